This design comes from an exercise in tuning for small area and a short achievable clock period on the open sky130 flow, not from production work.
RTL that was checked went through simulation tests only; none was proved equivalent to the original.
Runs are listed by start time; runs that overlapped did not see each other's results, and the first one shown may already differ from the original design.
The series may have gaps, and a smaller design here may also do less where the tests do not look.
For runs 2, 3, 20 to 22, 25 and 26, only the layout was checked, not whether the RTL still works.
No activity file was given, so power comes from the tool's default toggle rates.

--- flow/config.mk ---
export PLATFORM = sky130hd
export DESIGN_NAME = mac
export DESIGN_NICKNAME = mac
export VERILOG_FILES = /design/flow/design.v
export SDC_FILE = /design/flow/constraint.sdc
export NUM_CORES = 4
export LEC_CHECK = 0
export CAP_MARGIN = 20
export CORE_MARGIN = 2
export CORE_UTILIZATION = 40
export SLEW_MARGIN = 20
--- flow/constraint.sdc ---
create_clock -name core_clock -period 4.2 [get_ports {clk}]
set_input_delay 0.8400 -clock core_clock [delete_from_list [all_inputs] [get_ports {clk}]]
set_output_delay 0.8400 -clock core_clock [all_outputs]
set_load 0.01 [all_outputs]
--- flow/design.v ---
module mac(
  input clk,
  input rst,
  input signed [7:0] in_a,
  input signed [7:0] in_b,
  output logic signed [15:0] out);
  logic [7:0] reg_a;
  logic [7:0] reg_b;
  logic [15:0] reg_c;
  always@(posedge clk) begin
    if (rst) begin
      reg_a <= 8'h00;
      reg_b <= 8'h00;
    end
    else begin
      reg_a <= in_a;
      reg_b <= in_b;
    end
  end
  always@(posedge clk) begin
    if (rst) begin
      reg_c <= 16'h0000;
    end
    else begin
      reg_c <= (reg_a*reg_b) + reg_c;
    end
  end  
  assign out = reg_c;
endmodule
--- flow/run.sh ---
#!/bin/bash
# synth_recipe.tcl (not shown) runs the flow's synth.tcl, then flattens the netlist and writes it again
# the make line also repeats each setting of config.mk as NAME=value (left out here)
make -C /OpenROAD-flow-scripts/flow DESIGN_CONFIG=/design/flow/config.mk WORK_HOME=/design/flow/orfs CLKGATE_MAP_FILE= SYNTH_SCRIPT=/design/flow/synth_recipe.tcl finish
==> summary.txt, run 1 <==
run status no timing/DRC/antenna violations; Net Switching 0.688 mW; sw frac 41.5%; Pint 0.969 mW; CTS clock-pin slew for the worst setup and hold paths 70 ps; Largest stage delay, worst path 580 ps; crit-path leading delay family adder cells; CP Capture Type register; most frequent cells in the layout inv_1 (98), fa_1 (47), and2_1 (35); per-cell routed wire length 13.3 µm; Synth Cell Area 0.00343 mm²; Num CTS Buffers 5; clk root buf clkbuf_8; Starting Density 41.6%; DRC 0; Clock Path Buffers 2; Syn-to-layout area delta 22.0%; routing usage on met1 23.5%; post-DR vias/cell 4.60; Max Clock Skew 8.76 ps; first-pass GRT wire length 12.5 mm; WHS Path Cells 2; CTS sink cnt 32; total die area 0.00934 mm²; Net Count, Synth 484; Final setup violation count 0; DR iter-0 viols 54; WS Path Type register to register; core area 0.00826 mm²; gr ovfl total 0; Stages on worst setup path 13; fraction of layout cells with a size suffix above 1 13.3%; crit path DAT 4310 ps; relative slew slack 50.4%; Pins Over Slew Limit 0; chip height 96.6 µm; setup TNS 0 ps; largest net degree at the start of global routing 22; Mean Syn Cell Area 9.01 µm²; post-route ant nets 0; Final Cycle Share 97.0%; RD Place Congestion 0.853; max_cap viols 0; hpwl dp 5.98 mm; Primary FF master, synth dfxtp_1; Critical Path Fanout Max 8; most frequent CP cell fa_1; layer with the highest usage met2; Pleak 1.99 nW; M2 GR Usage 25.8%; Antenna diodes 0; most common cell after layout, fill and taps aside inv_1; Final Hold Viols 0; fin crit period 4080 ps; FP Rows 33; Total Wirelength 7.12 mm; Power Dens Cells 396 mW/mm²; H-tree depth 2; CTS tree yes; sequential power share 24.9%; chip width 96.6 µm; post-synthesis cell count 381; Yosys cell types 43; vias in the first global route 2581; Post-synth EDFFs 0; Placed Cells 525; fillcell total 792; buffers added on ports 33; clock power share 15.6%; Least-Margin Pin Slew 742 ps; Worst Hold Class register to register; Seq/Total Area, Yosys 18.7%; maximum vdd drop 0.215 mV; non-filler cells, final 535; buffers and inverters on the worst path 2; NumNets Final 532; CP max stage cell fa_1; met3 Usage GRT 2.96%; Gate power share 59.6%; synth warn 1; WP data required 4430 ps; Final Hold Slack 597 ps; max frequency 0.245 GHz; Setup crit start kind register; Synth Register Bits 32; IO Count 34; clock latency on the worst-skew pair 290 ps; initial antenna violation count 0; CP cell instances and2_1 > fa_1 > fa_1 > fa_1 > inv_1 > fa_1 > inv_1 > ha_4 > nand4_1 > nor2_2 > a21oi_2 > or4_1 > nand4_1; asr flop ratio synth 0%; First-pass DRT Iterations 4; Total GRT Usage 16.4%; DR vias 2460; R2R cell count 13
## cells by family (layout without fill, tap and decap cells)
kind of cell	count (synthesis)	in the layout	share of synthesized area [%]
DFF	32	32	18.7
xor gates and xnor gates	6	6	1.53
muxes	2	2	0.765
AOI/OAI and AO/OA	27	27	5.83
adders and majority gates	85	85	41.9
buffers and inverters	102	151	11.2
and+or+nand+nor	127	127	20.1
## worst reg2reg max path, delay by kind of cell, from the launching register on
| kind | cells | cell delay, ps |
|---|---|---|
| AOI/OAI and AO/OA | 1 | 100 |
| adders and majority gates | 5 | 2410 |
| buffers and inverters | 2 | 120 |
| DFF | 1 | 380 |
| and+or+nand+nor | 5 | 1020 |
## state kept, by name, indices dropped and copies added, names as in the netlist
register,count
reg_a,8
reg_c,16
reg_b,8
## stage by stage
| stage | total power, mW | utilization, % | setup slack, ps | cell area [µm²] |
|---|---|---|---|---|
| after floorplan | 1.03 | - | 271 | 3430 |
| after global placement | 1.33 | 47.9 | -109 | 3950 |
| after detailed placement | 1.34 | 47.9 | -129 | 3950 |
| after CTS | 1.62 | 49.2 | -3.57 | 4060 |
| after global routing | 1.83 | 50.7 | -45.6 | 4190 |
| final | 1.66 | 50.7 | 125 | 4190 |
## Yosys cell counts, types with 2 or more instances
cell	n	area (µm²)
nor2b_1	23	144
inv_1	98	368
nand4b_1	2	17.5
and2_1	35	219
dfxtp_1	32	641
o21ai_0	2	10.0
nor3b_1	2	15.0
o21ai_2	2	17.5
nand2_1	32	120
nor3_1	2	10.0
ha_1	35	438
a21oi_1	9	45.0
nand4_1	2	12.5
or4_1	2	15.0
xnor2_1	3	26.3
xor2_1	3	26.3
clkbuf_1	2	7.51
fa_1	50	1000
a21oi_2	3	26.3
nand3_1	5	25.0
nor2_1	15	56.3
## layer usage
metal | wire length [µm] | share of wire, %
met5 | 0 | 0
met4 | 106 | 1.5
met3 | 167 | 2.3
met2 | 3290 | 46
met1 | 3560 | 50
## final timing paths
path / end / start / slack (ps)
setup / recovery: reg_c[14] / reg_a[3] / 120
hold / removal: reg_c[0] / reg_c[0] / 600
setup reg to reg: reg_c[14] / reg_a[3] / 120
hold reg to reg: reg_c[0] / reg_c[0] / 600
## timing repair
action | in CTS | in global routing
endpoints found under the setup margin | 4 | 6
buffers inserted | 0 | 2
pin swaps | 0 | 11
hold buffers | 0 | 0
gates resized for setup | 12 | 28
cloned | 0 | 0
## cell type report
class                      instances  area [µm²]  area share (%)
multi-input combinational        247        2490            59.5
inverter                          98         368            8.78
tap                              105         131            3.14
sequential                        32         687            16.4
clock buffer                       8        90.1            2.15
timing repair buffer              45         420            10.0
## power by group through the flow
stage	combinational, mW	sequential [mW]	clock, mW
global route	1.13	0.421	0.284
detailed placement	0.921	0.423	0
CTS	0.931	0.417	0.271
finish	0.987	0.412	0.258
floorplan	0.601	0.429	0
global placement	0.912	0.422	0
==> run 2: changes to the inputs <==
==> flow/design.v (replaced) <==
module mac(
  input clk,
  input rst,
  input signed [7:0] in_a,
  input signed [7:0] in_b,
  output logic signed [15:0] out);
  logic [15:0] reg_p;
  logic [15:0] reg_c;
  always @(posedge clk) begin
    if (rst) begin
      reg_p <= 16'h0000;
      reg_c <= 16'h0000;
    end
    else begin
      reg_p <= $unsigned(in_a) * $unsigned(in_b);
      reg_c <= reg_c + reg_p;
    end
  end
  assign out = reg_c;
endmodule
==> run 2 against run 1 <==
  * Now fails the layout checks on setup timing
  * Non-clock buffer count rose by 47
  * Power rose by 50%
  * Register-to-register slack improved by 1700 ps
  * Cell area rose by 16%
  * Sequential share of layout area down 3.2 points
  * Die area is 6.6% higher
  * First-iteration DRC count rose by 1.9%
  * Flip-flop and latch count unchanged
  * Core utilization rose by 4.5 points
  * Critical path depth is 3 higher
  * Critical path type is now primary input to register
  * Highest routed layer unchanged
==> summary.txt, run 2 <==
Num CTS Buffers 5 (unchanged); Yosys cell types 47 (was 43); initial antenna violation count 0 (unchanged); CP Capture Type register (unchanged); synth warn 1 (unchanged); Final Worst Setup Slack -188 ps (was 125 ps); per-cell routed wire length 13.1 µm (was 13.3 µm); vias in the first global route 3302 (was 2581); Critical Path Fanout Max 5 (was 8); Net Switching 1.05 mW (was 0.688 mW); post-synth top area cell fa_1 (unchanged); post-route ant nets 0 (unchanged); top cell type's share of synthesized area 20.2% (was 29.2%); gr ovfl total 0 (unchanged); FP Rows 34 (was 33); fraction of layout cells with a size suffix above 1 25.9% (was 13.3%); r2r setup slk 1860 ps (was 120 ps); top flop regs reg_c: 16 flops, reg_p: 16 flops (was reg_c: 16 flops, reg_a: 8 flops, reg_b: 8 flops); max frequency 0.228 GHz (was 0.245 GHz); hpwl dp 6.60 mm (was 5.98 mm); Min-Delay Endpoint reg_c[0] (unchanged); DRC 0 (unchanged); sequential power share 18.4% (was 24.9%); IO Count 34 (unchanged); most frequent cells in the layout inv_1 (53), buf_4 (49), ha_1 (46) (was inv_1 (98), fa_1 (47), and2_1 (35)); First-pass DRT Iterations 4 (unchanged); Final setup violation count 4 (was 0); asr flop ratio synth 0% (unchanged); Synth Cell Area 0.00367 mm² (was 0.00343 mm²); clock power share 9.6% (was 15.6%); run status finished with violations (was no timing/DRC/antenna violations); chip height 99.8 µm (was 96.6 µm); CTS tree yes (unchanged); most common cell after layout, fill and taps aside inv_1 (unchanged); Net Count, Synth 522 (was 484); clk root buf clkbuf_8 (unchanged); Total Wirelength 8.07 mm (was 7.12 mm); Post-synth EDFFs 0 (unchanged); Synth Register Bits 32 (unchanged); Mean Syn Cell Area 8.82 µm² (was 9.01 µm²); CTS clock-pin slew for the worst setup and hold paths 60 ps (was 70 ps); Syn-to-layout area delta 32.4% (was 22.0%); Least-Margin Pin Slew 628 ps (was 742 ps); maximum vdd drop 0.236 mV (was 0.215 mV); Post-synth top cells inv_1 (56), ha_1 (51), and2_1 (49), fa_1 (37), dfxtp_1 (32) (was inv_1 (98), fa_1 (50), and2_1 (35), ha_1 (35)); fillcell total 816 (was 792); Worst Hold Class register to register (unchanged); Final Hold Viols 0 (unchanged); Total GRT Usage 17.4% (was 16.4%); RD Place Congestion 0.866 (was 0.853); H-tree depth 2 (unchanged); count leader, synth inv_1 (unchanged); post-DR vias/cell 5.05 (was 4.60); hold path startpoint reg_p[0] (was reg_c[0]); WS Path Type primary input to register (was register to register); Pleak 2.44 nW (was 1.99 nW); WP data required 4360 ps (was 4430 ps); sw frac 42.1% (was 41.5%); Starting Density 41.7% (was 41.6%); Clock Path Buffers 2 (unchanged); R2R cell count 8 (was 13); top cells by area, synth fa_1 (20%), dfxtp_1 (17%), ha_1 (17%), and2_1 (8.4%), inv_1 (5.7%) (was fa_1 (29%), dfxtp_1 (19%), ha_1 (13%), inv_1 (11%), and2_1 (6.4%)); WL met2 4.04 mm (was 3.29 mm); cts hold-fix bufs 0 (unchanged); sequential standard cell area 641 µm² (was 687 µm²); Pins Over Slew Limit 0 (unchanged); setup TNS -451 ps (was 0 ps); post-layout util 55.2% (was 50.7%); layout violations setup timing; DR iter-0 viols 55 (was 54); worst flop-to-flop path endpoint reg_c[14] (unchanged)
-- run 2: final cells by class --
type	count	area share (%)
clock buffer	8	1.85
inverter	56	4.33
multi-input combinational	322	61.5
sequential	32	13.2
tap	108	2.78
timing repair buffer	92	16.4
-- run 2: kinds of logic (layout without fill, tap and decap cells) --
logic type | after synthesis | after routing | share of synthesized area [%]
flip-flops | 32 | 32 | 17.5
XOR/XNOR | 10 | 10 | 2.39
AND/OR/NAND/NOR | 146 | 146 | 21.3
buffers and inverters | 62 | 156 | 6.37
multiplexers | 6 | 6 | 1.84
AO/OA/AOI/OAI | 72 | 72 | 13.1
adder cells (fa/ha/maj) | 88 | 88 | 37.6
-- run 2: worst max-delay path: stages --
cell     delay [ps]
buf_8           110
buf_6           110
buf_6           100
and2_4          130
fa_1            490
fa_1            450
fa_1            520
inv_1            50
fa_1            470
inv_1            40
ha_2            180
a21o_1          180
a21o_1          150
a21o_1          190
a41oi_2         230
mux2_4          330
-- run 2: worst max path at each step --
stage / end / slack, ps / cells after the start
after global placement: reg_p[12] / -960 / 15
after CTS: reg_p[12] / -210 / 15
after global routing: reg_p[12] / -260 / 15
final: reg_p[12] / -190 / 16
after detailed placement: reg_p[12] / -1030 / 15
after floorplan: reg_p[14] / -250 / 13
-- run 2: power groups by stage --
stage / combinational (mW) / sequential (mW) / clock, mW
4_1_cts: 1.72 / 0.459 / 0.250
2_1_floorplan: 1.08 / 0.476 / 0
6_report: 1.79 / 0.459 / 0.240
5_1_grt: 2.01 / 0.469 / 0.264
3_5_place_dp: 1.65 / 0.466 / 0
3_3_place_gp: 1.61 / 0.465 / 0
-- run 2: metrics by stage --
step	hold slack (ps)	power, mW	setup WS, ps	instances
after floorplan	524	1.55	-249	416
after global placement	530	2.08	-957	599
after detailed placement	554	2.11	-1030	599
after CTS	576	2.43	-211	616
after global routing	620	2.74	-256	618
final	564	2.49	-188	618
-- run 2: metal layers --
layer  vias up  track usage [%]
li1       1570                -
met1      1497             21.2
met3        12             1.88
met2        39             32.4
met4         0             4.53
met5         -                0
-- run 2: what timing repair did --
item,in CTS,in global routing
pin swaps,22,13
endpoints found under the setup margin,9,7
buffers inserted,9,3
gates resized for setup,95,18
==> run 3: changes to the inputs <==
==> flow/design.v (replaced) <==
module mac(
  input clk,
  input rst,
  input signed [7:0] in_a,
  input signed [7:0] in_b,
  output logic signed [15:0] out);
  logic [7:0] ga;
  logic [15:0] row0_d, row1_d;
  logic [15:0] row0, row1;
  logic [15:0] reg_c;
  wire pp0_0, pp0_1, pp0_2, pp0_3, pp0_4, pp0_5, pp0_6, pp0_7, pp1_0, pp1_1, pp1_2, pp1_3, pp1_4, pp1_5, pp1_6, pp1_7, pp2_0, pp2_1, pp2_2, pp2_3, pp2_4, pp2_5, pp2_6, pp2_7, pp3_0, pp3_1, pp3_2, pp3_3, pp3_4, pp3_5, pp3_6, pp3_7, pp4_0, pp4_1, pp4_2, pp4_3, pp4_4, pp4_5, pp4_6, pp4_7, pp5_0, pp5_1, pp5_2, pp5_3, pp5_4, pp5_5, pp5_6, pp5_7, pp6_0, pp6_1, pp6_2, pp6_3, pp6_4, pp6_5, pp6_6, pp6_7, pp7_0, pp7_1, pp7_2, pp7_3, pp7_4, pp7_5, pp7_6, pp7_7, s1, c2, s3, c4, s5, c6, s7, c8, s9, c10, s11, c12, s13, c14, s15, c16, s17, c18, s19, c20, s21, c22, s23, c24, s25, c26, s27, c28, s29, c30, s31, c32, s33, c34, s35, c36, s37, c38, s39, c40, s41, c42, s43, c44, s45, c46, s47, c48, s49, c50, s51, c52, s53, c54, s55, c56, s57, c58, s59, c60, s61, c62, s63, c64, s65, c66, s67, c68, s69, c70, s71, c72, s73, c74, s75, c76, s77, c78, s79, c80, s81, c82, s83, c84;
  assign ga = rst ? 8'h00 : in_a;
  assign pp0_0 = ga[0] & in_b[0];
  assign pp0_1 = ga[0] & in_b[1];
  assign pp0_2 = ga[0] & in_b[2];
  assign pp0_3 = ga[0] & in_b[3];
  assign pp0_4 = ga[0] & in_b[4];
  assign pp0_5 = ga[0] & in_b[5];
  assign pp0_6 = ga[0] & in_b[6];
  assign pp0_7 = ga[0] & in_b[7];
  assign pp1_0 = ga[1] & in_b[0];
  assign pp1_1 = ga[1] & in_b[1];
  assign pp1_2 = ga[1] & in_b[2];
  assign pp1_3 = ga[1] & in_b[3];
  assign pp1_4 = ga[1] & in_b[4];
  assign pp1_5 = ga[1] & in_b[5];
  assign pp1_6 = ga[1] & in_b[6];
  assign pp1_7 = ga[1] & in_b[7];
  assign pp2_0 = ga[2] & in_b[0];
  assign pp2_1 = ga[2] & in_b[1];
  assign pp2_2 = ga[2] & in_b[2];
  assign pp2_3 = ga[2] & in_b[3];
  assign pp2_4 = ga[2] & in_b[4];
  assign pp2_5 = ga[2] & in_b[5];
  assign pp2_6 = ga[2] & in_b[6];
  assign pp2_7 = ga[2] & in_b[7];
  assign pp3_0 = ga[3] & in_b[0];
  assign pp3_1 = ga[3] & in_b[1];
  assign pp3_2 = ga[3] & in_b[2];
  assign pp3_3 = ga[3] & in_b[3];
  assign pp3_4 = ga[3] & in_b[4];
  assign pp3_5 = ga[3] & in_b[5];
  assign pp3_6 = ga[3] & in_b[6];
  assign pp3_7 = ga[3] & in_b[7];
  assign pp4_0 = ga[4] & in_b[0];
  assign pp4_1 = ga[4] & in_b[1];
  assign pp4_2 = ga[4] & in_b[2];
  assign pp4_3 = ga[4] & in_b[3];
  assign pp4_4 = ga[4] & in_b[4];
  assign pp4_5 = ga[4] & in_b[5];
  assign pp4_6 = ga[4] & in_b[6];
  assign pp4_7 = ga[4] & in_b[7];
  assign pp5_0 = ga[5] & in_b[0];
  assign pp5_1 = ga[5] & in_b[1];
  assign pp5_2 = ga[5] & in_b[2];
  assign pp5_3 = ga[5] & in_b[3];
  assign pp5_4 = ga[5] & in_b[4];
  assign pp5_5 = ga[5] & in_b[5];
  assign pp5_6 = ga[5] & in_b[6];
  assign pp5_7 = ga[5] & in_b[7];
  assign pp6_0 = ga[6] & in_b[0];
  assign pp6_1 = ga[6] & in_b[1];
  assign pp6_2 = ga[6] & in_b[2];
  assign pp6_3 = ga[6] & in_b[3];
  assign pp6_4 = ga[6] & in_b[4];
  assign pp6_5 = ga[6] & in_b[5];
  assign pp6_6 = ga[6] & in_b[6];
  assign pp6_7 = ga[6] & in_b[7];
  assign pp7_0 = ga[7] & in_b[0];
  assign pp7_1 = ga[7] & in_b[1];
  assign pp7_2 = ga[7] & in_b[2];
  assign pp7_3 = ga[7] & in_b[3];
  assign pp7_4 = ga[7] & in_b[4];
  assign pp7_5 = ga[7] & in_b[5];
  assign pp7_6 = ga[7] & in_b[6];
  assign pp7_7 = ga[7] & in_b[7];
  assign s1 = pp0_2 ^ pp1_1;
  assign c2 = pp0_2 & pp1_1;
  assign s3 = pp0_3 ^ pp1_2 ^ pp2_1;
  assign c4 = (pp0_3 & pp1_2) | (pp0_3 & pp2_1) | (pp1_2 & pp2_1);
  assign s5 = pp3_0 ^ c2;
  assign c6 = pp3_0 & c2;
  assign s7 = pp0_4 ^ pp1_3 ^ pp2_2;
  assign c8 = (pp0_4 & pp1_3) | (pp0_4 & pp2_2) | (pp1_3 & pp2_2);
  assign s9 = pp3_1 ^ pp4_0 ^ c4;
  assign c10 = (pp3_1 & pp4_0) | (pp3_1 & c4) | (pp4_0 & c4);
  assign s11 = c6 ^ s7;
  assign c12 = c6 & s7;
  assign s13 = pp0_5 ^ pp1_4 ^ pp2_3;
  assign c14 = (pp0_5 & pp1_4) | (pp0_5 & pp2_3) | (pp1_4 & pp2_3);
  assign s15 = pp3_2 ^ pp4_1 ^ pp5_0;
  assign c16 = (pp3_2 & pp4_1) | (pp3_2 & pp5_0) | (pp4_1 & pp5_0);
  assign s17 = c8 ^ s13 ^ s15;
  assign c18 = (c8 & s13) | (c8 & s15) | (s13 & s15);
  assign s19 = c12 ^ c10;
  assign c20 = c12 & c10;
  assign s21 = pp0_6 ^ pp1_5 ^ pp2_4;
  assign c22 = (pp0_6 & pp1_5) | (pp0_6 & pp2_4) | (pp1_5 & pp2_4);
  assign s23 = pp3_3 ^ pp4_2 ^ pp5_1;
  assign c24 = (pp3_3 & pp4_2) | (pp3_3 & pp5_1) | (pp4_2 & pp5_1);
  assign s25 = pp6_0 ^ c14 ^ c16;
  assign c26 = (pp6_0 & c14) | (pp6_0 & c16) | (c14 & c16);
  assign s27 = s21 ^ s23 ^ c18;
  assign c28 = (s21 & s23) | (s21 & c18) | (s23 & c18);
  assign s29 = s25 ^ c20;
  assign c30 = s25 & c20;
  assign s31 = pp0_7 ^ pp1_6 ^ pp2_5;
  assign c32 = (pp0_7 & pp1_6) | (pp0_7 & pp2_5) | (pp1_6 & pp2_5);
  assign s33 = pp3_4 ^ pp4_3 ^ pp5_2;
  assign c34 = (pp3_4 & pp4_3) | (pp3_4 & pp5_2) | (pp4_3 & pp5_2);
  assign s35 = pp6_1 ^ pp7_0 ^ c22;
  assign c36 = (pp6_1 & pp7_0) | (pp6_1 & c22) | (pp7_0 & c22);
  assign s37 = c24 ^ s31 ^ s33;
  assign c38 = (c24 & s31) | (c24 & s33) | (s31 & s33);
  assign s39 = c26 ^ s35 ^ s37;
  assign c40 = (c26 & s35) | (c26 & s37) | (s35 & s37);
  assign s41 = c30 ^ c28;
  assign c42 = c30 & c28;
  assign s43 = pp1_7 ^ pp2_6 ^ pp3_5;
  assign c44 = (pp1_7 & pp2_6) | (pp1_7 & pp3_5) | (pp2_6 & pp3_5);
  assign s45 = pp4_4 ^ pp5_3 ^ pp6_2;
  assign c46 = (pp4_4 & pp5_3) | (pp4_4 & pp6_2) | (pp5_3 & pp6_2);
  assign s47 = pp7_1 ^ c32 ^ c34;
  assign c48 = (pp7_1 & c32) | (pp7_1 & c34) | (c32 & c34);
  assign s49 = s43 ^ s45 ^ c36;
  assign c50 = (s43 & s45) | (s43 & c36) | (s45 & c36);
  assign s51 = c38 ^ s47 ^ s49;
  assign c52 = (c38 & s47) | (c38 & s49) | (s47 & s49);
  assign s53 = c40 ^ c42;
  assign c54 = c40 & c42;
  assign s55 = pp2_7 ^ pp3_6 ^ pp4_5;
  assign c56 = (pp2_7 & pp3_6) | (pp2_7 & pp4_5) | (pp3_6 & pp4_5);
  assign s57 = pp5_4 ^ pp6_3 ^ pp7_2;
  assign c58 = (pp5_4 & pp6_3) | (pp5_4 & pp7_2) | (pp6_3 & pp7_2);
  assign s59 = c44 ^ c46 ^ s55;
  assign c60 = (c44 & c46) | (c44 & s55) | (c46 & s55);
  assign s61 = s57 ^ c48 ^ s59;
  assign c62 = (s57 & c48) | (s57 & s59) | (c48 & s59);
  assign s63 = c50 ^ s61 ^ c54;
  assign c64 = (c50 & s61) | (c50 & c54) | (s61 & c54);
  assign s65 = pp3_7 ^ pp4_6 ^ pp5_5;
  assign c66 = (pp3_7 & pp4_6) | (pp3_7 & pp5_5) | (pp4_6 & pp5_5);
  assign s67 = pp6_4 ^ pp7_3 ^ c56;
  assign c68 = (pp6_4 & pp7_3) | (pp6_4 & c56) | (pp7_3 & c56);
  assign s69 = c58 ^ s65 ^ c60;
  assign c70 = (c58 & s65) | (c58 & c60) | (s65 & c60);
  assign s71 = s67 ^ c62 ^ s69;
  assign c72 = (s67 & c62) | (s67 & s69) | (c62 & s69);
  assign s73 = pp4_7 ^ pp5_6 ^ pp6_5;
  assign c74 = (pp4_7 & pp5_6) | (pp4_7 & pp6_5) | (pp5_6 & pp6_5);
  assign s75 = pp7_4 ^ c66 ^ s73;
  assign c76 = (pp7_4 & c66) | (pp7_4 & s73) | (c66 & s73);
  assign s77 = c68 ^ s75 ^ c70;
  assign c78 = (c68 & s75) | (c68 & c70) | (s75 & c70);
  assign s79 = pp5_7 ^ pp6_6 ^ pp7_5;
  assign c80 = (pp5_7 & pp6_6) | (pp5_7 & pp7_5) | (pp6_6 & pp7_5);
  assign s81 = c74 ^ s79 ^ c76;
  assign c82 = (c74 & s79) | (c74 & c76) | (s79 & c76);
  assign s83 = pp6_7 ^ pp7_6 ^ c80;
  assign c84 = (pp6_7 & pp7_6) | (pp6_7 & c80) | (pp7_6 & c80);
  assign row0_d = {1'b0, pp7_7, s83, s81, c72, s71, c52, s51, s39, s29, s17, s11, s3, pp2_0, pp0_1, pp0_0};
  assign row1_d = {1'b0, c84, c82, c78, s77, c64, s63, s53, s41, s27, s19, s9, s5, s1, pp1_0, 1'b0};
  always @(posedge clk) begin
    row0 <= row0_d;
    row1 <= row1_d;
    if (rst)
      reg_c <= 16'h0000;
    else
      reg_c <= reg_c + row0 + row1;
  end
  assign out = reg_c;
endmodule
==> run 3 against run 2 <==
  * Now clean on timing, DRC and antenna
  * Combinational power shrank 44%
  * Critical path depth down 8
  * Routed wire length decreased by 22%
  * Synthesized cell count is 25% lower
  * Final cell count fell by 25%
  * Worst hold slack about the same
  * Count of clock-buffer cells in the layout down 2
  * Maximum frequency up 16%
  * Area after synthesis down 10%
  * Highest routed layer unchanged
==> summary.txt, run 3 <==
post-synth top area cell fa_1 (unchanged); Post-Synth Adder-Cell Area 38.8% (was 37.6%); top cells by area, synth fa_1 (30%), dfxtp_1 (27%), ha_1 (8.4%), and2_1 (6.3%), nand2_1 (3.9%) (was fa_1 (20%), dfxtp_1 (17%), ha_1 (17%), and2_1 (8.4%), inv_1 (5.7%)); largest net degree at the start of global routing 25 (was 41); post-layout util 48.4% (was 55.2%); clk root buf clkbuf_8 (unchanged); Yosys cell types 47 (unchanged); CTS clock-pin slew for the worst setup and hold paths 80 ps (was 60 ps); first-pass GRT wire length 11.0 mm (was 14.4 mm); Syn-to-layout area delta 18.9% (was 32.4%); max_cap viols 0 (unchanged); Final Hold Viols 0 (unchanged); FP Rows 33 (was 34); post-synthesis xor/xnor area fraction 1.33% (was 2.39%); RD Place Congestion 0.818 (was 0.866); post-synthesis cell count 312 (was 416); fillcell total 778 (was 816); vias in the first global route 2282 (was 3302); Placed Cells 454 (was 599); WL met2 2.88 mm (was 4.04 mm); fin crit period 3790 ps (was 4390 ps); Least-Margin Pin Slew 387 ps (was 628 ps); DR iter-0 viols 59 (was 55); post-route ant nets 0 (unchanged); Total Wirelength 6.33 mm (was 8.07 mm); largest reg by FF count reg_c; R2R cell count 9 (was 8); Final Worst Setup Slack 409 ps (was -188 ps); initial antenna violation count 0 (unchanged); total die area 0.00897 mm² (was 0.00996 mm²); max reg flops 16; Setup crit start kind primary input (unchanged); DR vias 2244 (was 3118); Mean Syn Cell Area 10.6 µm² (was 8.82 µm²); Antenna diodes 0 (unchanged); sequential power share 30.5% (was 18.4%); CP Capture Type register (unchanged); chip height 94.7 µm (was 99.8 µm); CTS sink cnt 45 (was 32); finished layout cell area 0.00391 mm² (was 0.00486 mm²); Tot Pwr 1.95 mW (was 2.49 mW); sw frac 38.3% (was 42.1%); WHS Path Cells 2 (unchanged); metal3 WL 173 µm (was 139 µm); crit path DAT 3960 ps (was 4550 ps); compound-gate portion of the synthesized area 9.20% (was 13.1%); run status no timing/DRC/antenna violations (was finished with violations); buffers added on ports 33 (unchanged); clock latency on the worst-skew pair 290 ps (was 270 ps); cts hold-fix bufs 0 (unchanged); count leader, synth fa_1 (was inv_1); Num CTS Buffers 5 (unchanged); First-pass DRT Iterations 4 (unchanged); Worst Hold Class register to register (unchanged); Simple-Gate Fraction of Synth Area 18.3% (was 21.3%); most common cell after layout, fill and taps aside fa_1 (was inv_1); Net Count, Synth 402 (was 522); pre-CTS setup slack 80.6 ps (was -1030 ps); post-DR vias/cell 4.86 (was 5.05); gr ovfl total 0 (unchanged); CTS-repair resized insts 0 (was 95); WS Path Type primary input to register (unchanged); hpwl dp 5.21 mm (was 6.60 mm); synth warn 1 (unchanged); Pleak 1.78 nW (was 2.44 nW); Final Cycle Share 90.3% (was 104%); Post-CTS Setup Repair Bufs 0 (was 9); non-filler cells, final 462 (was 618); Pint 1.20 mW (was 1.44 mW); relative slew slack 73.5% (was 57.0%); largest family of logic cells by synthesized area adder cells (unchanged)
## run 3: cell types whose count changed after synthesis, moves of 6 or more
cell,delta
ha_1,-29
inv_1,-26
and2_1,-16
dfxtp_1,+13
fa_1,+13
o21ai_0,-13
nor2_1,-12
a21oi_1,-8
a21o_1,-6
## run 3: critical path, cell delays in order
cell             delay [ps]
clkdlybuf4s50_1         530
nor2b_1                 390
and2_1                  210
fa_1                    440
fa_1                    500
fa_1                    400
ha_1                    230
fa_1                    420
## run 3: cell families (layout without fill, tap and decap cells)
logic type / Yosys count / count (layout)
flops: 45 / 45
mux: 2 / 2
simple gates: 114 / 114
xor+xnor: 5 / 5
compound gates: 39 / 39
fa+ha+maj: 72 / 72
buf+inv: 35 / 80
## run 3: routing by layer
layer | track usage (%) | vias to the layer above
li1 | - | 1099
met1 | 23.0 | 1089
met2 | 24.5 | 49
met3 | 1.44 | 7
met4 | 4.83 | 0
met5 | 0 | -
## run 3: final timing paths
| check | startpoint | end | slack, ps |
|---|---|---|---|
| worst max-delay path | rst | row1[9] | 410 |
| worst min-delay path | row0[0] | reg_c[0] | 560 |
| worst max register to register | reg_c[1] | reg_c[13] | 1510 |
| worst min register to register | row0[0] | reg_c[0] | 560 |
## run 3: area by class of cell
| class | instances | area, µm² | share of cell area (%) |
|---|---|---|---|
| inverters | 30 | 113 | 2.88 |
| clock buffers | 6 | 82.6 | 2.11 |
| repair buffers | 42 | 398 | 10.2 |
| multi-input cells | 232 | 2250 | 57.5 |
| flip-flops and latches | 45 | 901 | 23.0 |
| clock inverters | 2 | 37.5 | 0.959 |
| well taps | 105 | 131 | 3.36 |
## run 3: power groups by stage
stage / logic [mW] / clock network, mW / registers (mW)
6_report: 1.01 / 0.340 / 0.594
5_1_grt: 1.15 / 0.365 / 0.609
4_1_cts: 1.02 / 0.350 / 0.598
3_5_place_dp: 1.01 / 0 / 0.607
3_3_place_gp: 0.993 / 0 / 0.605
2_1_floorplan: 0.722 / 0 / 0.616
==> run 4: changes to the inputs <==
--- a/flow/design.v
+++ b/flow/design.v
@@ -5,74 +5,73 @@
   input signed [7:0] in_b,
   output logic signed [15:0] out);
-  logic [7:0] ga;
+  logic rst_q;
   logic [15:0] row0_d, row1_d;
   logic [15:0] row0, row1;
   logic [15:0] reg_c;
   wire pp0_0, pp0_1, pp0_2, pp0_3, pp0_4, pp0_5, pp0_6, pp0_7, pp1_0, pp1_1, pp1_2, pp1_3, pp1_4, pp1_5, pp1_6, pp1_7, pp2_0, pp2_1, pp2_2, pp2_3, pp2_4, pp2_5, pp2_6, pp2_7, pp3_0, pp3_1, pp3_2, pp3_3, pp3_4, pp3_5, pp3_6, pp3_7, pp4_0, pp4_1, pp4_2, pp4_3, pp4_4, pp4_5, pp4_6, pp4_7, pp5_0, pp5_1, pp5_2, pp5_3, pp5_4, pp5_5, pp5_6, pp5_7, pp6_0, pp6_1, pp6_2, pp6_3, pp6_4, pp6_5, pp6_6, pp6_7, pp7_0, pp7_1, pp7_2, pp7_3, pp7_4, pp7_5, pp7_6, pp7_7, s1, c2, s3, c4, s5, c6, s7, c8, s9, c10, s11, c12, s13, c14, s15, c16, s17, c18, s19, c20, s21, c22, s23, c24, s25, c26, s27, c28, s29, c30, s31, c32, s33, c34, s35, c36, s37, c38, s39, c40, s41, c42, s43, c44, s45, c46, s47, c48, s49, c50, s51, c52, s53, c54, s55, c56, s57, c58, s59, c60, s61, c62, s63, c64, s65, c66, s67, c68, s69, c70, s71, c72, s73, c74, s75, c76, s77, c78, s79, c80, s81, c82, s83, c84;
-  assign ga = rst ? 8'h00 : in_a;
-  assign pp0_0 = ga[0] & in_b[0];
-  assign pp0_1 = ga[0] & in_b[1];
-  assign pp0_2 = ga[0] & in_b[2];
-  assign pp0_3 = ga[0] & in_b[3];
-  assign pp0_4 = ga[0] & in_b[4];
-  assign pp0_5 = ga[0] & in_b[5];
-  assign pp0_6 = ga[0] & in_b[6];
-  assign pp0_7 = ga[0] & in_b[7];
-  assign pp1_0 = ga[1] & in_b[0];
-  assign pp1_1 = ga[1] & in_b[1];
-  assign pp1_2 = ga[1] & in_b[2];
-  assign pp1_3 = ga[1] & in_b[3];
-  assign pp1_4 = ga[1] & in_b[4];
-  assign pp1_5 = ga[1] & in_b[5];
-  assign pp1_6 = ga[1] & in_b[6];
-  assign pp1_7 = ga[1] & in_b[7];
-  assign pp2_0 = ga[2] & in_b[0];
-  assign pp2_1 = ga[2] & in_b[1];
-  assign pp2_2 = ga[2] & in_b[2];
-  assign pp2_3 = ga[2] & in_b[3];
-  assign pp2_4 = ga[2] & in_b[4];
-  assign pp2_5 = ga[2] & in_b[5];
-  assign pp2_6 = ga[2] & in_b[6];
-  assign pp2_7 = ga[2] & in_b[7];
-  assign pp3_0 = ga[3] & in_b[0];
-  assign pp3_1 = ga[3] & in_b[1];
-  assign pp3_2 = ga[3] & in_b[2];
-  assign pp3_3 = ga[3] & in_b[3];
-  assign pp3_4 = ga[3] & in_b[4];
-  assign pp3_5 = ga[3] & in_b[5];
-  assign pp3_6 = ga[3] & in_b[6];
-  assign pp3_7 = ga[3] & in_b[7];
-  assign pp4_0 = ga[4] & in_b[0];
-  assign pp4_1 = ga[4] & in_b[1];
-  assign pp4_2 = ga[4] & in_b[2];
-  assign pp4_3 = ga[4] & in_b[3];
-  assign pp4_4 = ga[4] & in_b[4];
-  assign pp4_5 = ga[4] & in_b[5];
-  assign pp4_6 = ga[4] & in_b[6];
-  assign pp4_7 = ga[4] & in_b[7];
-  assign pp5_0 = ga[5] & in_b[0];
-  assign pp5_1 = ga[5] & in_b[1];
-  assign pp5_2 = ga[5] & in_b[2];
-  assign pp5_3 = ga[5] & in_b[3];
-  assign pp5_4 = ga[5] & in_b[4];
-  assign pp5_5 = ga[5] & in_b[5];
-  assign pp5_6 = ga[5] & in_b[6];
-  assign pp5_7 = ga[5] & in_b[7];
-  assign pp6_0 = ga[6] & in_b[0];
-  assign pp6_1 = ga[6] & in_b[1];
-  assign pp6_2 = ga[6] & in_b[2];
-  assign pp6_3 = ga[6] & in_b[3];
-  assign pp6_4 = ga[6] & in_b[4];
-  assign pp6_5 = ga[6] & in_b[5];
-  assign pp6_6 = ga[6] & in_b[6];
-  assign pp6_7 = ga[6] & in_b[7];
-  assign pp7_0 = ga[7] & in_b[0];
-  assign pp7_1 = ga[7] & in_b[1];
-  assign pp7_2 = ga[7] & in_b[2];
-  assign pp7_3 = ga[7] & in_b[3];
-  assign pp7_4 = ga[7] & in_b[4];
-  assign pp7_5 = ga[7] & in_b[5];
-  assign pp7_6 = ga[7] & in_b[6];
-  assign pp7_7 = ga[7] & in_b[7];
+  assign pp0_0 = in_a[0] & in_b[0];
+  assign pp0_1 = in_a[0] & in_b[1];
+  assign pp0_2 = in_a[0] & in_b[2];
+  assign pp0_3 = in_a[0] & in_b[3];
+  assign pp0_4 = in_a[0] & in_b[4];
+  assign pp0_5 = in_a[0] & in_b[5];
+  assign pp0_6 = in_a[0] & in_b[6];
+  assign pp0_7 = in_a[0] & in_b[7];
+  assign pp1_0 = in_a[1] & in_b[0];
+  assign pp1_1 = in_a[1] & in_b[1];
+  assign pp1_2 = in_a[1] & in_b[2];
+  assign pp1_3 = in_a[1] & in_b[3];
+  assign pp1_4 = in_a[1] & in_b[4];
+  assign pp1_5 = in_a[1] & in_b[5];
+  assign pp1_6 = in_a[1] & in_b[6];
+  assign pp1_7 = in_a[1] & in_b[7];
+  assign pp2_0 = in_a[2] & in_b[0];
+  assign pp2_1 = in_a[2] & in_b[1];
+  assign pp2_2 = in_a[2] & in_b[2];
+  assign pp2_3 = in_a[2] & in_b[3];
+  assign pp2_4 = in_a[2] & in_b[4];
+  assign pp2_5 = in_a[2] & in_b[5];
+  assign pp2_6 = in_a[2] & in_b[6];
+  assign pp2_7 = in_a[2] & in_b[7];
+  assign pp3_0 = in_a[3] & in_b[0];
+  assign pp3_1 = in_a[3] & in_b[1];
+  assign pp3_2 = in_a[3] & in_b[2];
+  assign pp3_3 = in_a[3] & in_b[3];
+  assign pp3_4 = in_a[3] & in_b[4];
+  assign pp3_5 = in_a[3] & in_b[5];
+  assign pp3_6 = in_a[3] & in_b[6];
+  assign pp3_7 = in_a[3] & in_b[7];
+  assign pp4_0 = in_a[4] & in_b[0];
+  assign pp4_1 = in_a[4] & in_b[1];
+  assign pp4_2 = in_a[4] & in_b[2];
+  assign pp4_3 = in_a[4] & in_b[3];
+  assign pp4_4 = in_a[4] & in_b[4];
+  assign pp4_5 = in_a[4] & in_b[5];
+  assign pp4_6 = in_a[4] & in_b[6];
+  assign pp4_7 = in_a[4] & in_b[7];
+  assign pp5_0 = in_a[5] & in_b[0];
+  assign pp5_1 = in_a[5] & in_b[1];
+  assign pp5_2 = in_a[5] & in_b[2];
+  assign pp5_3 = in_a[5] & in_b[3];
+  assign pp5_4 = in_a[5] & in_b[4];
+  assign pp5_5 = in_a[5] & in_b[5];
+  assign pp5_6 = in_a[5] & in_b[6];
+  assign pp5_7 = in_a[5] & in_b[7];
+  assign pp6_0 = in_a[6] & in_b[0];
+  assign pp6_1 = in_a[6] & in_b[1];
+  assign pp6_2 = in_a[6] & in_b[2];
+  assign pp6_3 = in_a[6] & in_b[3];
+  assign pp6_4 = in_a[6] & in_b[4];
+  assign pp6_5 = in_a[6] & in_b[5];
+  assign pp6_6 = in_a[6] & in_b[6];
+  assign pp6_7 = in_a[6] & in_b[7];
+  assign pp7_0 = in_a[7] & in_b[0];
+  assign pp7_1 = in_a[7] & in_b[1];
+  assign pp7_2 = in_a[7] & in_b[2];
+  assign pp7_3 = in_a[7] & in_b[3];
+  assign pp7_4 = in_a[7] & in_b[4];
+  assign pp7_5 = in_a[7] & in_b[5];
+  assign pp7_6 = in_a[7] & in_b[6];
+  assign pp7_7 = in_a[7] & in_b[7];
   assign s1 = pp0_2 ^ pp1_1;
   assign c2 = pp0_2 & pp1_1;
@@ -164,5 +163,6 @@
     row0 <= row0_d;
     row1 <= row1_d;
-    if (rst)
+    rst_q <= rst;
+    if (rst || rst_q)
       reg_c <= 16'h0000;
     else
==> run 4 against run 3 <==
  * Largest power group unchanged
  * Power increased by 8.3%
  * Via count shrank 8.8%
  * Die area fell by 3.9%
  * Count of clock-buffer cells in the layout is the same
  * Critical path type unchanged
  * Sequential share of layout area up 1.8 points
  * Maximum frequency up 9.3%
  * Global-route usage is 0.87 points lower
  * Clock power decreased by 4%
==> summary.txt, run 4 <==
run status no timing/DRC/antenna violations (unchanged); Final setup violation count 0 (unchanged); Total GRT Usage 14.8% (was 15.6%); DR iter-0 viols 36 (was 59); Final Worst Setup Slack 731 ps (was 409 ps); clock latency on the worst-skew pair 300 ps (was 290 ps); Placement Cell Area 0.00360 mm² (was 0.00379 mm²); r2r setup slk 1450 ps (was 1510 ps); top cells by area, synth fa_1 (32%), dfxtp_1 (29%), ha_1 (8.7%), and2_1 (6.3%), nand2_1 (4.6%) (was fa_1 (30%), dfxtp_1 (27%), ha_1 (8.4%), and2_1 (6.3%), nand2_1 (3.9%)); asr flop ratio synth 0% (unchanged); CP max stage cell fa_1 (was clkdlybuf4s50_1); most frequent cells in the layout fa_1 (50), dfxtp_1 (46), nand2_1 (39) (was fa_1 (50), dfxtp_1 (45), nand2_1 (34)); Num CTS Buffers 5 (unchanged); top cell type's share of synthesized area 31.7% (was 30.4%); NumNets Final 427 (was 446); Syn-to-layout area delta 17.4% (was 18.9%); Worst Hold Class register to register (unchanged); max reg flops 16 (unchanged); RSZ-0062 raised after global routing no (unchanged); Pleak 1.67 nW (was 1.78 nW); Setup crit start kind primary input (unchanged); max frequency 0.288 GHz (was 0.264 GHz); WP data required 4380 ps (was 4370 ps); non-filler cells, final 440 (was 462); total die area 0.00862 mm² (was 0.00897 mm²); most common cell after layout, fill and taps aside fa_1 (unchanged); post-DR vias/cell 4.65 (was 4.86); CTS clock-pin slew for the worst setup and hold paths 80 ps (about the same); relative slew slack 78.0% (was 73.5%); Synth Cell Area 0.00316 mm² (was 0.00329 mm²); setup TNS 0 ps (unchanged); per-cell routed wire length 13.1 µm (was 13.7 µm); largest net degree at the start of global routing 17 (was 25); Pins Over Slew Limit 0 (unchanged); DR vias 2046 (was 2244); hpwl dp 4.78 mm (was 5.21 mm); finished layout cell area 0.00371 mm² (was 0.00391 mm²); cts hold-fix bufs 0 (unchanged); Post-CTS Setup Repair Bufs 0 (unchanged); Final Hold Viols 0 (unchanged); synth warn 1 (unchanged); post-synth top area cell fa_1 (unchanged); First-pass DRT Iterations 6 (was 4); Total Wirelength 5.75 mm (was 6.33 mm); most frequent CP cell fa_1 (unchanged); Antenna diodes 0 (unchanged); Synth Register Bits 46 (was 45); max_cap viols 0 (unchanged); CP Capture Type register (unchanged); vias in the first global route 2107 (was 2282); CTS tree yes (unchanged); post-layout util 48.2% (was 48.4%); largest reg by FF count reg_c (unchanged); Yosys cell types 33 (was 47); RD Place Congestion 0.852 (was 0.818); post-synthesis cell count 300 (was 312); fin crit period 3470 ps (was 3790 ps); CTS sink cnt 46 (was 45); fraction of layout cells with a size suffix above 1 3.85% (was 8.96%); chip height 92.9 µm (was 94.7 µm); count leader, synth fa_1 (unchanged); WS Path Type primary input to register (unchanged); Mean Syn Cell Area 10.5 µm² (was 10.6 µm²); Largest stage delay, worst path 560 ps (was 530 ps); Max Clock Skew 7.51 ps (was 6.46 ps); FP Rows 32 (was 33); crit path DAT 3650 ps (was 3960 ps); initial antenna violation count 0 (unchanged); Net Count, Synth 390 (was 402); Power Dens Cells 569 mW/mm² (was 498 mW/mm²); Starting Density 41.1% (was 40.7%); top flop regs reg_c: 16 flops, row0: 15 flops, row1: 14 flops (unchanged); core area 0.00769 mm² (was 0.00809 mm²); Critical Path Fanout Max 8 (was 7); clk root buf clkbuf_8 (unchanged); Seq/Total Area, Yosys 29.1% (was 27.4%); buffers added on ports 33 (unchanged); H-tree depth 2 (unchanged); maximum vdd drop 0.194 mV (about the same); IO Count 34 (unchanged); DRC 0 (unchanged); first-pass GRT wire length 10.1 mm (was 11.0 mm); Placed Cells 432 (was 454); Primary FF master, synth dfxtp_1 (unchanged); Final Cycle Share 82.6% (was 90.3%); Post-synth EDFFs 0 (unchanged); chip width 92.9 µm (was 94.7 µm); gr ovfl total 0 (unchanged); CTS-repair resized insts 0 (unchanged); CP cell instances clkdlybuf4s50_1 > and2_1 > fa_1 > fa_1 > fa_1 > ha_1 > fa_1 (was clkdlybuf4s50_1 > nor2b_1 > and2_1 > fa_1 > fa_1 > fa_1 > ha_1 > fa_1); pre-CTS setup slack 421 ps (was 80.6 ps); Clock Path Buffers 2 (unchanged); post-route ant nets 0 (unchanged); Tot Pwr 2.11 mW (was 1.95 mW); Post-synth top cells fa_1 (50), dfxtp_1 (46), nand2_1 (39), and2_1 (32), inv_1 (31) (was fa_1 (50), dfxtp_1 (45), nand2_1 (34), and2_1 (33), inv_1 (30)); Least-Margin Pin Slew 325 ps (was 387 ps); Final Hold Slack 607 ps (was 563 ps)
run 4: cell types whose count changed after synthesis, moves of 2 or more:
cell	before	now
nor2b_1	14	3
nor2_1	10	17
nand2_1	34	39
nor3_1	6	1
xnor2_1	1	6
a21o_1	6	2
a21oi_1	8	12
o21ai_0	2	5
a21oi_2	2	0
nand3_1	6	4
nand4_1	1	3
o21ai_2	2	0
or3_1	2	0
xor2_1	4	6
run 4: routing by layer:
| metal | track usage, % | share of wire [%] | vias to the layer above |
|---|---|---|---|
| met1 | 21.4 | 51 | 979 |
| met3 | 2.03 | 2.6 | 5 |
| li1 | - | - | 1025 |
| met5 | 0 | 0 | - |
| met2 | 23.2 | 45 | 37 |
| met4 | 4.04 | 1.2 | 0 |
run 4: final timing paths:
kind | from | end | depth (start not counted)
setup / recovery | in_b[7] | row1[9] | 7
hold / removal | row0[0] | reg_c[0] | 3
setup reg to reg | reg_c[1] | reg_c[15] | 10
hold reg to reg | row0[0] | reg_c[0] | 3
run 4: area by class of cell:
cell class / instances / area, µm²
clock buffer: 6 / 72.6
clock inverter: 2 / 37.5
fill: 723 / 3980
inverter: 31 / 116
multi-input combinational: 220 / 2100
sequential: 46 / 921
tap: 102 / 128
timing repair buffer: 33 / 330
run 4: cells by family after synthesis:
kind of cell	synth area share (%)
and+or+nand+nor	16.9
xor gates and xnor gates	3.33
AOI/OAI and AO/OA	5.94
DFF	29.1
adders and majority gates	40.4
buffers and inverters	4.28
run 4: worst max-delay path: cells and delay by family:
| kind | cells | cell delay (ps) |
|---|---|---|
| adders and majority gates | 5 | 2020 |
| buffers and inverters | 1 | 540 |
| and+or+nand+nor | 1 | 240 |
run 4: where the power goes:
| part | switching [mW] | internal (mW) |
|---|---|---|
| Combinational | 0.621 | 0.552 |
| Sequential | 0.0685 | 0.543 |
| Clock | 0.148 | 0.178 |
| Total | 0.837 | 1.27 |
==> run 5: changes to the inputs <==
--- a/flow/config.mk
+++ b/flow/config.mk
@@ -9,3 +9,4 @@
 export CORE_MARGIN = 2
 export CORE_UTILIZATION = 40
+export SETUP_SLACK_MARGIN = 0.6
 export SLEW_MARGIN = 20
==> run 5 against run 4 <==
  * First-iteration DRC count is the same
  * Combinational power is essentially flat
  * Flip-flop and latch count is the same
  * Synthesized cell count is the same
  * Final cell count is the same
  * Critical path depth is the same
  * Worst hold slack is the same
  * Sequential share of layout area is the same
  * Register-to-register slack is essentially flat
  * Clock skew is the same
  * Sequential power is essentially flat
  * Global-route usage is the same
  * Largest power group unchanged
==> summary.txt, run 5 <==
run status no timing/DRC/antenna violations (unchanged); Power Dens Cells 569 mW/mm² (unchanged); post-synth top area cell fa_1 (unchanged); WP data required 4380 ps (about the same); largest family of logic cells by synthesized area adder cells (unchanged); asr flop ratio synth 0% (unchanged); First-pass DRT Iterations 6 (unchanged); post-synthesis xor/xnor area fraction 3.33% (unchanged); DR vias 2046 (unchanged); max reg flops 16 (unchanged); Synth Cell Area 0.00316 mm² (unchanged); top cells by area, synth fa_1 (32%), dfxtp_1 (29%), ha_1 (8.7%), and2_1 (6.3%), nand2_1 (4.6%) (unchanged); Simple-Gate Fraction of Synth Area 16.9% (unchanged); compound-gate portion of the synthesized area 5.94% (unchanged); Seq/Total Area, Yosys 29.1% (unchanged); chip width 92.9 µm (unchanged); max_cap viols 0 (unchanged); Syn-to-layout area delta 17.4% (unchanged); DR iter-0 viols 36 (unchanged); Total GRT Usage 14.8% (unchanged); Mean Syn Cell Area 10.5 µm² (unchanged); per-cell routed wire length 13.1 µm (unchanged); chip height 92.9 µm (unchanged); top cell type's share of synthesized area 31.7% (unchanged); Placed Cells 432 (unchanged); fillcell total 723 (unchanged); Total Wirelength 5.75 mm (unchanged); CTS clock-pin slew for the worst setup and hold paths 80 ps (about the same); CTS sink cnt 46 (unchanged); Starting Density 41.1% (unchanged); Antenna diodes 0 (unchanged); maximum vdd drop 0.194 mV (unchanged); post-DR vias/cell 4.65 (unchanged); vias in the first global route 2107 (unchanged); CTS-repair resized insts 0 (unchanged); setup TNS 0 ps (unchanged); largest net degree at the start of global routing 17 (unchanged); most common cell after layout, fill and taps aside fa_1 (unchanged); hpwl dp 4.78 mm (unchanged); Post-synth EDFFs 0 (unchanged); gr ovfl total 0 (unchanged); Final Hold Viols 0 (unchanged); Clock Path Buffers 2 (unchanged); NumNets Final 427 (unchanged); CTS tree yes (unchanged); Final Hold Slack 607 ps (unchanged); Pleak 1.67 nW (unchanged); H-tree depth 2 (unchanged); Placement Cell Area 0.00360 mm² (unchanged); buffers added on ports 33 (unchanged); Final setup violation count 0 (unchanged); Synth Register Bits 46 (unchanged); initial antenna violation count 0 (unchanged); IO Count 34 (unchanged); non-filler cells, final 440 (unchanged); clk root buf clkbuf_8 (unchanged); FP Rows 32 (unchanged); WS Path Type primary input to register (unchanged); crit path DAT 3650 ps (about the same); Num CTS Buffers 5 (unchanged); Setup crit start kind primary input (unchanged); Post-Synth Adder-Cell Area 40.4% (unchanged); count leader, synth fa_1 (unchanged); largest reg by FF count reg_c (unchanged); Pins Over Slew Limit 0 (unchanged); Primary FF master, synth dfxtp_1 (unchanged); synth warn 1 (unchanged); clock latency on the worst-skew pair 300 ps (about the same); DRC 0 (unchanged); Worst Hold Class register to register (unchanged); max frequency 0.288 GHz (unchanged); Max Clock Skew 7.51 ps (unchanged); top flop regs reg_c: 16 flops, row0: 15 flops, row1: 14 flops (unchanged); cts hold-fix bufs 0 (unchanged); Critical Path Fanout Max 8 (unchanged); RSZ-0062 raised after global routing no (unchanged); relative slew slack 78.0% (unchanged); Final Cycle Share 82.6% (unchanged); post-layout util 48.2% (unchanged); finished layout cell area 0.00371 mm² (unchanged); Least-Margin Pin Slew 325 ps (unchanged); post-synthesis cell count 300 (unchanged); Post-CTS Setup Repair Bufs 0 (unchanged); RD Place Congestion 0.852 (unchanged); most frequent cells in the layout fa_1 (50), dfxtp_1 (46), nand2_1 (39) (unchanged); mux cell area share after synthesis 0% (unchanged); fraction of layout cells with a size suffix above 1 3.85% (unchanged); total die area 0.00862 mm² (unchanged); fin crit period 3470 ps (unchanged); first-pass GRT wire length 10.1 mm (unchanged); post-route ant nets 0 (unchanged); Post-synth top cells fa_1 (50), dfxtp_1 (46), nand2_1 (39), and2_1 (32), inv_1 (31) (unchanged); core area 0.00769 mm² (unchanged); Yosys cell types 33 (unchanged); CP Capture Type register (unchanged); Net Count, Synth 390 (unchanged)
==> run 5: cell families after synthesis <==
family / after synthesis
DFF: 46
AOI/OAI and AO/OA: 29
adders and majority gates: 72
and+or+nand+nor: 107
xor gates and xnor gates: 12
buffers and inverters: 34
==> run 5: layer usage <==
layer  wire length, µm  global-route usage, %  vias to the layer above
li1                  -                      -                     1025
met2              2620                   23.2                       37
met3               151                   2.03                        5
met4                70                   4.04                        0
met1              2910                   21.4                      979
met5                 0                      0                        -
==> run 5: final timing paths <==
kind                                from        end  slack [ps]  cells after the start
worst max-delay path             in_b[7]    row1[9]         730                      7
worst min-delay path             row0[0]   reg_c[0]         610                      3
worst min register to register   row0[0]   reg_c[0]         610                      3
worst max register to register  reg_c[1]  reg_c[15]        1450                     10
==> run 5: where the power goes <==
group          total, mW  switching [mW]  internal (mW)
clock              0.326           0.148          0.178
combinational       1.17           0.621          0.552
sequential         0.611          0.0685          0.543
total               2.11           0.837           1.27
==> run 5: critical path, cell delays in order <==
cell	delay, ps
clkdlybuf4s50_1	540
and2_1	240
fa_1	560
fa_1	450
fa_1	380
ha_1	210
fa_1	420
==> run 5: area by class of cell <==
cell class / count / area [µm²] / area share [%]
sequential: 46 / 921 / 24.8
clock buffer: 6 / 72.6 / 1.96
multi-input combinational: 220 / 2100 / 56.7
inverter: 31 / 116 / 3.14
clock inverter: 2 / 37.5 / 1.01
tap: 102 / 128 / 3.44
timing repair buffer: 33 / 330 / 8.91
==> run 5: stage by stage <==
step / setup slack, ps / total power [mW]
after floorplan: 1110 / 1.53
after global placement: 455 / 1.77
after detailed placement: 421 / 1.79
after CTS: 744 / 2.13
after global routing: 641 / 2.31
final: 731 / 2.11
==> run 6: changes to the inputs <==
--- a/flow/config.mk
+++ b/flow/config.mk
@@ -9,4 +9,4 @@
 export CORE_MARGIN = 2
 export CORE_UTILIZATION = 40
-export SETUP_SLACK_MARGIN = 0.6
+export SETUP_SLACK_MARGIN = 1.0
 export SLEW_MARGIN = 20
==> run 6 against run 5 <==
  * Sequential power barely moved
  * Power fell by 0.33%
  * Sequential share of layout area rose by 0.38 points
  * Flip-flop and latch count did not move
  * Core utilization fell by 0.73 points
  * Maximum frequency rose by 10%
  * Worst setup slack improved by 320 ps
  * Cell area fell by 1.5%
  * Final cell count did not move
  * Critical endpoint unchanged
  * Largest power group unchanged
==> summary.txt, run 6 <==
H-tree depth 2 (unchanged); Final setup violation count 0 (unchanged); Post-synth top cells fa_1 (50), dfxtp_1 (46), nand2_1 (39), and2_1 (32), inv_1 (31) (unchanged); NumNets Final 427 (unchanged); clk root buf clkbuf_8 (unchanged); cts hold-fix bufs 0 (unchanged); First-pass DRT Iterations 4 (was 6); RSZ-0062 raised after global routing no (unchanged); DR iter-0 viols 38 (was 36); largest reg by FF count reg_c (unchanged); fillcell total 732 (was 723); total die area 0.00862 mm² (unchanged); Total Wirelength 5.78 mm (was 5.75 mm); finished layout cell area 0.00365 mm² (was 0.00371 mm²); worst flop-to-flop path endpoint reg_c[15] (unchanged); Yosys cell types 33 (unchanged); Syn-to-layout area delta 15.6% (was 17.4%); Clock Path Buffers 2 (unchanged); top cells by area, synth fa_1 (32%), dfxtp_1 (29%), ha_1 (8.7%), and2_1 (6.3%), nand2_1 (4.6%) (unchanged); IO Count 34 (unchanged); Mean Syn Cell Area 10.5 µm² (unchanged); Min-Delay Endpoint reg_c[0] (unchanged); fin crit period 3150 ps (was 3470 ps); R2R cell count 10 (unchanged); Num CTS Buffers 5 (unchanged); top flop regs reg_c: 16 flops, row0: 15 flops, row1: 14 flops (unchanged); clock latency on the worst-skew pair 300 ps (about the same); count leader, synth fa_1 (unchanged); Antenna diodes 0 (unchanged); max reg flops 16 (unchanged); Net Count, Synth 390 (unchanged); Starting Density 41.1% (unchanged); post-synthesis cell count 300 (unchanged); CTS clock-pin slew for the worst setup and hold paths 80 ps (about the same); per-cell routed wire length 13.1 µm (about the same); CP max stage cell fa_1 (unchanged); pre-CTS setup slack 421 ps (unchanged); post-synth top area cell fa_1 (unchanged); non-filler cells, final 440 (unchanged); most frequent CP cell fa_1 (unchanged); CTS tree yes (unchanged); max_cap viols 0 (unchanged); maximum vdd drop 0.193 mV (was 0.194 mV); r2r setup slk 1440 ps (was 1450 ps); post-DR vias/cell 4.66 (was 4.65); hpwl dp 4.78 mm (unchanged); first-pass GRT wire length 10.1 mm (about the same); worst reg2reg path startpoint reg_c[1] (unchanged); crit path DAT 3320 ps (was 3650 ps); Total GRT Usage 14.8% (about the same); synth warn 1 (unchanged); Power Dens Cells 576 mW/mm² (was 569 mW/mm²); DR vias 2050 (was 2046); WHS Path Cells 3 (unchanged); fraction of layout cells with a size suffix above 1 6.80% (was 3.85%); Final Cycle Share 74.9% (was 82.6%); Synth Register Bits 46 (unchanged); Seq/Total Area, Yosys 29.1% (unchanged); vias in the first global route 2100 (was 2107); Largest stage delay, worst path 500 ps (was 560 ps); buffers added on ports 33 (unchanged); Synth Cell Area 0.00316 mm² (unchanged); initial antenna violation count 0 (unchanged); WP data required 4380 ps (about the same); Max Clock Skew 8.30 ps (was 7.51 ps); chip width 92.9 µm (unchanged); hold path startpoint row0[0] (unchanged); gr ovfl total 0 (unchanged); relative slew slack 77.7% (was 78.0%); Placed Cells 432 (unchanged); RD Place Congestion 0.852 (unchanged); Pleak 1.68 nW (was 1.67 nW); Primary FF master, synth dfxtp_1 (unchanged); asr flop ratio synth 0% (unchanged); core area 0.00769 mm² (unchanged); Setup crit start kind primary input (unchanged); Post-synth EDFFs 0 (unchanged); max frequency 0.318 GHz (was 0.288 GHz); most common cell after layout, fill and taps aside fa_1 (unchanged); Least-Margin Pin Slew 329 ps (was 325 ps); Final Worst Setup Slack 1050 ps (was 731 ps); DRC 0 (unchanged); Worst Hold Class register to register (unchanged); setup TNS 0 ps (unchanged); Critical Path Fanout Max 8 (unchanged); Placement Cell Area 0.00360 mm² (unchanged); top cell type's share of synthesized area 31.7% (unchanged); Final Hold Viols 0 (unchanged); CTS sink cnt 46 (unchanged); WS Path Type primary input to register (unchanged); largest net degree at the start of global routing 17 (unchanged); CP cell instances dlygate4sd2_1 > and2_1 > fa_1 > fa_1 > fa_1 > ha_1 > fa_1 (was clkdlybuf4s50_1 > and2_1 > fa_1 > fa_1 > fa_1 > ha_1 > fa_1); CP Capture Type register (unchanged); FP Rows 32 (unchanged); post-route ant nets 0 (unchanged); most frequent cells in the layout fa_1 (50), dfxtp_1 (46), nand2_1 (39) (unchanged); Pins Over Slew Limit 0 (unchanged); chip height 92.9 µm (unchanged); run status no timing/DRC/antenna violations (unchanged)
run 6: power breakdown:
group	internal [mW]	switching [mW]	total (mW)
sequential	0.543	0.0683	0.611
combinational	0.546	0.621	1.17
clock	0.178	0.148	0.325
run 6: worst max-delay path, delay by kind of cell:
family,cells,cell delay [ps]
fa+ha+maj,5,1950
simple gates,1,210
buf+inv,1,320
run 6: worst max path at each step:
| stage | endpoint | cells past startpoint | startpoint |
|---|---|---|---|
| floorplan | row1[9] | 6 | in_b[7] |
| finish | row1[9] | 7 | in_a[5] |
| CTS | row1[9] | 7 | in_b[7] |
| detailed placement | row1[9] | 11 | in_a[0] |
| global placement | row1[9] | 7 | in_b[7] |
| global route | row1[9] | 7 | in_a[5] |
run 6: through the flow:
step	hold slack [ps]	total power [mW]	utilization (%)
after CTS	608	2.12	48.0
after global routing	610	2.30	47.5
after global placement	574	1.77	46.8
after floorplan	533	1.53	-
final	607	2.10	47.5
after detailed placement	586	1.79	46.8
run 6: cell families (layout without fill, tap and decap cells):
| family | Yosys count | after routing | share of synthesized area (%) |
|---|---|---|---|
| AOI/OAI and AO/OA | 29 | 29 | 5.94 |
| xor gates and xnor gates | 12 | 12 | 3.33 |
| adders and majority gates | 72 | 72 | 40.4 |
| buffers and inverters | 34 | 72 | 4.28 |
| DFF | 46 | 46 | 29.1 |
| and+or+nand+nor | 107 | 107 | 16.9 |
run 6: what timing repair did:
item | in CTS | in global routing
gates resized for setup | 15 | 20
setup endpoints to repair | 5 | 2
setup buffers | 0 | 0
pin swaps | 0 | 0
run 6: final cells by class:
cell class	count	area [µm²]	area share [%]
repair buffers	33	274	7.50
clock inverters	2	37.5	1.03
well taps	102	128	3.49
flip-flops and latches	46	921	25.2
inverters	31	116	3.19
clock buffers	6	72.6	1.99
multi-input cells	220	2100	57.6
run 6: metal layers:
layer | wire length [µm] | track usage, % | up-vias
met2 | 2660 | 23.2 | 41
met3 | 151 | 2.03 | 2
met4 | 34 | 4.04 | 0
li1 | - | - | 1022
met1 | 2940 | 21.5 | 985
met5 | 0 | 0 | -
==> run 7: changes to the inputs <==
--- a/flow/config.mk
+++ b/flow/config.mk
@@ -9,4 +9,4 @@
 export CORE_MARGIN = 2
 export CORE_UTILIZATION = 40
-export SETUP_SLACK_MARGIN = 1.0
+export SETUP_SLACK_MARGIN = 1.7
 export SLEW_MARGIN = 20
==> run 7 against run 6 <==
  * Sequential share of layout area shrank 2.0 points
  * Count of clock-buffer cells in the layout shrank 1
  * Register-to-register slack gained 170 ps
  * Clock power grew 1%
  * Sequential power shrank 0.7%
  * Critical path type unchanged
  * Global-route usage grew 0.70 points
  * Clock skew grew 4.1 ps
  * Die area is the same
  * Area after synthesis is the same
  * Synthesized cell count is the same
==> summary.txt, run 7 <==
vias in the first global route 2172 (was 2100); Num CTS Buffers 5 (unchanged); Yosys cell types 33 (unchanged); RSZ-0062 raised after global routing yes (was no); Final Hold Slack 567 ps (was 607 ps); DR vias 2096 (was 2050); largest reg by FF count reg_c (unchanged); max frequency 0.341 GHz (was 0.318 GHz); hpwl dp 4.94 mm (was 4.78 mm); largest net degree at the start of global routing 17 (unchanged); crit path DAT 3170 ps (was 3320 ps); most frequent cells in the layout dfxtp_1 (44), fa_1 (36), nand2_1 (30) (was fa_1 (50), dfxtp_1 (46), nand2_1 (39)); WL met2 2.90 mm (was 2.66 mm); Antenna diodes 0 (unchanged); run status no timing/DRC/antenna violations (unchanged); post-DR vias/cell 4.70 (was 4.66); chip width 92.9 µm (unchanged); maximum vdd drop 0.181 mV (was 0.193 mV); Worst Hold Class register to register (unchanged); WS Path Type primary input to register (unchanged); cts hold-fix bufs 0 (unchanged); Final Cycle Share 69.9% (was 74.9%); clk root buf clkbuf_8 (unchanged); post-route ant nets 0 (unchanged); initial antenna violation count 0 (unchanged); Net Count, Synth 390 (unchanged); Total Wirelength 6.16 mm (was 5.78 mm); Synth Register Bits 46 (unchanged); mux cell area share after synthesis 0% (unchanged); fin crit period 2930 ps (was 3150 ps); Total GRT Usage 15.5% (was 14.8%); total die area 0.00862 mm² (unchanged); CTS clock-pin slew for the worst setup and hold paths 90 ps (was 80 ps); CTS sink cnt 46 (unchanged); NumNets Final 433 (was 427); Simple-Gate Fraction of Synth Area 16.9% (unchanged); sequential standard cell area 923 µm² (was 921 µm²); relative slew slack 76.1% (was 77.7%); CTS tree yes (unchanged); Pins Over Slew Limit 0 (unchanged); Multi-input gate area 0.00227 mm² (was 0.00210 mm²); FP Rows 32 (unchanged); fillcell total 736 (was 732); Synth Cell Area 0.00316 mm² (unchanged); Syn-to-layout area delta 26.1% (was 15.6%); CP Capture Type register (unchanged); metal3 WL 156 µm (was 151 µm); DRC 0 (unchanged); Primary FF master, synth dfxtp_1 (unchanged); post-synth top area cell fa_1 (unchanged); core area 0.00769 mm² (unchanged); H-tree depth 2 (unchanged); chip height 92.9 µm (unchanged); wire length on met1 3.02 mm (was 2.94 mm); IO Count 34 (unchanged); per-cell routed wire length 13.8 µm (was 13.1 µm); Critical Path Fanout Max 7 (was 8); Setup crit start kind primary input (unchanged); largest family of logic cells by synthesized area adder cells (unchanged); RD Place Congestion 0.876 (was 0.852); most common cell after layout, fill and taps aside dfxtp_1 (was fa_1); compound-gate portion of the synthesized area 5.94% (unchanged); post-synthesis xor/xnor area fraction 3.33% (unchanged); top cell type's share of synthesized area 31.7% (unchanged); Least-Margin Pin Slew 358 ps (was 329 ps); post-synthesis cell count 300 (unchanged); top cells by area, synth fa_1 (32%), dfxtp_1 (29%), ha_1 (8.7%), and2_1 (6.3%), nand2_1 (4.6%) (unchanged); asr flop ratio synth 0% (unchanged); gr ovfl total 0 (unchanged); fraction of layout cells with a size suffix above 1 23.5% (was 6.80%); Final Hold Viols 0 (unchanged); synth warn 1 (unchanged); Starting Density 41.1% (unchanged); Seq/Total Area, Yosys 29.1% (unchanged); Clock Path Buffers 2 (unchanged); First-pass DRT Iterations 4 (unchanged); buffers added on ports 33 (unchanged); Post-Synth Adder-Cell Area 40.4% (unchanged); clock latency on the worst-skew pair 300 ps (about the same); Power Dens Cells 554 mW/mm² (was 576 mW/mm²); first-pass GRT wire length 10.4 mm (was 10.1 mm); top flop regs reg_c: 16 flops, row0: 15 flops, row1: 14 flops (unchanged); Mean Syn Cell Area 10.5 µm² (unchanged); count leader, synth fa_1 (unchanged); r2r setup slk 1610 ps (was 1440 ps); Pleak 1.75 nW (was 1.68 nW); Tot Pwr 2.21 mW (was 2.10 mW); WP data required 4440 ps (was 4380 ps); uppermost layer routed met4 (unchanged); non-filler cells, final 446 (was 440); Post-synth EDFFs 0 (unchanged); Post-synth top cells fa_1 (50), dfxtp_1 (46), nand2_1 (39), and2_1 (32), inv_1 (31) (unchanged); max reg flops 16 (unchanged); DR iter-0 viols 53 (was 38); Max Clock Skew 12.4 ps (was 8.30 ps); Placed Cells 433 (was 432); max_cap viols 0 (unchanged); Final setup violation count 0 (unchanged); setup TNS 0 ps (unchanged)
## run 7: cells by family (layout without fill, tap and decap cells)
kind of cell / count (synthesis) / count (layout)
flops: 46 / 46
buf+inv: 34 / 78
fa+ha+maj: 72 / 72
xor+xnor: 12 / 12
compound gates: 29 / 29
simple gates: 107 / 107
## run 7: timing repair
action | CTS | global route
pin swaps | 13 | 14
gates resized for setup | 117 | 30
endpoints found under the setup margin | 21 | 15
buffers inserted | 3 | 2
## run 7: layout make-up
| type | count | share of cell area (%) |
|---|---|---|
| multi-input combinational | 220 | 57.0 |
| clock buffer | 5 | 1.73 |
| tap | 102 | 3.20 |
| sequential | 46 | 23.2 |
| clock inverter | 3 | 1.13 |
| inverter | 31 | 2.92 |
| timing repair buffer | 39 | 10.9 |
## run 7: worst max-delay path: stages
cell and delay [ps]:
buf_12 110, and2_4 150, fa_1 550, fa_1 460, fa_2 380, ha_4 170, fa_2 500
## run 7: worst paths after layout
path | from | endpoint | depth (start not counted)
max | in_a[4] | row1[9] | 7
min | row0[0] | reg_c[0] | 3
max reg2reg | row1[1] | reg_c[15] | 10
min reg2reg | row0[0] | reg_c[0] | 3
## run 7: stage by stage
stage               util [%]  worst slack, ps  cell area, µm²
finish                  51.8             1270            3990
floorplan                  -             1180            3220
global placement        47.7              411            3670
CTS                     50.7             1230            3900
global route            51.8             1240            3990
detailed placement      47.7              316            3670
## run 7: layer usage
layer | vias to the layer above | GRT usage, %
met5 | - | 0
met3 | 6 | 2.20
met1 | 1014 | 22.2
li1 | 1038 | -
met4 | 0 | 4.78
met2 | 38 | 24.4
## run 7: power by group
| part | internal (mW) | leakage [nW] | switching (mW) | total [mW] |
|---|---|---|---|---|
| Sequential | 0.543 | 0.383 | 0.0644 | 0.607 |
| Combinational | 0.598 | 1.32 | 0.675 | 1.27 |
| Clock | 0.177 | 0.0504 | 0.152 | 0.329 |
| Total | 1.32 | 1.75 | 0.891 | 2.21 |
==> run 8: changes to the inputs <==
--- a/flow/config.mk
+++ b/flow/config.mk
@@ -9,4 +9,4 @@
 export CORE_MARGIN = 2
 export CORE_UTILIZATION = 40
-export SETUP_SLACK_MARGIN = 1.7
+export SETUP_SLACK_MARGIN = 2.0
 export SLEW_MARGIN = 20
==> run 8 against run 7 <==
  * Still clean
  * Core utilization rose by 3.4 points
  * Power rose by 12%
  * Die area is the same
  * Register-to-register slack got worse by 30 ps
  * Critical path depth is the same
  * Non-clock buffer count increased by 9
  * Cell area increased by 6.5%
  * Critical endpoint unchanged
  * Largest cell class unchanged
  * Largest power group unchanged
==> summary.txt, run 8 <==
run status no timing/DRC/antenna violations (unchanged); IO Count 34 (unchanged); max frequency 0.341 GHz (about the same); total die area 0.00862 mm² (unchanged); Final Hold Slack 573 ps (was 567 ps); Critical Path Fanout Max 6 (was 7); buffers and inverters on the worst path 1 (unchanged); relative slew slack 76.3% (was 76.1%); Num CTS Buffers 5 (unchanged); DR iter-0 viols 41 (was 53); NumNets Final 442 (was 433); Synth Cell Area 0.00316 mm² (unchanged); Final Hold Viols 0 (unchanged); crit-path leading delay family adder cells (unchanged); CTS sink cnt 46 (unchanged); Largest stage delay, worst path 550 ps (about the same); finished layout cell area 0.00424 mm² (was 0.00399 mm²); Total GRT Usage 16.3% (was 15.5%); gr ovfl total 0 (unchanged); Starting Density 41.1% (unchanged); hpwl dp 4.92 mm (was 4.94 mm); Final Cycle Share 69.8% (was 69.9%); Least-Margin Pin Slew 355 ps (was 358 ps); fillcell total 699 (was 736); Pleak 1.82 nW (was 1.75 nW); chip height 92.9 µm (unchanged); vias in the first global route 2296 (was 2172); Seq/Total Area, Yosys 29.1% (unchanged); crit path DAT 3090 ps (was 3170 ps); WP data required 4360 ps (was 4440 ps); Antenna diodes 0 (unchanged); Total Wirelength 6.51 mm (was 6.16 mm); first-pass GRT wire length 11.0 mm (was 10.4 mm); Final Worst Setup Slack 1270 ps (about the same); Max Clock Skew 16.9 ps (was 12.4 ps); Net Count, Synth 390 (unchanged); Mean Syn Cell Area 10.5 µm² (unchanged); First-pass DRT Iterations 4 (unchanged); DR vias 2154 (was 2096); clock latency on the worst-skew pair 300 ps (about the same); synth warn 1 (unchanged); Placement Cell Area 0.00373 mm² (was 0.00367 mm²); initial antenna violation count 0 (unchanged); Post-synth EDFFs 0 (unchanged); Final setup violation count 0 (unchanged); CP Capture Type register (unchanged); most common cell after layout, fill and taps aside dfxtp_1 (unchanged); post-synth top area cell fa_1 (unchanged); Tot Pwr 2.47 mW (was 2.21 mW); largest net degree at the start of global routing 17 (unchanged); Syn-to-layout area delta 34.3% (was 26.1%); cts hold-fix bufs 0 (unchanged); max_cap viols 0 (unchanged); RSZ-0062 raised after global routing yes (unchanged); per-cell routed wire length 14.3 µm (was 13.8 µm); Pins Over Slew Limit 0 (unchanged); chip width 92.9 µm (unchanged); FP Rows 32 (unchanged); post-DR vias/cell 4.74 (was 4.70); Primary FF master, synth dfxtp_1 (unchanged); buffers added on ports 33 (unchanged); fraction of layout cells with a size suffix above 1 34.4% (was 23.5%); fin crit period 2930 ps (about the same); CP cell instances buf_12 > and2_4 > fa_1 > fa_1 > fa_2 > ha_4 > fa_1 (was buf_12 > and2_4 > fa_1 > fa_1 > fa_2 > ha_4 > fa_2); Synth Register Bits 46 (unchanged); DRC 0 (unchanged); post-synthesis cell count 300 (unchanged); CTS tree yes (unchanged); top cell type's share of synthesized area 31.7% (unchanged); WS Path Type primary input to register (unchanged); setup TNS 0 ps (unchanged); pre-CTS setup slack 316 ps (about the same); most frequent cells in the layout dfxtp_1 (42), fa_1 (30), nand2_1 (26) (was dfxtp_1 (44), fa_1 (36), nand2_1 (30)); Yosys cell types 33 (unchanged); count leader, synth fa_1 (unchanged); top cells by area, synth fa_1 (32%), dfxtp_1 (29%), ha_1 (8.7%), and2_1 (6.3%), nand2_1 (4.6%) (unchanged); post-route ant nets 0 (unchanged); Power Dens Cells 582 mW/mm² (was 554 mW/mm²); top flop regs reg_c: 16 flops, row0: 15 flops, row1: 14 flops (unchanged); Post-synth top cells fa_1 (50), dfxtp_1 (46), nand2_1 (39), and2_1 (32), inv_1 (31) (unchanged); RD Place Congestion 0.867 (was 0.876); CP max stage cell fa_1 (unchanged); largest reg by FF count reg_c (unchanged); max reg flops 16 (unchanged); asr flop ratio synth 0% (unchanged); Clock Path Buffers 2 (unchanged); H-tree depth 2 (unchanged); Setup crit start kind primary input (unchanged); core area 0.00769 mm² (unchanged); Worst Hold Class register to register (unchanged); clk root buf clkbuf_8 (unchanged); maximum vdd drop 0.225 mV (was 0.181 mV); CTS clock-pin slew for the worst setup and hold paths 70 ps (was 90 ps); most frequent CP cell fa_1
[run 8: cell counts after synthesis]
No cell type changed its count.
[run 8: layer usage]
metal	global-route usage (%)	vias up	part of all wire, %
met2	26.3	34	46
li1	-	1051	-
met1	23.2	1063	50
met5	0	-	0
met4	4.78	0	1.3
met3	1.95	6	2.5
[run 8: kinds of logic after synthesis]
kind of cell	count (synthesis)	synth area share (%)
compound gates	29	5.94
xor+xnor	12	3.33
fa+ha+maj	72	40.4
buf+inv	34	4.28
flops	46	29.1
simple gates	107	16.9
[run 8: repair_timing]
item                       in CTS  in global routing
resized for setup             137                 38
pin swaps                      25                 23
setup endpoints to repair      30                 24
setup buffers                   8                  6
[run 8: cell type report]
type / count / area (µm²) / area share (%)
tap: 102 / 128 / 3.01
sequential: 46 / 926 / 21.8
multi-input combinational: 220 / 2470 / 58.3
timing repair buffer: 48 / 526 / 12.4
inverter: 31 / 116 / 2.74
clock buffer: 7 / 76.3 / 1.80
[run 8: worst paths after layout]
kind | endpoint | from | cells past startpoint | slack, ps
min | reg_c[0] | row0[0] | 3 | 570
min reg2reg | reg_c[0] | row0[0] | 3 | 570
max reg2reg | reg_c[15] | row1[1] | 10 | 1580
max | row1[9] | in_a[3] | 7 | 1270
[run 8: report_power, final]
part	internal, mW	leakage, nW	total (mW)	switching [mW]
Combinational	0.795	1.40	1.61	0.811
Clock	0.115	0.0383	0.252	0.138
Sequential	0.544	0.384	0.610	0.0662
Total	1.45	1.82	2.47	1.02
[run 8: through the flow]
stage	std cells	util, %
floorplan	300	-
global placement	433	48.6
detailed placement	433	48.6
CTS	448	52.4
global route	454	55.2
finish	454	55.2
[run 8: worst reg2reg max path, cell delays in order, from the launching register on]
cell and delay (ps):
dfxtp_2 320, fa_1 540, ha_2 180, inv_2 40, fa_2 330, and2b_2 270
o211ai_4 110, a31oi_4 270, nand4_1 150, a31o_2 250, a21oi_1 110
==> run 9: changes to the inputs <==
==> flow/flow/run.sh (new file) <==
#!/bin/bash
# Standard layout flow, unchanged; each tool's output goes to its own log.
set -e
bash standard.sh > standard.log 2>&1
==> flow/standard.sh (new file) <==
#!/bin/bash
# synth_recipe.tcl (not shown) runs the flow's synth.tcl, then flattens the netlist and writes it again
# the make line also repeats each setting of config.mk as NAME=value (left out here)
make -C /OpenROAD-flow-scripts/flow DESIGN_CONFIG=/design/flow/config.mk WORK_HOME=/design/flow/orfs CLKGATE_MAP_FILE= SYNTH_SCRIPT=/design/flow/synth_recipe.tcl "${@:-finish}"
--- a/flow/config.mk
+++ b/flow/config.mk
@@ -9,4 +9,4 @@
 export CORE_MARGIN = 2
 export CORE_UTILIZATION = 40
-export SETUP_SLACK_MARGIN = 2.0
+export SETUP_SLACK_MARGIN = 1.4
 export SLEW_MARGIN = 20
removed: flow/run.sh
==> run 9 against run 8 <==
  * Area after synthesis did not move
  * Highest routed layer unchanged
  * Sequential share of layout area grew 2.4 points
  * Flip-flop and latch count did not move
  * Combinational power fell by 24%
  * Sequential power hardly changed
  * Power down 16%
  * Worst setup slack improved by 21 ps
  * Clock power about the same
  * Largest power group unchanged
  * Routed wire length down 10%
==> summary.txt, run 9 <==
top cells by area, synth fa_1 (32%), dfxtp_1 (29%), ha_1 (8.7%), and2_1 (6.3%), nand2_1 (4.6%) (unchanged); Mean Syn Cell Area 10.5 µm² (unchanged); DR iter-0 viols 38 (was 41); hpwl dp 4.60 mm (was 4.92 mm); Pleak 1.72 nW (was 1.82 nW); CTS sink cnt 46 (unchanged); CP Capture Type register (unchanged); Antenna diodes 0 (unchanged); Num CTS Buffers 5 (unchanged); initial antenna violation count 0 (unchanged); Yosys cell types 33 (unchanged); max_cap viols 0 (unchanged); CP max stage cell fa_1 (unchanged); per-cell routed wire length 13.1 µm (was 14.3 µm); core area 0.00769 mm² (unchanged); Placed Cells 432 (was 433); Seq/Total Area, Yosys 29.1% (unchanged); CTS tree yes (unchanged); CP cell instances buf_12 > and2_4 > fa_1 > fa_1 > fa_2 > ha_4 > fa_1 (unchanged); Synth Register Bits 46 (unchanged); buffers added on ports 33 (unchanged); WHS Path Cells 3 (unchanged); setup TNS 0 ps (unchanged); largest net degree at the start of global routing 17 (unchanged); Total GRT Usage 14.9% (was 16.3%); cts hold-fix bufs 0 (unchanged); FP Rows 32 (unchanged); clock latency on the worst-skew pair 290 ps (was 300 ps); non-filler cells, final 446 (was 454); total die area 0.00862 mm² (unchanged); CTS clock-pin slew for the worst setup and hold paths 80 ps (was 70 ps); post-route ant nets 0 (unchanged); chip height 92.9 µm (unchanged); R2R cell count 11 (was 10); Final Cycle Share 69.3% (was 69.8%); Final Hold Viols 0 (unchanged); Max Clock Skew 7.73 ps (was 16.9 ps); IO Count 34 (unchanged); post-synth top area cell fa_1 (unchanged); Final Worst Setup Slack 1290 ps (was 1270 ps); Total Wirelength 5.86 mm (was 6.51 mm); Worst Hold Class register to register (unchanged); Pins Over Slew Limit 0 (unchanged); Post-synth top cells fa_1 (50), dfxtp_1 (46), nand2_1 (39), and2_1 (32), inv_1 (31) (unchanged); max reg flops 16 (unchanged); crit path DAT 3080 ps (was 3090 ps); asr flop ratio synth 0% (unchanged); post-layout util 49.5% (was 55.2%); fin crit period 2910 ps (was 2930 ps); gr ovfl total 0 (unchanged); Tot Pwr 2.08 mW (was 2.47 mW); synth warn 1 (unchanged); post-DR vias/cell 4.64 (was 4.74); vias in the first global route 2159 (was 2296); top cell type's share of synthesized area 31.7% (unchanged); largest reg by FF count reg_c (unchanged); Clock Path Buffers 2 (unchanged); Net Count, Synth 390 (unchanged); top flop regs reg_c: 16 flops, row0: 15 flops, row1: 14 flops (unchanged); Largest stage delay, worst path 510 ps (was 550 ps); first-pass GRT wire length 10.1 mm (was 11.0 mm); Final setup violation count 0 (unchanged); fraction of layout cells with a size suffix above 1 14.2% (was 34.4%); H-tree depth 2 (unchanged); Post-synth EDFFs 0 (unchanged); chip width 92.9 µm (unchanged); Starting Density 41.1% (unchanged); RD Place Congestion 0.841 (was 0.867); run status no timing/DRC/antenna violations (unchanged); most frequent CP cell fa_1 (unchanged); Least-Margin Pin Slew 361 ps (was 355 ps); most frequent cells in the layout dfxtp_1 (46), fa_1 (45), nand2_1 (39) (was dfxtp_1 (42), fa_1 (30), nand2_1 (26)); WP data required 4370 ps (was 4360 ps); First-pass DRT Iterations 6 (was 4); most common cell after layout, fill and taps aside dfxtp_1 (unchanged); max frequency 0.344 GHz (was 0.341 GHz); clk root buf clkbuf_8 (unchanged); fillcell total 737 (was 699); Critical Path Fanout Max 7 (was 6); post-synthesis cell count 300 (unchanged); relative slew slack 76.0% (was 76.3%); pre-CTS setup slack 454 ps (was 316 ps); maximum vdd drop 0.173 mV (was 0.225 mV); DR vias 2069 (was 2154); NumNets Final 434 (was 442); WS Path Type primary input to register (unchanged); RSZ-0062 raised after global routing yes (unchanged); count leader, synth fa_1 (unchanged); Primary FF master, synth dfxtp_1 (unchanged); Power Dens Cells 548 mW/mm² (was 582 mW/mm²); DRC 0 (unchanged); Syn-to-layout area delta 20.4% (was 34.3%); Synth Cell Area 0.00316 mm² (unchanged); Setup crit start kind primary input (unchanged)
run 9: cell counts after synthesis:
Identical to the previous run, type by type.
run 9: what timing repair did:
item                       4_1_cts  5_1_grt
resized for setup               95       13
gates cloned                     0        0
pin swaps                        7        8
buffers inserted                 2        5
setup endpoints to repair       13        4
run 9: path summary, 6_finish.rpt:
kind	startpoint	endpoint	slack (ps)
worst max-delay path	in_b[3]	row1[9]	1290
worst min-delay path	row0[0]	reg_c[0]	570
worst max register to register	reg_c[1]	reg_c[11]	1490
worst min register to register	row0[0]	reg_c[0]	570
run 9: final cells by class:
class / count / area (µm²) / area share [%]
clock buffer: 6 / 72.6 / 1.91
clock inverter: 1 / 7.51 / 0.197
inverter: 31 / 116 / 3.06
multi-input combinational: 220 / 2170 / 57.0
sequential: 46 / 921 / 24.2
tap: 102 / 128 / 3.36
timing repair buffer: 40 / 390 / 10.3
run 9: through the flow:
step           hold WS, ps  instance area (µm²)
2_1_floorplan          533                 3170
3_3_place_gp           546                 3610
3_5_place_dp           560                 3610
4_1_cts                579                 3720
5_1_grt                622                 3800
6_report               571                 3800
run 9: critical path, delay by kind of cell:
family / cells / cell delay (ps)
fa+ha+maj: 5 / 1980
buf+inv: 1 / 110
simple gates: 1 / 150
run 9: power by group:
group / internal, mW / total, mW / leakage, nW / switching [mW]
Sequential: 0.543 / 0.608 / 0.382 / 0.0653
Combinational: 0.576 / 1.22 / 1.30 / 0.646
Clock: 0.114 / 0.255 / 0.0373 / 0.141
run 9: cells by family (layout without fill, tap and decap cells):
group	Yosys count	in the layout	share of synthesized area (%)
AND/OR/NAND/NOR	107	107	16.9
buffers and inverters	34	78	4.28
adder cells (fa/ha/maj)	72	72	40.4
XOR/XNOR	12	12	3.33
AO/OA/AOI/OAI	29	29	5.94
flip-flops	46	46	29.1
run 9: per-layer routing:
layer | up-vias | routed length (µm) | global-route usage [%]
met5 | - | 0 | 0
met4 | 0 | 119 | 5.88
met3 | 11 | 194 | 2.28
met2 | 56 | 2600 | 23.6
met1 | 971 | 2940 | 20.7
li1 | 1031 | - | -
==> run 10: changes to the inputs <==
==> flow/run.sh (new file) <==
#!/bin/bash
# synth_recipe.tcl (not shown) runs the flow's synth.tcl, then flattens the netlist and writes it again
# the make line also repeats each setting of config.mk as NAME=value (left out here)
make -C /OpenROAD-flow-scripts/flow DESIGN_CONFIG=/design/flow/config.mk WORK_HOME=/design/flow/orfs CLKGATE_MAP_FILE= SYNTH_SCRIPT=/design/flow/synth_recipe.tcl finish
removed: flow/flow/run.sh
removed: flow/standard.sh
==> run 10 against run 9 <==
  * Die area unchanged
  * Cell area unchanged
  * Register-to-register slack about the same
  * Non-clock buffer count unchanged
  * Clock skew unchanged
  * Worst setup slack unchanged
  * Maximum frequency unchanged
  * First-iteration DRC count unchanged
  * Worst hold slack unchanged
==> summary.txt, run 10 <==
post-synthesis cell count 300 (unchanged); top flop regs reg_c: 16 flops, row0: 15 flops, row1: 14 flops (unchanged); Setup crit start kind primary input (unchanged); fin crit period 2910 ps (unchanged); CTS sink cnt 46 (unchanged); post-DR vias/cell 4.64 (unchanged); hpwl dp 4.60 mm (unchanged); Final setup violation count 0 (unchanged); DR iter-0 viols 38 (unchanged); Max Clock Skew 7.73 ps (unchanged); fraction of layout cells with a size suffix above 1 14.2% (unchanged); gr ovfl total 0 (unchanged); largest net degree at the start of global routing 17 (unchanged); IO Count 34 (unchanged); chip width 92.9 µm (unchanged); maximum vdd drop 0.173 mV (unchanged); CP Capture Type register (unchanged); initial antenna violation count 0 (unchanged); cts hold-fix bufs 0 (unchanged); per-cell routed wire length 13.1 µm (unchanged); fillcell total 737 (unchanged); total die area 0.00862 mm² (unchanged); max_cap viols 0 (unchanged); setup TNS 0 ps (unchanged); post-synth top area cell fa_1 (unchanged); Least-Margin Pin Slew 361 ps (unchanged); Net Count, Synth 390 (unchanged); run status no timing/DRC/antenna violations (unchanged); Starting Density 41.1% (unchanged); crit path DAT 3080 ps (about the same); Synth Cell Area 0.00316 mm² (unchanged); Pins Over Slew Limit 0 (unchanged); most frequent cells in the layout dfxtp_1 (46), fa_1 (45), nand2_1 (39) (unchanged); chip height 92.9 µm (unchanged); RSZ-0062 raised after global routing yes (unchanged); CTS clock-pin slew for the worst setup and hold paths 80 ps (about the same); Multi-input gate area 0.00217 mm² (unchanged); vias in the first global route 2159 (unchanged); Post-synth top cells fa_1 (50), dfxtp_1 (46), nand2_1 (39), and2_1 (32), inv_1 (31) (unchanged); Final Hold Viols 0 (unchanged); sequential standard cell area 921 µm² (unchanged); Worst Hold Class register to register (unchanged); WP data required 4370 ps (about the same); WS Path Type primary input to register (unchanged); Clock Path Buffers 2 (unchanged); DR vias 2069 (unchanged); DRC 0 (unchanged); RD Place Congestion 0.841 (unchanged); Num CTS Buffers 5 (unchanged); clock latency on the worst-skew pair 290 ps (about the same); Post-synth EDFFs 0 (unchanged); Total GRT Usage 14.9% (unchanged); Antenna diodes 0 (unchanged); Syn-to-layout area delta 20.4% (unchanged); Pleak 1.72 nW (unchanged); clk root buf clkbuf_8 (unchanged); max reg flops 16 (unchanged); most common cell after layout, fill and taps aside dfxtp_1 (unchanged); H-tree depth 2 (unchanged); core area 0.00769 mm² (unchanged); FP Rows 32 (unchanged); Synth Register Bits 46 (unchanged); First-pass DRT Iterations 6 (unchanged); largest reg by FF count reg_c (unchanged); CTS tree yes (unchanged); Power Dens Cells 548 mW/mm² (unchanged); Placed Cells 432 (unchanged); NumNets Final 434 (unchanged); Critical Path Fanout Max 7 (unchanged); non-filler cells, final 446 (unchanged); Mean Syn Cell Area 10.5 µm² (unchanged); first-pass GRT wire length 10.1 mm (unchanged); count leader, synth fa_1 (unchanged); synth warn 1 (unchanged); post-route ant nets 0 (unchanged); relative slew slack 76.0% (unchanged); max frequency 0.344 GHz (unchanged); Final Cycle Share 69.3% (unchanged); buffers added on ports 33 (unchanged); Total Wirelength 5.86 mm (unchanged); Primary FF master, synth dfxtp_1 (unchanged); Yosys cell types 33 (unchanged); Seq/Total Area, Yosys 29.1% (unchanged); asr flop ratio synth 0% (unchanged); top cell type's share of synthesized area 31.7% (unchanged); top cells by area, synth fa_1 (32%), dfxtp_1 (29%), ha_1 (8.7%), and2_1 (6.3%), nand2_1 (4.6%) (unchanged)
## run 10: cell counts in the layout (fill, tap and decap cells not counted)
Identical to the previous run, type by type.
## run 10: where the power goes
group / switching, mW / total (mW) / internal [mW]
Sequential: 0.0653 / 0.608 / 0.543
Clock: 0.141 / 0.255 / 0.114
Combinational: 0.646 / 1.22 / 0.576
Total: 0.852 / 2.08 / 1.23
## run 10: worst paths after layout
check / endpoint / cells after the start / from / slack, ps
max: row1[9] / 7 / in_b[3] / 1290
min: reg_c[0] / 3 / row0[0] / 570
max reg2reg: reg_c[11] / 11 / reg_c[1] / 1490
min reg2reg: reg_c[0] / 3 / row0[0] / 570
## run 10: per-stage QoR
| stage | hold slack (ps) | setup WS, ps | area [µm²] | power [mW] | util (%) |
|---|---|---|---|---|---|
| global route | 622 | 1250 | 3800 | 2.30 | 49.5 |
| floorplan | 533 | 1180 | 3170 | 1.53 | - |
| CTS | 579 | 1280 | 3720 | 2.07 | 48.4 |
| detailed placement | 560 | 454 | 3610 | 1.79 | 47.0 |
| global placement | 546 | 465 | 3610 | 1.78 | 47.0 |
| finish | 571 | 1290 | 3800 | 2.08 | 49.5 |
## run 10: kinds of logic after synthesis
family          after synthesis  share of synthesized area (%)
compound gates               29                           5.94
xor+xnor                     12                           3.33
fa+ha+maj                    72                           40.4
buf+inv                      34                           4.28
flops                        46                           29.1
simple gates                107                           16.9
## run 10: per-layer routing
| metal | GRT usage, % | vias to the layer above | part of all wire [%] |
|---|---|---|---|
| li1 | - | 1031 | - |
| met1 | 20.7 | 971 | 50 |
| met2 | 23.6 | 56 | 44 |
| met3 | 2.28 | 11 | 3.3 |
| met4 | 5.88 | 0 | 2.0 |
| met5 | 0 | - | 0 |
## run 10: worst max-delay path: stages
cell	delay (ps)
buf_12	110
and2_4	150
fa_1	500
fa_1	510
fa_2	380
ha_4	170
fa_1	420
## run 10: timing repair
item                       4_1_cts  5_1_grt
pin swaps                        7        8
setup endpoints to repair       13        4
buffers inserted                 2        5
gates resized for setup         95       13
## run 10: cell type report
class / count / share of cell area [%]
multi-input cells: 220 / 57.0
flip-flops and latches: 46 / 24.2
repair buffers: 40 / 10.3
well taps: 102 / 3.36
inverters: 31 / 3.06
clock buffers: 6 / 1.91
clock inverters: 1 / 0.197
==> run 11: changes to the inputs <==
==> flow/flow/run.sh (new file) <==
#!/bin/bash
# Standard layout flow with plain buf_1 cells as the port buffers (repair
# still upsizes them where timing needs it); each tool's output goes to its own log.
set -e
bash standard.sh "BUFFER_PORTS_ARGS=-buffer_cell sky130_fd_sc_hd__buf_1" finish > standard.log 2>&1
==> flow/standard.sh (new file) <==
#!/bin/bash
# synth_recipe.tcl (not shown) runs the flow's synth.tcl, then flattens the netlist and writes it again
# the make line also repeats each setting of config.mk as NAME=value (left out here)
make -C /OpenROAD-flow-scripts/flow DESIGN_CONFIG=/design/flow/config.mk WORK_HOME=/design/flow/orfs CLKGATE_MAP_FILE= SYNTH_SCRIPT=/design/flow/synth_recipe.tcl "${@:-finish}"
removed: flow/run.sh
==> run 11 against run 10 <==
  * Worst hold slack worse by 6.5 ps
  * Cell area down 3.8%
  * Critical path depth unchanged
  * Final cell count down 0.90%
  * Flip-flop and latch count unchanged
  * Non-clock buffer count down 5
  * Core utilization down 1.9 points
  * Die area unchanged
  * Critical endpoint unchanged
  * Largest power group unchanged
==> summary.txt, run 11 <==
Worst Hold Class register to register (unchanged); Total Wirelength 5.82 mm (was 5.86 mm); sequential standard cell area 921 µm² (unchanged); Synth Register Bits 46 (unchanged); DRC 0 (unchanged); CP Capture Type register (unchanged); RSZ-0062 raised after global routing yes (unchanged); Total GRT Usage 15.1% (was 14.9%); most common cell after layout, fill and taps aside dfxtp_1 (unchanged); maximum vdd drop 0.198 mV (was 0.173 mV); Post-synth EDFFs 0 (unchanged); WP data required 4430 ps (was 4370 ps); Least-Margin Pin Slew 337 ps (was 361 ps); Power Dens Cells 572 mW/mm² (was 548 mW/mm²); Simple-Gate Fraction of Synth Area 16.9% (unchanged); H-tree depth 2 (unchanged); Setup crit start kind primary input (unchanged); max_cap viols 0 (unchanged); CTS sink cnt 46 (unchanged); chip width 92.9 µm (unchanged); synth warn 1 (unchanged); core area 0.00769 mm² (unchanged); Net Count, Synth 390 (unchanged); Final setup violation count 0 (unchanged); fin crit period 2930 ps (was 2910 ps); Max Clock Skew 7.99 ps (was 7.73 ps); top flop regs reg_c: 16 flops, row0: 15 flops, row1: 14 flops (unchanged); post-synthesis xor/xnor area fraction 3.33% (unchanged); run status no timing/DRC/antenna violations (unchanged); Placed Cells 432 (unchanged); Primary FF master, synth dfxtp_1 (unchanged); finished layout cell area 0.00366 mm² (was 0.00380 mm²); FP Rows 32 (unchanged); post-synthesis cell count 300 (unchanged); IO Count 34 (unchanged); Synth Cell Area 0.00316 mm² (unchanged); clock latency on the worst-skew pair 290 ps (about the same); per-cell routed wire length 13.2 µm (was 13.1 µm); asr flop ratio synth 0% (unchanged); NumNets Final 429 (was 434); post-DR vias/cell 4.76 (was 4.64); buffers added on ports 33 (unchanged); CP max stage cell fa_2 (was fa_1); CTS tree yes (unchanged); gr ovfl total 0 (unchanged); total die area 0.00862 mm² (unchanged); Pleak 1.65 nW (was 1.72 nW); non-filler cells, final 442 (was 446); Mean Syn Cell Area 10.5 µm² (unchanged); DR vias 2104 (was 2069); post-layout util 47.6% (was 49.5%); Num CTS Buffers 5 (unchanged); Post-synth top cells fa_1 (50), dfxtp_1 (46), nand2_1 (39), and2_1 (32), inv_1 (31) (unchanged); DR iter-0 viols 46 (was 38); post-route ant nets 0 (unchanged); Post-Synth Adder-Cell Area 40.4% (unchanged); post-synth top area cell fa_1 (unchanged); Final Hold Viols 0 (unchanged); Placement Cell Area 0.00340 mm² (was 0.00361 mm²); Yosys cell types 33 (unchanged); top cell type's share of synthesized area 31.7% (unchanged); max frequency 0.341 GHz (was 0.344 GHz); largest net degree at the start of global routing 17 (unchanged); Seq/Total Area, Yosys 29.1% (unchanged); top cells by area, synth fa_1 (32%), dfxtp_1 (29%), ha_1 (8.7%), and2_1 (6.3%), nand2_1 (4.6%) (unchanged); cts hold-fix bufs 0 (unchanged); clk root buf clkbuf_8 (unchanged); hpwl dp 4.74 mm (was 4.60 mm); CP cell instances buf_4 > and2_1 > fa_1 > fa_1 > fa_2 > ha_4 > fa_2 (was buf_12 > and2_4 > fa_1 > fa_1 > fa_2 > ha_4 > fa_1); initial antenna violation count 0 (unchanged); Antenna diodes 0 (unchanged); First-pass DRT Iterations 4 (was 6); fillcell total 742 (was 737); setup TNS 0 ps (unchanged); fraction of layout cells with a size suffix above 1 14.1% (was 14.2%); count leader, synth fa_1 (unchanged); most frequent cells in the layout dfxtp_1 (46), fa_1 (42), nand2_1 (39) (was dfxtp_1 (46), fa_1 (45), nand2_1 (39)); Clock Path Buffers 2 (unchanged); max reg flops 16 (unchanged); Multi-input gate area 0.00217 mm² (about the same); compound-gate portion of the synthesized area 5.94% (unchanged); WS Path Type primary input to register (unchanged); CTS clock-pin slew for the worst setup and hold paths 80 ps (about the same); largest family of logic cells by synthesized area adder cells (unchanged); RD Place Congestion 0.861 (was 0.841); largest reg by FF count reg_c (unchanged); chip height 92.9 µm (unchanged); mux cell area share after synthesis 0% (unchanged); crit path DAT 3170 ps (was 3080 ps); relative slew slack 77.2% (was 76.0%); Final Hold Slack 565 ps (was 571 ps); Largest stage delay, worst path 510 ps (about the same); Final Cycle Share 69.8% (was 69.3%); Critical Path Fanout Max 8 (was 7); Pins Over Slew Limit 0 (unchanged); Starting Density 41.1% (unchanged); vias in the first global route 2185 (was 2159); Syn-to-layout area delta 15.8% (was 20.4%); first-pass GRT wire length 10.2 mm (was 10.1 mm)
run 11: power breakdown:
group	internal [mW]	total, mW	switching (mW)
combinational	0.522	1.16	0.638
sequential	0.543	0.609	0.0658
clock	0.178	0.323	0.145
total	1.24	2.09	0.849
run 11: logic make-up (layout without fill, tap and decap cells):
logic type      Yosys count  count (layout)
compound gates           29              29
xor+xnor                 12              12
fa+ha+maj                72              72
buf+inv                  34              74
flops                    46              46
simple gates            107             107
run 11: layout make-up:
class | instances | share of cell area (%)
Inverter | 31 | 3.18
Tap cell | 102 | 3.49
Sequential cell | 46 | 25.2
Timing Repair Buffer | 35 | 5.81
Clock inverter | 2 | 1.03
Clock buffer | 6 | 1.98
Multi-Input combinational cell | 220 | 59.4
run 11: final timing paths:
| kind | from | endpoint | slack [ps] | cells past startpoint |
|---|---|---|---|---|
| hold / removal | row0[0] | reg_c[0] | 560 | 3 |
| hold reg to reg | row0[0] | reg_c[0] | 560 | 3 |
| setup / recovery | in_b[7] | row1[9] | 1270 | 7 |
| setup reg to reg | reg_c[1] | reg_c[15] | 1540 | 10 |
run 11: layer usage:
metal	wire, µm	up-vias	share of wire [%]	global-route usage, %
li1	-	1024	-	-
met1	2770	1011	48	19.6
met2	2700	59	46	25.2
met3	240	10	4.1	2.93
met4	100	0	1.7	5.39
met5	0	-	0	0
run 11: timing repair:
| action | 4_1_cts | 5_1_grt |
|---|---|---|
| endpoints found under the setup margin | 5 | 5 |
| setup buffers | 0 | 2 |
| gates resized for setup | 29 | 24 |
| pin swaps | 3 | 6 |
| cloned | 0 | 0 |
run 11: stage by stage:
stage,power (mW),setup WS [ps]
final,2.09,1270
after floorplan,1.53,1180
after detailed placement,1.74,763
after CTS,2.10,1260
after global routing,2.32,1250
after global placement,1.73,823
run 11: critical path, delay by kind of cell:
family | cells | cell delay [ps]
adders and majority gates | 5 | 2010
buffers and inverters | 1 | 140
and+or+nand+nor | 1 | 170
==> run 12: changes to the inputs <==
==> flow/flow/run.sh (replaced) <==
#!/bin/bash
# Standard layout flow with plain buf_1 cells as the port buffers and area
# recovery on paths with slack; each tool's output goes to its own log.
set -e
bash standard.sh "BUFFER_PORTS_ARGS=-buffer_cell sky130_fd_sc_hd__buf_1" RECOVER_POWER=100 finish > standard.log 2>&1
==> run 12 against run 11 <==
  * Worst setup slack worse by 220 ps
  * Die area stayed put
  * Largest cell class unchanged
  * Clock skew is 1.3 ps higher
  * Non-clock buffer count stayed put
  * Worst hold slack hardly changed
  * Still clean
  * Global-route usage stayed put
==> summary.txt, run 12 <==
post-synth top area cell fa_1 (unchanged); DR vias 2069 (was 2104); hold path startpoint row0[0] (unchanged); Clock Path Buffers 2 (unchanged); hpwl dp 4.74 mm (unchanged); r2r setup slk 1360 ps (was 1540 ps); top cells by area, synth fa_1 (32%), dfxtp_1 (29%), ha_1 (8.7%), and2_1 (6.3%), nand2_1 (4.6%) (unchanged); DR iter-0 viols 46 (unchanged); CTS sink cnt 46 (unchanged); most common cell after layout, fill and taps aside dfxtp_1 (unchanged); asr flop ratio synth 0% (unchanged); Post-synth top cells fa_1 (50), dfxtp_1 (46), nand2_1 (39), and2_1 (32), inv_1 (31) (unchanged); setup TNS 0 ps (unchanged); vias in the first global route 2185 (unchanged); DRC 0 (unchanged); post-route ant nets 0 (unchanged); Syn-to-layout area delta 14.5% (was 15.8%); Placement Cell Area 0.00340 mm² (unchanged); Setup crit start kind primary input (unchanged); post-DR vias/cell 4.68 (was 4.76); count leader, synth fa_1 (unchanged); Critical Path Fanout Max 8 (unchanged); chip height 92.9 µm (unchanged); maximum vdd drop 0.198 mV (about the same); per-cell routed wire length 13.1 µm (was 13.2 µm); max reg flops 16 (unchanged); largest reg by FF count reg_c (unchanged); Pleak 1.63 nW (was 1.65 nW); largest net degree at the start of global routing 17 (unchanged); CP max stage cell fa_1 (was fa_2); Yosys cell types 33 (unchanged); chip width 92.9 µm (unchanged); synth warn 1 (unchanged); Net Count, Synth 390 (unchanged); Min-Delay Endpoint reg_c[0] (unchanged); Num CTS Buffers 5 (unchanged); Mean Syn Cell Area 10.5 µm² (unchanged); WP data required 4370 ps (was 4430 ps); Total Wirelength 5.81 mm (was 5.82 mm); Total GRT Usage 15.1% (unchanged); CTS clock-pin slew for the worst setup and hold paths 80 ps (about the same); Final Hold Viols 0 (unchanged); Final Cycle Share 75.0% (was 69.8%); Worst Setup SP in_a[1] (was in_b[7]); top cell type's share of synthesized area 31.7% (unchanged); CTS tree yes (unchanged); Antenna diodes 0 (unchanged); Final setup violation count 0 (unchanged); post-synthesis cell count 300 (unchanged); FP Rows 32 (unchanged); Pins Over Slew Limit 0 (unchanged); Worst Hold Class register to register (unchanged); Least-Margin Pin Slew 989 ps (was 337 ps); Seq/Total Area, Yosys 29.1% (unchanged); Synth Cell Area 0.00316 mm² (unchanged); top flop regs reg_c: 16 flops, row0: 15 flops, row1: 14 flops (unchanged); RSZ-0062 raised after global routing yes (unchanged); CP Capture Type register (unchanged); NumNets Final 429 (unchanged); Post-synth EDFFs 0 (unchanged); Starting Density 41.1% (unchanged); Primary FF master, synth dfxtp_1 (unchanged); Largest stage delay, worst path 570 ps (was 510 ps); fin crit period 3150 ps (was 2930 ps); First-pass DRT Iterations 4 (unchanged); gr ovfl total 0 (unchanged); H-tree depth 2 (unchanged); worst flop-to-flop path endpoint reg_c[15] (unchanged); WHS Path Cells 3 (unchanged); finished layout cell area 0.00362 mm² (was 0.00366 mm²); worst reg2reg path startpoint reg_c[1] (unchanged); R2R cell count 10 (unchanged); post-layout util 47.1% (was 47.6%); clock latency on the worst-skew pair 290 ps (about the same); WS Path Type primary input to register (unchanged); run status no timing/DRC/antenna violations (unchanged); IO Count 34 (unchanged); CP cell instances clkbuf_1 > nand2_1 > fa_1 > fa_1 > inv_1 > fa_2 > fa_2 (was buf_4 > and2_1 > fa_1 > fa_1 > fa_2 > ha_4 > fa_2); relative slew slack 34.0% (was 77.2%); fraction of layout cells with a size suffix above 1 10.3% (was 14.1%); most frequent cells in the layout dfxtp_1 (46), fa_1 (45), nand2_1 (39) (was dfxtp_1 (46), fa_1 (42), nand2_1 (39)); Synth Register Bits 46 (unchanged); RD Place Congestion 0.861 (unchanged); crit path DAT 3320 ps (was 3170 ps); max_cap viols 0 (unchanged); Max Clock Skew 9.24 ps (was 7.99 ps); Power Dens Cells 571 mW/mm² (was 572 mW/mm²); max frequency 0.318 GHz (was 0.341 GHz); first-pass GRT wire length 10.2 mm (unchanged); buffers added on ports 33 (unchanged); total die area 0.00862 mm² (unchanged); core area 0.00769 mm² (unchanged); clk root buf clkbuf_8 (unchanged); initial antenna violation count 0 (unchanged)
[run 12: changes by cell type in the layout (fill, tap and decap cells not counted), moves of 2 or more]
cell,previous run,this run
and2_0,0,7
and2_1,26,21
and2_4,7,5
buf_4,7,5
clkbuf_1,1,5
fa_1,42,45
fa_2,8,5
inv_1,29,31
inv_2,2,0
[run 12: repair_timing]
item	CTS	global route
buffers inserted	0	2
gates resized for setup	29	24
setup endpoints to repair	5	5
pin swaps	3	6
hold buffers	0	0
[run 12: cell type report]
| cell class | count | area (µm²) |
|---|---|---|
| fill | 752 | 4070 |
| timing repair buffer | 35 | 204 |
| sequential | 46 | 921 |
| tap | 102 | 128 |
| multi-input combinational | 220 | 2140 |
| inverter | 31 | 116 |
| clock inverter | 2 | 37.5 |
| clock buffer | 6 | 72.6 |
[run 12: worst max path at each step]
stage                     slack [ps]       to  cells after the start
after floorplan                 1180  row1[9]                      6
after global placement           820  row1[9]                     11
after detailed placement         760  row1[9]                      7
after CTS                       1260  row1[9]                      7
after global routing             950  row1[9]                     10
final                           1050  row1[9]                      7
[run 12: cells by family (layout without fill, tap and decap cells)]
logic type	count (synthesis)	in the layout	share of synthesized area, %
DFF	46	46	29.1
buffers and inverters	34	74	4.28
adders and majority gates	72	72	40.4
xor gates and xnor gates	12	12	3.33
AOI/OAI and AO/OA	29	29	5.94
and+or+nand+nor	107	107	16.9
[run 12: report_power, final]
part,leakage [nW],total (mW),switching (mW),internal (mW)
Combinational,1.20,1.13,0.620,0.513
Sequential,0.382,0.609,0.0657,0.543
Clock,0.0514,0.323,0.145,0.178
[run 12: through the flow]
stage               worst slack [ps]  power (mW)  hold slack, ps  cells
floorplan                       1180        1.53             533    300
global placement                 823        1.73             549    432
detailed placement               763        1.74             554    432
CTS                             1260        2.10             575    440
global route                     948        2.29             600    442
finish                          1050        2.06             565    442
[run 12: per-layer routing]
| metal | global-route usage (%) | part of all wire [%] |
|---|---|---|
| met1 | 19.6 | 48 |
| met2 | 25.2 | 47 |
| met3 | 2.93 | 3.6 |
| met4 | 5.39 | 1.3 |
| met5 | 0 | 0 |
[run 12: worst max-delay path: cells and delay by family]
family                     cells  cell delay [ps]
adders and majority gates      4             2010
and+or+nand+nor                1              140
buffers and inverters          2              330
==> run 13: changes to the inputs <==
==> flow/design.v (replaced) <==
module mac(
  input clk,
  input rst,
  input signed [7:0] in_a,
  input signed [7:0] in_b,
  output logic signed [15:0] out);
  logic rst_q;
  logic [15:0] reg_c;
  logic [15:0] row0_d, row0;
  logic [15:0] row1_d, row1;
  wire pp0_0, pp0_1, pp0_2, pp0_3, pp0_4, pp0_5, pp0_6, pp0_7, pp1_0, pp1_1,
       pp1_2, pp1_3, pp1_4, pp1_5, pp1_6, pp1_7, pp2_0, pp2_1, pp2_2, pp2_3,
       pp2_4, pp2_5, pp2_6, pp2_7, pp3_0, pp3_1, pp3_2, pp3_3, pp3_4, pp3_5,
       pp3_6, pp3_7, pp4_0, pp4_1, pp4_2, pp4_3, pp4_4, pp4_5, pp4_6, pp4_7,
       pp5_0, pp5_1, pp5_2, pp5_3, pp5_4, pp5_5, pp5_6, pp5_7, pp6_0, pp6_1,
       pp6_2, pp6_3, pp6_4, pp6_5, pp6_6, pp6_7, pp7_0, pp7_1, pp7_2, pp7_3,
       pp7_4, pp7_5, pp7_6, pp7_7, s1, c2, s3, c4, s5, c6,
       s7, c8, s9, c10, s11, c12, s13, c14, s15, c16,
       s17, c18, s19, c20, s21, c22, s23, c24, s25, c26,
       s27, c28, s29, c30, s31, c32, s33, c34, s35, c36,
       s37, c38, s39, c40, s41, c42, s43, c44, s45, c46,
       s47, c48, s49, c50, s51, c52, s53, c54, s55, c56,
       s57, c58, s59, c60, s61, c62, s63, c64, s65, c66,
       s67, c68, s69, c70, s71, c72, s73, c74, s75, c76,
       s77, c78, s79, c80, s81, c82, s83, c84;
  assign pp0_0 = in_a[0] & in_b[0];
  assign pp0_1 = in_a[0] & in_b[1];
  assign pp0_2 = in_a[0] & in_b[2];
  assign pp0_3 = in_a[0] & in_b[3];
  assign pp0_4 = in_a[0] & in_b[4];
  assign pp0_5 = in_a[0] & in_b[5];
  assign pp0_6 = in_a[0] & in_b[6];
  assign pp0_7 = in_a[0] & in_b[7];
  assign pp1_0 = in_a[1] & in_b[0];
  assign pp1_1 = in_a[1] & in_b[1];
  assign pp1_2 = in_a[1] & in_b[2];
  assign pp1_3 = in_a[1] & in_b[3];
  assign pp1_4 = in_a[1] & in_b[4];
  assign pp1_5 = in_a[1] & in_b[5];
  assign pp1_6 = in_a[1] & in_b[6];
  assign pp1_7 = in_a[1] & in_b[7];
  assign pp2_0 = in_a[2] & in_b[0];
  assign pp2_1 = in_a[2] & in_b[1];
  assign pp2_2 = in_a[2] & in_b[2];
  assign pp2_3 = in_a[2] & in_b[3];
  assign pp2_4 = in_a[2] & in_b[4];
  assign pp2_5 = in_a[2] & in_b[5];
  assign pp2_6 = in_a[2] & in_b[6];
  assign pp2_7 = in_a[2] & in_b[7];
  assign pp3_0 = in_a[3] & in_b[0];
  assign pp3_1 = in_a[3] & in_b[1];
  assign pp3_2 = in_a[3] & in_b[2];
  assign pp3_3 = in_a[3] & in_b[3];
  assign pp3_4 = in_a[3] & in_b[4];
  assign pp3_5 = in_a[3] & in_b[5];
  assign pp3_6 = in_a[3] & in_b[6];
  assign pp3_7 = in_a[3] & in_b[7];
  assign pp4_0 = in_a[4] & in_b[0];
  assign pp4_1 = in_a[4] & in_b[1];
  assign pp4_2 = in_a[4] & in_b[2];
  assign pp4_3 = in_a[4] & in_b[3];
  assign pp4_4 = in_a[4] & in_b[4];
  assign pp4_5 = in_a[4] & in_b[5];
  assign pp4_6 = in_a[4] & in_b[6];
  assign pp4_7 = in_a[4] & in_b[7];
  assign pp5_0 = in_a[5] & in_b[0];
  assign pp5_1 = in_a[5] & in_b[1];
  assign pp5_2 = in_a[5] & in_b[2];
  assign pp5_3 = in_a[5] & in_b[3];
  assign pp5_4 = in_a[5] & in_b[4];
  assign pp5_5 = in_a[5] & in_b[5];
  assign pp5_6 = in_a[5] & in_b[6];
  assign pp5_7 = in_a[5] & in_b[7];
  assign pp6_0 = in_a[6] & in_b[0];
  assign pp6_1 = in_a[6] & in_b[1];
  assign pp6_2 = in_a[6] & in_b[2];
  assign pp6_3 = in_a[6] & in_b[3];
  assign pp6_4 = in_a[6] & in_b[4];
  assign pp6_5 = in_a[6] & in_b[5];
  assign pp6_6 = in_a[6] & in_b[6];
  assign pp6_7 = in_a[6] & in_b[7];
  assign pp7_0 = in_a[7] & in_b[0];
  assign pp7_1 = in_a[7] & in_b[1];
  assign pp7_2 = in_a[7] & in_b[2];
  assign pp7_3 = in_a[7] & in_b[3];
  assign pp7_4 = in_a[7] & in_b[4];
  assign pp7_5 = in_a[7] & in_b[5];
  assign pp7_6 = in_a[7] & in_b[6];
  assign pp7_7 = in_a[7] & in_b[7];
  assign s1 = pp0_6 ^ pp1_5;
  assign c2 = pp0_6 & pp1_5;
  assign s3 = pp0_7 ^ pp1_6 ^ pp2_5;
  assign c4 = (pp0_7 & pp1_6) | (pp0_7 & pp2_5) | (pp1_6 & pp2_5);
  assign s5 = pp3_4 ^ pp4_3;
  assign c6 = pp3_4 & pp4_3;
  assign s7 = pp1_7 ^ pp2_6 ^ pp3_5;
  assign c8 = (pp1_7 & pp2_6) | (pp1_7 & pp3_5) | (pp2_6 & pp3_5);
  assign s9 = pp4_4 ^ pp5_3;
  assign c10 = pp4_4 & pp5_3;
  assign s11 = pp2_7 ^ pp3_6 ^ pp4_5;
  assign c12 = (pp2_7 & pp3_6) | (pp2_7 & pp4_5) | (pp3_6 & pp4_5);
  assign s13 = pp0_4 ^ pp1_3;
  assign c14 = pp0_4 & pp1_3;
  assign s15 = pp0_5 ^ pp1_4 ^ pp2_3;
  assign c16 = (pp0_5 & pp1_4) | (pp0_5 & pp2_3) | (pp1_4 & pp2_3);
  assign s17 = pp3_2 ^ pp4_1;
  assign c18 = pp3_2 & pp4_1;
  assign s19 = pp2_4 ^ pp3_3 ^ pp4_2;
  assign c20 = (pp2_4 & pp3_3) | (pp2_4 & pp4_2) | (pp3_3 & pp4_2);
  assign s21 = pp5_1 ^ pp6_0 ^ s1;
  assign c22 = (pp5_1 & pp6_0) | (pp5_1 & s1) | (pp6_0 & s1);
  assign s23 = pp5_2 ^ pp6_1 ^ pp7_0;
  assign c24 = (pp5_2 & pp6_1) | (pp5_2 & pp7_0) | (pp6_1 & pp7_0);
  assign s25 = c2 ^ s3 ^ s5;
  assign c26 = (c2 & s3) | (c2 & s5) | (s3 & s5);
  assign s27 = pp6_2 ^ pp7_1 ^ c4;
  assign c28 = (pp6_2 & pp7_1) | (pp6_2 & c4) | (pp7_1 & c4);
  assign s29 = c6 ^ s7 ^ s9;
  assign c30 = (c6 & s7) | (c6 & s9) | (s7 & s9);
  assign s31 = pp5_4 ^ pp6_3 ^ pp7_2;
  assign c32 = (pp5_4 & pp6_3) | (pp5_4 & pp7_2) | (pp6_3 & pp7_2);
  assign s33 = c8 ^ c10 ^ s11;
  assign c34 = (c8 & c10) | (c8 & s11) | (c10 & s11);
  assign s35 = pp3_7 ^ pp4_6 ^ pp5_5;
  assign c36 = (pp3_7 & pp4_6) | (pp3_7 & pp5_5) | (pp4_6 & pp5_5);
  assign s37 = pp6_4 ^ pp7_3 ^ c12;
  assign c38 = (pp6_4 & pp7_3) | (pp6_4 & c12) | (pp7_3 & c12);
  assign s39 = pp4_7 ^ pp5_6 ^ pp6_5;
  assign c40 = (pp4_7 & pp5_6) | (pp4_7 & pp6_5) | (pp5_6 & pp6_5);
  assign s41 = pp0_3 ^ pp1_2;
  assign c42 = pp0_3 & pp1_2;
  assign s43 = pp2_2 ^ pp3_1 ^ pp4_0;
  assign c44 = (pp2_2 & pp3_1) | (pp2_2 & pp4_0) | (pp3_1 & pp4_0);
  assign s45 = pp5_0 ^ c14 ^ s15;
  assign c46 = (pp5_0 & c14) | (pp5_0 & s15) | (c14 & s15);
  assign s47 = c16 ^ c18 ^ s19;
  assign c48 = (c16 & c18) | (c16 & s19) | (c18 & s19);
  assign s49 = c20 ^ c22 ^ s23;
  assign c50 = (c20 & c22) | (c20 & s23) | (c22 & s23);
  assign s51 = c24 ^ c26 ^ s27;
  assign c52 = (c24 & c26) | (c24 & s27) | (c26 & s27);
  assign s53 = c28 ^ c30 ^ s31;
  assign c54 = (c28 & c30) | (c28 & s31) | (c30 & s31);
  assign s55 = c32 ^ c34 ^ s35;
  assign c56 = (c32 & c34) | (c32 & s35) | (c34 & s35);
  assign s57 = pp7_4 ^ c36 ^ c38;
  assign c58 = (pp7_4 & c36) | (pp7_4 & c38) | (c36 & c38);
  assign s59 = pp5_7 ^ pp6_6 ^ pp7_5;
  assign c60 = (pp5_7 & pp6_6) | (pp5_7 & pp7_5) | (pp6_6 & pp7_5);
  assign s61 = pp0_2 ^ pp1_1;
  assign c62 = pp0_2 & pp1_1;
  assign s63 = pp2_1 ^ pp3_0 ^ s41;
  assign c64 = (pp2_1 & pp3_0) | (pp2_1 & s41) | (pp3_0 & s41);
  assign s65 = s13 ^ c42 ^ s43;
  assign c66 = (s13 & c42) | (s13 & s43) | (c42 & s43);
  assign s67 = s17 ^ c44 ^ s45;
  assign c68 = (s17 & c44) | (s17 & s45) | (c44 & s45);
  assign s69 = s21 ^ c46 ^ s47;
  assign c70 = (s21 & c46) | (s21 & s47) | (c46 & s47);
  assign s71 = s25 ^ c48 ^ s49;
  assign c72 = (s25 & c48) | (s25 & s49) | (c48 & s49);
  assign s73 = s29 ^ c50 ^ s51;
  assign c74 = (s29 & c50) | (s29 & s51) | (c50 & s51);
  assign s75 = s33 ^ c52 ^ s53;
  assign c76 = (s33 & c52) | (s33 & s53) | (c52 & s53);
  assign s77 = s37 ^ c54 ^ s55;
  assign c78 = (s37 & c54) | (s37 & s55) | (c54 & s55);
  assign s79 = s39 ^ c56 ^ s57;
  assign c80 = (s39 & c56) | (s39 & s57) | (c56 & s57);
  assign s81 = c40 ^ c58 ^ s59;
  assign c82 = (c40 & c58) | (c40 & s59) | (c58 & s59);
  assign s83 = pp6_7 ^ pp7_6 ^ c60;
  assign c84 = (pp6_7 & pp7_6) | (pp6_7 & c60) | (pp7_6 & c60);
  assign row0_d = {1'b0, pp7_7, c82, c80, c78, c76, c74, c72, c70, c68, c66, c64, c62, pp2_0, pp0_1, pp0_0};
  assign row1_d = {1'b0, c84, s83, s81, s79, s77, s75, s73, s71, s69, s67, s65, s63, s61, pp1_0, 1'b0};
  always @(posedge clk) begin
    row0 <= row0_d;
    row1 <= row1_d;
    rst_q <= rst;
    if (rst || rst_q)
      reg_c <= 16'h0000;
    else
      reg_c <= reg_c + row0 + row1;
  end
  assign out = reg_c;
endmodule
==> flow/run.sh (new file) <==
#!/bin/bash
# synth_recipe.tcl (not shown) runs the flow's synth.tcl, then flattens the netlist and writes it again
# the make line also repeats each setting of config.mk as NAME=value (left out here)
make -C /OpenROAD-flow-scripts/flow DESIGN_CONFIG=/design/flow/config.mk WORK_HOME=/design/flow/orfs CLKGATE_MAP_FILE= SYNTH_SCRIPT=/design/flow/synth_recipe.tcl finish
removed: flow/flow/run.sh
removed: flow/standard.sh
==> run 13 against run 12 <==
  * Register-to-register slack improved by 160 ps
  * Clock power is 19% lower
  * Sequential share of layout area is 1.2 points lower
  * First-iteration DRC count decreased by 15%
  * Worst hold slack got worse by 12 ps
  * Synthesized cell count grew 5.0%
  * Area after synthesis increased by 2.4%
  * Largest cell class unchanged
  * Highest routed layer unchanged
==> summary.txt, run 13 <==
run status no timing/DRC/antenna violations (unchanged); First-pass DRT Iterations 4 (unchanged); count leader, synth fa_1 (unchanged); WS Path Type primary input to register (unchanged); Pins Over Slew Limit 0 (unchanged); crit-path leading delay family adder cells (unchanged); Final Worst Setup Slack 1440 ps (was 1050 ps); pre-CTS setup slack 492 ps (was 763 ps); cts hold-fix bufs 0 (unchanged); post-route ant nets 0 (unchanged); post-synthesis cell count 315 (was 300); Power Dens Cells 550 mW/mm² (was 571 mW/mm²); per-cell routed wire length 14.2 µm (was 13.1 µm); largest reg by FF count reg_c (unchanged); Total GRT Usage 16.4% (was 15.1%); Syn-to-layout area delta 17.4% (was 14.5%); CTS clock-pin slew for the worst setup and hold paths 90 ps (was 80 ps); Final Cycle Share 65.6% (was 75.0%); top cell type's share of synthesized area 30.9% (was 31.7%); top flop regs reg_c: 16 flops, row0: 15 flops, row1: 14 flops (unchanged); core area 0.00777 mm² (was 0.00769 mm²); Primary FF master, synth dfxtp_1 (unchanged); Final Hold Slack 552 ps (was 565 ps); Pint 1.21 mW (was 1.23 mW); post-DR vias/cell 4.91 (was 4.68); max frequency 0.363 GHz (was 0.318 GHz); gr ovfl total 0 (unchanged); buffers and inverters on the worst path 4 (was 2); Worst Hold Class register to register (unchanged); max reg flops 16 (unchanged); Critical Path Fanout Max 8 (unchanged); largest net degree at the start of global routing 16 (was 17); Num CTS Buffers 5 (unchanged); Post-synth top cells fa_1 (50), dfxtp_1 (46), inv_1 (38), nand2_1 (38), and2_1 (35) (was fa_1 (50), dfxtp_1 (46), nand2_1 (39), and2_1 (32), inv_1 (31)); crit path DAT 2930 ps (was 3320 ps); Synth Register Bits 46 (unchanged); Max Clock Skew 6.76 ps (was 9.24 ps); sequential power share 29.3% (was 29.5%); sw frac 42.3% (was 40.3%); Mean Syn Cell Area 10.3 µm² (was 10.5 µm²); CP Capture Type register (unchanged); Seq/Total Area, Yosys 28.5% (was 29.1%); relative slew slack 73.4% (was 34.0%); IO Count 34 (unchanged); Tot Pwr 2.09 mW (was 2.06 mW); setup TNS 0 ps (unchanged); most common cell after layout, fill and taps aside dfxtp_1 (unchanged); DRC 0 (unchanged); post-synth top area cell fa_1 (unchanged); chip width 93.9 µm (was 92.9 µm); first-pass GRT wire length 11.2 mm (was 10.2 mm); H-tree depth 2 (unchanged); Largest stage delay, worst path 530 ps (was 570 ps); RSZ-0062 raised after global routing yes (unchanged); FP Rows 32 (unchanged); Antenna diodes 0 (unchanged); Net Switching 0.885 mW (was 0.831 mW); post-layout util 48.9% (was 47.1%); CP cell instances buf_2 > nand2_1 > fa_2 > inv_1 > fa_2 > inv_2 > fa_1 > inv_1 > fa_1 (was clkbuf_1 > nand2_1 > fa_1 > fa_1 > inv_1 > fa_2 > fa_2); CTS sink cnt 46 (unchanged); WP data required 4380 ps (was 4370 ps); fin crit period 2760 ps (was 3150 ps); DR iter-0 viols 39 (was 46); most frequent cells in the layout dfxtp_1 (46), fa_1 (45), inv_1 (36) (was dfxtp_1 (46), fa_1 (45), nand2_1 (39)); max_cap viols 0 (unchanged); initial antenna violation count 0 (unchanged); Gate power share 58.2% (was 54.9%); Synth Cell Area 0.00324 mm² (was 0.00316 mm²); fraction of layout cells with a size suffix above 1 10.7% (was 10.3%); vias in the first global route 2312 (was 2185); asr flop ratio synth 0% (unchanged); maximum vdd drop 0.184 mV (was 0.198 mV); Yosys cell types 39 (was 33); Least-Margin Pin Slew 394 ps (was 989 ps); RD Place Congestion 0.816 (was 0.861); clk root buf clkbuf_8 (unchanged); Starting Density 41.7% (was 41.1%); chip height 93.9 µm (was 92.9 µm); CTS tree yes (unchanged); Final setup violation count 0 (unchanged); buffers added on ports 33 (unchanged); Post-synth EDFFs 0 (unchanged); Final Hold Viols 0 (unchanged); DR vias 2240 (was 2069); clock power share 12.6% (was 15.6%); clock latency on the worst-skew pair 290 ps (about the same); hpwl dp 5.24 mm (was 4.74 mm); Setup crit start kind primary input (unchanged); NumNets Final 443 (was 429); Total Wirelength 6.50 mm (was 5.81 mm); Pleak 1.70 nW (was 1.63 nW); total die area 0.00882 mm² (was 0.00862 mm²); CP max stage cell fa_2 (was fa_1); Net Count, Synth 405 (was 390); Clock Path Buffers 2 (unchanged); top cells by area, synth fa_1 (31%), dfxtp_1 (28%), ha_1 (8.5%), and2_1 (6.8%), inv_1 (4.4%) (was fa_1 (32%), dfxtp_1 (29%), ha_1 (8.7%), and2_1 (6.3%), nand2_1 (4.6%)); synth warn 1 (unchanged)
## run 13: area by class of cell
cell class                 instances  area [µm²]
inverter                          38         143
clock buffer                       6        72.6
sequential                        46         921
timing repair buffer              35         307
clock inverter                     2        13.8
multi-input combinational        227        2220
tap                              102         128
fill                             762        3970
## run 13: cells by family after synthesis
kind of cell | synth area share, %
fa+ha+maj | 39.4
buf+inv | 4.87
simple gates | 18.9
flops | 28.5
compound gates | 6.65
xor+xnor | 1.62
## run 13: timing repair
item	CTS	global route
gates resized for setup	58	18
gates cloned	0	0
setup endpoints to repair	16	5
pin swaps	1	3
setup buffers	1	1
## run 13: path summary, 6_finish.rpt
path                            slack, ps  cells after the start   endpoint     start
worst max-delay path                 1440                      9    row1[8]   in_a[0]
worst min-delay path                  550                      2   reg_c[0]   row0[0]
worst max register to register       1520                      9  reg_c[13]  reg_c[1]
worst min register to register        550                      2   reg_c[0]   row0[0]
## run 13: worst min-delay path: cells and delay by family, from the launching register on
| kind | cells | cell delay [ps] |
|---|---|---|
| simple gates | 1 | 100 |
| fa+ha+maj | 1 | 100 |
| flops | 1 | 320 |
## run 13: metal layers
metal	routed length (µm)	up-vias	GRT usage (%)
met3	227	6	1.85
met2	3050	47	26.1
li1	-	1087	-
met5	0	-	0
met1	3140	1100	23.7
met4	78	0	4.47
## run 13: per-stage QoR
step	cell area [µm²]	cells
detailed placement	3710	446
global placement	3710	446
CTS	3780	455
finish	3800	456
floorplan	3270	315
global route	3800	456
## run 13: power by group through the flow
| stage | Combinational [mW] | Sequential, mW | Clock, mW |
|---|---|---|---|
| floorplan | 0.866 | 0.628 | 0 |
| global placement | 1.17 | 0.624 | 0 |
| detailed placement | 1.19 | 0.625 | 0 |
| CTS | 1.20 | 0.615 | 0.275 |
| global route | 1.37 | 0.629 | 0.291 |
| finish | 1.22 | 0.613 | 0.263 |
==> run 14: changes to the inputs <==
==> flow/flow/run.sh (new file) <==
#!/bin/bash
# Standard layout flow with two changes: Yosys's synth runs with -noabc, so
# the full adders written in the RTL reach extract_fa without the inverters
# abc -fast would add, and the port buffers are plain buf_1 cells (repair
# still upsizes them where timing needs it). Each tool's output is logged.
set -e
bash standard.sh SYNTH_ARGS=-noabc "BUFFER_PORTS_ARGS=-buffer_cell sky130_fd_sc_hd__buf_1" finish > standard.log 2>&1
==> flow/standard.sh (new file) <==
#!/bin/bash
# synth_recipe.tcl (not shown) runs the flow's synth.tcl, then flattens the netlist and writes it again
# the make line also repeats each setting of config.mk as NAME=value (left out here)
make -C /OpenROAD-flow-scripts/flow DESIGN_CONFIG=/design/flow/config.mk WORK_HOME=/design/flow/orfs CLKGATE_MAP_FILE= SYNTH_SCRIPT=/design/flow/synth_recipe.tcl "${@:-finish}"
--- a/flow/config.mk
+++ b/flow/config.mk
@@ -9,4 +9,4 @@
 export CORE_MARGIN = 2
 export CORE_UTILIZATION = 40
-export SETUP_SLACK_MARGIN = 1.4
+export SETUP_SLACK_MARGIN = 1.7
 export SLEW_MARGIN = 20
removed: flow/run.sh
==> run 14 against run 13 <==
  * Core utilization down 0.69 points
  * Clock power up 5%
  * Worst setup slack better by 46 ps
  * Register-to-register slack better by 210 ps
  * Critical path type unchanged
  * Highest routed layer unchanged
==> summary.txt, run 14 <==
run status no timing/DRC/antenna violations (unchanged); CTS sink cnt 46 (unchanged); fin crit period 2710 ps (was 2760 ps); initial antenna violation count 0 (unchanged); max reg flops 16 (unchanged); Critical Path Fanout Max 6 (was 8); total die area 0.00858 mm² (was 0.00882 mm²); count leader, synth and2_1 (was fa_1); largest reg by FF count reg_c (unchanged); RSZ-0062 raised after global routing yes (unchanged); core area 0.00769 mm² (was 0.00777 mm²); gr ovfl total 0 (unchanged); most frequent cells in the layout and2_1 (55), dfxtp_1 (46), fa_1 (32) (was dfxtp_1 (46), fa_1 (45), inv_1 (36)); DR iter-0 viols 35 (was 39); Final Cycle Share 64.5% (was 65.6%); setup TNS 0 ps (unchanged); clk root buf clkbuf_8 (unchanged); Max Clock Skew 6.55 ps (was 6.76 ps); relative slew slack 70.7% (was 73.4%); Worst Hold Class register to register (unchanged); crit path DAT 2890 ps (was 2930 ps); Mean Syn Cell Area 11.6 µm² (was 10.3 µm²); post-route ant nets 0 (unchanged); synth warn 1 (unchanged); post-synthesis cell count 271 (was 315); Antenna diodes 0 (unchanged); Least-Margin Pin Slew 438 ps (was 394 ps); Power Dens Cells 559 mW/mm² (was 550 mW/mm²); maximum vdd drop 0.180 mV (was 0.184 mV); post-synth top area cell fa_1 (unchanged); max_cap viols 0 (unchanged); Total Wirelength 6.17 mm (was 6.50 mm); max frequency 0.369 GHz (was 0.363 GHz); CTS clock-pin slew for the worst setup and hold paths 90 ps (about the same); first-pass GRT wire length 10.5 mm (was 11.2 mm); Post-synth top cells and2_1 (68), fa_1 (50), dfxtp_1 (46), ha_1 (22), a21oi_1 (13) (was fa_1 (50), dfxtp_1 (46), inv_1 (38), nand2_1 (38), and2_1 (35)); WS Path Type primary input to register (unchanged); Syn-to-layout area delta 18.0% (was 17.4%); Synth Cell Area 0.00314 mm² (was 0.00324 mm²); Seq/Total Area, Yosys 29.3% (was 28.5%); Setup crit start kind primary input (unchanged); RD Place Congestion 0.855 (was 0.816); buffers added on ports 33 (unchanged); Final Hold Viols 0 (unchanged); Num CTS Buffers 5 (unchanged); H-tree depth 2 (unchanged); CTS tree yes (unchanged); Net Count, Synth 361 (was 405); Synth Register Bits 46 (unchanged); Pleak 1.61 nW (was 1.70 nW); clock latency on the worst-skew pair 300 ps (was 290 ps); Yosys cell types 36 (was 39); top flop regs reg_c: 16 flops, row0: 15 flops, row1: 14 flops (unchanged); Pint 1.18 mW (was 1.21 mW); most common cell after layout, fill and taps aside and2_1 (was dfxtp_1); cts hold-fix bufs 0 (unchanged); NumNets Final 403 (was 443); Starting Density 40.9% (was 41.7%); WP data required 4380 ps (about the same); FP Rows 32 (unchanged); hpwl dp 5.06 mm (was 5.24 mm); CP Capture Type register (unchanged); Net Switching 0.889 mW (was 0.885 mW); Clock Path Buffers 2 (unchanged); per-cell routed wire length 14.8 µm (was 14.2 µm); fillcell total 752 (was 762); vias in the first global route 2121 (was 2312); chip height 92.6 µm (was 93.9 µm); sw frac 42.9% (was 42.3%); Placement Cell Area 0.00346 mm² (was 0.00371 mm²); asr flop ratio synth 0% (unchanged); DR vias 1999 (was 2240); top cell type's share of synthesized area 31.9% (was 30.9%); Final setup violation count 0 (unchanged); fraction of layout cells with a size suffix above 1 21.3% (was 10.7%); top cells by area, synth fa_1 (32%), dfxtp_1 (29%), and2_1 (14%), ha_1 (8.8%), a21oi_1 (2.1%) (was fa_1 (31%), dfxtp_1 (28%), ha_1 (8.5%), and2_1 (6.8%), inv_1 (4.4%)); finished layout cell area 0.00371 mm² (was 0.00380 mm²); post-DR vias/cell 4.81 (was 4.91); chip width 92.6 µm (was 93.9 µm); First-pass DRT Iterations 4 (unchanged); Primary FF master, synth dfxtp_1 (unchanged); IO Count 34 (unchanged); Total GRT Usage 15.6% (was 16.4%); clock power share 13.4% (was 12.6%); sequential power share 29.4% (was 29.3%); DRC 0 (unchanged); largest net degree at the start of global routing 17 (was 16); Gate power share 57.2% (was 58.2%); Post-synth EDFFs 0 (unchanged); Pins Over Slew Limit 0 (unchanged)
-- run 14: changes by cell type after synthesis, sizes merged, moves of 5 or more --
cell / before / now
nand2: 38 / 11
inv: 38 / 3
nor3: 11 / 6
and2: 35 / 68
-- run 14: worst paths after layout --
| check | depth (start not counted) | from | slack [ps] | endpoint |
|---|---|---|---|---|
| hold reg to reg | 2 | rst_q | 540 | reg_c[12] |
| setup / recovery | 6 | in_b[5] | 1490 | row1[9] |
| hold / removal | 2 | rst_q | 540 | reg_c[12] |
| setup reg to reg | 7 | reg_c[5] | 1730 | reg_c[12] |
-- run 14: worst max-delay path, stage by stage --
cell    delay (ps)
buf_8          100
and2_4         150
fa_2           460
fa_2           350
fa_1           530
fa_2           440
-- run 14: layout make-up --
type                       count  area (µm²)  share of cell area (%)
clock buffer                   5        68.8                    1.86
clock inverter                 3        22.5                   0.607
inverter                       3        11.3                   0.304
multi-input combinational    221        2330                    62.9
sequential                    46         921                    24.8
tap                          102         128                    3.44
timing repair buffer          36         224                    6.04
-- run 14: cells by family after synthesis --
logic type,share of synthesized area [%]
mux,0.319
fa+ha+maj,40.6
buf+inv,0.478
compound gates,7.89
simple gates,19.2
xor+xnor,2.23
flops,29.3
-- run 14: metrics by stage --
step / instances / total power [mW] / hold slack, ps / worst slack, ps / utilization (%)
detailed placement: 405 / 1.74 / 525 / 959 / 45.0
CTS: 414 / 2.04 / 546 / 1470 / 47.2
global placement: 405 / 1.73 / 529 / 1020 / 45.0
global route: 416 / 2.28 / 577 / 1460 / 48.2
floorplan: 271 / 1.50 / 507 / 1350 / -
finish: 416 / 2.07 / 540 / 1490 / 48.2
-- run 14: layer usage --
layer	GRT usage, %	share of wire, %
met1	22.7	51
met2	24.6	45
met3	2.28	3.2
met4	4.04	1.2
met5	0	0
-- run 14: repair_timing --
| item | in CTS | in global routing |
|---|---|---|
| pin swaps | 9 | 13 |
| buffers inserted | 1 | 2 |
| resized for setup | 34 | 14 |
| hold endpoints to repair | 0 | 0 |
| endpoints found under the setup margin | 14 | 15 |
-- run 14: power by group through the flow --
stage	clock [mW]	sequential, mW	combinational [mW]
floorplan	0	0.627	0.868
global placement	0	0.624	1.11
detailed placement	0	0.624	1.12
CTS	0.286	0.613	1.14
global route	0.298	0.627	1.36
finish	0.277	0.611	1.19
==> run 15: changes to the inputs <==
--- a/flow/config.mk
+++ b/flow/config.mk
@@ -9,4 +9,4 @@
 export CORE_MARGIN = 2
 export CORE_UTILIZATION = 40
-export SETUP_SLACK_MARGIN = 1.7
+export SETUP_SLACK_MARGIN = 1.4
 export SLEW_MARGIN = 20
==> run 15 against run 14 <==
  * Still clean on timing, DRC and antenna
  * Global-route usage increased by 0.13 points
  * Sequential power about the same
  * Die area unchanged
  * Clock skew increased by 4.4 ps
  * Maximum frequency decreased by 2.4%
  * Area after synthesis unchanged
  * Power decreased by 0.32%
  * Flip-flop and latch count unchanged
  * Sequential share of layout area increased by 1.2 points
  * Highest routed layer unchanged
==> summary.txt, run 15 <==
synth warn 1 (unchanged); clock power share 16.2% (was 13.4%); First-pass DRT Iterations 4 (unchanged); run status no timing/DRC/antenna violations (unchanged); Final Worst Setup Slack 1420 ps (was 1490 ps); Pleak 1.56 nW (was 1.61 nW); Yosys cell types 36 (unchanged); Mean Syn Cell Area 11.6 µm² (unchanged); FP Rows 32 (unchanged); Placement Cell Area 0.00341 mm² (was 0.00346 mm²); sequential standard cell area 921 µm² (unchanged); WHS Path Cells 2 (unchanged); sw frac 40.8% (was 42.9%); Synth Register Bits 46 (unchanged); CP cell instances buf_2 > and2_4 > fa_2 > fa_2 > fa_1 > fa_1 (was buf_8 > and2_4 > fa_2 > fa_2 > fa_1 > fa_2); most common cell after layout, fill and taps aside and2_1 (unchanged); total die area 0.00858 mm² (unchanged); fraction of layout cells with a size suffix above 1 10.0% (was 21.3%); CP Capture Type register (unchanged); chip height 92.6 µm (unchanged); Clock Path Buffers 2 (unchanged); crit path DAT 2950 ps (was 2890 ps); CTS tree yes (unchanged); crit-path leading delay family adder cells (unchanged); Post-synth top cells and2_1 (68), fa_1 (50), dfxtp_1 (46), ha_1 (22), a21oi_1 (13) (unchanged); Num CTS Buffers 5 (unchanged); Critical Path Fanout Max 8 (was 6); Synth Cell Area 0.00314 mm² (unchanged); Multi-input gate area 0.00223 mm² (was 0.00233 mm²); Worst Hold Class register to register (unchanged); DR iter-0 viols 56 (was 35); Final Cycle Share 66.1% (was 64.5%); Post-synth EDFFs 0 (unchanged); NumNets Final 400 (was 403); post-route ant nets 0 (unchanged); WS Path Type primary input to register (unchanged); clock latency on the worst-skew pair 300 ps (about the same); IO Count 34 (unchanged); initial antenna violation count 0 (unchanged); Pint 1.22 mW (was 1.18 mW); RD Place Congestion 0.868 (was 0.855); DR vias 2041 (was 1999); vias in the first global route 2073 (was 2121); Total Wirelength 6.26 mm (was 6.17 mm); RSZ-0062 raised after global routing yes (unchanged); H-tree depth 2 (unchanged); R2R cell count 8 (was 7); fillcell total 739 (was 752); Least-Margin Pin Slew 439 ps (was 438 ps); finished layout cell area 0.00354 mm² (was 0.00371 mm²); Setup crit start kind primary input (unchanged); relative slew slack 70.6% (was 70.7%); Total GRT Usage 15.7% (was 15.6%); chip width 92.6 µm (unchanged); post-DR vias/cell 4.95 (was 4.81); count leader, synth and2_1 (unchanged); Final Hold Viols 0 (unchanged); top cell type's share of synthesized area 31.9% (unchanged); fin crit period 2780 ps (was 2710 ps); asr flop ratio synth 0% (unchanged); Max Clock Skew 10.9 ps (was 6.55 ps); Antenna diodes 0 (unchanged); Stages on worst setup path 6 (unchanged); Gate power share 54.1% (was 57.2%); Net Count, Synth 361 (unchanged); buffers added on ports 33 (unchanged); sequential power share 29.7% (was 29.4%); largest net degree at the start of global routing 14 (was 17); Tot Pwr 2.07 mW (about the same); Seq/Total Area, Yosys 29.3% (unchanged); max frequency 0.360 GHz (was 0.369 GHz); Final setup violation count 0 (unchanged); first-pass GRT wire length 10.4 mm (was 10.5 mm); CTS clock-pin slew for the worst setup and hold paths 90 ps (about the same); gr ovfl total 0 (unchanged); setup TNS 0 ps (unchanged); maximum vdd drop 0.203 mV (was 0.180 mV); CP max stage cell fa_2 (was fa_1); hpwl dp 5.30 mm (was 5.06 mm); per-cell routed wire length 15.2 µm (was 14.8 µm); DRC 0 (unchanged); CTS sink cnt 46 (unchanged); Starting Density 40.9% (unchanged); Net Switching 0.843 mW (was 0.889 mW); post-synth top area cell fa_1 (unchanged); top flop regs reg_c: 16 flops, row0: 15 flops, row1: 14 flops (unchanged); core area 0.00769 mm² (unchanged); WP data required 4380 ps (about the same); most frequent cells in the layout and2_1 (65), dfxtp_1 (46), fa_1 (43) (was and2_1 (55), dfxtp_1 (46), fa_1 (32)); max reg flops 16 (unchanged); post-synthesis cell count 271 (unchanged); max_cap viols 0 (unchanged); Pins Over Slew Limit 0 (unchanged); top cells by area, synth fa_1 (32%), dfxtp_1 (29%), and2_1 (14%), ha_1 (8.8%), a21oi_1 (2.1%) (unchanged); Power Dens Cells 584 mW/mm² (was 559 mW/mm²); Primary FF master, synth dfxtp_1 (unchanged); buffers and inverters on the worst path 1 (unchanged); clk root buf clkbuf_8 (unchanged); pre-CTS setup slack 996 ps (was 959 ps); Largest stage delay, worst path 550 ps (was 530 ps); Syn-to-layout area delta 12.6% (was 18.0%); largest reg by FF count reg_c (unchanged)
run 15: cell counts after synthesis:
Identical to the previous run, type by type.
run 15: through the flow:
step	cells	hold slack, ps	utilization, %
final	412	570	46.0
after global routing	412	582	46.0
after CTS	412	567	45.9
after detailed placement	405	539	44.4
after global placement	405	528	44.4
after floorplan	271	507	-
run 15: cells by family after synthesis:
family | synth area share, %
xor gates and xnor gates | 2.23
buffers and inverters | 0.478
DFF | 29.3
muxes | 0.319
adders and majority gates | 40.6
AOI/OAI and AO/OA | 7.89
and+or+nand+nor | 19.2
run 15: final timing paths:
kind	endpoint	start	slack, ps
setup / recovery	row1[8]	in_a[2]	1420
hold / removal	reg_c[12]	rst_q	570
setup reg to reg	reg_c[11]	reg_c[1]	1710
hold reg to reg	reg_c[12]	rst_q	570
run 15: tightest hold or removal path, cell delays in order (launching register included):
cell and delay (ps):
dfxtp_1 360, or3_2 120, mux2i_1 50
run 15: repair_timing:
action | 4_1_cts | 5_1_grt
endpoints found under the setup margin | 5 | 6
setup buffers | 0 | 0
endpoints found under the hold margin | 0 | 0
hold buffers | 0 | 0
pin swaps | 0 | 1
gates resized for setup | 6 | 4
cloned | 0 | 0
run 15: routing by layer:
| layer | up-vias | global-route usage [%] | part of all wire, % |
|---|---|---|---|
| met3 | 5 | 2.20 | 2.9 |
| met2 | 36 | 25.2 | 46 |
| met1 | 1016 | 22.4 | 50 |
| met4 | 0 | 4.78 | 1.2 |
| li1 | 984 | - | - |
| met5 | - | 0 | 0 |
run 15: power by group through the flow:
stage,clock [mW],combinational (mW),sequential (mW)
after floorplan,0,0.859,0.627
after CTS,0.342,1.13,0.616
final,0.335,1.12,0.614
after global routing,0.356,1.29,0.627
after global placement,0,1.09,0.625
after detailed placement,0,1.12,0.627
run 15: layout make-up:
cell class              count  area share, %
multi-input cells         221           63.1
flip-flops and latches     46           26.0
repair buffers             33           3.78
well taps                 102           3.61
clock buffers               6           2.33
clock inverters             1          0.849
inverters                   3          0.318
==> run 16: changes to the inputs <==
--- a/flow/config.mk
+++ b/flow/config.mk
@@ -9,4 +9,4 @@
 export CORE_MARGIN = 2
 export CORE_UTILIZATION = 40
-export SETUP_SLACK_MARGIN = 1.4
+export SETUP_SLACK_MARGIN = 1.2
 export SLEW_MARGIN = 20
==> run 16 against run 15 <==
  * Synthesized cell count did not move
  * Core utilization fell by 0.81 points
  * Critical path type unchanged
  * Cell area fell by 1.8%
  * Highest routed layer unchanged
  * Critical endpoint is now row1[9]
==> summary.txt, run 16 <==
DR iter-0 viols 65 (was 56); Pint 1.14 mW (was 1.22 mW); fraction of layout cells with a size suffix above 1 4.52% (was 10.0%); Post-synth top cells and2_1 (68), fa_1 (50), dfxtp_1 (46), ha_1 (22), a21oi_1 (13) (unchanged); Starting Density 40.9% (unchanged); finished layout cell area 0.00347 mm² (was 0.00354 mm²); relative slew slack 70.5% (was 70.6%); clock latency on the worst-skew pair 300 ps (about the same); top cells by area, synth fa_1 (32%), dfxtp_1 (29%), and2_1 (14%), ha_1 (8.8%), a21oi_1 (2.1%) (unchanged); fin crit period 2940 ps (was 2780 ps); Power Dens Cells 569 mW/mm² (was 584 mW/mm²); count leader, synth and2_1 (unchanged); Pleak 1.52 nW (was 1.56 nW); DR vias 1981 (was 2041); clock power share 13.2% (was 16.2%); max frequency 0.341 GHz (was 0.360 GHz); Yosys cell types 36 (unchanged); top flop regs reg_c: 16 flops, row0: 15 flops, row1: 14 flops (unchanged); chip width 92.6 µm (unchanged); r2r setup slk 1730 ps (was 1710 ps); most frequent cells in the layout and2_1 (68), fa_1 (50), dfxtp_1 (46) (was and2_1 (65), dfxtp_1 (46), fa_1 (43)); Total GRT Usage 15.1% (was 15.7%); H-tree depth 2 (unchanged); per-cell routed wire length 14.5 µm (was 15.2 µm); Num CTS Buffers 5 (unchanged); first-pass GRT wire length 10.0 mm (was 10.4 mm); Synth Cell Area 0.00314 mm² (unchanged); top cell type's share of synthesized area 31.9% (unchanged); Final Cycle Share 69.9% (was 66.1%); Final Hold Viols 0 (unchanged); crit path DAT 3120 ps (was 2950 ps); Max Clock Skew 5.28 ps (was 10.9 ps); clk root buf clkbuf_8 (unchanged); largest reg by FF count reg_c (unchanged); RSZ-0062 raised after global routing no (was yes); most common cell after layout, fill and taps aside and2_1 (unchanged); gr ovfl total 0 (unchanged); total die area 0.00858 mm² (unchanged); vias in the first global route 1983 (was 2073); maximum vdd drop 0.182 mV (was 0.203 mV); Least-Margin Pin Slew 440 ps (was 439 ps); Placement Cell Area 0.00339 mm² (was 0.00341 mm²); Clock Path Buffers 2 (unchanged); Antenna diodes 0 (unchanged); max_cap viols 0 (unchanged); WS Path Type primary input to register (unchanged); Total Wirelength 5.97 mm (was 6.26 mm); Final setup violation count 0 (unchanged); post-DR vias/cell 4.81 (was 4.95); asr flop ratio synth 0% (unchanged); run status no timing/DRC/antenna violations (unchanged); DRC 0 (unchanged); largest net degree at the start of global routing 15 (was 14); sw frac 42.4% (was 40.8%); initial antenna violation count 0 (unchanged); CTS clock-pin slew for the worst setup and hold paths 80 ps (was 90 ps); CP Capture Type register (unchanged); core area 0.00769 mm² (unchanged); Net Count, Synth 361 (unchanged); Setup crit start kind primary input (unchanged); Mean Syn Cell Area 11.6 µm² (unchanged); Post-CTS Setup Repair Bufs 0 (unchanged); CTS sink cnt 46 (unchanged); Critical Path Fanout Max 8 (unchanged); RD Place Congestion 0.816 (was 0.868); Worst Hold Class register to register (unchanged); Net Switching 0.839 mW (was 0.843 mW); setup TNS 0 ps (unchanged); CTS tree yes (unchanged); Tot Pwr 1.98 mW (was 2.07 mW); WP data required 4380 ps (about the same); max reg flops 16 (unchanged); Seq/Total Area, Yosys 29.3% (unchanged); post-synthesis cell count 271 (unchanged); Pins Over Slew Limit 0 (unchanged); FP Rows 32 (unchanged); chip height 92.6 µm (unchanged); post-synth top area cell fa_1 (unchanged); sequential power share 31.0% (was 29.7%); buffers added on ports 33 (unchanged); IO Count 34 (unchanged); post-route ant nets 0 (unchanged); First-pass DRT Iterations 4 (unchanged); synth warn 1 (unchanged); Gate power share 55.9% (was 54.1%); hpwl dp 4.97 mm (was 5.30 mm); Synth Register Bits 46 (unchanged); Primary FF master, synth dfxtp_1 (unchanged); Post-synth EDFFs 0 (unchanged); NumNets Final 400 (unchanged); Syn-to-layout area delta 10.6% (was 12.6%)
==> run 16: cell counts after synthesis <==
Identical to the previous run, type by type.
==> run 16: cell type report <==
cell class	count	area, µm²
Sequential cell	46	921
Fill cell	751	4210
Tap cell	102	128
Inverter	3	11.3
Clock buffer	5	68.8
Multi-Input combinational cell	221	2210
Clock inverter	2	15.0
Timing Repair Buffer	33	125
==> run 16: routing by layer <==
metal  vias to the layer above  global-route usage, %  part of all wire [%]
met5                         -                      0                     0
met4                         0                   4.41                   1.2
met3                         7                   2.52                   3.1
met1                       963                   22.6                    51
met2                        31                   22.7                    44
li1                        980                      -                     -
==> run 16: path summary, 6_finish.rpt <==
check	from	cells after the start	endpoint
worst min-delay path	rst_q	2	reg_c[12]
worst min register to register	rst_q	2	reg_c[12]
worst max-delay path	in_a[3]	6	row1[9]
worst max register to register	reg_c[1]	8	reg_c[11]
==> run 16: power groups by stage <==
stage          Clock, mW  Sequential [mW]  Combinational [mW]
4_1_cts            0.272            0.615                1.11
5_1_grt            0.287            0.628                1.27
6_report           0.260            0.613                1.11
2_1_floorplan          0            0.627               0.855
3_5_place_dp           0            0.626                1.10
3_3_place_gp           0            0.625                1.09
==> run 16: cell families (layout without fill, tap and decap cells) <==
family / Yosys count / after routing / share of synthesized area (%)
and+or+nand+nor: 104 / 104 / 19.2
buffers and inverters: 4 / 43 / 0.478
muxes: 1 / 1 / 0.319
AOI/OAI and AO/OA: 36 / 36 / 7.89
DFF: 46 / 46 / 29.3
adders and majority gates: 72 / 72 / 40.6
xor gates and xnor gates: 8 / 8 / 2.23
==> run 16: timing repair <==
action                     CTS  global route
resized for setup            0             1
setup endpoints to repair    0             2
hold buffers                 0             0
==> run 16: per-stage QoR <==
stage               utilization, %  hold WS, ps  instances  worst slack, ps
global route                  45.2          578        412             1210
finish                        45.2          556        412             1260
global placement              44.1          537        405              977
detailed placement            44.1          535        405              933
floorplan                        -          507        271             1250
CTS                           45.2          558        412             1260
==> run 16: critical path, stage by stage <==
cell and delay (ps):
buf_1 260, and2_1 190, fa_1 430, fa_1 440
fa_1 540, fa_1 410
==> run 17: changes to the inputs <==
--- a/flow/config.mk
+++ b/flow/config.mk
@@ -8,5 +8,5 @@
 export CAP_MARGIN = 20
 export CORE_MARGIN = 2
-export CORE_UTILIZATION = 40
-export SETUP_SLACK_MARGIN = 1.2
+export CORE_UTILIZATION = 60
+export SETUP_SLACK_MARGIN = 1.4
 export SLEW_MARGIN = 20
==> run 17 against run 16 <==
  * Final cell count is 7.8% lower
  * Maximum frequency is 6.0% higher
  * Via count is 2.5% higher
  * Worst hold slack worse by 5.2 ps
  * Die area is 32% lower
  * Power is 4.7% higher
  * Worst setup slack better by 170 ps
  * Cell area is 0.79% higher
  * Combinational power hardly changed
  * Register-to-register slack worse by 60 ps
  * Sequential share of layout area is 0.21 points lower
  * Still clean
==> summary.txt, run 17 <==
Net Count, Synth 361 (unchanged); Post-CTS Setup Repair Bufs 0 (unchanged); post-synth top area cell fa_1 (unchanged); Tot Pwr 2.07 mW (was 1.98 mW); Setup crit start kind primary input (unchanged); Starting Density 61.9% (was 40.9%); R2R cell count 8 (unchanged); worst reg2reg path startpoint reg_c[1] (unchanged); RD Place Congestion 0.849 (was 0.816); chip width 76.4 µm (was 92.6 µm); Num CTS Buffers 5 (unchanged); CTS sink cnt 46 (unchanged); fin crit period 2770 ps (was 2940 ps); clock latency on the worst-skew pair 300 ps (about the same); Synth Register Bits 46 (unchanged); NumNets Final 400 (unchanged); hold path startpoint rst_q (unchanged); Synth Cell Area 0.00314 mm² (unchanged); Stages on worst setup path 6 (unchanged); WS Path Type primary input to register (unchanged); Clock Path Buffers 2 (unchanged); post-synthesis cell count 271 (unchanged); Final Cycle Share 65.9% (was 69.9%); top cells by area, synth fa_1 (32%), dfxtp_1 (29%), and2_1 (14%), ha_1 (8.8%), a21oi_1 (2.1%) (unchanged); CP Capture Type register (unchanged); Pins Over Slew Limit 0 (unchanged); crit-path leading delay family adder cells (unchanged); top cell type's share of synthesized area 31.9% (unchanged); buffers and inverters on the worst path 1 (unchanged); max reg flops 16 (unchanged); CTS tree yes (unchanged); post-DR vias/cell 5.34 (was 4.81); hpwl dp 4.79 mm (was 4.97 mm); Mean Syn Cell Area 11.6 µm² (unchanged); maximum vdd drop 0.299 mV (was 0.182 mV); largest net degree at the start of global routing 14 (was 15); CTS clock-pin slew for the worst setup and hold paths 80 ps (about the same); WHS Path Cells 2 (unchanged); WP data required 4370 ps (was 4380 ps); CP cell instances clkbuf_4 > and2_4 > fa_2 > fa_2 > fa_1 > fa_1 (was buf_1 > and2_1 > fa_1 > fa_1 > fa_1 > fa_1); Simple-Gate Fraction of Synth Area 19.2% (unchanged); most frequent cells in the layout and2_1 (64), dfxtp_1 (46), fa_1 (43) (was and2_1 (68), fa_1 (50), dfxtp_1 (46)); Syn-to-layout area delta 11.5% (was 10.6%); Final setup violation count 0 (unchanged); WL met2 2.64 mm (was 2.65 mm); Final Hold Viols 0 (unchanged); run status no timing/DRC/antenna violations (unchanged); per-cell routed wire length 15.6 µm (was 14.5 µm); fraction of layout cells with a size suffix above 1 10.3% (was 4.52%); compound-gate portion of the synthesized area 7.89% (unchanged); Yosys cell types 36 (unchanged); chip height 76.4 µm (was 92.6 µm); DR iter-0 viols 44 (was 65); Pleak 1.56 nW (was 1.52 nW); Seq/Total Area, Yosys 29.3% (unchanged); uppermost layer routed met4 (unchanged); core area 0.00507 mm² (was 0.00769 mm²); count leader, synth and2_1 (unchanged); Post-synth EDFFs 0 (unchanged); setup TNS 0 ps (unchanged); Total GRT Usage 22.6% (was 15.1%); total die area 0.00583 mm² (was 0.00858 mm²); top flop regs reg_c: 16 flops, row0: 15 flops, row1: 14 flops (unchanged); wire length on met1 2.95 mm (was 3.06 mm); worst flop-to-flop path endpoint reg_c[11] (unchanged); Worst Hold Class register to register (unchanged); Least-Margin Pin Slew 346 ps (was 440 ps); H-tree depth 2 (unchanged); buffers added on ports 33 (unchanged); max_cap viols 0 (unchanged); mux cell area share after synthesis 0.319% (unchanged)
[run 17: cell families after synthesis]
| group | count (synthesis) |
|---|---|
| AND/OR/NAND/NOR | 104 |
| adder cells (fa/ha/maj) | 72 |
| flip-flops | 46 |
| AO/OA/AOI/OAI | 36 |
| XOR/XNOR | 8 |
| buffers and inverters | 4 |
| multiplexers | 1 |
[run 17: per-stage QoR]
stage	area (µm²)	util [%]	hold slack, ps	instances	setup WS (ps)
3_3_place_gp	3370	66.4	525	373	1070
4_1_cts	3490	68.9	558	380	1430
3_5_place_dp	3370	66.4	544	373	1010
6_report	3500	69.0	551	380	1430
2_1_floorplan	3160	-	507	271	1330
5_1_grt	3500	69.0	612	380	1400
[run 17: how the worst max path moves through the flow]
stage | start | slack (ps) | end
after detailed placement | in_a[2] | 1010 | row1[9]
final | in_a[2] | 1430 | row1[8]
after global placement | in_b[6] | 1070 | row1[8]
after floorplan | in_a[2] | 1330 | row1[10]
after CTS | in_a[2] | 1430 | row1[10]
after global routing | in_a[2] | 1400 | row1[8]
[run 17: worst register-to-register path: stages, from the launching register on]
cell	delay [ps]
dfxtp_1	340
fa_1	480
ha_1	240
fa_1	420
a21oi_1	320
o211ai_2	190
a21oi_1	200
xor2_1	170
nor2_1	50
[run 17: per-layer routing]
metal,global-route usage (%),vias to the layer above
met3,4.86,9
met5,0,-
met1,32.9,987
met2,35.0,55
li1,-,980
met4,5.82,0
[run 17: area by class of cell]
type	instances	area, µm²
multi-input cells	221	2230
fillers	428	1570
clock inverters	1	30.0
well taps	70	87.6
repair buffers	33	136
clock buffers	6	82.6
inverters	3	11.3
flip-flops and latches	46	921
[run 17: report_power, final]
part / switching (mW) / internal [mW]
registers: 0.0668 / 0.545
clock network: 0.142 / 0.190
logic: 0.637 / 0.490
[run 17: what timing repair did]
action                                  4_1_cts  5_1_grt
pin swaps                                     0        1
hold buffers                                  0        0
gates cloned                                  0        0
gates resized for setup                       8        3
endpoints found under the setup margin        4        3
==> run 18: changes to the inputs <==
==> flow/flow/run.sh (replaced) <==
#!/bin/bash
# Standard layout flow with two changes: Yosys's synth runs with -noabc, so
# the full adders written in the RTL reach extract_fa without the inverters
# abc -fast would add, CTS adds no dummy loads, and the port buffers are plain buf_1 cells (repair
# still upsizes them where timing needs it). Each tool's output is logged.
set -e
bash standard.sh SYNTH_ARGS=-noabc "BUFFER_PORTS_ARGS=-buffer_cell sky130_fd_sc_hd__buf_1" "CTS_ARGS=-sink_clustering_enable -repair_clock_nets -dont_use_dummy_load -buf_list sky130_fd_sc_hd__clkbuf_4 -sink_clustering_size 30 -sink_clustering_max_diameter 100" finish > standard.log 2>&1
--- a/flow/config.mk
+++ b/flow/config.mk
@@ -8,5 +8,5 @@
 export CAP_MARGIN = 20
 export CORE_MARGIN = 2
-export CORE_UTILIZATION = 60
+export CORE_UTILIZATION = 40
 export SETUP_SLACK_MARGIN = 1.4
 export SLEW_MARGIN = 20
==> run 18 against run 17 <==
  * Core utilization shrank 24 points
  * Final cell count up 7.9%
  * Global-route usage decreased by 7.1 points
  * Register-to-register slack barely moved
  * Clock power is 45% lower
  * Sequential share of layout area rose by 0.32 points
  * Largest power group unchanged
==> summary.txt, run 18 <==
max reg flops 16 (unchanged); buffers and inverters on the worst path 1 (unchanged); DR iter-0 viols 59 (was 44); buffers added on ports 33 (unchanged); Least-Margin Pin Slew 429 ps (was 346 ps); CTS sink cnt 46 (unchanged); hpwl dp 5.30 mm (was 4.79 mm); top cells by area, synth fa_1 (32%), dfxtp_1 (29%), and2_1 (14%), ha_1 (8.8%), a21oi_1 (2.1%) (unchanged); Post-Synth Adder-Cell Area 40.6% (unchanged); DRC 0 (unchanged); fraction of layout cells with a size suffix above 1 9.09% (was 10.3%); Final Cycle Share 64.7% (was 65.9%); CTS tree yes (unchanged); Tot Pwr 1.91 mW (was 2.07 mW); RD Place Congestion 0.868 (was 0.849); Final Hold Viols 0 (unchanged); finished layout cell area 0.00346 mm² (was 0.00350 mm²); mux cell area share after synthesis 0.319% (unchanged); IO Count 34 (unchanged); Yosys cell types 36 (unchanged); synth warn 1 (unchanged); DR vias 2032 (was 2031); relative slew slack 71.3% (was 76.8%); top flop regs reg_c: 16 flops, row0: 15 flops, row1: 14 flops (unchanged); asr flop ratio synth 0% (unchanged); initial antenna violation count 0 (unchanged); Pins Over Slew Limit 0 (unchanged); First-pass DRT Iterations 4 (unchanged); Total GRT Usage 15.5% (was 22.6%); Net Count, Synth 361 (unchanged); gr ovfl total 0 (unchanged); Num CTS Buffers 5 (unchanged); clk root buf clkbuf_4 (was clkbuf_8); Worst Hold Class register to register (unchanged); Placement Cell Area 0.00341 mm² (was 0.00337 mm²); clock latency on the worst-skew pair 340 ps (was 300 ps); Clock Path Buffers 2 (unchanged); CTS clock-pin slew for the worst setup and hold paths 120 ps (was 80 ps); RSZ-0062 raised after global routing no (was yes); Post-synth EDFFs 0 (unchanged); Synth Cell Area 0.00314 mm² (unchanged); Antenna diodes 0 (unchanged); post-synth top area cell fa_1 (unchanged); Post-synth top cells and2_1 (68), fa_1 (50), dfxtp_1 (46), ha_1 (22), a21oi_1 (13) (unchanged); Pleak 1.52 nW (was 1.56 nW); pre-CTS setup slack 996 ps (was 1010 ps); core area 0.00769 mm² (was 0.00507 mm²); vias in the first global route 2062 (was 2104); Primary FF master, synth dfxtp_1 (unchanged); total die area 0.00858 mm² (was 0.00583 mm²); H-tree depth 2 (unchanged); most frequent cells in the layout and2_1 (66), dfxtp_1 (46), fa_1 (43) (was and2_1 (64), dfxtp_1 (46), fa_1 (43)); Syn-to-layout area delta 10.1% (was 11.5%); WS Path Type primary input to register (unchanged); post-DR vias/cell 4.96 (was 5.34); per-cell routed wire length 15.2 µm (was 15.6 µm); largest family of logic cells by synthesized area adder cells (unchanged); run status no timing/DRC/antenna violations (unchanged); post-layout util 45.0% (was 69.0%); Mean Syn Cell Area 11.6 µm² (unchanged); setup TNS 0 ps (unchanged); most common cell after layout, fill and taps aside and2_1 (unchanged); crit path DAT 2950 ps (was 2940 ps); first-pass GRT wire length 10.3 mm (about the same); post-synthesis cell count 271 (unchanged); Post-CTS Setup Repair Bufs 0 (unchanged); Simple-Gate Fraction of Synth Area 19.2% (unchanged); Placed Cells 405 (was 373); Setup crit start kind primary input (unchanged); fin crit period 2720 ps (was 2770 ps); WP data required 4440 ps (was 4370 ps); chip height 92.6 µm (was 76.4 µm); maximum vdd drop 0.177 mV (was 0.299 mV); Critical Path Fanout Max 8 (unchanged); cts hold-fix bufs 0 (unchanged); max_cap viols 0 (unchanged); post-synthesis xor/xnor area fraction 2.23% (unchanged); Max Clock Skew 11.4 ps (about the same); chip width 92.6 µm (was 76.4 µm); CP max stage cell fa_2 (unchanged); Synth Register Bits 46 (unchanged); Final Hold Slack 574 ps (was 551 ps); Seq/Total Area, Yosys 29.3% (unchanged); CP Capture Type register (unchanged); largest reg by FF count reg_c (unchanged); Total Wirelength 6.23 mm (was 5.92 mm); Largest stage delay, worst path 540 ps (about the same); FP Rows 32 (was 26); post-route ant nets 0 (unchanged); NumNets Final 400 (unchanged); crit-path leading delay family adder cells (unchanged); non-filler cells, final 410 (was 380); top cell type's share of synthesized area 31.9% (unchanged); CP cell instances clkbuf_2 > and2_4 > fa_2 > fa_2 > fa_1 > fa_1 (was clkbuf_4 > and2_4 > fa_2 > fa_2 > fa_1 > fa_1); compound-gate portion of the synthesized area 7.89% (unchanged); largest net degree at the start of global routing 14 (unchanged); count leader, synth and2_1 (unchanged); Final Worst Setup Slack 1480 ps (was 1430 ps); Power Dens Cells 553 mW/mm² (was 592 mW/mm²); Starting Density 40.9% (was 61.9%); Final setup violation count 0 (unchanged); max frequency 0.368 GHz (was 0.361 GHz)
[run 18: cell counts after synthesis]
Identical to the previous run, type by type.
[run 18: kinds of logic (layout without fill, tap and decap cells)]
family	after synthesis	in the layout
adders and majority gates	72	72
DFF	46	46
buffers and inverters	4	41
xor gates and xnor gates	8	8
and+or+nand+nor	104	104
AOI/OAI and AO/OA	36	36
muxes	1	1
[run 18: what timing repair did]
| item | 4_1_cts | 5_1_grt |
|---|---|---|
| cloned | 0 | 0 |
| gates resized for setup | 1 | 7 |
| endpoints found under the setup margin | 1 | 3 |
[run 18: power breakdown]
part	leakage, nW	internal [mW]	switching (mW)
logic	1.12	0.488	0.629
registers	0.382	0.545	0.0683
clock network	0.0230	0.0563	0.127
total	1.52	1.09	0.824
[run 18: tightest hold or removal path, cell delays in order (launching register included)]
cell and delay, ps:
dfxtp_1 360, or3_2 120, mux2i_1 50
[run 18: final timing paths]
check,cells past startpoint,slack (ps),end,start
worst max register to register,8,1670,reg_c[11],reg_c[1]
worst min-delay path,2,570,reg_c[12],rst_q
worst min register to register,2,570,reg_c[12],rst_q
worst max-delay path,6,1480,row1[8],in_a[2]
[run 18: final cells by class]
type | count | area [µm²]
Tap cell | 102 | 128
Sequential cell | 46 | 921
Multi-Input combinational cell | 221 | 2230
Fill cell | 754 | 4230
Clock buffer | 5 | 37.5
Inverter | 3 | 11.3
Timing Repair Buffer | 33 | 134
[run 18: metal layers]
metal	GRT usage, %	vias up	routed length (µm)
met1	22.2	1006	3090
li1	-	981	-
met4	3.68	0	69
met3	2.20	5	206
met2	25.3	40	2870
met5	0	-	0
==> run 19: changes to the inputs <==
==> flow/flow/run.sh (replaced) <==
#!/bin/bash
# Standard layout flow with two changes: Yosys's synth runs with -noabc, so
# the full adders written in the RTL reach extract_fa without the inverters
# abc -fast would add, CTS adds no dummy loads, and the port buffers are plain buf_1 cells (repair
# still upsizes them where timing needs it). Each tool's output is logged.
set -e
bash standard.sh SYNTH_ARGS=-noabc "BUFFER_PORTS_ARGS=-buffer_cell sky130_fd_sc_hd__buf_1" "CTS_ARGS=-sink_clustering_enable -repair_clock_nets -dont_use_dummy_load -buf_list sky130_fd_sc_hd__clkbuf_4" finish > standard.log 2>&1
==> run 19 against run 18 <==
  * Maximum frequency stayed put
  * Via count stayed put
  * Die area stayed put
  * Power stayed put
  * Sequential power hardly changed
  * First-iteration DRC count stayed put
  * Register-to-register slack hardly changed
  * Non-clock buffer count stayed put
  * Area after synthesis stayed put
  * Critical path type unchanged
  * Largest power group unchanged
  * Highest routed layer unchanged
==> summary.txt, run 19 <==
relative slew slack 71.3% (unchanged); Least-Margin Pin Slew 429 ps (unchanged); maximum vdd drop 0.177 mV (unchanged); CTS tree yes (unchanged); most common cell after layout, fill and taps aside and2_1 (unchanged); RSZ-0062 raised after global routing no (unchanged); Max Clock Skew 11.4 ps (unchanged); top flop regs reg_c: 16 flops, row0: 15 flops, row1: 14 flops (unchanged); Net Switching 0.824 mW (unchanged); CP cell instances clkbuf_2 > and2_4 > fa_2 > fa_2 > fa_1 > fa_1 (unchanged); hold path startpoint rst_q (unchanged); core area 0.00769 mm² (unchanged); Total Wirelength 6.23 mm (unchanged); Pleak 1.52 nW (unchanged); chip height 92.6 µm (unchanged); top cell type's share of synthesized area 31.9% (unchanged); Yosys cell types 36 (unchanged); Stages on worst setup path 6 (unchanged); WS Path Type primary input to register (unchanged); Pins Over Slew Limit 0 (unchanged); max reg flops 16 (unchanged); sequential power share 32.1% (about the same); post-route ant nets 0 (unchanged); Net Count, Synth 361 (unchanged); Post-synth EDFFs 0 (unchanged); cts hold-fix bufs 0 (unchanged); NumNets Final 400 (unchanged); hpwl dp 5.30 mm (unchanged); Gate power share 58.4% (about the same); clock latency on the worst-skew pair 340 ps (about the same); Synth Register Bits 46 (unchanged); Final setup violation count 0 (unchanged); Seq/Total Area, Yosys 29.3% (unchanged); per-cell routed wire length 15.2 µm (unchanged); crit path DAT 2950 ps (about the same); clk root buf clkbuf_4 (unchanged); First-pass DRT Iterations 4 (unchanged); clock power share 9.6% (about the same); count leader, synth and2_1 (unchanged); run status no timing/DRC/antenna violations (unchanged); Largest stage delay, worst path 540 ps (about the same); H-tree depth 2 (unchanged); CTS clock-pin slew for the worst setup and hold paths 120 ps (about the same); vias in the first global route 2062 (unchanged); most frequent cells in the layout and2_1 (66), dfxtp_1 (46), fa_1 (43) (unchanged); IO Count 34 (unchanged); fin crit period 2720 ps (unchanged); Final Hold Viols 0 (unchanged); pre-CTS setup slack 996 ps (unchanged); synth warn 1 (unchanged); post-synthesis cell count 271 (unchanged); largest reg by FF count reg_c (unchanged); max frequency 0.368 GHz (unchanged); Pint 1.09 mW (unchanged); chip width 92.6 µm (unchanged); gr ovfl total 0 (unchanged); Clock Path Buffers 2 (unchanged); Final Cycle Share 64.7% (unchanged); initial antenna violation count 0 (unchanged); Worst Setup SP in_a[2] (unchanged); worst reg2reg path startpoint reg_c[1] (unchanged); Tot Pwr 1.91 mW (unchanged); Starting Density 40.9% (unchanged); Critical Path Fanout Max 8 (unchanged); sw frac 43.1% (unchanged); post-DR vias/cell 4.96 (unchanged); Primary FF master, synth dfxtp_1 (unchanged); buffers and inverters on the worst path 1 (unchanged); DR vias 2032 (unchanged); Num CTS Buffers 5 (unchanged); top cells by area, synth fa_1 (32%), dfxtp_1 (29%), and2_1 (14%), ha_1 (8.8%), a21oi_1 (2.1%) (unchanged); first-pass GRT wire length 10.3 mm (unchanged); DRC 0 (unchanged); Worst Hold Class register to register (unchanged); Total GRT Usage 15.5% (unchanged); Mean Syn Cell Area 11.6 µm² (unchanged); largest net degree at the start of global routing 14 (unchanged); FP Rows 32 (unchanged); WHS Path Cells 2 (unchanged); CTS sink cnt 46 (unchanged); R2R cell count 8 (unchanged); Syn-to-layout area delta 10.1% (unchanged); WP data required 4440 ps (about the same); Setup crit start kind primary input (unchanged); Post-synth top cells and2_1 (68), fa_1 (50), dfxtp_1 (46), ha_1 (22), a21oi_1 (13) (unchanged); Power Dens Cells 553 mW/mm² (unchanged); post-synth top area cell fa_1 (unchanged); Final Worst Setup Slack 1480 ps (unchanged); max_cap viols 0 (unchanged); asr flop ratio synth 0% (unchanged); DR iter-0 viols 59 (unchanged); Antenna diodes 0 (unchanged); buffers added on ports 33 (unchanged); CP Capture Type register (unchanged); total die area 0.00858 mm² (unchanged); crit-path leading delay family adder cells (unchanged); fraction of layout cells with a size suffix above 1 9.09% (unchanged); Synth Cell Area 0.00314 mm² (unchanged); RD Place Congestion 0.868 (unchanged); fillcell total 754 (unchanged); CP max stage cell fa_2 (unchanged); setup TNS 0 ps (unchanged)
## run 19: cell counts after synthesis
Identical to the previous run, type by type.
## run 19: worst paths after layout
kind	to	slack (ps)
setup / recovery	row1[8]	1480
setup reg to reg	reg_c[11]	1670
hold reg to reg	reg_c[12]	570
hold / removal	reg_c[12]	570
## run 19: power by group through the flow
stage | sequential (mW) | clock (mW) | combinational [mW]
after floorplan | 0.627 | 0 | 0.859
after detailed placement | 0.627 | 0 | 1.12
final | 0.613 | 0.183 | 1.12
after global placement | 0.625 | 0 | 1.09
after global routing | 0.627 | 0.202 | 1.29
after CTS | 0.616 | 0.190 | 1.12
## run 19: cell families after synthesis
family	after synthesis	synth area share (%)
AO/OA/AOI/OAI	36	7.89
XOR/XNOR	8	2.23
AND/OR/NAND/NOR	104	19.2
flip-flops	46	29.3
adder cells (fa/ha/maj)	72	40.6
buffers and inverters	4	0.478
multiplexers	1	0.319
## run 19: layer usage
layer	global-route usage (%)	vias to the layer above	wire, µm
li1	-	981	-
met1	22.2	1006	3090
met2	25.3	40	2870
met3	2.20	5	206
met4	3.68	0	69
met5	0	-	0
## run 19: layout make-up
class	count	area, µm²	area share [%]
Multi-Input combinational cell	221	2230	64.4
Sequential cell	46	921	26.6
Timing Repair Buffer	33	134	3.87
Tap cell	102	128	3.69
Clock buffer	5	37.5	1.08
Inverter	3	11.3	0.325
## run 19: what timing repair did
item	CTS	global route
setup endpoints to repair	1	3
buffers inserted	0	0
gates resized for setup	1	7
## run 19: worst min-delay path, cell delays in order, from the launching register on
cell and delay [ps]:
dfxtp_1 360, or3_2 120, mux2i_1 50
## run 19: through the flow
stage	std cells	instance area (µm²)	hold WS (ps)	utilization, %
2_1_floorplan	271	3160	507	-
3_3_place_gp	405	3410	528	44.4
3_5_place_dp	405	3410	539	44.4
4_1_cts	410	3450	571	44.9
5_1_grt	410	3460	586	45.0
6_report	410	3460	574	45.0
==> run 20: changes to the inputs <==
--- a/flow/design.v
+++ b/flow/design.v
@@ -7,6 +7,6 @@
   logic rst_q;
   logic [15:0] reg_c;
-  logic [15:0] row0_d, row0;
-  logic [15:0] row1_d, row1;
+  logic [15:0] sum_a, sum_b;
+  logic q_pp0_0, q_pp0_1, q_pp1_0, q_pp2_0, q_s61, q_c62, q_s63, q_c64, q_s65, q_c66, q_s67, q_c68, q_s69, q_c70, q_s71, q_c72, q_s73, q_c74, q_s75, q_c76, q_s77, q_c78, q_s79, q_c80, q_s81, q_c82, q_s83, q_pp7_7, q_c84;
   wire pp0_0, pp0_1, pp0_2, pp0_3, pp0_4, pp0_5, pp0_6, pp0_7, pp1_0, pp1_1,
        pp1_2, pp1_3, pp1_4, pp1_5, pp1_6, pp1_7, pp2_0, pp2_1, pp2_2, pp2_3,
@@ -23,5 +23,8 @@
        s57, c58, s59, c60, s61, c62, s63, c64, s65, c66,
        s67, c68, s69, c70, s71, c72, s73, c74, s75, c76,
-       s77, c78, s79, c80, s81, c82, s83, c84;
+       s77, c78, s79, c80, s81, c82, s83, c84, s85, c86,
+       s87, c88, s89, c90, s91, c92, s93, c94, s95, c96,
+       s97, c98, s99, c100, s101, c102, s103, c104, s105, c106,
+       s107, c108, s109, c110, s111, c112;
   assign pp0_0 = in_a[0] & in_b[0];
   assign pp0_1 = in_a[0] & in_b[1];
@@ -172,14 +175,69 @@
   assign s83 = pp6_7 ^ pp7_6 ^ c60;
   assign c84 = (pp6_7 & pp7_6) | (pp6_7 & c60) | (pp7_6 & c60);
-  assign row0_d = {1'b0, pp7_7, c82, c80, c78, c76, c74, c72, c70, c68, c66, c64, c62, pp2_0, pp0_1, pp0_0};
-  assign row1_d = {1'b0, c84, s83, s81, s79, s77, s75, s73, s71, s69, s67, s65, s63, s61, pp1_0, 1'b0};
+  assign s85 = reg_c[1] ^ q_pp0_1 ^ q_pp1_0;
+  assign c86 = (reg_c[1] & q_pp0_1) | (reg_c[1] & q_pp1_0) | (q_pp0_1 & q_pp1_0);
+  assign s87 = reg_c[2] ^ q_pp2_0 ^ q_s61;
+  assign c88 = (reg_c[2] & q_pp2_0) | (reg_c[2] & q_s61) | (q_pp2_0 & q_s61);
+  assign s89 = reg_c[3] ^ q_c62 ^ q_s63;
+  assign c90 = (reg_c[3] & q_c62) | (reg_c[3] & q_s63) | (q_c62 & q_s63);
+  assign s91 = reg_c[4] ^ q_c64 ^ q_s65;
+  assign c92 = (reg_c[4] & q_c64) | (reg_c[4] & q_s65) | (q_c64 & q_s65);
+  assign s93 = reg_c[5] ^ q_c66 ^ q_s67;
+  assign c94 = (reg_c[5] & q_c66) | (reg_c[5] & q_s67) | (q_c66 & q_s67);
+  assign s95 = reg_c[6] ^ q_c68 ^ q_s69;
+  assign c96 = (reg_c[6] & q_c68) | (reg_c[6] & q_s69) | (q_c68 & q_s69);
+  assign s97 = reg_c[7] ^ q_c70 ^ q_s71;
+  assign c98 = (reg_c[7] & q_c70) | (reg_c[7] & q_s71) | (q_c70 & q_s71);
+  assign s99 = reg_c[8] ^ q_c72 ^ q_s73;
+  assign c100 = (reg_c[8] & q_c72) | (reg_c[8] & q_s73) | (q_c72 & q_s73);
+  assign s101 = reg_c[9] ^ q_c74 ^ q_s75;
+  assign c102 = (reg_c[9] & q_c74) | (reg_c[9] & q_s75) | (q_c74 & q_s75);
+  assign s103 = reg_c[10] ^ q_c76 ^ q_s77;
+  assign c104 = (reg_c[10] & q_c76) | (reg_c[10] & q_s77) | (q_c76 & q_s77);
+  assign s105 = reg_c[11] ^ q_c78 ^ q_s79;
+  assign c106 = (reg_c[11] & q_c78) | (reg_c[11] & q_s79) | (q_c78 & q_s79);
+  assign s107 = reg_c[12] ^ q_c80 ^ q_s81;
+  assign c108 = (reg_c[12] & q_c80) | (reg_c[12] & q_s81) | (q_c80 & q_s81);
+  assign s109 = reg_c[13] ^ q_c82 ^ q_s83;
+  assign c110 = (reg_c[13] & q_c82) | (reg_c[13] & q_s83) | (q_c82 & q_s83);
+  assign s111 = reg_c[14] ^ q_pp7_7 ^ q_c84;
+  assign c112 = (reg_c[14] & q_pp7_7) | (reg_c[14] & q_c84) | (q_pp7_7 & q_c84);
+  assign sum_a = {reg_c[15], s111, s109, s107, s105, s103, s101, s99, s97, s95, s93, s91, s89, s87, s85, reg_c[0]};
+  assign sum_b = {c112, c110, c108, c106, c104, c102, c100, c98, c96, c94, c92, c90, c88, c86, 1'b0, q_pp0_0};
   always @(posedge clk) begin
-    row0 <= row0_d;
-    row1 <= row1_d;
+    q_pp0_0 <= pp0_0;
+    q_pp0_1 <= pp0_1;
+    q_pp1_0 <= pp1_0;
+    q_pp2_0 <= pp2_0;
+    q_s61 <= s61;
+    q_c62 <= c62;
+    q_s63 <= s63;
+    q_c64 <= c64;
+    q_s65 <= s65;
+    q_c66 <= c66;
+    q_s67 <= s67;
+    q_c68 <= c68;
+    q_s69 <= s69;
+    q_c70 <= c70;
+    q_s71 <= s71;
+    q_c72 <= c72;
+    q_s73 <= s73;
+    q_c74 <= c74;
+    q_s75 <= s75;
+    q_c76 <= c76;
+    q_s77 <= s77;
+    q_c78 <= c78;
+    q_s79 <= s79;
+    q_c80 <= c80;
+    q_s81 <= s81;
+    q_c82 <= c82;
+    q_s83 <= s83;
+    q_pp7_7 <= pp7_7;
+    q_c84 <= c84;
     rst_q <= rst;
     if (rst || rst_q)
       reg_c <= 16'h0000;
     else
-      reg_c <= reg_c + row0 + row1;
+      reg_c <= sum_a + sum_b;
   end
   assign out = reg_c;
==> flow/flow/run.sh (replaced) <==
#!/bin/bash
# Standard layout flow with two changes: Yosys's synth runs with -noabc, so
# the full adders written in the RTL reach extract_fa without the inverters
# abc -fast would add, CTS adds no dummy loads, and the port buffers are plain buf_1 cells (repair
# still upsizes them where timing needs it). Each tool's output is logged.
set -e
bash standard.sh SYNTH_ARGS=-noabc "BUFFER_PORTS_ARGS=-buffer_cell sky130_fd_sc_hd__buf_1" "CTS_ARGS=-sink_clustering_enable -repair_clock_nets -dont_use_dummy_load" finish > standard.log 2>&1
==> run 20 against run 19 <==
  * Still clean on timing, DRC and antenna
  * Non-clock buffer count stayed put
  * Worst hold slack worse by 14 ps
  * First-iteration DRC count rose by 29%
  * Global-route usage increased by 0.66 points
  * Routed wire length grew 7.2%
  * Via count is 3.9% higher
  * Synthesized cell count up 5.2%
  * Cell area grew 2.8%
  * Register-to-register slack worse by 160 ps
  * Largest power group unchanged
==> summary.txt, run 20 <==
run status no timing/DRC/antenna violations (unchanged); Clock Path Buffers 2 (unchanged); Final Hold Slack 560 ps (was 574 ps); largest net degree at the start of global routing 14 (unchanged); clock power share 11.4% (was 9.6%); post-route ant nets 0 (unchanged); DR vias 2112 (was 2032); Antenna diodes 0 (unchanged); crit path DAT 2940 ps (was 2950 ps); Synth Register Bits 46 (unchanged); post-layout util 45.8% (was 45.0%); max_cap viols 0 (unchanged); metal3 WL 239 µm (was 206 µm); sw frac 44.8% (was 43.1%); NumNets Final 409 (was 400); Final Hold Viols 0 (unchanged); CP cell instances buf_2 > and2_4 > fa_1 > fa_2 > fa_1 > fa_1 (was clkbuf_2 > and2_4 > fa_2 > fa_2 > fa_1 > fa_1); Final Cycle Share 66.0% (was 64.7%); CTS sink cnt 46 (unchanged); CP max stage cell fa_1 (was fa_2); WL met2 3.06 mm (was 2.87 mm); first-pass GRT wire length 10.8 mm (was 10.3 mm); post-synthesis cell count 285 (was 271); Net Switching 0.961 mW (was 0.824 mW); post-synth top area cell fa_1 (unchanged); buffers and inverters on the worst path 1 (unchanged); largest reg by FF count reg_c (unchanged); max reg flops 16 (unchanged); First-pass DRT Iterations 4 (unchanged); RSZ-0062 raised after global routing yes (was no); CP Capture Type register (unchanged); core area 0.00777 mm² (was 0.00769 mm²); chip height 93.9 µm (was 92.6 µm); vias in the first global route 2170 (was 2062); Largest stage delay, worst path 510 ps (was 540 ps); DRC 0 (unchanged); non-filler cells, final 420 (was 410); Primary FF master, synth dfxtp_1 (unchanged); initial antenna violation count 0 (unchanged); max frequency 0.361 GHz (was 0.368 GHz); DR iter-0 viols 76 (was 59); WS Path Type primary input to register (unchanged); post-DR vias/cell 5.03 (was 4.96); gr ovfl total 0 (unchanged); Mean Syn Cell Area 11.3 µm² (was 11.6 µm²); most common cell after layout, fill and taps aside and2_1 (unchanged); chip width 93.9 µm (was 92.6 µm); Power Dens Cells 603 mW/mm² (was 553 mW/mm²); Syn-to-layout area delta 9.98% (was 10.1%); Placed Cells 415 (was 405); top cells by area, synth fa_1 (30%), dfxtp_1 (28%), and2_1 (13%), ha_1 (8.5%), a21oi_1 (1.7%) (was fa_1 (32%), dfxtp_1 (29%), and2_1 (14%), ha_1 (8.8%), a21oi_1 (2.1%)); total die area 0.00882 mm² (was 0.00858 mm²); synth warn 1 (unchanged); H-tree depth 2 (unchanged); Final setup violation count 0 (unchanged); Post-CTS Setup Repair Bufs 0 (unchanged); Critical Path Fanout Max 8 (unchanged); worst flop-to-flop path endpoint reg_c[12] (was reg_c[11]); top cell type's share of synthesized area 30.3% (was 31.9%); RD Place Congestion 0.847 (was 0.868); wire length on met1 3.30 mm (was 3.09 mm); cts hold-fix bufs 0 (unchanged); sequential power share 29.0% (was 32.1%); Gate power share 59.6% (was 58.4%); Worst Hold Class register to register (unchanged); CTS clock-pin slew for the worst setup and hold paths 80 ps (was 120 ps); maximum vdd drop 0.184 mV (was 0.177 mV); clk root buf clkbuf_8 (was clkbuf_4); Min-Delay Endpoint reg_c[0] (was reg_c[12]); Pins Over Slew Limit 0 (unchanged); WP data required 4370 ps (was 4440 ps)
[run 20: worst max path at each step]
| stage | startpoint | to | depth (start not counted) |
|---|---|---|---|
| finish | in_a[4] | q_s77 | 6 |
| global route | in_a[4] | q_s77 | 6 |
| CTS | in_a[4] | q_s77 | 6 |
| detailed placement | in_a[3] | q_s77 | 6 |
| global placement | in_a[3] | q_s77 | 6 |
| floorplan | in_a[2] | q_s77 | 5 |
[run 20: final cells by class]
type | count | area [µm²] | share of cell area [%]
timing repair buffer | 33 | 134 | 3.76
tap | 102 | 128 | 3.59
inverter | 3 | 11.3 | 0.317
clock buffer | 5 | 68.8 | 1.93
sequential | 46 | 921 | 25.9
multi-input combinational | 231 | 2290 | 64.5
[run 20: kinds of logic (layout without fill, tap and decap cells)]
group | Yosys count | in the layout | synth area share (%)
AND/OR/NAND/NOR | 112 | 112 | 20.2
adder cells (fa/ha/maj) | 71 | 71 | 38.8
flip-flops | 46 | 46 | 28.5
AO/OA/AOI/OAI | 39 | 39 | 8.51
XOR/XNOR | 9 | 9 | 2.44
buffers and inverters | 8 | 41 | 1.51
[run 20: repair_timing]
action,CTS,global route
resized for setup,5,7
pin swaps,0,4
cloned,0,0
endpoints found under the setup margin,5,6
[run 20: metal layers]
metal,GRT usage [%],up-vias
met3,2.01,5
li1,-,1029
met1,23.7,1025
met2,25.1,53
met4,4.95,0
met5,0,-
[run 20: power groups by stage]
stage | combinational [mW] | clock, mW | sequential (mW)
finish | 1.28 | 0.244 | 0.621
global route | 1.43 | 0.270 | 0.639
CTS | 1.27 | 0.256 | 0.624
detailed placement | 1.26 | 0 | 0.635
global placement | 1.23 | 0 | 0.632
floorplan | 1.01 | 0 | 0.637
[run 20: through the flow]
| step | worst slack [ps] | cell area, µm² |
|---|---|---|
| after CTS | 1390 | 3550 |
| after floorplan | 1330 | 3260 |
| final | 1430 | 3560 |
| after detailed placement | 995 | 3470 |
| after global routing | 1390 | 3560 |
| after global placement | 1050 | 3470 |
[run 20: worst reg2reg max path, cell delays in order, from the launching register on]
cell and delay [ps]:
dfxtp_1 340, fa_1 480, ha_1 330, a21o_2 260, a221oi_4 430, nor3_2 100, or4_1 470, and3_1 180
==> run 21: changes to the inputs <==
--- a/flow/design.v
+++ b/flow/design.v
@@ -8,5 +8,5 @@
   logic [15:0] reg_c;
   logic [15:0] sum_a, sum_b;
-  logic q_pp0_0, q_pp0_1, q_pp1_0, q_pp2_0, q_s61, q_c62, q_s63, q_c64, q_s65, q_c66, q_s67, q_c68, q_s69, q_c70, q_s71, q_c72, q_s73, q_c74, q_s75, q_c76, q_s77, q_c78, q_s79, q_c80, q_s81, q_c82, q_s83, q_pp7_7, q_c84;
+  logic q_pp0_0, q_s85, q_s87, q_s89, q_s91, q_c66, q_s67, q_c92, q_c68, q_s69, q_c70, q_s71, q_c72, q_s73, q_c74, q_s75, q_c76, q_s77, q_c78, q_s79, q_c80, q_s81, q_c82, q_s83, q_pp7_7, q_c84;
   wire pp0_0, pp0_1, pp0_2, pp0_3, pp0_4, pp0_5, pp0_6, pp0_7, pp1_0, pp1_1,
        pp1_2, pp1_3, pp1_4, pp1_5, pp1_6, pp1_7, pp2_0, pp2_1, pp2_2, pp2_3,
@@ -175,12 +175,12 @@
   assign s83 = pp6_7 ^ pp7_6 ^ c60;
   assign c84 = (pp6_7 & pp7_6) | (pp6_7 & c60) | (pp7_6 & c60);
-  assign s85 = reg_c[1] ^ q_pp0_1 ^ q_pp1_0;
-  assign c86 = (reg_c[1] & q_pp0_1) | (reg_c[1] & q_pp1_0) | (q_pp0_1 & q_pp1_0);
-  assign s87 = reg_c[2] ^ q_pp2_0 ^ q_s61;
-  assign c88 = (reg_c[2] & q_pp2_0) | (reg_c[2] & q_s61) | (q_pp2_0 & q_s61);
-  assign s89 = reg_c[3] ^ q_c62 ^ q_s63;
-  assign c90 = (reg_c[3] & q_c62) | (reg_c[3] & q_s63) | (q_c62 & q_s63);
-  assign s91 = reg_c[4] ^ q_c64 ^ q_s65;
-  assign c92 = (reg_c[4] & q_c64) | (reg_c[4] & q_s65) | (q_c64 & q_s65);
+  assign s85 = pp0_1 ^ pp1_0;
+  assign c86 = pp0_1 & pp1_0;
+  assign s87 = pp2_0 ^ s61 ^ c86;
+  assign c88 = (pp2_0 & s61) | (pp2_0 & c86) | (s61 & c86);
+  assign s89 = c62 ^ s63 ^ c88;
+  assign c90 = (c62 & s63) | (c62 & c88) | (s63 & c88);
+  assign s91 = c64 ^ s65 ^ c90;
+  assign c92 = (c64 & s65) | (c64 & c90) | (s65 & c90);
   assign s93 = reg_c[5] ^ q_c66 ^ q_s67;
   assign c94 = (reg_c[5] & q_c66) | (reg_c[5] & q_s67) | (q_c66 & q_s67);
@@ -203,18 +203,15 @@
   assign s111 = reg_c[14] ^ q_pp7_7 ^ q_c84;
   assign c112 = (reg_c[14] & q_pp7_7) | (reg_c[14] & q_c84) | (q_pp7_7 & q_c84);
-  assign sum_a = {reg_c[15], s111, s109, s107, s105, s103, s101, s99, s97, s95, s93, s91, s89, s87, s85, reg_c[0]};
-  assign sum_b = {c112, c110, c108, c106, c104, c102, c100, c98, c96, c94, c92, c90, c88, c86, 1'b0, q_pp0_0};
+  assign sum_a = {reg_c[15], s111, s109, s107, s105, s103, s101, s99, s97, s95, s93, reg_c[4], reg_c[3], reg_c[2], reg_c[1], reg_c[0]};
+  assign sum_b = {c112, c110, c108, c106, c104, c102, c100, c98, c96, c94, q_c92, q_s91, q_s89, q_s87, q_s85, q_pp0_0};
   always @(posedge clk) begin
     q_pp0_0 <= pp0_0;
-    q_pp0_1 <= pp0_1;
-    q_pp1_0 <= pp1_0;
-    q_pp2_0 <= pp2_0;
-    q_s61 <= s61;
-    q_c62 <= c62;
-    q_s63 <= s63;
-    q_c64 <= c64;
-    q_s65 <= s65;
+    q_s85 <= s85;
+    q_s87 <= s87;
+    q_s89 <= s89;
+    q_s91 <= s91;
     q_c66 <= c66;
     q_s67 <= s67;
+    q_c92 <= c92;
     q_c68 <= c68;
     q_s69 <= s69;
==> run 21 against run 20 <==
  * Worst setup slack got worse by 18 ps
  * Register-to-register slack improved by 410 ps
  * Final cell count decreased by 1.7%
  * Flip-flop and latch count decreased by 3
  * Highest routed layer unchanged
  * Via count decreased by 2.5%
==> summary.txt, run 21 <==
Post-synth EDFFs 0 (unchanged); Starting Density 41.5% (was 41.6%); Synth Cell Area 0.00322 mm² (was 0.00323 mm²); initial antenna violation count 0 (unchanged); FP Rows 32 (unchanged); Synth Register Bits 43 (was 46); clock power share 11.2% (was 11.4%); largest reg by FF count reg_c (unchanged); post-synthesis xor/xnor area fraction 2.45% (was 2.44%); max reg flops 16 (unchanged); NumNets Final 403 (was 409); Net Switching 0.912 mW (was 0.961 mW); M2 GR Usage 26.1% (was 25.1%); top cell type's share of synthesized area 30.4% (was 30.3%); Critical Path Fanout Max 7 (was 8); fraction of layout cells with a size suffix above 1 15.4% (was 10.7%); Worst Hold Class register to register (unchanged); DR vias 2059 (was 2112); Placed Cells 407 (was 415); Clock Path Buffers 2 (unchanged); Net Count, Synth 365 (was 374); Tot Pwr 2.08 mW (was 2.14 mW); post-synth top area cell fa_1 (unchanged); First-pass DRT Iterations 4 (unchanged); layer with the highest usage met2 (unchanged); Syn-to-layout area delta 11.6% (was 9.98%); mux cell area share after synthesis 0.311% (was 0%); post-route ant nets 0 (unchanged); largest net degree at the start of global routing 14 (unchanged); max_cap viols 0 (unchanged); Total GRT Usage 16.1% (was 16.2%); asr flop ratio synth 0% (unchanged); WS Path Type primary input to register (unchanged); total die area 0.00879 mm² (was 0.00882 mm²); Post-Synth Adder-Cell Area 39.4% (was 38.8%); synth warn 1 (unchanged); Final Hold Slack 541 ps (was 560 ps); non-filler cells, final 413 (was 420); crit path DAT 2960 ps (was 2940 ps); pre-CTS setup slack 1000 ps (was 995 ps); setup TNS 0 ps (unchanged); DRC 0 (unchanged); post-DR vias/cell 4.99 (was 5.03); gr ovfl total 0 (unchanged); relative slew slack 75.0% (was 57.2%); H-tree depth 2 (unchanged); Simple-Gate Fraction of Synth Area 19.0% (was 20.2%); Mean Syn Cell Area 11.7 µm² (was 11.3 µm²); clk root buf clkbuf_8 (unchanged); sequential power share 28.5% (was 29.0%); run status no timing/DRC/antenna violations (unchanged); Final setup violation count 0 (unchanged); post-synthesis cell count 275 (was 285); IO Count 34 (unchanged); compound-gate portion of the synthesized area 11.1% (was 8.51%); most common cell after layout, fill and taps aside and2_1 (unchanged); CTS sink cnt 43 (was 46); max frequency 0.359 GHz (was 0.361 GHz); Gate power share 60.3% (was 59.6%); Seq/Total Area, Yosys 26.7% (was 28.5%); Primary FF master, synth dfxtp_1 (unchanged); RD Place Congestion 0.884 (was 0.847); most frequent cells in the layout and2_1 (61), dfxtp_1 (43), fa_1 (42) (was and2_1 (62), dfxtp_1 (46), fa_1 (42)); Pint 1.17 mW (was 1.18 mW); Yosys cell types 45 (was 40); Post-synth top cells and2_1 (66), fa_1 (49), dfxtp_1 (43), ha_1 (23), a21oi_1 (11) (was and2_1 (66), fa_1 (49), dfxtp_1 (46), ha_1 (22), nor2_1 (12)); Final Worst Setup Slack 1410 ps (was 1430 ps); top cells by area, synth fa_1 (30%), dfxtp_1 (27%), and2_1 (13%), ha_1 (8.9%), a21oi_1 (1.7%) (was fa_1 (30%), dfxtp_1 (28%), and2_1 (13%), ha_1 (8.5%), a21oi_1 (1.7%)); cts hold-fix bufs 0 (unchanged); clock latency on the worst-skew pair 290 ps (about the same); Max Clock Skew 13.2 ps (was 10.7 ps); core area 0.00777 mm² (unchanged); Worst Setup SP in_b[5] (was in_a[4]); count leader, synth and2_1 (unchanged); chip height 93.8 µm (was 93.9 µm); CP Capture Type register (unchanged); Setup crit start kind primary input (unchanged); Least-Margin Pin Slew 374 ps (was 640 ps); CTS clock-pin slew for the worst setup and hold paths 70 ps (was 80 ps); routing usage on met1 22.8% (was 23.7%); Total Wirelength 6.36 mm (was 6.68 mm); hold path startpoint rst_q (was q_pp0_0); CTS tree yes (unchanged); Pleak 1.56 nW (was 1.54 nW); RSZ-0062 raised after global routing yes (unchanged); worst reg2reg path startpoint reg_c[8] (was reg_c[2]); largest family of logic cells by synthesized area adder cells (unchanged); WP data required 4370 ps (about the same); Num CTS Buffers 5 (unchanged); chip width 93.8 µm (was 93.9 µm); DR iter-0 viols 46 (was 76); met3 Usage GRT 2.01% (unchanged); Power Dens Cells 578 mW/mm² (was 603 mW/mm²); Final Cycle Share 66.4% (was 66.0%); hpwl dp 5.36 mm (was 5.51 mm); sw frac 43.9% (was 44.8%); maximum vdd drop 0.193 mV (was 0.184 mV); buffers added on ports 33 (unchanged); vias in the first global route 2192 (was 2170); Pins Over Slew Limit 0 (unchanged); fin crit period 2790 ps (was 2770 ps); per-cell routed wire length 15.4 µm (was 15.9 µm); Antenna diodes 0 (unchanged); Final Hold Viols 0 (unchanged); first-pass GRT wire length 10.9 mm (was 10.8 mm)
==> run 21: path summary, 6_finish.rpt <==
kind | end | slack, ps | depth (start not counted)
min reg2reg | reg_c[11] | 540 | 2
min | reg_c[11] | 540 | 2
max | q_s77 | 1410 | 6
max reg2reg | reg_c[15] | 1920 | 7
==> run 21: logic make-up (layout without fill, tap and decap cells) <==
family,Yosys count,in the layout
buffers and inverters,4,40
AO/OA/AOI/OAI,44,44
XOR/XNOR,9,9
AND/OR/NAND/NOR,102,102
adder cells (fa/ha/maj),72,72
flip-flops,43,43
multiplexers,1,1
==> run 21: worst max-delay path, stage by stage <==
cell and delay (ps):
buf_8 110, and2_4 150, fa_1 500, fa_2 420, fa_1 470, fa_1 470
==> run 21: final cells by class <==
type	count	area [µm²]
fillers	750	4170
multi-input cells	228	2360
flip-flops and latches	43	861
repair buffers	34	179
well taps	102	128
clock buffers	5	68.8
inverters	1	3.75
==> run 21: per-stage QoR <==
stage | utilization [%] | instance area [µm²]
6_report | 46.3 | 3600
5_1_grt | 46.3 | 3600
4_1_cts | 45.6 | 3540
3_5_place_dp | 44.6 | 3470
3_3_place_gp | 44.6 | 3470
2_1_floorplan | - | 3250
==> run 21: what timing repair did <==
action,4_1_cts,5_1_grt
resized for setup,6,24
buffers inserted,0,1
hold endpoints to repair,0,0
pin swaps,0,5
setup endpoints to repair,4,4
==> run 21: power by group through the flow <==
stage                     combinational [mW]  sequential, mW  clock (mW)
after floorplan                         1.01           0.603           0
after global placement                  1.23           0.602           0
after detailed placement                1.25           0.605           0
after CTS                               1.25           0.595       0.242
after global routing                    1.41           0.607       0.258
final                                   1.25           0.592       0.233
==> run 21: layer usage <==
| metal | vias up | wire length, µm |
|---|---|---|
| li1 | 1008 | - |
| met1 | 1013 | 3130 |
| met2 | 33 | 3000 |
| met3 | 5 | 149 |
| met4 | 0 | 73 |
| met5 | - | 0 |
==> run 22: changes to the inputs <==
--- a/flow/config.mk
+++ b/flow/config.mk
@@ -6,4 +6,5 @@
 export NUM_CORES = 4
 export LEC_CHECK = 0
+export ABC_AREA = 1
 export CAP_MARGIN = 20
 export CORE_MARGIN = 2
==> run 22 against run 21 <==
  * Core utilization decreased by 0.45 points
  * Maximum frequency is 1.1% higher
  * Die area up 7.2%
  * Clock power rose by 3%
  * Sequential share of layout area down 1.3 points
  * Largest cell class unchanged
  * Largest power group unchanged
==> summary.txt, run 22 <==
run status no timing/DRC/antenna violations (unchanged); Pins Over Slew Limit 0 (unchanged); Total Wirelength 6.94 mm (was 6.36 mm); Seq/Total Area, Yosys 24.8% (was 26.7%); synth warn 1 (unchanged); total die area 0.00942 mm² (was 0.00879 mm²); top cells by area, synth fa_1 (28%), dfxtp_1 (25%), nand2_1 (15%), inv_1 (11%), ha_1 (8.3%) (was fa_1 (30%), dfxtp_1 (27%), and2_1 (13%), ha_1 (8.9%), a21oi_1 (1.7%)); Mean Syn Cell Area 7.86 µm² (was 11.7 µm²); most frequent cells in the layout nand2_1 (133), inv_1 (96), dfxtp_1 (43) (was and2_1 (61), dfxtp_1 (43), fa_1 (42)); clk root buf clkbuf_8 (unchanged); RD Place Congestion 0.836 (was 0.884); Yosys cell types 21 (was 45); chip width 97.1 µm (was 93.8 µm); Syn-to-layout area delta 9.90% (was 11.6%); Critical Path Fanout Max 8 (was 7); CP max stage cell fa_2 (was fa_1); Clock Path Buffers 2 (unchanged); FP Rows 33 (was 32); Total GRT Usage 16.1% (about the same); Starting Density 41.7% (was 41.5%); Synth Register Bits 43 (unchanged); Post-CTS Setup Repair Bufs 0 (unchanged); hold path startpoint q_pp0_0 (was rst_q); post-layout util 45.9% (was 46.3%); Net Count, Synth 531 (was 365); gr ovfl total 0 (unchanged); WHS Path Cells 3 (was 2); setup TNS 0 ps (unchanged); fin crit period 2760 ps (was 2790 ps); initial antenna violation count 0 (unchanged); Pleak 2.24 nW (was 1.56 nW); asr flop ratio synth 0% (unchanged); hpwl dp 5.92 mm (was 5.36 mm); Post-synth EDFFs 0 (unchanged); largest reg by FF count reg_c (unchanged); WP data required 4380 ps (was 4370 ps); core area 0.00830 mm² (was 0.00777 mm²); Num CTS Buffers 5 (unchanged); Worst Hold Class register to register (unchanged); DR vias 2526 (was 2059); crit path DAT 2940 ps (was 2960 ps); H-tree depth 2 (unchanged); largest net degree at the start of global routing 16 (was 14); post-route ant nets 0 (unchanged); r2r setup slk 2190 ps (was 1920 ps); clock latency on the worst-skew pair 300 ps (was 290 ps); Primary FF master, synth dfxtp_1 (unchanged); NumNets Final 554 (was 403); first-pass GRT wire length 12.4 mm (was 10.9 mm); vias in the first global route 2668 (was 2192); Largest stage delay, worst path 610 ps (was 500 ps); post-DR vias/cell 4.46 (was 4.99); cts hold-fix bufs 0 (unchanged); chip height 97.1 µm (was 93.8 µm); most common cell after layout, fill and taps aside nand2_1 (was and2_1); count leader, synth nand2_1 (was and2_1); R2R cell count 9 (was 7); Final setup violation count 0 (unchanged); Antenna diodes 0 (unchanged); most frequent CP cell fa_2 (was fa_1); worst reg2reg path startpoint reg_c[11] (was reg_c[8]); max reg flops 16 (unchanged); Synth Cell Area 0.00346 mm² (was 0.00322 mm²); RSZ-0062 raised after global routing no (was yes); CTS tree yes (unchanged); DR iter-0 viols 56 (was 46); Least-Margin Pin Slew 658 ps (was 374 ps); max frequency 0.362 GHz (was 0.359 GHz); Final Cycle Share 65.7% (was 66.4%); IO Count 34 (unchanged); Final Hold Viols 0 (unchanged); post-synthesis cell count 441 (was 275); Power Dens Cells 572 mW/mm² (was 578 mW/mm²); max_cap viols 0 (unchanged); post-synth top area cell fa_1 (unchanged); Setup crit start kind primary input (unchanged); per-cell routed wire length 12.2 µm (was 15.4 µm); fraction of layout cells with a size suffix above 1 11.0% (was 15.4%); maximum vdd drop 0.174 mV (was 0.193 mV); buffers added on ports 33 (unchanged); CP cell instances buf_6 > nand2_2 > inv_2 > fa_2 > fa_2 > fa_2 > fa_2 (was buf_8 > and2_4 > fa_1 > fa_2 > fa_1 > fa_1); DRC 0 (unchanged); CTS clock-pin slew for the worst setup and hold paths 80 ps (was 70 ps); top cell type's share of synthesized area 28.3% (was 30.4%); WS Path Type primary input to register (unchanged); CTS sink cnt 43 (unchanged); Final Hold Slack 576 ps (was 541 ps); worst flop-to-flop path endpoint reg_c[12] (was reg_c[15]); relative slew slack 56.1% (was 75.0%); CP Capture Type register (unchanged); Max Clock Skew 11.6 ps (was 13.2 ps); First-pass DRT Iterations 4 (unchanged); Post-synth top cells nand2_1 (136), inv_1 (100), fa_1 (49), dfxtp_1 (43), nor2_1 (27) (was and2_1 (66), fa_1 (49), dfxtp_1 (43), ha_1 (23), a21oi_1 (11)); Min-Delay Endpoint reg_c[0] (was reg_c[11])
[run 22: cell type report]
cell class / instances / area (µm²)
fill: 851 / 4490
multi-input combinational: 279 / 2190
tap: 105 / 131
sequential: 43 / 861
clock buffer: 5 / 68.8
inverter: 102 / 383
timing repair buffer: 33 / 173
[run 22: kinds of logic (layout without fill, tap and decap cells)]
kind of cell	Yosys count	in the layout	synth area share, %
AO/OA/AOI/OAI	21	21	3.36
XOR/XNOR	1	1	0.253
adder cells (fa/ha/maj)	72	72	36.6
buffers and inverters	119	140	13.1
flip-flops	43	43	24.8
AND/OR/NAND/NOR	185	185	21.8
[run 22: where the power goes]
group | total [mW] | switching, mW | internal, mW
registers | 0.602 | 0.0767 | 0.526
logic | 1.34 | 0.847 | 0.491
clock network | 0.239 | 0.132 | 0.107
total | 2.18 | 1.06 | 1.12
[run 22: what timing repair did]
action / CTS / global route
endpoints found under the hold margin: 0 / 0
setup endpoints to repair: 6 / 4
pin swaps: 0 / 4
resized for setup: 8 / 26
[run 22: worst max path at each step]
stage             from    end  slack [ps]  depth (start not counted)
2_1_floorplan  in_a[2]  q_s73        1260                          7
3_3_place_gp   in_a[2]  q_s75        1020                          7
3_5_place_dp   in_b[6]  q_s75         920                          7
4_1_cts        in_b[6]  q_s75        1400                          7
5_1_grt        in_a[1]  q_s75        1400                          7
6_report       in_a[1]  q_s75        1440                          7
[run 22: metal layers]
metal,up-vias,routed length [µm],track usage (%),share of wire (%)
li1,1305,-,-,-
met4,0,120,5.31,1.7
met1,1179,3240,21.0,47
met3,10,146,1.58,2.1
met2,32,3430,28.0,49
met5,-,0,0,0
[run 22: critical path: cells and delay by family]
family / cells / cell delay [ps]
fa+ha+maj: 4 / 1880
buf+inv: 2 / 150
simple gates: 1 / 60
[run 22: per-stage QoR]
stage	setup slack, ps	instance area, µm²	total power, mW	instances
after floorplan	1260	3570	1.64	441
after global placement	1020	3680	1.90	562
after detailed placement	922	3680	1.95	562
after CTS	1400	3760	2.20	567
after global routing	1400	3810	2.44	567
final	1440	3810	2.18	567
==> run 23: changes to the inputs <==
==> flow/design.v: back to that of run 13 <==
==> run 23 against run 22 <==
  * Still clean
  * Critical path depth unchanged
  * Core utilization is 1.6 points lower
  * Synthesized cell count fell by 1.8%
  * First-iteration DRC count shrank 45%
==> summary.txt, run 23 <==
IO Count 34 (unchanged); Power Dens Cells 572 mW/mm² (about the same); RD Place Congestion 0.846 (was 0.836); sequential power share 28.8% (was 27.6%); layer with the highest usage met2 (unchanged); top flop regs reg_c: 16 flops, row0: 15 flops, row1: 14 flops; chip width 97.4 µm (was 97.1 µm); most frequent cells in the layout nand2_1 (127), inv_1 (98), dfxtp_1 (46) (was nand2_1 (133), inv_1 (96), dfxtp_1 (43)); Final setup violation count 0 (unchanged); worst reg2reg path startpoint reg_c[1] (was reg_c[11]); sequential standard cell area 921 µm² (was 861 µm²); WS Path Type primary input to register (unchanged); Pleak 2.24 nW (about the same); total die area 0.00948 mm² (was 0.00942 mm²); Synth Cell Area 0.00349 mm² (was 0.00346 mm²); largest net degree at the start of global routing 16 (unchanged); count leader, synth nand2_1 (unchanged); WP data required 4360 ps (was 4380 ps); Pint 1.15 mW (was 1.12 mW); gr ovfl total 0 (unchanged); Seq/Total Area, Yosys 26.4% (was 24.8%); relative slew slack 41.8% (was 56.1%); Net Switching 1.03 mW (was 1.06 mW); most common cell after layout, fill and taps aside nand2_1 (unchanged); Final Hold Viols 0 (unchanged); buffers added on ports 33 (unchanged); Post-CTS Setup Repair Bufs 0 (unchanged); Final Cycle Share 65.9% (was 65.7%); core area 0.00859 mm² (was 0.00830 mm²); Net Count, Synth 523 (was 531); clock latency on the worst-skew pair 300 ps (about the same); Gate power share 60.2% (was 61.4%); per-cell routed wire length 12.3 µm (was 12.2 µm); finished layout cell area 0.00381 mm² (about the same); post-synthesis cell count 433 (was 441); r2r setup slk 1870 ps (was 2190 ps); clock power share 11.0% (about the same); Worst Hold Class register to register (unchanged); crit path DAT 2930 ps (was 2940 ps); Tot Pwr 2.18 mW (about the same); CTS tree yes (unchanged); Primary FF master, synth dfxtp_1 (unchanged); Post-synth top cells nand2_1 (129), inv_1 (101), fa_1 (50), dfxtp_1 (46), nor2_1 (23) (was nand2_1 (136), inv_1 (100), fa_1 (49), dfxtp_1 (43), nor2_1 (27)); CP Capture Type register (unchanged); WHS Path Cells 3 (unchanged); Antenna diodes 0 (unchanged); post-DR vias/cell 4.43 (was 4.46); Final Hold Slack 580 ps (was 576 ps); run status no timing/DRC/antenna violations (unchanged); post-synth top area cell fa_1 (unchanged); NumNets Final 546 (was 554); Setup crit start kind primary input (unchanged); Num CTS Buffers 5 (unchanged); Max Clock Skew 16.9 ps (was 11.6 ps); clk root buf clkbuf_8 (unchanged); synth warn 1 (unchanged); Total Wirelength 6.89 mm (was 6.94 mm); fillcell total 875 (was 851); DRC 0 (unchanged); R2R cell count 10 (was 9); Multi-input gate area 0.00215 mm² (was 0.00219 mm²); Synth Register Bits 46 (was 43); CTS clock-pin slew for the worst setup and hold paths 90 ps (was 80 ps); fraction of layout cells with a size suffix above 1 9.47% (was 11.0%); hpwl dp 5.92 mm (about the same); Yosys cell types 20 (was 21); Starting Density 40.6% (was 41.7%); top cells by area, synth fa_1 (29%), dfxtp_1 (26%), nand2_1 (14%), inv_1 (11%), ha_1 (7.9%) (was fa_1 (28%), dfxtp_1 (25%), nand2_1 (15%), inv_1 (11%), ha_1 (8.3%)); non-filler cells, final 562 (was 567); largest reg by FF count reg_c (unchanged); max_cap viols 0 (unchanged); Least-Margin Pin Slew 870 ps (was 658 ps); Critical Path Fanout Max 8 (unchanged); initial antenna violation count 0 (unchanged); setup TNS 0 ps (unchanged); Placement Cell Area 0.00371 mm² (was 0.00368 mm²); M2 GR Usage 27.1% (was 28.0%); Post-synth EDFFs 0 (unchanged); sw frac 47.2% (was 48.4%); Pins Over Slew Limit 0 (unchanged); DR vias 2491 (was 2526); DR iter-0 viols 31 (was 56); first-pass GRT wire length 12.1 mm (was 12.4 mm); worst flop-to-flop path endpoint reg_c[13] (was reg_c[12]); CP endpoint row1[10] (was q_s75); Placed Cells 557 (was 562); routing usage on met1 20.3% (was 21.0%); max reg flops 16 (unchanged); H-tree depth 2 (unchanged); Clock Path Buffers 2 (unchanged); asr flop ratio synth 0% (unchanged); maximum vdd drop 0.182 mV (was 0.174 mV); Syn-to-layout area delta 9.18% (was 9.90%); Worst Setup SP in_a[4] (was in_a[1]); top cell type's share of synthesized area 28.7% (was 28.3%); fin crit period 2770 ps (was 2760 ps); Total GRT Usage 15.7% (was 16.1%); FP Rows 34 (was 33); vias in the first global route 2640 (was 2668); RSZ-0062 raised after global routing no (unchanged); Mean Syn Cell Area 8.06 µm² (was 7.86 µm²); max frequency 0.361 GHz (was 0.362 GHz)
[run 23: routing by layer]
layer | routed length (µm) | share of wire [%] | vias to the layer above
li1 | - | - | 1281
met5 | 0 | 0 | -
met1 | 3360 | 49 | 1164
met3 | 153 | 2.2 | 12
met2 | 3230 | 47 | 34
met4 | 148 | 2.1 | 0
[run 23: metrics by stage]
stage	setup WS, ps	util, %
CTS	1420	44.1
detailed placement	946	43.1
floorplan	1260	-
global placement	1010	43.1
global route	1410	44.3
finish	1430	44.3
[run 23: what timing repair did]
item | 4_1_cts | 5_1_grt
hold buffers | 0 | 0
pin swaps | 0 | 4
endpoints found under the hold margin | 0 | 0
setup endpoints to repair | 4 | 2
resized for setup | 8 | 16
[run 23: power groups by stage]
stage / combinational (mW) / sequential [mW] / clock, mW
after floorplan: 1.01 / 0.641 / 0
after global placement: 1.28 / 0.639 / 0
after detailed placement: 1.31 / 0.642 / 0
after CTS: 1.32 / 0.631 / 0.251
after global routing: 1.53 / 0.645 / 0.268
final: 1.31 / 0.628 / 0.241
[run 23: critical path, stage by stage]
cell and delay [ps]:
buf_4 140, nand2_2 70, inv_2 40, fa_2 480, fa_2 400, fa_2 550, fa_1 410
[run 23: worst min path at each step]
stage | start | end | slack, ps
4_1_cts | row0[0] | reg_c[0] | 590
2_1_floorplan | rst_q | reg_c[7] | 500
6_report | row0[0] | reg_c[0] | 580
5_1_grt | row0[0] | reg_c[0] | 640
3_3_place_gp | row0[0] | reg_c[0] | 550
3_5_place_dp | row0[0] | reg_c[0] | 560
[run 23: layout make-up]
class	count	area share [%]
tap	108	3.55
clock buffer	5	1.81
inverter	101	9.95
sequential	46	24.2
timing repair buffer	33	4.04
multi-input combinational	269	56.5
[run 23: cell families after synthesis]
| logic type | count (synthesis) | synth area share (%) |
|---|---|---|
| and+or+nand+nor | 178 | 21.2 |
| AOI/OAI and AO/OA | 18 | 2.58 |
| buffers and inverters | 118 | 12.9 |
| adders and majority gates | 72 | 36.6 |
| DFF | 46 | 26.4 |
| xor gates and xnor gates | 1 | 0.251 |
==> run 24: changes to the inputs <==
--- a/flow/config.mk
+++ b/flow/config.mk
@@ -6,5 +6,4 @@
 export NUM_CORES = 4
 export LEC_CHECK = 0
-export ABC_AREA = 1
 export CAP_MARGIN = 20
 export CORE_MARGIN = 2
==> run 24 against run 23 <==
  * Area after synthesis down 9.9%
  * Maximum frequency is essentially flat
  * Sequential power shrank 2%
  * Routed wire length decreased by 8.9%
  * Worst setup slack got worse by 1.0 ps
  * Die area shrank 9.5%
  * Cell area decreased by 8.3%
  * Critical path type unchanged
  * Critical endpoint is now row1[8]
  * Largest cell class unchanged
==> summary.txt, run 24 <==
Final setup violation count 0 (unchanged); DR iter-0 viols 53 (was 31); Max Clock Skew 7.58 ps (was 16.9 ps); clock power share 12.2% (was 11.0%); max_cap viols 0 (unchanged); largest reg by FF count reg_c (unchanged); Setup crit start kind primary input (unchanged); Pins Over Slew Limit 0 (unchanged); buffers added on ports 33 (unchanged); Net Count, Synth 361 (was 523); initial antenna violation count 0 (unchanged); Starting Density 40.9% (was 40.6%); hpwl dp 5.30 mm (was 5.92 mm); largest net degree at the start of global routing 14 (was 16); Primary FF master, synth dfxtp_1 (unchanged); top cell type's share of synthesized area 31.9% (was 28.7%); CTS tree yes (unchanged); sequential standard cell area 921 µm² (unchanged); relative slew slack 71.2% (was 41.8%); Power Dens Cells 564 mW/mm² (was 572 mW/mm²); IO Count 34 (unchanged); WS Path Type primary input to register (unchanged); Critical Path Fanout Max 8 (unchanged); Antenna diodes 0 (unchanged); NumNets Final 400 (was 546); sw frac 42.1% (was 47.2%); Min-Delay Endpoint reg_c[12] (was reg_c[0]); top cells by area, synth fa_1 (32%), dfxtp_1 (29%), and2_1 (14%), ha_1 (8.8%), a21oi_1 (2.1%) (was fa_1 (29%), dfxtp_1 (26%), nand2_1 (14%), inv_1 (11%), ha_1 (7.9%)); RSZ-0062 raised after global routing yes (was no); worst reg2reg path startpoint reg_c[1] (unchanged); First-pass DRT Iterations 4 (unchanged); Final Hold Viols 0 (unchanged); worst flop-to-flop path endpoint reg_c[11] (was reg_c[13]); Largest stage delay, worst path 540 ps (was 550 ps); Post-synth top cells and2_1 (68), fa_1 (50), dfxtp_1 (46), ha_1 (22), a21oi_1 (13) (was nand2_1 (129), inv_1 (101), fa_1 (50), dfxtp_1 (46), nor2_1 (23)); r2r setup slk 1680 ps (was 1870 ps); Placed Cells 405 (was 557); most frequent cells in the layout and2_1 (65), dfxtp_1 (46), fa_1 (43) (was nand2_1 (127), inv_1 (98), dfxtp_1 (46)); chip width 92.6 µm (was 97.4 µm); CP max stage cell fa_2 (unchanged); Num CTS Buffers 5 (unchanged); per-cell routed wire length 15.3 µm (was 12.3 µm); Final Worst Setup Slack 1430 ps (about the same); Net Switching 0.829 mW (was 1.03 mW); Pint 1.14 mW (was 1.15 mW); buffers and inverters on the worst path 1 (was 2); Syn-to-layout area delta 11.2% (was 9.18%); crit path DAT 2940 ps (was 2930 ps); run status no timing/DRC/antenna violations (unchanged); finished layout cell area 0.00349 mm² (was 0.00381 mm²); count leader, synth and2_1 (was nand2_1); CP Capture Type register (unchanged); Total GRT Usage 15.7% (about the same); Synth Cell Area 0.00314 mm² (was 0.00349 mm²); vias in the first global route 2055 (was 2640); Final Cycle Share 65.9% (about the same); Tot Pwr 1.97 mW (was 2.18 mW); Least-Margin Pin Slew 430 ps (was 870 ps); hold path startpoint rst_q (was row0[0]); CTS clock-pin slew for the worst setup and hold paths 80 ps (was 90 ps); total die area 0.00858 mm² (was 0.00948 mm²); post-route ant nets 0 (unchanged); setup TNS 0 ps (unchanged); fillcell total 745 (was 875); clock latency on the worst-skew pair 290 ps (was 300 ps); WHS Path Cells 2 (was 3); post-layout util 45.4% (was 44.3%); DRC 0 (unchanged); crit-path leading delay family adder cells (unchanged); fin crit period 2770 ps (about the same); chip height 92.6 µm (was 97.4 µm)
[run 24: cell types whose count changed after synthesis, sizes merged, moves of 10 or more]
cell / before / now
clkbuf: 15 / 1
nand3: 12 / 2
nor2: 27 / 8
nand2: 134 / 11
inv: 101 / 3
and2: 3 / 68
[run 24: timing repair]
item | in CTS | in global routing
endpoints found under the setup margin | 5 | 6
buffers inserted | 0 | 0
pin swaps | 0 | 1
gates resized for setup | 6 | 4
[run 24: cell families after synthesis]
logic type / after synthesis / share of synthesized area [%]
DFF: 46 / 29.3
AOI/OAI and AO/OA: 36 / 7.89
and+or+nand+nor: 104 / 19.2
muxes: 1 / 0.319
buffers and inverters: 4 / 0.478
adders and majority gates: 72 / 40.6
xor gates and xnor gates: 8 / 2.23
[run 24: cell type report]
type	instances	area share, %
tap	102	3.65
sequential	46	26.4
clock buffer	5	1.97
timing repair buffer	33	3.83
inverter	3	0.322
multi-input combinational	221	63.9
[run 24: power by group through the flow]
| stage | registers, mW | logic (mW) | clock network (mW) |
|---|---|---|---|
| 2_1_floorplan | 0.627 | 0.859 | 0 |
| 4_1_cts | 0.616 | 1.12 | 0.248 |
| 5_1_grt | 0.627 | 1.29 | 0.260 |
| 3_3_place_gp | 0.625 | 1.09 | 0 |
| 3_5_place_dp | 0.627 | 1.12 | 0 |
| 6_report | 0.614 | 1.12 | 0.240 |
[run 24: how the worst max path moves through the flow]
stage               slack [ps]       end  depth (start not counted)     from
floorplan                 1330  row1[10]                          5  in_a[2]
global placement          1060   row1[8]                          6  in_a[1]
detailed placement        1000   row1[8]                          6  in_a[1]
CTS                       1380   row1[8]                          6  in_b[7]
global route              1380   row1[8]                          6  in_a[2]
finish                    1430   row1[8]                          6  in_a[2]
[run 24: worst min-delay path, cell delays in order (launching register included)]
cell     delay, ps
dfxtp_1        350
or3_2          120
mux2i_1         50
[run 24: layer usage]
| layer | global-route usage [%] | routed length [µm] | vias to the layer above |
|---|---|---|---|
| met5 | 0 | 0 | - |
| met4 | 4.78 | 82 | 0 |
| met3 | 2.20 | 170 | 4 |
| met2 | 25.3 | 2900 | 34 |
| met1 | 22.2 | 3130 | 1012 |
| li1 | - | - | 984 |
==> run 25: changes to the inputs <==
--- a/flow/design.v
+++ b/flow/design.v
@@ -9,4 +9,5 @@
   logic [15:0] row0_d, row0;
   logic [15:0] row1_d, row1;
+  logic [15:0] row2_d, row2;
   wire pp0_0, pp0_1, pp0_2, pp0_3, pp0_4, pp0_5, pp0_6, pp0_7, pp1_0, pp1_1,
        pp1_2, pp1_3, pp1_4, pp1_5, pp1_6, pp1_7, pp2_0, pp2_1, pp2_2, pp2_3,
@@ -21,7 +22,5 @@
        s37, c38, s39, c40, s41, c42, s43, c44, s45, c46,
        s47, c48, s49, c50, s51, c52, s53, c54, s55, c56,
-       s57, c58, s59, c60, s61, c62, s63, c64, s65, c66,
-       s67, c68, s69, c70, s71, c72, s73, c74, s75, c76,
-       s77, c78, s79, c80, s81, c82, s83, c84;
+       s57, c58, s59, c60;
   assign pp0_0 = in_a[0] & in_b[0];
   assign pp0_1 = in_a[0] & in_b[1];
@@ -148,38 +147,16 @@
   assign s59 = pp5_7 ^ pp6_6 ^ pp7_5;
   assign c60 = (pp5_7 & pp6_6) | (pp5_7 & pp7_5) | (pp6_6 & pp7_5);
-  assign s61 = pp0_2 ^ pp1_1;
-  assign c62 = pp0_2 & pp1_1;
-  assign s63 = pp2_1 ^ pp3_0 ^ s41;
-  assign c64 = (pp2_1 & pp3_0) | (pp2_1 & s41) | (pp3_0 & s41);
-  assign s65 = s13 ^ c42 ^ s43;
-  assign c66 = (s13 & c42) | (s13 & s43) | (c42 & s43);
-  assign s67 = s17 ^ c44 ^ s45;
-  assign c68 = (s17 & c44) | (s17 & s45) | (c44 & s45);
-  assign s69 = s21 ^ c46 ^ s47;
-  assign c70 = (s21 & c46) | (s21 & s47) | (c46 & s47);
-  assign s71 = s25 ^ c48 ^ s49;
-  assign c72 = (s25 & c48) | (s25 & s49) | (c48 & s49);
-  assign s73 = s29 ^ c50 ^ s51;
-  assign c74 = (s29 & c50) | (s29 & s51) | (c50 & s51);
-  assign s75 = s33 ^ c52 ^ s53;
-  assign c76 = (s33 & c52) | (s33 & s53) | (c52 & s53);
-  assign s77 = s37 ^ c54 ^ s55;
-  assign c78 = (s37 & c54) | (s37 & s55) | (c54 & s55);
-  assign s79 = s39 ^ c56 ^ s57;
-  assign c80 = (s39 & c56) | (s39 & s57) | (c56 & s57);
-  assign s81 = c40 ^ c58 ^ s59;
-  assign c82 = (c40 & c58) | (c40 & s59) | (c58 & s59);
-  assign s83 = pp6_7 ^ pp7_6 ^ c60;
-  assign c84 = (pp6_7 & pp7_6) | (pp6_7 & c60) | (pp7_6 & c60);
-  assign row0_d = {1'b0, pp7_7, c82, c80, c78, c76, c74, c72, c70, c68, c66, c64, c62, pp2_0, pp0_1, pp0_0};
-  assign row1_d = {1'b0, c84, s83, s81, s79, s77, s75, s73, s71, s69, s67, s65, s63, s61, pp1_0, 1'b0};
+  assign row0_d = {1'b0, pp7_7, pp6_7, c40, s39, s37, s33, s29, s25, s21, s17, s13, pp2_1, pp0_2, pp0_1, pp0_0};
+  assign row1_d = {1'b0, 1'b0, pp7_6, c58, c56, c54, c52, c50, c48, c46, c44, c42, pp3_0, pp1_1, pp1_0, 1'b0};
+  assign row2_d = {1'b0, 1'b0, c60, s59, s57, s55, s53, s51, s49, s47, s45, s43, s41, pp2_0, 1'b0, 1'b0};
   always @(posedge clk) begin
     row0 <= row0_d;
     row1 <= row1_d;
+    row2 <= row2_d;
     rst_q <= rst;
     if (rst || rst_q)
       reg_c <= 16'h0000;
     else
-      reg_c <= reg_c + row0 + row1;
+      reg_c <= reg_c + row0 + row1 + row2;
   end
   assign out = reg_c;
--- a/flow/config.mk
+++ b/flow/config.mk
@@ -9,4 +9,4 @@
 export CORE_MARGIN = 2
 export CORE_UTILIZATION = 40
-export SETUP_SLACK_MARGIN = 1.4
+export SETUP_SLACK_MARGIN = 1.8
 export SLEW_MARGIN = 20
==> run 25 against run 24 <==
  * Still clean
  * Combinational power increased by 58%
  * Clock power increased by 55%
  * Count of clock-buffer cells in the layout increased by 4
  * Maximum frequency decreased by 4.1%
  * Critical path type is now register to register
  * Critical endpoint is now reg_c[12]
==> summary.txt, run 25 <==
Post-synth top cells and2_1 (68), dfxtp_1 (57), fa_1 (50), ha_1 (23), nor2_1 (14) (was and2_1 (68), fa_1 (50), dfxtp_1 (46), ha_1 (22), a21oi_1 (13)); Total Wirelength 6.76 mm (was 6.28 mm); DR vias 2128 (was 2034); largest net degree at the start of global routing 12 (was 14); vias in the first global route 2291 (was 2055); first-pass GRT wire length 11.4 mm (was 10.3 mm); CTS sink cnt 57 (was 46); R2R cell count 9 (was 8); relative slew slack 50.3% (was 71.2%); Post-synth EDFFs 0 (unchanged); worst flop-to-flop path endpoint reg_c[12] (was reg_c[11]); CP Capture Type register (unchanged); chip height 96.2 µm (was 92.6 µm); Pleak 1.68 nW (was 1.54 nW); Critical Path Fanout Max 3 (was 8); Least-Margin Pin Slew 742 ps (was 430 ps); most common cell after layout, fill and taps aside and2_1 (unchanged); Primary FF master, synth dfxtp_1 (unchanged); Yosys cell types 37 (was 36); r2r setup slk 1320 ps (was 1680 ps); Final Cycle Share 68.7% (was 65.9%); core area 0.00822 mm² (was 0.00769 mm²); FP Rows 33 (was 32); maximum vdd drop 0.267 mV (was 0.198 mV); WP data required 4440 ps (was 4380 ps); CP endpoint reg_c[12] (was row1[8]); Final setup violation count 0 (unchanged); Synth Register Bits 57 (was 46); buffers added on ports 33 (unchanged); fin crit period 2880 ps (was 2770 ps); Antenna diodes 0 (unchanged); First-pass DRT Iterations 6 (was 4); hpwl dp 5.37 mm (was 5.30 mm); top cells by area, synth dfxtp_1 (34%), fa_1 (29%), and2_1 (13%), ha_1 (8.5%), nor2_1 (1.5%) (was fa_1 (32%), dfxtp_1 (29%), and2_1 (14%), ha_1 (8.8%), a21oi_1 (2.1%)); Setup crit start kind register (was primary input); IO Count 34 (unchanged); chip width 96.2 µm (was 92.6 µm); setup TNS 0 ps (unchanged); post-synthesis cell count 284 (was 271); fillcell total 755 (was 745); gr ovfl total 0 (unchanged); DR iter-0 viols 34 (was 53); max_cap viols 0 (unchanged); RD Place Congestion 0.806 (was 0.868); max frequency 0.347 GHz (was 0.361 GHz); initial antenna violation count 0 (unchanged); synth warn 1 (unchanged); WHS Path Cells 2 (unchanged); DRC 0 (unchanged); Max Clock Skew 22.2 ps (was 7.58 ps); Final Hold Viols 0 (unchanged); asr flop ratio synth 0% (unchanged); Starting Density 41.4% (was 40.9%); most frequent cells in the layout and2_1 (67), dfxtp_1 (52), fa_1 (42) (was and2_1 (65), dfxtp_1 (46), fa_1 (43)); WS Path Type register to register (was primary input to register); Synth Cell Area 0.00340 mm² (was 0.00314 mm²); clk root buf clkbuf_8 (unchanged); post-route ant nets 0 (unchanged); max reg flops 16 (unchanged); Num CTS Buffers 9 (was 5); NumNets Final 426 (was 400); cts hold-fix bufs 0 (unchanged); Pins Over Slew Limit 0 (unchanged); Net Count, Synth 375 (was 361); Power Dens Cells 704 mW/mm² (was 564 mW/mm²); post-DR vias/cell 4.86 (was 4.96); Tot Pwr 2.86 mW (was 1.97 mW); Clock Path Buffers 2 (unchanged); Worst Hold Class register to register (unchanged); post-synth top area cell dfxtp_1 (was fa_1); RSZ-0062 raised after global routing yes (unchanged); top cell type's share of synthesized area 33.6% (was 31.9%); Syn-to-layout area delta 19.4% (was 11.2%); crit path DAT 3130 ps (was 2940 ps); per-cell routed wire length 15.4 µm (was 15.3 µm); Min-Delay Endpoint reg_c[0] (was reg_c[12]); Worst Setup SP reg_c[2] (was in_a[2]); total die area 0.00925 mm² (was 0.00858 mm²); clock latency on the worst-skew pair 330 ps (was 290 ps); Mean Syn Cell Area 12.0 µm² (was 11.6 µm²); fraction of layout cells with a size suffix above 1 21.3% (was 9.42%); Total GRT Usage 16.8% (was 15.7%); top flop regs reg_c: 16 flops, row0: 15 flops, row1: 13 flops (was reg_c: 16 flops, row0: 15 flops, row1: 14 flops); H-tree depth 3 (was 2); CTS clock-pin slew for the worst setup and hold paths 70 ps (was 80 ps); hold path startpoint row0[0] (was rst_q); CTS tree yes (unchanged); count leader, synth and2_1 (unchanged); largest reg by FF count reg_c (unchanged); worst reg2reg path startpoint reg_c[2] (was reg_c[1]); run status no timing/DRC/antenna violations (unchanged); Seq/Total Area, Yosys 33.6% (was 29.3%)
-- run 25: changes by cell type in the layout (fill, tap and decap cells not counted), sizes merged, moves of 5 or more --
cell and change:
clkbuf +9, dfxtp +11, nand2 -5, nor2 +6
-- run 25: area by class of cell --
| class | count | area (µm²) | share of cell area [%] |
|---|---|---|---|
| sequential | 57 | 1150 | 28.3 |
| timing repair buffer | 41 | 195 | 4.81 |
| tap | 105 | 131 | 3.24 |
| clock buffer | 9 | 124 | 3.05 |
| multi-input combinational | 226 | 2460 | 60.6 |
-- run 25: metrics by stage --
step	instance area [µm²]	hold slack, ps	instances	utilization (%)	worst slack [ps]
after floorplan	3550	505	284	-	1500
after global placement	3800	527	421	46.2	1440
after detailed placement	3800	545	421	46.2	1370
after CTS	3990	563	434	48.6	1380
after global routing	4060	596	438	49.4	1260
final	4060	552	438	49.4	1320
-- run 25: metal layers --
layer  global-route usage [%]  vias up  routed length (µm)
met2                     24.4       37                2960
li1                         -     1050                   -
met5                        0        -                   0
met3                     4.15       13                 229
met1                     24.0     1028                3390
met4                     7.14        0                 176
-- run 25: power breakdown --
| group | total (mW) | internal, mW | switching (mW) |
|---|---|---|---|
| combinational | 1.77 | 0.861 | 0.911 |
| sequential | 0.716 | 0.643 | 0.0731 |
| clock | 0.371 | 0.190 | 0.181 |
| total | 2.86 | 1.69 | 1.16 |
-- run 25: cell families (layout without fill, tap and decap cells) --
logic type               after synthesis  in the layout  share of synthesized area, %
AO/OA/AOI/OAI                         38             38                          8.06
XOR/XNOR                               6              6                          1.55
adder cells (fa/ha/maj)               73             73                          37.9
buffers and inverters                  1             50                         0.110
flip-flops                            57             57                          33.6
multiplexers                           1              1                         0.295
AND/OR/NAND/NOR                      108            108                          18.5
-- run 25: timing repair --
| action | in CTS | in global routing |
|---|---|---|
| setup endpoints to repair | 10 | 15 |
| gates cloned | 0 | 0 |
| hold endpoints to repair | 0 | 0 |
| pin swaps | 10 | 18 |
| gates resized for setup | 9 | 16 |
| buffers inserted | 4 | 4 |
-- run 25: critical path: stages, from the launching register on --
cell and delay [ps]:
dfxtp_2 340, fa_2 570, fa_1 440, ha_4 190
fa_2 350, a21oi_2 170, nor2_2 80, o311a_1 320
o21ai_1 150, nor3b_2 190
==> run 26: changes to the inputs <==
--- a/flow/config.mk
+++ b/flow/config.mk
@@ -9,4 +9,4 @@
 export CORE_MARGIN = 2
 export CORE_UTILIZATION = 40
-export SETUP_SLACK_MARGIN = 1.8
+export SETUP_SLACK_MARGIN = 1.5
 export SLEW_MARGIN = 20
==> run 26 against run 25 <==
  * Final cell count is 0.46% lower
  * Sequential share of layout area up 0.50 points
  * Global-route usage barely moved
  * Core utilization fell by 1.0 points
  * Cell area decreased by 2.1%
  * Flip-flop and latch count unchanged
  * Combinational power down about 10%
  * Register-to-register slack is essentially flat
  * Count of clock-buffer cells in the layout is the same
  * Still clean on timing, DRC and antenna
  * Area after synthesis stayed put
  * Largest power group unchanged
==> summary.txt, run 26 <==
top cells by area, synth dfxtp_1 (34%), fa_1 (29%), and2_1 (13%), ha_1 (8.5%), nor2_1 (1.5%) (unchanged); count leader, synth and2_1 (unchanged); Pins Over Slew Limit 0 (unchanged); hpwl dp 5.28 mm (was 5.37 mm); CP max stage cell fa_2 (unchanged); asr flop ratio synth 0% (unchanged); Worst Hold Class register to register (unchanged); gr ovfl total 0 (unchanged); clk root buf clkbuf_8 (unchanged); Primary FF master, synth dfxtp_1 (unchanged); H-tree depth 3 (unchanged); max reg flops 16 (unchanged); crit-path leading delay family adder cells (unchanged); Final Hold Viols 0 (unchanged); per-cell routed wire length 15.4 µm (about the same); Largest stage delay, worst path 570 ps (about the same); Final Cycle Share 68.7% (about the same); most common cell after layout, fill and taps aside and2_1 (unchanged); FP Rows 33 (unchanged); DR vias 2157 (was 2128); NumNets Final 424 (was 426); Placed Cells 421 (unchanged); Least-Margin Pin Slew 736 ps (was 742 ps); CTS clock-pin slew for the worst setup and hold paths 60 ps (was 70 ps); buffers and inverters on the worst path 1 (was 0); Net Count, Synth 375 (unchanged); max frequency 0.346 GHz (was 0.347 GHz); DR iter-0 viols 58 (was 34); post-synth top area cell dfxtp_1 (unchanged); Final setup violation count 0 (unchanged); Pleak 1.66 nW (was 1.68 nW); clock latency on the worst-skew pair 330 ps (about the same); top flop regs reg_c: 16 flops, row0: 15 flops, row1: 13 flops (unchanged); Yosys cell types 37 (unchanged); CP cell instances fa_2 > fa_1 > ha_4 > fa_2 > a21oi_4 > nor2_4 > buf_4 > o211ai_1 > nand3_1 > a21oi_2 (was fa_2 > fa_1 > ha_4 > fa_2 > a21oi_2 > nor2_2 > o311a_1 > o21ai_1 > nor3b_2); vias in the first global route 2288 (was 2291); Post-synth top cells and2_1 (68), dfxtp_1 (57), fa_1 (50), ha_1 (23), nor2_1 (14) (unchanged); initial antenna violation count 0 (unchanged); largest net degree at the start of global routing 11 (was 12); total die area 0.00925 mm² (unchanged); max_cap viols 0 (unchanged); setup TNS 0 ps (unchanged); CTS tree yes (unchanged); IO Count 34 (unchanged); post-DR vias/cell 4.95 (was 4.86); relative slew slack 50.8% (was 50.3%); chip width 96.2 µm (unchanged); synth warn 1 (unchanged); maximum vdd drop 0.226 mV (was 0.267 mV); WS Path Type register to register (unchanged); Antenna diodes 0 (unchanged); Mean Syn Cell Area 12.0 µm² (unchanged); WP data required 4450 ps (was 4440 ps); largest reg by FF count reg_c (unchanged); Syn-to-layout area delta 17.0% (was 19.4%); Total Wirelength 6.73 mm (was 6.76 mm); Total GRT Usage 16.9% (was 16.8%); most frequent cells in the layout and2_1 (68), dfxtp_1 (55), fa_1 (47) (was and2_1 (67), dfxtp_1 (52), fa_1 (42)); Post-synth EDFFs 0 (unchanged); Critical Path Fanout Max 3 (unchanged); cts hold-fix bufs 0 (unchanged); fraction of layout cells with a size suffix above 1 13.9% (was 21.3%); crit path DAT 3140 ps (was 3130 ps); Setup crit start kind register (unchanged); post-route ant nets 0 (unchanged); run status no timing/DRC/antenna violations (unchanged); Synth Cell Area 0.00340 mm² (unchanged); chip height 96.2 µm (unchanged); Power Dens Cells 672 mW/mm² (was 704 mW/mm²); CTS sink cnt 57 (unchanged); buffers added on ports 33 (unchanged); Num CTS Buffers 9 (unchanged); non-filler cells, final 436 (was 438); Seq/Total Area, Yosys 33.6% (unchanged); Clock Path Buffers 2 (unchanged); DRC 0 (unchanged); post-synthesis cell count 284 (unchanged); fin crit period 2890 ps (was 2880 ps); CP Capture Type register (unchanged); first-pass GRT wire length 11.5 mm (was 11.4 mm); First-pass DRT Iterations 4 (was 6); Final Hold Slack 542 ps (was 552 ps); Synth Register Bits 57 (unchanged); RSZ-0062 raised after global routing yes (unchanged); Max Clock Skew 19.1 ps (was 22.2 ps); most frequent CP cell fa_2 (unchanged); top cell type's share of synthesized area 33.6% (unchanged); Starting Density 41.4% (unchanged); core area 0.00822 mm² (unchanged); RD Place Congestion 0.801 (was 0.806)
[run 26: cell counts after synthesis]
No cell type changed its count.
[run 26: power breakdown]
group	leakage, nW	internal (mW)	switching [mW]
Combinational	1.12	0.741	0.849
Sequential	0.474	0.642	0.0688
Clock	0.0647	0.190	0.183
[run 26: cells by family (layout without fill, tap and decap cells)]
logic type               count (synthesis)  count (layout)  synth area share, %
flip-flops                              57              57                 33.6
XOR/XNOR                                 6               6                 1.55
AO/OA/AOI/OAI                           38              38                 8.06
multiplexers                             1               1                0.295
adder cells (fa/ha/maj)                 73              73                 37.9
AND/OR/NAND/NOR                        108             108                 18.5
buffers and inverters                    1              48                0.110
[run 26: timing repair]
item / CTS / global route
setup endpoints to repair: 7 / 9
pin swaps: 2 / 10
cloned: 0 / 0
setup buffers: 2 / 4
resized for setup: 4 / 7
[run 26: worst reg2reg max path, cell delays in order (launching register included)]
cell and delay, ps:
dfxtp_2 330, fa_2 570, fa_1 450, ha_4 190
fa_2 370, a21oi_4 180, nor2_4 70, buf_4 130
o211ai_1 240, nand3_1 140, a21oi_2 140
[run 26: final timing paths]
kind                            startpoint         to  slack, ps  depth (start not counted)
worst max-delay path              reg_c[2]  reg_c[10]       1310                         10
worst min-delay path                 rst_q  reg_c[14]        540                          2
worst max register to register    reg_c[2]  reg_c[10]       1310                         10
worst min register to register       rst_q  reg_c[14]        540                          2
[run 26: cell type report]
cell class	instances	area, µm²
Fill cell	744	4240
Multi-Input combinational cell	226	2400
Sequential cell	57	1140
Timing Repair Buffer	39	173
Tap cell	105	131
Clock buffer	9	124
[run 26: through the flow]
step | instance area, µm² | util, % | setup slack, ps | total power, mW
finish | 3980 | 48.4 | 1310 | 2.67
global route | 3980 | 48.4 | 1230 | 2.92
CTS | 3910 | 47.5 | 1360 | 2.61
detailed placement | 3740 | 45.5 | 1340 | 2.17
global placement | 3740 | 45.5 | 1420 | 2.15
floorplan | 3490 | - | 1500 | 1.87
[run 26: layer usage]
metal	wire [µm]	track usage (%)
met1	3420	24.7
met4	138	6.31
met3	267	4.07
met5	0	0
met2	2900	24.1
==> run 27: changes to the inputs <==
==> flow/design.v: back to that of run 13 <==
--- a/flow/config.mk
+++ b/flow/config.mk
@@ -6,7 +6,8 @@
 export NUM_CORES = 4
 export LEC_CHECK = 0
+export ABC_CLOCK_PERIOD_IN_PS = 2500
 export CAP_MARGIN = 20
 export CORE_MARGIN = 2
 export CORE_UTILIZATION = 40
-export SETUP_SLACK_MARGIN = 1.5
+export SETUP_SLACK_MARGIN = 1.4
 export SLEW_MARGIN = 20
==> run 27 against run 26 <==
  * Non-clock buffer count shrank 6
  * Area after synthesis is 7.5% lower
  * Critical path type is now primary input to register
  * Global-route usage down 1.2 points
==> summary.txt, run 27 <==
run status no timing/DRC/antenna violations (unchanged); clock power share 12.2% (was 14.0%); Final Cycle Share 65.9% (was 68.7%); Final Hold Viols 0 (unchanged); FP Rows 32 (was 33); non-filler cells, final 410 (was 436); CP cell instances buf_2 > and2_4 > fa_2 > fa_2 > fa_1 > fa_1 (was fa_2 > fa_1 > ha_4 > fa_2 > a21oi_4 > nor2_4 > buf_4 > o211ai_1 > nand3_1 > a21oi_2); Yosys cell types 36 (was 37); Net Switching 0.829 mW (was 1.10 mW); Starting Density 40.9% (was 41.4%); CTS sink cnt 46 (was 57); post-DR vias/cell 4.96 (was 4.95); fraction of layout cells with a size suffix above 1 9.42% (was 13.9%); clock latency on the worst-skew pair 290 ps (was 330 ps); top cells by area, synth fa_1 (32%), dfxtp_1 (29%), and2_1 (14%), ha_1 (8.8%), a21oi_1 (2.1%) (was dfxtp_1 (34%), fa_1 (29%), and2_1 (13%), ha_1 (8.5%), nor2_1 (1.5%)); clk root buf clkbuf_8 (unchanged); count leader, synth and2_1 (unchanged); post-synthesis cell count 271 (was 284); DRC 0 (unchanged); largest net degree at the start of global routing 14 (was 11); CP max stage cell fa_2 (unchanged); NumNets Final 400 (was 424); post-route ant nets 0 (unchanged); Max Clock Skew 7.58 ps (was 19.1 ps); post-layout util 45.4% (was 48.4%); max frequency 0.361 GHz (was 0.346 GHz); CTS tree yes (unchanged); Mean Syn Cell Area 11.6 µm² (was 12.0 µm²); DR vias 2034 (was 2157); most frequent cells in the layout and2_1 (65), dfxtp_1 (46), fa_1 (43) (was and2_1 (68), dfxtp_1 (55), fa_1 (47)); WP data required 4380 ps (was 4450 ps); total die area 0.00858 mm² (was 0.00925 mm²); max reg flops 16 (unchanged); Least-Margin Pin Slew 430 ps (was 736 ps); buffers added on ports 33 (unchanged); top flop regs reg_c: 16 flops, row0: 15 flops, row1: 14 flops (was reg_c: 16 flops, row0: 15 flops, row1: 13 flops); Pint 1.14 mW (was 1.57 mW); crit path DAT 2940 ps (was 3140 ps); First-pass DRT Iterations 4 (unchanged); Pleak 1.54 nW (was 1.66 nW); Post-synth top cells and2_1 (68), fa_1 (50), dfxtp_1 (46), ha_1 (22), a21oi_1 (13) (was and2_1 (68), dfxtp_1 (57), fa_1 (50), ha_1 (23), nor2_1 (14)); Final setup violation count 0 (unchanged); synth warn 1 (unchanged); hpwl dp 5.30 mm (was 5.28 mm); asr flop ratio synth 0% (unchanged); H-tree depth 2 (was 3); chip width 92.6 µm (was 96.2 µm); Final Worst Setup Slack 1430 ps (was 1310 ps); top cell type's share of synthesized area 31.9% (was 33.6%); Post-CTS Setup Repair Bufs 0 (was 2); most common cell after layout, fill and taps aside and2_1 (unchanged); vias in the first global route 2055 (was 2288); Power Dens Cells 564 mW/mm² (was 672 mW/mm²); Syn-to-layout area delta 11.2% (was 17.0%); Synth Cell Area 0.00314 mm² (was 0.00340 mm²); pre-CTS setup slack 996 ps (was 1340 ps); Num CTS Buffers 5 (was 9); r2r setup slk 1680 ps (was 1310 ps); post-synth top area cell fa_1 (was dfxtp_1); Placed Cells 405 (was 421); Final Hold Slack 568 ps (was 542 ps); CP Capture Type register (unchanged); Total Wirelength 6.28 mm (was 6.73 mm); per-cell routed wire length 15.3 µm (was 15.4 µm); Primary FF master, synth dfxtp_1 (unchanged); IO Count 34 (unchanged); setup TNS 0 ps (unchanged); Gate power share 56.7% (was 59.5%); sw frac 42.1% (was 41.2%); max_cap viols 0 (unchanged); RSZ-0062 raised after global routing yes (unchanged); Net Count, Synth 361 (was 375); relative slew slack 71.2% (was 50.8%); CTS clock-pin slew for the worst setup and hold paths 80 ps (was 60 ps); Antenna diodes 0 (unchanged); largest reg by FF count reg_c (unchanged); Total GRT Usage 15.7% (was 16.9%); sequential power share 31.1% (was 26.6%); Synth Register Bits 46 (was 57); gr ovfl total 0 (unchanged); Worst Hold Class register to register (unchanged); Clock Path Buffers 2 (unchanged); Seq/Total Area, Yosys 29.3% (was 33.6%); fin crit period 2770 ps (was 2890 ps); chip height 92.6 µm (was 96.2 µm); first-pass GRT wire length 10.3 mm (was 11.5 mm); DR iter-0 viols 53 (was 58); Pins Over Slew Limit 0 (unchanged); maximum vdd drop 0.198 mV (was 0.226 mV); initial antenna violation count 0 (unchanged); Setup crit start kind primary input (was register); WS Path Type primary input to register (was register to register); Post-synth EDFFs 0 (unchanged); RD Place Congestion 0.868 (was 0.801); Critical Path Fanout Max 8 (was 3); Largest stage delay, worst path 540 ps (was 570 ps); core area 0.00769 mm² (was 0.00822 mm²)
## run 27: layer usage
metal	routed length [µm]	track usage, %
met5	0	0
met4	82	4.78
met2	2900	25.3
met3	170	2.20
met1	3130	22.2
## run 27: layout make-up
cell class,instances,area [µm²]
multi-input combinational,221,2230
inverter,3,11.3
clock buffer,5,68.8
fill,745,4190
sequential,46,921
tap,102,128
timing repair buffer,33,134
## run 27: worst max-delay path, delay by kind of cell
kind                       cells  cell delay (ps)
and+or+nand+nor                1              170
adders and majority gates      4             1790
buffers and inverters          1              140
## run 27: power by group through the flow
stage	Combinational, mW	Sequential, mW	Clock, mW
2_1_floorplan	0.859	0.627	0
3_3_place_gp	1.09	0.625	0
3_5_place_dp	1.12	0.627	0
4_1_cts	1.12	0.616	0.248
5_1_grt	1.29	0.627	0.260
6_report	1.12	0.614	0.240
## run 27: repair_timing
action                                  4_1_cts  5_1_grt
pin swaps                                     0        1
resized for setup                             6        4
endpoints found under the setup margin        5        6
hold buffers                                  0        0
## run 27: path summary, 6_finish.rpt
path	from	end	depth (start not counted)
min	rst_q	reg_c[12]	2
max reg2reg	reg_c[1]	reg_c[11]	8
min reg2reg	rst_q	reg_c[12]	2
max	in_a[2]	row1[8]	6
## run 27: kinds of logic after synthesis
logic type	count (synthesis)	synth area share, %
flops	46	29.3
buf+inv	4	0.478
simple gates	104	19.2
compound gates	36	7.89
fa+ha+maj	72	40.6
mux	1	0.319
xor+xnor	8	2.23
## run 27: through the flow
step,area (µm²),total power [mW]
4_1_cts,3490,1.99
2_1_floorplan,3160,1.49
6_report,3490,1.97
5_1_grt,3490,2.18
3_5_place_dp,3410,1.74
3_3_place_gp,3410,1.72
==> run 28: changes to the inputs <==
--- a/flow/config.mk
+++ b/flow/config.mk
@@ -6,5 +6,5 @@
 export NUM_CORES = 4
 export LEC_CHECK = 0
-export ABC_CLOCK_PERIOD_IN_PS = 2500
+export ABC_CLOCK_PERIOD_IN_PS = 10000
 export CAP_MARGIN = 20
 export CORE_MARGIN = 2
==> run 28 against run 27 <==
  * Maximum frequency stayed put
  * Routed wire length stayed put
  * Flip-flop and latch count stayed put
  * First-iteration DRC count stayed put
  * Sequential share of layout area stayed put
  * Count of clock-buffer cells in the layout stayed put
  * Power stayed put
  * Area after synthesis stayed put
  * Combinational power hardly changed
==> summary.txt, run 28 <==
synth warn 1 (unchanged); CTS clock-pin slew for the worst setup and hold paths 80 ps (about the same); Primary FF master, synth dfxtp_1 (unchanged); Multi-input gate area 0.00223 mm² (unchanged); Yosys cell types 36 (unchanged); most frequent cells in the layout and2_1 (65), dfxtp_1 (46), fa_1 (43) (unchanged); CP cell instances buf_2 > and2_4 > fa_2 > fa_2 > fa_1 > fa_1 (unchanged); Largest stage delay, worst path 540 ps (about the same); post-DR vias/cell 4.96 (unchanged); Num CTS Buffers 5 (unchanged); Setup crit start kind primary input (unchanged); fin crit period 2770 ps (unchanged); Critical Path Fanout Max 8 (unchanged); Final setup violation count 0 (unchanged); largest net degree at the start of global routing 14 (unchanged); core area 0.00769 mm² (unchanged); DRC 0 (unchanged); vias in the first global route 2055 (unchanged); max reg flops 16 (unchanged); max_cap viols 0 (unchanged); total die area 0.00858 mm² (unchanged); Post-synth EDFFs 0 (unchanged); RD Place Congestion 0.868 (unchanged); fillcell total 745 (unchanged); Post-Synth Adder-Cell Area 40.6% (unchanged); RSZ-0062 raised after global routing yes (unchanged); post-synthesis cell count 271 (unchanged); fraction of layout cells with a size suffix above 1 9.42% (unchanged); clock latency on the worst-skew pair 290 ps (about the same); relative slew slack 71.2% (unchanged); maximum vdd drop 0.198 mV (unchanged); Seq/Total Area, Yosys 29.3% (unchanged); Worst Hold Class register to register (unchanged); Mean Syn Cell Area 11.6 µm² (unchanged); Pins Over Slew Limit 0 (unchanged); post-synthesis xor/xnor area fraction 2.23% (unchanged); cts hold-fix bufs 0 (unchanged); Post-synth top cells and2_1 (68), fa_1 (50), dfxtp_1 (46), ha_1 (22), a21oi_1 (13) (unchanged); IO Count 34 (unchanged); First-pass DRT Iterations 4 (unchanged); DR iter-0 viols 53 (unchanged); CP max stage cell fa_2 (unchanged); Simple-Gate Fraction of Synth Area 19.2% (unchanged); Antenna diodes 0 (unchanged); CTS tree yes (unchanged); asr flop ratio synth 0% (unchanged); largest reg by FF count reg_c (unchanged); NumNets Final 400 (unchanged); chip width 92.6 µm (unchanged); DR vias 2034 (unchanged); setup TNS 0 ps (unchanged); post-route ant nets 0 (unchanged); initial antenna violation count 0 (unchanged); Starting Density 40.9% (unchanged); CP Capture Type register (unchanged); Syn-to-layout area delta 11.2% (unchanged); crit-path leading delay family adder cells (unchanged); H-tree depth 2 (unchanged); max frequency 0.361 GHz (unchanged); Max Clock Skew 7.58 ps (unchanged); Synth Register Bits 46 (unchanged); Placed Cells 405 (unchanged); non-filler cells, final 410 (unchanged); Clock Path Buffers 2 (unchanged); first-pass GRT wire length 10.3 mm (unchanged); compound-gate portion of the synthesized area 7.89% (unchanged); WS Path Type primary input to register (unchanged); top cells by area, synth fa_1 (32%), dfxtp_1 (29%), and2_1 (14%), ha_1 (8.8%), a21oi_1 (2.1%) (unchanged); hpwl dp 5.30 mm (unchanged); count leader, synth and2_1 (unchanged); Final Hold Viols 0 (unchanged); Total GRT Usage 15.7% (unchanged); sequential standard cell area 921 µm² (unchanged); Post-CTS Setup Repair Bufs 0 (unchanged); buffers and inverters on the worst path 1 (unchanged); FP Rows 32 (unchanged); Final Cycle Share 65.9% (unchanged); CTS sink cnt 46 (unchanged); most common cell after layout, fill and taps aside and2_1 (unchanged); WP data required 4380 ps (about the same); Least-Margin Pin Slew 430 ps (unchanged); gr ovfl total 0 (unchanged); buffers added on ports 33 (unchanged); chip height 92.6 µm (unchanged); Net Count, Synth 361 (unchanged); mux cell area share after synthesis 0.319% (unchanged); Power Dens Cells 564 mW/mm² (unchanged); post-synth top area cell fa_1 (unchanged); Pleak 1.54 nW (unchanged); largest family of logic cells by synthesized area adder cells (unchanged); per-cell routed wire length 15.3 µm (unchanged); run status no timing/DRC/antenna violations (unchanged); Synth Cell Area 0.00314 mm² (unchanged); crit path DAT 2940 ps (about the same); top cell type's share of synthesized area 31.9% (unchanged); Total Wirelength 6.28 mm (unchanged); clk root buf clkbuf_8 (unchanged); top flop regs reg_c: 16 flops, row0: 15 flops, row1: 14 flops (unchanged)
==> run 28: logic make-up after synthesis <==
| logic type | count (synthesis) |
|---|---|
| adders and majority gates | 72 |
| AOI/OAI and AO/OA | 36 |
| DFF | 46 |
| xor gates and xnor gates | 8 |
| buffers and inverters | 4 |
| muxes | 1 |
| and+or+nand+nor | 104 |
==> run 28: worst paths after layout <==
| path | start | endpoint | slack [ps] | cells after the start |
|---|---|---|---|---|
| worst max-delay path | in_a[2] | row1[8] | 1430 | 6 |
| worst min-delay path | rst_q | reg_c[12] | 570 | 2 |
| worst max register to register | reg_c[1] | reg_c[11] | 1680 | 8 |
| worst min register to register | rst_q | reg_c[12] | 570 | 2 |
==> run 28: area by class of cell <==
class	count	area share, %
timing repair buffer	33	3.83
multi-input combinational	221	63.9
tap	102	3.65
sequential	46	26.4
inverter	3	0.322
clock buffer	5	1.97
==> run 28: through the flow <==
step | utilization [%] | cell area, µm² | hold slack, ps | power, mW | setup WS, ps
floorplan | - | 3160 | 507 | 1.49 | 1330
global placement | 44.4 | 3410 | 528 | 1.72 | 1060
detailed placement | 44.4 | 3410 | 539 | 1.74 | 996
CTS | 45.4 | 3490 | 565 | 1.99 | 1380
global route | 45.4 | 3490 | 580 | 2.18 | 1380
finish | 45.4 | 3490 | 568 | 1.97 | 1430
==> run 28: what timing repair did <==
item,in CTS,in global routing
endpoints found under the setup margin,5,6
pin swaps,0,1
gates resized for setup,6,4
==> run 28: routing by layer <==
layer / routed length (µm) / GRT usage (%) / share of wire (%)
met1: 3130 / 22.2 / 50
met2: 2900 / 25.3 / 46
met3: 170 / 2.20 / 2.7
met4: 82 / 4.78 / 1.3
met5: 0 / 0 / 0
==> run 28: report_power, final <==
group / internal [mW] / switching [mW]
clock network: 0.107 / 0.133
registers: 0.546 / 0.0682
logic: 0.488 / 0.628
total: 1.14 / 0.829
==> run 28: worst reg2reg max path, cell delays in order (launching register included) <==
cell      delay, ps
dfxtp_1         330
fa_1            500
ha_1            260
fa_1            410
a21oi_1         290
o211ai_2        190
a21oi_1         190
xor2_1          170
nor2_1           60
==> run 29: changes to the inputs <==
--- a/flow/flow/run.sh
+++ b/flow/flow/run.sh
@@ -5,3 +5,3 @@
 # still upsizes them where timing needs it). Each tool's output is logged.
 set -e
-bash standard.sh SYNTH_ARGS=-noabc "BUFFER_PORTS_ARGS=-buffer_cell sky130_fd_sc_hd__buf_1" "CTS_ARGS=-sink_clustering_enable -repair_clock_nets -dont_use_dummy_load" finish > standard.log 2>&1
+bash standard.sh ADDER_MAP_FILE= SYNTH_ARGS=-noabc "BUFFER_PORTS_ARGS=-buffer_cell sky130_fd_sc_hd__buf_1" "CTS_ARGS=-sink_clustering_enable -repair_clock_nets -dont_use_dummy_load" finish > standard.log 2>&1
--- a/flow/config.mk
+++ b/flow/config.mk
@@ -6,5 +6,4 @@
 export NUM_CORES = 4
 export LEC_CHECK = 0
-export ABC_CLOCK_PERIOD_IN_PS = 10000
 export CAP_MARGIN = 20
 export CORE_MARGIN = 2
==> run 29 against run 28 <==
  * Clock power barely moved
  * Routed wire length grew 42%
  * Count of clock-buffer cells in the layout stayed put
  * Critical path type is now register to register
  * Core utilization down 1.4 points
  * Die area up 32%
  * Critical endpoint is now reg_c[15]
  * Sequential power rose by 14%
  * Synthesized cell count grew 94%
  * Global-route usage rose by 0.59 points
  * Register-to-register slack worse by 210 ps
  * First-iteration DRC count up 96%
  * Final cell count grew 64%
  * Cell area is 29% higher
==> summary.txt, run 29 <==
First-pass DRT Iterations 4 (unchanged); top cell type's share of synthesized area 22.0% (was 31.9%); CP Capture Type register (unchanged); metal3 WL 241 µm (was 170 µm); layer with the highest usage met2 (unchanged); hold path startpoint row0[0] (was rst_q); Yosys cell types 58 (was 36); DR iter-0 viols 104 (was 53); CTS clock-pin slew for the worst setup and hold paths 80 ps (about the same); H-tree depth 2 (unchanged); finished layout cell area 0.00451 mm² (was 0.00349 mm²); fraction of layout cells with a size suffix above 1 6.52% (was 9.42%); buffers and inverters on the worst path 0 (was 1); Worst Hold Class register to register (unchanged); Synth Cell Area 0.00418 mm² (was 0.00314 mm²); Total GRT Usage 16.3% (was 15.7%); max frequency 0.366 GHz (was 0.361 GHz); DRC 0 (unchanged); post-layout util 44.1% (was 45.4%); chip width 106 µm (was 92.6 µm); largest net degree at the start of global routing 20 (was 14); NumNets Final 557 (was 400); largest reg by FF count reg_c (unchanged); count leader, synth nand2_1 (was and2_1); sw frac 45.8% (was 42.1%); max reg flops 16 (unchanged); Pint 1.36 mW (was 1.14 mW); Multi-input gate area 0.00317 mm² (was 0.00223 mm²); Net Count, Synth 545 (was 361); WHS Path Cells 2 (unchanged); Primary FF master, synth dfxtp_1 (unchanged); initial antenna violation count 0 (unchanged); run status no timing/DRC/antenna violations (unchanged); top cells by area, synth dfxtp_1 (22%), xnor2_1 (13%), xor2_1 (8.8%), nand2_1 (8.2%), maj3_1 (7.7%) (was fa_1 (32%), dfxtp_1 (29%), and2_1 (14%), ha_1 (8.8%), a21oi_1 (2.1%)); Pins Over Slew Limit 0 (unchanged); Placement Cell Area 0.00437 mm² (was 0.00341 mm²); per-cell routed wire length 13.2 µm (was 15.3 µm); Post-Synth Adder-Cell Area 7.93% (was 40.6%); hpwl dp 6.93 mm (was 5.30 mm); FP Rows 37 (was 32); post-synthesis xor/xnor area fraction 27.6% (was 2.23%); Final Cycle Share 65.0% (was 65.9%); Starting Density 40.9% (about the same); WP data required 4370 ps (was 4380 ps); largest family of logic cells by synthesized area XOR/XNOR gates (was adder cells); Final Hold Viols 0 (unchanged); compound-gate portion of the synthesized area 20.6% (was 7.89%); WL met2 4.02 mm (was 2.90 mm); post-synth top area cell dfxtp_1 (was fa_1); first-pass GRT wire length 15.2 mm (was 10.3 mm); chip height 106 µm (was 92.6 µm); synth warn 1 (unchanged); fin crit period 2730 ps (was 2770 ps); RSZ-0062 raised after global routing yes (unchanged); Pleak 1.59 nW (was 1.54 nW); Tot Pwr 2.51 mW (was 1.97 mW); Seq/Total Area, Yosys 22.0% (was 29.3%); Mean Syn Cell Area 7.93 µm² (was 11.6 µm²); Post-synth EDFFs 0 (unchanged); Antenna diodes 0 (unchanged); maximum vdd drop 0.212 mV (was 0.198 mV); crit-path leading delay family compound AO/OA/AOI/OAI gates (was adder cells); routing usage on met1 23.4% (was 22.2%); Critical Path Fanout Max 5 (was 8); vias in the first global route 3252 (was 2055); setup TNS 0 ps (unchanged); Total Wirelength 8.90 mm (was 6.28 mm); fillcell total 1016 (was 745); Stages on worst setup path 8 (was 6); total die area 0.0113 mm² (was 0.00858 mm²); Clock Path Buffers 2 (unchanged)
[run 29: changes by cell type in the layout (fill, tap and decap cells not counted), moves of 27 or more]
cell | previous run | this run
nand2_1 | 11 | 91
and2_1 | 65 | 8
xnor2_1 | 4 | 60
fa_1 | 43 | 0
xor2_1 | 4 | 41
maj3_1 | 0 | 32
o21ai_0 | 1 | 28
[run 29: cells by family after synthesis]
| group | count (synthesis) |
|---|---|
| xor gates and xnor gates | 114 |
| AOI/OAI and AO/OA | 129 |
| buffers and inverters | 37 |
| muxes | 6 |
| and+or+nand+nor | 162 |
| DFF | 46 |
| adders and majority gates | 33 |
[run 29: area by class of cell]
type / count / area share (%)
repair buffers: 34 / 3.08
clock buffers: 5 / 1.53
flip-flops and latches: 46 / 20.6
inverters: 8 / 0.666
well taps: 136 / 3.77
multi-input cells: 444 / 70.4
[run 29: worst reg2reg max path, cell delays in order, from the launching register on]
cell and delay [ps]:
dfxtp_4 380, xnor3_2 460, xor2_2 190, or4b_4 550
a211oi_4 310, o211ai_4 140, a2111oi_4 350, or4_1 170
nand2_1 50
[run 29: final timing paths]
path	end	slack, ps
setup / recovery	reg_c[15]	1470
hold / removal	reg_c[0]	570
setup reg to reg	reg_c[15]	1470
hold reg to reg	reg_c[0]	570
[run 29: repair_timing]
item	4_1_cts	5_1_grt
pin swaps	0	2
resized for setup	7	12
endpoints found under the setup margin	6	11
setup buffers	0	0
[run 29: metrics by stage]
| step | setup WS [ps] | hold WS, ps | cells |
|---|---|---|---|
| after global routing | 1340 | 595 | 673 |
| after detailed placement | 939 | 553 | 668 |
| after floorplan | 1460 | 509 | 527 |
| final | 1470 | 569 | 673 |
| after CTS | 1350 | 565 | 673 |
| after global placement | 1090 | 558 | 668 |
[run 29: power groups by stage]
stage | clock, mW | combinational [mW] | sequential (mW)
floorplan | 0 | 1.26 | 0.668
global placement | 0 | 1.46 | 0.698
detailed placement | 0 | 1.49 | 0.706
CTS | 0.249 | 1.52 | 0.694
global route | 0.266 | 1.74 | 0.720
finish | 0.237 | 1.57 | 0.699
==> run 30: changes to the inputs <==
==> flow/flow/run.sh (replaced) <==
#!/bin/bash
# Standard layout flow with two changes: Yosys's synth runs with -noabc, so
# the full adders written in the RTL reach extract_fa without the inverters
# abc -fast would add, CTS adds no dummy loads, and the port buffers are plain buf_1 cells (repair
# still upsizes them where timing needs it). Each tool's output is logged.
set -e
bash standard.sh ADDER_MAP_FILE= "BUFFER_PORTS_ARGS=-buffer_cell sky130_fd_sc_hd__buf_1" "CTS_ARGS=-sink_clustering_enable -repair_clock_nets -dont_use_dummy_load" finish > standard.log 2>&1
==> run 30 against run 29 <==
  * Worst hold slack got worse by 3.1 ps
  * Synthesized cell count fell by 1.1%
  * Combinational power increased by 3%
  * Count of clock-buffer cells in the layout unchanged
  * Final cell count up 0.45%
  * Worst setup slack improved by 100 ps
  * Still clean on timing, DRC and antenna
  * Via count fell by 0.83%
  * First-iteration DRC count grew 35%
==> summary.txt, run 30 <==
Num CTS Buffers 5 (unchanged); H-tree depth 2 (unchanged); Clock Path Buffers 2 (unchanged); Pins Over Slew Limit 0 (unchanged); Synth Cell Area 0.00416 mm² (was 0.00418 mm²); non-filler cells, final 676 (was 673); Final Hold Slack 566 ps (was 569 ps); Synth Register Bits 46 (unchanged); compound-gate portion of the synthesized area 18.7% (was 20.6%); Final Hold Viols 0 (unchanged); CP Capture Type register (unchanged); IO Count 34 (unchanged); hpwl dp 7.18 mm (was 6.93 mm); post-layout util 44.1% (about the same); total die area 0.0112 mm² (was 0.0113 mm²); post-synth top area cell dfxtp_1 (unchanged); Final Cycle Share 62.6% (was 65.0%); max frequency 0.380 GHz (was 0.366 GHz); CTS clock-pin slew for the worst setup and hold paths 100 ps (was 80 ps); fraction of layout cells with a size suffix above 1 5.93% (was 6.52%); relative slew slack 57.3% (was 48.2%); Mean Syn Cell Area 7.98 µm² (was 7.93 µm²); most common cell after layout, fill and taps aside nand2_1 (unchanged); fin crit period 2630 ps (was 2730 ps); Total GRT Usage 16.8% (was 16.3%); post-synthesis xor/xnor area fraction 27.4% (was 27.6%); Starting Density 40.8% (was 40.9%); Total Wirelength 9.05 mm (was 8.90 mm); vias in the first global route 3354 (was 3252); Post-Synth Adder-Cell Area 7.76% (was 7.93%); DR iter-0 viols 140 (was 104); Worst Hold Class register to register (unchanged); maximum vdd drop 0.197 mV (was 0.212 mV); run status no timing/DRC/antenna violations (unchanged); WP data required 4390 ps (was 4370 ps); synth warn 1 (unchanged); Net Count, Synth 539 (was 545); count leader, synth nand2_1 (unchanged); largest net degree at the start of global routing 20 (unchanged); first-pass GRT wire length 15.6 mm (was 15.2 mm); most frequent cells in the layout nand2_1 (89), xnor2_1 (57), dfxtp_1 (46) (was nand2_1 (91), xnor2_1 (60), dfxtp_1 (43)); chip width 106 µm (about the same); gr ovfl total 0 (unchanged); top cell type's share of synthesized area 22.1% (was 22.0%); mux cell area share after synthesis 0.481% (was 1.50%); clock latency on the worst-skew pair 310 ps (was 290 ps); Post-synth top cells nand2_1 (90), xnor2_1 (57), dfxtp_1 (46), nor2_1 (36), xor2_1 (33) (was nand2_1 (91), xnor2_1 (61), dfxtp_1 (46), xor2_1 (42), maj3_1 (32)); Setup crit start kind primary input (was register); post-DR vias/cell 5.28 (was 5.35); Pleak 1.66 nW (was 1.59 nW); Post-synth EDFFs 0 (unchanged); chip height 106 µm (about the same); CP max stage cell xor3_1 (was or4b_4); buffers and inverters on the worst path 2 (was 0); fillcell total 1081 (was 1016); Least-Margin Pin Slew 634 ps (was 777 ps); Largest stage delay, worst path 440 ps (was 550 ps); top cells by area, synth dfxtp_1 (22%), xnor2_1 (12%), nand2_1 (8.1%), maj3_1 (7.2%), xor2_1 (7.0%) (was dfxtp_1 (22%), xnor2_1 (13%), xor2_1 (8.8%), nand2_1 (8.2%), maj3_1 (7.7%)); buffers added on ports 33 (unchanged); RD Place Congestion 0.838 (was 0.866); WS Path Type primary input to register (was register to register); RSZ-0062 raised after global routing no (was yes); max reg flops 16 (unchanged); CP cell instances buf_1 > buf_4 > nand2_2 > maj3_1 > o21a_1 > a21oi_2 > xor2_1 > xnor2_1 > xor3_1 (was xnor3_2 > xor2_2 > or4b_4 > a211oi_4 > o211ai_4 > a2111oi_4 > or4_1 > nand2_1); Power Dens Cells 571 mW/mm² (was 556 mW/mm²); initial antenna violation count 0 (unchanged); setup TNS 0 ps (unchanged); CTS tree yes (unchanged); top flop regs reg_c: 16 flops, row0: 15 flops, row1: 14 flops (unchanged); post-synthesis cell count 521 (was 527); Multi-input gate area 0.00313 mm² (was 0.00317 mm²)
run 30: area by class of cell:
| class | count | area share (%) |
|---|---|---|
| Clock buffer | 5 | 1.53 |
| Inverter | 9 | 0.753 |
| Multi-Input combinational cell | 443 | 69.8 |
| Sequential cell | 46 | 20.5 |
| Tap cell | 136 | 3.79 |
| Timing Repair Buffer | 37 | 3.60 |
run 30: routing by layer:
| metal | vias to the layer above | track usage, % | wire length, µm |
|---|---|---|---|
| li1 | 1862 | - | - |
| met1 | 1635 | 23.3 | 4560 |
| met2 | 61 | 28.0 | 4090 |
| met3 | 10 | 1.78 | 273 |
| met4 | 0 | 4.42 | 125 |
| met5 | - | 0 | 0 |
run 30: final timing paths:
path | end | start | cells past startpoint | slack (ps)
max | row1[9] | in_b[6] | 9 | 1570
min | reg_c[13] | rst_q | 3 | 570
max reg2reg | reg_c[11] | row0[3] | 7 | 1600
min reg2reg | reg_c[13] | rst_q | 3 | 570
run 30: power by group:
group | switching (mW) | internal [mW] | total (mW)
sequential | 0.149 | 0.550 | 0.698
clock | 0.137 | 0.108 | 0.245
combinational | 0.858 | 0.760 | 1.62
run 30: logic make-up after synthesis:
kind of cell | after synthesis
compound gates | 119
xor+xnor | 105
fa+ha+maj | 32
buf+inv | 32
flops | 46
mux | 2
simple gates | 185
run 30: repair_timing:
action                     in CTS  in global routing
setup endpoints to repair       3                 11
gates cloned                    0                  0
hold buffers                    0                  0
resized for setup               3                  9
run 30: worst reg2reg max path: stages, from the launching register on:
cell	delay, ps
dfxtp_1	430
xnor3_4	570
xnor2_1	180
and4bb_2	280
nor4_4	360
nor3_1	120
or3_1	360
a21oi_1	190
run 30: metrics by stage:
stage	setup WS, ps	cell area [µm²]
after CTS	1410	4460
after floorplan	1410	4160
final	1570	4490
after global placement	1020	4390
after global routing	1420	4490
after detailed placement	919	4390
==> run 31: changes to the inputs <==
--- a/flow/flow/run.sh
+++ b/flow/flow/run.sh
@@ -5,3 +5,3 @@
 # still upsizes them where timing needs it). Each tool's output is logged.
 set -e
-bash standard.sh ADDER_MAP_FILE= "BUFFER_PORTS_ARGS=-buffer_cell sky130_fd_sc_hd__buf_1" "CTS_ARGS=-sink_clustering_enable -repair_clock_nets -dont_use_dummy_load" finish > standard.log 2>&1
+bash standard.sh SYNTH_ARGS=-noabc "BUFFER_PORTS_ARGS=-buffer_cell sky130_fd_sc_hd__buf_1" "CTS_ARGS=-sink_clustering_enable -repair_clock_nets -dont_use_dummy_load" finish > standard.log 2>&1
--- a/flow/config.mk
+++ b/flow/config.mk
@@ -9,4 +9,4 @@
 export CORE_MARGIN = 2
 export CORE_UTILIZATION = 40
-export SETUP_SLACK_MARGIN = 1.4
+export SETUP_SLACK_MARGIN = 1.3
 export SLEW_MARGIN = 20
==> run 31 against run 30 <==
  * Final cell count shrank 39%
  * Die area down 24%
  * Area after synthesis fell by 24%
  * Synthesized cell count is 48% lower
  * Clock power is 2% lower
  * Combinational power decreased by 32%
  * Non-clock buffer count is 4 lower
  * Cell area fell by 23%
  * First-iteration DRC count is 61% lower
  * Clock skew is 6.1 ps lower
  * Sequential power fell by 12%
  * Highest routed layer unchanged
  * Global-route usage fell by 1.5 points
==> summary.txt, run 31 <==
largest net degree at the start of global routing 17 (was 20); WS Path Type primary input to register (unchanged); crit-path leading delay family adder cells (was XOR/XNOR gates); WP data required 4360 ps (was 4390 ps); Final Hold Slack 559 ps (was 566 ps); setup TNS 0 ps (unchanged); CP Capture Type register (unchanged); top cell type's share of synthesized area 31.9% (was 22.1%); Antenna diodes 0 (unchanged); DR iter-0 viols 55 (was 140); Min-Delay Endpoint reg_c[12] (was reg_c[13]); synth warn 1 (unchanged); Largest stage delay, worst path 530 ps (was 440 ps); run status no timing/DRC/antenna violations (unchanged); Tot Pwr 1.96 mW (was 2.56 mW); first-pass GRT wire length 10.2 mm (was 15.6 mm); Post-synth EDFFs 0 (unchanged); cts hold-fix bufs 0 (unchanged); count leader, synth and2_1 (was nand2_1); post-route ant nets 0 (unchanged); top flop regs reg_c: 16 flops, row0: 15 flops, row1: 14 flops (unchanged); Num CTS Buffers 5 (unchanged); Final Cycle Share 67.6% (was 62.6%); pre-CTS setup slack 991 ps (was 919 ps); CTS clock-pin slew for the worst setup and hold paths 70 ps (was 100 ps); Placement Cell Area 0.00340 mm² (was 0.00439 mm²); Final setup violation count 0 (unchanged); Synth Cell Area 0.00314 mm² (was 0.00416 mm²); Primary FF master, synth dfxtp_1 (unchanged); Multi-input gate area 0.00222 mm² (was 0.00313 mm²); Placed Cells 405 (was 671); Worst Hold Class register to register (unchanged); post-synthesis cell count 271 (was 521); most common cell after layout, fill and taps aside and2_1 (was nand2_1); asr flop ratio synth 0% (unchanged); total die area 0.00858 mm² (was 0.0112 mm²); Power Dens Cells 563 mW/mm² (was 571 mW/mm²); WHS Path Cells 2 (was 3); largest reg by FF count reg_c (unchanged); core area 0.00769 mm² (was 0.0102 mm²); Total Wirelength 5.99 mm (was 9.05 mm); RD Place Congestion 0.810 (was 0.838); non-filler cells, final 410 (was 676); initial antenna violation count 0 (unchanged); gr ovfl total 0 (unchanged); max_cap viols 0 (unchanged); IO Count 34 (unchanged); fraction of layout cells with a size suffix above 1 6.82% (was 5.93%); Total GRT Usage 15.3% (was 16.8%); crit path DAT 3000 ps (was 2820 ps); Final Hold Viols 0 (unchanged); top cells by area, synth fa_1 (32%), dfxtp_1 (29%), and2_1 (14%), ha_1 (8.8%), a21oi_1 (2.1%) (was dfxtp_1 (22%), xnor2_1 (12%), nand2_1 (8.1%), maj3_1 (7.2%), xor2_1 (7.0%)); Seq/Total Area, Yosys 29.3% (was 22.1%); maximum vdd drop 0.202 mV (was 0.197 mV); fillcell total 766 (was 1081); worst flop-to-flop path endpoint reg_c[11] (unchanged); Post-synth top cells and2_1 (68), fa_1 (50), dfxtp_1 (46), ha_1 (22), a21oi_1 (13) (was nand2_1 (90), xnor2_1 (57), dfxtp_1 (46), nor2_1 (36), xor2_1 (33)); CTS sink cnt 46 (unchanged); Setup crit start kind primary input (unchanged); clock latency on the worst-skew pair 290 ps (was 310 ps); post-DR vias/cell 4.85 (was 5.28); Net Count, Synth 361 (was 539); Max Clock Skew 16.9 ps (was 23.0 ps); DRC 0 (unchanged); CP cell instances buf_1 > and2_1 > fa_2 > fa_2 > fa_1 > fa_1 (was buf_1 > buf_4 > nand2_2 > maj3_1 > o21a_1 > a21oi_2 > xor2_1 > xnor2_1 > xor3_1); H-tree depth 2 (unchanged); buffers and inverters on the worst path 1 (was 2); max frequency 0.352 GHz (was 0.380 GHz); FP Rows 32 (was 37); Synth Register Bits 46 (unchanged); post-synth top area cell fa_1 (was dfxtp_1)
==> run 31: cell count changes after synthesis, sizes merged, moves of 7 or more <==
| cell | previous run | this run |
|---|---|---|
| nand2 | 90 | 11 |
| and2 | 13 | 68 |
| xnor2 | 57 | 4 |
| fa | 0 | 50 |
| maj3 | 32 | 0 |
| xor2 | 33 | 4 |
| nor2 | 36 | 8 |
| o21ai | 31 | 3 |
| ha | 0 | 22 |
| a21oi | 31 | 13 |
| clkbuf | 19 | 1 |
| xor3 | 8 | 0 |
| xnor3 | 7 | 0 |
==> run 31: repair_timing <==
item                       CTS  global route
setup endpoints to repair    1             3
resized for setup            1             6
pin swaps                    0             0
==> run 31: cell families after synthesis <==
| logic type | synth area share, % |
|---|---|
| buffers and inverters | 0.478 |
| muxes | 0.319 |
| xor gates and xnor gates | 2.23 |
| AOI/OAI and AO/OA | 7.89 |
| adders and majority gates | 40.6 |
| DFF | 29.3 |
| and+or+nand+nor | 19.2 |
==> run 31: how the worst max path moves through the flow <==
stage                        from       end  depth (start not counted)  slack, ps
after global routing      in_b[5]   row1[8]                          6       1280
after floorplan           in_b[7]   row1[8]                          5       1290
after global placement    in_a[3]  row1[10]                          6       1030
after detailed placement  in_a[1]   row1[8]                          6        990
final                     in_b[5]   row1[8]                          6       1360
after CTS                 in_b[7]   row1[8]                          6       1310
==> run 31: power breakdown <==
part           internal, mW  switching (mW)
Sequential            0.546          0.0688
Clock                 0.107           0.132
Combinational         0.483           0.621
==> run 31: worst reg2reg max path, cell delays in order, from the launching register on <==
cell and delay, ps:
dfxtp_1 330, fa_1 480, ha_1 250, fa_1 410, a21oi_1 280, o211ai_2 190
a21oi_1 190, xor2_1 160, nor2_1 60
==> run 31: cell type report <==
type / instances / area share [%]
Clock buffer: 5 / 1.98
Inverter: 3 / 0.324
Multi-Input combinational cell: 221 / 63.8
Sequential cell: 46 / 26.5
Tap cell: 102 / 3.67
Timing Repair Buffer: 33 / 3.78
==> run 31: layer usage <==
layer,global-route usage [%],wire length [µm]
met5,0,0
met4,4.41,48
met3,1.55,145
met2,24.6,2790
met1,22.2,3000
==> run 32: changes to the inputs <==
--- a/flow/config.mk
+++ b/flow/config.mk
@@ -9,4 +9,4 @@
 export CORE_MARGIN = 2
 export CORE_UTILIZATION = 40
-export SETUP_SLACK_MARGIN = 1.3
+export SETUP_SLACK_MARGIN = 1.5
 export SLEW_MARGIN = 20
==> run 32 against run 31 <==
  * Global-route usage increased by 0.27 points
  * Sequential share of layout area is 0.86 points lower
  * Sequential power is essentially flat
  * Final cell count grew 0.24%
  * Synthesized cell count did not move
  * Area after synthesis unchanged
  * Power is 1.5% higher
  * Maximum frequency increased by 4.1%
  * Via count increased by 1.6%
  * Critical path depth stayed put
  * Flip-flop and latch count unchanged
  * Clock skew decreased by 1.3 ps
==> summary.txt, run 32 <==
Setup crit start kind primary input (unchanged); largest reg by FF count reg_c (unchanged); Synth Cell Area 0.00314 mm² (unchanged); Final Hold Viols 0 (unchanged); Worst Setup SP in_a[2] (was in_b[5]); CTS clock-pin slew for the worst setup and hold paths 80 ps (was 70 ps); non-filler cells, final 411 (was 410); Clock Path Buffers 2 (unchanged); Syn-to-layout area delta 14.3% (was 10.6%); initial antenna violation count 0 (unchanged); max reg flops 16 (unchanged); fraction of layout cells with a size suffix above 1 13.9% (was 6.82%); Num CTS Buffers 5 (unchanged); first-pass GRT wire length 10.4 mm (was 10.2 mm); RD Place Congestion 0.865 (was 0.810); most common cell after layout, fill and taps aside and2_1 (unchanged); chip height 92.6 µm (unchanged); CP Capture Type register (unchanged); Max Clock Skew 15.6 ps (was 16.9 ps); top cells by area, synth fa_1 (32%), dfxtp_1 (29%), and2_1 (14%), ha_1 (8.8%), a21oi_1 (2.1%) (unchanged); run status no timing/DRC/antenna violations (unchanged); DRC 0 (unchanged); Mean Syn Cell Area 11.6 µm² (unchanged); Post-synth top cells and2_1 (68), fa_1 (50), dfxtp_1 (46), ha_1 (22), a21oi_1 (13) (unchanged); CTS sink cnt 46 (unchanged); hold path startpoint rst_q (unchanged); hpwl dp 5.18 mm (was 5.05 mm); synth warn 1 (unchanged); Pins Over Slew Limit 0 (unchanged); FP Rows 32 (unchanged); Yosys cell types 36 (unchanged); top cell type's share of synthesized area 31.9% (unchanged); maximum vdd drop 0.170 mV (was 0.202 mV); Starting Density 40.9% (unchanged); NumNets Final 401 (was 400); First-pass DRT Iterations 4 (unchanged); IO Count 34 (unchanged); Largest stage delay, worst path 540 ps (was 530 ps); asr flop ratio synth 0% (unchanged); Total GRT Usage 15.6% (was 15.3%); worst reg2reg path startpoint reg_c[1] (unchanged); Primary FF master, synth dfxtp_1 (unchanged); Placement Cell Area 0.00343 mm² (was 0.00340 mm²); clock latency on the worst-skew pair 290 ps (about the same); Final Cycle Share 64.9% (was 67.6%); Worst Hold Class register to register (unchanged); post-route ant nets 0 (unchanged); vias in the first global route 2111 (was 2042); Total Wirelength 6.26 mm (was 5.99 mm); DR iter-0 viols 59 (was 55); clk root buf clkbuf_8 (unchanged); H-tree depth 2 (unchanged); relative slew slack 70.6% (was 72.5%); buffers added on ports 33 (unchanged); max frequency 0.367 GHz (was 0.352 GHz); Power Dens Cells 553 mW/mm² (was 563 mW/mm²); count leader, synth and2_1 (unchanged); fin crit period 2730 ps (was 2840 ps); top flop regs reg_c: 16 flops, row0: 15 flops, row1: 14 flops (unchanged); Critical Path Fanout Max 8 (unchanged); chip width 92.6 µm (unchanged); CTS tree yes (unchanged); RSZ-0062 raised after global routing yes (unchanged); post-synth top area cell fa_1 (unchanged); core area 0.00769 mm² (unchanged); Seq/Total Area, Yosys 29.3% (unchanged); finished layout cell area 0.00359 mm² (was 0.00348 mm²); Post-synth EDFFs 0 (unchanged); most frequent cells in the layout and2_1 (60), dfxtp_1 (46), fa_1 (37) (was and2_1 (68), fa_1 (46), dfxtp_1 (46)); per-cell routed wire length 15.2 µm (was 14.6 µm); post-synthesis cell count 271 (unchanged); Net Count, Synth 361 (unchanged); CP cell instances buf_8 > and2_4 > fa_2 > fa_2 > fa_1 > fa_1 (was buf_1 > and2_1 > fa_2 > fa_2 > fa_1 > fa_1); Final setup violation count 0 (unchanged); max_cap viols 0 (unchanged); Antenna diodes 0 (unchanged); WS Path Type primary input to register (unchanged); DR vias 2021 (was 1990); largest net degree at the start of global routing 15 (was 17); Synth Register Bits 46 (unchanged); Placed Cells 405 (unchanged); gr ovfl total 0 (unchanged); setup TNS 0 ps (unchanged); CP max stage cell fa_2 (was fa_1); total die area 0.00858 mm² (unchanged); Tot Pwr 1.99 mW (was 1.96 mW); Pleak 1.56 nW (was 1.53 nW); post-DR vias/cell 4.92 (was 4.85); crit path DAT 2900 ps (was 3000 ps); WP data required 4370 ps (was 4360 ps); Least-Margin Pin Slew 439 ps (was 411 ps)
run 32: cell counts after synthesis:
No cell type changed its count.
run 32: logic make-up (layout without fill, tap and decap cells):
kind of cell,after synthesis,in the layout,share of synthesized area (%)
AOI/OAI and AO/OA,36,36,7.89
adders and majority gates,72,72,40.6
muxes,1,1,0.319
buffers and inverters,4,42,0.478
and+or+nand+nor,104,104,19.2
xor gates and xnor gates,8,8,2.23
DFF,46,46,29.3
run 32: worst max-delay path: cells and delay by family:
family,cells,cell delay (ps)
fa+ha+maj,4,1790
simple gates,1,160
buf+inv,1,110
run 32: layout make-up:
| class | instances | area, µm² |
|---|---|---|
| fill | 739 | 4100 |
| timing repair buffer | 34 | 193 |
| tap | 102 | 128 |
| clock buffer | 5 | 68.8 |
| multi-input combinational | 221 | 2270 |
| sequential | 46 | 921 |
| inverter | 3 | 11.3 |
run 32: worst paths after layout:
kind	slack, ps	cells after the start	endpoint
worst min register to register	550	2	reg_c[12]
worst max-delay path	1470	6	row1[8]
worst max register to register	1740	8	reg_c[11]
worst min-delay path	550	2	reg_c[12]
run 32: per-stage QoR:
stage	hold WS, ps	setup slack (ps)	util, %
floorplan	507	1350	-
global placement	532	1040	44.6
detailed placement	540	990	44.6
CTS	553	1440	46.4
global route	576	1440	46.7
finish	554	1470	46.7
run 32: timing repair:
action | CTS | global route
endpoints found under the setup margin | 8 | 6
pin swaps | 8 | 7
setup buffers | 1 | 0
hold buffers | 0 | 0
gates resized for setup | 27 | 5
run 32: report_power, final:
| group | internal (mW) | leakage, nW | switching (mW) | total (mW) |
|---|---|---|---|---|
| Combinational | 0.499 | 1.14 | 0.636 | 1.13 |
| Sequential | 0.546 | 0.382 | 0.0679 | 0.614 |
| Clock | 0.107 | 0.0359 | 0.132 | 0.240 |
| Total | 1.15 | 1.56 | 0.836 | 1.99 |
run 32: routing by layer:
metal	share of wire [%]	global-route usage [%]	vias up	wire length, µm
met5	0	0	-	0
met4	1.3	4.41	0	84
met3	3.3	1.71	7	209
met2	46	25.2	45	2870
met1	49	22.4	988	3100
li1	-	-	981	-
==> run 33: changes to the inputs <==
--- a/flow/flow/run.sh
+++ b/flow/flow/run.sh
@@ -5,3 +5,3 @@
 # still upsizes them where timing needs it). Each tool's output is logged.
 set -e
-bash standard.sh SYNTH_ARGS=-noabc "BUFFER_PORTS_ARGS=-buffer_cell sky130_fd_sc_hd__buf_1" "CTS_ARGS=-sink_clustering_enable -repair_clock_nets -dont_use_dummy_load" finish > standard.log 2>&1
+bash standard.sh SYNTH_ARGS=-noabc SYNTH_OPERATIONS_ARGS=-nofsm "BUFFER_PORTS_ARGS=-buffer_cell sky130_fd_sc_hd__buf_1" "CTS_ARGS=-sink_clustering_enable -repair_clock_nets -dont_use_dummy_load" finish > standard.log 2>&1
--- a/flow/config.mk
+++ b/flow/config.mk
@@ -9,4 +9,4 @@
 export CORE_MARGIN = 2
 export CORE_UTILIZATION = 40
-export SETUP_SLACK_MARGIN = 1.5
+export SETUP_SLACK_MARGIN = 1.4
 export SLEW_MARGIN = 20
==> run 33 against run 32 <==
  * Via count is 14% lower
  * Sequential share of layout area up 1.1 points
  * Power is 7.6% lower
  * Count of clock-buffer cells in the layout is the same
  * Clock skew down 6.1 ps
  * First-iteration DRC count decreased by 46%
  * Worst hold slack worse by 4.5 ps
  * Flip-flop and latch count stayed put
  * Cell area decreased by 3.9%
  * Worst setup slack worse by 66 ps
  * Register-to-register slack worse by 210 ps
  * Global-route usage fell by 0.87 points
  * Still clean on timing, DRC and antenna
==> summary.txt, run 33 <==
run status no timing/DRC/antenna violations (unchanged); DR vias 1728 (was 2021); Final Cycle Share 66.5% (was 64.9%); top flop regs reg_c: 16 flops, row0: 15 flops, row1: 14 flops (unchanged); chip width 90.9 µm (was 92.6 µm); chip height 90.9 µm (was 92.6 µm); worst reg2reg path startpoint row0[2] (was reg_c[1]); top cells by area, synth fa_1 (37%), dfxtp_1 (30%), and2_1 (15%), ha_1 (8.7%), xnor2_1 (2.0%) (was fa_1 (32%), dfxtp_1 (29%), and2_1 (14%), ha_1 (8.8%), a21oi_1 (2.1%)); max frequency 0.358 GHz (was 0.367 GHz); per-cell routed wire length 14.5 µm (was 15.2 µm); Net Count, Synth 334 (was 361); pre-CTS setup slack 984 ps (was 990 ps); initial antenna violation count 0 (unchanged); hold path startpoint row0[0] (was rst_q); Gate power share 53.3% (was 57.1%); non-filler cells, final 377 (was 411); Num CTS Buffers 5 (unchanged); Starting Density 41.4% (was 40.9%); Pint 1.14 mW (was 1.15 mW); top cell type's share of synthesized area 37.1% (was 31.9%); first-pass GRT wire length 9.32 mm (was 10.4 mm); vias in the first global route 1812 (was 2111); compound-gate portion of the synthesized area 3.44% (was 7.89%); Least-Margin Pin Slew 708 ps (was 439 ps); First-pass DRT Iterations 4 (unchanged); max reg flops 16 (unchanged); sw frac 38.1% (was 42.0%); cts hold-fix bufs 0 (unchanged); CTS tree yes (unchanged); Power Dens Cells 532 mW/mm² (was 553 mW/mm²); setup TNS 0 ps (unchanged); CP cell instances buf_2 > and2_1 > fa_1 > fa_2 > fa_1 > fa_1 (was buf_8 > and2_4 > fa_2 > fa_2 > fa_1 > fa_1); r2r setup slk 1530 ps (was 1740 ps); FP Rows 31 (was 32); worst flop-to-flop path endpoint reg_c[14] (was reg_c[11]); fillcell total 701 (was 739); fin crit period 2790 ps (was 2730 ps); Clock Path Buffers 2 (unchanged); Synth Register Bits 46 (unchanged); Post-synth EDFFs 0 (unchanged); Critical Path Fanout Max 8 (unchanged); hpwl dp 4.58 mm (was 5.18 mm); Largest stage delay, worst path 500 ps (was 540 ps); WP data required 4370 ps (about the same); Antenna diodes 0 (unchanged); Primary FF master, synth dfxtp_1 (unchanged); CP Capture Type register (unchanged); Max Clock Skew 9.52 ps (was 15.6 ps); CTS sink cnt 46 (unchanged); H-tree depth 2 (unchanged); largest family of logic cells by synthesized area adder cells (unchanged); largest reg by FF count reg_c (unchanged); most common cell after layout, fill and taps aside and2_1 (unchanged); Synth Cell Area 0.00302 mm² (was 0.00314 mm²); post-route ant nets 0 (unchanged); RD Place Congestion 0.817 (was 0.865); count leader, synth and2_1 (unchanged); clock power share 12.9% (was 12.1%); Min-Delay Endpoint reg_c[0] (was reg_c[12]); IO Count 34 (unchanged); fraction of layout cells with a size suffix above 1 13.7% (was 13.9%); post-synthesis cell count 239 (was 271); WS Path Type primary input to register (unchanged); Final Hold Slack 550 ps (was 554 ps); Mean Syn Cell Area 12.6 µm² (was 11.6 µm²); most frequent CP cell fa_1; post-synth top area cell fa_1 (unchanged); Syn-to-layout area delta 14.2% (was 14.3%); clock latency on the worst-skew pair 290 ps (about the same); max_cap viols 0 (unchanged); crit path DAT 2960 ps (was 2900 ps)
[run 33: changes by cell type after synthesis, sizes merged, moves of 2 or more]
| cell | before | now |
|---|---|---|
| nand4 | 3 | 0 |
| xor2 | 4 | 1 |
| nand2 | 11 | 3 |
| nor3 | 6 | 2 |
| xnor2 | 4 | 7 |
| a21oi | 13 | 4 |
| and3 | 2 | 0 |
| fa | 50 | 56 |
| inv | 3 | 0 |
| and2 | 68 | 73 |
| or3 | 2 | 0 |
| o21a | 5 | 0 |
[run 33: cell type report]
cell class	count	area (µm²)	share of cell area, %
multi-input cells	192	2180	63.2
flip-flops and latches	46	921	26.7
repair buffers	35	156	4.53
well taps	99	124	3.59
clock buffers	5	68.8	1.99
[run 33: how the worst max path moves through the flow]
stage	from	to	slack (ps)	cells after the start
after detailed placement	in_a[3]	row1[10]	980	6
final	in_a[2]	row1[10]	1410	6
after floorplan	in_a[2]	row1[10]	1330	5
after global routing	in_a[4]	row1[10]	1400	6
after global placement	in_a[2]	row1[9]	1000	6
after CTS	in_a[2]	row1[10]	1400	6
[run 33: logic make-up (layout without fill, tap and decap cells)]
group | after synthesis | after routing
AO/OA/AOI/OAI | 15 | 15
flip-flops | 46 | 46
buffers and inverters | 1 | 40
AND/OR/NAND/NOR | 92 | 92
XOR/XNOR | 8 | 8
adder cells (fa/ha/maj) | 77 | 77
[run 33: repair_timing]
| action | 4_1_cts | 5_1_grt |
|---|---|---|
| setup endpoints to repair | 8 | 6 |
| setup buffers | 2 | 0 |
| gates resized for setup | 8 | 19 |
| pin swaps | 5 | 8 |
[run 33: metal layers]
layer	wire length (µm)	vias to the layer above	track usage, %
met1	2840	844	21.9
met3	215	6	3.34
li1	-	843	-
met2	2330	35	21.3
met4	82	0	4.92
met5	0	-	0
[run 33: power by group through the flow]
stage | sequential [mW] | combinational [mW] | clock (mW)
after floorplan | 0.636 | 0.709 | 0
after global placement | 0.632 | 0.904 | 0
after detailed placement | 0.633 | 0.930 | 0
after CTS | 0.623 | 0.954 | 0.247
after global routing | 0.639 | 1.13 | 0.266
final | 0.621 | 0.979 | 0.236
[run 33: worst max-delay path, delay by kind of cell]
kind	cells	cell delay [ps]
fa+ha+maj	4	1790
simple gates	1	180
buf+inv	1	150
==> run 34: changes to the inputs <==
--- a/flow/config.mk
+++ b/flow/config.mk
@@ -9,4 +9,4 @@
 export CORE_MARGIN = 2
 export CORE_UTILIZATION = 40
-export SETUP_SLACK_MARGIN = 1.4
+export SETUP_SLACK_MARGIN = 1.5
 export SLEW_MARGIN = 20
==> run 34 against run 33 <==
  * Core utilization up 0.62 points
  * Synthesized cell count is the same
  * Routed wire length decreased by 1.2%
  * Register-to-register slack worse by 50 ps
  * Sequential power about the same
==> summary.txt, run 34 <==
fin crit period 2750 ps (was 2790 ps); relative slew slack 52.0% (was 52.6%); Primary FF master, synth dfxtp_1 (unchanged); setup TNS 0 ps (unchanged); asr flop ratio synth 0% (unchanged); Power Dens Cells 521 mW/mm² (was 532 mW/mm²); count leader, synth and2_1 (unchanged); Starting Density 41.4% (unchanged); largest net degree at the start of global routing 15 (unchanged); chip width 90.9 µm (unchanged); Setup crit start kind primary input (unchanged); Seq/Total Area, Yosys 30.5% (unchanged); First-pass DRT Iterations 4 (unchanged); CTS tree yes (unchanged); total die area 0.00827 mm² (unchanged); clk root buf clkbuf_8 (unchanged); Pins Over Slew Limit 0 (unchanged); CTS sink cnt 46 (unchanged); hpwl dp 4.52 mm (was 4.58 mm); Pleak 1.51 nW (was 1.50 nW); CTS clock-pin slew for the worst setup and hold paths 90 ps (was 80 ps); Post-synth top cells and2_1 (73), fa_1 (56), dfxtp_1 (46), ha_1 (21), nor2_1 (9) (unchanged); clock latency on the worst-skew pair 290 ps (about the same); Max Clock Skew 13.7 ps (was 9.52 ps); Final Hold Viols 0 (unchanged); top cells by area, synth fa_1 (37%), dfxtp_1 (30%), and2_1 (15%), ha_1 (8.7%), xnor2_1 (2.0%) (unchanged); run status no timing/DRC/antenna violations (unchanged); Net Count, Synth 334 (unchanged); DRC 0 (unchanged); most frequent cells in the layout and2_1 (66), dfxtp_1 (45), fa_1 (41) (was and2_1 (69), fa_1 (47), dfxtp_1 (46)); synth warn 1 (unchanged); per-cell routed wire length 14.3 µm (was 14.5 µm); Worst Hold Class register to register (unchanged); RSZ-0062 raised after global routing yes (unchanged); max_cap viols 0 (unchanged); non-filler cells, final 378 (was 377); Post-synth EDFFs 0 (unchanged); most common cell after layout, fill and taps aside and2_1 (unchanged); Critical Path Fanout Max 6 (was 8); fraction of layout cells with a size suffix above 1 16.5% (was 13.7%); Synth Cell Area 0.00302 mm² (unchanged); cts hold-fix bufs 0 (unchanged); Total Wirelength 5.40 mm (was 5.47 mm); post-route ant nets 0 (unchanged); IO Count 34 (unchanged); WP data required 4430 ps (was 4370 ps); H-tree depth 2 (unchanged); WS Path Type primary input to register (unchanged); max frequency 0.364 GHz (was 0.358 GHz); FP Rows 31 (unchanged); Final Worst Setup Slack 1450 ps (was 1410 ps); Total GRT Usage 14.9% (was 14.7%); post-synthesis cell count 239 (unchanged); core area 0.00729 mm² (unchanged); maximum vdd drop 0.162 mV (was 0.166 mV); Final setup violation count 0 (unchanged); Antenna diodes 0 (unchanged); crit path DAT 2980 ps (was 2960 ps); top flop regs reg_c: 16 flops, row0: 15 flops, row1: 14 flops (unchanged); post-DR vias/cell 4.59 (was 4.58); initial antenna violation count 0 (unchanged); Placed Cells 370 (unchanged); pre-CTS setup slack 994 ps (was 984 ps); Syn-to-layout area delta 15.7% (was 14.2%); first-pass GRT wire length 9.57 mm (was 9.32 mm); Final Cycle Share 65.5% (was 66.5%); DR iter-0 viols 28 (was 32); Clock Path Buffers 2 (unchanged); RD Place Congestion 0.843 (was 0.817); buffers added on ports 33 (unchanged); Synth Register Bits 46 (unchanged); chip height 90.9 µm (unchanged); Yosys cell types 20 (unchanged); Num CTS Buffers 5 (unchanged); post-synth top area cell fa_1 (unchanged); top cell type's share of synthesized area 37.1% (unchanged); vias in the first global route 1906 (was 1812); NumNets Final 376 (was 375); CP Capture Type register (unchanged); gr ovfl total 0 (unchanged); largest reg by FF count reg_c (unchanged); max reg flops 16 (unchanged); r2r setup slk 1480 ps (was 1530 ps); Mean Syn Cell Area 12.6 µm² (unchanged); DR vias 1734 (was 1728); Least-Margin Pin Slew 717 ps (was 708 ps)
==> run 34: cell counts after synthesis <==
Identical to the previous run, type by type.
==> run 34: cell families (layout without fill, tap and decap cells) <==
family | Yosys count | in the layout | share of synthesized area, %
simple gates | 92 | 92 | 17.8
fa+ha+maj | 77 | 77 | 45.8
flops | 46 | 46 | 30.5
compound gates | 15 | 15 | 3.44
xor+xnor | 8 | 8 | 2.32
buf+inv | 1 | 41 | 0.124
==> run 34: final timing paths <==
check        startpoint         to  cells after the start
max             in_a[2]    row1[8]                      6
min             row0[0]   reg_c[0]                      2
max reg2reg    reg_c[3]  reg_c[14]                      8
min reg2reg     row0[0]   reg_c[0]                      2
==> run 34: worst max-delay path, cell delays in order <==
cell and delay [ps]:
buf_8 100, and2_4 150, fa_2 400, fa_2 540
fa_1 420, fa_2 520
==> run 34: what timing repair did <==
item                       in CTS  in global routing
resized for setup              15                 29
setup buffers                   1                  2
setup endpoints to repair       9                  7
pin swaps                       9                 12
==> run 34: per-stage QoR <==
stage	hold WS (ps)	power [mW]	util (%)	area, µm²
CTS	559	1.82	46.9	3420
finish	551	1.82	47.9	3500
detailed placement	533	1.56	45.3	3300
global route	593	2.03	47.9	3500
floorplan	516	1.35	-	3060
global placement	526	1.54	45.3	3300
==> run 34: final cells by class <==
type	count	area, µm²
tap	99	124
fill	717	3800
clock buffer	5	68.8
multi-input combinational	192	2170
timing repair buffer	36	208
sequential	46	922
==> run 34: power by group <==
group | leakage (nW) | internal (mW) | total, mW | switching (mW)
registers | 0.382 | 0.550 | 0.619 | 0.0688
clock network | 0.0359 | 0.107 | 0.239 | 0.132
logic | 1.10 | 0.467 | 0.962 | 0.495
==> run 34: routing by layer <==
metal / vias up / wire [µm] / track usage [%]
met5: - / 0 / 0
met4: 0 / 77 / 4.17
met3: 5 / 184 / 2.59
met2: 30 / 2380 / 22.5
met1: 855 / 2760 / 22.1
li1: 844 / - / -
==> run 35: changes to the inputs <==
==> flow/design.v (replaced) <==
module mac(
  input clk,
  input rst,
  input signed [7:0] in_a,
  input signed [7:0] in_b,
  output logic signed [15:0] out);
  logic rst_q;
  logic [15:0] reg_c;
  logic [15:0] row0_d, row0;
  logic [15:0] row1_d, row1;
  wire pp0_0, pp0_1, pp0_2, pp0_3, pp0_4, pp0_5, pp0_6, pp0_7, pp1_0, pp1_1,
       pp1_2, pp1_3, pp1_4, pp1_5, pp1_6, pp1_7, pp2_0, pp2_1, pp2_2, pp2_3,
       pp2_4, pp2_5, pp2_6, pp2_7, pp3_0, pp3_1, pp3_2, pp3_3, pp3_4, pp3_5,
       pp3_6, pp3_7, pp4_0, pp4_1, pp4_2, pp4_3, pp4_4, pp4_5, pp4_6, pp4_7,
       pp5_0, pp5_1, pp5_2, pp5_3, pp5_4, pp5_5, pp5_6, pp5_7, pp6_0, pp6_1,
       pp6_2, pp6_3, pp6_4, pp6_5, pp6_6, pp6_7, pp7_0, pp7_1, pp7_2, pp7_3,
       pp7_4, pp7_5, pp7_6, pp7_7, s1, c1, s2, c2, s3, c3,
       s4, c4, s5, c5, s6, c6, s7, c7, s8, c8,
       s9, c9, s10, c10, s11, c11, s12, c12, s13, c13,
       s14, c14, s15, c15, s16, c16, s17, c17, s18, c18,
       s19, c19, s20, c20, s21, c21, s22, c22, s23, c23,
       s24, c24, s25, c25, s26, c26, s27, c27, s28, c28,
       s29, c29, s30, c30, s31, c31, s32, c32, s33, c33,
       s34, c34, s35, c35, s36, c36, s37, c37, s38, c38,
       s39, c39, s40, c40, s41, c41, s42, c42;
  assign pp0_0 = in_a[0] & in_b[0];
  assign pp0_1 = in_a[0] & in_b[1];
  assign pp0_2 = in_a[0] & in_b[2];
  assign pp0_3 = in_a[0] & in_b[3];
  assign pp0_4 = in_a[0] & in_b[4];
  assign pp0_5 = in_a[0] & in_b[5];
  assign pp0_6 = in_a[0] & in_b[6];
  assign pp0_7 = in_a[0] & in_b[7];
  assign pp1_0 = in_a[1] & in_b[0];
  assign pp1_1 = in_a[1] & in_b[1];
  assign pp1_2 = in_a[1] & in_b[2];
  assign pp1_3 = in_a[1] & in_b[3];
  assign pp1_4 = in_a[1] & in_b[4];
  assign pp1_5 = in_a[1] & in_b[5];
  assign pp1_6 = in_a[1] & in_b[6];
  assign pp1_7 = in_a[1] & in_b[7];
  assign pp2_0 = in_a[2] & in_b[0];
  assign pp2_1 = in_a[2] & in_b[1];
  assign pp2_2 = in_a[2] & in_b[2];
  assign pp2_3 = in_a[2] & in_b[3];
  assign pp2_4 = in_a[2] & in_b[4];
  assign pp2_5 = in_a[2] & in_b[5];
  assign pp2_6 = in_a[2] & in_b[6];
  assign pp2_7 = in_a[2] & in_b[7];
  assign pp3_0 = in_a[3] & in_b[0];
  assign pp3_1 = in_a[3] & in_b[1];
  assign pp3_2 = in_a[3] & in_b[2];
  assign pp3_3 = in_a[3] & in_b[3];
  assign pp3_4 = in_a[3] & in_b[4];
  assign pp3_5 = in_a[3] & in_b[5];
  assign pp3_6 = in_a[3] & in_b[6];
  assign pp3_7 = in_a[3] & in_b[7];
  assign pp4_0 = in_a[4] & in_b[0];
  assign pp4_1 = in_a[4] & in_b[1];
  assign pp4_2 = in_a[4] & in_b[2];
  assign pp4_3 = in_a[4] & in_b[3];
  assign pp4_4 = in_a[4] & in_b[4];
  assign pp4_5 = in_a[4] & in_b[5];
  assign pp4_6 = in_a[4] & in_b[6];
  assign pp4_7 = in_a[4] & in_b[7];
  assign pp5_0 = in_a[5] & in_b[0];
  assign pp5_1 = in_a[5] & in_b[1];
  assign pp5_2 = in_a[5] & in_b[2];
  assign pp5_3 = in_a[5] & in_b[3];
  assign pp5_4 = in_a[5] & in_b[4];
  assign pp5_5 = in_a[5] & in_b[5];
  assign pp5_6 = in_a[5] & in_b[6];
  assign pp5_7 = in_a[5] & in_b[7];
  assign pp6_0 = in_a[6] & in_b[0];
  assign pp6_1 = in_a[6] & in_b[1];
  assign pp6_2 = in_a[6] & in_b[2];
  assign pp6_3 = in_a[6] & in_b[3];
  assign pp6_4 = in_a[6] & in_b[4];
  assign pp6_5 = in_a[6] & in_b[5];
  assign pp6_6 = in_a[6] & in_b[6];
  assign pp6_7 = in_a[6] & in_b[7];
  assign pp7_0 = in_a[7] & in_b[0];
  assign pp7_1 = in_a[7] & in_b[1];
  assign pp7_2 = in_a[7] & in_b[2];
  assign pp7_3 = in_a[7] & in_b[3];
  assign pp7_4 = in_a[7] & in_b[4];
  assign pp7_5 = in_a[7] & in_b[5];
  assign pp7_6 = in_a[7] & in_b[6];
  assign pp7_7 = in_a[7] & in_b[7];
  assign s1 = pp0_2 ^ pp1_1 ^ pp2_0;
  assign c1 = (pp0_2 & pp1_1) | (pp0_2 & pp2_0) | (pp1_1 & pp2_0);
  assign s2 = pp0_3 ^ pp1_2 ^ pp2_1;
  assign c2 = (pp0_3 & pp1_2) | (pp0_3 & pp2_1) | (pp1_2 & pp2_1);
  assign s3 = pp3_0 ^ c1 ^ s2;
  assign c3 = (pp3_0 & c1) | (pp3_0 & s2) | (c1 & s2);
  assign s4 = pp0_4 ^ pp1_3 ^ pp2_2;
  assign c4 = (pp0_4 & pp1_3) | (pp0_4 & pp2_2) | (pp1_3 & pp2_2);
  assign s5 = pp3_1 ^ pp4_0 ^ c2;
  assign c5 = (pp3_1 & pp4_0) | (pp3_1 & c2) | (pp4_0 & c2);
  assign s6 = s4 ^ s5 ^ c3;
  assign c6 = (s4 & s5) | (s4 & c3) | (s5 & c3);
  assign s7 = pp0_5 ^ pp1_4 ^ pp2_3;
  assign c7 = (pp0_5 & pp1_4) | (pp0_5 & pp2_3) | (pp1_4 & pp2_3);
  assign s8 = pp3_2 ^ pp4_1;
  assign c8 = pp3_2 & pp4_1;
  assign s9 = pp5_0 ^ s8 ^ c4;
  assign c9 = (pp5_0 & s8) | (pp5_0 & c4) | (s8 & c4);
  assign s10 = s7 ^ c5 ^ s9;
  assign c10 = (s7 & c5) | (s7 & s9) | (c5 & s9);
  assign s11 = pp0_6 ^ pp1_5 ^ pp2_4;
  assign c11 = (pp0_6 & pp1_5) | (pp0_6 & pp2_4) | (pp1_5 & pp2_4);
  assign s12 = pp3_3 ^ pp4_2 ^ pp5_1;
  assign c12 = (pp3_3 & pp4_2) | (pp3_3 & pp5_1) | (pp4_2 & pp5_1);
  assign s13 = pp6_0 ^ c8 ^ c7;
  assign c13 = (pp6_0 & c8) | (pp6_0 & c7) | (c8 & c7);
  assign s14 = s11 ^ s12 ^ c9;
  assign c14 = (s11 & s12) | (s11 & c9) | (s12 & c9);
  assign s15 = s13 ^ s14 ^ c10;
  assign c15 = (s13 & s14) | (s13 & c10) | (s14 & c10);
  assign s16 = pp0_7 ^ pp1_6 ^ pp2_5;
  assign c16 = (pp0_7 & pp1_6) | (pp0_7 & pp2_5) | (pp1_6 & pp2_5);
  assign s17 = pp3_4 ^ pp4_3;
  assign c17 = pp3_4 & pp4_3;
  assign s18 = pp5_2 ^ pp6_1 ^ pp7_0;
  assign c18 = (pp5_2 & pp6_1) | (pp5_2 & pp7_0) | (pp6_1 & pp7_0);
  assign s19 = s17 ^ c11 ^ c12;
  assign c19 = (s17 & c11) | (s17 & c12) | (c11 & c12);
  assign s20 = s16 ^ s18 ^ c13;
  assign c20 = (s16 & s18) | (s16 & c13) | (s18 & c13);
  assign s21 = s19 ^ c14 ^ s20;
  assign c21 = (s19 & c14) | (s19 & s20) | (c14 & s20);
  assign s22 = pp1_7 ^ pp2_6 ^ pp3_5;
  assign c22 = (pp1_7 & pp2_6) | (pp1_7 & pp3_5) | (pp2_6 & pp3_5);
  assign s23 = pp4_4 ^ pp5_3;
  assign c23 = pp4_4 & pp5_3;
  assign s24 = pp6_2 ^ pp7_1 ^ c17;
  assign c24 = (pp6_2 & pp7_1) | (pp6_2 & c17) | (pp7_1 & c17);
  assign s25 = s23 ^ c16 ^ c18;
  assign c25 = (s23 & c16) | (s23 & c18) | (c16 & c18);
  assign s26 = s22 ^ s24 ^ c19;
  assign c26 = (s22 & s24) | (s22 & c19) | (s24 & c19);
  assign s27 = s25 ^ c20 ^ s26;
  assign c27 = (s25 & c20) | (s25 & s26) | (c20 & s26);
  assign s28 = pp2_7 ^ pp3_6 ^ pp4_5;
  assign c28 = (pp2_7 & pp3_6) | (pp2_7 & pp4_5) | (pp3_6 & pp4_5);
  assign s29 = pp5_4 ^ pp6_3 ^ pp7_2;
  assign c29 = (pp5_4 & pp6_3) | (pp5_4 & pp7_2) | (pp6_3 & pp7_2);
  assign s30 = c23 ^ c22 ^ s28;
  assign c30 = (c23 & c22) | (c23 & s28) | (c22 & s28);
  assign s31 = s29 ^ c24 ^ c25;
  assign c31 = (s29 & c24) | (s29 & c25) | (c24 & c25);
  assign s32 = s30 ^ c26 ^ s31;
  assign c32 = (s30 & c26) | (s30 & s31) | (c26 & s31);
  assign s33 = pp3_7 ^ pp4_6 ^ pp5_5;
  assign c33 = (pp3_7 & pp4_6) | (pp3_7 & pp5_5) | (pp4_6 & pp5_5);
  assign s34 = pp6_4 ^ pp7_3 ^ c28;
  assign c34 = (pp6_4 & pp7_3) | (pp6_4 & c28) | (pp7_3 & c28);
  assign s35 = c29 ^ s33 ^ s34;
  assign c35 = (c29 & s33) | (c29 & s34) | (s33 & s34);
  assign s36 = c30 ^ c31 ^ s35;
  assign c36 = (c30 & c31) | (c30 & s35) | (c31 & s35);
  assign s37 = pp4_7 ^ pp5_6 ^ pp6_5;
  assign c37 = (pp4_7 & pp5_6) | (pp4_7 & pp6_5) | (pp5_6 & pp6_5);
  assign s38 = pp7_4 ^ c33 ^ s37;
  assign c38 = (pp7_4 & c33) | (pp7_4 & s37) | (c33 & s37);
  assign s39 = c34 ^ s38 ^ c35;
  assign c39 = (c34 & s38) | (c34 & c35) | (s38 & c35);
  assign s40 = pp5_7 ^ pp6_6 ^ pp7_5;
  assign c40 = (pp5_7 & pp6_6) | (pp5_7 & pp7_5) | (pp6_6 & pp7_5);
  assign s41 = c37 ^ s40 ^ c38;
  assign c41 = (c37 & s40) | (c37 & c38) | (s40 & c38);
  assign s42 = pp6_7 ^ pp7_6 ^ c40;
  assign c42 = (pp6_7 & pp7_6) | (pp6_7 & c40) | (pp7_6 & c40);
  assign row0_d = {1'b0, pp7_7, s42, s41, s39, c32, c27, c21, c15, s15, c6, s6, s3, s1, pp0_1, pp0_0};
  assign row1_d = {1'b0, c42, c41, c39, c36, s36, s32, s27, s21, 1'b0, s10, 1'b0, 1'b0, 1'b0, pp1_0, 1'b0};
  always @(posedge clk) begin
    row0 <= row0_d;
    row1 <= row1_d;
    rst_q <= rst;
    if (rst || rst_q)
      reg_c <= 16'h0000;
    else
      reg_c <= reg_c + row0 + row1;
  end
  assign out = reg_c;
endmodule
==> flow/flow/run.sh (replaced) <==
#!/bin/bash
# Standard layout flow with two changes: Yosys's synth runs with -noabc, so
# the full adders written in the RTL reach extract_fa without the inverters
# abc -fast would add, CTS adds no dummy loads, and the port buffers are plain buf_1 cells (repair
# still upsizes them where timing needs it). Each tool's output is logged.
set -e
bash standard.sh SYNTH_ARGS=-noabc "BUFFER_PORTS_ARGS=-buffer_cell sky130_fd_sc_hd__buf_1" "CTS_ARGS=-sink_clustering_enable -repair_clock_nets -dont_use_dummy_load" finish > standard.log 2>&1
--- a/flow/config.mk
+++ b/flow/config.mk
@@ -9,4 +9,4 @@
 export CORE_MARGIN = 2
 export CORE_UTILIZATION = 40
-export SETUP_SLACK_MARGIN = 1.5
+export SETUP_SLACK_MARGIN = 1.4
 export SLEW_MARGIN = 20
==> run 35 against run 34 <==
  * Area after synthesis rose by 2.6%
  * Clock power fell by 4%
  * Final cell count rose by 9.3%
  * Synthesized cell count rose by 15%
  * Sequential share of layout area fell by 2.2 points
  * Die area rose by 2.5%
  * Global-route usage rose by 0.98 points
  * Still clean on timing, DRC and antenna
==> summary.txt, run 35 <==
R2R cell count 8 (unchanged); Worst Hold Class register to register (unchanged); Starting Density 40.8% (was 41.4%); largest net degree at the start of global routing 14 (was 15); Antenna diodes 0 (unchanged); core area 0.00761 mm² (was 0.00729 mm²); RD Place Congestion 0.849 (was 0.843); Post-CTS Setup Repair Bufs 0 (was 1); relative slew slack 54.7% (was 52.0%); DR vias 2086 (was 1734); Post-synth top cells and2_1 (67), fa_1 (50), dfxtp_1 (42), ha_1 (22), a21oi_1 (11) (was and2_1 (73), fa_1 (56), dfxtp_1 (46), ha_1 (21), nor2_1 (9)); per-cell routed wire length 15.3 µm (was 14.3 µm); First-pass DRT Iterations 4 (unchanged); chip width 92.0 µm (was 90.9 µm); clock latency on the worst-skew pair 280 ps (was 290 ps); initial antenna violation count 0 (unchanged); Net Count, Synth 366 (was 334); fraction of layout cells with a size suffix above 1 13.5% (was 16.5%); WHS Path Cells 2 (unchanged); first-pass GRT wire length 10.6 mm (was 9.57 mm); crit path DAT 2920 ps (was 2980 ps); sw frac 44.3% (was 38.2%); Pins Over Slew Limit 0 (unchanged); Post-synth EDFFs 0 (unchanged); setup TNS 0 ps (unchanged); hpwl dp 5.03 mm (was 4.52 mm); WP data required 4370 ps (was 4430 ps); DR iter-0 viols 48 (was 28); finished layout cell area 0.00347 mm² (was 0.00350 mm²); Least-Margin Pin Slew 676 ps (was 717 ps); Final setup violation count 0 (unchanged); vias in the first global route 2164 (was 1906); chip height 92.0 µm (was 90.9 µm); max_cap viols 0 (unchanged); worst reg2reg path startpoint reg_c[1] (was reg_c[3]); DRC 0 (unchanged); Synth Cell Area 0.00310 mm² (was 0.00302 mm²); CP Capture Type register (unchanged); IO Count 34 (unchanged); post-route ant nets 0 (unchanged); Num CTS Buffers 5 (unchanged); Final Cycle Share 65.6% (was 65.5%); Synth Register Bits 42 (was 46); clock power share 10.9% (was 13.1%); Mean Syn Cell Area 11.2 µm² (was 12.6 µm²); most common cell after layout, fill and taps aside and2_1 (unchanged); fin crit period 2760 ps (was 2750 ps); largest reg by FF count reg_c (unchanged); Total GRT Usage 15.9% (was 14.9%); hold path startpoint rst_q (was row0[0]); Min-Delay Endpoint reg_c[14] (was reg_c[0]); Final Worst Setup Slack 1440 ps (was 1450 ps); Net Switching 0.939 mW (was 0.696 mW); CTS sink cnt 42 (was 46); Pint 1.18 mW (was 1.12 mW); maximum vdd drop 0.218 mV (was 0.162 mV); Max Clock Skew 5.56 ps (was 13.7 ps); Seq/Total Area, Yosys 27.1% (was 30.5%); buffers added on ports 33 (unchanged); max frequency 0.363 GHz (was 0.364 GHz); top cell type's share of synthesized area 32.3% (was 37.1%); H-tree depth 2 (unchanged); CTS tree yes (unchanged); Setup crit start kind primary input (unchanged); max reg flops 16 (unchanged); most frequent cells in the layout and2_1 (63), dfxtp_1 (42), fa_1 (36) (was and2_1 (66), dfxtp_1 (45), fa_1 (41)); Power Dens Cells 611 mW/mm² (was 521 mW/mm²); Placement Cell Area 0.00337 mm² (was 0.00330 mm²); pre-CTS setup slack 1000 ps (was 994 ps); run status no timing/DRC/antenna violations (unchanged); sequential power share 28.4% (was 34.0%)
-- run 35: routing by layer --
layer  up-vias  part of all wire [%]  track usage, %
met4         0                   1.2            4.10
met2        40                    47            26.4
met3         6                   2.7            1.56
met1      1037                    49            22.3
li1       1003                     -               -
met5         -                     0               0
-- run 35: worst max-delay path, stage by stage --
cell and delay, ps:
buf_2 150, and2_4 170, fa_2 380, fa_1 460
fa_1 510, fa_1 410
-- run 35: final cells by class --
class	count	area [µm²]
fill	733	4130
sequential	42	841
multi-input combinational	229	2290
timing repair buffer	33	143
tap	102	128
inverter	2	7.51
clock buffer	5	68.8
-- run 35: how the worst max path moves through the flow --
stage          startpoint  cells after the start        to
4_1_cts           in_a[2]                      6  row1[10]
6_report          in_a[2]                      6  row1[10]
5_1_grt           in_b[3]                      6   row0[6]
2_1_floorplan     in_a[3]                      5   row1[8]
3_3_place_gp      in_b[3]                      6   row1[8]
3_5_place_dp      in_b[3]                      6   row1[8]
-- run 35: kinds of logic after synthesis --
kind of cell / Yosys count / synth area share (%)
XOR/XNOR: 8 / 2.26
buffers and inverters: 5 / 0.605
adder cells (fa/ha/maj): 72 / 41.2
AND/OR/NAND/NOR: 112 / 21.0
multiplexers: 1 / 0.323
flip-flops: 42 / 27.1
AO/OA/AOI/OAI: 36 / 7.51
-- run 35: what timing repair did --
item / in CTS / in global routing
resized for setup: 13 / 9
setup endpoints to repair: 4 / 7
pin swaps: 0 / 3
hold buffers: 0 / 0
hold endpoints to repair: 0 / 0
-- run 35: power by group through the flow --
stage	Clock (mW)	Sequential, mW	Combinational, mW
5_1_grt	0.259	0.620	1.45
2_1_floorplan	0	0.618	0.968
6_report	0.230	0.602	1.29
3_5_place_dp	0	0.615	1.26
4_1_cts	0.243	0.606	1.29
3_3_place_gp	0	0.614	1.24
-- run 35: through the flow --
step           std cells  power (mW)
5_1_grt              413        2.33
3_3_place_gp         408        1.85
6_report             413        2.12
3_5_place_dp         408        1.88
4_1_cts              413        2.13
2_1_floorplan        276        1.59
==> run 36: changes to the inputs <==
--- a/flow/flow/run.sh
+++ b/flow/flow/run.sh
@@ -5,3 +5,3 @@
 # still upsizes them where timing needs it). Each tool's output is logged.
 set -e
-bash standard.sh SYNTH_ARGS=-noabc "BUFFER_PORTS_ARGS=-buffer_cell sky130_fd_sc_hd__buf_1" "CTS_ARGS=-sink_clustering_enable -repair_clock_nets -dont_use_dummy_load" finish > standard.log 2>&1
+bash standard.sh SYNTH_ARGS=-noabc SYNTH_OPERATIONS_ARGS=-nofsm "BUFFER_PORTS_ARGS=-buffer_cell sky130_fd_sc_hd__buf_1" "CTS_ARGS=-sink_clustering_enable -repair_clock_nets -dont_use_dummy_load" finish > standard.log 2>&1
==> run 36 against run 35 <==
  * Critical path type unchanged
  * Flip-flop and latch count did not move
  * Still clean
  * Area after synthesis fell by 5.1%
  * Highest routed layer unchanged
  * Register-to-register slack barely moved
  * Largest power group unchanged
  * Sequential power fell by 4.3%
==> summary.txt, run 36 <==
NumNets Final 367 (was 403); most common cell after layout, fill and taps aside and2_1 (unchanged); largest family of logic cells by synthesized area adder cells (unchanged); DR vias 1739 (was 2086); Synth Register Bits 42 (unchanged); fin crit period 2760 ps (about the same); Final Cycle Share 65.7% (was 65.6%); Antenna diodes 0 (unchanged); chip height 89.8 µm (was 92.0 µm); post-route ant nets 0 (unchanged); H-tree depth 2 (unchanged); WS Path Type primary input to register (unchanged); Total GRT Usage 14.3% (was 15.9%); R2R cell count 10 (was 8); post-layout util 47.8% (was 45.7%); post-synth top area cell fa_1 (unchanged); largest reg by FF count reg_c (unchanged); run status no timing/DRC/antenna violations (unchanged); Synth Cell Area 0.00294 mm² (was 0.00310 mm²); worst flop-to-flop path endpoint reg_c[15] (was reg_c[9]); Pins Over Slew Limit 0 (unchanged); Post-synth top cells and2_1 (73), fa_1 (56), dfxtp_1 (42), ha_1 (21), nor2_1 (11) (was and2_1 (67), fa_1 (50), dfxtp_1 (42), ha_1 (22), a21oi_1 (11)); Seq/Total Area, Yosys 28.6% (was 27.1%); RD Place Congestion 0.811 (was 0.849); synth warn 1 (unchanged); compound-gate portion of the synthesized area 4.04% (was 7.51%); initial antenna violation count 0 (unchanged); Critical Path Fanout Max 8 (unchanged); Least-Margin Pin Slew 582 ps (was 676 ps); max frequency 0.362 GHz (was 0.363 GHz); relative slew slack 61.1% (was 54.7%); Final Hold Viols 0 (unchanged); Net Count, Synth 328 (was 366); CTS clock-pin slew for the worst setup and hold paths 70 ps (about the same); most frequent cells in the layout and2_1 (70), dfxtp_1 (42), fa_1 (41) (was and2_1 (63), dfxtp_1 (42), fa_1 (36)); finished layout cell area 0.00343 mm² (was 0.00347 mm²); Simple-Gate Fraction of Synth Area 17.7% (was 21.0%); post-DR vias/cell 4.71 (was 5.05); WP data required 4360 ps (was 4370 ps); chip width 89.8 µm (was 92.0 µm); Num CTS Buffers 5 (unchanged); total die area 0.00806 mm² (was 0.00847 mm²); largest net degree at the start of global routing 14 (unchanged); top flop regs reg_c: 16 flops, row0: 15 flops, row1: 10 flops (unchanged); Syn-to-layout area delta 16.5% (was 12.0%); first-pass GRT wire length 9.22 mm (was 10.6 mm); Placed Cells 364 (was 408); First-pass DRT Iterations 4 (unchanged); Post-CTS Setup Repair Bufs 0 (unchanged); IO Count 34 (unchanged); non-filler cells, final 369 (was 413); Final Worst Setup Slack 1440 ps (about the same); worst reg2reg path startpoint reg_c[5] (was reg_c[1]); count leader, synth and2_1 (unchanged); gr ovfl total 0 (unchanged); Total Wirelength 5.35 mm (was 6.33 mm); CTS sink cnt 42 (unchanged); DR iter-0 viols 31 (was 48); max reg flops 16 (unchanged); setup TNS 0 ps (unchanged); Worst Hold Class register to register (unchanged); per-cell routed wire length 14.5 µm (was 15.3 µm); post-synthesis xor/xnor area fraction 2.38% (was 2.26%); Setup crit start kind primary input (unchanged); Final setup violation count 0 (unchanged); Starting Density 41.0% (was 40.8%); Worst Setup SP in_b[3] (was in_a[2]); asr flop ratio synth 0% (unchanged); Power Dens Cells 530 mW/mm² (was 611 mW/mm²); hpwl dp 4.40 mm (was 5.03 mm); Post-Synth Adder-Cell Area 47.0% (was 41.2%)
[run 36: cell count changes in the layout (fill, tap and decap cells not counted), moves of 6 or more]
cell     before  now
nand2_1       9    3
nand3_1       6    0
ha_1         22   16
and2_1       63   70
a21oi_1      11    0
[run 36: logic make-up after synthesis]
kind of cell,after synthesis
fa+ha+maj,77
xor+xnor,8
buf+inv,2
simple gates,89
compound gates,15
flops,42
[run 36: cell type report]
| type | instances | area [µm²] |
|---|---|---|
| clock buffer | 5 | 68.8 |
| fill | 660 | 3750 |
| inverter | 1 | 3.75 |
| multi-input combinational | 189 | 2250 |
| sequential | 42 | 841 |
| tap | 99 | 124 |
| timing repair buffer | 33 | 143 |
[run 36: worst min path at each step]
| stage | slack [ps] | to | from | depth (start not counted) |
|---|---|---|---|---|
| after floorplan | 520 | reg_c[0] | row0[0] | 2 |
| after global placement | 500 | reg_c[15] | reg_c[15] | 2 |
| after detailed placement | 510 | reg_c[15] | reg_c[15] | 2 |
| after CTS | 530 | reg_c[15] | reg_c[15] | 2 |
| after global routing | 590 | reg_c[0] | row0[0] | 2 |
| final | 510 | reg_c[15] | reg_c[15] | 2 |
[run 36: per-stage QoR]
| step | power (mW) | hold slack (ps) |
|---|---|---|
| floorplan | 1.28 | 516 |
| global placement | 1.45 | 498 |
| detailed placement | 1.48 | 505 |
| CTS | 1.72 | 527 |
| global route | 2.04 | 593 |
| finish | 1.82 | 514 |
[run 36: critical path: stages]
cell	delay, ps
buf_2	160
and2_4	160
fa_2	390
fa_2	400
fa_1	560
fa_1	420
[run 36: report_power, final]
group / switching [mW] / total [mW] / internal (mW)
combinational: 0.513 / 1.02 / 0.506
sequential: 0.0633 / 0.576 / 0.513
clock: 0.116 / 0.223 / 0.107
total: 0.692 / 1.82 / 1.13
[run 36: routing by layer]
metal / global-route usage, % / up-vias / share of wire, %
li1: - / 820 / -
met1: 20.9 / 879 / 49
met2: 21.8 / 34 / 46
met3: 2.35 / 6 / 3.2
met4: 4.62 / 0 / 1.1
met5: 0 / - / 0
[run 36: what timing repair did]
action | in CTS | in global routing
pin swaps | 2 | 13
gates cloned | 0 | 0
endpoints found under the hold margin | 0 | 0
gates resized for setup | 13 | 23
endpoints found under the setup margin | 6 | 8
hold buffers | 0 | 0
==> run 37: changes to the inputs <==
==> flow/flow/run.sh (replaced) <==
#!/bin/bash
# The standard layout flow (standard.sh), with these make variables:
# - SYNTH_ARGS=-noabc: Yosys's synth skips its early abc -fast, so the full
#   adders written out in the RTL reach extract_fa without added inverters
#   (the final abc mapping still runs).
# - SYNTH_OPERATIONS_ARGS=-nofsm: replaces the default Kogge-Stone extra map
#   for $lcu with nothing (-nofsm is already set), so + uses Yosys's own
#   Brent-Kung carry network, which is smaller.
# - BUFFER_PORTS_ARGS: the port buffers are buf_1 cells (repair still upsizes
#   them where timing needs it).
# - CTS_ARGS: ORFS's default CTS arguments plus -dont_use_dummy_load.
# make's output goes to standard.log; each ORFS step logs to orfs/logs/.
set -e
bash standard.sh SYNTH_ARGS=-noabc SYNTH_OPERATIONS_ARGS=-nofsm "BUFFER_PORTS_ARGS=-buffer_cell sky130_fd_sc_hd__buf_1" "CTS_ARGS=-sink_clustering_enable -repair_clock_nets -dont_use_dummy_load" finish > standard.log 2>&1
--- a/flow/config.mk
+++ b/flow/config.mk
@@ -9,4 +9,4 @@
 export CORE_MARGIN = 2
 export CORE_UTILIZATION = 40
-export SETUP_SLACK_MARGIN = 1.4
+export SETUP_SLACK_MARGIN = 1.5
 export SLEW_MARGIN = 20
==> run 37 against run 36 <==
  * Still clean
  * Final cell count up 1.6%
  * Critical path depth stayed put
  * Clock skew barely moved
  * First-iteration DRC count rose by 35%
  * Count of clock-buffer cells in the layout stayed put
  * Core utilization increased by 1.4 points
  * Critical path type unchanged
  * Critical endpoint is now row1[10]
==> summary.txt, run 37 <==
count leader, synth and2_1 (unchanged); cts hold-fix bufs 0 (unchanged); Primary FF master, synth dfxtp_1 (unchanged); Multi-input gate area 0.00226 mm² (was 0.00225 mm²); largest family of logic cells by synthesized area adder cells (unchanged); IO Count 34 (unchanged); Critical Path Fanout Max 4 (was 8); most frequent cells in the layout and2_1 (60), dfxtp_1 (42), fa_1 (39) (was and2_1 (70), dfxtp_1 (42), fa_1 (41)); metal3 WL 167 µm (was 173 µm); Total GRT Usage 14.9% (was 14.3%); clk root buf clkbuf_8 (unchanged); top flop regs reg_c: 16 flops, row0: 15 flops, row1: 10 flops (unchanged); CTS clock-pin slew for the worst setup and hold paths 70 ps (about the same); setup TNS 0 ps (unchanged); Post-synth top cells and2_1 (73), fa_1 (56), dfxtp_1 (42), ha_1 (21), nor2_1 (11) (unchanged); Net Switching 0.701 mW (was 0.692 mW); RSZ-0062 raised after global routing yes (unchanged); Seq/Total Area, Yosys 28.6% (unchanged); sequential standard cell area 841 µm² (unchanged); maximum vdd drop 0.157 mV (was 0.161 mV); crit path DAT 2870 ps (was 2920 ps); Synth Cell Area 0.00294 mm² (unchanged); Max Clock Skew 11.3 ps (was 11.8 ps); synth warn 1 (unchanged); most common cell after layout, fill and taps aside and2_1 (unchanged); initial antenna violation count 0 (unchanged); clock latency on the worst-skew pair 290 ps (was 280 ps); fillcell total 647 (was 660); Pint 1.15 mW (was 1.13 mW); post-synth top area cell fa_1 (unchanged); relative slew slack 58.4% (was 61.1%); pre-CTS setup slack 1060 ps (was 990 ps); Starting Density 41.0% (unchanged); clock power share 12.3% (was 12.2%); CTS tree yes (unchanged); compound-gate portion of the synthesized area 4.04% (unchanged); Final Worst Setup Slack 1500 ps (was 1440 ps); Final setup violation count 0 (unchanged); vias in the first global route 1846 (was 1849); H-tree depth 2 (unchanged); hpwl dp 4.49 mm (was 4.40 mm); Mean Syn Cell Area 12.6 µm² (unchanged); DR vias 1743 (was 1739); Post-Synth Adder-Cell Area 47.0% (unchanged); max_cap viols 0 (unchanged); Clock Path Buffers 2 (unchanged); Syn-to-layout area delta 20.0% (was 16.5%); Antenna diodes 0 (unchanged); post-DR vias/cell 4.65 (was 4.71); CTS sink cnt 42 (unchanged); RD Place Congestion 0.837 (was 0.811); WP data required 4370 ps (was 4360 ps); WL met2 2.58 mm (was 2.49 mm); Post-synth EDFFs 0 (unchanged); chip width 89.8 µm (unchanged); CP Capture Type register (unchanged); sw frac 37.8% (was 38.1%); DRC 0 (unchanged); total die area 0.00806 mm² (unchanged); fraction of layout cells with a size suffix above 1 26.1% (was 20.0%); Synth Register Bits 42 (unchanged); top cell type's share of synthesized area 38.1% (unchanged); uppermost layer routed met4 (unchanged); buffers added on ports 33 (unchanged); Simple-Gate Fraction of Synth Area 17.7% (unchanged); Final Cycle Share 64.3% (was 65.7%); NumNets Final 373 (was 367); max frequency 0.370 GHz (was 0.362 GHz); Pleak 1.52 nW (was 1.45 nW); Setup crit start kind primary input (unchanged); Pins Over Slew Limit 0 (unchanged); Least-Margin Pin Slew 622 ps (was 582 ps); Gate power share 56.4% (was 56.1%); core area 0.00718 mm² (unchanged); DR iter-0 viols 42 (was 31); Power Dens Cells 525 mW/mm² (was 530 mW/mm²); largest reg by FF count reg_c (unchanged); post-route ant nets 0 (unchanged); chip height 89.8 µm (unchanged); Final Hold Viols 0 (unchanged); Total Wirelength 5.55 mm (was 5.35 mm); FP Rows 31 (unchanged); top cells by area, synth fa_1 (38%), dfxtp_1 (29%), and2_1 (16%), ha_1 (8.9%), xnor2_1 (2.1%) (unchanged); sequential power share 31.2% (was 31.7%); wire length on met1 2.70 mm (was 2.63 mm); first-pass GRT wire length 9.45 mm (was 9.22 mm); largest net degree at the start of global routing 14 (unchanged); run status no timing/DRC/antenna violations (unchanged); WS Path Type primary input to register (unchanged); post-synthesis cell count 233 (unchanged); Tot Pwr 1.85 mW (was 1.82 mW); gr ovfl total 0 (unchanged); mux cell area share after synthesis 0% (unchanged); Worst Hold Class register to register (unchanged); Yosys cell types 22 (unchanged); Num CTS Buffers 5 (unchanged); max reg flops 16 (unchanged); asr flop ratio synth 0% (unchanged); per-cell routed wire length 14.8 µm (was 14.5 µm); post-synthesis xor/xnor area fraction 2.38% (unchanged); First-pass DRT Iterations 3 (was 4); fin crit period 2700 ps (was 2760 ps); Net Count, Synth 328 (unchanged)
run 37: cell counts after synthesis:
Identical to the previous run, type by type.
run 37: worst max-delay path: stages:
cell	delay (ps)
buf_8	110
and2_4	150
fa_2	400
fa_1	460
fa_1	510
fa_1	400
run 37: worst paths after layout:
kind                    end  cells past startpoint      start  slack, ps
setup reg to reg  reg_c[15]                     10    row1[5]       1550
setup / recovery   row1[10]                      6    in_a[2]       1500
hold reg to reg   reg_c[15]                      2  reg_c[15]        540
hold / removal    reg_c[15]                      2  reg_c[15]        540
run 37: layer usage:
layer | GRT usage (%) | vias to the layer above
li1 | - | 832
met1 | 20.5 | 876
met2 | 24.1 | 28
met3 | 2.43 | 7
met4 | 5.38 | 0
met5 | 0 | -
run 37: cell type report:
type,instances,area share (%)
clock buffers,5,1.95
multi-input cells,189,63.9
repair buffers,39,6.70
inverters,1,0.106
well taps,99,3.51
flip-flops and latches,42,23.8
run 37: per-stage QoR:
stage	cells	util, %	hold slack [ps]	area, µm²
final	375	49.2	540	3530
after floorplan	233	-	516	2990
after CTS	371	47.8	547	3430
after detailed placement	364	45.0	521	3230
after global placement	364	45.0	500	3230
after global routing	375	49.2	571	3530
run 37: cells by family after synthesis:
logic type      Yosys count
buf+inv                   2
xor+xnor                  8
flops                    42
compound gates           15
fa+ha+maj                77
simple gates             89
run 37: power groups by stage:
stage / clock [mW] / combinational (mW) / sequential, mW
3_5_place_dp: 0 / 0.897 / 0.590
6_report: 0.229 / 1.05 / 0.579
3_3_place_gp: 0 / 0.869 / 0.591
5_1_grt: 0.253 / 1.20 / 0.593
4_1_cts: 0.239 / 0.957 / 0.581
2_1_floorplan: 0 / 0.689 / 0.594
run 37: timing repair:
action / in CTS / in global routing
gates cloned: 0 / 0
endpoints found under the setup margin: 9 / 9
gates resized for setup: 36 / 18
buffers inserted: 2 / 4
pin swaps: 6 / 16
==> run 38: changes to the inputs <==
--- a/flow/config.mk
+++ b/flow/config.mk
@@ -9,4 +9,4 @@
 export CORE_MARGIN = 2
 export CORE_UTILIZATION = 40
-export SETUP_SLACK_MARGIN = 1.5
+export SETUP_SLACK_MARGIN = 1.3
 export SLEW_MARGIN = 20
==> run 38 against run 37 <==
  * Non-clock buffer count decreased by 6
  * Area after synthesis unchanged
  * Critical path depth unchanged
  * Worst setup slack worse by 180 ps
  * First-iteration DRC count decreased by 48%
  * Worst hold slack got worse by 2.0 ps
  * Flip-flop and latch count unchanged
==> summary.txt, run 38 <==
run status no timing/DRC/antenna violations (unchanged); chip height 89.8 µm (unchanged); max reg flops 16 (unchanged); fraction of layout cells with a size suffix above 1 10.0% (was 26.1%); Final setup violation count 0 (unchanged); Max Clock Skew 9.26 ps (was 11.3 ps); Yosys cell types 22 (unchanged); Post-synth EDFFs 0 (unchanged); first-pass GRT wire length 8.94 mm (was 9.45 mm); largest net degree at the start of global routing 14 (unchanged); relative slew slack 56.1% (was 58.4%); CTS tree yes (unchanged); count leader, synth and2_1 (unchanged); CTS sink cnt 42 (unchanged); Power Dens Cells 521 mW/mm² (was 525 mW/mm²); cts hold-fix bufs 0 (unchanged); DR iter-0 viols 22 (was 42); Num CTS Buffers 5 (unchanged); top cells by area, synth fa_1 (38%), dfxtp_1 (29%), and2_1 (16%), ha_1 (8.9%), xnor2_1 (2.1%) (unchanged); sw frac 38.5% (was 37.8%); IO Count 34 (unchanged); fin crit period 2880 ps (was 2700 ps); Worst Setup SP in_a[1] (was in_a[2]); gr ovfl total 0 (unchanged); Primary FF master, synth dfxtp_1 (unchanged); Clock Path Buffers 2 (unchanged); fillcell total 684 (was 647); layer with the highest usage met2 (unchanged); clock power share 13.0% (was 12.3%); Total GRT Usage 14.1% (was 14.9%); hpwl dp 4.45 mm (was 4.49 mm); metal3 WL 197 µm (was 167 µm); asr flop ratio synth 0% (unchanged); post-synth top area cell fa_1 (unchanged); Setup crit start kind primary input (unchanged); setup TNS 0 ps (unchanged); chip width 89.8 µm (unchanged); post-DR vias/cell 4.64 (was 4.65); Starting Density 41.0% (unchanged); uppermost layer routed met4 (unchanged); Mean Syn Cell Area 12.6 µm² (unchanged); sequential power share 33.6% (was 31.2%); DRC 0 (unchanged); Pins Over Slew Limit 0 (unchanged); Pint 1.06 mW (was 1.15 mW); Seq/Total Area, Yosys 28.6% (unchanged); most common cell after layout, fill and taps aside and2_1 (unchanged); DR vias 1712 (was 1743); M2 GR Usage 21.7% (was 24.1%); buffers added on ports 33 (unchanged); FP Rows 31 (unchanged); Critical Path Fanout Max 8 (was 4); Net Switching 0.662 mW (was 0.701 mW); Synth Cell Area 0.00294 mm² (unchanged); vias in the first global route 1820 (was 1846); Least-Margin Pin Slew 657 ps (was 622 ps); RD Place Congestion 0.811 (was 0.837); hold path startpoint reg_c[15] (unchanged); buffers and inverters on the worst path 1 (unchanged); Worst Hold Class register to register (unchanged); Gate power share 53.4% (was 56.4%); Net Count, Synth 328 (unchanged); crit path DAT 3040 ps (was 2870 ps); Post-synth top cells and2_1 (73), fa_1 (56), dfxtp_1 (42), ha_1 (21), nor2_1 (11) (unchanged); Tot Pwr 1.72 mW (was 1.85 mW); post-route ant nets 0 (unchanged); Largest stage delay, worst path 580 ps (was 510 ps); Antenna diodes 0 (unchanged); core area 0.00718 mm² (unchanged); CP Capture Type register (unchanged); Syn-to-layout area delta 12.3% (was 20.0%); max_cap viols 0 (unchanged); RSZ-0062 raised after global routing no (was yes); crit-path leading delay family adder cells (unchanged); top cell type's share of synthesized area 38.1% (unchanged); Final Hold Viols 0 (unchanged); Final Cycle Share 68.5% (was 64.3%); max frequency 0.348 GHz (was 0.370 GHz); WL met2 2.43 mm (was 2.58 mm); First-pass DRT Iterations 4 (was 3); synth warn 1 (unchanged); maximum vdd drop 0.157 mV (about the same); WS Path Type primary input to register (unchanged); largest reg by FF count reg_c (unchanged); routing usage on met1 19.8% (was 20.5%); post-synthesis cell count 233 (unchanged); worst reg2reg path startpoint reg_c[1] (was row1[5]); total die area 0.00806 mm² (unchanged); CP max stage cell fa_2 (was fa_1); Pleak 1.43 nW (was 1.52 nW); clk root buf clkbuf_8 (unchanged); Total Wirelength 5.39 mm (was 5.55 mm); WP data required 4370 ps (about the same); Synth Register Bits 42 (unchanged); top flop regs reg_c: 16 flops, row0: 15 flops, row1: 10 flops (unchanged); initial antenna violation count 0 (unchanged); clock latency on the worst-skew pair 280 ps (was 290 ps); met3 Usage GRT 3.02% (was 2.43%); per-cell routed wire length 14.6 µm (was 14.8 µm); CTS clock-pin slew for the worst setup and hold paths 70 ps (about the same); most frequent cells in the layout and2_1 (73), fa_1 (46), dfxtp_1 (42) (was and2_1 (60), dfxtp_1 (42), fa_1 (39)); NumNets Final 367 (was 373)
[run 38: changes by cell type in the layout (fill, tap and decap cells not counted), moves of 2 or more]
cell      change
clkbuf_2      +2
buf_6         -2
ha_4          -4
ha_1          +5
buf_2         -6
and2_4       -13
buf_4         -9
buf_1        +12
and2_1       +13
fa_2          -7
fa_1          +7
[run 38: timing repair]
action,CTS,global route
endpoints found under the hold margin,0,0
gates resized for setup,1,12
endpoints found under the setup margin,4,6
buffers inserted,0,0
[run 38: tightest hold or removal path, delay by kind of cell (launching register included)]
family | cells | cell delay [ps]
xor gates and xnor gates | 1 | 80
and+or+nand+nor | 1 | 70
DFF | 1 | 350
[run 38: worst paths after layout]
path	cells past startpoint	to	slack, ps
worst max-delay path	6	row1[8]	1320
worst min-delay path	2	reg_c[15]	540
worst max register to register	10	reg_c[15]	1460
worst min register to register	2	reg_c[15]	540
[run 38: logic make-up (layout without fill, tap and decap cells)]
kind of cell / count (synthesis) / after routing / share of synthesized area (%)
adder cells (fa/ha/maj): 77 / 77 / 47.0
XOR/XNOR: 8 / 8 / 2.38
AND/OR/NAND/NOR: 89 / 89 / 17.7
buffers and inverters: 2 / 39 / 0.255
flip-flops: 42 / 42 / 28.6
AO/OA/AOI/OAI: 15 / 15 / 4.04
[run 38: power groups by stage]
stage                     clock network (mW)  registers, mW  logic (mW)
final                                  0.224          0.578       0.918
after global routing                   0.248          0.596        1.06
after CTS                              0.233          0.582       0.904
after detailed placement                   0          0.590       0.897
after global placement                     0          0.590       0.861
after floorplan                            0          0.594       0.682
[run 38: metrics by stage]
step | cells | setup WS (ps) | utilization [%] | hold slack (ps) | cell area [µm²]
after floorplan | 233 | 1280 | - | 516 | 2950
after global placement | 364 | 979 | 44.5 | 501 | 3200
after detailed placement | 364 | 977 | 44.5 | 517 | 3200
after CTS | 369 | 1310 | 45.5 | 535 | 3270
after global routing | 369 | 1280 | 46.0 | 571 | 3300
final | 369 | 1320 | 46.0 | 538 | 3300
[run 38: layout make-up]
cell class / count / area, µm² / share of cell area, %
Timing Repair Buffer: 33 / 129 / 3.90
Multi-Input combinational cell: 189 / 2140 / 64.7
Inverter: 1 / 3.75 / 0.114
Sequential cell: 42 / 841 / 25.5
Tap cell: 99 / 124 / 3.75
Clock buffer: 5 / 68.8 / 2.08
==> run 39: changes to the inputs <==
--- a/flow/config.mk
+++ b/flow/config.mk
@@ -8,5 +8,6 @@
 export CAP_MARGIN = 20
 export CORE_MARGIN = 2
-export CORE_UTILIZATION = 40
-export SETUP_SLACK_MARGIN = 1.3
+export CORE_UTILIZATION = 60
+export PLACE_DENSITY = 0.75
+export SETUP_SLACK_MARGIN = 1.4
 export SLEW_MARGIN = 20
==> run 39 against run 38 <==
  * Maximum frequency increased by 4.7%
  * Non-clock buffer count increased by 1
  * Count of clock-buffer cells in the layout unchanged
  * Worst hold slack got worse by 26 ps
  * Synthesized cell count unchanged
  * Critical endpoint is now row1[7]
  * Largest cell class unchanged
  * Largest power group unchanged
==> summary.txt, run 39 <==
run status no timing/DRC/antenna violations (unchanged); total die area 0.00548 mm² (was 0.00806 mm²); most frequent cells in the layout and2_1 (69), fa_1 (41), dfxtp_1 (41) (was and2_1 (73), fa_1 (46), dfxtp_1 (42)); Synth Register Bits 42 (unchanged); CP max stage cell fa_1 (was fa_2); CTS clock-pin slew for the worst setup and hold paths 70 ps (about the same); buffers and inverters on the worst path 1 (unchanged); DR iter-0 viols 44 (was 22); chip width 74.0 µm (was 89.8 µm); First-pass DRT Iterations 4 (unchanged); Yosys cell types 22 (unchanged); Syn-to-layout area delta 15.4% (was 12.3%); post-DR vias/cell 5.16 (was 4.64); relative slew slack 58.3% (was 56.1%); Least-Margin Pin Slew 623 ps (was 657 ps); CTS tree yes (unchanged); post-synth top area cell fa_1 (unchanged); Total GRT Usage 21.0% (was 14.1%); DR vias 1744 (was 1712); top cells by area, synth fa_1 (38%), dfxtp_1 (29%), and2_1 (16%), ha_1 (8.9%), xnor2_1 (2.1%) (unchanged); fraction of layout cells with a size suffix above 1 20.3% (was 10.0%); WP data required 4360 ps (was 4370 ps); Num CTS Buffers 5 (unchanged); Tot Pwr 1.81 mW (was 1.72 mW); Post-synth top cells and2_1 (73), fa_1 (56), dfxtp_1 (42), ha_1 (21), nor2_1 (11) (unchanged); Net Count, Synth 328 (unchanged); fillcell total 342 (was 684); maximum vdd drop 0.216 mV (was 0.157 mV); FP Rows 25 (was 31); finished layout cell area 0.00339 mm² (was 0.00330 mm²); Seq/Total Area, Yosys 28.6% (unchanged); clk root buf clkbuf_8 (unchanged); hpwl dp 4.10 mm (was 4.45 mm); core area 0.00472 mm² (was 0.00718 mm²); top cell type's share of synthesized area 38.1% (unchanged); largest net degree at the start of global routing 12 (was 14); crit path DAT 2910 ps (was 3040 ps); Power Dens Cells 535 mW/mm² (was 521 mW/mm²); sequential standard cell area 842 µm² (was 841 µm²); Setup crit start kind primary input (unchanged); max reg flops 16 (unchanged); initial antenna violation count 0 (unchanged); Pleak 1.46 nW (was 1.43 nW); Clock Path Buffers 2 (unchanged); setup TNS 0 ps (unchanged); Starting Density 62.3% (was 41.0%); Primary FF master, synth dfxtp_1 (unchanged); CP cell instances buf_2 > and2_1 > fa_2 > fa_2 > fa_1 > fa_1 (was buf_1 > and2_1 > fa_1 > fa_2 > fa_2 > fa_1); asr flop ratio synth 0% (unchanged); gr ovfl total 0 (unchanged); H-tree depth 2 (unchanged); Synth Cell Area 0.00294 mm² (unchanged); Mean Syn Cell Area 12.6 µm² (unchanged); vias in the first global route 1797 (was 1820); Placement Cell Area 0.00318 mm² (was 0.00320 mm²); CTS sink cnt 42 (unchanged); synth warn 1 (unchanged); max_cap viols 0 (unchanged); Final Hold Viols 0 (unchanged); Largest stage delay, worst path 570 ps (was 580 ps); max frequency 0.364 GHz (was 0.348 GHz); most common cell after layout, fill and taps aside and2_1 (unchanged); RD Place Congestion 0.857 (was 0.811); post-route ant nets 0 (unchanged); buffers added on ports 33 (unchanged); chip height 74.0 µm (was 89.8 µm); Final setup violation count 0 (unchanged); Multi-input gate area 0.00225 mm² (was 0.00214 mm²); count leader, synth and2_1 (unchanged); Final Cycle Share 65.4% (was 68.5%); RSZ-0062 raised after global routing yes (was no); NumNets Final 368 (was 367); Post-synth EDFFs 0 (unchanged); WS Path Type primary input to register (unchanged); per-cell routed wire length 14.8 µm (was 14.6 µm); top flop regs reg_c: 16 flops, row0: 15 flops, row1: 10 flops (unchanged); crit-path leading delay family adder cells (unchanged); Pins Over Slew Limit 0 (unchanged); CP Capture Type register (unchanged); clock latency on the worst-skew pair 290 ps (was 280 ps); Antenna diodes 0 (unchanged); largest reg by FF count reg_c (unchanged); Worst Hold Class register to register (unchanged); Total Wirelength 4.99 mm (was 5.39 mm); DRC 0 (unchanged); Critical Path Fanout Max 8 (unchanged); Max Clock Skew 11.7 ps (was 9.26 ps); first-pass GRT wire length 8.51 mm (was 8.94 mm); IO Count 34 (unchanged); post-synthesis cell count 233 (unchanged); fin crit period 2750 ps (was 2880 ps)
[run 39: cells by family after synthesis]
group	after synthesis	share of synthesized area (%)
buffers and inverters	2	0.255
adder cells (fa/ha/maj)	77	47.0
flip-flops	42	28.6
XOR/XNOR	8	2.38
AO/OA/AOI/OAI	15	4.04
AND/OR/NAND/NOR	89	17.7
[run 39: per-stage QoR]
| stage | hold WS, ps | utilization, % | setup WS [ps] | std cells |
|---|---|---|---|---|
| after floorplan | 516 | - | 1320 | 233 |
| after global placement | 495 | 67.2 | 1070 | 332 |
| after detailed placement | 512 | 67.2 | 1020 | 332 |
| after CTS | 530 | 69.3 | 1390 | 337 |
| after global routing | 592 | 71.8 | 1380 | 338 |
| final | 512 | 71.8 | 1450 | 338 |
[run 39: worst reg2reg max path: cells and delay by family (launching register included)]
kind                     cells  cell delay (ps)
AO/OA/AOI/OAI                4              780
AND/OR/NAND/NOR              1              150
flip-flops                   1              330
adder cells (fa/ha/maj)      3             1320
[run 39: power by group]
group          internal, mW  switching [mW]
Sequential            0.513          0.0659
Clock                 0.107           0.117
Combinational         0.498           0.513
Total                  1.12           0.696
[run 39: layer usage]
metal / vias to the layer above / global-route usage [%] / wire (µm)
met5: - / 0 / 0
met4: 0 / 6.67 / 62
met3: 6 / 2.98 / 177
met2: 40 / 31.5 / 2270
met1: 878 / 31.8 / 2480
li1: 820 / - / -
[run 39: path summary, 6_finish.rpt]
check,from,end,slack [ps],cells past startpoint
worst max-delay path,in_a[0],row1[7],1450,6
worst min-delay path,reg_c[15],reg_c[15],510,2
worst max register to register,row1[5],reg_c[14],1520,8
worst min register to register,reg_c[15],reg_c[15],510,2
[run 39: what timing repair did]
item                       CTS  global route
gates cloned                 0             0
pin swaps                    1            12
resized for setup           11            25
hold buffers                 0             0
setup endpoints to repair    3             7
setup buffers                0             1
[run 39: layout make-up]
class	count	area share (%)
clock buffer	5	2.03
inverter	1	0.111
multi-input combinational	189	66.2
sequential	42	24.8
tap	67	2.47
timing repair buffer	34	4.39
==> run 40: changes to the inputs <==
--- a/flow/config.mk
+++ b/flow/config.mk
@@ -8,6 +8,6 @@
 export CAP_MARGIN = 20
 export CORE_MARGIN = 2
-export CORE_UTILIZATION = 60
-export PLACE_DENSITY = 0.75
+export CORE_UTILIZATION = 40
+export GPL_TIMING_DRIVEN = 1
 export SETUP_SLACK_MARGIN = 1.4
 export SLEW_MARGIN = 20
==> run 40 against run 39 <==
  * Worst hold slack better by 2.4 ps
  * Final cell count rose by 9.2%
  * Maximum frequency down 0.54%
  * Clock power about the same
  * Count of clock-buffer cells in the layout is the same
  * Critical path type unchanged
==> summary.txt, run 40 <==
RSZ-0062 raised after global routing yes (unchanged); most frequent cells in the layout and2_1 (70), dfxtp_1 (42), fa_1 (41) (was and2_1 (69), fa_1 (41), dfxtp_1 (41)); cts hold-fix bufs 0 (unchanged); Setup crit start kind primary input (unchanged); maximum vdd drop 0.161 mV (was 0.216 mV); total die area 0.00806 mm² (was 0.00548 mm²); WS Path Type primary input to register (unchanged); Net Count, Synth 328 (unchanged); CTS clock-pin slew for the worst setup and hold paths 70 ps (about the same); Antenna diodes 0 (unchanged); vias in the first global route 1849 (was 1797); buffers added on ports 33 (unchanged); CP max stage cell fa_1 (unchanged); hpwl dp 4.40 mm (was 4.10 mm); CTS sink cnt 42 (unchanged); WP data required 4360 ps (about the same); Total Wirelength 5.35 mm (was 4.99 mm); CTS tree yes (unchanged); Max Clock Skew 11.8 ps (was 11.7 ps); Worst Hold Class register to register (unchanged); Largest stage delay, worst path 560 ps (was 570 ps); Post-synth EDFFs 0 (unchanged); First-pass DRT Iterations 4 (unchanged); Total GRT Usage 14.3% (was 21.0%); fraction of layout cells with a size suffix above 1 20.0% (was 20.3%); CP Capture Type register (unchanged); Final Worst Setup Slack 1440 ps (was 1450 ps); chip width 89.8 µm (was 74.0 µm); per-cell routed wire length 14.5 µm (was 14.8 µm); Pint 1.13 mW (was 1.12 mW); synth warn 1 (unchanged); Tot Pwr 1.82 mW (was 1.81 mW); Final Cycle Share 65.7% (was 65.4%); Pins Over Slew Limit 0 (unchanged); relative slew slack 61.1% (was 58.3%); DRC 0 (unchanged); core area 0.00718 mm² (was 0.00472 mm²); Critical Path Fanout Max 8 (unchanged); top flop regs reg_c: 16 flops, row0: 15 flops, row1: 10 flops (unchanged); post-synth top area cell fa_1 (unchanged); Gate power share 56.1% (was 55.7%); first-pass GRT wire length 9.22 mm (was 8.51 mm); Synth Cell Area 0.00294 mm² (unchanged); CP cell instances buf_2 > and2_4 > fa_2 > fa_2 > fa_1 > fa_1 (was buf_2 > and2_1 > fa_2 > fa_2 > fa_1 > fa_1); clock latency on the worst-skew pair 280 ps (was 290 ps); asr flop ratio synth 0% (unchanged); pre-CTS setup slack 990 ps (was 1020 ps); max_cap viols 0 (unchanged); Primary FF master, synth dfxtp_1 (unchanged); Final setup violation count 0 (unchanged); fin crit period 2760 ps (was 2750 ps); Num CTS Buffers 5 (unchanged); max frequency 0.362 GHz (was 0.364 GHz); Mean Syn Cell Area 12.6 µm² (unchanged); clock power share 12.2% (was 12.4%); largest net degree at the start of global routing 14 (was 12); IO Count 34 (unchanged); top cell type's share of synthesized area 38.1% (unchanged); post-layout util 47.8% (was 71.8%); chip height 89.8 µm (was 74.0 µm); initial antenna violation count 0 (unchanged); post-DR vias/cell 4.71 (was 5.16); Seq/Total Area, Yosys 28.6% (unchanged); post-synthesis cell count 233 (unchanged); NumNets Final 367 (was 368); max reg flops 16 (unchanged); Final Hold Viols 0 (unchanged); Starting Density 41.0% (was 62.3%); sequential power share 31.7% (was 31.9%); top cells by area, synth fa_1 (38%), dfxtp_1 (29%), and2_1 (16%), ha_1 (8.9%), xnor2_1 (2.1%) (unchanged); most common cell after layout, fill and taps aside and2_1 (unchanged); DR iter-0 viols 31 (was 44); Synth Register Bits 42 (unchanged); sw frac 38.1% (was 38.3%); count leader, synth and2_1 (unchanged); post-route ant nets 0 (unchanged); Pleak 1.45 nW (was 1.46 nW); FP Rows 31 (was 25); Least-Margin Pin Slew 582 ps (was 623 ps); H-tree depth 2 (unchanged); gr ovfl total 0 (unchanged); Clock Path Buffers 2 (unchanged); Power Dens Cells 530 mW/mm² (was 535 mW/mm²); Placed Cells 364 (was 332); Post-synth top cells and2_1 (73), fa_1 (56), dfxtp_1 (42), ha_1 (21), nor2_1 (11) (unchanged); Syn-to-layout area delta 16.5% (was 15.4%); non-filler cells, final 369 (was 338); setup TNS 0 ps (unchanged); Net Switching 0.692 mW (was 0.696 mW); largest reg by FF count reg_c (unchanged); Yosys cell types 22 (unchanged); DR vias 1739 (was 1744); clk root buf clkbuf_8 (unchanged); run status no timing/DRC/antenna violations (unchanged); crit path DAT 2920 ps (was 2910 ps); Post-CTS Setup Repair Bufs 0 (unchanged); RD Place Congestion 0.811 (was 0.857)
-- run 40: cell types whose count changed in the layout (fill, tap and decap cells not counted), sizes merged --
cell,delta
buf,+2
clkbuf,-3
-- run 40: stage by stage --
| stage | cell area, µm² | hold slack, ps |
|---|---|---|
| 3_5_place_dp | 3220 | 505 |
| 3_3_place_gp | 3220 | 498 |
| 2_1_floorplan | 2970 | 516 |
| 5_1_grt | 3430 | 593 |
| 4_1_cts | 3310 | 527 |
| 6_report | 3430 | 514 |
-- run 40: area by class of cell --
class	instances	area [µm²]
Sequential cell	42	841
Inverter	1	3.75
Timing Repair Buffer	33	143
Clock buffer	5	68.8
Fill cell	660	3750
Tap cell	99	124
Multi-Input combinational cell	189	2250
-- run 40: logic make-up after synthesis --
group / synth area share, %
xor+xnor: 2.38
fa+ha+maj: 47.0
compound gates: 4.04
simple gates: 17.7
flops: 28.6
buf+inv: 0.255
-- run 40: path summary, 6_finish.rpt --
check                               start   endpoint  slack, ps  depth (start not counted)
worst min-delay path            reg_c[15]  reg_c[15]        510                          2
worst max register to register   reg_c[5]  reg_c[15]       1550                         10
worst max-delay path              in_b[3]    row1[8]       1440                          6
worst min register to register  reg_c[15]  reg_c[15]        510                          2
-- run 40: power by group through the flow --
| stage | combinational (mW) | sequential [mW] | clock, mW |
|---|---|---|---|
| global placement | 0.866 | 0.588 | 0 |
| CTS | 0.906 | 0.580 | 0.233 |
| detailed placement | 0.891 | 0.589 | 0 |
| floorplan | 0.685 | 0.594 | 0 |
| finish | 1.02 | 0.576 | 0.223 |
| global route | 1.20 | 0.593 | 0.247 |
-- run 40: per-layer routing --
layer  up-vias  global-route usage, %  share of wire, %
met5         -                      0                 0
li1        820                      -                 -
met2        34                   21.8                46
met1       879                   20.9                49
met4         0                   4.62               1.1
met3         6                   2.35               3.2
-- run 40: repair_timing --
item	CTS	global route
resized for setup	13	23
endpoints found under the setup margin	6	8
pin swaps	2	13
endpoints found under the hold margin	0	0
-- run 40: worst max-delay path: cells and delay by family --
family,cells,cell delay (ps)
adders and majority gates,4,1770
buffers and inverters,1,160
and+or+nand+nor,1,160
==> run 41: changes to the inputs <==
--- a/flow/config.mk
+++ b/flow/config.mk
@@ -9,5 +9,5 @@
 export CORE_MARGIN = 2
 export CORE_UTILIZATION = 40
-export GPL_TIMING_DRIVEN = 1
 export SETUP_SLACK_MARGIN = 1.4
 export SLEW_MARGIN = 20
+export TNS_END_PERCENT = 0
==> run 41 against run 40 <==
  * Power decreased by 3.3%
  * Critical path depth unchanged
  * Register-to-register slack is essentially flat
  * Flip-flop and latch count unchanged
  * Combinational power is 6% lower
  * Still clean
==> summary.txt, run 41 <==
top flop regs reg_c: 16 flops, row0: 15 flops, row1: 10 flops (unchanged); crit path DAT 2970 ps (was 2920 ps); most frequent cells in the layout and2_1 (71), fa_1 (43), dfxtp_1 (41) (was and2_1 (70), dfxtp_1 (42), fa_1 (41)); hpwl dp 4.45 mm (was 4.40 mm); NumNets Final 367 (unchanged); gr ovfl total 0 (unchanged); post-synthesis cell count 233 (unchanged); setup TNS 0 ps (unchanged); clk root buf clkbuf_8 (unchanged); Yosys cell types 22 (unchanged); per-cell routed wire length 14.4 µm (was 14.5 µm); CTS sink cnt 42 (unchanged); Final setup violation count 0 (unchanged); WP data required 4370 ps (was 4360 ps); Power Dens Cells 523 mW/mm² (was 530 mW/mm²); cts hold-fix bufs 0 (unchanged); maximum vdd drop 0.179 mV (was 0.161 mV); Post-synth EDFFs 0 (unchanged); Final Cycle Share 66.8% (was 65.7%); top cells by area, synth fa_1 (38%), dfxtp_1 (29%), and2_1 (16%), ha_1 (8.9%), xnor2_1 (2.1%) (unchanged); Total Wirelength 5.31 mm (was 5.35 mm); First-pass DRT Iterations 4 (unchanged); largest reg by FF count reg_c (unchanged); DR iter-0 viols 19 (was 31); worst flop-to-flop path endpoint reg_c[15] (unchanged); initial antenna violation count 0 (unchanged); Primary FF master, synth dfxtp_1 (unchanged); Pleak 1.45 nW (about the same); Largest stage delay, worst path 510 ps (was 560 ps); Setup crit start kind primary input (unchanged); vias in the first global route 1763 (was 1849); Total GRT Usage 14.1% (was 14.3%); worst reg2reg path startpoint reg_c[1] (was reg_c[5]); CP Capture Type register (unchanged); H-tree depth 2 (unchanged); run status no timing/DRC/antenna violations (unchanged); Max Clock Skew 12.8 ps (was 11.8 ps); Post-synth top cells and2_1 (73), fa_1 (56), dfxtp_1 (42), ha_1 (21), nor2_1 (11) (unchanged); Final Hold Viols 0 (unchanged); RD Place Congestion 0.775 (was 0.811); Synth Cell Area 0.00294 mm² (unchanged); Worst Setup SP in_b[7] (was in_b[3]); Placement Cell Area 0.00320 mm² (was 0.00322 mm²); CP endpoint row1[10] (was row1[8]); Stages on worst setup path 6 (unchanged); Pins Over Slew Limit 0 (unchanged); Synth Register Bits 42 (unchanged); DRC 0 (unchanged); Critical Path Fanout Max 8 (unchanged); Final Hold Slack 527 ps (was 514 ps); Clock Path Buffers 2 (unchanged); clock latency on the worst-skew pair 280 ps (about the same); CTS tree yes (unchanged); Mean Syn Cell Area 12.6 µm² (unchanged); most frequent CP cell fa_1; CP max stage cell fa_1 (unchanged); FP Rows 31 (unchanged); Antenna diodes 0 (unchanged); first-pass GRT wire length 8.94 mm (was 9.22 mm); top cell type's share of synthesized area 38.1% (unchanged); buffers added on ports 33 (unchanged); fin crit period 2800 ps (was 2760 ps); WS Path Type primary input to register (unchanged); finished layout cell area 0.00336 mm² (was 0.00343 mm²); Seq/Total Area, Yosys 28.6% (unchanged); Least-Margin Pin Slew 624 ps (was 582 ps); chip height 89.8 µm (unchanged); r2r setup slk 1550 ps (about the same); CP cell instances buf_2 > and2_4 > fa_1 > fa_1 > fa_1 > fa_1 (was buf_2 > and2_4 > fa_2 > fa_2 > fa_1 > fa_1); Syn-to-layout area delta 14.3% (was 16.5%); post-route ant nets 0 (unchanged); IO Count 34 (unchanged); largest net degree at the start of global routing 14 (unchanged); R2R cell count 10 (unchanged); chip width 89.8 µm (unchanged); crit-path leading delay family adder cells (unchanged); Net Count, Synth 328 (unchanged); buffers and inverters on the worst path 1 (unchanged); Num CTS Buffers 5 (unchanged); DR vias 1738 (was 1739); RSZ-0062 raised after global routing yes (unchanged); post-DR vias/cell 4.71 (about the same); core area 0.00718 mm² (unchanged); post-synth top area cell fa_1 (unchanged); fillcell total 669 (was 660); max frequency 0.357 GHz (was 0.362 GHz); count leader, synth and2_1 (unchanged); max_cap viols 0 (unchanged); max reg flops 16 (unchanged); fraction of layout cells with a size suffix above 1 17.0% (was 20.0%); CTS clock-pin slew for the worst setup and hold paths 70 ps (about the same); Starting Density 41.0% (unchanged); relative slew slack 58.3% (was 61.1%); most common cell after layout, fill and taps aside and2_1 (unchanged); Worst Hold Class register to register (unchanged); asr flop ratio synth 0% (unchanged); total die area 0.00806 mm² (unchanged); synth warn 1 (unchanged)
## run 41: per-stage QoR
stage / setup WS (ps) / total power [mW] / util, % / instances
finish: 1400 / 1.76 / 46.9 / 369
global route: 1370 / 1.94 / 46.9 / 369
CTS: 1370 / 1.74 / 46.0 / 369
detailed placement: 971 / 1.49 / 44.6 / 364
global placement: 990 / 1.45 / 44.6 / 364
floorplan: 1310 / 1.28 / - / 233
## run 41: layer usage
layer,track usage (%),share of wire [%],vias to the layer above
met5,0,0,-
met2,21.5,46,26
met3,2.68,2.7,6
met4,4.23,1.4,0
met1,20.6,50,883
li1,-,-,823
## run 41: layout make-up
type                    instances  area, µm²  share of cell area, %
repair buffers                 33        139                   4.13
well taps                      99        124                   3.68
inverters                       1       3.75                  0.112
clock buffers                   5       68.8                   2.05
flip-flops and latches         42        842                   25.0
multi-input cells             189       2190                   65.0
## run 41: what timing repair did
| action | in CTS | in global routing |
|---|---|---|
| buffers inserted | 0 | 0 |
| setup endpoints to repair | 10 | 8 |
| resized for setup | 17 | 15 |
| pin swaps | 1 | 5 |
## run 41: where the power goes
part / switching [mW] / internal (mW) / leakage (nW)
sequential: 0.0669 / 0.513 / 0.349
combinational: 0.493 / 0.463 / 1.06
clock: 0.115 / 0.107 / 0.0359
## run 41: cell families after synthesis
| family | count (synthesis) | share of synthesized area [%] |
|---|---|---|
| XOR/XNOR | 8 | 2.38 |
| buffers and inverters | 2 | 0.255 |
| adder cells (fa/ha/maj) | 77 | 47.0 |
| flip-flops | 42 | 28.6 |
| AO/OA/AOI/OAI | 15 | 4.04 |
| AND/OR/NAND/NOR | 89 | 17.7 |
## run 41: worst min-delay path, stage by stage, from the launching register on
cell and delay (ps):
dfxtp_1 340, xnor2_1 80, nor2_1 70
## run 41: worst min-delay path by stage
| stage | start | end | slack (ps) | cells past startpoint |
|---|---|---|---|---|
| after floorplan | row0[0] | reg_c[0] | 520 | 2 |
| after global placement | reg_c[15] | reg_c[15] | 500 | 2 |
| after detailed placement | reg_c[15] | reg_c[15] | 510 | 2 |
| after CTS | reg_c[15] | reg_c[15] | 540 | 2 |
| after global routing | reg_c[15] | reg_c[15] | 580 | 2 |
| final | reg_c[15] | reg_c[15] | 530 | 2 |
==> run 42: changes to the inputs <==
--- a/flow/config.mk
+++ b/flow/config.mk
@@ -9,5 +9,5 @@
 export CORE_MARGIN = 2
 export CORE_UTILIZATION = 40
-export SETUP_SLACK_MARGIN = 1.4
+export SETUP_SLACK_MARGIN = 1.5
 export SLEW_MARGIN = 20
-export TNS_END_PERCENT = 0
+export TNS_END_PERCENT = 10
==> run 42 against run 41 <==
  * Maximum frequency up 0.12%
  * Global-route usage up 0.11 points
  * Register-to-register slack worse by 20 ps
  * Largest power group unchanged
  * Critical endpoint unchanged
==> summary.txt, run 42 <==
Post-synth top cells and2_1 (73), fa_1 (56), dfxtp_1 (42), ha_1 (21), nor2_1 (11) (unchanged); Final Worst Setup Slack 1400 ps (about the same); largest reg by FF count reg_c (unchanged); top cells by area, synth fa_1 (38%), dfxtp_1 (29%), and2_1 (16%), ha_1 (8.9%), xnor2_1 (2.1%) (unchanged); post-route ant nets 0 (unchanged); count leader, synth and2_1 (unchanged); WS Path Type primary input to register (unchanged); gr ovfl total 0 (unchanged); Final setup violation count 0 (unchanged); Final Cycle Share 66.7% (was 66.8%); Power Dens Cells 537 mW/mm² (was 523 mW/mm²); fraction of layout cells with a size suffix above 1 19.2% (was 17.0%); Clock Path Buffers 2 (unchanged); Total Wirelength 5.43 mm (was 5.31 mm); DRC 0 (unchanged); FP Rows 31 (unchanged); hpwl dp 4.45 mm (unchanged); most frequent cells in the layout and2_1 (70), fa_1 (44), dfxtp_1 (39) (was and2_1 (71), fa_1 (43), dfxtp_1 (41)); post-layout util 47.9% (was 46.9%); core area 0.00718 mm² (unchanged); CTS sink cnt 42 (unchanged); WP data required 4360 ps (was 4370 ps); largest net degree at the start of global routing 14 (unchanged); RD Place Congestion 0.775 (unchanged); DR iter-0 viols 25 (was 19); Pins Over Slew Limit 0 (unchanged); DR vias 1729 (was 1738); vias in the first global route 1780 (was 1763); Num CTS Buffers 5 (unchanged); chip width 89.8 µm (unchanged); Antenna diodes 0 (unchanged); Primary FF master, synth dfxtp_1 (unchanged); clock latency on the worst-skew pair 280 ps (about the same); NumNets Final 368 (was 367); top flop regs reg_c: 16 flops, row0: 15 flops, row1: 10 flops (unchanged); R2R cell count 10 (unchanged); worst flop-to-flop path endpoint reg_c[15] (unchanged); CTS clock-pin slew for the worst setup and hold paths 70 ps (about the same); worst reg2reg path startpoint row1[5] (was reg_c[1]); hold path startpoint reg_c[15] (unchanged); non-filler cells, final 370 (was 369); Total GRT Usage 14.2% (was 14.1%); Synth Register Bits 42 (unchanged); Seq/Total Area, Yosys 28.6% (unchanged); Max Clock Skew 13.2 ps (was 12.8 ps); IO Count 34 (unchanged); post-DR vias/cell 4.67 (was 4.71); First-pass DRT Iterations 4 (unchanged); setup TNS 0 ps (unchanged); post-synth top area cell fa_1 (unchanged); per-cell routed wire length 14.7 µm (was 14.4 µm); Synth Cell Area 0.00294 mm² (unchanged); maximum vdd drop 0.180 mV (was 0.179 mV); WHS Path Cells 2 (unchanged); Yosys cell types 22 (unchanged); Syn-to-layout area delta 16.8% (was 14.3%); CTS tree yes (unchanged); Placed Cells 364 (unchanged); run status no timing/DRC/antenna violations (unchanged); H-tree depth 2 (unchanged); Worst Hold Class register to register (unchanged); relative slew slack 56.8% (was 58.3%); max_cap viols 0 (unchanged); post-synthesis cell count 233 (unchanged); Min-Delay Endpoint reg_c[15] (unchanged); Final Hold Viols 0 (unchanged); asr flop ratio synth 0% (unchanged); initial antenna violation count 0 (unchanged); Net Count, Synth 328 (unchanged); pre-CTS setup slack 971 ps (unchanged); Least-Margin Pin Slew 645 ps (was 624 ps); RSZ-0062 raised after global routing yes (unchanged); cts hold-fix bufs 0 (unchanged); synth warn 1 (unchanged); CP Capture Type register (unchanged); top cell type's share of synthesized area 38.1% (unchanged); Starting Density 41.0% (unchanged); fin crit period 2800 ps (about the same); Tot Pwr 1.85 mW (was 1.76 mW); Setup crit start kind primary input (unchanged); total die area 0.00806 mm² (unchanged); clk root buf clkbuf_8 (unchanged); chip height 89.8 µm (unchanged); max frequency 0.357 GHz (about the same); buffers added on ports 33 (unchanged); first-pass GRT wire length 9.00 mm (was 8.94 mm); r2r setup slk 1530 ps (was 1550 ps); Critical Path Fanout Max 8 (unchanged); Pleak 1.46 nW (was 1.45 nW); crit path DAT 2970 ps (about the same); most common cell after layout, fill and taps aside and2_1 (unchanged); Post-synth EDFFs 0 (unchanged); max reg flops 16 (unchanged); Mean Syn Cell Area 12.6 µm² (unchanged)
## run 42: cell counts after synthesis
No cell type changed its count.
## run 42: how the worst max path moves through the flow
stage          startpoint   endpoint  slack [ps]
2_1_floorplan     in_b[7]   row1[10]        1310
3_3_place_gp      in_b[4]    row0[6]         990
3_5_place_dp      in_a[0]    row0[6]         970
4_1_cts           in_b[7]   row1[10]        1410
5_1_grt           row1[5]  reg_c[15]        1380
6_report          in_a[3]   row1[10]        1400
## run 42: report_power, final
part | switching, mW | total, mW | leakage, nW | internal [mW]
logic | 0.524 | 1.04 | 1.07 | 0.516
registers | 0.0677 | 0.582 | 0.350 | 0.514
clock network | 0.116 | 0.223 | 0.0359 | 0.107
total | 0.708 | 1.85 | 1.46 | 1.14
## run 42: timing repair
| action | 4_1_cts | 5_1_grt |
|---|---|---|
| gates resized for setup | 25 | 15 |
| pin swaps | 4 | 16 |
| buffers inserted | 0 | 1 |
| setup endpoints to repair | 13 | 14 |
## run 42: metrics by stage
step	area, µm²	hold slack [ps]
2_1_floorplan	2950	516
3_3_place_gp	3200	498
3_5_place_dp	3200	513
4_1_cts	3330	535
5_1_grt	3440	587
6_report	3440	529
## run 42: kinds of logic (layout without fill, tap and decap cells)
family / Yosys count / count (layout) / share of synthesized area, %
simple gates: 89 / 89 / 17.7
xor+xnor: 8 / 8 / 2.38
compound gates: 15 / 15 / 4.04
flops: 42 / 42 / 28.6
buf+inv: 2 / 40 / 0.255
fa+ha+maj: 77 / 77 / 47.0
## run 42: worst max-delay path: stages
cell and delay [ps]:
buf_2 150, and2_1 180, fa_1 410, fa_1 460, fa_1 510, fa_1 410
## run 42: final cells by class
type,instances,area (µm²)
Clock buffer,5,68.8
Fill cell,673,3740
Inverter,1,3.75
Multi-Input combinational cell,189,2250
Sequential cell,42,845
Tap cell,99,124
Timing Repair Buffer,34,146
## run 42: routing by layer
| layer | GRT usage, % | up-vias | routed length (µm) |
|---|---|---|---|
| met4 | 4.23 | 0 | 75 |
| met5 | 0 | - | 0 |
| met3 | 2.68 | 6 | 154 |
| met2 | 21.7 | 28 | 2540 |
| met1 | 20.7 | 875 | 2660 |
| li1 | - | 820 | - |
==> run 43: changes to the inputs <==
--- a/flow/config.mk
+++ b/flow/config.mk
@@ -11,3 +11,3 @@
 export SETUP_SLACK_MARGIN = 1.5
 export SLEW_MARGIN = 20
-export TNS_END_PERCENT = 10
+export TNS_END_PERCENT = 30
==> run 43 against run 42 <==
  * Area after synthesis unchanged
  * Routed wire length down 1.8%
  * Global-route usage about the same
  * Die area unchanged
  * Synthesized cell count unchanged
  * Cell area up 1.4%
==> summary.txt, run 43 <==
run status no timing/DRC/antenna violations (unchanged); RSZ-0062 raised after global routing yes (unchanged); H-tree depth 2 (unchanged); Antenna diodes 0 (unchanged); vias in the first global route 1867 (was 1780); Primary FF master, synth dfxtp_1 (unchanged); Total Wirelength 5.33 mm (was 5.43 mm); Total GRT Usage 14.2% (about the same); most frequent CP cell fa_1 (unchanged); CTS tree yes (unchanged); Yosys cell types 22 (unchanged); DRC 0 (unchanged); Seq/Total Area, Yosys 28.6% (unchanged); Tot Pwr 1.85 mW (about the same); Final setup violation count 0 (unchanged); crit-path leading delay family adder cells (unchanged); Final Cycle Share 64.0% (was 66.7%); fillcell total 675 (was 673); Placement Cell Area 0.00322 mm² (was 0.00320 mm²); count leader, synth and2_1 (unchanged); top cell type's share of synthesized area 38.1% (unchanged); max reg flops 16 (unchanged); crit path DAT 2860 ps (was 2970 ps); Mean Syn Cell Area 12.6 µm² (unchanged); hold path startpoint reg_c[15] (unchanged); chip width 89.8 µm (unchanged); CP cell instances buf_4 > and2_4 > fa_2 > fa_1 > fa_1 > fa_1 (was buf_2 > and2_1 > fa_1 > fa_1 > fa_1 > fa_1); top cells by area, synth fa_1 (38%), dfxtp_1 (29%), and2_1 (16%), ha_1 (8.9%), xnor2_1 (2.1%) (unchanged); sw frac 38.2% (was 38.4%); R2R cell count 10 (unchanged); top flop regs reg_c: 16 flops, row0: 15 flops, row1: 10 flops (unchanged); buffers and inverters on the worst path 1 (unchanged); CTS sink cnt 42 (unchanged); Starting Density 41.0% (unchanged); buffers added on ports 33 (unchanged); finished layout cell area 0.00348 mm² (was 0.00344 mm²); hpwl dp 4.33 mm (was 4.45 mm); post-synth top area cell fa_1 (unchanged); WS Path Type primary input to register (unchanged); Final Worst Setup Slack 1510 ps (was 1400 ps); total die area 0.00806 mm² (unchanged); CTS clock-pin slew for the worst setup and hold paths 70 ps (about the same); WP data required 4370 ps (was 4360 ps); non-filler cells, final 373 (was 370); gr ovfl total 0 (unchanged); Stages on worst setup path 6 (unchanged); Pins Over Slew Limit 0 (unchanged); Final Hold Slack 526 ps (was 529 ps); DR iter-0 viols 24 (was 25); Post-synth top cells and2_1 (73), fa_1 (56), dfxtp_1 (42), ha_1 (21), nor2_1 (11) (unchanged); chip height 89.8 µm (unchanged); NumNets Final 371 (was 368); Placed Cells 364 (unchanged); asr flop ratio synth 0% (unchanged); fin crit period 2690 ps (was 2800 ps); r2r setup slk 1540 ps (was 1530 ps); core area 0.00718 mm² (unchanged); Syn-to-layout area delta 18.4% (was 16.8%); post-DR vias/cell 4.69 (was 4.67); Pleak 1.49 nW (was 1.46 nW); maximum vdd drop 0.161 mV (was 0.180 mV); max frequency 0.372 GHz (was 0.357 GHz); CP Capture Type register (unchanged); worst reg2reg path startpoint reg_c[9] (was row1[5]); Least-Margin Pin Slew 594 ps (was 645 ps); Num CTS Buffers 5 (unchanged); Largest stage delay, worst path 510 ps (about the same); largest reg by FF count reg_c (unchanged); FP Rows 31 (unchanged); Pint 1.15 mW (was 1.14 mW); sequential standard cell area 842 µm² (was 845 µm²); initial antenna violation count 0 (unchanged); Synth Register Bits 42 (unchanged); Power Dens Cells 532 mW/mm² (was 537 mW/mm²); post-layout util 48.5% (was 47.9%); post-route ant nets 0 (unchanged); WHS Path Cells 2 (unchanged); First-pass DRT Iterations 4 (unchanged); post-synthesis cell count 233 (unchanged); Setup crit start kind primary input (unchanged); Max Clock Skew 12.0 ps (was 13.2 ps); Critical Path Fanout Max 8 (unchanged); Final Hold Viols 0 (unchanged); clock power share 12.3% (was 12.1%); synth warn 1 (unchanged); Clock Path Buffers 2 (unchanged); largest net degree at the start of global routing 14 (unchanged); cts hold-fix bufs 0 (unchanged); most frequent cells in the layout and2_1 (63), dfxtp_1 (41), fa_1 (39) (was and2_1 (70), fa_1 (44), dfxtp_1 (39)); DR vias 1751 (was 1729); Net Switching 0.708 mW (about the same); most common cell after layout, fill and taps aside and2_1 (unchanged); worst flop-to-flop path endpoint reg_c[15] (unchanged); Gate power share 56.5% (was 56.4%); per-cell routed wire length 14.3 µm (was 14.7 µm); Synth Cell Area 0.00294 mm² (unchanged); Net Count, Synth 328 (unchanged); clk root buf clkbuf_8 (unchanged); RD Place Congestion 0.745 (was 0.775); Worst Hold Class register to register (unchanged); max_cap viols 0 (unchanged); first-pass GRT wire length 9.12 mm (was 9.00 mm)
run 43: worst max-delay path by stage:
stage	from	to	slack [ps]
detailed placement	in_a[0]	row1[7]	1040
floorplan	in_b[7]	row1[10]	1310
global route	reg_c[9]	reg_c[15]	1440
global placement	in_a[0]	row1[7]	1080
finish	in_a[3]	row1[10]	1510
CTS	in_a[3]	row1[8]	1460
run 43: cell families (layout without fill, tap and decap cells):
| kind of cell | count (synthesis) | after routing | synth area share, % |
|---|---|---|---|
| flops | 42 | 42 | 28.6 |
| buf+inv | 2 | 43 | 0.255 |
| fa+ha+maj | 77 | 77 | 47.0 |
| compound gates | 15 | 15 | 4.04 |
| xor+xnor | 8 | 8 | 2.38 |
| simple gates | 89 | 89 | 17.7 |
run 43: layer usage:
layer | up-vias | track usage [%] | wire length [µm]
li1 | 825 | - | -
met5 | - | 0 | 0
met1 | 886 | 19.7 | 2580
met3 | 6 | 2.93 | 190
met4 | 0 | 4.62 | 81
met2 | 34 | 22.6 | 2480
run 43: layout make-up:
class | count | share of cell area, %
sequential | 42 | 24.2
inverter | 1 | 0.108
clock buffer | 5 | 1.98
tap | 99 | 3.56
timing repair buffer | 37 | 5.42
multi-input combinational | 189 | 64.8
run 43: what timing repair did:
action / 4_1_cts / 5_1_grt
gates resized for setup: 26 / 26
pin swaps: 8 / 11
buffers inserted: 1 / 3
setup endpoints to repair: 11 / 10
gates cloned: 0 / 0
run 43: power groups by stage:
stage                     logic [mW]  registers, mW  clock network (mW)
after CTS                      0.954          0.583               0.238
after detailed placement       0.883          0.592                   0
after global routing            1.20          0.595               0.252
final                           1.05          0.579               0.228
after global placement         0.863          0.590                   0
after floorplan                0.687          0.594                   0
run 43: worst reg2reg max path: stages, from the launching register on:
cell and delay, ps:
dfxtp_1 340, fa_1 590, ha_4 230, a21oi_2 170, nor2_1 70, a211oi_2 250, a32oi_2 170, fa_2 380
xor2_2 190, xnor2_1 130, nor2_1 50
==> run 44: changes to the inputs <==
--- a/flow/flow/run.sh
+++ b/flow/flow/run.sh
@@ -12,3 +12,3 @@
 # make's output goes to standard.log; each ORFS step logs to orfs/logs/.
 set -e
-bash standard.sh SYNTH_ARGS=-noabc SYNTH_OPERATIONS_ARGS=-nofsm "BUFFER_PORTS_ARGS=-buffer_cell sky130_fd_sc_hd__buf_1" "CTS_ARGS=-sink_clustering_enable -repair_clock_nets -dont_use_dummy_load" finish > standard.log 2>&1
+bash standard.sh SYNTH_ARGS=-noabc SYNTH_OPERATIONS_ARGS=-nofsm "BUFFER_PORTS_ARGS=-buffer_cell sky130_fd_sc_hd__buf_1" "CTS_ARGS=-sink_clustering_enable -repair_clock_nets -dont_use_dummy_load -sink_clustering_size 30 -sink_clustering_max_diameter 200" finish > standard.log 2>&1
--- a/flow/config.mk
+++ b/flow/config.mk
@@ -9,5 +9,4 @@
 export CORE_MARGIN = 2
 export CORE_UTILIZATION = 40
-export SETUP_SLACK_MARGIN = 1.5
+export SETUP_SLACK_MARGIN = 1.4
 export SLEW_MARGIN = 20
-export TNS_END_PERCENT = 30
==> run 44 against run 43 <==
  * Power is 2.0% lower
  * Register-to-register slack hardly changed
  * Clock skew barely moved
  * Count of clock-buffer cells in the layout did not move
  * Critical endpoint is now row1[8]
  * Highest routed layer unchanged
==> summary.txt, run 44 <==
run status no timing/DRC/antenna violations (unchanged); Yosys cell types 22 (unchanged); cts hold-fix bufs 0 (unchanged); IO Count 34 (unchanged); top cells by area, synth fa_1 (38%), dfxtp_1 (29%), and2_1 (16%), ha_1 (8.9%), xnor2_1 (2.1%) (unchanged); Starting Density 41.0% (unchanged); initial antenna violation count 0 (unchanged); asr flop ratio synth 0% (unchanged); Total Wirelength 5.35 mm (was 5.33 mm); RSZ-0062 raised after global routing yes (unchanged); DR vias 1739 (was 1751); top flop regs reg_c: 16 flops, row0: 15 flops, row1: 10 flops (unchanged); Net Count, Synth 328 (unchanged); post-route ant nets 0 (unchanged); Post-synth top cells and2_1 (73), fa_1 (56), dfxtp_1 (42), ha_1 (21), nor2_1 (11) (unchanged); largest family of logic cells by synthesized area adder cells (unchanged); Post-CTS Setup Repair Bufs 0 (was 1); Worst Hold Class register to register (unchanged); largest net degree at the start of global routing 14 (unchanged); fraction of layout cells with a size suffix above 1 20.0% (was 24.8%); Simple-Gate Fraction of Synth Area 17.7% (unchanged); Critical Path Fanout Max 8 (unchanged); Setup crit start kind primary input (unchanged); sw frac 38.1% (was 38.2%); Seq/Total Area, Yosys 28.6% (unchanged); count leader, synth and2_1 (unchanged); Mean Syn Cell Area 12.6 µm² (unchanged); per-cell routed wire length 14.5 µm (was 14.3 µm); hpwl dp 4.40 mm (was 4.33 mm); max frequency 0.362 GHz (was 0.372 GHz); gr ovfl total 0 (unchanged); WS Path Type primary input to register (unchanged); First-pass DRT Iterations 4 (unchanged); Final Cycle Share 65.7% (was 64.0%); post-DR vias/cell 4.71 (was 4.69); fin crit period 2760 ps (was 2690 ps); Placed Cells 364 (unchanged); CP Capture Type register (unchanged); largest reg by FF count reg_c (unchanged); Pins Over Slew Limit 0 (unchanged); DRC 0 (unchanged); Synth Register Bits 42 (unchanged); core area 0.00718 mm² (unchanged); Antenna diodes 0 (unchanged); maximum vdd drop 0.161 mV (about the same); fillcell total 660 (was 675); post-synthesis cell count 233 (unchanged); DR iter-0 viols 31 (was 24); Post-synth EDFFs 0 (unchanged); mux cell area share after synthesis 0% (unchanged); most frequent cells in the layout and2_1 (70), dfxtp_1 (42), fa_1 (41) (was and2_1 (63), dfxtp_1 (41), fa_1 (39)); FP Rows 31 (unchanged); clock power share 12.2% (was 12.3%); chip width 89.8 µm (unchanged); Final setup violation count 0 (unchanged); max reg flops 16 (unchanged); Num CTS Buffers 5 (unchanged); CTS tree yes (unchanged); Clock Path Buffers 2 (unchanged); buffers added on ports 33 (unchanged); Syn-to-layout area delta 16.5% (was 18.4%); total die area 0.00806 mm² (unchanged); relative slew slack 61.1% (was 60.2%); chip height 89.8 µm (unchanged); post-synthesis xor/xnor area fraction 2.38% (unchanged); setup TNS 0 ps (unchanged); Final Hold Slack 514 ps (was 526 ps); Power Dens Cells 530 mW/mm² (was 532 mW/mm²); crit path DAT 2920 ps (was 2860 ps); Post-Synth Adder-Cell Area 47.0% (unchanged); Synth Cell Area 0.00294 mm² (unchanged); Primary FF master, synth dfxtp_1 (unchanged); WP data required 4360 ps (was 4370 ps); top cell type's share of synthesized area 38.1% (unchanged); clock latency on the worst-skew pair 280 ps (was 290 ps); Pleak 1.45 nW (was 1.49 nW); Pint 1.13 mW (was 1.15 mW); non-filler cells, final 369 (was 373); compound-gate portion of the synthesized area 4.04% (unchanged); max_cap viols 0 (unchanged); vias in the first global route 1849 (was 1867); Net Switching 0.692 mW (was 0.708 mW); Max Clock Skew 11.8 ps (was 12.0 ps); post-synth top area cell fa_1 (unchanged); H-tree depth 2 (unchanged); NumNets Final 367 (was 371); Total GRT Usage 14.3% (was 14.2%); most common cell after layout, fill and taps aside and2_1 (unchanged); clk root buf clkbuf_8 (unchanged); CTS clock-pin slew for the worst setup and hold paths 70 ps (about the same); CTS sink cnt 42 (unchanged); RD Place Congestion 0.811 (was 0.745); sequential power share 31.7% (was 31.2%); synth warn 1 (unchanged); Final Hold Viols 0 (unchanged); Least-Margin Pin Slew 582 ps (was 594 ps); Gate power share 56.1% (was 56.5%); first-pass GRT wire length 9.22 mm (was 9.12 mm)
[run 44: cell types whose count changed in the layout (fill, tap and decap cells not counted), sizes merged]
cell / before / now
clkbuf: 8 / 9
buf: 34 / 29
[run 44: cells by family (layout without fill, tap and decap cells)]
| family | after synthesis | count (layout) |
|---|---|---|
| compound gates | 15 | 15 |
| xor+xnor | 8 | 8 |
| fa+ha+maj | 77 | 77 |
| buf+inv | 2 | 39 |
| flops | 42 | 42 |
| simple gates | 89 | 89 |
[run 44: layout make-up]
type	instances	area, µm²	share of cell area [%]
Clock buffer	5	68.8	2.01
Tap cell	99	124	3.61
Multi-Input combinational cell	189	2250	65.6
Timing Repair Buffer	33	143	4.16
Inverter	1	3.75	0.109
Sequential cell	42	841	24.5
[run 44: metal layers]
layer / vias to the layer above / routed length [µm] / GRT usage (%)
li1: 820 / - / -
met1: 879 / 2630 / 20.9
met2: 34 / 2490 / 21.8
met3: 6 / 173 / 2.35
met4: 0 / 59 / 4.62
met5: - / 0 / 0
[run 44: final timing paths]
check	start	endpoint	slack, ps	cells past startpoint
worst max-delay path	in_b[3]	row1[8]	1440	6
worst min register to register	reg_c[15]	reg_c[15]	510	2
worst min-delay path	reg_c[15]	reg_c[15]	510	2
worst max register to register	reg_c[5]	reg_c[15]	1550	10
[run 44: power groups by stage]
stage | Combinational, mW | Clock (mW) | Sequential [mW]
floorplan | 0.685 | 0 | 0.594
global placement | 0.866 | 0 | 0.588
detailed placement | 0.891 | 0 | 0.589
CTS | 0.906 | 0.233 | 0.580
global route | 1.20 | 0.247 | 0.593
finish | 1.02 | 0.223 | 0.576
[run 44: stage by stage]
step / power (mW) / utilization (%) / worst slack, ps / cell area (µm²)
final: 1.82 / 47.8 / 1440 / 3430
after detailed placement: 1.48 / 44.8 / 990 / 3220
after global routing: 2.04 / 47.8 / 1350 / 3430
after CTS: 1.72 / 46.1 / 1420 / 3310
after floorplan: 1.28 / - / 1320 / 2970
after global placement: 1.45 / 44.8 / 1020 / 3220
[run 44: critical path, stage by stage]
cell	delay [ps]
buf_2	160
and2_4	160
fa_2	390
fa_2	400
fa_1	560
fa_1	420
[run 44: what timing repair did]
| action | CTS | global route |
|---|---|---|
| pin swaps | 2 | 13 |
| setup endpoints to repair | 6 | 8 |
| resized for setup | 13 | 23 |
==> run 45: changes to the inputs <==
--- a/flow/flow/run.sh
+++ b/flow/flow/run.sh
@@ -12,3 +12,3 @@
 # make's output goes to standard.log; each ORFS step logs to orfs/logs/.
 set -e
-bash standard.sh SYNTH_ARGS=-noabc SYNTH_OPERATIONS_ARGS=-nofsm "BUFFER_PORTS_ARGS=-buffer_cell sky130_fd_sc_hd__buf_1" "CTS_ARGS=-sink_clustering_enable -repair_clock_nets -dont_use_dummy_load -sink_clustering_size 30 -sink_clustering_max_diameter 200" finish > standard.log 2>&1
+bash standard.sh SYNTH_ARGS=-noabc SYNTH_OPERATIONS_ARGS=-nofsm "BUFFER_PORTS_ARGS=-buffer_cell sky130_fd_sc_hd__buf_1" "CTS_ARGS=-sink_clustering_enable -repair_clock_nets -dont_use_dummy_load" finish > standard.log 2>&1
--- a/flow/config.mk
+++ b/flow/config.mk
@@ -11,2 +11,3 @@
 export SETUP_SLACK_MARGIN = 1.4
 export SLEW_MARGIN = 20
+export TNS_END_PERCENT = 30
==> run 45 against run 44 <==
  * Area after synthesis unchanged
  * Largest power group unchanged
  * Clock power hardly changed
  * Critical path depth unchanged
  * Critical endpoint unchanged
  * Flip-flop and latch count unchanged
==> summary.txt, run 45 <==
run status no timing/DRC/antenna violations (unchanged); post-route ant nets 0 (unchanged); count leader, synth and2_1 (unchanged); largest reg by FF count reg_c (unchanged); fraction of layout cells with a size suffix above 1 17.0% (was 20.0%); Setup crit start kind primary input (unchanged); Placed Cells 364 (unchanged); Pleak 1.45 nW (about the same); first-pass GRT wire length 8.56 mm (was 9.22 mm); Critical Path Fanout Max 8 (unchanged); Num CTS Buffers 5 (unchanged); Net Count, Synth 328 (unchanged); cts hold-fix bufs 0 (unchanged); IO Count 34 (unchanged); Yosys cell types 22 (unchanged); Seq/Total Area, Yosys 28.6% (unchanged); largest net degree at the start of global routing 14 (unchanged); Post-synth EDFFs 0 (unchanged); post-synth top area cell fa_1 (unchanged); crit path DAT 2950 ps (was 2920 ps); gr ovfl total 0 (unchanged); Pins Over Slew Limit 0 (unchanged); most common cell after layout, fill and taps aside and2_1 (unchanged); most frequent cells in the layout and2_1 (68), fa_1 (42), dfxtp_1 (42) (was and2_1 (70), dfxtp_1 (42), fa_1 (41)); RSZ-0062 raised after global routing yes (unchanged); DR iter-0 viols 15 (was 31); CTS sink cnt 42 (unchanged); DRC 0 (unchanged); FP Rows 31 (unchanged); post-DR vias/cell 4.52 (was 4.71); post-synthesis cell count 233 (unchanged); Total GRT Usage 13.5% (was 14.3%); top flop regs reg_c: 16 flops, row0: 15 flops, row1: 10 flops (unchanged); clock latency on the worst-skew pair 290 ps (was 280 ps); Post-Synth Adder-Cell Area 47.0% (unchanged); max frequency 0.360 GHz (was 0.362 GHz); Final setup violation count 0 (unchanged); hpwl dp 4.28 mm (was 4.40 mm); initial antenna violation count 0 (unchanged); Max Clock Skew 18.1 ps (was 11.8 ps); top cells by area, synth fa_1 (38%), dfxtp_1 (29%), and2_1 (16%), ha_1 (8.9%), xnor2_1 (2.1%) (unchanged); chip width 89.8 µm (unchanged); Final Cycle Share 66.1% (was 65.7%); Total Wirelength 5.00 mm (was 5.35 mm); core area 0.00718 mm² (unchanged); setup TNS 0 ps (unchanged); Syn-to-layout area delta 15.0% (was 16.5%); Antenna diodes 0 (unchanged); CTS clock-pin slew for the worst setup and hold paths 80 ps (was 70 ps); Synth Cell Area 0.00294 mm² (unchanged); buffers added on ports 33 (unchanged); RD Place Congestion 0.776 (was 0.811); top cell type's share of synthesized area 38.1% (unchanged); max_cap viols 0 (unchanged); asr flop ratio synth 0% (unchanged); clk root buf clkbuf_8 (unchanged); Starting Density 41.0% (unchanged); max reg flops 16 (unchanged); Power Dens Cells 516 mW/mm² (was 530 mW/mm²); WS Path Type primary input to register (unchanged); Post-CTS Setup Repair Bufs 0 (unchanged); largest family of logic cells by synthesized area adder cells (unchanged); chip height 89.8 µm (unchanged); H-tree depth 2 (unchanged); mux cell area share after synthesis 0% (unchanged); Least-Margin Pin Slew 587 ps (was 582 ps); relative slew slack 60.7% (was 61.1%); Final Hold Viols 0 (unchanged); total die area 0.00806 mm² (unchanged); WP data required 4370 ps (was 4360 ps); Worst Hold Class register to register (unchanged); Primary FF master, synth dfxtp_1 (unchanged); Mean Syn Cell Area 12.6 µm² (unchanged); Simple-Gate Fraction of Synth Area 17.7% (unchanged); Clock Path Buffers 2 (unchanged); NumNets Final 367 (unchanged); maximum vdd drop 0.166 mV (was 0.161 mV); post-synthesis xor/xnor area fraction 2.38% (unchanged); CP Capture Type register (unchanged); fin crit period 2770 ps (was 2760 ps); DR vias 1669 (was 1739); Synth Register Bits 42 (unchanged); fillcell total 681 (was 660); compound-gate portion of the synthesized area 4.04% (unchanged); vias in the first global route 1695 (was 1849); non-filler cells, final 369 (unchanged); Post-synth top cells and2_1 (73), fa_1 (56), dfxtp_1 (42), ha_1 (21), nor2_1 (11) (unchanged); CTS tree yes (unchanged); synth warn 1 (unchanged); First-pass DRT Iterations 4 (unchanged); per-cell routed wire length 13.6 µm (was 14.5 µm)
## run 45: logic make-up after synthesis
logic type	Yosys count
and+or+nand+nor	89
adders and majority gates	77
DFF	42
AOI/OAI and AO/OA	15
xor gates and xnor gates	8
buffers and inverters	2
## run 45: path summary, 6_finish.rpt
path,depth (start not counted),slack (ps),start,to
max,6,1430,in_a[0],row1[8]
min,2,540,reg_c[15],reg_c[15]
max reg2reg,10,1520,reg_c[5],reg_c[15]
min reg2reg,2,540,reg_c[15],reg_c[15]
## run 45: area by class of cell
type / instances / area, µm² / area share (%)
inverters: 1 / 3.75 / 0.111
clock buffers: 5 / 68.8 / 2.03
repair buffers: 33 / 160 / 4.73
flip-flops and latches: 42 / 841 / 24.9
multi-input cells: 189 / 2190 / 64.6
well taps: 99 / 124 / 3.66
## run 45: what timing repair did
item,CTS,global route
resized for setup,11,30
endpoints found under the setup margin,8,10
pin swaps,1,6
## run 45: power by group
group / total [mW] / internal [mW] / switching, mW
Clock: 0.225 / 0.107 / 0.118
Sequential: 0.578 / 0.513 / 0.0651
Combinational: 0.943 / 0.464 / 0.478
## run 45: per-layer routing
layer	vias to the layer above	global-route usage [%]	routed length [µm]
li1	817	-	-
met1	820	20.5	2570
met2	25	19.3	2220
met3	7	2.51	136
met4	0	5.00	85
met5	-	0	0
## run 45: critical path: stages
cell and delay [ps]:
clkbuf_2 130, and2_1 190, fa_2 420, fa_2 400, fa_1 560, fa_1 400
## run 45: through the flow
stage / power, mW / util (%) / cell area [µm²] / setup slack [ps] / hold slack (ps)
floorplan: 1.28 / - / 2960 / 1310 / 516
global placement: 1.45 / 44.7 / 3210 / 1020 / 497
detailed placement: 1.47 / 44.7 / 3210 / 994 / 536
CTS: 1.72 / 46.1 / 3310 / 1390 / 552
global route: 1.93 / 47.1 / 3380 / 1360 / 572
finish: 1.75 / 47.1 / 3380 / 1430 / 540
==> run 46: changes to the inputs <==
--- a/flow/flow/run.sh
+++ b/flow/flow/run.sh
@@ -9,6 +9,6 @@
 # - BUFFER_PORTS_ARGS: the port buffers are buf_1 cells (repair still upsizes
 #   them where timing needs it).
-# - CTS_ARGS: ORFS's default CTS arguments plus -dont_use_dummy_load.
-# make's output goes to standard.log; each ORFS step logs to orfs/logs/.
 set -e
+export FLOW_SIZER_TCL="$PWD/flow/sizer.tcl"
+export POST_GLOBAL_ROUTE_TCL="$PWD/flow/post_grt.tcl"
 bash standard.sh SYNTH_ARGS=-noabc SYNTH_OPERATIONS_ARGS=-nofsm "BUFFER_PORTS_ARGS=-buffer_cell sky130_fd_sc_hd__buf_1" "CTS_ARGS=-sink_clustering_enable -repair_clock_nets -dont_use_dummy_load" finish > standard.log 2>&1
==> flow/flow/post_grt.tcl (new file) <==
# Runs at the end of ORFS's global route step (POST_GLOBAL_ROUTE_TCL hook):
# resize cells with the greedy sizer in sizer.tcl, then legalize, update the
# global routing and parasitics, and write the route guides again, as ORFS
# does after its own timing repair in this step.
source $::env(FLOW_SIZER_TCL)
log_cmd global_route -start_incremental
sz_run [expr {$::env(FLOW_PERIOD_NS) * 1e-9}] 6
log_cmd detailed_placement
log_cmd global_route -end_incremental
log_cmd estimate_parasitics -global_routing
log_cmd repair_design -slew_margin 20 -cap_margin 20
log_cmd detailed_placement
check_placement -verbose
log_cmd estimate_parasitics -global_routing
report_worst_slack -max
report_worst_slack -min
report_design_area
write_guides $::env(RESULTS_DIR)/route.guide
==> flow/flow/sizer.tcl (new file) <==
proc sz_cost {} {
  set a [rsz::design_area]
  set w [sta::worst_slack_cmd max]
  return [list [expr {$a * ($::sz_period - $w)}] $a $w]
}
proc sz_ok {} {
  if {[sta::worst_slack_cmd min] < $::sz_hold_floor} { return 0 }
  if {[sta::max_slew_violation_count] > $::sz_slew0} { return 0 }
  if {[sta::max_capacitance_violation_count] > $::sz_cap0} { return 0 }
  return 1
}
proc sz_run {period passes} {
  set ::sz_period $period
  set ::sz_hold_floor 0.1e-9
  set ::sz_slew0 [sta::max_slew_violation_count]
  set ::sz_cap0 [sta::max_capacitance_violation_count]
  set block [ord::get_db_block]
  set db [ord::get_db]
  # families: master name without the trailing _N drive suffix
  array set fam {}
  foreach lib [$db getLibs] {
    foreach m [$lib getMasters] {
      set n [$m getName]
      if {[regexp {^(sky130_fd_sc_hd__[a-z0-9]+)_([0-9]+)$} $n -> base d]} {
        if {[llength [get_lib_cells -quiet */$n]] == 0} continue
        if {[get_property [get_lib_cells */$n] dont_use]} continue
        lappend fam($base) $n
      }
    }
  }
  set c0 [sz_cost]
  
  for {set p 0} {$p < $passes} {incr p} {
    set changed 0
    foreach inst [$block getInsts] {
      set iname [$inst getName]
      set mname [[$inst getMaster] getName]
      if {[string match "clkbuf_*" $iname] || [string match "clkload*" $iname]} continue
      if {![regexp {^(sky130_fd_sc_hd__[a-z0-9]+)_([0-9]+)$} $mname -> base d]} continue
      if {![info exists fam($base)]} continue
      if {[string match "*tap*" $base] || [string match "*fill*" $base] || [string match "*decap*" $base]} continue
      set best [lindex [sz_cost] 0]
      set bestm $mname
      foreach alt $fam($base) {
        if {$alt eq $mname} continue
        replace_cell $iname $alt
        set c [sz_cost]
        if {[lindex $c 0] < $best * (1 - 1e-5) && [sz_ok]} {
          set best [lindex $c 0]; set bestm $alt
        }
        replace_cell $iname $mname
      }
      if {$bestm ne $mname} { replace_cell $iname $bestm; incr changed }
    }
    set c [sz_cost]
    
    if {$changed == 0} break
  }
}
--- a/flow/config.mk
+++ b/flow/config.mk
@@ -11,3 +11,2 @@
 export SETUP_SLACK_MARGIN = 1.4
 export SLEW_MARGIN = 20
-export TNS_END_PERCENT = 30
==> run 46 against run 45 <==
  * Area after synthesis is the same
  * Synthesized cell count is the same
  * The flow now stops in 5_1_grt
==> summary.txt, run 46 <==
halt point of the flow 5_1_grt; post-synthesis xor/xnor area fraction 2.38% (unchanged); top cells by area, synth fa_1 (38%), dfxtp_1 (29%), and2_1 (16%), ha_1 (8.9%), xnor2_1 (2.1%) (unchanged); chip height 89.8 µm (unchanged); Net Count, Synth 328 (unchanged); top cell type's share of synthesized area 38.1% (unchanged); buffers added on ports 33 (unchanged); Synth Cell Area 0.00294 mm² (unchanged); Synth Register Bits 42 (unchanged); asr flop ratio synth 0% (unchanged); Err [ERROR EST-0104] inconsistent parasitics state; synth warn 1 (unchanged); CTS sink cnt 42 (unchanged); post-synthesis cell count 233 (unchanged); Seq/Total Area, Yosys 28.6% (unchanged); H-tree depth 2 (unchanged); FP Rows 31 (unchanged); Post-synth EDFFs 0 (unchanged); Clock Path Buffers 2 (unchanged); Primary FF master, synth dfxtp_1 (unchanged); Yosys cell types 22 (unchanged); post-synth top area cell fa_1 (unchanged); category of the worst endpoint register input; hpwl dp 4.40 mm (was 4.28 mm); chip width 89.8 µm (unchanged); Post-synth top cells and2_1 (73), fa_1 (56), dfxtp_1 (42), ha_1 (21), nor2_1 (11) (unchanged); clk root buf clkbuf_8 (unchanged); compound-gate portion of the synthesized area 4.04% (unchanged); initial antenna violation count 0; GR repair worst EP reg_c[15]$_SDFF_PP0_/D; IO Count 34 (unchanged); largest net degree at the start of global routing 14; mux cell area share after synthesis 0% (unchanged); Mean Syn Cell Area 12.6 µm² (unchanged); Post-Synth Adder-Cell Area 47.0% (unchanged); Simple-Gate Fraction of Synth Area 17.7% (unchanged); count leader, synth and2_1 (unchanged); cts hold-fix bufs 0 (unchanged); Starting Density 41.0% (unchanged); largest family of logic cells by synthesized area adder cells (unchanged); RD Place Congestion 0.811 (was 0.776); Num CTS Buffers 5 (unchanged); run status did not finish (was no timing/DRC/antenna violations)
run 46: cell counts after synthesis:
Identical to the previous run, type by type.
run 46: cells by family after synthesis:
group / count (synthesis)
xor+xnor: 8
flops: 42
fa+ha+maj: 77
buf+inv: 2
simple gates: 89
compound gates: 15
run 46: worst min path at each step:
stage                     cells after the start      start  slack, ps        end
after global placement                        2  reg_c[15]        500  reg_c[15]
after CTS                                     2  reg_c[15]        530  reg_c[15]
after detailed placement                      2  reg_c[15]        510  reg_c[15]
after floorplan                               2    row0[0]        520   reg_c[0]
run 46: per-stage QoR:
stage	setup WS, ps	cells	total power [mW]	cell area (µm²)	util, %
3_3_place_gp	1020	364	1.45	3220	44.8
2_1_floorplan	1320	233	1.28	2970	-
4_1_cts	1420	369	1.72	3310	46.1
3_5_place_dp	990	364	1.48	3220	44.8
run 46: repair_timing:
item                                    in CTS
pin swaps                                    2
resized for setup                           13
buffers inserted                             0
endpoints found under the setup margin       6
run 46: power groups by stage:
stage	combinational [mW]	sequential, mW	clock [mW]
after global placement	0.866	0.588	0
after detailed placement	0.891	0.589	0
after floorplan	0.685	0.594	0
after CTS	0.906	0.580	0.233
==> run 47: changes to the inputs <==
--- a/flow/flow/post_grt.tcl
+++ b/flow/flow/post_grt.tcl
@@ -4,6 +4,6 @@
 # does after its own timing repair in this step.
 source $::env(FLOW_SIZER_TCL)
+sz_run [expr {$::env(FLOW_PERIOD_NS) * 1e-9}] 6
 log_cmd global_route -start_incremental
-sz_run [expr {$::env(FLOW_PERIOD_NS) * 1e-9}] 6
 log_cmd detailed_placement
 log_cmd global_route -end_incremental
==> run 47 against run 46 <==
  * The run again fails in 5_1_grt
  * Area after synthesis is the same
  * Synthesized cell count is the same
==> summary.txt, run 47 <==
run status did not finish (unchanged); halt point of the flow 5_1_grt (unchanged); Err [ERROR EST-0104] inconsistent parasitics state (unchanged); Yosys cell types 22 (unchanged); GR repair worst EP reg_c[15]$_SDFF_PP0_/D (unchanged); IO Count 34 (unchanged); Synth Register Bits 42 (unchanged); chip width 89.8 µm (unchanged); Seq/Total Area, Yosys 28.6% (unchanged); asr flop ratio synth 0% (unchanged); initial antenna violation count 0; category of the worst endpoint register input (unchanged); hpwl dp 4.40 mm (unchanged); post-synth top area cell fa_1 (unchanged); Mean Syn Cell Area 12.6 µm² (unchanged); Clock Path Buffers 2 (unchanged); top cells by area, synth fa_1 (38%), dfxtp_1 (29%), and2_1 (16%), ha_1 (8.9%), xnor2_1 (2.1%) (unchanged); Synth Cell Area 0.00294 mm² (unchanged); Post-synth EDFFs 0 (unchanged); Num CTS Buffers 5 (unchanged); post-synthesis cell count 233 (unchanged); synth warn 1 (unchanged); Net Count, Synth 328 (unchanged); cts hold-fix bufs 0 (unchanged); H-tree depth 2 (unchanged); clk root buf clkbuf_8 (unchanged); Starting Density 41.0% (unchanged); RD Place Congestion 0.811 (unchanged); Placement Cell Area 0.00322 mm² (unchanged); count leader, synth and2_1 (unchanged); Primary FF master, synth dfxtp_1 (unchanged); CTS sink cnt 42 (unchanged); top cell type's share of synthesized area 38.1% (unchanged); pre-CTS setup slack 990 ps (unchanged); Post-synth top cells and2_1 (73), fa_1 (56), dfxtp_1 (42), ha_1 (21), nor2_1 (11) (unchanged); buffers added on ports 33 (unchanged); largest net degree at the start of global routing 14; FP Rows 31 (unchanged); chip height 89.8 µm (unchanged)
-- run 47: cell counts after synthesis --
No cell type changed its count.
-- run 47: worst max path at each step --
| stage | to | slack (ps) |
|---|---|---|
| 3_3_place_gp | row1[8] | 1020 |
| 3_5_place_dp | row1[8] | 990 |
| 4_1_cts | row1[9] | 1420 |
| 2_1_floorplan | row1[8] | 1320 |
-- run 47: logic make-up after synthesis --
group | count (synthesis) | share of synthesized area, %
XOR/XNOR | 8 | 2.38
adder cells (fa/ha/maj) | 77 | 47.0
buffers and inverters | 2 | 0.255
AO/OA/AOI/OAI | 15 | 4.04
flip-flops | 42 | 28.6
AND/OR/NAND/NOR | 89 | 17.7
-- run 47: power groups by stage --
| stage | clock network, mW | logic [mW] | registers (mW) |
|---|---|---|---|
| 3_3_place_gp | 0 | 0.866 | 0.588 |
| 4_1_cts | 0.233 | 0.906 | 0.580 |
| 2_1_floorplan | 0 | 0.685 | 0.594 |
| 3_5_place_dp | 0 | 0.891 | 0.589 |
-- run 47: what timing repair did --
action,CTS
setup endpoints to repair,6
pin swaps,2
hold endpoints to repair,0
gates resized for setup,13
setup buffers,0
gates cloned,0
-- run 47: per-stage QoR --
step / cells / hold slack (ps) / power [mW] / utilization (%)
after floorplan: 233 / 516 / 1.28 / -
after global placement: 364 / 498 / 1.45 / 44.8
after detailed placement: 364 / 505 / 1.48 / 44.8
after CTS: 369 / 527 / 1.72 / 46.1
==> run 48: changes to the inputs <==
--- a/flow/flow/post_grt.tcl
+++ b/flow/flow/post_grt.tcl
@@ -8,7 +8,4 @@
 log_cmd detailed_placement
 log_cmd global_route -end_incremental
-log_cmd estimate_parasitics -global_routing
-log_cmd repair_design -slew_margin 20 -cap_margin 20
-log_cmd detailed_placement
 check_placement -verbose
 log_cmd estimate_parasitics -global_routing
--- a/flow/flow/sizer.tcl
+++ b/flow/flow/sizer.tcl
@@ -6,6 +6,6 @@
 proc sz_ok {} {
   if {[sta::worst_slack_cmd min] < $::sz_hold_floor} { return 0 }
-  if {[sta::max_slew_violation_count] > $::sz_slew0} { return 0 }
-  if {[sta::max_capacitance_violation_count] > $::sz_cap0} { return 0 }
+  if {[sta::max_slew_check_slack_limit] < $::sz_slew0} { return 0 }
+  if {[sta::max_capacitance_check_slack_limit] < $::sz_cap0} { return 0 }
   return 1
 }
@@ -13,6 +13,8 @@
   set ::sz_period $period
   set ::sz_hold_floor 0.1e-9
-  set ::sz_slew0 [sta::max_slew_violation_count]
-  set ::sz_cap0 [sta::max_capacitance_violation_count]
+  # keep max slew and max capacitance at least 20% inside their limits (as
+  # ORFS's SLEW_MARGIN and CAP_MARGIN do), or no worse than at the start
+  set ::sz_slew0 [expr {min(0.2, [sta::max_slew_check_slack_limit])}]
+  set ::sz_cap0 [expr {min(0.2, [sta::max_capacitance_check_slack_limit])}]
   set block [ord::get_db_block]
   set db [ord::get_db]
==> run 48 against run 47 <==
  * The run now finishes clean
  * Synthesized cell count did not move
  * Area after synthesis did not move
==> summary.txt, run 48 <==
FP Rows 31 (unchanged); Synth Register Bits 42 (unchanged); Final Worst Setup Slack 1180 ps; synth warn 1 (unchanged); Gate power share 52.2%; Pint 1.04 mW; Multi-input gate area 0.00209 mm²; Yosys cell types 22 (unchanged); cts hold-fix bufs 0 (unchanged); Clock Path Buffers 2 (unchanged); Total GRT Usage 14.3%; CTS sink cnt 42 (unchanged); CTS tree yes; count leader, synth and2_1 (unchanged); Final Cycle Share 72.0%; NumNets Final 367; chip height 89.8 µm (unchanged); vias in the first global route 1849; buffers added on ports 33 (unchanged); max_cap viols 0; DR iter-0 viols 36; WS Path Type register to register; Max Clock Skew 12.4 ps; clk root buf clkbuf_8 (unchanged); hpwl dp 4.40 mm (unchanged); CP Capture Type register; clock latency on the worst-skew pair 280 ps; Post-synth EDFFs 0 (unchanged); gr ovfl total 0; Final Hold Viols 0; IO Count 34 (unchanged); fin crit period 3020 ps; Seq/Total Area, Yosys 28.6% (unchanged); total die area 0.00806 mm²; routing usage on met1 20.9%; Net Switching 0.635 mW; Starting Density 41.0% (unchanged); first-pass GRT wire length 9.22 mm; Synth Cell Area 0.00294 mm² (unchanged); max reg flops 16; layer with the highest usage met2; asr flop ratio synth 0% (unchanged); Post-synth top cells and2_1 (73), fa_1 (56), dfxtp_1 (42), ha_1 (21), nor2_1 (11) (unchanged); relative slew slack 61.1%; Syn-to-layout area delta 10.9%; RD Place Congestion 0.811 (unchanged); Post-CTS Setup Repair Bufs 0 (unchanged); clock power share 13.3%; core area 0.00718 mm²; top cells by area, synth fa_1 (38%), dfxtp_1 (29%), and2_1 (16%), ha_1 (8.9%), xnor2_1 (2.1%) (unchanged); sequential standard cell area 841 µm²; top cell type's share of synthesized area 38.1% (unchanged); Primary FF master, synth dfxtp_1 (unchanged); Total Wirelength 5.32 mm; DR vias 1711; setup TNS 0 ps; largest reg by FF count reg_c; CTS-repair resized insts 13 (unchanged); Worst Hold Class register to register; sw frac 38.0%; most frequent cells in the layout and2_1 (71), fa_1 (50), dfxtp_1 (42); Mean Syn Cell Area 12.6 µm² (unchanged); initial antenna violation count 0; Tot Pwr 1.67 mW; most common cell after layout, fill and taps aside and2_1; met3 Usage GRT 2.35%; top flop regs reg_c: 16 flops, row0: 15 flops, row1: 10 flops; run status no timing/DRC/antenna violations (was did not finish); Least-Margin Pin Slew 582 ps; largest net degree at the start of global routing 14; Critical Path Fanout Max 4; Pleak 1.42 nW; per-cell routed wire length 14.4 µm; fillcell total 687; H-tree depth 2 (unchanged); max frequency 0.331 GHz; CTS clock-pin slew for the worst setup and hold paths 70 ps; post-DR vias/cell 4.64; M2 GR Usage 21.8%; fraction of layout cells with a size suffix above 1 4.81%; DRC 0; Num CTS Buffers 5 (unchanged); WP data required 4350 ps; post-route ant nets 0; Antenna diodes 0; Final setup violation count 0; Power Dens Cells 512 mW/mm²; chip width 89.8 µm (unchanged); Setup crit start kind register; Net Count, Synth 328 (unchanged); sequential power share 34.5%; pre-CTS setup slack 990 ps (unchanged); crit path DAT 3180 ps; Pins Over Slew Limit 0; post-synth top area cell fa_1 (unchanged); maximum vdd drop 0.153 mV; post-synthesis cell count 233 (unchanged); First-pass DRT Iterations 4
==> run 48: through the flow <==
step	util, %	cell area (µm²)	hold WS (ps)	instances
finish	45.5	3260	516	369
global placement	44.8	3220	498	364
detailed placement	44.8	3220	505	364
CTS	46.1	3310	527	369
floorplan	-	2970	516	233
==> run 48: worst paths after layout <==
check / cells past startpoint / startpoint / slack (ps) / end
setup / recovery: 10 / reg_c[5] / 1180 / reg_c[15]
hold / removal: 2 / reg_c[15] / 520 / reg_c[15]
setup reg to reg: 10 / reg_c[5] / 1180 / reg_c[15]
hold reg to reg: 2 / reg_c[15] / 520 / reg_c[15]
==> run 48: power groups by stage <==
stage	Clock [mW]	Sequential (mW)	Combinational (mW)
2_1_floorplan	0	0.594	0.685
3_5_place_dp	0	0.589	0.891
4_1_cts	0.233	0.580	0.906
6_report	0.223	0.576	0.871
3_3_place_gp	0	0.588	0.866
==> run 48: layout make-up <==
| class | count | area share (%) |
|---|---|---|
| clock buffers | 5 | 2.11 |
| inverters | 1 | 0.115 |
| multi-input cells | 189 | 64.2 |
| flip-flops and latches | 42 | 25.8 |
| well taps | 99 | 3.80 |
| repair buffers | 33 | 4.03 |
==> run 48: worst max-delay path, stage by stage, from the launching register on <==
cell and delay, ps:
dfxtp_1 330, fa_1 490, ha_1 350, o211ai_1 100
o21ai_0 470, o2111ai_1 250, a32oi_1 290, fa_1 220
xor2_1 200, xnor2_1 140, nor2_1 50
==> run 48: kinds of logic (layout without fill, tap and decap cells) <==
| group | after synthesis | count (layout) | synth area share (%) |
|---|---|---|---|
| DFF | 42 | 42 | 28.6 |
| AOI/OAI and AO/OA | 15 | 15 | 4.04 |
| adders and majority gates | 77 | 77 | 47.0 |
| and+or+nand+nor | 89 | 89 | 17.7 |
| buffers and inverters | 2 | 39 | 0.255 |
| xor gates and xnor gates | 8 | 8 | 2.38 |
==> run 48: metal layers <==
layer | vias up | wire [µm]
met5 | - | 0
met2 | 31 | 2480
li1 | 820 | -
met3 | 4 | 168
met1 | 856 | 2620
met4 | 0 | 59
==> run 49: changes to the inputs <==
--- a/flow/flow/post_grt.tcl
+++ b/flow/flow/post_grt.tcl
@@ -4,5 +4,5 @@
 # does after its own timing repair in this step.
 source $::env(FLOW_SIZER_TCL)
-sz_run [expr {$::env(FLOW_PERIOD_NS) * 1e-9}] 6
+sz_run [expr {$::env(FLOW_PERIOD_NS) * 1e-9}] 6 -global_routing
 log_cmd global_route -start_incremental
 log_cmd detailed_placement
--- a/flow/flow/sizer.tcl
+++ b/flow/flow/sizer.tcl
@@ -1,2 +1,6 @@
+proc sz_swap {iname m} {
+  replace_cell $iname $m
+  estimate_parasitics $::sz_est
+}
 proc sz_cost {} {
   set a [rsz::design_area]
@@ -10,6 +14,7 @@
   return 1
 }
-proc sz_run {period passes} {
+proc sz_run {period passes est} {
   set ::sz_period $period
+  set ::sz_est $est
   set ::sz_hold_floor 0.1e-9
   # keep max slew and max capacitance at least 20% inside their limits (as
@@ -46,12 +51,12 @@
       foreach alt $fam($base) {
         if {$alt eq $mname} continue
-        replace_cell $iname $alt
+        sz_swap $iname $alt
         set c [sz_cost]
         if {[lindex $c 0] < $best * (1 - 1e-5) && [sz_ok]} {
           set best [lindex $c 0]; set bestm $alt
         }
-        replace_cell $iname $mname
+        sz_swap $iname $mname
       }
-      if {$bestm ne $mname} { replace_cell $iname $bestm; incr changed }
+      if {$bestm ne $mname} { sz_swap $iname $bestm; incr changed }
     }
     set c [sz_cost]
==> run 49 against run 48 <==
  * Still clean
  * Sequential share of layout area is 0.84 points lower
  * Clock skew is 0.58 ps lower
  * Core utilization is 1.6 points higher
  * First-iteration DRC count is 22% lower
  * Cell area is 3.5% higher
  * Critical path type is now primary input to register
  * Largest cell class unchanged
  * Largest power group unchanged
==> summary.txt, run 49 <==
hold path startpoint reg_c[15] (unchanged); DR vias 1721 (was 1711); max_cap viols 0 (unchanged); DR iter-0 viols 28 (was 36); fillcell total 668 (was 687); max reg flops 16 (unchanged); r2r setup slk 1550 ps (was 1180 ps); CP Capture Type register (unchanged); post-synthesis cell count 233 (unchanged); count leader, synth and2_1 (unchanged); Pins Over Slew Limit 0 (unchanged); RD Place Congestion 0.811 (unchanged); Tot Pwr 1.75 mW (was 1.67 mW); R2R cell count 10 (unchanged); Power Dens Cells 519 mW/mm² (was 512 mW/mm²); chip height 89.8 µm (unchanged); most common cell after layout, fill and taps aside and2_1 (unchanged); Post-synth top cells and2_1 (73), fa_1 (56), dfxtp_1 (42), ha_1 (21), nor2_1 (11) (unchanged); Setup crit start kind primary input (was register); buffers and inverters on the worst path 1 (was 0); Clock Path Buffers 2 (unchanged); CTS clock-pin slew for the worst setup and hold paths 70 ps (about the same); setup TNS 0 ps (unchanged); NumNets Final 367 (unchanged); post-DR vias/cell 4.66 (was 4.64); CTS tree yes (unchanged); asr flop ratio synth 0% (unchanged); top flop regs reg_c: 16 flops, row0: 15 flops, row1: 10 flops (unchanged); vias in the first global route 1849 (unchanged); per-cell routed wire length 14.3 µm (was 14.4 µm); IO Count 34 (unchanged); Synth Cell Area 0.00294 mm² (unchanged); run status no timing/DRC/antenna violations (unchanged); CP max stage cell fa_1 (unchanged); Antenna diodes 0 (unchanged); Largest stage delay, worst path 550 ps (was 490 ps); crit-path leading delay family adder cells (was compound AO/OA/AOI/OAI gates); WHS Path Cells 2 (unchanged); top cell type's share of synthesized area 38.1% (unchanged); fin crit period 2790 ps (was 3020 ps); relative slew slack 61.0% (was 61.1%); H-tree depth 2 (unchanged); WP data required 4360 ps (was 4350 ps); Least-Margin Pin Slew 583 ps (was 582 ps); post-synth top area cell fa_1 (unchanged); synth warn 1 (unchanged); Total Wirelength 5.29 mm (was 5.32 mm); clk root buf clkbuf_8 (unchanged); top cells by area, synth fa_1 (38%), dfxtp_1 (29%), and2_1 (16%), ha_1 (8.9%), xnor2_1 (2.1%) (unchanged); DRC 0 (unchanged); WS Path Type primary input to register (was register to register); cts hold-fix bufs 0 (unchanged); Post-synth EDFFs 0 (unchanged); Multi-input gate area 0.00220 mm² (was 0.00209 mm²); gr ovfl total 0 (unchanged); Post-CTS Setup Repair Bufs 0 (unchanged); initial antenna violation count 0 (unchanged); buffers added on ports 33 (unchanged); largest reg by FF count reg_c (unchanged); first-pass GRT wire length 9.22 mm (unchanged); Primary FF master, synth dfxtp_1 (unchanged); largest net degree at the start of global routing 14 (unchanged); chip width 89.8 µm (unchanged); core area 0.00718 mm² (unchanged); crit path DAT 2950 ps (was 3180 ps); max frequency 0.359 GHz (was 0.331 GHz); sequential standard cell area 842 µm² (was 841 µm²); First-pass DRT Iterations 4 (unchanged); CTS-repair resized insts 13 (unchanged); Mean Syn Cell Area 12.6 µm² (unchanged); post-route ant nets 0 (unchanged); worst reg2reg path startpoint reg_c[9] (was reg_c[5]); CTS sink cnt 42 (unchanged); Net Count, Synth 328 (unchanged); Synth Register Bits 42 (unchanged); CP cell instances buf_2 > and2_0 > fa_2 > fa_2 > fa_1 > fa_1 (was fa_1 > ha_1 > o211ai_1 > o21ai_0 > o2111ai_1 > a32oi_1 > fa_1 > xor2_1 > xnor2_1 > nor2_1); Seq/Total Area, Yosys 28.6% (unchanged); Final Hold Viols 0 (unchanged); FP Rows 31 (unchanged); hpwl dp 4.40 mm (unchanged); maximum vdd drop 0.160 mV (was 0.153 mV); Min-Delay Endpoint reg_c[15] (unchanged); worst flop-to-flop path endpoint reg_c[15] (unchanged); Starting Density 41.0% (unchanged); Syn-to-layout area delta 14.8% (was 10.9%); total die area 0.00806 mm² (unchanged); Worst Hold Class register to register (unchanged); Final setup violation count 0 (unchanged); fraction of layout cells with a size suffix above 1 16.7% (was 4.81%); Max Clock Skew 11.8 ps (was 12.4 ps); most frequent cells in the layout and2_1 (70), fa_1 (41), dfxtp_1 (41) (was and2_1 (71), fa_1 (50), dfxtp_1 (42)); Pleak 1.43 nW (was 1.42 nW); Critical Path Fanout Max 8 (was 4); Final Cycle Share 66.4% (was 72.0%); Yosys cell types 22 (unchanged); Total GRT Usage 14.3% (unchanged); clock latency on the worst-skew pair 280 ps (about the same); Num CTS Buffers 5 (unchanged)
==> run 49: cell counts after synthesis <==
Identical to the previous run, type by type.
==> run 49: kinds of logic after synthesis <==
kind of cell | after synthesis | synth area share (%)
buffers and inverters | 2 | 0.255
flip-flops | 42 | 28.6
adder cells (fa/ha/maj) | 77 | 47.0
XOR/XNOR | 8 | 2.38
AND/OR/NAND/NOR | 89 | 17.7
AO/OA/AOI/OAI | 15 | 4.04
==> run 49: worst register-to-register path, delay by kind of cell (launching register included) <==
| family | cells | cell delay [ps] |
|---|---|---|
| adder cells (fa/ha/maj) | 3 | 1200 |
| AO/OA/AOI/OAI | 3 | 570 |
| flip-flops | 1 | 340 |
| XOR/XNOR | 2 | 320 |
| AND/OR/NAND/NOR | 2 | 130 |
==> run 49: how the worst max path moves through the flow <==
stage                         end  slack, ps  cells after the start     from
final                     row1[8]       1410                      6  in_a[3]
after CTS                 row1[9]       1420                      6  in_b[1]
after detailed placement  row1[8]        990                      6  in_b[3]
after global placement    row1[8]       1020                      6  in_b[3]
after floorplan           row1[8]       1320                      5  in_a[3]
==> run 49: power by group <==
group          leakage (nW)  switching, mW  internal, mW
Combinational          1.04          0.489         0.464
Clock                0.0359          0.116         0.107
Sequential            0.349         0.0635         0.513
==> run 49: through the flow <==
stage	hold WS [ps]	std cells	cell area, µm²	util [%]	worst slack [ps]
finish	514	369	3380	47.1	1410
global placement	498	364	3220	44.8	1020
CTS	527	369	3310	46.1	1420
detailed placement	505	364	3220	44.8	990
floorplan	516	233	2970	-	1320
==> run 49: layout make-up <==
class	count	area share, %
timing repair buffer	33	4.04
multi-input combinational	189	65.2
clock buffer	5	2.04
tap	99	3.67
sequential	42	24.9
inverter	1	0.111
==> run 49: metal layers <==
metal,GRT usage (%),wire [µm],vias up,part of all wire (%)
li1,-,-,822,-
met4,4.62,57,0,1.1
met3,2.35,195,4,3.7
met1,20.9,2580,863,49
met2,21.8,2460,32,46
met5,0,0,-,0
==> run 50: changes to the inputs <==
--- a/flow/config.mk
+++ b/flow/config.mk
@@ -11,2 +11,3 @@
 export SETUP_SLACK_MARGIN = 1.4
 export SLEW_MARGIN = 20
+export TNS_END_PERCENT = 30
==> run 50 against run 49 <==
  * Largest power group unchanged
  * Count of clock-buffer cells in the layout did not move
  * Flip-flop and latch count did not move
  * Critical path type unchanged
  * Routed wire length fell by 5.8%
  * Worst setup slack got worse by 5.7 ps
  * Die area did not move
  * Combinational power fell by 3.7%
  * Core utilization fell by 0.23 points
  * Non-clock buffer count did not move
  * Synthesized cell count did not move
  * Clock power barely moved
  * Critical endpoint is now row1[10]
==> summary.txt, run 50 <==
Final setup violation count 0 (unchanged); gr ovfl total 0 (unchanged); layer with the highest usage met1 (was met2); clk root buf clkbuf_8 (unchanged); First-pass DRT Iterations 4 (unchanged); initial antenna violation count 0 (unchanged); M2 GR Usage 19.3% (was 21.8%); max reg flops 16 (unchanged); Placed Cells 364 (unchanged); clock latency on the worst-skew pair 290 ps (was 280 ps); top flop regs reg_c: 16 flops, row0: 15 flops, row1: 10 flops (unchanged); Seq/Total Area, Yosys 28.6% (unchanged); Antenna diodes 0 (unchanged); Final Worst Setup Slack 1410 ps (about the same); Synth Register Bits 42 (unchanged); RD Place Congestion 0.776 (was 0.811); fraction of layout cells with a size suffix above 1 14.4% (was 16.7%); hpwl dp 4.28 mm (was 4.40 mm); Pleak 1.45 nW (was 1.43 nW); per-cell routed wire length 13.5 µm (was 14.3 µm); Placement Cell Area 0.00321 mm² (was 0.00322 mm²); Worst Hold Class register to register (unchanged); R2R cell count 10 (unchanged); Least-Margin Pin Slew 587 ps (was 583 ps); WP data required 4370 ps (was 4360 ps); finished layout cell area 0.00336 mm² (was 0.00338 mm²); WHS Path Cells 2 (unchanged); DRC 0 (unchanged); Final Hold Viols 0 (unchanged); chip width 89.8 µm (unchanged); Net Count, Synth 328 (unchanged); non-filler cells, final 369 (unchanged); Post-CTS Setup Repair Bufs 0 (unchanged); largest net degree at the start of global routing 14 (unchanged); max frequency 0.358 GHz (was 0.359 GHz); total die area 0.00806 mm² (unchanged); setup TNS 0 ps (unchanged); vias in the first global route 1695 (was 1849); IO Count 34 (unchanged); Total GRT Usage 13.5% (was 14.3%); CTS-repair resized insts 11 (was 13); Mean Syn Cell Area 12.6 µm² (unchanged); buffers added on ports 33 (unchanged); Total Wirelength 4.98 mm (was 5.29 mm); chip height 89.8 µm (unchanged); DR iter-0 viols 13 (was 28); Power Dens Cells 512 mW/mm² (was 519 mW/mm²); first-pass GRT wire length 8.56 mm (was 9.22 mm); relative slew slack 60.7% (was 61.0%); Final Cycle Share 66.5% (was 66.4%); run status no timing/DRC/antenna violations (unchanged); cts hold-fix bufs 0 (unchanged); FP Rows 31 (unchanged); asr flop ratio synth 0% (unchanged); Synth Cell Area 0.00294 mm² (unchanged); post-DR vias/cell 4.53 (was 4.66); routing usage on met1 20.5% (was 20.9%); worst reg2reg path startpoint reg_c[5] (was reg_c[9]); CP Capture Type register (unchanged); Critical Path Fanout Max 8 (unchanged); Clock Path Buffers 2 (unchanged); count leader, synth and2_1 (unchanged); Max Clock Skew 18.1 ps (was 11.8 ps); met3 Usage GRT 2.51% (was 2.35%); NumNets Final 367 (unchanged); Worst Setup SP in_a[3] (unchanged); post-route ant nets 0 (unchanged); Yosys cell types 22 (unchanged); max_cap viols 0 (unchanged); worst flop-to-flop path endpoint reg_c[15] (unchanged); WS Path Type primary input to register (unchanged); Syn-to-layout area delta 14.2% (was 14.8%); CTS sink cnt 42 (unchanged); Final Hold Slack 540 ps (was 514 ps); most common cell after layout, fill and taps aside and2_1 (unchanged); Setup crit start kind primary input (unchanged); synth warn 1 (unchanged); top cell type's share of synthesized area 38.1% (unchanged); DR vias 1673 (was 1721); CTS clock-pin slew for the worst setup and hold paths 80 ps (was 70 ps); hold path startpoint reg_c[15] (unchanged); core area 0.00718 mm² (unchanged); Primary FF master, synth dfxtp_1 (unchanged); pre-CTS setup slack 994 ps (was 990 ps); post-synth top area cell fa_1 (unchanged); post-synthesis cell count 233 (unchanged); Post-synth top cells and2_1 (73), fa_1 (56), dfxtp_1 (42), ha_1 (21), nor2_1 (11) (unchanged); top cells by area, synth fa_1 (38%), dfxtp_1 (29%), and2_1 (16%), ha_1 (8.9%), xnor2_1 (2.1%) (unchanged); crit path DAT 2970 ps (was 2950 ps); CP endpoint row1[10] (was row1[8]); H-tree depth 2 (unchanged); largest reg by FF count reg_c (unchanged); fin crit period 2790 ps (about the same); Pins Over Slew Limit 0 (unchanged); CTS tree yes (unchanged); most frequent cells in the layout and2_1 (69), fa_1 (43), dfxtp_1 (42) (was and2_1 (70), fa_1 (41), dfxtp_1 (41)); maximum vdd drop 0.161 mV (was 0.160 mV); Post-synth EDFFs 0 (unchanged); Num CTS Buffers 5 (unchanged); Starting Density 41.0% (unchanged); r2r setup slk 1530 ps (was 1550 ps)
-- run 50: cell counts after synthesis --
No cell type changed its count.
-- run 50: how the worst min path moves through the flow --
| stage | endpoint | slack [ps] |
|---|---|---|
| after floorplan | reg_c[0] | 520 |
| after global placement | reg_c[15] | 500 |
| after detailed placement | reg_c[15] | 540 |
| after CTS | reg_c[15] | 550 |
| final | reg_c[15] | 540 |
-- run 50: kinds of logic (layout without fill, tap and decap cells) --
group                      after synthesis  in the layout  share of synthesized area, %
buffers and inverters                    2             39                         0.255
and+or+nand+nor                         89             89                          17.7
adders and majority gates               77             77                          47.0
xor gates and xnor gates                 8              8                          2.38
AOI/OAI and AO/OA                       15             15                          4.04
DFF                                     42             42                          28.6
-- run 50: layout make-up --
| cell class | instances | area [µm²] |
|---|---|---|
| tap | 99 | 124 |
| fill | 683 | 3810 |
| clock buffer | 5 | 68.8 |
| sequential | 42 | 841 |
| inverter | 1 | 3.75 |
| multi-input combinational | 189 | 2160 |
| timing repair buffer | 33 | 160 |
-- run 50: stage by stage --
step / power (mW) / util (%)
floorplan: 1.28 / -
global placement: 1.45 / 44.7
detailed placement: 1.47 / 44.7
CTS: 1.72 / 46.1
finish: 1.72 / 46.8
-- run 50: critical path, cell delays in order --
cell and delay, ps:
buf_6 110, and2_1 170, fa_2 390, fa_1 490, fa_1 550, fa_1 410
-- run 50: report_power, final --
part	internal, mW	leakage (nW)	switching (mW)	total [mW]
Clock	0.107	0.0359	0.117	0.224
Combinational	0.451	1.06	0.467	0.918
Sequential	0.513	0.349	0.0651	0.578
-- run 50: layer usage --
layer  vias to the layer above  part of all wire, %
li1                        817                    -
met5                         -                    0
met3                         7                  2.7
met1                       824                   52
met2                        25                   44
met4                         0                  1.7
==> run 51: changes to the inputs <==
--- a/flow/config.mk
+++ b/flow/config.mk
@@ -9,5 +9,4 @@
 export CORE_MARGIN = 2
 export CORE_UTILIZATION = 40
-export SETUP_SLACK_MARGIN = 1.4
+export SETUP_SLACK_MARGIN = 0.8
 export SLEW_MARGIN = 20
-export TNS_END_PERCENT = 30
==> run 51 against run 50 <==
  * Still clean
  * Core utilization down 1.2 points
  * Maximum frequency shrank 3.8%
  * Register-to-register slack lost 90 ps
  * Synthesized cell count unchanged
  * Final cell count unchanged
  * Sequential power about the same
  * Sequential share of layout area grew 0.72 points
  * Largest cell class unchanged
  * Highest routed layer unchanged
==> summary.txt, run 51 <==
run status no timing/DRC/antenna violations (unchanged); Worst Setup SP in_a[0] (was in_a[3]); asr flop ratio synth 0% (unchanged); Net Switching 0.630 mW (was 0.649 mW); initial antenna violation count 0 (unchanged); post-DR vias/cell 4.54 (was 4.53); Least-Margin Pin Slew 624 ps (was 587 ps); Final setup violation count 0 (unchanged); maximum vdd drop 0.202 mV (was 0.161 mV); WP data required 4370 ps (about the same); DR vias 1677 (was 1673); Primary FF master, synth dfxtp_1 (unchanged); max_cap viols 0 (unchanged); hpwl dp 4.22 mm (was 4.28 mm); WS Path Type primary input to register (unchanged); Pins Over Slew Limit 0 (unchanged); fraction of layout cells with a size suffix above 1 5.56% (was 14.4%); clock latency on the worst-skew pair 280 ps (was 290 ps); FP Rows 31 (unchanged); buffers added on ports 33 (unchanged); Syn-to-layout area delta 11.2% (was 14.2%); chip height 89.8 µm (unchanged); CTS clock-pin slew for the worst setup and hold paths 70 ps (was 80 ps); Gate power share 52.0% (was 53.4%); vias in the first global route 1757 (was 1695); CTS tree yes (unchanged); IO Count 34 (unchanged); Synth Register Bits 42 (unchanged); post-route ant nets 0 (unchanged); Total Wirelength 4.94 mm (was 4.98 mm); CP cell instances buf_1 > and2_1 > fa_1 > fa_1 > fa_1 > fa_1 (was buf_6 > and2_1 > fa_2 > fa_1 > fa_1 > fa_1); RD Place Congestion 0.761 (was 0.776); Post-synth EDFFs 0 (unchanged); Post-CTS Setup Repair Bufs 0 (unchanged); cts hold-fix bufs 0 (unchanged); Pint 1.04 mW (was 1.07 mW); H-tree depth 2 (unchanged); CTS sink cnt 42 (unchanged); gr ovfl total 0 (unchanged); Placement Cell Area 0.00319 mm² (was 0.00321 mm²); crit path DAT 3080 ps (was 2970 ps); DR iter-0 viols 18 (was 13); Pleak 1.42 nW (was 1.45 nW); most frequent CP cell fa_1 (unchanged); clk root buf clkbuf_8 (unchanged); finished layout cell area 0.00327 mm² (was 0.00336 mm²); Seq/Total Area, Yosys 28.6% (unchanged); core area 0.00718 mm² (unchanged); Yosys cell types 22 (unchanged); top flop regs reg_c: 16 flops, row0: 15 flops, row1: 10 flops (unchanged); count leader, synth and2_1 (unchanged); Setup crit start kind primary input (unchanged); DRC 0 (unchanged); Final Hold Viols 0 (unchanged); relative slew slack 58.3% (was 60.7%); Total GRT Usage 13.3% (was 13.5%); Power Dens Cells 511 mW/mm² (was 512 mW/mm²); post-synth top area cell fa_1 (unchanged); total die area 0.00806 mm² (unchanged); Post-synth top cells and2_1 (73), fa_1 (56), dfxtp_1 (42), ha_1 (21), nor2_1 (11) (unchanged); per-cell routed wire length 13.4 µm (was 13.5 µm); Net Count, Synth 328 (unchanged); Max Clock Skew 7.32 ps (was 18.1 ps); synth warn 1 (unchanged); sw frac 37.7% (about the same); top cells by area, synth fa_1 (38%), dfxtp_1 (29%), and2_1 (16%), ha_1 (8.9%), xnor2_1 (2.1%) (unchanged); Critical Path Fanout Max 8 (unchanged); Final Hold Slack 535 ps (was 540 ps); Clock Path Buffers 2 (unchanged); post-synthesis cell count 233 (unchanged); most common cell after layout, fill and taps aside and2_1 (unchanged); chip width 89.8 µm (unchanged); worst reg2reg path startpoint reg_c[1] (was reg_c[5]); clock power share 13.3% (was 13.0%); largest reg by FF count reg_c (unchanged); setup TNS 0 ps (unchanged); sequential power share 34.6% (was 33.6%); Mean Syn Cell Area 12.6 µm² (unchanged); first-pass GRT wire length 8.64 mm (was 8.56 mm); Final Cycle Share 69.2% (was 66.5%); most frequent cells in the layout and2_1 (73), fa_1 (52), dfxtp_1 (41) (was and2_1 (69), fa_1 (43), dfxtp_1 (42)); Antenna diodes 0 (unchanged); Starting Density 41.0% (unchanged); CP Capture Type register (unchanged); CP max stage cell fa_1 (unchanged); NumNets Final 367 (unchanged); hold path startpoint reg_c[15] (unchanged); fin crit period 2910 ps (was 2790 ps); buffers and inverters on the worst path 1 (unchanged); First-pass DRT Iterations 4 (unchanged); Tot Pwr 1.67 mW (was 1.72 mW); Synth Cell Area 0.00294 mm² (unchanged); Worst Hold Class register to register (unchanged); Num CTS Buffers 5 (unchanged); max reg flops 16 (unchanged); largest net degree at the start of global routing 14 (unchanged); CTS-repair resized insts 0 (was 11); crit-path leading delay family adder cells (unchanged); Largest stage delay, worst path 530 ps (was 550 ps); max frequency 0.344 GHz (was 0.358 GHz); top cell type's share of synthesized area 38.1% (unchanged)
[run 51: cell counts after synthesis]
Identical to the previous run, type by type.
[run 51: worst paths after layout]
kind	cells after the start	slack, ps	endpoint
min reg2reg	2	530	reg_c[15]
min	2	530	reg_c[15]
max	6	1290	row1[9]
max reg2reg	10	1440	reg_c[15]
[run 51: final cells by class]
| cell class | count | area, µm² |
|---|---|---|
| sequential | 42 | 842 |
| fill | 692 | 3900 |
| tap | 99 | 124 |
| multi-input combinational | 189 | 2110 |
| timing repair buffer | 33 | 124 |
| inverter | 1 | 3.75 |
| clock buffer | 5 | 68.8 |
[run 51: cells by family after synthesis]
logic type	Yosys count	share of synthesized area (%)
xor gates and xnor gates	8	2.38
AOI/OAI and AO/OA	15	4.04
adders and majority gates	77	47.0
DFF	42	28.6
and+or+nand+nor	89	17.7
buffers and inverters	2	0.255
[run 51: power groups by stage]
stage	Sequential, mW	Combinational, mW	Clock, mW
2_1_floorplan	0.594	0.680	0
3_3_place_gp	0.589	0.857	0
3_5_place_dp	0.590	0.873	0
4_1_cts	0.582	0.882	0.235
6_report	0.579	0.870	0.223
[run 51: tightest hold or removal path: stages, from the launching register on]
cell	delay [ps]
dfxtp_1	350
xnor2_1	80
nor2_1	70
[run 51: metal layers]
metal / GRT usage, % / vias to the layer above / wire length [µm] / part of all wire [%]
li1: - / 818 / - / -
met1: 19.9 / 829 / 2580 / 52
met2: 19.9 / 26 / 2170 / 44
met3: 2.26 / 4 / 140 / 2.8
met4: 4.23 / 0 / 49 / 0.99
met5: 0 / - / 0 / 0
[run 51: through the flow]
step                utilization (%)  cells  setup WS, ps
floorplan                         -    233          1230
global placement               44.4    364           974
detailed placement             44.4    364           962
CTS                            45.4    369          1280
finish                         45.6    369          1290
==> run 52: changes to the inputs <==
--- a/flow/config.mk
+++ b/flow/config.mk
@@ -9,4 +9,4 @@
 export CORE_MARGIN = 2
 export CORE_UTILIZATION = 40
-export SETUP_SLACK_MARGIN = 0.8
+export SETUP_SLACK_MARGIN = 1.1
 export SLEW_MARGIN = 20
==> run 52 against run 51 <==
  * Still clean
  * Worst setup slack is the same
  * Clock power about the same
  * Sequential power hardly changed
  * Count of clock-buffer cells in the layout stayed put
  * Cell area is the same
  * Die area is the same
  * Routed wire length unchanged
  * Highest routed layer unchanged
==> summary.txt, run 52 <==
gr ovfl total 0 (unchanged); first-pass GRT wire length 8.64 mm (unchanged); most frequent CP cell fa_1 (unchanged); clk root buf clkbuf_8 (unchanged); Post-synth EDFFs 0 (unchanged); Pins Over Slew Limit 0 (unchanged); Num CTS Buffers 5 (unchanged); Setup crit start kind primary input (unchanged); DR vias 1677 (unchanged); max reg flops 16 (unchanged); FP Rows 31 (unchanged); r2r setup slk 1440 ps (about the same); buffers added on ports 33 (unchanged); fraction of layout cells with a size suffix above 1 5.56% (unchanged); IO Count 34 (unchanged); Primary FF master, synth dfxtp_1 (unchanged); WS Path Type primary input to register (unchanged); Largest stage delay, worst path 530 ps (about the same); post-synth top area cell fa_1 (unchanged); NumNets Final 367 (unchanged); Post-CTS Setup Repair Bufs 0 (unchanged); hpwl dp 4.22 mm (unchanged); top cells by area, synth fa_1 (38%), dfxtp_1 (29%), and2_1 (16%), ha_1 (8.9%), xnor2_1 (2.1%) (unchanged); DRC 0 (unchanged); total die area 0.00806 mm² (unchanged); RD Place Congestion 0.761 (unchanged); CP Capture Type register (unchanged); setup TNS 0 ps (unchanged); post-DR vias/cell 4.54 (unchanged); Mean Syn Cell Area 12.6 µm² (unchanged); most common cell after layout, fill and taps aside and2_1 (unchanged); finished layout cell area 0.00327 mm² (unchanged); Synth Register Bits 42 (unchanged); initial antenna violation count 0 (unchanged); clock latency on the worst-skew pair 280 ps (about the same); maximum vdd drop 0.202 mV (unchanged); top flop regs reg_c: 16 flops, row0: 15 flops, row1: 10 flops (unchanged); DR iter-0 viols 18 (unchanged); hold path startpoint reg_c[15] (unchanged); Final setup violation count 0 (unchanged); Critical Path Fanout Max 8 (unchanged); top cell type's share of synthesized area 38.1% (unchanged); largest reg by FF count reg_c (unchanged); worst flop-to-flop path endpoint reg_c[15] (unchanged); Antenna diodes 0 (unchanged); Seq/Total Area, Yosys 28.6% (unchanged); max frequency 0.344 GHz (unchanged); most frequent cells in the layout and2_1 (73), fa_1 (52), dfxtp_1 (41) (unchanged); Net Count, Synth 328 (unchanged); CTS clock-pin slew for the worst setup and hold paths 70 ps (about the same); crit path DAT 3080 ps (about the same); Post-synth top cells and2_1 (73), fa_1 (56), dfxtp_1 (42), ha_1 (21), nor2_1 (11) (unchanged); CTS sink cnt 42 (unchanged); Min-Delay Endpoint reg_c[15] (unchanged); Worst Hold Class register to register (unchanged); fin crit period 2910 ps (unchanged); First-pass DRT Iterations 4 (unchanged); CTS tree yes (unchanged); Syn-to-layout area delta 11.2% (unchanged); Total Wirelength 4.94 mm (unchanged); Yosys cell types 22 (unchanged); synth warn 1 (unchanged); CP cell instances buf_1 > and2_1 > fa_1 > fa_1 > fa_1 > fa_1 (unchanged); max_cap viols 0 (unchanged); vias in the first global route 1757 (unchanged); Tot Pwr 1.67 mW (unchanged); Clock Path Buffers 2 (unchanged); chip height 89.8 µm (unchanged); relative slew slack 58.3% (unchanged); H-tree depth 2 (unchanged); WHS Path Cells 2 (unchanged); Least-Margin Pin Slew 624 ps (unchanged); Pleak 1.42 nW (unchanged); Starting Density 41.0% (unchanged); Synth Cell Area 0.00294 mm² (unchanged); CTS-repair resized insts 0 (unchanged); Power Dens Cells 511 mW/mm² (unchanged); chip width 89.8 µm (unchanged); cts hold-fix bufs 0 (unchanged); Total GRT Usage 13.3% (unchanged); Placement Cell Area 0.00319 mm² (unchanged); CP max stage cell fa_1 (unchanged); core area 0.00718 mm² (unchanged); per-cell routed wire length 13.4 µm (unchanged); Final Hold Slack 535 ps (unchanged); post-layout util 45.6% (unchanged); WP data required 4370 ps (about the same); largest net degree at the start of global routing 14 (unchanged); post-synthesis cell count 233 (unchanged); asr flop ratio synth 0% (unchanged); worst reg2reg path startpoint reg_c[1] (unchanged); Max Clock Skew 7.32 ps (unchanged); Final Hold Viols 0 (unchanged); count leader, synth and2_1 (unchanged); R2R cell count 10 (unchanged); post-route ant nets 0 (unchanged); run status no timing/DRC/antenna violations (unchanged); Final Cycle Share 69.2% (unchanged)
## run 52: cell counts in the layout (fill, tap and decap cells not counted)
No cell type changed its count.
## run 52: power by group
group          switching (mW)  internal [mW]  total, mW
clock network           0.116          0.107      0.223
registers              0.0649          0.514      0.579
logic                   0.449          0.421      0.870
total                   0.630           1.04       1.67
## run 52: critical path, delay by kind of cell
family	cells	cell delay, ps
buf+inv	1	150
simple gates	1	210
fa+ha+maj	4	1870
## run 52: cell type report
| cell class | instances | area (µm²) |
|---|---|---|
| Tap cell | 99 | 124 |
| Sequential cell | 42 | 842 |
| Fill cell | 692 | 3900 |
| Inverter | 1 | 3.75 |
| Multi-Input combinational cell | 189 | 2110 |
| Clock buffer | 5 | 68.8 |
| Timing Repair Buffer | 33 | 124 |
## run 52: layer usage
metal | GRT usage [%] | wire [µm]
met1 | 19.9 | 2580
met2 | 19.9 | 2170
met3 | 2.26 | 140
met4 | 4.23 | 49
met5 | 0 | 0
## run 52: cells by family after synthesis
logic type / share of synthesized area (%)
AOI/OAI and AO/OA: 4.04
xor gates and xnor gates: 2.38
adders and majority gates: 47.0
buffers and inverters: 0.255
DFF: 28.6
and+or+nand+nor: 17.7
## run 52: through the flow
| step | instances | setup slack (ps) |
|---|---|---|
| 4_1_cts | 369 | 1280 |
| 2_1_floorplan | 233 | 1230 |
| 6_report | 369 | 1290 |
| 3_3_place_gp | 364 | 974 |
| 3_5_place_dp | 364 | 962 |
## run 52: how the worst max path moves through the flow
stage,from,to,slack (ps),cells past startpoint
6_report,in_a[0],row1[9],1290,6
4_1_cts,in_a[3],row1[8],1280,6
3_5_place_dp,in_a[3],row1[8],960,6
3_3_place_gp,in_a[3],row1[8],970,6
2_1_floorplan,in_a[0],row1[8],1230,5
==> run 53: changes to the inputs <==
--- a/flow/flow/run.sh
+++ b/flow/flow/run.sh
@@ -11,4 +11,5 @@
 set -e
 export FLOW_SIZER_TCL="$PWD/flow/sizer.tcl"
+export FLOW_PINS_TCL="$PWD/flow/pins.tcl"
 export POST_GLOBAL_ROUTE_TCL="$PWD/flow/post_grt.tcl"
 bash standard.sh SYNTH_ARGS=-noabc SYNTH_OPERATIONS_ARGS=-nofsm "BUFFER_PORTS_ARGS=-buffer_cell sky130_fd_sc_hd__buf_1" "CTS_ARGS=-sink_clustering_enable -repair_clock_nets -dont_use_dummy_load" finish > standard.log 2>&1
==> flow/flow/pins.tcl (new file) <==
proc sz_setpins {inst pins nets} {
  foreach p $pins n $nets {
    set it [$inst findITerm $p]
    $it disconnect
  }
  foreach p $pins n $nets {
    set it [$inst findITerm $p]
    $it connect $n
  }
  estimate_parasitics $::sz_est
}
proc sz_perms {l} {
  if {[llength $l] <= 1} { return [list $l] }
  set out {}
  foreach x $l {
    set rest [lsearch -all -inline -not -exact $l $x]
    foreach p [sz_perms $rest] { lappend out [concat [list $x] $p] }
  }
  return $out
}
proc sz_pin_run {period passes est} {
  set ::sz_period $period
  set ::sz_est $est
  set ::sz_hold_floor 0.1e-9
  set ::sz_slew0 [expr {min(0.2, [sta::max_slew_check_slack_limit])}]
  set ::sz_cap0 [expr {min(0.2, [sta::max_capacitance_check_slack_limit])}]
  set block [ord::get_db_block]
  puts "pins: start [sz_cost]"
  for {set p 0} {$p < $passes} {incr p} {
    set changed 0
    foreach inst [$block getInsts] {
      set m [[$inst getMaster] getName]
      if {[string match "sky130_fd_sc_hd__fa_*" $m]} {
        set pins {A B CIN}
      } elseif {[string match "sky130_fd_sc_hd__ha_*" $m]} {
        set pins {A B}
      } else continue
      set nets {}
      foreach pn $pins { lappend nets [[$inst findITerm $pn] getNet] }
      if {[lsearch $nets "NULL"] >= 0} continue
      set best [lindex [sz_cost] 0]; set bestn $nets
      foreach perm [lrange [sz_perms $nets] 1 end] {
        sz_setpins $inst $pins $perm
        set c [sz_cost]
        if {[lindex $c 0] < $best * (1 - 1e-5) && [sz_ok]} { set best [lindex $c 0]; set bestn $perm }
      }
      sz_setpins $inst $pins $bestn
      if {$bestn ne $nets} { incr changed }
    }
    puts "pins: pass $p changed $changed [sz_cost]"
    if {$changed == 0} break
  }
}
==> flow/flow/post_grt.tcl (replaced) <==
source $::env(FLOW_SIZER_TCL)
source $::env(FLOW_PINS_TCL)
set period [expr {$::env(FLOW_PERIOD_NS) * 1e-9}]
log_cmd global_route -start_incremental
sz_pin_run $period 3 -global_routing
sz_run $period 4 -global_routing
sz_pin_run $period 2 -global_routing
log_cmd detailed_placement
log_cmd global_route -end_incremental
check_placement -verbose
log_cmd estimate_parasitics -global_routing
report_worst_slack -max
report_worst_slack -min
report_design_area
write_guides $::env(RESULTS_DIR)/route.guide
--- a/flow/config.mk
+++ b/flow/config.mk
@@ -9,4 +9,4 @@
 export CORE_MARGIN = 2
 export CORE_UTILIZATION = 40
-export SETUP_SLACK_MARGIN = 1.1
+export SETUP_SLACK_MARGIN = 1.4
 export SLEW_MARGIN = 20
==> run 53 against run 52 <==
  * Clock power barely moved
  * Power rose by 5.3%
  * Cell area rose by 3.3%
  * Maximum frequency rose by 4.2%
  * Critical path depth did not move
  * First-iteration DRC count rose by 61%
  * Count of clock-buffer cells in the layout did not move
  * Combinational power rose by about 10%
  * Worst hold slack got worse by 19 ps
  * Sequential share of layout area fell by 0.81 points
  * Worst setup slack improved by 120 ps
  * Critical path type unchanged
  * Critical endpoint is now row1[8]
  * Largest cell class unchanged
  * Largest power group unchanged
==> summary.txt, run 53 <==
IO Count 34 (unchanged); WS Path Type primary input to register (unchanged); finished layout cell area 0.00338 mm² (was 0.00327 mm²); Antenna diodes 0 (unchanged); Post-CTS Setup Repair Bufs 0 (unchanged); H-tree depth 2 (unchanged); largest net degree at the start of global routing 14 (unchanged); clock latency on the worst-skew pair 280 ps (about the same); max reg flops 16 (unchanged); vias in the first global route 1849 (was 1757); buffers added on ports 33 (unchanged); Post-synth top cells and2_1 (73), fa_1 (56), dfxtp_1 (42), ha_1 (21), nor2_1 (11) (unchanged); count leader, synth and2_1 (unchanged); CTS tree yes (unchanged); Worst Hold Class register to register (unchanged); largest reg by FF count reg_c (unchanged); Seq/Total Area, Yosys 28.6% (unchanged); Starting Density 41.0% (unchanged); post-synthesis cell count 233 (unchanged); Setup crit start kind primary input (unchanged); DR iter-0 viols 29 (was 18); Multi-input gate area 0.00220 mm² (was 0.00211 mm²); asr flop ratio synth 0% (unchanged); RD Place Congestion 0.811 (was 0.761); chip height 89.8 µm (unchanged); gr ovfl total 0 (unchanged); NumNets Final 367 (unchanged); fraction of layout cells with a size suffix above 1 16.7% (was 5.56%); maximum vdd drop 0.162 mV (was 0.202 mV); Syn-to-layout area delta 14.8% (was 11.2%); setup TNS 0 ps (unchanged); top cells by area, synth fa_1 (38%), dfxtp_1 (29%), and2_1 (16%), ha_1 (8.9%), xnor2_1 (2.1%) (unchanged); chip width 89.8 µm (unchanged); Total GRT Usage 14.3% (was 13.3%); total die area 0.00806 mm² (unchanged); clk root buf clkbuf_8 (unchanged); CTS sink cnt 42 (unchanged); Pleak 1.45 nW (was 1.42 nW); CTS-repair resized insts 13 (was 0); hpwl dp 4.40 mm (was 4.22 mm); first-pass GRT wire length 9.22 mm (was 8.64 mm); fillcell total 674 (was 692); Final Cycle Share 66.4% (was 69.2%); top cell type's share of synthesized area 38.1% (unchanged); First-pass DRT Iterations 4 (unchanged); DRC 0 (unchanged); post-layout util 47.1% (was 45.6%); post-route ant nets 0 (unchanged); Mean Syn Cell Area 12.6 µm² (unchanged); max_cap viols 0 (unchanged); Primary FF master, synth dfxtp_1 (unchanged); Final Hold Viols 0 (unchanged); sequential standard cell area 842 µm² (unchanged); top flop regs reg_c: 16 flops, row0: 15 flops, row1: 10 flops (unchanged); cts hold-fix bufs 0 (unchanged); max frequency 0.359 GHz (was 0.344 GHz); Clock Path Buffers 2 (unchanged); run status no timing/DRC/antenna violations (unchanged); Synth Cell Area 0.00294 mm² (unchanged); Num CTS Buffers 5 (unchanged); post-DR vias/cell 4.68 (was 4.54); initial antenna violation count 0 (unchanged); WP data required 4360 ps (was 4370 ps); Least-Margin Pin Slew 588 ps (was 624 ps); CP Capture Type register (unchanged); most common cell after layout, fill and taps aside and2_1 (unchanged); core area 0.00718 mm² (unchanged); DR vias 1726 (was 1677); fin crit period 2790 ps (was 2910 ps); Power Dens Cells 521 mW/mm² (was 511 mW/mm²); per-cell routed wire length 14.4 µm (was 13.4 µm); Yosys cell types 22 (unchanged); Final setup violation count 0 (unchanged); most frequent cells in the layout and2_1 (73), fa_1 (45), dfxtp_1 (41) (was and2_1 (73), fa_1 (52), dfxtp_1 (41)); Net Count, Synth 328 (unchanged); Pins Over Slew Limit 0 (unchanged); post-synth top area cell fa_1 (unchanged); Final Hold Slack 516 ps (was 535 ps); synth warn 1 (unchanged); Critical Path Fanout Max 8 (unchanged); relative slew slack 60.6% (was 58.3%); Post-synth EDFFs 0 (unchanged); CTS clock-pin slew for the worst setup and hold paths 70 ps (about the same); Max Clock Skew 11.9 ps (was 7.32 ps); Synth Register Bits 42 (unchanged); crit path DAT 2950 ps (was 3080 ps); Total Wirelength 5.32 mm (was 4.94 mm); FP Rows 31 (unchanged); Placement Cell Area 0.00322 mm² (was 0.00319 mm²)
run 53: cell counts after synthesis:
No cell type changed its count.
run 53: final timing paths:
kind,cells after the start,slack (ps),end,startpoint
setup / recovery,6,1410,row1[8],in_a[3]
setup reg to reg,10,1560,reg_c[15],row1[1]
hold / removal,2,520,reg_c[15],reg_c[15]
hold reg to reg,2,520,reg_c[15],reg_c[15]
run 53: through the flow:
step           power (mW)  worst slack, ps  std cells
2_1_floorplan        1.28             1320        233
3_3_place_gp         1.45             1020        364
3_5_place_dp         1.48              990        364
4_1_cts              1.72             1420        369
6_report             1.76             1410        369
run 53: logic make-up after synthesis:
group	count (synthesis)	synth area share, %
adder cells (fa/ha/maj)	77	47.0
flip-flops	42	28.6
XOR/XNOR	8	2.38
buffers and inverters	2	0.255
AND/OR/NAND/NOR	89	17.7
AO/OA/AOI/OAI	15	4.04
run 53: worst max-delay path, cell delays in order:
cell    delay (ps)
buf_2          140
and2_1         190
fa_2           400
fa_2           400
fa_1           560
fa_1           420
run 53: cell type report:
class                   instances  area share, %
well taps                      99           3.67
flip-flops and latches         42           24.9
repair buffers                 33           4.15
clock buffers                   5           2.04
multi-input cells             189           65.1
inverters                       1          0.111
run 53: power breakdown:
part	total, mW	switching [mW]	leakage, nW	internal (mW)
registers	0.577	0.0639	0.349	0.513
logic	0.960	0.496	1.06	0.464
clock network	0.222	0.115	0.0359	0.107
run 53: routing by layer:
| metal | vias to the layer above | share of wire, % | global-route usage (%) |
|---|---|---|---|
| met5 | - | 0 | 0 |
| li1 | 820 | - | - |
| met4 | 0 | 1.1 | 4.62 |
| met1 | 872 | 49 | 20.9 |
| met3 | 4 | 3.1 | 2.35 |
| met2 | 30 | 46 | 21.8 |
==> run 54: changes to the inputs <==
--- a/flow/config.mk
+++ b/flow/config.mk
@@ -11,2 +11,3 @@
 export SETUP_SLACK_MARGIN = 1.4
 export SLEW_MARGIN = 20
+export TNS_END_PERCENT = 30
==> run 54 against run 53 <==
  * Combinational power down 6.4%
  * Non-clock buffer count unchanged
  * Clock power hardly changed
  * Area after synthesis unchanged
  * Sequential power about the same
  * Critical path type unchanged
  * Critical endpoint unchanged
  * Largest cell class unchanged
==> summary.txt, run 54 <==
WHS Path Cells 2 (unchanged); gr ovfl total 0 (unchanged); DR vias 1674 (was 1726); largest family of logic cells by synthesized area adder cells (unchanged); clock latency on the worst-skew pair 290 ps (was 280 ps); Clock Path Buffers 2 (unchanged); Num CTS Buffers 5 (unchanged); relative slew slack 60.7% (was 60.6%); Primary FF master, synth dfxtp_1 (unchanged); fin crit period 2760 ps (was 2790 ps); max_cap viols 0 (unchanged); Pleak 1.45 nW (about the same); setup TNS 0 ps (unchanged); Seq/Total Area, Yosys 28.6% (unchanged); Least-Margin Pin Slew 587 ps (was 588 ps); non-filler cells, final 369 (unchanged); Post-synth EDFFs 0 (unchanged); Final Hold Slack 541 ps (was 516 ps); post-synthesis xor/xnor area fraction 2.38% (unchanged); WS Path Type primary input to register (unchanged); CTS sink cnt 42 (unchanged); Worst Hold Class register to register (unchanged); largest net degree at the start of global routing 14 (unchanged); First-pass DRT Iterations 4 (unchanged); NumNets Final 367 (unchanged); Post-CTS Setup Repair Bufs 0 (unchanged); Setup crit start kind primary input (unchanged); CTS-repair resized insts 11 (was 13); Final Cycle Share 65.7% (was 66.4%); vias in the first global route 1695 (was 1849); Final Hold Viols 0 (unchanged); Post-synth top cells and2_1 (73), fa_1 (56), dfxtp_1 (42), ha_1 (21), nor2_1 (11) (unchanged); CP Capture Type register (unchanged); IO Count 34 (unchanged); Yosys cell types 22 (unchanged); RD Place Congestion 0.776 (was 0.811); Antenna diodes 0 (unchanged); buffers added on ports 33 (unchanged); Largest stage delay, worst path 570 ps (was 560 ps); Critical Path Fanout Max 8 (unchanged); core area 0.00718 mm² (unchanged); Final setup violation count 0 (unchanged); count leader, synth and2_1 (unchanged); Starting Density 41.0% (unchanged); hpwl dp 4.28 mm (was 4.40 mm); max reg flops 16 (unchanged); crit path DAT 2930 ps (was 2950 ps); CTS clock-pin slew for the worst setup and hold paths 80 ps (was 70 ps); post-synth top area cell fa_1 (unchanged); Power Dens Cells 508 mW/mm² (was 521 mW/mm²); Pins Over Slew Limit 0 (unchanged); Max Clock Skew 17.9 ps (was 11.9 ps); CTS tree yes (unchanged); most frequent cells in the layout and2_1 (70), fa_1 (43), dfxtp_1 (41) (was and2_1 (73), fa_1 (45), dfxtp_1 (41)); R2R cell count 10 (unchanged); most common cell after layout, fill and taps aside and2_1 (unchanged); H-tree depth 2 (unchanged); Placed Cells 364 (unchanged); top cells by area, synth fa_1 (38%), dfxtp_1 (29%), and2_1 (16%), ha_1 (8.9%), xnor2_1 (2.1%) (unchanged); DR iter-0 viols 14 (was 29); first-pass GRT wire length 8.56 mm (was 9.22 mm); clk root buf clkbuf_8 (unchanged); compound-gate portion of the synthesized area 4.04% (unchanged); post-synthesis cell count 233 (unchanged); FP Rows 31 (unchanged); cts hold-fix bufs 0 (unchanged); synth warn 1 (unchanged); per-cell routed wire length 13.5 µm (was 14.4 µm); post-route ant nets 0 (unchanged); top cell type's share of synthesized area 38.1% (unchanged); total die area 0.00806 mm² (unchanged); fraction of layout cells with a size suffix above 1 15.2% (was 16.7%); post-DR vias/cell 4.54 (was 4.68); post-layout util 46.7% (was 47.1%); Synth Register Bits 42 (unchanged); Simple-Gate Fraction of Synth Area 17.7% (unchanged); chip width 89.8 µm (unchanged); WP data required 4370 ps (was 4360 ps); asr flop ratio synth 0% (unchanged); maximum vdd drop 0.163 mV (was 0.162 mV); chip height 89.8 µm (unchanged); Post-Synth Adder-Cell Area 47.0% (unchanged); max frequency 0.362 GHz (was 0.359 GHz); Total GRT Usage 13.5% (was 14.3%); Syn-to-layout area delta 14.0% (was 14.8%); initial antenna violation count 0 (unchanged); DRC 0 (unchanged); CP cell instances buf_1 > and2_1 > fa_2 > fa_2 > fa_1 > fa_1 (was buf_2 > and2_1 > fa_2 > fa_2 > fa_1 > fa_1); Total Wirelength 4.98 mm (was 5.32 mm); Mean Syn Cell Area 12.6 µm² (unchanged); run status no timing/DRC/antenna violations (unchanged); top flop regs reg_c: 16 flops, row0: 15 flops, row1: 10 flops (unchanged); Synth Cell Area 0.00294 mm² (unchanged); mux cell area share after synthesis 0% (unchanged); Net Count, Synth 328 (unchanged); largest reg by FF count reg_c (unchanged); CP max stage cell fa_1 (unchanged)
-- run 54: cell type report --
type | instances | area [µm²]
Inverter | 1 | 3.75
Fill cell | 684 | 3820
Tap cell | 99 | 124
Timing Repair Buffer | 33 | 156
Sequential cell | 42 | 842
Clock buffer | 5 | 68.8
Multi-Input combinational cell | 189 | 2160
-- run 54: final timing paths --
kind / to / start / slack [ps]
hold / removal: reg_c[15] / reg_c[15] / 540
setup / recovery: row1[8] / in_b[1] / 1440
setup reg to reg: reg_c[15] / reg_c[1] / 1530
hold reg to reg: reg_c[15] / reg_c[15] / 540
-- run 54: per-stage QoR --
step	power (mW)	setup slack (ps)	area [µm²]
2_1_floorplan	1.28	1310	2960
3_5_place_dp	1.47	994	3210
6_report	1.70	1440	3350
4_1_cts	1.72	1390	3310
3_3_place_gp	1.45	1020	3210
-- run 54: where the power goes --
| group | switching (mW) | leakage (nW) | internal [mW] |
|---|---|---|---|
| combinational | 0.463 | 1.06 | 0.436 |
| clock | 0.117 | 0.0359 | 0.107 |
| sequential | 0.0650 | 0.349 | 0.513 |
-- run 54: logic make-up (layout without fill, tap and decap cells) --
family          count (synthesis)  after routing
flops                          42             42
xor+xnor                        8              8
simple gates                   89             89
fa+ha+maj                      77             77
compound gates                 15             15
buf+inv                         2             39
-- run 54: critical path, delay by kind of cell --
| family | cells | cell delay, ps |
|---|---|---|
| fa+ha+maj | 4 | 1720 |
| simple gates | 1 | 200 |
| buf+inv | 1 | 160 |
-- run 54: layer usage --
| layer | routed length (µm) | GRT usage [%] | vias to the layer above |
|---|---|---|---|
| met3 | 135 | 2.51 | 7 |
| li1 | - | - | 817 |
| met4 | 85 | 5.00 | 0 |
| met5 | 0 | 0 | - |
| met2 | 2200 | 19.3 | 25 |
| met1 | 2550 | 20.5 | 825 |
==> run 55: changes to the inputs <==
--- a/flow/flow/run.sh
+++ b/flow/flow/run.sh
@@ -12,4 +12,5 @@
 export FLOW_SIZER_TCL="$PWD/flow/sizer.tcl"
 export FLOW_PINS_TCL="$PWD/flow/pins.tcl"
+export POST_RESIZE_TCL="$PWD/flow/post_resize.tcl"
 export POST_GLOBAL_ROUTE_TCL="$PWD/flow/post_grt.tcl"
 bash standard.sh SYNTH_ARGS=-noabc SYNTH_OPERATIONS_ARGS=-nofsm "BUFFER_PORTS_ARGS=-buffer_cell sky130_fd_sc_hd__buf_1" "CTS_ARGS=-sink_clustering_enable -repair_clock_nets -dont_use_dummy_load" finish > standard.log 2>&1
==> flow/flow/post_resize.tcl (new file) <==
# Runs at the end of ORFS's placement resize step (POST_RESIZE_TCL hook),
# before clock tree synthesis and its timing repair: permute the inputs of
# full and half adders (pins.tcl) on placement parasitics, so that the later
# repairs start from the better pin assignment. Cells do not move.
source $::env(FLOW_SIZER_TCL)
source $::env(FLOW_PINS_TCL)
log_cmd estimate_parasitics -placement
sz_pin_run [expr {$::env(FLOW_PERIOD_NS) * 1e-9}] 3 -placement
report_worst_slack -max
--- a/flow/config.mk
+++ b/flow/config.mk
@@ -9,5 +9,5 @@
 export CORE_MARGIN = 2
 export CORE_UTILIZATION = 40
-export SETUP_SLACK_MARGIN = 1.4
+export SETUP_SLACK_MARGIN = 1.5
 export SLEW_MARGIN = 20
 export TNS_END_PERCENT = 30
==> run 55 against run 54 <==
  * Still clean on timing, DRC and antenna
  * Core utilization is 0.89 points higher
  * Flip-flop and latch count unchanged
  * Clock power is 2% higher
  * Final cell count is 0.81% higher
  * Critical path type unchanged
==> summary.txt, run 55 <==
synth warn 1 (unchanged); chip height 89.8 µm (unchanged); Net Switching 0.679 mW (was 0.645 mW); Final setup violation count 0 (unchanged); r2r setup slk 1580 ps (was 1530 ps); Largest stage delay, worst path 510 ps (was 570 ps); run status no timing/DRC/antenna violations (unchanged); cts hold-fix bufs 0 (unchanged); crit path DAT 2880 ps (was 2930 ps); Gate power share 54.2% (was 52.8%); max reg flops 16 (unchanged); first-pass GRT wire length 8.98 mm (was 8.56 mm); hold path startpoint reg_c[15] (unchanged); R2R cell count 9 (was 10); Starting Density 41.0% (unchanged); count leader, synth and2_1 (unchanged); post-synth top area cell fa_1 (unchanged); CP max stage cell fa_1 (unchanged); CTS sink cnt 42 (unchanged); Syn-to-layout area delta 16.1% (was 14.0%); maximum vdd drop 0.157 mV (was 0.163 mV); sequential standard cell area 842 µm² (unchanged); Num CTS Buffers 5 (unchanged); largest reg by FF count reg_c (unchanged); Clock Path Buffers 2 (unchanged); First-pass DRT Iterations 2 (was 4); RD Place Congestion 0.745 (was 0.776); top cells by area, synth fa_1 (38%), dfxtp_1 (29%), and2_1 (16%), ha_1 (8.9%), xnor2_1 (2.1%) (unchanged); Post-synth top cells and2_1 (73), fa_1 (56), dfxtp_1 (42), ha_1 (21), nor2_1 (11) (unchanged); Least-Margin Pin Slew 607 ps (was 587 ps); Post-synth EDFFs 0 (unchanged); CTS-repair resized insts 25 (was 11); Primary FF master, synth dfxtp_1 (unchanged); buffers added on ports 33 (unchanged); most frequent CP cell fa_1; sw frac 38.4% (was 37.9%); max_cap viols 0 (unchanged); Seq/Total Area, Yosys 28.6% (unchanged); fin crit period 2710 ps (was 2760 ps); Max Clock Skew 11.2 ps (was 17.9 ps); Pleak 1.46 nW (was 1.45 nW); Pins Over Slew Limit 0 (unchanged); Critical Path Fanout Max 8 (unchanged); post-synthesis xor/xnor area fraction 2.38% (unchanged); vias in the first global route 1837 (was 1695); compound-gate portion of the synthesized area 4.04% (unchanged); gr ovfl total 0 (unchanged); Synth Cell Area 0.00294 mm² (unchanged); largest family of logic cells by synthesized area adder cells (unchanged); WS Path Type primary input to register (unchanged); asr flop ratio synth 0% (unchanged); mux cell area share after synthesis 0% (unchanged); worst flop-to-flop path endpoint reg_c[15] (unchanged); Total Wirelength 5.22 mm (was 4.98 mm); WP data required 4370 ps (about the same); Final Cycle Share 64.6% (was 65.7%); worst reg2reg path startpoint reg_c[7] (was reg_c[1]); Worst Hold Class register to register (unchanged); Net Count, Synth 328 (unchanged); per-cell routed wire length 14.0 µm (was 13.5 µm); IO Count 34 (unchanged); NumNets Final 370 (was 367); largest net degree at the start of global routing 14 (unchanged); Setup crit start kind primary input (unchanged); clock power share 12.9% (was 13.2%); CP cell instances buf_4 > and2_1 > fa_2 > fa_1 > fa_1 > fa_1 (was buf_1 > and2_1 > fa_2 > fa_2 > fa_1 > fa_1); setup TNS 0 ps (unchanged); max frequency 0.369 GHz (was 0.362 GHz); fraction of layout cells with a size suffix above 1 19.8% (was 15.2%); Antenna diodes 0 (unchanged); total die area 0.00806 mm² (unchanged); hpwl dp 4.32 mm (was 4.28 mm); most common cell after layout, fill and taps aside and2_1 (unchanged); CP Capture Type register (unchanged); top cell type's share of synthesized area 38.1% (unchanged); sequential power share 32.9% (was 34.0%); Post-CTS Setup Repair Bufs 1 (was 0); initial antenna violation count 0 (unchanged); H-tree depth 2 (unchanged); Post-Synth Adder-Cell Area 47.0% (unchanged); post-layout util 47.6% (was 46.7%); Pint 1.09 mW (was 1.06 mW); Synth Register Bits 42 (unchanged); DRC 0 (unchanged); Power Dens Cells 518 mW/mm² (was 508 mW/mm²); FP Rows 31 (unchanged); Total GRT Usage 14.0% (was 13.5%); most frequent cells in the layout and2_1 (66), dfxtp_1 (41), fa_1 (40) (was and2_1 (70), fa_1 (43), dfxtp_1 (41)); clk root buf clkbuf_8 (unchanged); top flop regs reg_c: 16 flops, row0: 15 flops, row1: 10 flops (unchanged); Multi-input gate area 0.00221 mm² (was 0.00216 mm²); CTS clock-pin slew for the worst setup and hold paths 70 ps (was 80 ps); DR iter-0 viols 24 (was 14); Final Hold Viols 0 (unchanged); Simple-Gate Fraction of Synth Area 17.7% (unchanged); post-route ant nets 0 (unchanged); clock latency on the worst-skew pair 290 ps (about the same); Min-Delay Endpoint reg_c[15] (unchanged); Mean Syn Cell Area 12.6 µm² (unchanged); core area 0.00718 mm² (unchanged); DR vias 1689 (was 1674); CTS tree yes (unchanged)
==> run 55: routing by layer <==
layer | up-vias | part of all wire, % | GRT usage, %
met2 | 28 | 45 | 21.9
met5 | - | 0 | 0
met3 | 5 | 2.7 | 2.60
met1 | 834 | 51 | 19.8
met4 | 0 | 1.5 | 4.49
li1 | 822 | - | -
==> run 55: worst max-delay path by stage <==
stage / from / to / slack (ps) / cells past startpoint
after floorplan: in_b[7] / row1[10] / 1310 / 5
after CTS: in_b[2] / row1[8] / 1460 / 6
after detailed placement: in_a[4] / row1[10] / 1040 / 6
after global placement: in_a[0] / row1[7] / 1080 / 6
final: in_b[5] / row1[10] / 1490 / 6
==> run 55: through the flow <==
step / cell area (µm²) / hold slack (ps) / setup WS, ps / power (mW) / std cells
after floorplan: 2980 / 516 / 1310 / 1.28 / 233
after global placement: 3220 / 503 / 1080 / 1.45 / 364
after detailed placement: 3220 / 517 / 1040 / 1.48 / 364
after CTS: 3380 / 532 / 1460 / 1.77 / 370
final: 3420 / 523 / 1490 / 1.77 / 372
==> run 55: final cells by class <==
cell class	instances	share of cell area (%)
timing repair buffer	36	5.02
clock buffer	5	2.01
inverter	1	0.110
sequential	42	24.7
tap	99	3.63
multi-input combinational	189	64.6
==> run 55: worst max-delay path: cells and delay by family <==
| kind | cells | cell delay (ps) |
|---|---|---|
| adder cells (fa/ha/maj) | 4 | 1750 |
| AND/OR/NAND/NOR | 1 | 160 |
| buffers and inverters | 1 | 130 |
==> run 55: cell families after synthesis <==
group                    count (synthesis)
XOR/XNOR                                 8
flip-flops                              42
AND/OR/NAND/NOR                         89
adder cells (fa/ha/maj)                 77
buffers and inverters                    2
AO/OA/AOI/OAI                           15
==> run 55: power by group through the flow <==
stage / logic, mW / registers [mW] / clock network, mW
6_report: 0.959 / 0.582 / 0.228
3_5_place_dp: 0.883 / 0.592 / 0
3_3_place_gp: 0.863 / 0.590 / 0
2_1_floorplan: 0.687 / 0.594 / 0
4_1_cts: 0.953 / 0.583 / 0.236
==> run 56: changes to the inputs <==
--- a/flow/config.mk
+++ b/flow/config.mk
@@ -9,5 +9,5 @@
 export CORE_MARGIN = 2
 export CORE_UTILIZATION = 40
-export SETUP_SLACK_MARGIN = 1.5
+export SETUP_SLACK_MARGIN = 1.3
 export SLEW_MARGIN = 20
 export TNS_END_PERCENT = 30
==> run 56 against run 55 <==
  * Die area is the same
  * Core utilization fell by 1.6 points
  * Worst setup slack lost 140 ps
  * Sequential share of layout area is 0.82 points higher
  * Maximum frequency shrank 4.8%
  * Highest routed layer unchanged
  * Register-to-register slack worse by 80 ps
  * Count of clock-buffer cells in the layout is the same
  * Largest cell class unchanged
  * Flip-flop and latch count unchanged
  * Sequential power about the same
  * Clock skew about the same
  * Worst hold slack better by 9.3 ps
  * First-iteration DRC count grew 29%
==> summary.txt, run 56 <==
Net Switching 0.658 mW (was 0.679 mW); synth warn 1 (unchanged); post-synthesis cell count 233 (unchanged); crit-path leading delay family adder cells (unchanged); RD Place Congestion 0.797 (was 0.745); WP data required 4350 ps (was 4370 ps); Gate power share 53.3% (was 54.2%); gr ovfl total 0 (unchanged); fraction of layout cells with a size suffix above 1 8.89% (was 19.8%); Power Dens Cells 522 mW/mm² (was 518 mW/mm²); Starting Density 41.0% (unchanged); pre-CTS setup slack 1000 ps (was 1040 ps); initial antenna violation count 0 (unchanged); CP max stage cell fa_1 (unchanged); IO Count 34 (unchanged); DR vias 1685 (was 1689); Multi-input gate area 0.00213 mm² (was 0.00221 mm²); first-pass GRT wire length 8.88 mm (was 8.98 mm); hpwl dp 4.28 mm (was 4.32 mm); most frequent cells in the layout and2_1 (72), fa_1 (53), dfxtp_1 (42) (was and2_1 (66), dfxtp_1 (41), fa_1 (40)); Syn-to-layout area delta 12.2% (was 16.1%); largest net degree at the start of global routing 14 (unchanged); buffers and inverters on the worst path 1 (unchanged); setup TNS 0 ps (unchanged); Seq/Total Area, Yosys 28.6% (unchanged); fin crit period 2850 ps (was 2710 ps); Pint 1.07 mW (was 1.09 mW); max_cap viols 0 (unchanged); CTS-repair resized insts 0 (was 25); DRC 0 (unchanged); Synth Register Bits 42 (unchanged); maximum vdd drop 0.168 mV (was 0.157 mV); clk root buf clkbuf_8 (unchanged); Final setup violation count 0 (unchanged); Worst Hold Class register to register (unchanged); max reg flops 16 (unchanged); post-DR vias/cell 4.57 (was 4.54); vias in the first global route 1758 (was 1837); Final Cycle Share 67.9% (was 64.6%); Critical Path Fanout Max 8 (unchanged); non-filler cells, final 369 (was 372); top cell type's share of synthesized area 38.1% (unchanged); top flop regs reg_c: 16 flops, row0: 15 flops, row1: 10 flops (unchanged); most common cell after layout, fill and taps aside and2_1 (unchanged); CP Capture Type register (unchanged); CTS tree yes (unchanged); Pins Over Slew Limit 0 (unchanged); clock latency on the worst-skew pair 280 ps (was 290 ps); max frequency 0.351 GHz (was 0.369 GHz); Synth Cell Area 0.00294 mm² (unchanged); Setup crit start kind primary input (unchanged); Final Hold Viols 0 (unchanged); Primary FF master, synth dfxtp_1 (unchanged); crit path DAT 3010 ps (was 2880 ps); Clock Path Buffers 2 (unchanged); Total GRT Usage 14.0% (about the same); buffers added on ports 33 (unchanged); Post-synth EDFFs 0 (unchanged); First-pass DRT Iterations 4 (was 2); CTS sink cnt 42 (unchanged); sequential standard cell area 841 µm² (was 842 µm²); relative slew slack 56.0% (was 59.4%); post-synth top area cell fa_1 (unchanged); Post-synth top cells and2_1 (73), fa_1 (56), dfxtp_1 (42), ha_1 (21), nor2_1 (11) (unchanged); chip width 89.8 µm (unchanged); total die area 0.00806 mm² (unchanged); Placed Cells 364 (unchanged); asr flop ratio synth 0% (unchanged); top cells by area, synth fa_1 (38%), dfxtp_1 (29%), and2_1 (16%), ha_1 (8.9%), xnor2_1 (2.1%) (unchanged); post-route ant nets 0 (unchanged); count leader, synth and2_1 (unchanged); per-cell routed wire length 14.2 µm (was 14.0 µm); WS Path Type primary input to register (unchanged); sw frac 38.2% (was 38.4%); most frequent CP cell fa_1 (unchanged); Max Clock Skew 11.4 ps (was 11.2 ps); Largest stage delay, worst path 510 ps (about the same); fillcell total 688 (was 679); FP Rows 31 (unchanged); DR iter-0 viols 31 (was 24); cts hold-fix bufs 0 (unchanged); Final Worst Setup Slack 1350 ps (was 1490 ps); NumNets Final 367 (was 370); Mean Syn Cell Area 12.6 µm² (unchanged); Pleak 1.45 nW (was 1.46 nW); Total Wirelength 5.25 mm (was 5.22 mm); run status no timing/DRC/antenna violations (unchanged); CTS clock-pin slew for the worst setup and hold paths 70 ps (about the same); Post-CTS Setup Repair Bufs 0 (was 1); sequential power share 33.6% (was 32.9%); Antenna diodes 0 (unchanged); H-tree depth 2 (unchanged); core area 0.00718 mm² (unchanged); CP cell instances buf_1 > and2_1 > fa_1 > fa_1 > fa_1 > fa_1 (was buf_4 > and2_1 > fa_2 > fa_1 > fa_1 > fa_1); clock power share 13.1% (was 12.9%); Net Count, Synth 328 (unchanged); Yosys cell types 22 (unchanged); chip height 89.8 µm (unchanged); Num CTS Buffers 5 (unchanged); largest reg by FF count reg_c (unchanged); Least-Margin Pin Slew 657 ps (was 607 ps)
## run 56: cell counts after synthesis
Identical to the previous run, type by type.
## run 56: logic make-up after synthesis
family                   count (synthesis)  share of synthesized area [%]
flip-flops                              42                           28.6
AND/OR/NAND/NOR                         89                           17.7
adder cells (fa/ha/maj)                 77                           47.0
AO/OA/AOI/OAI                           15                           4.04
buffers and inverters                    2                          0.255
XOR/XNOR                                 8                           2.38
## run 56: cell type report
type,instances,area share [%]
clock buffer,5,2.08
sequential,42,25.5
multi-input combinational,189,64.6
tap,99,3.75
inverter,1,0.114
timing repair buffer,33,3.98
## run 56: metrics by stage
step	hold WS [ps]	utilization (%)	power (mW)	cell area, µm²
3_3_place_gp	499	44.5	1.45	3190
6_report	532	46.0	1.72	3300
2_1_floorplan	516	-	1.27	2950
4_1_cts	542	45.4	1.71	3260
3_5_place_dp	520	44.5	1.47	3190
## run 56: routing by layer
layer / share of wire, % / GRT usage, %
met1: 50 / 20.4
met2: 45 / 21.5
met3: 3.2 / 2.51
met4: 1.0 / 4.23
met5: 0 / 0
## run 56: final timing paths
kind,endpoint,slack [ps],from,cells past startpoint
max reg2reg,reg_c[15],1500,row1[1],10
min reg2reg,reg_c[15],530,reg_c[15],2
min,reg_c[15],530,reg_c[15],2
max,row1[9],1350,in_b[5],6
## run 56: worst reg2reg max path, stage by stage, from the launching register on
cell,delay [ps]
dfxtp_1,320
fa_2,420
ha_1,320
a211oi_2,260
o21ai_2,120
o2111ai_2,210
a32oi_1,160
fa_1,400
xor2_1,210
xnor2_1,140
nor2_1,50
## run 56: power by group through the flow
stage | clock (mW) | sequential [mW] | combinational, mW
after floorplan | 0 | 0.594 | 0.681
after global placement | 0 | 0.591 | 0.861
after detailed placement | 0 | 0.591 | 0.879
after CTS | 0.237 | 0.582 | 0.889
final | 0.225 | 0.580 | 0.918
==> run 57: changes to the inputs <==
--- a/flow/config.mk
+++ b/flow/config.mk
@@ -9,5 +9,5 @@
 export CORE_MARGIN = 2
 export CORE_UTILIZATION = 40
-export SETUP_SLACK_MARGIN = 1.3
+export SETUP_SLACK_MARGIN = 1.4
 export SLEW_MARGIN = 20
 export TNS_END_PERCENT = 30
==> run 57 against run 56 <==
  * Synthesized cell count is the same
  * Power shrank 1.0%
  * Count of clock-buffer cells in the layout is the same
  * Via count shrank 0.65%
  * Still clean
  * Non-clock buffer count is the same
  * Combinational power shrank 2%
  * Area after synthesis is the same
  * Critical path type unchanged
==> summary.txt, run 57 <==
clk root buf clkbuf_8 (unchanged); most frequent CP cell fa_1 (unchanged); post-DR vias/cell 4.54 (was 4.57); synth warn 1 (unchanged); first-pass GRT wire length 8.46 mm (was 8.88 mm); sequential power share 33.9% (was 33.6%); top cells by area, synth fa_1 (38%), dfxtp_1 (29%), and2_1 (16%), ha_1 (8.9%), xnor2_1 (2.1%) (unchanged); metal3 WL 163 µm (was 168 µm); IO Count 34 (unchanged); maximum vdd drop 0.170 mV (was 0.168 mV); CP Capture Type register (unchanged); crit path DAT 2950 ps (was 3010 ps); clock latency on the worst-skew pair 290 ps (was 280 ps); run status no timing/DRC/antenna violations (unchanged); wire length on met1 2.53 mm (was 2.64 mm); Mean Syn Cell Area 12.6 µm² (unchanged); Final Hold Viols 0 (unchanged); per-cell routed wire length 13.4 µm (was 14.2 µm); Num CTS Buffers 5 (unchanged); Total Wirelength 4.96 mm (was 5.25 mm); Pleak 1.43 nW (was 1.45 nW); relative slew slack 60.5% (was 56.0%); fin crit period 2780 ps (was 2850 ps); Placed Cells 364 (unchanged); max_cap viols 0 (unchanged); Synth Cell Area 0.00294 mm² (unchanged); chip width 89.8 µm (unchanged); Final Hold Slack 541 ps (was 532 ps); Net Count, Synth 328 (unchanged); DRC 0 (unchanged); most common cell after layout, fill and taps aside and2_1 (unchanged); Pins Over Slew Limit 0 (unchanged); Setup crit start kind primary input (unchanged); R2R cell count 10 (unchanged); uppermost layer routed met4 (unchanged); Total GRT Usage 13.3% (was 14.0%); post-synthesis cell count 233 (unchanged); DR vias 1674 (was 1685); non-filler cells, final 369 (unchanged); core area 0.00718 mm² (unchanged); DR iter-0 viols 16 (was 31); vias in the first global route 1698 (was 1758); max frequency 0.360 GHz (was 0.351 GHz); Max Clock Skew 15.3 ps (was 11.4 ps); WS Path Type primary input to register (unchanged); CTS tree yes (unchanged); Final setup violation count 0 (unchanged); WHS Path Cells 2 (unchanged); post-synth top area cell fa_1 (unchanged); Starting Density 41.0% (unchanged); Final Worst Setup Slack 1420 ps (was 1350 ps); CP max stage cell fa_1 (unchanged); fraction of layout cells with a size suffix above 1 13.3% (was 8.89%); Synth Register Bits 42 (unchanged); chip height 89.8 µm (unchanged); top cell type's share of synthesized area 38.1% (unchanged); count leader, synth and2_1 (unchanged); gr ovfl total 0 (unchanged); setup TNS 0 ps (unchanged); Seq/Total Area, Yosys 28.6% (unchanged); post-route ant nets 0 (unchanged); Yosys cell types 22 (unchanged); H-tree depth 2 (unchanged); CP cell instances buf_2 > and2_1 > fa_2 > fa_1 > fa_1 > fa_1 (was buf_1 > and2_1 > fa_1 > fa_1 > fa_1 > fa_1); First-pass DRT Iterations 4 (unchanged); Clock Path Buffers 2 (unchanged); Antenna diodes 0 (unchanged); WP data required 4370 ps (was 4350 ps); asr flop ratio synth 0% (unchanged); Net Switching 0.649 mW (was 0.658 mW); clock power share 13.1% (about the same); FP Rows 31 (unchanged); Post-synth top cells and2_1 (73), fa_1 (56), dfxtp_1 (42), ha_1 (21), nor2_1 (11) (unchanged); buffers added on ports 33 (unchanged); CTS clock-pin slew for the worst setup and hold paths 80 ps (was 70 ps); CTS-repair resized insts 10 (was 0); total die area 0.00806 mm² (unchanged); Least-Margin Pin Slew 591 ps (was 657 ps); WL met2 2.18 mm (was 2.39 mm); largest reg by FF count reg_c (unchanged); hpwl dp 4.26 mm (was 4.28 mm); fillcell total 695 (was 688); Pint 1.06 mW (was 1.07 mW); Post-CTS Setup Repair Bufs 0 (unchanged); Final Cycle Share 66.1% (was 67.9%); top flop regs reg_c: 16 flops, row0: 15 flops, row1: 10 flops (unchanged); Gate power share 52.9% (was 53.3%); pre-CTS setup slack 999 ps (was 1000 ps); Post-synth EDFFs 0 (unchanged); CTS sink cnt 42 (unchanged); most frequent cells in the layout and2_1 (73), fa_1 (43), dfxtp_1 (41) (was and2_1 (72), fa_1 (53), dfxtp_1 (42)); Power Dens Cells 513 mW/mm² (was 522 mW/mm²); RD Place Congestion 0.776 (was 0.797); largest net degree at the start of global routing 14 (unchanged); NumNets Final 367 (unchanged); Syn-to-layout area delta 13.0% (was 12.2%); Worst Hold Class register to register (unchanged); sw frac 38.0% (was 38.2%); initial antenna violation count 0 (unchanged); max reg flops 16 (unchanged); Primary FF master, synth dfxtp_1 (unchanged); Critical Path Fanout Max 8 (unchanged); Largest stage delay, worst path 520 ps (was 510 ps); cts hold-fix bufs 0 (unchanged)
## run 57: changes by cell type in the layout (fill, tap and decap cells not counted), moves of 2 or more
cell	change
fa_1	-10
fa_2	+10
buf_1	-2
clkbuf_2	-6
buf_2	+8
## run 57: critical path, delay by kind of cell
family,cells,cell delay (ps)
adder cells (fa/ha/maj),4,1770
buffers and inverters,1,140
AND/OR/NAND/NOR,1,180
## run 57: per-layer routing
layer	global-route usage (%)	vias to the layer above
li1	-	818
met1	20.0	818
met2	19.3	31
met3	2.51	7
met4	5.00	0
met5	0	-
## run 57: power by group through the flow
stage / logic, mW / registers [mW] / clock network, mW
after floorplan: 0.684 / 0.594 / 0
after detailed placement: 0.884 / 0.590 / 0
after global placement: 0.860 / 0.590 / 0
after CTS: 0.907 / 0.581 / 0.236
final: 0.902 / 0.579 / 0.224
## run 57: worst paths after layout
check	start	endpoint	slack [ps]
min reg2reg	reg_c[15]	reg_c[15]	540
min	reg_c[15]	reg_c[15]	540
max	in_b[7]	row1[10]	1420
max reg2reg	row0[1]	reg_c[15]	1550
## run 57: layout make-up
type / instances / area, µm² / share of cell area [%]
sequential: 42 / 842 / 25.3
clock buffer: 5 / 68.8 / 2.07
multi-input combinational: 189 / 2150 / 64.7
inverter: 1 / 3.75 / 0.113
tap: 99 / 124 / 3.73
timing repair buffer: 33 / 134 / 4.03
## run 57: per-stage QoR
stage	cell area [µm²]	util, %	power (mW)
floorplan	2960	-	1.28
global placement	3210	44.7	1.45
detailed placement	3210	44.7	1.47
CTS	3310	46.1	1.72
finish	3320	46.3	1.71
## run 57: kinds of logic (layout without fill, tap and decap cells)
logic type / count (synthesis) / count (layout) / share of synthesized area [%]
AOI/OAI and AO/OA: 15 / 15 / 4.04
xor gates and xnor gates: 8 / 8 / 2.38
buffers and inverters: 2 / 39 / 0.255
DFF: 42 / 42 / 28.6
and+or+nand+nor: 89 / 89 / 17.7
adders and majority gates: 77 / 77 / 47.0

==> static timing again, ports no longer ideal <==
The results above use ideal ports. As a check the final layouts listed here were re-extracted and re-timed, cells and wires unchanged.
Step 1: set_driving_cell puts a clkbuf_16 on clk and a buf_2 on each other input, an assumption about the parent block.
Step 2 times the ports against the registers' clock, not the clock port: input delays grow and output delays shrink by t, the midpoint of the rising clock arrivals with the driver on.
a / b / c = no drivers / after step 1 / after step 2; a / b = the first two.
run	shift t [ns]	setup slack, ns	worst register clock-pin slew, ns	pins driven straight from the clock port
run 1	0.316	0.125 / 0.125 / 0.125	0.07 / 0.07	1
run 2	0.299	-0.188 / -0.199 / -0.498	0.07 / 0.07	1
run 3	0.314	0.409 / 0.405 / 0.091	0.09 / 0.09	1
run 4	0.319	0.731 / 0.736 / 0.417	0.09 / 0.09	1
run 5	0.319	0.731 / 0.736 / 0.417	0.09 / 0.09	1
run 6	0.317	1.054 / 1.060 / 0.744	0.09 / 0.09	1
run 7	0.323	1.266 / 1.244 / 0.921	0.09 / 0.09	1
run 8	0.322	1.269 / 1.252 / 0.930	0.09 / 0.09	1
run 9	0.316	1.290 / 1.274 / 0.958	0.08 / 0.08	1
run 10	0.316	1.290 / 1.274 / 0.958	0.08 / 0.08	1
run 11	0.317	1.269 / 1.258 / 0.941	0.09 / 0.09	1
run 12	0.317	1.052 / 1.057 / 0.741	0.09 / 0.09	1
run 13	0.317	1.445 / 1.440 / 1.124	0.09 / 0.09	1
run 14	0.320	1.491 / 1.476 / 1.157	0.09 / 0.09	1
run 15	0.322	1.424 / 1.433 / 1.111	0.09 / 0.09	1
run 16	0.323	1.263 / 1.265 / 0.943	0.08 / 0.08	1
run 17	0.320	1.430 / 1.436 / 1.116	0.09 / 0.09	1
run 18	0.359	1.483 / 1.483 / 1.123	0.12 / 0.12	1
run 19	0.359	1.483 / 1.483 / 1.123	0.12 / 0.12	1
run 20	0.314	1.429 / 1.437 / 1.123	0.08 / 0.08	1
run 21	0.311	1.411 / 1.399 / 1.087	0.08 / 0.08	1
run 22	0.322	1.440 / 1.435 / 1.113	0.08 / 0.08	1
run 23	0.316	1.434 / 1.441 / 1.126	0.09 / 0.09	1
run 24	0.318	1.433 / 1.442 / 1.124	0.08 / 0.08	1
run 25	0.348	1.315 / 1.315 / 1.315	0.07 / 0.07	1
run 26	0.350	1.314 / 1.314 / 1.314	0.07 / 0.07	1
run 27	0.318	1.433 / 1.442 / 1.124	0.08 / 0.08	1
run 28	0.318	1.433 / 1.442 / 1.124	0.08 / 0.08	1
run 29	0.316	1.470 / 1.470 / 1.198	0.08 / 0.08	1
run 30	0.325	1.572 / 1.579 / 1.254	0.10 / 0.10	1
run 31	0.310	1.361 / 1.366 / 1.055	0.09 / 0.09	1
run 32	0.311	1.474 / 1.463 / 1.152	0.09 / 0.09	1
run 33	0.314	1.409 / 1.414 / 1.100	0.08 / 0.08	1
run 34	0.314	1.449 / 1.437 / 1.123	0.09 / 0.09	1
run 35	0.308	1.443 / 1.450 / 1.142	0.07 / 0.07	1
run 36	0.301	1.439 / 1.449 / 1.148	0.07 / 0.07	1
run 37	0.312	1.500 / 1.491 / 1.178	0.08 / 0.08	1
run 38	0.303	1.324 / 1.330 / 1.027	0.07 / 0.07	1
run 39	0.305	1.454 / 1.456 / 1.151	0.07 / 0.07	1
run 40	0.301	1.439 / 1.449 / 1.148	0.07 / 0.07	1
run 41	0.305	1.396 / 1.407 / 1.102	0.07 / 0.07	1
run 42	0.305	1.399 / 1.411 / 1.106	0.07 / 0.07	1
run 43	0.311	1.510 / 1.516 / 1.205	0.07 / 0.07	1
run 44	0.301	1.439 / 1.449 / 1.148	0.07 / 0.07	1
run 45	0.309	1.426 / 1.427 / 1.118	0.08 / 0.08	1
run 48	0.302	1.177 / 1.177 / 0.990	0.07 / 0.07	1
run 49	0.301	1.411 / 1.421 / 1.120	0.07 / 0.07	1
run 50	0.308	1.406 / 1.405 / 1.097	0.08 / 0.08	1
run 51	0.307	1.294 / 1.300 / 0.993	0.07 / 0.07	1
run 52	0.307	1.294 / 1.300 / 0.993	0.07 / 0.07	1
run 53	0.301	1.412 / 1.422 / 1.120	0.07 / 0.07	1
run 54	0.309	1.440 / 1.447 / 1.138	0.08 / 0.08	1
run 55	0.310	1.487 / 1.493 / 1.182	0.08 / 0.08	1
run 56	0.307	1.349 / 1.356 / 1.049	0.08 / 0.08	1
run 57	0.309	1.424 / 1.433 / 1.124	0.08 / 0.08	1
